From an optimization exercise on the open Yosys and OpenROAD flow, aimed at small area and a short achievable clock period; shortcuts taken in it are not production practice.
The RTL was checked by simulation tests, not by an equivalence proof against the original design.
Order is by start time. A run may have started before the one above it ended, and the first run may already hold edits.
The series may have gaps, and a smaller design here may also do less where the tests do not look.
No activity file was given, so power comes from the tool's default toggle rates.

==> flow/design.v <==
module clock_divider #(parameter BASE_SPEED = 50000000) (input logic clk, input logic[19:0] speed, input logic reset, output logic outClk);
		localparam counterBits = $clog2(BASE_SPEED);
		logic[(counterBits-1):0] counter;
		logic newClk, rstTrigger, counterRst;
		logic[3:0] shiftReg;
		always @(posedge clk)
		begin
			if (shiftReg == 4'b1111) 
			begin 
				rstTrigger <= 1;
				counter <= 0;
			end
			else if (counterRst)
			begin
				rstTrigger <= 0;
				counter <= 0;
			end
			else 
			begin 
				rstTrigger <= 0;
				counter <= counter + 1; 
			end
			shiftReg <= {shiftReg[2:0], reset};
		end
		always_comb
		begin
			if (rstTrigger) 
			begin 
				newClk = 1'b0; 
				counterRst = 1'b0;
			end
			else if (speed == 0) 
			begin 
				newClk = 1'b0; 
				counterRst = 1'b0;
			end
			else if (counter <= ((BASE_SPEED / speed) / 2))
			begin
				newClk = 1'b0;
				counterRst = 1'b0;
			end
			else if (counter <= (BASE_SPEED / speed)) 
			begin 
				newClk = 1'b1; 
				counterRst = 1'b0;
			end
			else 
			begin 
				newClk = 1'b0;
				counterRst = 1'b1;
			end
		end
		assign outClk = newClk;
endmodule
==> flow/run.sh <==
#!/bin/bash
# synth_recipe.tcl (not shown) runs the flow's synth.tcl, then flattens the netlist and writes it again
# the make line also repeats each setting of config.mk as NAME=value (left out here)
make -C /OpenROAD-flow-scripts/flow DESIGN_CONFIG=/design/flow/config.mk WORK_HOME=/design/flow/orfs CLKGATE_MAP_FILE= SYNTH_SCRIPT=/design/flow/synth_recipe.tcl finish
==> flow/config.mk <==
export PLATFORM = sky130hd
export DESIGN_NAME = clock_divider
export DESIGN_NICKNAME = clock_divider
export VERILOG_FILES = /design/flow/design.v
export SDC_FILE = /design/flow/constraint.sdc
export NUM_CORES = 4
export LEC_CHECK = 0
export CAP_MARGIN = 20
export CORE_MARGIN = 2
export CORE_UTILIZATION = 40
export SLEW_MARGIN = 20
==> flow/constraint.sdc <==
create_clock -name core_clock -period 140.0 [get_ports {clk}]
set_input_delay 28.0000 -clock core_clock [delete_from_list [all_inputs] [get_ports {clk}]]
set_output_delay 28.0000 -clock core_clock [all_outputs]
set_load 0.01 [all_outputs]
==> metrics.md, run 1 <==
| Metric | Value |
|---|---|
| H-tree level count | 2 |
| Seq cells post-synth | 31 |
| Worst setup SP type | input pin |
| Drt via density | 6.092 |
| Slew at the pin closest to its max-slew limit | 0.8775 ns |
| Fin crit period | 135.38 ns |
| Die height | 272.3 µm |
| Core area | 0.07136 mm² |
| Setup CP Type | input pin to output port |
| Placed cells | 5197 |
| CP dominant cell by count | o21a_1 |
| Synth top area share | 20.43% |
| CP required | 112.00 ns |
| Yosys top cell by area | ha_1 |
| Initial antenna violation count | 1 |
| Layout Cells excl Fill | 5267 |
| Largest net degree at the start of global routing | 65 |
| Hold_buf cts | 0 |
| Clock Skew | 0.008534 ns |
| GRT overflow | 0 |
| Async set or reset register ratio after synthesis | 0% |
| Total track usage | 26.01% |
| Initial core utilization | 40.33% |
| Design area | 0.03226 mm² |
| DRT Pass-1 Iters | 7 |
| Post-synth EDFFs | 0 |
| Most common cell in the netlist | ha_1 |
| Via count | 32089 |
| Crit path DAT | 107.38 ns |
| Status | complete, no violations |
| CP max stage cell | or4b_4 |
| Slew Viols, Final | 0 |
| Post-DP Area | 0.03087 mm² |
| Pre-CTS setup slack | -1.042 ns |
| Final Hold Fails | 0 |
| DRT iter0 DRCs | 2492 |
| Synth Instances | 4183 |
| Port-buffer cells | 22 |
| Layout net count | 4808 |
| Post-route setup slack | 4.625 ns |
| Final setup fails | 0 |
| Routed len/inst | 19.48 µm |
| Inserted Clock Buffers | 5 |
| Post-synth top cells | ha_1 (470), nor2_1 (439), nand2_1 (435) |
| Ranking of synthesized cells by area | ha_1 (20%), nor2_1 (5.7%), a21oi_1 (5.7%), nand2_1 (5.7%), xnor2_1 (5.6%) |
| Area grow syn2layout | 12.09% |
| Critical Path Fanout Max | 39 |
| ANT nets after route | 0 |
| Clock buffer depth | 2 |
| GPL Wtd Cong | 0.9824 |
| Synth warnings | 1 |
| Worst hold margin | 0.3448 ns |
| Antenna cells | 0 |
| Crit-path max cell delay | 0.61 ns |
| Mean area per synthesized cell | 6.881 µm² |
| TritonCTS clock tree | built |
| Peak Freq | 7.387 MHz |
| Cell variety after synth | 118 |
| Sequential share of the synthesized area | 2.156% |
| Share of cells above drive strength 1 | 12.30% |
| Die ar. | 0.07412 mm² |
| Final period utilization | 96.70% |
| Residual DRC | 0 |
| WL final | 102600 µm |
| Clk slew on worst S/H paths | 0.06 ns |
| First-pass GRT wire length | 157900 µm |
| Row Count | 98 |
| Vias in the first global route | 29529 |
| Clock Sinks | 31 |
| I/O pin total | 23 |
| CP endpoint kind | output port |
| Root Buffer | clkbuf_16 |
| Die width | 272.3 µm |
| Predominant post-synthesis flop cell | dfxtp_1 |
| Hold/Removal Path Class | register to register |
| Clock Latency Late Sink | 0.29 ns |
| Synthesized cell area | 0.02878 mm² |
| Slew HR | 41.43% |
| Max Cap Viol | 0 |
| Dpl hpwl | 79310 µm |
sequential cells by signal, indices dropped and copies added (netlist names):
name        cells
counter        26
shiftReg        4
rstTrigger      1
placed cells by master, fill, tap and decap left out, drive strengths merged, types with 112 or more instances in the layout:
master,instances
a21o,133
a21oi,332
buf,202
ha,470
inv,148
nand2,435
nand2b,117
nor2,440
nor3,127
o21a,138
o21ai,303
xnor2,185
xor2,112
worst paths after layout:
kind,startpoint,end,slack [ns],cells after the start
max,speed[12],outClk,4.62,399
min,shiftReg[1]$_DFF_P_,shiftReg[2]$_DFF_P_,0.34,0
max reg2reg,counter[1]$_SDFF_PP0_,counter[23]$_SDFF_PP0_,135.66,22
min reg2reg,shiftReg[1]$_DFF_P_,shiftReg[2]$_DFF_P_,0.34,0
per-stage QoR:
step	utilization (%)	TNS, ns
floorplan	-	0
global placement	43.24	0
detailed placement	43.25	-1.042
CTS	43.62	0
global route	45.21	-0.4208
finish	45.21	0
kinds of logic after synthesis:
family	share of synthesized area (%)
flip-flops	2.156
adder cells (fa/ha/maj)	20.43
other	0.01303
AO/OA/AOI/OAI	33.00
XOR/XNOR	9.063
buffers and inverters	3.634
multiplexers	5.181
AND/OR/NAND/NOR	26.52
critical path: cells and delay by family:
family	cells	cell delay, ns
muxes	7	2.38
buffers and inverters	28	5.24
AOI/OAI and AO/OA	233	43.57
adders and majority gates	31	10.14
and+or+nand+nor	100	18.00
timing repair:
action / CTS / global route
buffers inserted: 5 / 52
setup endpoints to repair: 1 / 1
gates cloned: 0 / 5
pin swaps: 1 / 40
resized for setup: 10 / 162
layout make-up:
class	instances	area, µm²
multi-input cells	3897	27830
clock inverters	2	35.03
well taps	950	1189
clock buffers	6	138.9
flip-flops and latches	31	620.6
fillers	7453	39100
repair inverters	3	25.02
inverters	155	621.8
repair buffers	223	1802
layer usage:
layer,wire length [µm],vias to the layer above,global-route usage (%)
met3,4969,228,1.596
met5,0,-,0
met2,47340,931,44.62
li1,-,15952,-
met1,46510,14978,34.46
met4,3778,0,8.690
Power of run 1 is not shown: default switching activity piles up to over one toggle a cycle in this logic, so the estimate is an artifact.
==> run 2: changes to the inputs <==
==> flow/design.v (replaced) <==
module clock_divider #(parameter BASE_SPEED = 50000000) (input logic clk, input logic[19:0] speed, input logic reset, output logic outClk);
	logic [25:0] counter;
	logic rstTrigger;
	logic [3:0] shiftReg;
	logic [19:0] speedOr;    
	always_comb begin
		speedOr[19] = speed[19];
		for (int k = 18; k >= 0; k--) speedOr[k] = speedOr[k+1] | speed[k];
	end
	logic big;
	always_comb begin
		big = 1'b0;
		for (int i = 7; i < 26; i++) big = big | (counter[i] & speedOr[26-i]);
	end
	wire [12:0] d1, d2, d3;
	for (genvar j = 0; j < 13; j++) begin : g_dig
		assign d1[j] = counter[2*j] & ~counter[2*j+1];
		assign d2[j] = ~counter[2*j] & counter[2*j+1];
		assign d3[j] = counter[2*j] & counter[2*j+1];
	end
	wire [21:0] s3 = {2'b0, speed} + {1'b0, speed, 1'b0};
	wire [26:0] prod;
	wire pp_0_0;
	wire pp_0_1;
	wire pp_0_2;
	wire pp_0_3;
	wire pp_0_4;
	wire pp_0_5;
	wire pp_0_6;
	wire pp_0_7;
	wire pp_0_8;
	wire pp_0_9;
	wire pp_0_10;
	wire pp_0_11;
	wire pp_0_12;
	wire pp_0_13;
	wire pp_0_14;
	wire pp_0_15;
	wire pp_0_16;
	wire pp_0_17;
	wire pp_0_18;
	wire pp_0_19;
	wire pp_0_20;
	wire pp_0_21;
	wire pp_1_0;
	wire pp_1_1;
	wire pp_1_2;
	wire pp_1_3;
	wire pp_1_4;
	wire pp_1_5;
	wire pp_1_6;
	wire pp_1_7;
	wire pp_1_8;
	wire pp_1_9;
	wire pp_1_10;
	wire pp_1_11;
	wire pp_1_12;
	wire pp_1_13;
	wire pp_1_14;
	wire pp_1_15;
	wire pp_1_16;
	wire pp_1_17;
	wire pp_1_18;
	wire pp_1_19;
	wire pp_1_20;
	wire pp_1_21;
	wire pp_2_0;
	wire pp_2_1;
	wire pp_2_2;
	wire pp_2_3;
	wire pp_2_4;
	wire pp_2_5;
	wire pp_2_6;
	wire pp_2_7;
	wire pp_2_8;
	wire pp_2_9;
	wire pp_2_10;
	wire pp_2_11;
	wire pp_2_12;
	wire pp_2_13;
	wire pp_2_14;
	wire pp_2_15;
	wire pp_2_16;
	wire pp_2_17;
	wire pp_2_18;
	wire pp_2_19;
	wire pp_2_20;
	wire pp_2_21;
	wire pp_3_0;
	wire pp_3_1;
	wire pp_3_2;
	wire pp_3_3;
	wire pp_3_4;
	wire pp_3_5;
	wire pp_3_6;
	wire pp_3_7;
	wire pp_3_8;
	wire pp_3_9;
	wire pp_3_10;
	wire pp_3_11;
	wire pp_3_12;
	wire pp_3_13;
	wire pp_3_14;
	wire pp_3_15;
	wire pp_3_16;
	wire pp_3_17;
	wire pp_3_18;
	wire pp_3_19;
	wire pp_3_20;
	wire pp_4_0;
	wire pp_4_1;
	wire pp_4_2;
	wire pp_4_3;
	wire pp_4_4;
	wire pp_4_5;
	wire pp_4_6;
	wire pp_4_7;
	wire pp_4_8;
	wire pp_4_9;
	wire pp_4_10;
	wire pp_4_11;
	wire pp_4_12;
	wire pp_4_13;
	wire pp_4_14;
	wire pp_4_15;
	wire pp_4_16;
	wire pp_4_17;
	wire pp_4_18;
	wire pp_5_0;
	wire pp_5_1;
	wire pp_5_2;
	wire pp_5_3;
	wire pp_5_4;
	wire pp_5_5;
	wire pp_5_6;
	wire pp_5_7;
	wire pp_5_8;
	wire pp_5_9;
	wire pp_5_10;
	wire pp_5_11;
	wire pp_5_12;
	wire pp_5_13;
	wire pp_5_14;
	wire pp_5_15;
	wire pp_5_16;
	wire pp_6_0;
	wire pp_6_1;
	wire pp_6_2;
	wire pp_6_3;
	wire pp_6_4;
	wire pp_6_5;
	wire pp_6_6;
	wire pp_6_7;
	wire pp_6_8;
	wire pp_6_9;
	wire pp_6_10;
	wire pp_6_11;
	wire pp_6_12;
	wire pp_6_13;
	wire pp_6_14;
	wire pp_7_0;
	wire pp_7_1;
	wire pp_7_2;
	wire pp_7_3;
	wire pp_7_4;
	wire pp_7_5;
	wire pp_7_6;
	wire pp_7_7;
	wire pp_7_8;
	wire pp_7_9;
	wire pp_7_10;
	wire pp_7_11;
	wire pp_7_12;
	wire pp_8_0;
	wire pp_8_1;
	wire pp_8_2;
	wire pp_8_3;
	wire pp_8_4;
	wire pp_8_5;
	wire pp_8_6;
	wire pp_8_7;
	wire pp_8_8;
	wire pp_8_9;
	wire pp_8_10;
	wire pp_9_0;
	wire pp_9_1;
	wire pp_9_2;
	wire pp_9_3;
	wire pp_9_4;
	wire pp_9_5;
	wire pp_9_6;
	wire pp_9_7;
	wire pp_9_8;
	wire pp_10_0;
	wire pp_10_1;
	wire pp_10_2;
	wire pp_10_3;
	wire pp_10_4;
	wire pp_10_5;
	wire pp_10_6;
	wire pp_11_0;
	wire pp_11_1;
	wire pp_11_2;
	wire pp_11_3;
	wire pp_11_4;
	wire pp_12_0;
	wire pp_12_1;
	wire pp_12_2;
	wire hs1;
	wire hc2;
	wire fs3;
	wire fc4;
	wire fs5;
	wire fc6;
	wire hs7;
	wire hc8;
	wire fs9;
	wire fc10;
	wire fs11;
	wire fc12;
	wire fs13;
	wire fc14;
	wire fs15;
	wire fc16;
	wire fs17;
	wire fc18;
	wire fs19;
	wire fc20;
	wire fs21;
	wire fc22;
	wire fs23;
	wire fc24;
	wire fs25;
	wire fc26;
	wire fs27;
	wire fc28;
	wire fs29;
	wire fc30;
	wire hs31;
	wire hc32;
	wire hs33;
	wire hc34;
	wire fs35;
	wire fc36;
	wire fs37;
	wire fc38;
	wire hs39;
	wire hc40;
	wire fs41;
	wire fc42;
	wire fs43;
	wire fc44;
	wire fs45;
	wire fc46;
	wire fs47;
	wire fc48;
	wire hs49;
	wire hc50;
	wire fs51;
	wire fc52;
	wire fs53;
	wire fc54;
	wire fs55;
	wire fc56;
	wire fs57;
	wire fc58;
	wire fs59;
	wire fc60;
	wire fs61;
	wire fc62;
	wire fs63;
	wire fc64;
	wire fs65;
	wire fc66;
	wire fs67;
	wire fc68;
	wire fs69;
	wire fc70;
	wire fs71;
	wire fc72;
	wire fs73;
	wire fc74;
	wire fs75;
	wire fc76;
	wire fs77;
	wire fc78;
	wire fs79;
	wire fc80;
	wire fs81;
	wire fc82;
	wire fs83;
	wire fc84;
	wire fs85;
	wire fc86;
	wire fs87;
	wire fc88;
	wire fs89;
	wire fc90;
	wire fs91;
	wire fc92;
	wire fs93;
	wire fc94;
	wire fs95;
	wire fc96;
	wire fs97;
	wire fc98;
	wire fs99;
	wire fc100;
	wire fs101;
	wire fc102;
	wire fs103;
	wire fc104;
	wire fs105;
	wire fc106;
	wire fs107;
	wire fc108;
	wire fs109;
	wire fc110;
	wire hs111;
	wire hc112;
	wire fs113;
	wire fc114;
	wire fs115;
	wire fc116;
	wire hs117;
	wire hc118;
	wire fs119;
	wire fc120;
	wire fs121;
	wire fc122;
	wire fs123;
	wire fc124;
	wire fs125;
	wire fc126;
	wire fs127;
	wire fc128;
	wire fs129;
	wire fc130;
	wire fs131;
	wire fc132;
	wire fs133;
	wire fc134;
	wire fs135;
	wire fc136;
	wire fs137;
	wire fc138;
	wire fs139;
	wire fc140;
	wire fs141;
	wire fc142;
	wire fs143;
	wire fc144;
	wire fs145;
	wire fc146;
	wire fs147;
	wire fc148;
	wire fs149;
	wire fc150;
	wire fs151;
	wire fc152;
	wire fs153;
	wire fc154;
	wire fs155;
	wire fc156;
	wire fs157;
	wire fc158;
	wire fs159;
	wire fc160;
	wire fs161;
	wire fc162;
	wire fs163;
	wire fc164;
	wire fs165;
	wire fc166;
	wire fs167;
	wire fc168;
	wire fs169;
	wire fc170;
	wire fs171;
	wire fc172;
	wire fs173;
	wire fc174;
	wire fs175;
	wire fc176;
	wire fs177;
	wire fc178;
	wire fs179;
	wire fc180;
	wire fs181;
	wire fc182;
	wire hs183;
	wire hc184;
	wire fs185;
	wire fc186;
	wire fs187;
	wire fc188;
	wire fs189;
	wire fc190;
	wire fs191;
	wire fc192;
	wire fs193;
	wire fc194;
	wire fs195;
	wire fc196;
	wire fs197;
	wire fc198;
	wire fs199;
	wire fc200;
	wire fs201;
	wire fc202;
	wire fs203;
	wire fc204;
	wire fs205;
	wire fc206;
	wire fs207;
	wire fc208;
	wire fs209;
	wire fc210;
	wire fs211;
	wire fc212;
	wire fs213;
	wire fc214;
	wire fs215;
	wire fc216;
	wire fs217;
	wire fc218;
	wire fs219;
	wire fc220;
	wire fs221;
	wire fc222;
	wire fs223;
	wire fc224;
	wire hs225;
	wire hc226;
	wire fs227;
	wire fc228;
	wire fs229;
	wire fc230;
	wire fs231;
	wire fc232;
	wire fs233;
	wire fc234;
	wire fs235;
	wire fc236;
	wire fs237;
	wire fc238;
	wire fs239;
	wire fc240;
	wire fs241;
	wire fc242;
	wire fs243;
	wire fc244;
	wire fs245;
	wire fc246;
	wire fs247;
	wire fc248;
	wire fs249;
	wire fc250;
	wire fs251;
	wire fc252;
	wire fs253;
	wire fc254;
	wire fs255;
	wire fc256;
	wire fs257;
	wire fc258;
	wire fs259;
	wire fc260;
	wire fs261;
	wire fc262;
	wire fs263;
	wire fc264;
	wire fs265;
	wire fc266;
	wire fs267;
	wire fc268;
	wire fs269;
	wire fc270;
	wire hs271;
	wire hc272;
	wire fs273;
	wire fc274;
	wire fs275;
	wire fc276;
	wire fs277;
	wire fc278;
	wire fs279;
	wire fc280;
	wire fs281;
	wire fc282;
	wire fs283;
	wire fc284;
	wire fs285;
	wire fc286;
	wire fs287;
	wire fc288;
	wire fs289;
	wire fc290;
	wire fs291;
	wire fc292;
	wire fs293;
	wire fc294;
	wire fs295;
	wire fc296;
	wire fs297;
	wire fc298;
	wire fs299;
	wire fc300;
	wire fs301;
	wire fc302;
	wire fs303;
	wire fc304;
	wire fs305;
	wire fc306;
	wire fs307;
	wire fc308;
	wire fs309;
	wire fc310;
	wire fs311;
	wire fc312;
	wire fs313;
	wire fc314;
	wire fs315;
	wire fc316;
	wire fs317;
	wire fc318;
	wire ls319;
	assign pp_0_0 = ((d1[0] & speed[0]) | (d3[0] & s3[0]));
	assign pp_0_1 = ((d1[0] & speed[1]) | (d2[0] & speed[0]) | (d3[0] & s3[1]));
	assign pp_0_2 = ((d1[0] & speed[2]) | (d2[0] & speed[1]) | (d3[0] & s3[2]));
	assign pp_0_3 = ((d1[0] & speed[3]) | (d2[0] & speed[2]) | (d3[0] & s3[3]));
	assign pp_0_4 = ((d1[0] & speed[4]) | (d2[0] & speed[3]) | (d3[0] & s3[4]));
	assign pp_0_5 = ((d1[0] & speed[5]) | (d2[0] & speed[4]) | (d3[0] & s3[5]));
	assign pp_0_6 = ((d1[0] & speed[6]) | (d2[0] & speed[5]) | (d3[0] & s3[6]));
	assign pp_0_7 = ((d1[0] & speed[7]) | (d2[0] & speed[6]) | (d3[0] & s3[7]));
	assign pp_0_8 = ((d1[0] & speed[8]) | (d2[0] & speed[7]) | (d3[0] & s3[8]));
	assign pp_0_9 = ((d1[0] & speed[9]) | (d2[0] & speed[8]) | (d3[0] & s3[9]));
	assign pp_0_10 = ((d1[0] & speed[10]) | (d2[0] & speed[9]) | (d3[0] & s3[10]));
	assign pp_0_11 = ((d1[0] & speed[11]) | (d2[0] & speed[10]) | (d3[0] & s3[11]));
	assign pp_0_12 = ((d1[0] & speed[12]) | (d2[0] & speed[11]) | (d3[0] & s3[12]));
	assign pp_0_13 = ((d1[0] & speed[13]) | (d2[0] & speed[12]) | (d3[0] & s3[13]));
	assign pp_0_14 = ((d1[0] & speed[14]) | (d2[0] & speed[13]) | (d3[0] & s3[14]));
	assign pp_0_15 = ((d1[0] & speed[15]) | (d2[0] & speed[14]) | (d3[0] & s3[15]));
	assign pp_0_16 = ((d1[0] & speed[16]) | (d2[0] & speed[15]) | (d3[0] & s3[16]));
	assign pp_0_17 = ((d1[0] & speed[17]) | (d2[0] & speed[16]) | (d3[0] & s3[17]));
	assign pp_0_18 = ((d1[0] & speed[18]) | (d2[0] & speed[17]) | (d3[0] & s3[18]));
	assign pp_0_19 = ((d1[0] & speed[19]) | (d2[0] & speed[18]) | (d3[0] & s3[19]));
	assign pp_0_20 = ((d2[0] & speed[19]) | (d3[0] & s3[20]));
	assign pp_0_21 = ((d3[0] & s3[21]));
	assign pp_1_0 = ((d1[1] & speed[0]) | (d3[1] & s3[0]));
	assign pp_1_1 = ((d1[1] & speed[1]) | (d2[1] & speed[0]) | (d3[1] & s3[1]));
	assign pp_1_2 = ((d1[1] & speed[2]) | (d2[1] & speed[1]) | (d3[1] & s3[2]));
	assign pp_1_3 = ((d1[1] & speed[3]) | (d2[1] & speed[2]) | (d3[1] & s3[3]));
	assign pp_1_4 = ((d1[1] & speed[4]) | (d2[1] & speed[3]) | (d3[1] & s3[4]));
	assign pp_1_5 = ((d1[1] & speed[5]) | (d2[1] & speed[4]) | (d3[1] & s3[5]));
	assign pp_1_6 = ((d1[1] & speed[6]) | (d2[1] & speed[5]) | (d3[1] & s3[6]));
	assign pp_1_7 = ((d1[1] & speed[7]) | (d2[1] & speed[6]) | (d3[1] & s3[7]));
	assign pp_1_8 = ((d1[1] & speed[8]) | (d2[1] & speed[7]) | (d3[1] & s3[8]));
	assign pp_1_9 = ((d1[1] & speed[9]) | (d2[1] & speed[8]) | (d3[1] & s3[9]));
	assign pp_1_10 = ((d1[1] & speed[10]) | (d2[1] & speed[9]) | (d3[1] & s3[10]));
	assign pp_1_11 = ((d1[1] & speed[11]) | (d2[1] & speed[10]) | (d3[1] & s3[11]));
	assign pp_1_12 = ((d1[1] & speed[12]) | (d2[1] & speed[11]) | (d3[1] & s3[12]));
	assign pp_1_13 = ((d1[1] & speed[13]) | (d2[1] & speed[12]) | (d3[1] & s3[13]));
	assign pp_1_14 = ((d1[1] & speed[14]) | (d2[1] & speed[13]) | (d3[1] & s3[14]));
	assign pp_1_15 = ((d1[1] & speed[15]) | (d2[1] & speed[14]) | (d3[1] & s3[15]));
	assign pp_1_16 = ((d1[1] & speed[16]) | (d2[1] & speed[15]) | (d3[1] & s3[16]));
	assign pp_1_17 = ((d1[1] & speed[17]) | (d2[1] & speed[16]) | (d3[1] & s3[17]));
	assign pp_1_18 = ((d1[1] & speed[18]) | (d2[1] & speed[17]) | (d3[1] & s3[18]));
	assign pp_1_19 = ((d1[1] & speed[19]) | (d2[1] & speed[18]) | (d3[1] & s3[19]));
	assign pp_1_20 = ((d2[1] & speed[19]) | (d3[1] & s3[20]));
	assign pp_1_21 = ((d3[1] & s3[21]));
	assign pp_2_0 = ((d1[2] & speed[0]) | (d3[2] & s3[0]));
	assign pp_2_1 = ((d1[2] & speed[1]) | (d2[2] & speed[0]) | (d3[2] & s3[1]));
	assign pp_2_2 = ((d1[2] & speed[2]) | (d2[2] & speed[1]) | (d3[2] & s3[2]));
	assign pp_2_3 = ((d1[2] & speed[3]) | (d2[2] & speed[2]) | (d3[2] & s3[3]));
	assign pp_2_4 = ((d1[2] & speed[4]) | (d2[2] & speed[3]) | (d3[2] & s3[4]));
	assign pp_2_5 = ((d1[2] & speed[5]) | (d2[2] & speed[4]) | (d3[2] & s3[5]));
	assign pp_2_6 = ((d1[2] & speed[6]) | (d2[2] & speed[5]) | (d3[2] & s3[6]));
	assign pp_2_7 = ((d1[2] & speed[7]) | (d2[2] & speed[6]) | (d3[2] & s3[7]));
	assign pp_2_8 = ((d1[2] & speed[8]) | (d2[2] & speed[7]) | (d3[2] & s3[8]));
	assign pp_2_9 = ((d1[2] & speed[9]) | (d2[2] & speed[8]) | (d3[2] & s3[9]));
	assign pp_2_10 = ((d1[2] & speed[10]) | (d2[2] & speed[9]) | (d3[2] & s3[10]));
	assign pp_2_11 = ((d1[2] & speed[11]) | (d2[2] & speed[10]) | (d3[2] & s3[11]));
	assign pp_2_12 = ((d1[2] & speed[12]) | (d2[2] & speed[11]) | (d3[2] & s3[12]));
	assign pp_2_13 = ((d1[2] & speed[13]) | (d2[2] & speed[12]) | (d3[2] & s3[13]));
	assign pp_2_14 = ((d1[2] & speed[14]) | (d2[2] & speed[13]) | (d3[2] & s3[14]));
	assign pp_2_15 = ((d1[2] & speed[15]) | (d2[2] & speed[14]) | (d3[2] & s3[15]));
	assign pp_2_16 = ((d1[2] & speed[16]) | (d2[2] & speed[15]) | (d3[2] & s3[16]));
	assign pp_2_17 = ((d1[2] & speed[17]) | (d2[2] & speed[16]) | (d3[2] & s3[17]));
	assign pp_2_18 = ((d1[2] & speed[18]) | (d2[2] & speed[17]) | (d3[2] & s3[18]));
	assign pp_2_19 = ((d1[2] & speed[19]) | (d2[2] & speed[18]) | (d3[2] & s3[19]));
	assign pp_2_20 = ((d2[2] & speed[19]) | (d3[2] & s3[20]));
	assign pp_2_21 = ((d3[2] & s3[21]));
	assign pp_3_0 = ((d1[3] & speed[0]) | (d3[3] & s3[0]));
	assign pp_3_1 = ((d1[3] & speed[1]) | (d2[3] & speed[0]) | (d3[3] & s3[1]));
	assign pp_3_2 = ((d1[3] & speed[2]) | (d2[3] & speed[1]) | (d3[3] & s3[2]));
	assign pp_3_3 = ((d1[3] & speed[3]) | (d2[3] & speed[2]) | (d3[3] & s3[3]));
	assign pp_3_4 = ((d1[3] & speed[4]) | (d2[3] & speed[3]) | (d3[3] & s3[4]));
	assign pp_3_5 = ((d1[3] & speed[5]) | (d2[3] & speed[4]) | (d3[3] & s3[5]));
	assign pp_3_6 = ((d1[3] & speed[6]) | (d2[3] & speed[5]) | (d3[3] & s3[6]));
	assign pp_3_7 = ((d1[3] & speed[7]) | (d2[3] & speed[6]) | (d3[3] & s3[7]));
	assign pp_3_8 = ((d1[3] & speed[8]) | (d2[3] & speed[7]) | (d3[3] & s3[8]));
	assign pp_3_9 = ((d1[3] & speed[9]) | (d2[3] & speed[8]) | (d3[3] & s3[9]));
	assign pp_3_10 = ((d1[3] & speed[10]) | (d2[3] & speed[9]) | (d3[3] & s3[10]));
	assign pp_3_11 = ((d1[3] & speed[11]) | (d2[3] & speed[10]) | (d3[3] & s3[11]));
	assign pp_3_12 = ((d1[3] & speed[12]) | (d2[3] & speed[11]) | (d3[3] & s3[12]));
	assign pp_3_13 = ((d1[3] & speed[13]) | (d2[3] & speed[12]) | (d3[3] & s3[13]));
	assign pp_3_14 = ((d1[3] & speed[14]) | (d2[3] & speed[13]) | (d3[3] & s3[14]));
	assign pp_3_15 = ((d1[3] & speed[15]) | (d2[3] & speed[14]) | (d3[3] & s3[15]));
	assign pp_3_16 = ((d1[3] & speed[16]) | (d2[3] & speed[15]) | (d3[3] & s3[16]));
	assign pp_3_17 = ((d1[3] & speed[17]) | (d2[3] & speed[16]) | (d3[3] & s3[17]));
	assign pp_3_18 = ((d1[3] & speed[18]) | (d2[3] & speed[17]) | (d3[3] & s3[18]));
	assign pp_3_19 = ((d1[3] & speed[19]) | (d2[3] & speed[18]) | (d3[3] & s3[19]));
	assign pp_3_20 = ((d2[3] & speed[19]) | (d3[3] & s3[20]));
	assign pp_4_0 = ((d1[4] & speed[0]) | (d3[4] & s3[0]));
	assign pp_4_1 = ((d1[4] & speed[1]) | (d2[4] & speed[0]) | (d3[4] & s3[1]));
	assign pp_4_2 = ((d1[4] & speed[2]) | (d2[4] & speed[1]) | (d3[4] & s3[2]));
	assign pp_4_3 = ((d1[4] & speed[3]) | (d2[4] & speed[2]) | (d3[4] & s3[3]));
	assign pp_4_4 = ((d1[4] & speed[4]) | (d2[4] & speed[3]) | (d3[4] & s3[4]));
	assign pp_4_5 = ((d1[4] & speed[5]) | (d2[4] & speed[4]) | (d3[4] & s3[5]));
	assign pp_4_6 = ((d1[4] & speed[6]) | (d2[4] & speed[5]) | (d3[4] & s3[6]));
	assign pp_4_7 = ((d1[4] & speed[7]) | (d2[4] & speed[6]) | (d3[4] & s3[7]));
	assign pp_4_8 = ((d1[4] & speed[8]) | (d2[4] & speed[7]) | (d3[4] & s3[8]));
	assign pp_4_9 = ((d1[4] & speed[9]) | (d2[4] & speed[8]) | (d3[4] & s3[9]));
	assign pp_4_10 = ((d1[4] & speed[10]) | (d2[4] & speed[9]) | (d3[4] & s3[10]));
	assign pp_4_11 = ((d1[4] & speed[11]) | (d2[4] & speed[10]) | (d3[4] & s3[11]));
	assign pp_4_12 = ((d1[4] & speed[12]) | (d2[4] & speed[11]) | (d3[4] & s3[12]));
	assign pp_4_13 = ((d1[4] & speed[13]) | (d2[4] & speed[12]) | (d3[4] & s3[13]));
	assign pp_4_14 = ((d1[4] & speed[14]) | (d2[4] & speed[13]) | (d3[4] & s3[14]));
	assign pp_4_15 = ((d1[4] & speed[15]) | (d2[4] & speed[14]) | (d3[4] & s3[15]));
	assign pp_4_16 = ((d1[4] & speed[16]) | (d2[4] & speed[15]) | (d3[4] & s3[16]));
	assign pp_4_17 = ((d1[4] & speed[17]) | (d2[4] & speed[16]) | (d3[4] & s3[17]));
	assign pp_4_18 = ((d1[4] & speed[18]) | (d2[4] & speed[17]) | (d3[4] & s3[18]));
	assign pp_5_0 = ((d1[5] & speed[0]) | (d3[5] & s3[0]));
	assign pp_5_1 = ((d1[5] & speed[1]) | (d2[5] & speed[0]) | (d3[5] & s3[1]));
	assign pp_5_2 = ((d1[5] & speed[2]) | (d2[5] & speed[1]) | (d3[5] & s3[2]));
	assign pp_5_3 = ((d1[5] & speed[3]) | (d2[5] & speed[2]) | (d3[5] & s3[3]));
	assign pp_5_4 = ((d1[5] & speed[4]) | (d2[5] & speed[3]) | (d3[5] & s3[4]));
	assign pp_5_5 = ((d1[5] & speed[5]) | (d2[5] & speed[4]) | (d3[5] & s3[5]));
	assign pp_5_6 = ((d1[5] & speed[6]) | (d2[5] & speed[5]) | (d3[5] & s3[6]));
	assign pp_5_7 = ((d1[5] & speed[7]) | (d2[5] & speed[6]) | (d3[5] & s3[7]));
	assign pp_5_8 = ((d1[5] & speed[8]) | (d2[5] & speed[7]) | (d3[5] & s3[8]));
	assign pp_5_9 = ((d1[5] & speed[9]) | (d2[5] & speed[8]) | (d3[5] & s3[9]));
	assign pp_5_10 = ((d1[5] & speed[10]) | (d2[5] & speed[9]) | (d3[5] & s3[10]));
	assign pp_5_11 = ((d1[5] & speed[11]) | (d2[5] & speed[10]) | (d3[5] & s3[11]));
	assign pp_5_12 = ((d1[5] & speed[12]) | (d2[5] & speed[11]) | (d3[5] & s3[12]));
	assign pp_5_13 = ((d1[5] & speed[13]) | (d2[5] & speed[12]) | (d3[5] & s3[13]));
	assign pp_5_14 = ((d1[5] & speed[14]) | (d2[5] & speed[13]) | (d3[5] & s3[14]));
	assign pp_5_15 = ((d1[5] & speed[15]) | (d2[5] & speed[14]) | (d3[5] & s3[15]));
	assign pp_5_16 = ((d1[5] & speed[16]) | (d2[5] & speed[15]) | (d3[5] & s3[16]));
	assign pp_6_0 = ((d1[6] & speed[0]) | (d3[6] & s3[0]));
	assign pp_6_1 = ((d1[6] & speed[1]) | (d2[6] & speed[0]) | (d3[6] & s3[1]));
	assign pp_6_2 = ((d1[6] & speed[2]) | (d2[6] & speed[1]) | (d3[6] & s3[2]));
	assign pp_6_3 = ((d1[6] & speed[3]) | (d2[6] & speed[2]) | (d3[6] & s3[3]));
	assign pp_6_4 = ((d1[6] & speed[4]) | (d2[6] & speed[3]) | (d3[6] & s3[4]));
	assign pp_6_5 = ((d1[6] & speed[5]) | (d2[6] & speed[4]) | (d3[6] & s3[5]));
	assign pp_6_6 = ((d1[6] & speed[6]) | (d2[6] & speed[5]) | (d3[6] & s3[6]));
	assign pp_6_7 = ((d1[6] & speed[7]) | (d2[6] & speed[6]) | (d3[6] & s3[7]));
	assign pp_6_8 = ((d1[6] & speed[8]) | (d2[6] & speed[7]) | (d3[6] & s3[8]));
	assign pp_6_9 = ((d1[6] & speed[9]) | (d2[6] & speed[8]) | (d3[6] & s3[9]));
	assign pp_6_10 = ((d1[6] & speed[10]) | (d2[6] & speed[9]) | (d3[6] & s3[10]));
	assign pp_6_11 = ((d1[6] & speed[11]) | (d2[6] & speed[10]) | (d3[6] & s3[11]));
	assign pp_6_12 = ((d1[6] & speed[12]) | (d2[6] & speed[11]) | (d3[6] & s3[12]));
	assign pp_6_13 = ((d1[6] & speed[13]) | (d2[6] & speed[12]) | (d3[6] & s3[13]));
	assign pp_6_14 = ((d1[6] & speed[14]) | (d2[6] & speed[13]) | (d3[6] & s3[14]));
	assign pp_7_0 = ((d1[7] & speed[0]) | (d3[7] & s3[0]));
	assign pp_7_1 = ((d1[7] & speed[1]) | (d2[7] & speed[0]) | (d3[7] & s3[1]));
	assign pp_7_2 = ((d1[7] & speed[2]) | (d2[7] & speed[1]) | (d3[7] & s3[2]));
	assign pp_7_3 = ((d1[7] & speed[3]) | (d2[7] & speed[2]) | (d3[7] & s3[3]));
	assign pp_7_4 = ((d1[7] & speed[4]) | (d2[7] & speed[3]) | (d3[7] & s3[4]));
	assign pp_7_5 = ((d1[7] & speed[5]) | (d2[7] & speed[4]) | (d3[7] & s3[5]));
	assign pp_7_6 = ((d1[7] & speed[6]) | (d2[7] & speed[5]) | (d3[7] & s3[6]));
	assign pp_7_7 = ((d1[7] & speed[7]) | (d2[7] & speed[6]) | (d3[7] & s3[7]));
	assign pp_7_8 = ((d1[7] & speed[8]) | (d2[7] & speed[7]) | (d3[7] & s3[8]));
	assign pp_7_9 = ((d1[7] & speed[9]) | (d2[7] & speed[8]) | (d3[7] & s3[9]));
	assign pp_7_10 = ((d1[7] & speed[10]) | (d2[7] & speed[9]) | (d3[7] & s3[10]));
	assign pp_7_11 = ((d1[7] & speed[11]) | (d2[7] & speed[10]) | (d3[7] & s3[11]));
	assign pp_7_12 = ((d1[7] & speed[12]) | (d2[7] & speed[11]) | (d3[7] & s3[12]));
	assign pp_8_0 = ((d1[8] & speed[0]) | (d3[8] & s3[0]));
	assign pp_8_1 = ((d1[8] & speed[1]) | (d2[8] & speed[0]) | (d3[8] & s3[1]));
	assign pp_8_2 = ((d1[8] & speed[2]) | (d2[8] & speed[1]) | (d3[8] & s3[2]));
	assign pp_8_3 = ((d1[8] & speed[3]) | (d2[8] & speed[2]) | (d3[8] & s3[3]));
	assign pp_8_4 = ((d1[8] & speed[4]) | (d2[8] & speed[3]) | (d3[8] & s3[4]));
	assign pp_8_5 = ((d1[8] & speed[5]) | (d2[8] & speed[4]) | (d3[8] & s3[5]));
	assign pp_8_6 = ((d1[8] & speed[6]) | (d2[8] & speed[5]) | (d3[8] & s3[6]));
	assign pp_8_7 = ((d1[8] & speed[7]) | (d2[8] & speed[6]) | (d3[8] & s3[7]));
	assign pp_8_8 = ((d1[8] & speed[8]) | (d2[8] & speed[7]) | (d3[8] & s3[8]));
	assign pp_8_9 = ((d1[8] & speed[9]) | (d2[8] & speed[8]) | (d3[8] & s3[9]));
	assign pp_8_10 = ((d1[8] & speed[10]) | (d2[8] & speed[9]) | (d3[8] & s3[10]));
	assign pp_9_0 = ((d1[9] & speed[0]) | (d3[9] & s3[0]));
	assign pp_9_1 = ((d1[9] & speed[1]) | (d2[9] & speed[0]) | (d3[9] & s3[1]));
	assign pp_9_2 = ((d1[9] & speed[2]) | (d2[9] & speed[1]) | (d3[9] & s3[2]));
	assign pp_9_3 = ((d1[9] & speed[3]) | (d2[9] & speed[2]) | (d3[9] & s3[3]));
	assign pp_9_4 = ((d1[9] & speed[4]) | (d2[9] & speed[3]) | (d3[9] & s3[4]));
	assign pp_9_5 = ((d1[9] & speed[5]) | (d2[9] & speed[4]) | (d3[9] & s3[5]));
	assign pp_9_6 = ((d1[9] & speed[6]) | (d2[9] & speed[5]) | (d3[9] & s3[6]));
	assign pp_9_7 = ((d1[9] & speed[7]) | (d2[9] & speed[6]) | (d3[9] & s3[7]));
	assign pp_9_8 = ((d1[9] & speed[8]) | (d2[9] & speed[7]) | (d3[9] & s3[8]));
	assign pp_10_0 = ((d1[10] & speed[0]) | (d3[10] & s3[0]));
	assign pp_10_1 = ((d1[10] & speed[1]) | (d2[10] & speed[0]) | (d3[10] & s3[1]));
	assign pp_10_2 = ((d1[10] & speed[2]) | (d2[10] & speed[1]) | (d3[10] & s3[2]));
	assign pp_10_3 = ((d1[10] & speed[3]) | (d2[10] & speed[2]) | (d3[10] & s3[3]));
	assign pp_10_4 = ((d1[10] & speed[4]) | (d2[10] & speed[3]) | (d3[10] & s3[4]));
	assign pp_10_5 = ((d1[10] & speed[5]) | (d2[10] & speed[4]) | (d3[10] & s3[5]));
	assign pp_10_6 = ((d1[10] & speed[6]) | (d2[10] & speed[5]) | (d3[10] & s3[6]));
	assign pp_11_0 = ((d1[11] & speed[0]) | (d3[11] & s3[0]));
	assign pp_11_1 = ((d1[11] & speed[1]) | (d2[11] & speed[0]) | (d3[11] & s3[1]));
	assign pp_11_2 = ((d1[11] & speed[2]) | (d2[11] & speed[1]) | (d3[11] & s3[2]));
	assign pp_11_3 = ((d1[11] & speed[3]) | (d2[11] & speed[2]) | (d3[11] & s3[3]));
	assign pp_11_4 = ((d1[11] & speed[4]) | (d2[11] & speed[3]) | (d3[11] & s3[4]));
	assign pp_12_0 = ((d1[12] & speed[0]) | (d3[12] & s3[0]));
	assign pp_12_1 = ((d1[12] & speed[1]) | (d2[12] & speed[0]) | (d3[12] & s3[1]));
	assign pp_12_2 = ((d1[12] & speed[2]) | (d2[12] & speed[1]) | (d3[12] & s3[2]));
	assign hs1 = pp_0_18 ^ pp_1_16;
	assign hc2 = pp_0_18 & pp_1_16;
	assign fs3 = pp_0_19 ^ pp_1_17 ^ pp_2_15;
	assign fc4 = (pp_0_19 & pp_1_17) | (pp_0_19 & pp_2_15) | (pp_1_17 & pp_2_15);
	assign fs5 = pp_0_20 ^ pp_1_18 ^ pp_2_16;
	assign fc6 = (pp_0_20 & pp_1_18) | (pp_0_20 & pp_2_16) | (pp_1_18 & pp_2_16);
	assign hs7 = pp_3_14 ^ pp_4_12;
	assign hc8 = pp_3_14 & pp_4_12;
	assign fs9 = pp_0_21 ^ pp_1_19 ^ pp_2_17;
	assign fc10 = (pp_0_21 & pp_1_19) | (pp_0_21 & pp_2_17) | (pp_1_19 & pp_2_17);
	assign fs11 = pp_3_15 ^ pp_4_13 ^ pp_5_11;
	assign fc12 = (pp_3_15 & pp_4_13) | (pp_3_15 & pp_5_11) | (pp_4_13 & pp_5_11);
	assign fs13 = pp_1_20 ^ pp_2_18 ^ pp_3_16;
	assign fc14 = (pp_1_20 & pp_2_18) | (pp_1_20 & pp_3_16) | (pp_2_18 & pp_3_16);
	assign fs15 = pp_4_14 ^ pp_5_12 ^ pp_6_10;
	assign fc16 = (pp_4_14 & pp_5_12) | (pp_4_14 & pp_6_10) | (pp_5_12 & pp_6_10);
	assign fs17 = pp_1_21 ^ pp_2_19 ^ pp_3_17;
	assign fc18 = (pp_1_21 & pp_2_19) | (pp_1_21 & pp_3_17) | (pp_2_19 & pp_3_17);
	assign fs19 = pp_4_15 ^ pp_5_13 ^ pp_6_11;
	assign fc20 = (pp_4_15 & pp_5_13) | (pp_4_15 & pp_6_11) | (pp_5_13 & pp_6_11);
	assign fs21 = pp_2_20 ^ pp_3_18 ^ pp_4_16;
	assign fc22 = (pp_2_20 & pp_3_18) | (pp_2_20 & pp_4_16) | (pp_3_18 & pp_4_16);
	assign fs23 = pp_5_14 ^ pp_6_12 ^ pp_7_10;
	assign fc24 = (pp_5_14 & pp_6_12) | (pp_5_14 & pp_7_10) | (pp_6_12 & pp_7_10);
	assign fs25 = pp_2_21 ^ pp_3_19 ^ pp_4_17;
	assign fc26 = (pp_2_21 & pp_3_19) | (pp_2_21 & pp_4_17) | (pp_3_19 & pp_4_17);
	assign fs27 = pp_5_15 ^ pp_6_13 ^ pp_7_11;
	assign fc28 = (pp_5_15 & pp_6_13) | (pp_5_15 & pp_7_11) | (pp_6_13 & pp_7_11);
	assign fs29 = pp_3_20 ^ pp_4_18 ^ pp_5_16;
	assign fc30 = (pp_3_20 & pp_4_18) | (pp_3_20 & pp_5_16) | (pp_4_18 & pp_5_16);
	assign hs31 = pp_6_14 ^ pp_7_12;
	assign hc32 = pp_6_14 & pp_7_12;
	assign hs33 = pp_0_12 ^ pp_1_10;
	assign hc34 = pp_0_12 & pp_1_10;
	assign fs35 = pp_0_13 ^ pp_1_11 ^ pp_2_9;
	assign fc36 = (pp_0_13 & pp_1_11) | (pp_0_13 & pp_2_9) | (pp_1_11 & pp_2_9);
	assign fs37 = pp_0_14 ^ pp_1_12 ^ pp_2_10;
	assign fc38 = (pp_0_14 & pp_1_12) | (pp_0_14 & pp_2_10) | (pp_1_12 & pp_2_10);
	assign hs39 = pp_3_8 ^ pp_4_6;
	assign hc40 = pp_3_8 & pp_4_6;
	assign fs41 = pp_0_15 ^ pp_1_13 ^ pp_2_11;
	assign fc42 = (pp_0_15 & pp_1_13) | (pp_0_15 & pp_2_11) | (pp_1_13 & pp_2_11);
	assign fs43 = pp_3_9 ^ pp_4_7 ^ pp_5_5;
	assign fc44 = (pp_3_9 & pp_4_7) | (pp_3_9 & pp_5_5) | (pp_4_7 & pp_5_5);
	assign fs45 = pp_0_16 ^ pp_1_14 ^ pp_2_12;
	assign fc46 = (pp_0_16 & pp_1_14) | (pp_0_16 & pp_2_12) | (pp_1_14 & pp_2_12);
	assign fs47 = pp_3_10 ^ pp_4_8 ^ pp_5_6;
	assign fc48 = (pp_3_10 & pp_4_8) | (pp_3_10 & pp_5_6) | (pp_4_8 & pp_5_6);
	assign hs49 = pp_6_4 ^ pp_7_2;
	assign hc50 = pp_6_4 & pp_7_2;
	assign fs51 = pp_0_17 ^ pp_1_15 ^ pp_2_13;
	assign fc52 = (pp_0_17 & pp_1_15) | (pp_0_17 & pp_2_13) | (pp_1_15 & pp_2_13);
	assign fs53 = pp_3_11 ^ pp_4_9 ^ pp_5_7;
	assign fc54 = (pp_3_11 & pp_4_9) | (pp_3_11 & pp_5_7) | (pp_4_9 & pp_5_7);
	assign fs55 = pp_6_5 ^ pp_7_3 ^ pp_8_1;
	assign fc56 = (pp_6_5 & pp_7_3) | (pp_6_5 & pp_8_1) | (pp_7_3 & pp_8_1);
	assign fs57 = pp_2_14 ^ pp_3_12 ^ pp_4_10;
	assign fc58 = (pp_2_14 & pp_3_12) | (pp_2_14 & pp_4_10) | (pp_3_12 & pp_4_10);
	assign fs59 = pp_5_8 ^ pp_6_6 ^ pp_7_4;
	assign fc60 = (pp_5_8 & pp_6_6) | (pp_5_8 & pp_7_4) | (pp_6_6 & pp_7_4);
	assign fs61 = pp_8_2 ^ pp_9_0 ^ hs1;
	assign fc62 = (pp_8_2 & pp_9_0) | (pp_8_2 & hs1) | (pp_9_0 & hs1);
	assign fs63 = pp_3_13 ^ pp_4_11 ^ pp_5_9;
	assign fc64 = (pp_3_13 & pp_4_11) | (pp_3_13 & pp_5_9) | (pp_4_11 & pp_5_9);
	assign fs65 = pp_6_7 ^ pp_7_5 ^ pp_8_3;
	assign fc66 = (pp_6_7 & pp_7_5) | (pp_6_7 & pp_8_3) | (pp_7_5 & pp_8_3);
	assign fs67 = pp_9_1 ^ hc2 ^ fs3;
	assign fc68 = (pp_9_1 & hc2) | (pp_9_1 & fs3) | (hc2 & fs3);
	assign fs69 = pp_5_10 ^ pp_6_8 ^ pp_7_6;
	assign fc70 = (pp_5_10 & pp_6_8) | (pp_5_10 & pp_7_6) | (pp_6_8 & pp_7_6);
	assign fs71 = pp_8_4 ^ pp_9_2 ^ pp_10_0;
	assign fc72 = (pp_8_4 & pp_9_2) | (pp_8_4 & pp_10_0) | (pp_9_2 & pp_10_0);
	assign fs73 = fc4 ^ fs5 ^ hs7;
	assign fc74 = (fc4 & fs5) | (fc4 & hs7) | (fs5 & hs7);
	assign fs75 = pp_6_9 ^ pp_7_7 ^ pp_8_5;
	assign fc76 = (pp_6_9 & pp_7_7) | (pp_6_9 & pp_8_5) | (pp_7_7 & pp_8_5);
	assign fs77 = pp_9_3 ^ pp_10_1 ^ fc6;
	assign fc78 = (pp_9_3 & pp_10_1) | (pp_9_3 & fc6) | (pp_10_1 & fc6);
	assign fs79 = hc8 ^ fs9 ^ fs11;
	assign fc80 = (hc8 & fs9) | (hc8 & fs11) | (fs9 & fs11);
	assign fs81 = pp_7_8 ^ pp_8_6 ^ pp_9_4;
	assign fc82 = (pp_7_8 & pp_8_6) | (pp_7_8 & pp_9_4) | (pp_8_6 & pp_9_4);
	assign fs83 = pp_10_2 ^ pp_11_0 ^ fc10;
	assign fc84 = (pp_10_2 & pp_11_0) | (pp_10_2 & fc10) | (pp_11_0 & fc10);
	assign fs85 = fc12 ^ fs13 ^ fs15;
	assign fc86 = (fc12 & fs13) | (fc12 & fs15) | (fs13 & fs15);
	assign fs87 = pp_7_9 ^ pp_8_7 ^ pp_9_5;
	assign fc88 = (pp_7_9 & pp_8_7) | (pp_7_9 & pp_9_5) | (pp_8_7 & pp_9_5);
	assign fs89 = pp_10_3 ^ pp_11_1 ^ fc14;
	assign fc90 = (pp_10_3 & pp_11_1) | (pp_10_3 & fc14) | (pp_11_1 & fc14);
	assign fs91 = fc16 ^ fs17 ^ fs19;
	assign fc92 = (fc16 & fs17) | (fc16 & fs19) | (fs17 & fs19);
	assign fs93 = pp_8_8 ^ pp_9_6 ^ pp_10_4;
	assign fc94 = (pp_8_8 & pp_9_6) | (pp_8_8 & pp_10_4) | (pp_9_6 & pp_10_4);
	assign fs95 = pp_11_2 ^ pp_12_0 ^ fc18;
	assign fc96 = (pp_11_2 & pp_12_0) | (pp_11_2 & fc18) | (pp_12_0 & fc18);
	assign fs97 = fc20 ^ fs21 ^ fs23;
	assign fc98 = (fc20 & fs21) | (fc20 & fs23) | (fs21 & fs23);
	assign fs99 = pp_8_9 ^ pp_9_7 ^ pp_10_5;
	assign fc100 = (pp_8_9 & pp_9_7) | (pp_8_9 & pp_10_5) | (pp_9_7 & pp_10_5);
	assign fs101 = pp_11_3 ^ pp_12_1 ^ fc22;
	assign fc102 = (pp_11_3 & pp_12_1) | (pp_11_3 & fc22) | (pp_12_1 & fc22);
	assign fs103 = fc24 ^ fs25 ^ fs27;
	assign fc104 = (fc24 & fs25) | (fc24 & fs27) | (fs25 & fs27);
	assign fs105 = pp_8_10 ^ pp_9_8 ^ pp_10_6;
	assign fc106 = (pp_8_10 & pp_9_8) | (pp_8_10 & pp_10_6) | (pp_9_8 & pp_10_6);
	assign fs107 = pp_11_4 ^ pp_12_2 ^ fc26;
	assign fc108 = (pp_11_4 & pp_12_2) | (pp_11_4 & fc26) | (pp_12_2 & fc26);
	assign fs109 = fc28 ^ fs29 ^ hs31;
	assign fc110 = (fc28 & fs29) | (fc28 & hs31) | (fs29 & hs31);
	assign hs111 = pp_0_8 ^ pp_1_6;
	assign hc112 = pp_0_8 & pp_1_6;
	assign fs113 = pp_0_9 ^ pp_1_7 ^ pp_2_5;
	assign fc114 = (pp_0_9 & pp_1_7) | (pp_0_9 & pp_2_5) | (pp_1_7 & pp_2_5);
	assign fs115 = pp_0_10 ^ pp_1_8 ^ pp_2_6;
	assign fc116 = (pp_0_10 & pp_1_8) | (pp_0_10 & pp_2_6) | (pp_1_8 & pp_2_6);
	assign hs117 = pp_3_4 ^ pp_4_2;
	assign hc118 = pp_3_4 & pp_4_2;
	assign fs119 = pp_0_11 ^ pp_1_9 ^ pp_2_7;
	assign fc120 = (pp_0_11 & pp_1_9) | (pp_0_11 & pp_2_7) | (pp_1_9 & pp_2_7);
	assign fs121 = pp_3_5 ^ pp_4_3 ^ pp_5_1;
	assign fc122 = (pp_3_5 & pp_4_3) | (pp_3_5 & pp_5_1) | (pp_4_3 & pp_5_1);
	assign fs123 = pp_2_8 ^ pp_3_6 ^ pp_4_4;
	assign fc124 = (pp_2_8 & pp_3_6) | (pp_2_8 & pp_4_4) | (pp_3_6 & pp_4_4);
	assign fs125 = pp_5_2 ^ pp_6_0 ^ hs33;
	assign fc126 = (pp_5_2 & pp_6_0) | (pp_5_2 & hs33) | (pp_6_0 & hs33);
	assign fs127 = pp_3_7 ^ pp_4_5 ^ pp_5_3;
	assign fc128 = (pp_3_7 & pp_4_5) | (pp_3_7 & pp_5_3) | (pp_4_5 & pp_5_3);
	assign fs129 = pp_6_1 ^ hc34 ^ fs35;
	assign fc130 = (pp_6_1 & hc34) | (pp_6_1 & fs35) | (hc34 & fs35);
	assign fs131 = pp_5_4 ^ pp_6_2 ^ pp_7_0;
	assign fc132 = (pp_5_4 & pp_6_2) | (pp_5_4 & pp_7_0) | (pp_6_2 & pp_7_0);
	assign fs133 = fc36 ^ fs37 ^ hs39;
	assign fc134 = (fc36 & fs37) | (fc36 & hs39) | (fs37 & hs39);
	assign fs135 = pp_6_3 ^ pp_7_1 ^ fc38;
	assign fc136 = (pp_6_3 & pp_7_1) | (pp_6_3 & fc38) | (pp_7_1 & fc38);
	assign fs137 = hc40 ^ fs41 ^ fs43;
	assign fc138 = (hc40 & fs41) | (hc40 & fs43) | (fs41 & fs43);
	assign fs139 = pp_8_0 ^ fc42 ^ fc44;
	assign fc140 = (pp_8_0 & fc42) | (pp_8_0 & fc44) | (fc42 & fc44);
	assign fs141 = fs45 ^ fs47 ^ hs49;
	assign fc142 = (fs45 & fs47) | (fs45 & hs49) | (fs47 & hs49);
	assign fs143 = fc46 ^ fc48 ^ hc50;
	assign fc144 = (fc46 & fc48) | (fc46 & hc50) | (fc48 & hc50);
	assign fs145 = fs51 ^ fs53 ^ fs55;
	assign fc146 = (fs51 & fs53) | (fs51 & fs55) | (fs53 & fs55);
	assign fs147 = fc52 ^ fc54 ^ fc56;
	assign fc148 = (fc52 & fc54) | (fc52 & fc56) | (fc54 & fc56);
	assign fs149 = fs57 ^ fs59 ^ fs61;
	assign fc150 = (fs57 & fs59) | (fs57 & fs61) | (fs59 & fs61);
	assign fs151 = fc58 ^ fc60 ^ fc62;
	assign fc152 = (fc58 & fc60) | (fc58 & fc62) | (fc60 & fc62);
	assign fs153 = fs63 ^ fs65 ^ fs67;
	assign fc154 = (fs63 & fs65) | (fs63 & fs67) | (fs65 & fs67);
	assign fs155 = fc64 ^ fc66 ^ fc68;
	assign fc156 = (fc64 & fc66) | (fc64 & fc68) | (fc66 & fc68);
	assign fs157 = fs69 ^ fs71 ^ fs73;
	assign fc158 = (fs69 & fs71) | (fs69 & fs73) | (fs71 & fs73);
	assign fs159 = fc70 ^ fc72 ^ fc74;
	assign fc160 = (fc70 & fc72) | (fc70 & fc74) | (fc72 & fc74);
	assign fs161 = fs75 ^ fs77 ^ fs79;
	assign fc162 = (fs75 & fs77) | (fs75 & fs79) | (fs77 & fs79);
	assign fs163 = fc76 ^ fc78 ^ fc80;
	assign fc164 = (fc76 & fc78) | (fc76 & fc80) | (fc78 & fc80);
	assign fs165 = fs81 ^ fs83 ^ fs85;
	assign fc166 = (fs81 & fs83) | (fs81 & fs85) | (fs83 & fs85);
	assign fs167 = fc82 ^ fc84 ^ fc86;
	assign fc168 = (fc82 & fc84) | (fc82 & fc86) | (fc84 & fc86);
	assign fs169 = fs87 ^ fs89 ^ fs91;
	assign fc170 = (fs87 & fs89) | (fs87 & fs91) | (fs89 & fs91);
	assign fs171 = fc88 ^ fc90 ^ fc92;
	assign fc172 = (fc88 & fc90) | (fc88 & fc92) | (fc90 & fc92);
	assign fs173 = fs93 ^ fs95 ^ fs97;
	assign fc174 = (fs93 & fs95) | (fs93 & fs97) | (fs95 & fs97);
	assign fs175 = fc94 ^ fc96 ^ fc98;
	assign fc176 = (fc94 & fc96) | (fc94 & fc98) | (fc96 & fc98);
	assign fs177 = fs99 ^ fs101 ^ fs103;
	assign fc178 = (fs99 & fs101) | (fs99 & fs103) | (fs101 & fs103);
	assign fs179 = fc100 ^ fc102 ^ fc104;
	assign fc180 = (fc100 & fc102) | (fc100 & fc104) | (fc102 & fc104);
	assign fs181 = fs105 ^ fs107 ^ fs109;
	assign fc182 = (fs105 & fs107) | (fs105 & fs109) | (fs107 & fs109);
	assign hs183 = pp_0_6 ^ pp_1_4;
	assign hc184 = pp_0_6 & pp_1_4;
	assign fs185 = pp_0_7 ^ pp_1_5 ^ pp_2_3;
	assign fc186 = (pp_0_7 & pp_1_5) | (pp_0_7 & pp_2_3) | (pp_1_5 & pp_2_3);
	assign fs187 = pp_2_4 ^ pp_3_2 ^ pp_4_0;
	assign fc188 = (pp_2_4 & pp_3_2) | (pp_2_4 & pp_4_0) | (pp_3_2 & pp_4_0);
	assign fs189 = pp_3_3 ^ pp_4_1 ^ hc112;
	assign fc190 = (pp_3_3 & pp_4_1) | (pp_3_3 & hc112) | (pp_4_1 & hc112);
	assign fs191 = pp_5_0 ^ fc114 ^ fs115;
	assign fc192 = (pp_5_0 & fc114) | (pp_5_0 & fs115) | (fc114 & fs115);
	assign fs193 = fc116 ^ hc118 ^ fs119;
	assign fc194 = (fc116 & hc118) | (fc116 & fs119) | (hc118 & fs119);
	assign fs195 = fc120 ^ fc122 ^ fs123;
	assign fc196 = (fc120 & fc122) | (fc120 & fs123) | (fc122 & fs123);
	assign fs197 = fc124 ^ fc126 ^ fs127;
	assign fc198 = (fc124 & fc126) | (fc124 & fs127) | (fc126 & fs127);
	assign fs199 = fc128 ^ fc130 ^ fs131;
	assign fc200 = (fc128 & fc130) | (fc128 & fs131) | (fc130 & fs131);
	assign fs201 = fc132 ^ fc134 ^ fs135;
	assign fc202 = (fc132 & fc134) | (fc132 & fs135) | (fc134 & fs135);
	assign fs203 = fc136 ^ fc138 ^ fs139;
	assign fc204 = (fc136 & fc138) | (fc136 & fs139) | (fc138 & fs139);
	assign fs205 = fc140 ^ fc142 ^ fs143;
	assign fc206 = (fc140 & fc142) | (fc140 & fs143) | (fc142 & fs143);
	assign fs207 = fc144 ^ fc146 ^ fs147;
	assign fc208 = (fc144 & fc146) | (fc144 & fs147) | (fc146 & fs147);
	assign fs209 = fc148 ^ fc150 ^ fs151;
	assign fc210 = (fc148 & fc150) | (fc148 & fs151) | (fc150 & fs151);
	assign fs211 = fc152 ^ fc154 ^ fs155;
	assign fc212 = (fc152 & fc154) | (fc152 & fs155) | (fc154 & fs155);
	assign fs213 = fc156 ^ fc158 ^ fs159;
	assign fc214 = (fc156 & fc158) | (fc156 & fs159) | (fc158 & fs159);
	assign fs215 = fc160 ^ fc162 ^ fs163;
	assign fc216 = (fc160 & fc162) | (fc160 & fs163) | (fc162 & fs163);
	assign fs217 = fc164 ^ fc166 ^ fs167;
	assign fc218 = (fc164 & fc166) | (fc164 & fs167) | (fc166 & fs167);
	assign fs219 = fc168 ^ fc170 ^ fs171;
	assign fc220 = (fc168 & fc170) | (fc168 & fs171) | (fc170 & fs171);
	assign fs221 = fc172 ^ fc174 ^ fs175;
	assign fc222 = (fc172 & fc174) | (fc172 & fs175) | (fc174 & fs175);
	assign fs223 = fc176 ^ fc178 ^ fs179;
	assign fc224 = (fc176 & fc178) | (fc176 & fs179) | (fc178 & fs179);
	assign hs225 = pp_0_4 ^ pp_1_2;
	assign hc226 = pp_0_4 & pp_1_2;
	assign fs227 = pp_0_5 ^ pp_1_3 ^ pp_2_1;
	assign fc228 = (pp_0_5 & pp_1_3) | (pp_0_5 & pp_2_1) | (pp_1_3 & pp_2_1);
	assign fs229 = pp_2_2 ^ pp_3_0 ^ hs183;
	assign fc230 = (pp_2_2 & pp_3_0) | (pp_2_2 & hs183) | (pp_3_0 & hs183);
	assign fs231 = pp_3_1 ^ hc184 ^ fs185;
	assign fc232 = (pp_3_1 & hc184) | (pp_3_1 & fs185) | (hc184 & fs185);
	assign fs233 = hs111 ^ fc186 ^ fs187;
	assign fc234 = (hs111 & fc186) | (hs111 & fs187) | (fc186 & fs187);
	assign fs235 = fs113 ^ fc188 ^ fs189;
	assign fc236 = (fs113 & fc188) | (fs113 & fs189) | (fc188 & fs189);
	assign fs237 = hs117 ^ fc190 ^ fs191;
	assign fc238 = (hs117 & fc190) | (hs117 & fs191) | (fc190 & fs191);
	assign fs239 = fs121 ^ fc192 ^ fs193;
	assign fc240 = (fs121 & fc192) | (fs121 & fs193) | (fc192 & fs193);
	assign fs241 = fs125 ^ fc194 ^ fs195;
	assign fc242 = (fs125 & fc194) | (fs125 & fs195) | (fc194 & fs195);
	assign fs243 = fs129 ^ fc196 ^ fs197;
	assign fc244 = (fs129 & fc196) | (fs129 & fs197) | (fc196 & fs197);
	assign fs245 = fs133 ^ fc198 ^ fs199;
	assign fc246 = (fs133 & fc198) | (fs133 & fs199) | (fc198 & fs199);
	assign fs247 = fs137 ^ fc200 ^ fs201;
	assign fc248 = (fs137 & fc200) | (fs137 & fs201) | (fc200 & fs201);
	assign fs249 = fs141 ^ fc202 ^ fs203;
	assign fc250 = (fs141 & fc202) | (fs141 & fs203) | (fc202 & fs203);
	assign fs251 = fs145 ^ fc204 ^ fs205;
	assign fc252 = (fs145 & fc204) | (fs145 & fs205) | (fc204 & fs205);
	assign fs253 = fs149 ^ fc206 ^ fs207;
	assign fc254 = (fs149 & fc206) | (fs149 & fs207) | (fc206 & fs207);
	assign fs255 = fs153 ^ fc208 ^ fs209;
	assign fc256 = (fs153 & fc208) | (fs153 & fs209) | (fc208 & fs209);
	assign fs257 = fs157 ^ fc210 ^ fs211;
	assign fc258 = (fs157 & fc210) | (fs157 & fs211) | (fc210 & fs211);
	assign fs259 = fs161 ^ fc212 ^ fs213;
	assign fc260 = (fs161 & fc212) | (fs161 & fs213) | (fc212 & fs213);
	assign fs261 = fs165 ^ fc214 ^ fs215;
	assign fc262 = (fs165 & fc214) | (fs165 & fs215) | (fc214 & fs215);
	assign fs263 = fs169 ^ fc216 ^ fs217;
	assign fc264 = (fs169 & fc216) | (fs169 & fs217) | (fc216 & fs217);
	assign fs265 = fs173 ^ fc218 ^ fs219;
	assign fc266 = (fs173 & fc218) | (fs173 & fs219) | (fc218 & fs219);
	assign fs267 = fs177 ^ fc220 ^ fs221;
	assign fc268 = (fs177 & fc220) | (fs177 & fs221) | (fc220 & fs221);
	assign fs269 = fs181 ^ fc222 ^ fs223;
	assign fc270 = (fs181 & fc222) | (fs181 & fs223) | (fc222 & fs223);
	assign hs271 = pp_0_2 ^ pp_1_0;
	assign hc272 = pp_0_2 & pp_1_0;
	assign fs273 = pp_0_3 ^ pp_1_1 ^ hc272;
	assign fc274 = (pp_0_3 & pp_1_1) | (pp_0_3 & hc272) | (pp_1_1 & hc272);
	assign fs275 = pp_2_0 ^ hs225 ^ fc274;
	assign fc276 = (pp_2_0 & hs225) | (pp_2_0 & fc274) | (hs225 & fc274);
	assign fs277 = hc226 ^ fs227 ^ fc276;
	assign fc278 = (hc226 & fs227) | (hc226 & fc276) | (fs227 & fc276);
	assign fs279 = fc228 ^ fs229 ^ fc278;
	assign fc280 = (fc228 & fs229) | (fc228 & fc278) | (fs229 & fc278);
	assign fs281 = fc230 ^ fs231 ^ fc280;
	assign fc282 = (fc230 & fs231) | (fc230 & fc280) | (fs231 & fc280);
	assign fs283 = fc232 ^ fs233 ^ fc282;
	assign fc284 = (fc232 & fs233) | (fc232 & fc282) | (fs233 & fc282);
	assign fs285 = fc234 ^ fs235 ^ fc284;
	assign fc286 = (fc234 & fs235) | (fc234 & fc284) | (fs235 & fc284);
	assign fs287 = fc236 ^ fs237 ^ fc286;
	assign fc288 = (fc236 & fs237) | (fc236 & fc286) | (fs237 & fc286);
	assign fs289 = fc238 ^ fs239 ^ fc288;
	assign fc290 = (fc238 & fs239) | (fc238 & fc288) | (fs239 & fc288);
	assign fs291 = fc240 ^ fs241 ^ fc290;
	assign fc292 = (fc240 & fs241) | (fc240 & fc290) | (fs241 & fc290);
	assign fs293 = fc242 ^ fs243 ^ fc292;
	assign fc294 = (fc242 & fs243) | (fc242 & fc292) | (fs243 & fc292);
	assign fs295 = fc244 ^ fs245 ^ fc294;
	assign fc296 = (fc244 & fs245) | (fc244 & fc294) | (fs245 & fc294);
	assign fs297 = fc246 ^ fs247 ^ fc296;
	assign fc298 = (fc246 & fs247) | (fc246 & fc296) | (fs247 & fc296);
	assign fs299 = fc248 ^ fs249 ^ fc298;
	assign fc300 = (fc248 & fs249) | (fc248 & fc298) | (fs249 & fc298);
	assign fs301 = fc250 ^ fs251 ^ fc300;
	assign fc302 = (fc250 & fs251) | (fc250 & fc300) | (fs251 & fc300);
	assign fs303 = fc252 ^ fs253 ^ fc302;
	assign fc304 = (fc252 & fs253) | (fc252 & fc302) | (fs253 & fc302);
	assign fs305 = fc254 ^ fs255 ^ fc304;
	assign fc306 = (fc254 & fs255) | (fc254 & fc304) | (fs255 & fc304);
	assign fs307 = fc256 ^ fs257 ^ fc306;
	assign fc308 = (fc256 & fs257) | (fc256 & fc306) | (fs257 & fc306);
	assign fs309 = fc258 ^ fs259 ^ fc308;
	assign fc310 = (fc258 & fs259) | (fc258 & fc308) | (fs259 & fc308);
	assign fs311 = fc260 ^ fs261 ^ fc310;
	assign fc312 = (fc260 & fs261) | (fc260 & fc310) | (fs261 & fc310);
	assign fs313 = fc262 ^ fs263 ^ fc312;
	assign fc314 = (fc262 & fs263) | (fc262 & fc312) | (fs263 & fc312);
	assign fs315 = fc264 ^ fs265 ^ fc314;
	assign fc316 = (fc264 & fs265) | (fc264 & fc314) | (fs265 & fc314);
	assign fs317 = fc266 ^ fs267 ^ fc316;
	assign fc318 = (fc266 & fs267) | (fc266 & fc316) | (fs267 & fc316);
	assign ls319 = fc268 ^ fs269 ^ fc318;
	assign prod = {ls319, fs317, fs315, fs313, fs311, fs309, fs307, fs305, fs303, fs301, fs299, fs297, fs295, fs293, fs291, fs289, fs287, fs285, fs283, fs281, fs279, fs277, fs275, fs273, hs271, pp_0_1, pp_0_0};
	wire leFull = !big && prod <= 27'(BASE_SPEED);
	wire leHalf = !big && prod <= 27'(BASE_SPEED / 2);
	wire active = !rstTrigger && (speed != 0);
	wire counterRst = active && !leFull;
	assign outClk = active && leFull && !leHalf;
	always @(posedge clk) begin
		if (shiftReg == 4'b1111) begin
			rstTrigger <= 1'b1;
			counter <= '0;
		end else if (counterRst) begin
			rstTrigger <= 1'b0;
			counter <= '0;
		end else begin
			rstTrigger <= 1'b0;
			counter <= counter + 1'b1;
		end
		shiftReg <= {shiftReg[2:0], reset};
	end
endmodule
==> metrics.md, run 2 <==
| Metric | Value |
|---|---|
| Status | complete, no violations (unchanged) |
| Crit-path max cell delay | 1.08 ns (was 0.61 ns) |
| Die width | 161.3 µm (was 272.3 µm) |
| Slew at the pin closest to its max-slew limit | 1.175 ns (was 0.8775 ns) |
| Via count | 9513 (was 32089) |
| Layout net count | 1472 (was 4808) |
| Final setup fails | 0 (unchanged) |
| RSZ-0062 raised after global routing | no |
| ANT nets after route | 0 (unchanged) |
| Post-DP Area | 0.01040 mm² (was 0.03087 mm²) |
| Synth Instances | 1307 (was 4183) |
| Reg with most FFs | counter (unchanged) |
| Seq cells post-synth | 31 (unchanged) |
| Highest-count cells in the layout ignoring fill and taps | inv_1 (192), nand2_1 (165), fa_1 (141) (was ha_1 (462), nor2_1 (432), nand2_1 (430)) |
| Die height | 161.3 µm (was 272.3 µm) |
| Clock buffer depth | 2 (unchanged) |
| Final Hold Fails | 0 (unchanged) |
| Area grow syn2layout | 7.026% (was 12.09%) |
| Yosys top cell by area | fa_1 (was ha_1) |
| GPL Wtd Cong | 1.043 (was 0.9824) |
| Fin crit period | 70.66 ns (was 135.38 ns) |
| Slew HR | 21.51% (was 41.43%) |
| I/O pin total | 23 (unchanged) |
| Initial antenna violation count | 1 (unchanged) |
| Routed len/inst | 22.22 µm (was 19.48 µm) |
| Worst hold path depth | 0 (unchanged) |
| Core area | 0.02432 mm² (was 0.07136 mm²) |
| Synth top area share | 28.51% (was 20.43%) |
| Inserted Clock Buffers | 5 (unchanged) |
| Post-synth top cells | inv_1 (192), nand2_1 (165), fa_1 (141) (was ha_1 (470), nor2_1 (439), nand2_1 (435)) |
| Hold Path Origin | shiftReg[1]$_DFF_P_ (unchanged) |
| Port-buffer cells | 22 (unchanged) |
| Worst r2r src | counter[5]$_SDFF_PP0_ (was counter[1]$_SDFF_PP0_) |
| Synth warnings | 1 (unchanged) |
| Hold/Removal Path Class | register to register (unchanged) |
| Slew Viols, Final | 0 (unchanged) |
| Clock Sinks | 31 (unchanged) |
| Static Leak | 4.278 nW |
| Mean area per synthesized cell | 7.575 µm² (was 6.881 µm²) |
| Initial core utilization | 40.71% (was 40.33%) |
| Worst setup SP type | input pin (unchanged) |
| Crit path DAT | 42.66 ns (was 107.38 ns) |
| CP dominant cell by count | fa_1 (was o21a_1) |
| Pwr/cell area | 14.24 mW/mm² |
| Worst hold margin | 0.3461 ns (was 0.3448 ns) |
| Clock Latency Late Sink | 0.28 ns (was 0.29 ns) |
| Critical Path Fanout Max | 24 (was 39) |
| Clk slew on worst S/H paths | 0.05 ns (was 0.06 ns) |
| Fill count | 2470 (was 7453) |
| Die ar. | 0.02603 mm² (was 0.07412 mm²) |
| CP required | 112.00 ns (about the same) |
| Reg area | 620.6 µm² (unchanged) |
| Multi-input logic area | 0.008098 mm² (was 0.02783 mm²) |
| Synthesized cell area | 0.009901 mm² (was 0.02878 mm²) |
| H-tree level count | 2 (unchanged) |
| Clock Skew | 0.005023 ns (was 0.008534 ns) |
| Dpl hpwl | 27300 µm (was 79310 µm) |
| CP top delay family | adder cells (was compound AO/OA/AOI/OAI gates) |
| Root Buffer | clkbuf_16 (unchanged) |
| Total track usage | 27.63% (was 26.01%) |
| Vias in the first global route | 9334 (was 29529) |
| Setup CP Type | input pin to output port (unchanged) |
| Reg2Reg Setup Slack | 126.95 ns (was 135.66 ns) |
| TritonCTS clock tree | built (unchanged) |
| Predominant post-synthesis flop cell | dfxtp_1 (unchanged) |
| Final period utilization | 50.47% (was 96.70%) |
| Commonest non-fill, non-tap cell in the layout | inv_1 (was ha_1) |
| Hold_buf cts | 0 (unchanged) |
| Async set or reset register ratio after synthesis | 0% (unchanged) |
| Fin Setup TNS | 0 ns (unchanged) |
| CP endpoint kind | output port (unchanged) |
| Worst r2r dst | counter[7]$_SDFF_PP0_ (was counter[23]$_SDFF_PP0_) |
| Largest registers | counter x26, shiftReg x4, rstTrigger x1 (unchanged) |
| Residual DRC | 0 (unchanged) |
| Sequential share of the synthesized area | 6.268% (was 2.156%) |
| First-pass GRT wire length | 55200 µm (was 157900 µm) |
| Max Cap Viol | 0 (unchanged) |
| Design area | 0.01060 mm² (was 0.03226 mm²) |
| WL final | 35400 µm (was 102600 µm) |
| Drt via density | 5.972 (was 6.092) |
| Most common cell in the netlist | inv_1 (was ha_1) |
| Row Count | 57 (was 98) |
| Post_cts resized | 0 (was 10) |
| Peak Freq | 14.15 MHz (was 7.387 MHz) |
| DRT iter0 DRCs | 1162 (was 2492) |
| CP max stage cell | clkdlybuf4s50_1 (was or4b_4) |
| Worst Hold End | shiftReg[2]$_DFF_P_ (unchanged) |
| DRT Pass-1 Iters | 9 (was 7) |
| Final Util | 43.57% (was 45.21%) |
| Ranking of synthesized cells by area | fa_1 (29%), inv_1 (7.3%), dfxtp_1 (6.3%), o21ai_0 (6.3%), nand2_1 (6.3%) (was ha_1 (20%), nor2_1 (5.7%), a21oi_1 (5.7%), nand2_1 (5.7%), xnor2_1 (5.6%)) |
| Worst Reg-to-Reg Cells | 45 (was 22) |
| Post-synth EDFFs | 0 (unchanged) |
| GRT overflow | 0 (unchanged) |
| Setup repair bufs after CTS | 0 (was 5) |
| Largest register FFs | 26 (unchanged) |
| Cell variety after synth | 64 (was 118) |
| Largest net degree at the start of global routing | 42 (was 65) |
| Peak VDD IR | 0.01381 mV |
| Buf+Inv Stages, Crit Path | 10 (was 28) |
| Share of cells above drive strength 1 | 4.657% (was 12.30%) |
-- run 2: cell types whose count changed in the layout (fill, tap and decap cells not counted), sizes merged, moves of 126 or more --
| cell | before | now |
|---|---|---|
| a21oi | 332 | 50 |
| o21ai | 303 | 126 |
| a21o | 133 | 7 |
| ha | 470 | 43 |
| buf | 202 | 44 |
| xnor2 | 185 | 32 |
| nand2 | 435 | 165 |
| fa | 0 | 141 |
| o21a | 138 | 6 |
| nor2 | 440 | 58 |
-- run 2: worst reg2reg max path: cells and delay by family, from the launching register on --
family	cells	cell delay (ns)
adders and majority gates	22	7.35
xor gates and xnor gates	9	2.17
buffers and inverters	10	1.22
and+or+nand+nor	2	1.11
AOI/OAI and AO/OA	2	0.74
DFF	1	0.31
-- run 2: cells by family after synthesis --
logic type	count (synthesis)	share of synthesized area, %
and+or+nand+nor	347	15.82
DFF	31	6.268
adders and majority gates	184	33.94
AOI/OAI and AO/OA	346	23.15
buffers and inverters	308	11.94
muxes	32	3.235
xor gates and xnor gates	59	5.636
-- run 2: per-layer routing --
layer  GRT usage [%]  routed length (µm)  up-vias
met5               0                   0        -
met4           14.69                2105        0
met3           3.441                3310      109
met2           44.08               16000      575
met1           36.76               13990     4549
li1                -                   -     4280
-- run 2: area by class of cell --
cell class / instances / area share, %
Multi-Input combinational cell: 968 / 76.42
Inverter: 194 / 6.872
Sequential cell: 31 / 5.857
Timing Repair Buffer: 66 / 5.195
Tap cell: 324 / 3.826
Clock buffer: 6 / 1.216
Clock inverter: 2 / 0.5668
Antenna cell: 2 / 0.04723
-- run 2: how the worst max path moves through the flow --
stage	start	end	slack, ns	cells past startpoint
floorplan	speed[3]	outClk	72.15	48
global placement	speed[0]	outClk	69.70	50
detailed placement	speed[0]	outClk	69.43	50
CTS	speed[0]	outClk	69.43	50
global route	speed[0]	outClk	68.59	50
finish	speed[0]	outClk	69.34	50
-- run 2: power by group --
group | internal [mW] | switching [mW] | total [mW]
registers | 0.00977 | 0.000741 | 0.0105
logic | 0.0470 | 0.0794 | 0.126
clock network | 0.0102 | 0.00388 | 0.0141
total | 0.0669 | 0.0840 | 0.151
-- run 2: per-stage QoR --
stage | power [mW] | setup WS [ns] | cells
3_3_place_gp | 0.1342 | 69.70 | 1583
5_1_grt | 0.1666 | 68.59 | 1593
2_1_floorplan | 0.09747 | 72.15 | 1307
3_5_place_dp | 0.1362 | 69.43 | 1583
6_report | 0.1509 | 69.34 | 1593
4_1_cts | 0.1508 | 69.43 | 1591
==> run 3: changes to the inputs <==
==> flow/design.v (replaced) <==
module clock_divider #(parameter BASE_SPEED = 50000000) (input logic clk, input logic[19:0] speed, input logic reset, output logic outClk);
	logic [12:0] d1, d2, d3;
	logic rstTrigger;
	logic [3:0] shiftReg;
	wire [25:0] counter;
	for (genvar j = 0; j < 13; j++) begin : g_cnt
		assign counter[2*j]   = d1[j] | d3[j];
		assign counter[2*j+1] = d2[j] | d3[j];
	end
	logic [19:0] speedOr;    
	always_comb begin
		speedOr[19] = speed[19];
		for (int k = 18; k >= 0; k--) speedOr[k] = speedOr[k+1] | speed[k];
	end
	logic big;
	always_comb begin
		big = 1'b0;
		for (int i = 7; i < 26; i++) big = big | (counter[i] & speedOr[26-i]);
	end
	wire [21:0] s3 = {2'b0, speed} + {1'b0, speed, 1'b0};
	wire [26:0] qsum;
		wire pp_0_0;
	wire pp_0_1;
	wire pp_0_2;
	wire pp_0_3;
	wire pp_0_4;
	wire pp_0_5;
	wire pp_0_6;
	wire pp_0_7;
	wire pp_0_8;
	wire pp_0_9;
	wire pp_0_10;
	wire pp_0_11;
	wire pp_0_12;
	wire pp_0_13;
	wire pp_0_14;
	wire pp_0_15;
	wire pp_0_16;
	wire pp_0_17;
	wire pp_0_18;
	wire pp_0_19;
	wire pp_0_20;
	wire pp_0_21;
	wire pp_1_0;
	wire pp_1_1;
	wire pp_1_2;
	wire pp_1_3;
	wire pp_1_4;
	wire pp_1_5;
	wire pp_1_6;
	wire pp_1_7;
	wire pp_1_8;
	wire pp_1_9;
	wire pp_1_10;
	wire pp_1_11;
	wire pp_1_12;
	wire pp_1_13;
	wire pp_1_14;
	wire pp_1_15;
	wire pp_1_16;
	wire pp_1_17;
	wire pp_1_18;
	wire pp_1_19;
	wire pp_1_20;
	wire pp_1_21;
	wire pp_2_0;
	wire pp_2_1;
	wire pp_2_2;
	wire pp_2_3;
	wire pp_2_4;
	wire pp_2_5;
	wire pp_2_6;
	wire pp_2_7;
	wire pp_2_8;
	wire pp_2_9;
	wire pp_2_10;
	wire pp_2_11;
	wire pp_2_12;
	wire pp_2_13;
	wire pp_2_14;
	wire pp_2_15;
	wire pp_2_16;
	wire pp_2_17;
	wire pp_2_18;
	wire pp_2_19;
	wire pp_2_20;
	wire pp_2_21;
	wire pp_3_0;
	wire pp_3_1;
	wire pp_3_2;
	wire pp_3_3;
	wire pp_3_4;
	wire pp_3_5;
	wire pp_3_6;
	wire pp_3_7;
	wire pp_3_8;
	wire pp_3_9;
	wire pp_3_10;
	wire pp_3_11;
	wire pp_3_12;
	wire pp_3_13;
	wire pp_3_14;
	wire pp_3_15;
	wire pp_3_16;
	wire pp_3_17;
	wire pp_3_18;
	wire pp_3_19;
	wire pp_3_20;
	wire pp_4_0;
	wire pp_4_1;
	wire pp_4_2;
	wire pp_4_3;
	wire pp_4_4;
	wire pp_4_5;
	wire pp_4_6;
	wire pp_4_7;
	wire pp_4_8;
	wire pp_4_9;
	wire pp_4_10;
	wire pp_4_11;
	wire pp_4_12;
	wire pp_4_13;
	wire pp_4_14;
	wire pp_4_15;
	wire pp_4_16;
	wire pp_4_17;
	wire pp_4_18;
	wire pp_5_0;
	wire pp_5_1;
	wire pp_5_2;
	wire pp_5_3;
	wire pp_5_4;
	wire pp_5_5;
	wire pp_5_6;
	wire pp_5_7;
	wire pp_5_8;
	wire pp_5_9;
	wire pp_5_10;
	wire pp_5_11;
	wire pp_5_12;
	wire pp_5_13;
	wire pp_5_14;
	wire pp_5_15;
	wire pp_5_16;
	wire pp_6_0;
	wire pp_6_1;
	wire pp_6_2;
	wire pp_6_3;
	wire pp_6_4;
	wire pp_6_5;
	wire pp_6_6;
	wire pp_6_7;
	wire pp_6_8;
	wire pp_6_9;
	wire pp_6_10;
	wire pp_6_11;
	wire pp_6_12;
	wire pp_6_13;
	wire pp_6_14;
	wire pp_7_0;
	wire pp_7_1;
	wire pp_7_2;
	wire pp_7_3;
	wire pp_7_4;
	wire pp_7_5;
	wire pp_7_6;
	wire pp_7_7;
	wire pp_7_8;
	wire pp_7_9;
	wire pp_7_10;
	wire pp_7_11;
	wire pp_7_12;
	wire pp_8_0;
	wire pp_8_1;
	wire pp_8_2;
	wire pp_8_3;
	wire pp_8_4;
	wire pp_8_5;
	wire pp_8_6;
	wire pp_8_7;
	wire pp_8_8;
	wire pp_8_9;
	wire pp_8_10;
	wire pp_9_0;
	wire pp_9_1;
	wire pp_9_2;
	wire pp_9_3;
	wire pp_9_4;
	wire pp_9_5;
	wire pp_9_6;
	wire pp_9_7;
	wire pp_9_8;
	wire pp_10_0;
	wire pp_10_1;
	wire pp_10_2;
	wire pp_10_3;
	wire pp_10_4;
	wire pp_10_5;
	wire pp_10_6;
	wire pp_11_0;
	wire pp_11_1;
	wire pp_11_2;
	wire pp_11_3;
	wire pp_11_4;
	wire pp_12_0;
	wire pp_12_1;
	wire pp_12_2;
	wire hs1;
	wire hc2;
	wire fs3;
	wire fc4;
	wire fs5;
	wire fc6;
	wire hs7;
	wire hc8;
	wire fs9;
	wire fc10;
	wire fs11;
	wire fc12;
	wire fs13;
	wire fc14;
	wire fs15;
	wire fc16;
	wire fs17;
	wire fc18;
	wire fs19;
	wire fc20;
	wire fs21;
	wire fc22;
	wire fs23;
	wire fc24;
	wire fs25;
	wire fc26;
	wire fs27;
	wire fc28;
	wire fs29;
	wire fc30;
	wire hs31;
	wire hc32;
	wire hs33;
	wire hc34;
	wire fs35;
	wire fc36;
	wire fs37;
	wire fc38;
	wire hs39;
	wire hc40;
	wire fs41;
	wire fc42;
	wire fs43;
	wire fc44;
	wire fs45;
	wire fc46;
	wire fs47;
	wire fc48;
	wire hs49;
	wire hc50;
	wire fs51;
	wire fc52;
	wire fs53;
	wire fc54;
	wire fs55;
	wire fc56;
	wire fs57;
	wire fc58;
	wire fs59;
	wire fc60;
	wire fs61;
	wire fc62;
	wire fs63;
	wire fc64;
	wire fs65;
	wire fc66;
	wire fs67;
	wire fc68;
	wire fs69;
	wire fc70;
	wire fs71;
	wire fc72;
	wire fs73;
	wire fc74;
	wire fs75;
	wire fc76;
	wire fs77;
	wire fc78;
	wire fs79;
	wire fc80;
	wire fs81;
	wire fc82;
	wire fs83;
	wire fc84;
	wire fs85;
	wire fc86;
	wire fs87;
	wire fc88;
	wire fs89;
	wire fc90;
	wire fs91;
	wire fc92;
	wire fs93;
	wire fc94;
	wire fs95;
	wire fc96;
	wire fs97;
	wire fc98;
	wire fs99;
	wire fc100;
	wire fs101;
	wire fc102;
	wire fs103;
	wire fc104;
	wire fs105;
	wire fc106;
	wire fs107;
	wire fc108;
	wire fs109;
	wire fc110;
	wire hs111;
	wire hc112;
	wire fs113;
	wire fc114;
	wire fs115;
	wire fc116;
	wire hs117;
	wire hc118;
	wire fs119;
	wire fc120;
	wire fs121;
	wire fc122;
	wire fs123;
	wire fc124;
	wire fs125;
	wire fc126;
	wire fs127;
	wire fc128;
	wire fs129;
	wire fc130;
	wire fs131;
	wire fc132;
	wire fs133;
	wire fc134;
	wire fs135;
	wire fc136;
	wire fs137;
	wire fc138;
	wire fs139;
	wire fc140;
	wire fs141;
	wire fc142;
	wire fs143;
	wire fc144;
	wire fs145;
	wire fc146;
	wire fs147;
	wire fc148;
	wire fs149;
	wire fc150;
	wire fs151;
	wire fc152;
	wire fs153;
	wire fc154;
	wire fs155;
	wire fc156;
	wire fs157;
	wire fc158;
	wire fs159;
	wire fc160;
	wire fs161;
	wire fc162;
	wire fs163;
	wire fc164;
	wire fs165;
	wire fc166;
	wire fs167;
	wire fc168;
	wire fs169;
	wire fc170;
	wire fs171;
	wire fc172;
	wire fs173;
	wire fc174;
	wire fs175;
	wire fc176;
	wire fs177;
	wire fc178;
	wire fs179;
	wire fc180;
	wire fs181;
	wire fc182;
	wire hs183;
	wire hc184;
	wire fs185;
	wire fc186;
	wire fs187;
	wire fc188;
	wire fs189;
	wire fc190;
	wire fs191;
	wire fc192;
	wire fs193;
	wire fc194;
	wire fs195;
	wire fc196;
	wire fs197;
	wire fc198;
	wire fs199;
	wire fc200;
	wire fs201;
	wire fc202;
	wire fs203;
	wire fc204;
	wire fs205;
	wire fc206;
	wire fs207;
	wire fc208;
	wire fs209;
	wire fc210;
	wire fs211;
	wire fc212;
	wire fs213;
	wire fc214;
	wire fs215;
	wire fc216;
	wire fs217;
	wire fc218;
	wire fs219;
	wire fc220;
	wire fs221;
	wire fc222;
	wire fs223;
	wire fc224;
	wire hs225;
	wire hc226;
	wire fs227;
	wire fc228;
	wire fs229;
	wire fc230;
	wire fs231;
	wire fc232;
	wire fs233;
	wire fc234;
	wire fs235;
	wire fc236;
	wire fs237;
	wire fc238;
	wire fs239;
	wire fc240;
	wire fs241;
	wire fc242;
	wire fs243;
	wire fc244;
	wire fs245;
	wire fc246;
	wire fs247;
	wire fc248;
	wire fs249;
	wire fc250;
	wire fs251;
	wire fc252;
	wire fs253;
	wire fc254;
	wire fs255;
	wire fc256;
	wire fs257;
	wire fc258;
	wire fs259;
	wire fc260;
	wire fs261;
	wire fc262;
	wire fs263;
	wire fc264;
	wire fs265;
	wire fc266;
	wire fs267;
	wire fc268;
	wire fs269;
	wire fc270;
	wire hs271;
	wire hc272;
	wire fs273;
	wire fc274;
	wire fs275;
	wire fc276;
	wire fs277;
	wire fc278;
	wire fs279;
	wire fc280;
	wire fs281;
	wire fc282;
	wire fs283;
	wire fc284;
	wire fs285;
	wire fc286;
	wire fs287;
	wire fc288;
	wire fs289;
	wire fc290;
	wire fs291;
	wire fc292;
	wire fs293;
	wire fc294;
	wire fs295;
	wire fc296;
	wire fs297;
	wire fc298;
	wire fs299;
	wire fc300;
	wire fs301;
	wire fc302;
	wire fs303;
	wire fc304;
	wire fs305;
	wire fc306;
	wire fs307;
	wire fc308;
	wire fs309;
	wire fc310;
	wire fs311;
	wire fc312;
	wire fs313;
	wire fc314;
	wire fs315;
	wire fc316;
	wire fs317;
	wire fc318;
	wire ls319;
	cd_pp u_pp_0_0 (.d1(d1[0]), .d2(d2[0]), .d3(d3[0]), .a(speed[0]), .b(1'b0), .c(s3[0]), .y(pp_0_0));
	cd_pp u_pp_0_1 (.d1(d1[0]), .d2(d2[0]), .d3(d3[0]), .a(speed[1]), .b(speed[0]), .c(s3[1]), .y(pp_0_1));
	cd_pp u_pp_0_2 (.d1(d1[0]), .d2(d2[0]), .d3(d3[0]), .a(speed[2]), .b(speed[1]), .c(s3[2]), .y(pp_0_2));
	cd_pp u_pp_0_3 (.d1(d1[0]), .d2(d2[0]), .d3(d3[0]), .a(speed[3]), .b(speed[2]), .c(s3[3]), .y(pp_0_3));
	cd_pp u_pp_0_4 (.d1(d1[0]), .d2(d2[0]), .d3(d3[0]), .a(speed[4]), .b(speed[3]), .c(s3[4]), .y(pp_0_4));
	cd_pp u_pp_0_5 (.d1(d1[0]), .d2(d2[0]), .d3(d3[0]), .a(speed[5]), .b(speed[4]), .c(s3[5]), .y(pp_0_5));
	cd_pp u_pp_0_6 (.d1(d1[0]), .d2(d2[0]), .d3(d3[0]), .a(speed[6]), .b(speed[5]), .c(s3[6]), .y(pp_0_6));
	cd_pp u_pp_0_7 (.d1(d1[0]), .d2(d2[0]), .d3(d3[0]), .a(speed[7]), .b(speed[6]), .c(s3[7]), .y(pp_0_7));
	cd_pp u_pp_0_8 (.d1(d1[0]), .d2(d2[0]), .d3(d3[0]), .a(speed[8]), .b(speed[7]), .c(s3[8]), .y(pp_0_8));
	cd_pp u_pp_0_9 (.d1(d1[0]), .d2(d2[0]), .d3(d3[0]), .a(speed[9]), .b(speed[8]), .c(s3[9]), .y(pp_0_9));
	cd_pp u_pp_0_10 (.d1(d1[0]), .d2(d2[0]), .d3(d3[0]), .a(speed[10]), .b(speed[9]), .c(s3[10]), .y(pp_0_10));
	cd_pp u_pp_0_11 (.d1(d1[0]), .d2(d2[0]), .d3(d3[0]), .a(speed[11]), .b(speed[10]), .c(s3[11]), .y(pp_0_11));
	cd_pp u_pp_0_12 (.d1(d1[0]), .d2(d2[0]), .d3(d3[0]), .a(speed[12]), .b(speed[11]), .c(s3[12]), .y(pp_0_12));
	cd_pp u_pp_0_13 (.d1(d1[0]), .d2(d2[0]), .d3(d3[0]), .a(speed[13]), .b(speed[12]), .c(s3[13]), .y(pp_0_13));
	cd_pp u_pp_0_14 (.d1(d1[0]), .d2(d2[0]), .d3(d3[0]), .a(speed[14]), .b(speed[13]), .c(s3[14]), .y(pp_0_14));
	cd_pp u_pp_0_15 (.d1(d1[0]), .d2(d2[0]), .d3(d3[0]), .a(speed[15]), .b(speed[14]), .c(s3[15]), .y(pp_0_15));
	cd_pp u_pp_0_16 (.d1(d1[0]), .d2(d2[0]), .d3(d3[0]), .a(speed[16]), .b(speed[15]), .c(s3[16]), .y(pp_0_16));
	cd_pp u_pp_0_17 (.d1(d1[0]), .d2(d2[0]), .d3(d3[0]), .a(speed[17]), .b(speed[16]), .c(s3[17]), .y(pp_0_17));
	cd_pp u_pp_0_18 (.d1(d1[0]), .d2(d2[0]), .d3(d3[0]), .a(speed[18]), .b(speed[17]), .c(s3[18]), .y(pp_0_18));
	cd_pp u_pp_0_19 (.d1(d1[0]), .d2(d2[0]), .d3(d3[0]), .a(speed[19]), .b(speed[18]), .c(s3[19]), .y(pp_0_19));
	cd_pp u_pp_0_20 (.d1(d1[0]), .d2(d2[0]), .d3(d3[0]), .a(1'b0), .b(speed[19]), .c(s3[20]), .y(pp_0_20));
	cd_pp u_pp_0_21 (.d1(d1[0]), .d2(d2[0]), .d3(d3[0]), .a(1'b0), .b(1'b0), .c(s3[21]), .y(pp_0_21));
	cd_pp u_pp_1_0 (.d1(d1[1]), .d2(d2[1]), .d3(d3[1]), .a(speed[0]), .b(1'b0), .c(s3[0]), .y(pp_1_0));
	cd_pp u_pp_1_1 (.d1(d1[1]), .d2(d2[1]), .d3(d3[1]), .a(speed[1]), .b(speed[0]), .c(s3[1]), .y(pp_1_1));
	cd_pp u_pp_1_2 (.d1(d1[1]), .d2(d2[1]), .d3(d3[1]), .a(speed[2]), .b(speed[1]), .c(s3[2]), .y(pp_1_2));
	cd_pp u_pp_1_3 (.d1(d1[1]), .d2(d2[1]), .d3(d3[1]), .a(speed[3]), .b(speed[2]), .c(s3[3]), .y(pp_1_3));
	cd_pp u_pp_1_4 (.d1(d1[1]), .d2(d2[1]), .d3(d3[1]), .a(speed[4]), .b(speed[3]), .c(s3[4]), .y(pp_1_4));
	cd_pp u_pp_1_5 (.d1(d1[1]), .d2(d2[1]), .d3(d3[1]), .a(speed[5]), .b(speed[4]), .c(s3[5]), .y(pp_1_5));
	cd_pp u_pp_1_6 (.d1(d1[1]), .d2(d2[1]), .d3(d3[1]), .a(speed[6]), .b(speed[5]), .c(s3[6]), .y(pp_1_6));
	cd_pp u_pp_1_7 (.d1(d1[1]), .d2(d2[1]), .d3(d3[1]), .a(speed[7]), .b(speed[6]), .c(s3[7]), .y(pp_1_7));
	cd_pp u_pp_1_8 (.d1(d1[1]), .d2(d2[1]), .d3(d3[1]), .a(speed[8]), .b(speed[7]), .c(s3[8]), .y(pp_1_8));
	cd_pp u_pp_1_9 (.d1(d1[1]), .d2(d2[1]), .d3(d3[1]), .a(speed[9]), .b(speed[8]), .c(s3[9]), .y(pp_1_9));
	cd_pp u_pp_1_10 (.d1(d1[1]), .d2(d2[1]), .d3(d3[1]), .a(speed[10]), .b(speed[9]), .c(s3[10]), .y(pp_1_10));
	cd_pp u_pp_1_11 (.d1(d1[1]), .d2(d2[1]), .d3(d3[1]), .a(speed[11]), .b(speed[10]), .c(s3[11]), .y(pp_1_11));
	cd_pp u_pp_1_12 (.d1(d1[1]), .d2(d2[1]), .d3(d3[1]), .a(speed[12]), .b(speed[11]), .c(s3[12]), .y(pp_1_12));
	cd_pp u_pp_1_13 (.d1(d1[1]), .d2(d2[1]), .d3(d3[1]), .a(speed[13]), .b(speed[12]), .c(s3[13]), .y(pp_1_13));
	cd_pp u_pp_1_14 (.d1(d1[1]), .d2(d2[1]), .d3(d3[1]), .a(speed[14]), .b(speed[13]), .c(s3[14]), .y(pp_1_14));
	cd_pp u_pp_1_15 (.d1(d1[1]), .d2(d2[1]), .d3(d3[1]), .a(speed[15]), .b(speed[14]), .c(s3[15]), .y(pp_1_15));
	cd_pp u_pp_1_16 (.d1(d1[1]), .d2(d2[1]), .d3(d3[1]), .a(speed[16]), .b(speed[15]), .c(s3[16]), .y(pp_1_16));
	cd_pp u_pp_1_17 (.d1(d1[1]), .d2(d2[1]), .d3(d3[1]), .a(speed[17]), .b(speed[16]), .c(s3[17]), .y(pp_1_17));
	cd_pp u_pp_1_18 (.d1(d1[1]), .d2(d2[1]), .d3(d3[1]), .a(speed[18]), .b(speed[17]), .c(s3[18]), .y(pp_1_18));
	cd_pp u_pp_1_19 (.d1(d1[1]), .d2(d2[1]), .d3(d3[1]), .a(speed[19]), .b(speed[18]), .c(s3[19]), .y(pp_1_19));
	cd_pp u_pp_1_20 (.d1(d1[1]), .d2(d2[1]), .d3(d3[1]), .a(1'b0), .b(speed[19]), .c(s3[20]), .y(pp_1_20));
	cd_pp u_pp_1_21 (.d1(d1[1]), .d2(d2[1]), .d3(d3[1]), .a(1'b0), .b(1'b0), .c(s3[21]), .y(pp_1_21));
	cd_pp u_pp_2_0 (.d1(d1[2]), .d2(d2[2]), .d3(d3[2]), .a(speed[0]), .b(1'b0), .c(s3[0]), .y(pp_2_0));
	cd_pp u_pp_2_1 (.d1(d1[2]), .d2(d2[2]), .d3(d3[2]), .a(speed[1]), .b(speed[0]), .c(s3[1]), .y(pp_2_1));
	cd_pp u_pp_2_2 (.d1(d1[2]), .d2(d2[2]), .d3(d3[2]), .a(speed[2]), .b(speed[1]), .c(s3[2]), .y(pp_2_2));
	cd_pp u_pp_2_3 (.d1(d1[2]), .d2(d2[2]), .d3(d3[2]), .a(speed[3]), .b(speed[2]), .c(s3[3]), .y(pp_2_3));
	cd_pp u_pp_2_4 (.d1(d1[2]), .d2(d2[2]), .d3(d3[2]), .a(speed[4]), .b(speed[3]), .c(s3[4]), .y(pp_2_4));
	cd_pp u_pp_2_5 (.d1(d1[2]), .d2(d2[2]), .d3(d3[2]), .a(speed[5]), .b(speed[4]), .c(s3[5]), .y(pp_2_5));
	cd_pp u_pp_2_6 (.d1(d1[2]), .d2(d2[2]), .d3(d3[2]), .a(speed[6]), .b(speed[5]), .c(s3[6]), .y(pp_2_6));
	cd_pp u_pp_2_7 (.d1(d1[2]), .d2(d2[2]), .d3(d3[2]), .a(speed[7]), .b(speed[6]), .c(s3[7]), .y(pp_2_7));
	cd_pp u_pp_2_8 (.d1(d1[2]), .d2(d2[2]), .d3(d3[2]), .a(speed[8]), .b(speed[7]), .c(s3[8]), .y(pp_2_8));
	cd_pp u_pp_2_9 (.d1(d1[2]), .d2(d2[2]), .d3(d3[2]), .a(speed[9]), .b(speed[8]), .c(s3[9]), .y(pp_2_9));
	cd_pp u_pp_2_10 (.d1(d1[2]), .d2(d2[2]), .d3(d3[2]), .a(speed[10]), .b(speed[9]), .c(s3[10]), .y(pp_2_10));
	cd_pp u_pp_2_11 (.d1(d1[2]), .d2(d2[2]), .d3(d3[2]), .a(speed[11]), .b(speed[10]), .c(s3[11]), .y(pp_2_11));
	cd_pp u_pp_2_12 (.d1(d1[2]), .d2(d2[2]), .d3(d3[2]), .a(speed[12]), .b(speed[11]), .c(s3[12]), .y(pp_2_12));
	cd_pp u_pp_2_13 (.d1(d1[2]), .d2(d2[2]), .d3(d3[2]), .a(speed[13]), .b(speed[12]), .c(s3[13]), .y(pp_2_13));
	cd_pp u_pp_2_14 (.d1(d1[2]), .d2(d2[2]), .d3(d3[2]), .a(speed[14]), .b(speed[13]), .c(s3[14]), .y(pp_2_14));
	cd_pp u_pp_2_15 (.d1(d1[2]), .d2(d2[2]), .d3(d3[2]), .a(speed[15]), .b(speed[14]), .c(s3[15]), .y(pp_2_15));
	cd_pp u_pp_2_16 (.d1(d1[2]), .d2(d2[2]), .d3(d3[2]), .a(speed[16]), .b(speed[15]), .c(s3[16]), .y(pp_2_16));
	cd_pp u_pp_2_17 (.d1(d1[2]), .d2(d2[2]), .d3(d3[2]), .a(speed[17]), .b(speed[16]), .c(s3[17]), .y(pp_2_17));
	cd_pp u_pp_2_18 (.d1(d1[2]), .d2(d2[2]), .d3(d3[2]), .a(speed[18]), .b(speed[17]), .c(s3[18]), .y(pp_2_18));
	cd_pp u_pp_2_19 (.d1(d1[2]), .d2(d2[2]), .d3(d3[2]), .a(speed[19]), .b(speed[18]), .c(s3[19]), .y(pp_2_19));
	cd_pp u_pp_2_20 (.d1(d1[2]), .d2(d2[2]), .d3(d3[2]), .a(1'b0), .b(speed[19]), .c(s3[20]), .y(pp_2_20));
	cd_pp u_pp_2_21 (.d1(d1[2]), .d2(d2[2]), .d3(d3[2]), .a(1'b0), .b(1'b0), .c(s3[21]), .y(pp_2_21));
	cd_pp u_pp_3_0 (.d1(d1[3]), .d2(d2[3]), .d3(d3[3]), .a(speed[0]), .b(1'b0), .c(s3[0]), .y(pp_3_0));
	cd_pp u_pp_3_1 (.d1(d1[3]), .d2(d2[3]), .d3(d3[3]), .a(speed[1]), .b(speed[0]), .c(s3[1]), .y(pp_3_1));
	cd_pp u_pp_3_2 (.d1(d1[3]), .d2(d2[3]), .d3(d3[3]), .a(speed[2]), .b(speed[1]), .c(s3[2]), .y(pp_3_2));
	cd_pp u_pp_3_3 (.d1(d1[3]), .d2(d2[3]), .d3(d3[3]), .a(speed[3]), .b(speed[2]), .c(s3[3]), .y(pp_3_3));
	cd_pp u_pp_3_4 (.d1(d1[3]), .d2(d2[3]), .d3(d3[3]), .a(speed[4]), .b(speed[3]), .c(s3[4]), .y(pp_3_4));
	cd_pp u_pp_3_5 (.d1(d1[3]), .d2(d2[3]), .d3(d3[3]), .a(speed[5]), .b(speed[4]), .c(s3[5]), .y(pp_3_5));
	cd_pp u_pp_3_6 (.d1(d1[3]), .d2(d2[3]), .d3(d3[3]), .a(speed[6]), .b(speed[5]), .c(s3[6]), .y(pp_3_6));
	cd_pp u_pp_3_7 (.d1(d1[3]), .d2(d2[3]), .d3(d3[3]), .a(speed[7]), .b(speed[6]), .c(s3[7]), .y(pp_3_7));
	cd_pp u_pp_3_8 (.d1(d1[3]), .d2(d2[3]), .d3(d3[3]), .a(speed[8]), .b(speed[7]), .c(s3[8]), .y(pp_3_8));
	cd_pp u_pp_3_9 (.d1(d1[3]), .d2(d2[3]), .d3(d3[3]), .a(speed[9]), .b(speed[8]), .c(s3[9]), .y(pp_3_9));
	cd_pp u_pp_3_10 (.d1(d1[3]), .d2(d2[3]), .d3(d3[3]), .a(speed[10]), .b(speed[9]), .c(s3[10]), .y(pp_3_10));
	cd_pp u_pp_3_11 (.d1(d1[3]), .d2(d2[3]), .d3(d3[3]), .a(speed[11]), .b(speed[10]), .c(s3[11]), .y(pp_3_11));
	cd_pp u_pp_3_12 (.d1(d1[3]), .d2(d2[3]), .d3(d3[3]), .a(speed[12]), .b(speed[11]), .c(s3[12]), .y(pp_3_12));
	cd_pp u_pp_3_13 (.d1(d1[3]), .d2(d2[3]), .d3(d3[3]), .a(speed[13]), .b(speed[12]), .c(s3[13]), .y(pp_3_13));
	cd_pp u_pp_3_14 (.d1(d1[3]), .d2(d2[3]), .d3(d3[3]), .a(speed[14]), .b(speed[13]), .c(s3[14]), .y(pp_3_14));
	cd_pp u_pp_3_15 (.d1(d1[3]), .d2(d2[3]), .d3(d3[3]), .a(speed[15]), .b(speed[14]), .c(s3[15]), .y(pp_3_15));
	cd_pp u_pp_3_16 (.d1(d1[3]), .d2(d2[3]), .d3(d3[3]), .a(speed[16]), .b(speed[15]), .c(s3[16]), .y(pp_3_16));
	cd_pp u_pp_3_17 (.d1(d1[3]), .d2(d2[3]), .d3(d3[3]), .a(speed[17]), .b(speed[16]), .c(s3[17]), .y(pp_3_17));
	cd_pp u_pp_3_18 (.d1(d1[3]), .d2(d2[3]), .d3(d3[3]), .a(speed[18]), .b(speed[17]), .c(s3[18]), .y(pp_3_18));
	cd_pp u_pp_3_19 (.d1(d1[3]), .d2(d2[3]), .d3(d3[3]), .a(speed[19]), .b(speed[18]), .c(s3[19]), .y(pp_3_19));
	cd_pp u_pp_3_20 (.d1(d1[3]), .d2(d2[3]), .d3(d3[3]), .a(1'b0), .b(speed[19]), .c(s3[20]), .y(pp_3_20));
	cd_pp u_pp_4_0 (.d1(d1[4]), .d2(d2[4]), .d3(d3[4]), .a(speed[0]), .b(1'b0), .c(s3[0]), .y(pp_4_0));
	cd_pp u_pp_4_1 (.d1(d1[4]), .d2(d2[4]), .d3(d3[4]), .a(speed[1]), .b(speed[0]), .c(s3[1]), .y(pp_4_1));
	cd_pp u_pp_4_2 (.d1(d1[4]), .d2(d2[4]), .d3(d3[4]), .a(speed[2]), .b(speed[1]), .c(s3[2]), .y(pp_4_2));
	cd_pp u_pp_4_3 (.d1(d1[4]), .d2(d2[4]), .d3(d3[4]), .a(speed[3]), .b(speed[2]), .c(s3[3]), .y(pp_4_3));
	cd_pp u_pp_4_4 (.d1(d1[4]), .d2(d2[4]), .d3(d3[4]), .a(speed[4]), .b(speed[3]), .c(s3[4]), .y(pp_4_4));
	cd_pp u_pp_4_5 (.d1(d1[4]), .d2(d2[4]), .d3(d3[4]), .a(speed[5]), .b(speed[4]), .c(s3[5]), .y(pp_4_5));
	cd_pp u_pp_4_6 (.d1(d1[4]), .d2(d2[4]), .d3(d3[4]), .a(speed[6]), .b(speed[5]), .c(s3[6]), .y(pp_4_6));
	cd_pp u_pp_4_7 (.d1(d1[4]), .d2(d2[4]), .d3(d3[4]), .a(speed[7]), .b(speed[6]), .c(s3[7]), .y(pp_4_7));
	cd_pp u_pp_4_8 (.d1(d1[4]), .d2(d2[4]), .d3(d3[4]), .a(speed[8]), .b(speed[7]), .c(s3[8]), .y(pp_4_8));
	cd_pp u_pp_4_9 (.d1(d1[4]), .d2(d2[4]), .d3(d3[4]), .a(speed[9]), .b(speed[8]), .c(s3[9]), .y(pp_4_9));
	cd_pp u_pp_4_10 (.d1(d1[4]), .d2(d2[4]), .d3(d3[4]), .a(speed[10]), .b(speed[9]), .c(s3[10]), .y(pp_4_10));
	cd_pp u_pp_4_11 (.d1(d1[4]), .d2(d2[4]), .d3(d3[4]), .a(speed[11]), .b(speed[10]), .c(s3[11]), .y(pp_4_11));
	cd_pp u_pp_4_12 (.d1(d1[4]), .d2(d2[4]), .d3(d3[4]), .a(speed[12]), .b(speed[11]), .c(s3[12]), .y(pp_4_12));
	cd_pp u_pp_4_13 (.d1(d1[4]), .d2(d2[4]), .d3(d3[4]), .a(speed[13]), .b(speed[12]), .c(s3[13]), .y(pp_4_13));
	cd_pp u_pp_4_14 (.d1(d1[4]), .d2(d2[4]), .d3(d3[4]), .a(speed[14]), .b(speed[13]), .c(s3[14]), .y(pp_4_14));
	cd_pp u_pp_4_15 (.d1(d1[4]), .d2(d2[4]), .d3(d3[4]), .a(speed[15]), .b(speed[14]), .c(s3[15]), .y(pp_4_15));
	cd_pp u_pp_4_16 (.d1(d1[4]), .d2(d2[4]), .d3(d3[4]), .a(speed[16]), .b(speed[15]), .c(s3[16]), .y(pp_4_16));
	cd_pp u_pp_4_17 (.d1(d1[4]), .d2(d2[4]), .d3(d3[4]), .a(speed[17]), .b(speed[16]), .c(s3[17]), .y(pp_4_17));
	cd_pp u_pp_4_18 (.d1(d1[4]), .d2(d2[4]), .d3(d3[4]), .a(speed[18]), .b(speed[17]), .c(s3[18]), .y(pp_4_18));
	cd_pp u_pp_5_0 (.d1(d1[5]), .d2(d2[5]), .d3(d3[5]), .a(speed[0]), .b(1'b0), .c(s3[0]), .y(pp_5_0));
	cd_pp u_pp_5_1 (.d1(d1[5]), .d2(d2[5]), .d3(d3[5]), .a(speed[1]), .b(speed[0]), .c(s3[1]), .y(pp_5_1));
	cd_pp u_pp_5_2 (.d1(d1[5]), .d2(d2[5]), .d3(d3[5]), .a(speed[2]), .b(speed[1]), .c(s3[2]), .y(pp_5_2));
	cd_pp u_pp_5_3 (.d1(d1[5]), .d2(d2[5]), .d3(d3[5]), .a(speed[3]), .b(speed[2]), .c(s3[3]), .y(pp_5_3));
	cd_pp u_pp_5_4 (.d1(d1[5]), .d2(d2[5]), .d3(d3[5]), .a(speed[4]), .b(speed[3]), .c(s3[4]), .y(pp_5_4));
	cd_pp u_pp_5_5 (.d1(d1[5]), .d2(d2[5]), .d3(d3[5]), .a(speed[5]), .b(speed[4]), .c(s3[5]), .y(pp_5_5));
	cd_pp u_pp_5_6 (.d1(d1[5]), .d2(d2[5]), .d3(d3[5]), .a(speed[6]), .b(speed[5]), .c(s3[6]), .y(pp_5_6));
	cd_pp u_pp_5_7 (.d1(d1[5]), .d2(d2[5]), .d3(d3[5]), .a(speed[7]), .b(speed[6]), .c(s3[7]), .y(pp_5_7));
	cd_pp u_pp_5_8 (.d1(d1[5]), .d2(d2[5]), .d3(d3[5]), .a(speed[8]), .b(speed[7]), .c(s3[8]), .y(pp_5_8));
	cd_pp u_pp_5_9 (.d1(d1[5]), .d2(d2[5]), .d3(d3[5]), .a(speed[9]), .b(speed[8]), .c(s3[9]), .y(pp_5_9));
	cd_pp u_pp_5_10 (.d1(d1[5]), .d2(d2[5]), .d3(d3[5]), .a(speed[10]), .b(speed[9]), .c(s3[10]), .y(pp_5_10));
	cd_pp u_pp_5_11 (.d1(d1[5]), .d2(d2[5]), .d3(d3[5]), .a(speed[11]), .b(speed[10]), .c(s3[11]), .y(pp_5_11));
	cd_pp u_pp_5_12 (.d1(d1[5]), .d2(d2[5]), .d3(d3[5]), .a(speed[12]), .b(speed[11]), .c(s3[12]), .y(pp_5_12));
	cd_pp u_pp_5_13 (.d1(d1[5]), .d2(d2[5]), .d3(d3[5]), .a(speed[13]), .b(speed[12]), .c(s3[13]), .y(pp_5_13));
	cd_pp u_pp_5_14 (.d1(d1[5]), .d2(d2[5]), .d3(d3[5]), .a(speed[14]), .b(speed[13]), .c(s3[14]), .y(pp_5_14));
	cd_pp u_pp_5_15 (.d1(d1[5]), .d2(d2[5]), .d3(d3[5]), .a(speed[15]), .b(speed[14]), .c(s3[15]), .y(pp_5_15));
	cd_pp u_pp_5_16 (.d1(d1[5]), .d2(d2[5]), .d3(d3[5]), .a(speed[16]), .b(speed[15]), .c(s3[16]), .y(pp_5_16));
	cd_pp u_pp_6_0 (.d1(d1[6]), .d2(d2[6]), .d3(d3[6]), .a(speed[0]), .b(1'b0), .c(s3[0]), .y(pp_6_0));
	cd_pp u_pp_6_1 (.d1(d1[6]), .d2(d2[6]), .d3(d3[6]), .a(speed[1]), .b(speed[0]), .c(s3[1]), .y(pp_6_1));
	cd_pp u_pp_6_2 (.d1(d1[6]), .d2(d2[6]), .d3(d3[6]), .a(speed[2]), .b(speed[1]), .c(s3[2]), .y(pp_6_2));
	cd_pp u_pp_6_3 (.d1(d1[6]), .d2(d2[6]), .d3(d3[6]), .a(speed[3]), .b(speed[2]), .c(s3[3]), .y(pp_6_3));
	cd_pp u_pp_6_4 (.d1(d1[6]), .d2(d2[6]), .d3(d3[6]), .a(speed[4]), .b(speed[3]), .c(s3[4]), .y(pp_6_4));
	cd_pp u_pp_6_5 (.d1(d1[6]), .d2(d2[6]), .d3(d3[6]), .a(speed[5]), .b(speed[4]), .c(s3[5]), .y(pp_6_5));
	cd_pp u_pp_6_6 (.d1(d1[6]), .d2(d2[6]), .d3(d3[6]), .a(speed[6]), .b(speed[5]), .c(s3[6]), .y(pp_6_6));
	cd_pp u_pp_6_7 (.d1(d1[6]), .d2(d2[6]), .d3(d3[6]), .a(speed[7]), .b(speed[6]), .c(s3[7]), .y(pp_6_7));
	cd_pp u_pp_6_8 (.d1(d1[6]), .d2(d2[6]), .d3(d3[6]), .a(speed[8]), .b(speed[7]), .c(s3[8]), .y(pp_6_8));
	cd_pp u_pp_6_9 (.d1(d1[6]), .d2(d2[6]), .d3(d3[6]), .a(speed[9]), .b(speed[8]), .c(s3[9]), .y(pp_6_9));
	cd_pp u_pp_6_10 (.d1(d1[6]), .d2(d2[6]), .d3(d3[6]), .a(speed[10]), .b(speed[9]), .c(s3[10]), .y(pp_6_10));
	cd_pp u_pp_6_11 (.d1(d1[6]), .d2(d2[6]), .d3(d3[6]), .a(speed[11]), .b(speed[10]), .c(s3[11]), .y(pp_6_11));
	cd_pp u_pp_6_12 (.d1(d1[6]), .d2(d2[6]), .d3(d3[6]), .a(speed[12]), .b(speed[11]), .c(s3[12]), .y(pp_6_12));
	cd_pp u_pp_6_13 (.d1(d1[6]), .d2(d2[6]), .d3(d3[6]), .a(speed[13]), .b(speed[12]), .c(s3[13]), .y(pp_6_13));
	cd_pp u_pp_6_14 (.d1(d1[6]), .d2(d2[6]), .d3(d3[6]), .a(speed[14]), .b(speed[13]), .c(s3[14]), .y(pp_6_14));
	cd_pp u_pp_7_0 (.d1(d1[7]), .d2(d2[7]), .d3(d3[7]), .a(speed[0]), .b(1'b0), .c(s3[0]), .y(pp_7_0));
	cd_pp u_pp_7_1 (.d1(d1[7]), .d2(d2[7]), .d3(d3[7]), .a(speed[1]), .b(speed[0]), .c(s3[1]), .y(pp_7_1));
	cd_pp u_pp_7_2 (.d1(d1[7]), .d2(d2[7]), .d3(d3[7]), .a(speed[2]), .b(speed[1]), .c(s3[2]), .y(pp_7_2));
	cd_pp u_pp_7_3 (.d1(d1[7]), .d2(d2[7]), .d3(d3[7]), .a(speed[3]), .b(speed[2]), .c(s3[3]), .y(pp_7_3));
	cd_pp u_pp_7_4 (.d1(d1[7]), .d2(d2[7]), .d3(d3[7]), .a(speed[4]), .b(speed[3]), .c(s3[4]), .y(pp_7_4));
	cd_pp u_pp_7_5 (.d1(d1[7]), .d2(d2[7]), .d3(d3[7]), .a(speed[5]), .b(speed[4]), .c(s3[5]), .y(pp_7_5));
	cd_pp u_pp_7_6 (.d1(d1[7]), .d2(d2[7]), .d3(d3[7]), .a(speed[6]), .b(speed[5]), .c(s3[6]), .y(pp_7_6));
	cd_pp u_pp_7_7 (.d1(d1[7]), .d2(d2[7]), .d3(d3[7]), .a(speed[7]), .b(speed[6]), .c(s3[7]), .y(pp_7_7));
	cd_pp u_pp_7_8 (.d1(d1[7]), .d2(d2[7]), .d3(d3[7]), .a(speed[8]), .b(speed[7]), .c(s3[8]), .y(pp_7_8));
	cd_pp u_pp_7_9 (.d1(d1[7]), .d2(d2[7]), .d3(d3[7]), .a(speed[9]), .b(speed[8]), .c(s3[9]), .y(pp_7_9));
	cd_pp u_pp_7_10 (.d1(d1[7]), .d2(d2[7]), .d3(d3[7]), .a(speed[10]), .b(speed[9]), .c(s3[10]), .y(pp_7_10));
	cd_pp u_pp_7_11 (.d1(d1[7]), .d2(d2[7]), .d3(d3[7]), .a(speed[11]), .b(speed[10]), .c(s3[11]), .y(pp_7_11));
	cd_pp u_pp_7_12 (.d1(d1[7]), .d2(d2[7]), .d3(d3[7]), .a(speed[12]), .b(speed[11]), .c(s3[12]), .y(pp_7_12));
	cd_pp u_pp_8_0 (.d1(d1[8]), .d2(d2[8]), .d3(d3[8]), .a(speed[0]), .b(1'b0), .c(s3[0]), .y(pp_8_0));
	cd_pp u_pp_8_1 (.d1(d1[8]), .d2(d2[8]), .d3(d3[8]), .a(speed[1]), .b(speed[0]), .c(s3[1]), .y(pp_8_1));
	cd_pp u_pp_8_2 (.d1(d1[8]), .d2(d2[8]), .d3(d3[8]), .a(speed[2]), .b(speed[1]), .c(s3[2]), .y(pp_8_2));
	cd_pp u_pp_8_3 (.d1(d1[8]), .d2(d2[8]), .d3(d3[8]), .a(speed[3]), .b(speed[2]), .c(s3[3]), .y(pp_8_3));
	cd_pp u_pp_8_4 (.d1(d1[8]), .d2(d2[8]), .d3(d3[8]), .a(speed[4]), .b(speed[3]), .c(s3[4]), .y(pp_8_4));
	cd_pp u_pp_8_5 (.d1(d1[8]), .d2(d2[8]), .d3(d3[8]), .a(speed[5]), .b(speed[4]), .c(s3[5]), .y(pp_8_5));
	cd_pp u_pp_8_6 (.d1(d1[8]), .d2(d2[8]), .d3(d3[8]), .a(speed[6]), .b(speed[5]), .c(s3[6]), .y(pp_8_6));
	cd_pp u_pp_8_7 (.d1(d1[8]), .d2(d2[8]), .d3(d3[8]), .a(speed[7]), .b(speed[6]), .c(s3[7]), .y(pp_8_7));
	cd_pp u_pp_8_8 (.d1(d1[8]), .d2(d2[8]), .d3(d3[8]), .a(speed[8]), .b(speed[7]), .c(s3[8]), .y(pp_8_8));
	cd_pp u_pp_8_9 (.d1(d1[8]), .d2(d2[8]), .d3(d3[8]), .a(speed[9]), .b(speed[8]), .c(s3[9]), .y(pp_8_9));
	cd_pp u_pp_8_10 (.d1(d1[8]), .d2(d2[8]), .d3(d3[8]), .a(speed[10]), .b(speed[9]), .c(s3[10]), .y(pp_8_10));
	cd_pp u_pp_9_0 (.d1(d1[9]), .d2(d2[9]), .d3(d3[9]), .a(speed[0]), .b(1'b0), .c(s3[0]), .y(pp_9_0));
	cd_pp u_pp_9_1 (.d1(d1[9]), .d2(d2[9]), .d3(d3[9]), .a(speed[1]), .b(speed[0]), .c(s3[1]), .y(pp_9_1));
	cd_pp u_pp_9_2 (.d1(d1[9]), .d2(d2[9]), .d3(d3[9]), .a(speed[2]), .b(speed[1]), .c(s3[2]), .y(pp_9_2));
	cd_pp u_pp_9_3 (.d1(d1[9]), .d2(d2[9]), .d3(d3[9]), .a(speed[3]), .b(speed[2]), .c(s3[3]), .y(pp_9_3));
	cd_pp u_pp_9_4 (.d1(d1[9]), .d2(d2[9]), .d3(d3[9]), .a(speed[4]), .b(speed[3]), .c(s3[4]), .y(pp_9_4));
	cd_pp u_pp_9_5 (.d1(d1[9]), .d2(d2[9]), .d3(d3[9]), .a(speed[5]), .b(speed[4]), .c(s3[5]), .y(pp_9_5));
	cd_pp u_pp_9_6 (.d1(d1[9]), .d2(d2[9]), .d3(d3[9]), .a(speed[6]), .b(speed[5]), .c(s3[6]), .y(pp_9_6));
	cd_pp u_pp_9_7 (.d1(d1[9]), .d2(d2[9]), .d3(d3[9]), .a(speed[7]), .b(speed[6]), .c(s3[7]), .y(pp_9_7));
	cd_pp u_pp_9_8 (.d1(d1[9]), .d2(d2[9]), .d3(d3[9]), .a(speed[8]), .b(speed[7]), .c(s3[8]), .y(pp_9_8));
	cd_pp u_pp_10_0 (.d1(d1[10]), .d2(d2[10]), .d3(d3[10]), .a(speed[0]), .b(1'b0), .c(s3[0]), .y(pp_10_0));
	cd_pp u_pp_10_1 (.d1(d1[10]), .d2(d2[10]), .d3(d3[10]), .a(speed[1]), .b(speed[0]), .c(s3[1]), .y(pp_10_1));
	cd_pp u_pp_10_2 (.d1(d1[10]), .d2(d2[10]), .d3(d3[10]), .a(speed[2]), .b(speed[1]), .c(s3[2]), .y(pp_10_2));
	cd_pp u_pp_10_3 (.d1(d1[10]), .d2(d2[10]), .d3(d3[10]), .a(speed[3]), .b(speed[2]), .c(s3[3]), .y(pp_10_3));
	cd_pp u_pp_10_4 (.d1(d1[10]), .d2(d2[10]), .d3(d3[10]), .a(speed[4]), .b(speed[3]), .c(s3[4]), .y(pp_10_4));
	cd_pp u_pp_10_5 (.d1(d1[10]), .d2(d2[10]), .d3(d3[10]), .a(speed[5]), .b(speed[4]), .c(s3[5]), .y(pp_10_5));
	cd_pp u_pp_10_6 (.d1(d1[10]), .d2(d2[10]), .d3(d3[10]), .a(speed[6]), .b(speed[5]), .c(s3[6]), .y(pp_10_6));
	cd_pp u_pp_11_0 (.d1(d1[11]), .d2(d2[11]), .d3(d3[11]), .a(speed[0]), .b(1'b0), .c(s3[0]), .y(pp_11_0));
	cd_pp u_pp_11_1 (.d1(d1[11]), .d2(d2[11]), .d3(d3[11]), .a(speed[1]), .b(speed[0]), .c(s3[1]), .y(pp_11_1));
	cd_pp u_pp_11_2 (.d1(d1[11]), .d2(d2[11]), .d3(d3[11]), .a(speed[2]), .b(speed[1]), .c(s3[2]), .y(pp_11_2));
	cd_pp u_pp_11_3 (.d1(d1[11]), .d2(d2[11]), .d3(d3[11]), .a(speed[3]), .b(speed[2]), .c(s3[3]), .y(pp_11_3));
	cd_pp u_pp_11_4 (.d1(d1[11]), .d2(d2[11]), .d3(d3[11]), .a(speed[4]), .b(speed[3]), .c(s3[4]), .y(pp_11_4));
	cd_pp u_pp_12_0 (.d1(d1[12]), .d2(d2[12]), .d3(d3[12]), .a(speed[0]), .b(1'b0), .c(s3[0]), .y(pp_12_0));
	cd_pp u_pp_12_1 (.d1(d1[12]), .d2(d2[12]), .d3(d3[12]), .a(speed[1]), .b(speed[0]), .c(s3[1]), .y(pp_12_1));
	cd_pp u_pp_12_2 (.d1(d1[12]), .d2(d2[12]), .d3(d3[12]), .a(speed[2]), .b(speed[1]), .c(s3[2]), .y(pp_12_2));
	cd_ha u_hs1 (.a(pp_0_18), .b(pp_1_16), .s(hs1), .co(hc2));
	cd_fa u_fs3 (.a(pp_0_19), .b(pp_1_17), .c(pp_2_15), .s(fs3), .co(fc4));
	cd_fa u_fs5 (.a(pp_0_20), .b(pp_1_18), .c(pp_2_16), .s(fs5), .co(fc6));
	cd_ha u_hs7 (.a(pp_3_14), .b(pp_4_12), .s(hs7), .co(hc8));
	cd_fa u_fs9 (.a(pp_0_21), .b(pp_1_19), .c(pp_2_17), .s(fs9), .co(fc10));
	cd_fa u_fs11 (.a(pp_3_15), .b(pp_4_13), .c(pp_5_11), .s(fs11), .co(fc12));
	cd_fa u_fs13 (.a(pp_1_20), .b(pp_2_18), .c(pp_3_16), .s(fs13), .co(fc14));
	cd_fa u_fs15 (.a(pp_4_14), .b(pp_5_12), .c(pp_6_10), .s(fs15), .co(fc16));
	cd_fa u_fs17 (.a(pp_1_21), .b(pp_2_19), .c(pp_3_17), .s(fs17), .co(fc18));
	cd_fa u_fs19 (.a(pp_4_15), .b(pp_5_13), .c(pp_6_11), .s(fs19), .co(fc20));
	cd_fa u_fs21 (.a(pp_2_20), .b(pp_3_18), .c(pp_4_16), .s(fs21), .co(fc22));
	cd_fa u_fs23 (.a(pp_5_14), .b(pp_6_12), .c(pp_7_10), .s(fs23), .co(fc24));
	cd_fa u_fs25 (.a(pp_2_21), .b(pp_3_19), .c(pp_4_17), .s(fs25), .co(fc26));
	cd_fa u_fs27 (.a(pp_5_15), .b(pp_6_13), .c(pp_7_11), .s(fs27), .co(fc28));
	cd_fa u_fs29 (.a(pp_3_20), .b(pp_4_18), .c(pp_5_16), .s(fs29), .co(fc30));
	cd_ha u_hs31 (.a(pp_6_14), .b(pp_7_12), .s(hs31), .co(hc32));
	cd_ha u_hs33 (.a(pp_0_12), .b(pp_1_10), .s(hs33), .co(hc34));
	cd_fa u_fs35 (.a(pp_0_13), .b(pp_1_11), .c(pp_2_9), .s(fs35), .co(fc36));
	cd_fa u_fs37 (.a(pp_0_14), .b(pp_1_12), .c(pp_2_10), .s(fs37), .co(fc38));
	cd_ha u_hs39 (.a(pp_3_8), .b(pp_4_6), .s(hs39), .co(hc40));
	cd_fa u_fs41 (.a(pp_0_15), .b(pp_1_13), .c(pp_2_11), .s(fs41), .co(fc42));
	cd_fa u_fs43 (.a(pp_3_9), .b(pp_4_7), .c(pp_5_5), .s(fs43), .co(fc44));
	cd_fa u_fs45 (.a(pp_0_16), .b(pp_1_14), .c(pp_2_12), .s(fs45), .co(fc46));
	cd_fa u_fs47 (.a(pp_3_10), .b(pp_4_8), .c(pp_5_6), .s(fs47), .co(fc48));
	cd_ha u_hs49 (.a(pp_6_4), .b(pp_7_2), .s(hs49), .co(hc50));
	cd_fa u_fs51 (.a(pp_0_17), .b(pp_1_15), .c(pp_2_13), .s(fs51), .co(fc52));
	cd_fa u_fs53 (.a(pp_3_11), .b(pp_4_9), .c(pp_5_7), .s(fs53), .co(fc54));
	cd_fa u_fs55 (.a(pp_6_5), .b(pp_7_3), .c(pp_8_1), .s(fs55), .co(fc56));
	cd_fa u_fs57 (.a(pp_2_14), .b(pp_3_12), .c(pp_4_10), .s(fs57), .co(fc58));
	cd_fa u_fs59 (.a(pp_5_8), .b(pp_6_6), .c(pp_7_4), .s(fs59), .co(fc60));
	cd_fa u_fs61 (.a(pp_8_2), .b(pp_9_0), .c(hs1), .s(fs61), .co(fc62));
	cd_fa u_fs63 (.a(pp_3_13), .b(pp_4_11), .c(pp_5_9), .s(fs63), .co(fc64));
	cd_fa u_fs65 (.a(pp_6_7), .b(pp_7_5), .c(pp_8_3), .s(fs65), .co(fc66));
	cd_fa u_fs67 (.a(pp_9_1), .b(hc2), .c(fs3), .s(fs67), .co(fc68));
	cd_fa u_fs69 (.a(pp_5_10), .b(pp_6_8), .c(pp_7_6), .s(fs69), .co(fc70));
	cd_fa u_fs71 (.a(pp_8_4), .b(pp_9_2), .c(pp_10_0), .s(fs71), .co(fc72));
	cd_fa u_fs73 (.a(fc4), .b(fs5), .c(hs7), .s(fs73), .co(fc74));
	cd_fa u_fs75 (.a(pp_6_9), .b(pp_7_7), .c(pp_8_5), .s(fs75), .co(fc76));
	cd_fa u_fs77 (.a(pp_9_3), .b(pp_10_1), .c(fc6), .s(fs77), .co(fc78));
	cd_fa u_fs79 (.a(hc8), .b(fs9), .c(fs11), .s(fs79), .co(fc80));
	cd_fa u_fs81 (.a(pp_7_8), .b(pp_8_6), .c(pp_9_4), .s(fs81), .co(fc82));
	cd_fa u_fs83 (.a(pp_10_2), .b(pp_11_0), .c(fc10), .s(fs83), .co(fc84));
	cd_fa u_fs85 (.a(fc12), .b(fs13), .c(fs15), .s(fs85), .co(fc86));
	cd_fa u_fs87 (.a(pp_7_9), .b(pp_8_7), .c(pp_9_5), .s(fs87), .co(fc88));
	cd_fa u_fs89 (.a(pp_10_3), .b(pp_11_1), .c(fc14), .s(fs89), .co(fc90));
	cd_fa u_fs91 (.a(fc16), .b(fs17), .c(fs19), .s(fs91), .co(fc92));
	cd_fa u_fs93 (.a(pp_8_8), .b(pp_9_6), .c(pp_10_4), .s(fs93), .co(fc94));
	cd_fa u_fs95 (.a(pp_11_2), .b(pp_12_0), .c(fc18), .s(fs95), .co(fc96));
	cd_fa u_fs97 (.a(fc20), .b(fs21), .c(fs23), .s(fs97), .co(fc98));
	cd_fa u_fs99 (.a(pp_8_9), .b(pp_9_7), .c(pp_10_5), .s(fs99), .co(fc100));
	cd_fa u_fs101 (.a(pp_11_3), .b(pp_12_1), .c(fc22), .s(fs101), .co(fc102));
	cd_fa u_fs103 (.a(fc24), .b(fs25), .c(fs27), .s(fs103), .co(fc104));
	cd_fa u_fs105 (.a(pp_8_10), .b(pp_9_8), .c(pp_10_6), .s(fs105), .co(fc106));
	cd_fa u_fs107 (.a(pp_11_4), .b(pp_12_2), .c(fc26), .s(fs107), .co(fc108));
	cd_fa u_fs109 (.a(fc28), .b(fs29), .c(hs31), .s(fs109), .co(fc110));
	cd_ha u_hs111 (.a(pp_0_8), .b(pp_1_6), .s(hs111), .co(hc112));
	cd_fa u_fs113 (.a(pp_0_9), .b(pp_1_7), .c(pp_2_5), .s(fs113), .co(fc114));
	cd_fa u_fs115 (.a(pp_0_10), .b(pp_1_8), .c(pp_2_6), .s(fs115), .co(fc116));
	cd_ha u_hs117 (.a(pp_3_4), .b(pp_4_2), .s(hs117), .co(hc118));
	cd_fa u_fs119 (.a(pp_0_11), .b(pp_1_9), .c(pp_2_7), .s(fs119), .co(fc120));
	cd_fa u_fs121 (.a(pp_3_5), .b(pp_4_3), .c(pp_5_1), .s(fs121), .co(fc122));
	cd_fa u_fs123 (.a(pp_2_8), .b(pp_3_6), .c(pp_4_4), .s(fs123), .co(fc124));
	cd_fa u_fs125 (.a(pp_5_2), .b(pp_6_0), .c(hs33), .s(fs125), .co(fc126));
	cd_fa u_fs127 (.a(pp_3_7), .b(pp_4_5), .c(pp_5_3), .s(fs127), .co(fc128));
	cd_fa u_fs129 (.a(pp_6_1), .b(hc34), .c(fs35), .s(fs129), .co(fc130));
	cd_fa u_fs131 (.a(pp_5_4), .b(pp_6_2), .c(pp_7_0), .s(fs131), .co(fc132));
	cd_fa u_fs133 (.a(fc36), .b(fs37), .c(hs39), .s(fs133), .co(fc134));
	cd_fa u_fs135 (.a(pp_6_3), .b(pp_7_1), .c(fc38), .s(fs135), .co(fc136));
	cd_fa u_fs137 (.a(hc40), .b(fs41), .c(fs43), .s(fs137), .co(fc138));
	cd_fa u_fs139 (.a(pp_8_0), .b(fc42), .c(fc44), .s(fs139), .co(fc140));
	cd_fa u_fs141 (.a(fs45), .b(fs47), .c(hs49), .s(fs141), .co(fc142));
	cd_fa u_fs143 (.a(fc46), .b(fc48), .c(hc50), .s(fs143), .co(fc144));
	cd_fa u_fs145 (.a(fs51), .b(fs53), .c(fs55), .s(fs145), .co(fc146));
	cd_fa u_fs147 (.a(fc52), .b(fc54), .c(fc56), .s(fs147), .co(fc148));
	cd_fa u_fs149 (.a(fs57), .b(fs59), .c(fs61), .s(fs149), .co(fc150));
	cd_fa u_fs151 (.a(fc58), .b(fc60), .c(fc62), .s(fs151), .co(fc152));
	cd_fa u_fs153 (.a(fs63), .b(fs65), .c(fs67), .s(fs153), .co(fc154));
	cd_fa u_fs155 (.a(fc64), .b(fc66), .c(fc68), .s(fs155), .co(fc156));
	cd_fa u_fs157 (.a(fs69), .b(fs71), .c(fs73), .s(fs157), .co(fc158));
	cd_fa u_fs159 (.a(fc70), .b(fc72), .c(fc74), .s(fs159), .co(fc160));
	cd_fa u_fs161 (.a(fs75), .b(fs77), .c(fs79), .s(fs161), .co(fc162));
	cd_fa u_fs163 (.a(fc76), .b(fc78), .c(fc80), .s(fs163), .co(fc164));
	cd_fa u_fs165 (.a(fs81), .b(fs83), .c(fs85), .s(fs165), .co(fc166));
	cd_fa u_fs167 (.a(fc82), .b(fc84), .c(fc86), .s(fs167), .co(fc168));
	cd_fa u_fs169 (.a(fs87), .b(fs89), .c(fs91), .s(fs169), .co(fc170));
	cd_fa u_fs171 (.a(fc88), .b(fc90), .c(fc92), .s(fs171), .co(fc172));
	cd_fa u_fs173 (.a(fs93), .b(fs95), .c(fs97), .s(fs173), .co(fc174));
	cd_fa u_fs175 (.a(fc94), .b(fc96), .c(fc98), .s(fs175), .co(fc176));
	cd_fa u_fs177 (.a(fs99), .b(fs101), .c(fs103), .s(fs177), .co(fc178));
	cd_fa u_fs179 (.a(fc100), .b(fc102), .c(fc104), .s(fs179), .co(fc180));
	cd_fa u_fs181 (.a(fs105), .b(fs107), .c(fs109), .s(fs181), .co(fc182));
	cd_ha u_hs183 (.a(pp_0_6), .b(pp_1_4), .s(hs183), .co(hc184));
	cd_fa u_fs185 (.a(pp_0_7), .b(pp_1_5), .c(pp_2_3), .s(fs185), .co(fc186));
	cd_fa u_fs187 (.a(pp_2_4), .b(pp_3_2), .c(pp_4_0), .s(fs187), .co(fc188));
	cd_fa u_fs189 (.a(pp_3_3), .b(pp_4_1), .c(hc112), .s(fs189), .co(fc190));
	cd_fa u_fs191 (.a(pp_5_0), .b(fc114), .c(fs115), .s(fs191), .co(fc192));
	cd_fa u_fs193 (.a(fc116), .b(hc118), .c(fs119), .s(fs193), .co(fc194));
	cd_fa u_fs195 (.a(fc120), .b(fc122), .c(fs123), .s(fs195), .co(fc196));
	cd_fa u_fs197 (.a(fc124), .b(fc126), .c(fs127), .s(fs197), .co(fc198));
	cd_fa u_fs199 (.a(fc128), .b(fc130), .c(fs131), .s(fs199), .co(fc200));
	cd_fa u_fs201 (.a(fc132), .b(fc134), .c(fs135), .s(fs201), .co(fc202));
	cd_fa u_fs203 (.a(fc136), .b(fc138), .c(fs139), .s(fs203), .co(fc204));
	cd_fa u_fs205 (.a(fc140), .b(fc142), .c(fs143), .s(fs205), .co(fc206));
	cd_fa u_fs207 (.a(fc144), .b(fc146), .c(fs147), .s(fs207), .co(fc208));
	cd_fa u_fs209 (.a(fc148), .b(fc150), .c(fs151), .s(fs209), .co(fc210));
	cd_fa u_fs211 (.a(fc152), .b(fc154), .c(fs155), .s(fs211), .co(fc212));
	cd_fa u_fs213 (.a(fc156), .b(fc158), .c(fs159), .s(fs213), .co(fc214));
	cd_fa u_fs215 (.a(fc160), .b(fc162), .c(fs163), .s(fs215), .co(fc216));
	cd_fa u_fs217 (.a(fc164), .b(fc166), .c(fs167), .s(fs217), .co(fc218));
	cd_fa u_fs219 (.a(fc168), .b(fc170), .c(fs171), .s(fs219), .co(fc220));
	cd_fa u_fs221 (.a(fc172), .b(fc174), .c(fs175), .s(fs221), .co(fc222));
	cd_fa u_fs223 (.a(fc176), .b(fc178), .c(fs179), .s(fs223), .co(fc224));
	cd_ha u_hs225 (.a(pp_0_4), .b(pp_1_2), .s(hs225), .co(hc226));
	cd_fa u_fs227 (.a(pp_0_5), .b(pp_1_3), .c(pp_2_1), .s(fs227), .co(fc228));
	cd_fa u_fs229 (.a(pp_2_2), .b(pp_3_0), .c(hs183), .s(fs229), .co(fc230));
	cd_fa u_fs231 (.a(pp_3_1), .b(hc184), .c(fs185), .s(fs231), .co(fc232));
	cd_fa u_fs233 (.a(hs111), .b(fc186), .c(fs187), .s(fs233), .co(fc234));
	cd_fa u_fs235 (.a(fs113), .b(fc188), .c(fs189), .s(fs235), .co(fc236));
	cd_fa u_fs237 (.a(hs117), .b(fc190), .c(fs191), .s(fs237), .co(fc238));
	cd_fa u_fs239 (.a(fs121), .b(fc192), .c(fs193), .s(fs239), .co(fc240));
	cd_fa u_fs241 (.a(fs125), .b(fc194), .c(fs195), .s(fs241), .co(fc242));
	cd_fa u_fs243 (.a(fs129), .b(fc196), .c(fs197), .s(fs243), .co(fc244));
	cd_fa u_fs245 (.a(fs133), .b(fc198), .c(fs199), .s(fs245), .co(fc246));
	cd_fa u_fs247 (.a(fs137), .b(fc200), .c(fs201), .s(fs247), .co(fc248));
	cd_fa u_fs249 (.a(fs141), .b(fc202), .c(fs203), .s(fs249), .co(fc250));
	cd_fa u_fs251 (.a(fs145), .b(fc204), .c(fs205), .s(fs251), .co(fc252));
	cd_fa u_fs253 (.a(fs149), .b(fc206), .c(fs207), .s(fs253), .co(fc254));
	cd_fa u_fs255 (.a(fs153), .b(fc208), .c(fs209), .s(fs255), .co(fc256));
	cd_fa u_fs257 (.a(fs157), .b(fc210), .c(fs211), .s(fs257), .co(fc258));
	cd_fa u_fs259 (.a(fs161), .b(fc212), .c(fs213), .s(fs259), .co(fc260));
	cd_fa u_fs261 (.a(fs165), .b(fc214), .c(fs215), .s(fs261), .co(fc262));
	cd_fa u_fs263 (.a(fs169), .b(fc216), .c(fs217), .s(fs263), .co(fc264));
	cd_fa u_fs265 (.a(fs173), .b(fc218), .c(fs219), .s(fs265), .co(fc266));
	cd_fa u_fs267 (.a(fs177), .b(fc220), .c(fs221), .s(fs267), .co(fc268));
	cd_fa u_fs269 (.a(fs181), .b(fc222), .c(fs223), .s(fs269), .co(fc270));
	cd_ha u_hs271 (.a(pp_0_2), .b(pp_1_0), .s(hs271), .co(hc272));
	cd_fa u_fs273 (.a(pp_0_3), .b(pp_1_1), .c(hc272), .s(fs273), .co(fc274));
	cd_fa u_fs275 (.a(pp_2_0), .b(hs225), .c(fc274), .s(fs275), .co(fc276));
	cd_fa u_fs277 (.a(hc226), .b(fs227), .c(fc276), .s(fs277), .co(fc278));
	cd_fa u_fs279 (.a(fc228), .b(fs229), .c(fc278), .s(fs279), .co(fc280));
	cd_fa u_fs281 (.a(fc230), .b(fs231), .c(fc280), .s(fs281), .co(fc282));
	cd_fa u_fs283 (.a(fc232), .b(fs233), .c(fc282), .s(fs283), .co(fc284));
	cd_fa u_fs285 (.a(fc234), .b(fs235), .c(fc284), .s(fs285), .co(fc286));
	cd_fa u_fs287 (.a(fc236), .b(fs237), .c(fc286), .s(fs287), .co(fc288));
	cd_fa u_fs289 (.a(fc238), .b(fs239), .c(fc288), .s(fs289), .co(fc290));
	cd_fa u_fs291 (.a(fc240), .b(fs241), .c(fc290), .s(fs291), .co(fc292));
	cd_fa u_fs293 (.a(fc242), .b(fs243), .c(fc292), .s(fs293), .co(fc294));
	cd_fa u_fs295 (.a(fc244), .b(fs245), .c(fc294), .s(fs295), .co(fc296));
	cd_fa u_fs297 (.a(fc246), .b(fs247), .c(fc296), .s(fs297), .co(fc298));
	cd_fa u_fs299 (.a(fc248), .b(fs249), .c(fc298), .s(fs299), .co(fc300));
	cd_fa u_fs301 (.a(fc250), .b(fs251), .c(fc300), .s(fs301), .co(fc302));
	cd_fa u_fs303 (.a(fc252), .b(fs253), .c(fc302), .s(fs303), .co(fc304));
	cd_fa u_fs305 (.a(fc254), .b(fs255), .c(fc304), .s(fs305), .co(fc306));
	cd_fa u_fs307 (.a(fc256), .b(fs257), .c(fc306), .s(fs307), .co(fc308));
	cd_fa u_fs309 (.a(fc258), .b(fs259), .c(fc308), .s(fs309), .co(fc310));
	cd_fa u_fs311 (.a(fc260), .b(fs261), .c(fc310), .s(fs311), .co(fc312));
	cd_fa u_fs313 (.a(fc262), .b(fs263), .c(fc312), .s(fs313), .co(fc314));
	cd_fa u_fs315 (.a(fc264), .b(fs265), .c(fc314), .s(fs315), .co(fc316));
	cd_fa u_fs317 (.a(fc266), .b(fs267), .c(fc316), .s(fs317), .co(fc318));
	assign ls319 = fc268 ^ fs269 ^ fc318;
	assign qsum = {ls319, fs317, fs315, fs313, fs311, fs309, fs307, fs305, fs303, fs301, fs299, fs297, fs295, fs293, fs291, fs289, fs287, fs285, fs283, fs281, fs279, fs277, fs275, fs273, hs271, pp_0_1, pp_0_0};
	wire leFull = !big && (qsum >= 27'd15710763 && qsum <= 27'd65710763);
	wire leHalf = !big && (qsum >= 27'd40710763 && qsum <= 27'd65710763);
	wire active = !rstTrigger && (speed != 0);
	wire counterRst = active && !leFull;
	assign outClk = active && leFull && !leHalf;
	logic [13:0] inc;    
	always_comb begin
		inc[0] = 1'b1;
		for (int j = 0; j < 13; j++) inc[j+1] = inc[j] & d3[j];
	end
	always @(posedge clk) begin
		if (shiftReg == 4'b1111) begin
			rstTrigger <= 1'b1;
			d1 <= '0; d2 <= '0; d3 <= '0;
		end else if (counterRst) begin
			rstTrigger <= 1'b0;
			d1 <= '0; d2 <= '0; d3 <= '0;
		end else begin
			rstTrigger <= 1'b0;
			for (int j = 0; j < 13; j++)
				if (inc[j]) begin
					d1[j] <= !(d1[j] | d2[j] | d3[j]);
					d2[j] <= d1[j];
					d3[j] <= d2[j];
				end
		end
		shiftReg <= {shiftReg[2:0], reset};
	end
endmodule
module cd_fa (input logic a, b, c, output logic s, co);
	assign s = a ^ b ^ c;
	assign co = (a & b) | (a & c) | (b & c);
endmodule
module cd_ha (input logic a, b, output logic s, co);
	assign s = a ^ b;
	assign co = a & b;
endmodule
module cd_pp (input logic d1, d2, d3, a, b, c, output logic y);
	assign y = ~((d1 & a) | (d2 & b) | (d3 & c));
endmodule
--- a/flow/config.mk
+++ b/flow/config.mk
@@ -10,2 +10,3 @@
 export CORE_UTILIZATION = 40
 export SLEW_MARGIN = 20
+export SYNTH_HIERARCHICAL = 1
==> metrics.md, run 3 <==
| Metric | Value |
|---|---|
| DRT iter0 DRCs | 2449 (was 1162) |
| Via count | 8388 (was 9513) |
| Pint | 0.09318 mW (was 0.06692 mW) |
| First-pass GRT wire length | 49210 µm (was 55200 µm) |
| Buf+Inv Stages, Crit Path | 4 (was 10) |
| Clock buffer depth | 2 (unchanged) |
| CP max stage cell | xnor2_1 (was clkdlybuf4s50_1) |
| Async set or reset register ratio after synthesis | 0% (unchanged) |
| Design area | 0.009298 mm² (was 0.01060 mm²) |
| Root Buffer | clkbuf_16 (unchanged) |
| Critical Path Fanout Max | 41 (was 24) |
| CP dominant cell by count | fa_1 (unchanged) |
| Area grow syn2layout | 13.11% (was 7.026%) |
| Sw Share | 54.84% (was 55.66%) |
| Share of cells above drive strength 1 | 6.448% (was 4.657%) |
| Clk slew on worst S/H paths | 0.06 ns (was 0.05 ns) |
| Hold_buf cts | 0 (unchanged) |
| Fin Setup TNS | 0 ns (unchanged) |
| Max Cap Viol | 0 (unchanged) |
| Fill count | 1957 (was 2470) |
| Initial antenna violation count | 0 (was 1) |
| Mean area per synthesized cell | 10.76 µm² (was 7.575 µm²) |
| Clk pwr share | 5.6% (was 9.3%) |
| Fin crit period | 69.69 ns (was 70.66 ns) |
| Final Hold Fails | 0 (unchanged) |
| Highest-count cells in the layout ignoring fill and taps | a222oi_1 (186), fa_1 (149), nor2_1 (59) (was inv_1 (192), nand2_1 (165), fa_1 (141)) |
| Die height | 147.4 µm (was 161.3 µm) |
| Synthesized cell area | 0.008220 mm² (was 0.009901 mm²) |
| Synth Instances | 764 (was 1307) |
| Synth top area share | 36.29% (was 28.51%) |
| Routed len/inst | 28.45 µm (was 22.22 µm) |
| Setup CP Type | input pin to output port (unchanged) |
| Clock Sinks | 44 (was 31) |
| ANT nets after route | 0 (unchanged) |
| Clock Latency Late Sink | 0.28 ns (about the same) |
| Vias in the first global route | 7974 (was 9334) |
| Clock Skew | 0.005760 ns (was 0.005023 ns) |
| CP required | 112.00 ns (about the same) |
| Logic pwr share | 85.9% (was 83.7%) |
| Hold/Removal Path Class | register to register (unchanged) |
| Setup repair bufs after CTS | 0 (unchanged) |
| Slew HR | 18.43% (was 21.51%) |
| Pwr/cell area | 22.19 mW/mm² (was 14.24 mW/mm²) |
| Most common cell in the netlist | a222oi_1 (was inv_1) |
| Row Count | 52 (was 57) |
| Largest registers | d1 x13, d2 x13, d3 x13 (was counter x26, shiftReg x4, rstTrigger x1) |
| Cell variety after synth | 53 (was 64) |
| H-tree level count | 2 (unchanged) |
| Predominant post-synthesis flop cell | dfxtp_1 (unchanged) |
| Sequential share of power | 8.4% (was 7.0%) |
| Synth warnings | 7 (was 1) |
| Post-DP Area | 0.009148 mm² (was 0.01040 mm²) |
| Die width | 147.4 µm (was 161.3 µm) |
| Peak Freq | 14.35 MHz (was 14.15 MHz) |
| Slew at the pin closest to its max-slew limit | 1.222 ns (was 1.175 ns) |
| Initial core utilization | 40.76% (was 40.71%) |
| GRT overflow | 0 (unchanged) |
| Largest net degree at the start of global routing | 42 (unchanged) |
| Status | complete, no violations (unchanged) |
| TritonCTS clock tree | built (unchanged) |
| Sequential share of the synthesized area | 10.72% (was 6.268%) |
| Dpl hpwl | 22960 µm (was 27300 µm) |
| Crit path DAT | 41.69 ns (was 42.66 ns) |
| Residual DRC | 0 (unchanged) |
| Final setup fails | 0 (unchanged) |
| Peak VDD IR | 0.01910 mV (was 0.01381 mV) |
| NetSw | 0.1131 mW (was 0.08402 mW) |
| Static Leak | 2.728 nW (was 4.278 nW) |
| Post_cts resized | 0 (unchanged) |
| Seq cells post-synth | 44 (was 31) |
| Post-synth top cells | a222oi_1 (186), fa_1 (149), nor2_1 (59) (was inv_1 (192), nand2_1 (165), fa_1 (141)) |
| I/O pin total | 23 (unchanged) |
| Inserted Clock Buffers | 5 (unchanged) |
| Core area | 0.02017 mm² (was 0.02432 mm²) |
| RSZ-0062 raised after global routing | no (unchanged) |
| Layout net count | 1065 (was 1472) |
| DRT Pass-1 Iters | 22 (was 9) |
| Slew Viols, Final | 0 (unchanged) |
| Total power draw | 0.2063 mW (was 0.1509 mW) |
| Worst setup SP type | input pin (unchanged) |
| Drt via density | 7.469 (was 5.972) |
| Port-buffer cells | 22 (unchanged) |
| Yosys top cell by area | fa_1 (unchanged) |
| WL final | 31940 µm (was 35400 µm) |
| Crit-path max cell delay | 0.83 ns (was 1.08 ns) |
| Total track usage | 29.37% (was 27.63%) |
| Antenna cells | 0 (was 2) |
| Reg2Reg Setup Slack | 127.44 ns (was 126.95 ns) |
| Post-synth EDFFs | 0 (unchanged) |
| Die ar. | 0.02171 mm² (was 0.02603 mm²) |
| GPL Wtd Cong | 1.005 (was 1.043) |
| Ranking of synthesized cells by area | fa_1 (36%), a222oi_1 (23%), dfxtp_1 (11%), ha_1 (6.4%), nor2_1 (2.7%) (was fa_1 (29%), inv_1 (7.3%), dfxtp_1 (6.3%), o21ai_0 (6.3%), nand2_1 (6.3%)) |
| Commonest non-fill, non-tap cell in the layout | a222oi_1 (was inv_1) |
| Final period utilization | 49.78% (was 50.47%) |
| CP endpoint kind | output port (unchanged) |
| Final Util | 46.10% (was 43.57%) |
| CP top delay family | adder cells (unchanged) |
==> run 3: changes by cell type after synthesis, moves of 15 or more <==
cell	change
mux2i_1	-15
nand2_1	-136
xor2_1	-22
nor2b_1	-18
nor4_1	+15
xnor2_1	-17
o21ai_0	-102
a22oi_1	-60
a222oi_1	+171
nor3_1	-33
clkbuf_1	-93
a22o_1	-28
inv_1	-160
==> run 3: worst paths after layout <==
check | from | to | cells past startpoint
worst max-delay path | speed[0] | outClk | 38
worst min register to register | shiftReg[2]$_DFF_P_ | shiftReg[3]$_DFF_P_ | 0
worst min-delay path | shiftReg[2]$_DFF_P_ | shiftReg[3]$_DFF_P_ | 0
worst max register to register | d1[1]$_SDFFE_PP0P_ | d1[0]$_SDFF_PP0_ | 34
==> run 3: metrics by stage <==
stage          setup WS (ns)  hold slack, ns  instances
2_1_floorplan          72.76          0.3236        786
4_1_cts                70.47          0.3447       1123
3_5_place_dp           70.50          0.3302       1115
6_report               70.31          0.3442       1123
5_1_grt                69.74          0.3618       1123
3_3_place_gp           70.73          0.3272       1115
==> run 3: per-module statistics from Yosys, one instance, submodules excluded <==
module | cell area [µm²] | times used | flip-flops and latches
clock_divider | 3258 | 1 | 44
cd_pp | 10.01 | 186 | 0
cd_ha | 12.51 | 11 | 0
cd_fa | 20.02 | 148 | 0
==> run 3: logic make-up after synthesis <==
family | Yosys count | synth area share (%)
AO/OA/AOI/OAI | 295 | 31.08
adder cells (fa/ha/maj) | 191 | 42.68
AND/OR/NAND/NOR | 161 | 9.650
flip-flops | 44 | 10.72
buffers and inverters | 38 | 1.948
XOR/XNOR | 17 | 1.811
multiplexers | 17 | 2.070
other | 1 | 0.04562
==> run 3: final cells by class <==
| class | count | area, µm² | area share [%] |
|---|---|---|---|
| tap | 270 | 337.8 | 3.633 |
| clock inverter | 2 | 10.01 | 0.1077 |
| timing repair buffer | 65 | 543.0 | 5.840 |
| multi-input combinational | 704 | 7266 | 78.15 |
| inverter | 32 | 120.1 | 1.292 |
| clock buffer | 6 | 138.9 | 1.494 |
| sequential | 44 | 882.1 | 9.487 |
==> run 3: power groups by stage <==
stage / clock network (mW) / registers, mW / logic [mW]
2_1_floorplan: 0 / 0.0173 / 0.126
3_3_place_gp: 0 / 0.0174 / 0.175
3_5_place_dp: 0 / 0.0174 / 0.175
4_1_cts: 0.0119 / 0.0171 / 0.175
5_1_grt: 0.0125 / 0.0175 / 0.195
6_report: 0.0116 / 0.0174 / 0.177
==> run 3: metal layers <==
metal	up-vias	GRT usage, %	routed length (µm)
li1	3461	-	-
met1	4112	41.83	12330
met2	701	44.09	13830
met3	114	6.646	4263
met4	0	10.38	1523
met5	-	0	0
==> run 4: changes to the inputs <==
==> flow/design.v (replaced) <==
module clock_divider #(parameter BASE_SPEED = 50000000) (input logic clk, input logic[19:0] speed, input logic reset, output logic outClk);
	logic [25:0] counter;
	logic rstTrigger;
	logic [3:0] shiftReg;
	wire [13:0] rc;
	wire [12:0] p1, p2, n1, n1n;
	assign rc[0] = 1'b0;
	for (genvar j = 0; j < 13; j++) begin : g_dig
		assign rc[j+1] = counter[2*j+1] & (counter[2*j] | rc[j]);
		assign p1[j] = ~counter[2*j+1] & (counter[2*j] ^ rc[j]);
		assign p2[j] = counter[2*j+1] ? (~counter[2*j] & ~rc[j]) : (counter[2*j] & rc[j]);
		assign n1[j] = counter[2*j+1] & (counter[2*j] ^ rc[j]);
		assign n1n[j] = ~n1[j];
	end
	wire topn = ~(rc[13] & speed[0]);
	wire [19:0] nspeed = ~speed;
	logic [19:0] speedOr;    
	always_comb begin
		speedOr[19] = speed[19];
		for (int k = 18; k >= 0; k--) speedOr[k] = speedOr[k+1] | speed[k];
	end
	logic big;
	always_comb begin
		big = 1'b0;
		for (int i = 7; i < 26; i++) big = big | (counter[i] & speedOr[26-i]);
	end
	wire [26:0] qsum;
	wire pp0_0_1;
	wire pp0_1_2;
	wire pp0_2_3;
	wire pp0_3_4;
	wire pp0_4_5;
	wire pp0_5_6;
	wire pp0_6_7;
	wire pp0_7_8;
	wire pp0_8_9;
	wire pp0_9_10;
	wire pp0_10_11;
	wire pp0_11_12;
	wire pp0_12_13;
	wire pp0_13_14;
	wire pp0_14_15;
	wire pp0_15_16;
	wire pp0_16_17;
	wire pp0_17_18;
	wire pp0_18_19;
	wire pp0_19_20;
	wire pp0_20_21;
	wire pp1_0_22;
	wire pp1_1_23;
	wire pp1_2_24;
	wire pp1_3_25;
	wire pp1_4_26;
	wire pp1_5_27;
	wire pp1_6_28;
	wire pp1_7_29;
	wire pp1_8_30;
	wire pp1_9_31;
	wire pp1_10_32;
	wire pp1_11_33;
	wire pp1_12_34;
	wire pp1_13_35;
	wire pp1_14_36;
	wire pp1_15_37;
	wire pp1_16_38;
	wire pp1_17_39;
	wire pp1_18_40;
	wire pp1_19_41;
	wire pp1_20_42;
	wire pp2_0_43;
	wire pp2_1_44;
	wire pp2_2_45;
	wire pp2_3_46;
	wire pp2_4_47;
	wire pp2_5_48;
	wire pp2_6_49;
	wire pp2_7_50;
	wire pp2_8_51;
	wire pp2_9_52;
	wire pp2_10_53;
	wire pp2_11_54;
	wire pp2_12_55;
	wire pp2_13_56;
	wire pp2_14_57;
	wire pp2_15_58;
	wire pp2_16_59;
	wire pp2_17_60;
	wire pp2_18_61;
	wire pp2_19_62;
	wire pp2_20_63;
	wire pp3_0_64;
	wire pp3_1_65;
	wire pp3_2_66;
	wire pp3_3_67;
	wire pp3_4_68;
	wire pp3_5_69;
	wire pp3_6_70;
	wire pp3_7_71;
	wire pp3_8_72;
	wire pp3_9_73;
	wire pp3_10_74;
	wire pp3_11_75;
	wire pp3_12_76;
	wire pp3_13_77;
	wire pp3_14_78;
	wire pp3_15_79;
	wire pp3_16_80;
	wire pp3_17_81;
	wire pp3_18_82;
	wire pp3_19_83;
	wire pp3_20_84;
	wire pp4_0_85;
	wire pp4_1_86;
	wire pp4_2_87;
	wire pp4_3_88;
	wire pp4_4_89;
	wire pp4_5_90;
	wire pp4_6_91;
	wire pp4_7_92;
	wire pp4_8_93;
	wire pp4_9_94;
	wire pp4_10_95;
	wire pp4_11_96;
	wire pp4_12_97;
	wire pp4_13_98;
	wire pp4_14_99;
	wire pp4_15_100;
	wire pp4_16_101;
	wire pp4_17_102;
	wire pp4_18_103;
	wire pp5_0_104;
	wire pp5_1_105;
	wire pp5_2_106;
	wire pp5_3_107;
	wire pp5_4_108;
	wire pp5_5_109;
	wire pp5_6_110;
	wire pp5_7_111;
	wire pp5_8_112;
	wire pp5_9_113;
	wire pp5_10_114;
	wire pp5_11_115;
	wire pp5_12_116;
	wire pp5_13_117;
	wire pp5_14_118;
	wire pp5_15_119;
	wire pp5_16_120;
	wire pp6_0_121;
	wire pp6_1_122;
	wire pp6_2_123;
	wire pp6_3_124;
	wire pp6_4_125;
	wire pp6_5_126;
	wire pp6_6_127;
	wire pp6_7_128;
	wire pp6_8_129;
	wire pp6_9_130;
	wire pp6_10_131;
	wire pp6_11_132;
	wire pp6_12_133;
	wire pp6_13_134;
	wire pp6_14_135;
	wire pp7_0_136;
	wire pp7_1_137;
	wire pp7_2_138;
	wire pp7_3_139;
	wire pp7_4_140;
	wire pp7_5_141;
	wire pp7_6_142;
	wire pp7_7_143;
	wire pp7_8_144;
	wire pp7_9_145;
	wire pp7_10_146;
	wire pp7_11_147;
	wire pp7_12_148;
	wire pp8_0_149;
	wire pp8_1_150;
	wire pp8_2_151;
	wire pp8_3_152;
	wire pp8_4_153;
	wire pp8_5_154;
	wire pp8_6_155;
	wire pp8_7_156;
	wire pp8_8_157;
	wire pp8_9_158;
	wire pp8_10_159;
	wire pp9_0_160;
	wire pp9_1_161;
	wire pp9_2_162;
	wire pp9_3_163;
	wire pp9_4_164;
	wire pp9_5_165;
	wire pp9_6_166;
	wire pp9_7_167;
	wire pp9_8_168;
	wire pp10_0_169;
	wire pp10_1_170;
	wire pp10_2_171;
	wire pp10_3_172;
	wire pp10_4_173;
	wire pp10_5_174;
	wire pp10_6_175;
	wire pp11_0_176;
	wire pp11_1_177;
	wire pp11_2_178;
	wire pp11_3_179;
	wire pp11_4_180;
	wire pp12_0_181;
	wire pp12_1_182;
	wire pp12_2_183;
	wire hs184;
	wire hc185;
	wire hs186;
	wire hc187;
	wire fs188;
	wire fc189;
	wire hs190;
	wire hc191;
	wire fs192;
	wire fc193;
	wire hs194;
	wire hc195;
	wire fs196;
	wire fc197;
	wire fs198;
	wire fc199;
	wire hs200;
	wire hc201;
	wire fs202;
	wire fc203;
	wire fs204;
	wire fc205;
	wire hs206;
	wire hc207;
	wire fs208;
	wire fc209;
	wire fs210;
	wire fc211;
	wire fs212;
	wire fc213;
	wire fs214;
	wire fc215;
	wire fs216;
	wire fc217;
	wire hs218;
	wire hc219;
	wire fs220;
	wire fc221;
	wire fs222;
	wire fc223;
	wire fs224;
	wire fc225;
	wire fs226;
	wire fc227;
	wire fs228;
	wire fc229;
	wire hs230;
	wire hc231;
	wire fs232;
	wire fc233;
	wire fs234;
	wire fc235;
	wire hs236;
	wire hc237;
	wire hs238;
	wire hc239;
	wire hs240;
	wire hc241;
	wire fs242;
	wire fc243;
	wire hs244;
	wire hc245;
	wire fs246;
	wire fc247;
	wire hs248;
	wire hc249;
	wire fs250;
	wire fc251;
	wire fs252;
	wire fc253;
	wire hs254;
	wire hc255;
	wire fs256;
	wire fc257;
	wire fs258;
	wire fc259;
	wire hs260;
	wire hc261;
	wire fs262;
	wire fc263;
	wire fs264;
	wire fc265;
	wire fs266;
	wire fc267;
	wire fs268;
	wire fc269;
	wire fs270;
	wire fc271;
	wire fs272;
	wire fc273;
	wire fs274;
	wire fc275;
	wire fs276;
	wire fc277;
	wire fs278;
	wire fc279;
	wire fs280;
	wire fc281;
	wire fs282;
	wire fc283;
	wire fs284;
	wire fc285;
	wire fs286;
	wire fc287;
	wire fs288;
	wire fc289;
	wire fs290;
	wire fc291;
	wire fs292;
	wire fc293;
	wire fs294;
	wire fc295;
	wire fs296;
	wire fc297;
	wire fs298;
	wire fc299;
	wire fs300;
	wire fc301;
	wire fs302;
	wire fc303;
	wire fs304;
	wire fc305;
	wire fs306;
	wire fc307;
	wire fs308;
	wire fc309;
	wire fs310;
	wire fc311;
	wire fs312;
	wire fc313;
	wire fs314;
	wire fc315;
	wire fs316;
	wire fc317;
	wire fs318;
	wire fc319;
	wire fs320;
	wire fc321;
	wire fs322;
	wire fc323;
	wire fs324;
	wire fc325;
	wire fs326;
	wire fc327;
	wire hs328;
	wire hc329;
	wire hs330;
	wire hc331;
	wire fs332;
	wire fc333;
	wire hs334;
	wire hc335;
	wire fs336;
	wire fc337;
	wire hs338;
	wire hc339;
	wire fs340;
	wire fc341;
	wire fs342;
	wire fc343;
	wire fs344;
	wire fc345;
	wire fs346;
	wire fc347;
	wire fs348;
	wire fc349;
	wire fs350;
	wire fc351;
	wire fs352;
	wire fc353;
	wire fs354;
	wire fc355;
	wire fs356;
	wire fc357;
	wire fs358;
	wire fc359;
	wire fs360;
	wire fc361;
	wire fs362;
	wire fc363;
	wire fs364;
	wire fc365;
	wire fs366;
	wire fc367;
	wire fs368;
	wire fc369;
	wire fs370;
	wire fc371;
	wire fs372;
	wire fc373;
	wire fs374;
	wire fc375;
	wire fs376;
	wire fc377;
	wire fs378;
	wire fc379;
	wire fs380;
	wire fc381;
	wire fs382;
	wire fc383;
	wire fs384;
	wire fc385;
	wire fs386;
	wire fc387;
	wire fs388;
	wire fc389;
	wire fs390;
	wire fc391;
	wire fs392;
	wire fc393;
	wire fs394;
	wire fc395;
	wire fs396;
	wire fc397;
	wire fs398;
	wire fc399;
	wire fs400;
	wire fc401;
	wire fs402;
	wire fc403;
	wire fs404;
	wire fc405;
	wire fs406;
	wire fc407;
	wire hs408;
	wire hc409;
	wire hs410;
	wire hc411;
	wire fs412;
	wire fc413;
	wire fs414;
	wire fc415;
	wire fs416;
	wire fc417;
	wire fs418;
	wire fc419;
	wire fs420;
	wire fc421;
	wire fs422;
	wire fc423;
	wire fs424;
	wire fc425;
	wire fs426;
	wire fc427;
	wire fs428;
	wire fc429;
	wire fs430;
	wire fc431;
	wire fs432;
	wire fc433;
	wire fs434;
	wire fc435;
	wire fs436;
	wire fc437;
	wire fs438;
	wire fc439;
	wire fs440;
	wire fc441;
	wire fs442;
	wire fc443;
	wire fs444;
	wire fc445;
	wire fs446;
	wire fc447;
	wire fs448;
	wire fc449;
	wire fs450;
	wire fc451;
	wire fs452;
	wire fc453;
	wire hs454;
	wire hc455;
	wire hs456;
	wire hc457;
	wire fs458;
	wire fc459;
	wire fs460;
	wire fc461;
	wire fs462;
	wire fc463;
	wire fs464;
	wire fc465;
	wire fs466;
	wire fc467;
	wire fs468;
	wire fc469;
	wire fs470;
	wire fc471;
	wire fs472;
	wire fc473;
	wire fs474;
	wire fc475;
	wire fs476;
	wire fc477;
	wire fs478;
	wire fc479;
	wire fs480;
	wire fc481;
	wire fs482;
	wire fc483;
	wire fs484;
	wire fc485;
	wire fs486;
	wire fc487;
	wire fs488;
	wire fc489;
	wire fs490;
	wire fc491;
	wire fs492;
	wire fc493;
	wire fs494;
	wire fc495;
	wire fs496;
	wire fc497;
	wire fs498;
	wire fc499;
	wire fs500;
	wire fc501;
	wire fs502;
	wire fc503;
	wire hs504;
	wire hc505;
	wire qc506;
	wire qs507;
	wire qc508;
	wire hs509;
	wire hc510;
	wire qs511;
	wire qc512;
	wire hs513;
	wire hc514;
	wire qs515;
	wire qc516;
	wire hs517;
	wire hc518;
	wire qs519;
	wire qc520;
	wire hs521;
	wire hc522;
	wire qs523;
	wire qc524;
	wire hs525;
	wire hc526;
	wire qs527;
	wire qc528;
	wire hs529;
	wire hc530;
	wire qs531;
	wire qc532;
	wire hs533;
	wire hc534;
	wire qs535;
	wire qc536;
	wire hs537;
	wire hc538;
	wire qs539;
	wire qc540;
	wire hs541;
	wire hc542;
	wire qs543;
	wire qc544;
	wire hs545;
	wire hc546;
	wire qs547;
	wire qc548;
	wire hs549;
	wire hc550;
	wire qs551;
	wire qc552;
	wire hs553;
	wire hc554;
	wire qs555;
	wire qc556;
	wire hs557;
	wire hc558;
	wire qs559;
	wire qc560;
	wire hs561;
	wire hc562;
	wire qs563;
	wire qc564;
	wire hs565;
	wire hc566;
	wire qs567;
	wire qc568;
	wire hs569;
	wire hc570;
	wire qs571;
	wire qc572;
	wire hs573;
	wire hc574;
	wire qs575;
	wire qc576;
	wire hs577;
	wire hc578;
	wire qs579;
	wire qc580;
	wire hs581;
	wire hc582;
	wire qs583;
	wire qc584;
	wire hs585;
	wire hc586;
	wire qs587;
	wire qc588;
	wire hs589;
	wire hc590;
	wire qs591;
	wire qc592;
	wire hs593;
	wire hc594;
	wire qs595;
	wire qc596;
	wire hs597;
	wire hc598;
	wire qs599;
	wire qc600;
	wire hs601;
	wire hc602;
	wire qs603;
	wire qc604;
	wire lp605;
	wire qs606;
	cd_pp2 u_pp0_0_1 (.d1(p1[0]), .a(speed[0]), .d3(n1[0]), .c(nspeed[0]), .y(pp0_0_1));
	cd_pp u_pp0_1_2 (.d1(p1[0]), .a(speed[1]), .d2(p2[0]), .b(speed[0]), .d3(n1[0]), .c(nspeed[1]), .y(pp0_1_2));
	cd_pp u_pp0_2_3 (.d1(p1[0]), .a(speed[2]), .d2(p2[0]), .b(speed[1]), .d3(n1[0]), .c(nspeed[2]), .y(pp0_2_3));
	cd_pp u_pp0_3_4 (.d1(p1[0]), .a(speed[3]), .d2(p2[0]), .b(speed[2]), .d3(n1[0]), .c(nspeed[3]), .y(pp0_3_4));
	cd_pp u_pp0_4_5 (.d1(p1[0]), .a(speed[4]), .d2(p2[0]), .b(speed[3]), .d3(n1[0]), .c(nspeed[4]), .y(pp0_4_5));
	cd_pp u_pp0_5_6 (.d1(p1[0]), .a(speed[5]), .d2(p2[0]), .b(speed[4]), .d3(n1[0]), .c(nspeed[5]), .y(pp0_5_6));
	cd_pp u_pp0_6_7 (.d1(p1[0]), .a(speed[6]), .d2(p2[0]), .b(speed[5]), .d3(n1[0]), .c(nspeed[6]), .y(pp0_6_7));
	cd_pp u_pp0_7_8 (.d1(p1[0]), .a(speed[7]), .d2(p2[0]), .b(speed[6]), .d3(n1[0]), .c(nspeed[7]), .y(pp0_7_8));
	cd_pp u_pp0_8_9 (.d1(p1[0]), .a(speed[8]), .d2(p2[0]), .b(speed[7]), .d3(n1[0]), .c(nspeed[8]), .y(pp0_8_9));
	cd_pp u_pp0_9_10 (.d1(p1[0]), .a(speed[9]), .d2(p2[0]), .b(speed[8]), .d3(n1[0]), .c(nspeed[9]), .y(pp0_9_10));
	cd_pp u_pp0_10_11 (.d1(p1[0]), .a(speed[10]), .d2(p2[0]), .b(speed[9]), .d3(n1[0]), .c(nspeed[10]), .y(pp0_10_11));
	cd_pp u_pp0_11_12 (.d1(p1[0]), .a(speed[11]), .d2(p2[0]), .b(speed[10]), .d3(n1[0]), .c(nspeed[11]), .y(pp0_11_12));
	cd_pp u_pp0_12_13 (.d1(p1[0]), .a(speed[12]), .d2(p2[0]), .b(speed[11]), .d3(n1[0]), .c(nspeed[12]), .y(pp0_12_13));
	cd_pp u_pp0_13_14 (.d1(p1[0]), .a(speed[13]), .d2(p2[0]), .b(speed[12]), .d3(n1[0]), .c(nspeed[13]), .y(pp0_13_14));
	cd_pp u_pp0_14_15 (.d1(p1[0]), .a(speed[14]), .d2(p2[0]), .b(speed[13]), .d3(n1[0]), .c(nspeed[14]), .y(pp0_14_15));
	cd_pp u_pp0_15_16 (.d1(p1[0]), .a(speed[15]), .d2(p2[0]), .b(speed[14]), .d3(n1[0]), .c(nspeed[15]), .y(pp0_15_16));
	cd_pp u_pp0_16_17 (.d1(p1[0]), .a(speed[16]), .d2(p2[0]), .b(speed[15]), .d3(n1[0]), .c(nspeed[16]), .y(pp0_16_17));
	cd_pp u_pp0_17_18 (.d1(p1[0]), .a(speed[17]), .d2(p2[0]), .b(speed[16]), .d3(n1[0]), .c(nspeed[17]), .y(pp0_17_18));
	cd_pp u_pp0_18_19 (.d1(p1[0]), .a(speed[18]), .d2(p2[0]), .b(speed[17]), .d3(n1[0]), .c(nspeed[18]), .y(pp0_18_19));
	cd_pp u_pp0_19_20 (.d1(p1[0]), .a(speed[19]), .d2(p2[0]), .b(speed[18]), .d3(n1[0]), .c(nspeed[19]), .y(pp0_19_20));
	cd_pp1 u_pp0_20_21 (.d2(p2[0]), .b(speed[19]), .d3(n1[0]), .y(pp0_20_21));
	cd_pp2 u_pp1_0_22 (.d1(p1[1]), .a(speed[0]), .d3(n1[1]), .c(nspeed[0]), .y(pp1_0_22));
	cd_pp u_pp1_1_23 (.d1(p1[1]), .a(speed[1]), .d2(p2[1]), .b(speed[0]), .d3(n1[1]), .c(nspeed[1]), .y(pp1_1_23));
	cd_pp u_pp1_2_24 (.d1(p1[1]), .a(speed[2]), .d2(p2[1]), .b(speed[1]), .d3(n1[1]), .c(nspeed[2]), .y(pp1_2_24));
	cd_pp u_pp1_3_25 (.d1(p1[1]), .a(speed[3]), .d2(p2[1]), .b(speed[2]), .d3(n1[1]), .c(nspeed[3]), .y(pp1_3_25));
	cd_pp u_pp1_4_26 (.d1(p1[1]), .a(speed[4]), .d2(p2[1]), .b(speed[3]), .d3(n1[1]), .c(nspeed[4]), .y(pp1_4_26));
	cd_pp u_pp1_5_27 (.d1(p1[1]), .a(speed[5]), .d2(p2[1]), .b(speed[4]), .d3(n1[1]), .c(nspeed[5]), .y(pp1_5_27));
	cd_pp u_pp1_6_28 (.d1(p1[1]), .a(speed[6]), .d2(p2[1]), .b(speed[5]), .d3(n1[1]), .c(nspeed[6]), .y(pp1_6_28));
	cd_pp u_pp1_7_29 (.d1(p1[1]), .a(speed[7]), .d2(p2[1]), .b(speed[6]), .d3(n1[1]), .c(nspeed[7]), .y(pp1_7_29));
	cd_pp u_pp1_8_30 (.d1(p1[1]), .a(speed[8]), .d2(p2[1]), .b(speed[7]), .d3(n1[1]), .c(nspeed[8]), .y(pp1_8_30));
	cd_pp u_pp1_9_31 (.d1(p1[1]), .a(speed[9]), .d2(p2[1]), .b(speed[8]), .d3(n1[1]), .c(nspeed[9]), .y(pp1_9_31));
	cd_pp u_pp1_10_32 (.d1(p1[1]), .a(speed[10]), .d2(p2[1]), .b(speed[9]), .d3(n1[1]), .c(nspeed[10]), .y(pp1_10_32));
	cd_pp u_pp1_11_33 (.d1(p1[1]), .a(speed[11]), .d2(p2[1]), .b(speed[10]), .d3(n1[1]), .c(nspeed[11]), .y(pp1_11_33));
	cd_pp u_pp1_12_34 (.d1(p1[1]), .a(speed[12]), .d2(p2[1]), .b(speed[11]), .d3(n1[1]), .c(nspeed[12]), .y(pp1_12_34));
	cd_pp u_pp1_13_35 (.d1(p1[1]), .a(speed[13]), .d2(p2[1]), .b(speed[12]), .d3(n1[1]), .c(nspeed[13]), .y(pp1_13_35));
	cd_pp u_pp1_14_36 (.d1(p1[1]), .a(speed[14]), .d2(p2[1]), .b(speed[13]), .d3(n1[1]), .c(nspeed[14]), .y(pp1_14_36));
	cd_pp u_pp1_15_37 (.d1(p1[1]), .a(speed[15]), .d2(p2[1]), .b(speed[14]), .d3(n1[1]), .c(nspeed[15]), .y(pp1_15_37));
	cd_pp u_pp1_16_38 (.d1(p1[1]), .a(speed[16]), .d2(p2[1]), .b(speed[15]), .d3(n1[1]), .c(nspeed[16]), .y(pp1_16_38));
	cd_pp u_pp1_17_39 (.d1(p1[1]), .a(speed[17]), .d2(p2[1]), .b(speed[16]), .d3(n1[1]), .c(nspeed[17]), .y(pp1_17_39));
	cd_pp u_pp1_18_40 (.d1(p1[1]), .a(speed[18]), .d2(p2[1]), .b(speed[17]), .d3(n1[1]), .c(nspeed[18]), .y(pp1_18_40));
	cd_pp u_pp1_19_41 (.d1(p1[1]), .a(speed[19]), .d2(p2[1]), .b(speed[18]), .d3(n1[1]), .c(nspeed[19]), .y(pp1_19_41));
	cd_pp1 u_pp1_20_42 (.d2(p2[1]), .b(speed[19]), .d3(n1[1]), .y(pp1_20_42));
	cd_pp2 u_pp2_0_43 (.d1(p1[2]), .a(speed[0]), .d3(n1[2]), .c(nspeed[0]), .y(pp2_0_43));
	cd_pp u_pp2_1_44 (.d1(p1[2]), .a(speed[1]), .d2(p2[2]), .b(speed[0]), .d3(n1[2]), .c(nspeed[1]), .y(pp2_1_44));
	cd_pp u_pp2_2_45 (.d1(p1[2]), .a(speed[2]), .d2(p2[2]), .b(speed[1]), .d3(n1[2]), .c(nspeed[2]), .y(pp2_2_45));
	cd_pp u_pp2_3_46 (.d1(p1[2]), .a(speed[3]), .d2(p2[2]), .b(speed[2]), .d3(n1[2]), .c(nspeed[3]), .y(pp2_3_46));
	cd_pp u_pp2_4_47 (.d1(p1[2]), .a(speed[4]), .d2(p2[2]), .b(speed[3]), .d3(n1[2]), .c(nspeed[4]), .y(pp2_4_47));
	cd_pp u_pp2_5_48 (.d1(p1[2]), .a(speed[5]), .d2(p2[2]), .b(speed[4]), .d3(n1[2]), .c(nspeed[5]), .y(pp2_5_48));
	cd_pp u_pp2_6_49 (.d1(p1[2]), .a(speed[6]), .d2(p2[2]), .b(speed[5]), .d3(n1[2]), .c(nspeed[6]), .y(pp2_6_49));
	cd_pp u_pp2_7_50 (.d1(p1[2]), .a(speed[7]), .d2(p2[2]), .b(speed[6]), .d3(n1[2]), .c(nspeed[7]), .y(pp2_7_50));
	cd_pp u_pp2_8_51 (.d1(p1[2]), .a(speed[8]), .d2(p2[2]), .b(speed[7]), .d3(n1[2]), .c(nspeed[8]), .y(pp2_8_51));
	cd_pp u_pp2_9_52 (.d1(p1[2]), .a(speed[9]), .d2(p2[2]), .b(speed[8]), .d3(n1[2]), .c(nspeed[9]), .y(pp2_9_52));
	cd_pp u_pp2_10_53 (.d1(p1[2]), .a(speed[10]), .d2(p2[2]), .b(speed[9]), .d3(n1[2]), .c(nspeed[10]), .y(pp2_10_53));
	cd_pp u_pp2_11_54 (.d1(p1[2]), .a(speed[11]), .d2(p2[2]), .b(speed[10]), .d3(n1[2]), .c(nspeed[11]), .y(pp2_11_54));
	cd_pp u_pp2_12_55 (.d1(p1[2]), .a(speed[12]), .d2(p2[2]), .b(speed[11]), .d3(n1[2]), .c(nspeed[12]), .y(pp2_12_55));
	cd_pp u_pp2_13_56 (.d1(p1[2]), .a(speed[13]), .d2(p2[2]), .b(speed[12]), .d3(n1[2]), .c(nspeed[13]), .y(pp2_13_56));
	cd_pp u_pp2_14_57 (.d1(p1[2]), .a(speed[14]), .d2(p2[2]), .b(speed[13]), .d3(n1[2]), .c(nspeed[14]), .y(pp2_14_57));
	cd_pp u_pp2_15_58 (.d1(p1[2]), .a(speed[15]), .d2(p2[2]), .b(speed[14]), .d3(n1[2]), .c(nspeed[15]), .y(pp2_15_58));
	cd_pp u_pp2_16_59 (.d1(p1[2]), .a(speed[16]), .d2(p2[2]), .b(speed[15]), .d3(n1[2]), .c(nspeed[16]), .y(pp2_16_59));
	cd_pp u_pp2_17_60 (.d1(p1[2]), .a(speed[17]), .d2(p2[2]), .b(speed[16]), .d3(n1[2]), .c(nspeed[17]), .y(pp2_17_60));
	cd_pp u_pp2_18_61 (.d1(p1[2]), .a(speed[18]), .d2(p2[2]), .b(speed[17]), .d3(n1[2]), .c(nspeed[18]), .y(pp2_18_61));
	cd_pp u_pp2_19_62 (.d1(p1[2]), .a(speed[19]), .d2(p2[2]), .b(speed[18]), .d3(n1[2]), .c(nspeed[19]), .y(pp2_19_62));
	cd_pp1 u_pp2_20_63 (.d2(p2[2]), .b(speed[19]), .d3(n1[2]), .y(pp2_20_63));
	cd_pp2 u_pp3_0_64 (.d1(p1[3]), .a(speed[0]), .d3(n1[3]), .c(nspeed[0]), .y(pp3_0_64));
	cd_pp u_pp3_1_65 (.d1(p1[3]), .a(speed[1]), .d2(p2[3]), .b(speed[0]), .d3(n1[3]), .c(nspeed[1]), .y(pp3_1_65));
	cd_pp u_pp3_2_66 (.d1(p1[3]), .a(speed[2]), .d2(p2[3]), .b(speed[1]), .d3(n1[3]), .c(nspeed[2]), .y(pp3_2_66));
	cd_pp u_pp3_3_67 (.d1(p1[3]), .a(speed[3]), .d2(p2[3]), .b(speed[2]), .d3(n1[3]), .c(nspeed[3]), .y(pp3_3_67));
	cd_pp u_pp3_4_68 (.d1(p1[3]), .a(speed[4]), .d2(p2[3]), .b(speed[3]), .d3(n1[3]), .c(nspeed[4]), .y(pp3_4_68));
	cd_pp u_pp3_5_69 (.d1(p1[3]), .a(speed[5]), .d2(p2[3]), .b(speed[4]), .d3(n1[3]), .c(nspeed[5]), .y(pp3_5_69));
	cd_pp u_pp3_6_70 (.d1(p1[3]), .a(speed[6]), .d2(p2[3]), .b(speed[5]), .d3(n1[3]), .c(nspeed[6]), .y(pp3_6_70));
	cd_pp u_pp3_7_71 (.d1(p1[3]), .a(speed[7]), .d2(p2[3]), .b(speed[6]), .d3(n1[3]), .c(nspeed[7]), .y(pp3_7_71));
	cd_pp u_pp3_8_72 (.d1(p1[3]), .a(speed[8]), .d2(p2[3]), .b(speed[7]), .d3(n1[3]), .c(nspeed[8]), .y(pp3_8_72));
	cd_pp u_pp3_9_73 (.d1(p1[3]), .a(speed[9]), .d2(p2[3]), .b(speed[8]), .d3(n1[3]), .c(nspeed[9]), .y(pp3_9_73));
	cd_pp u_pp3_10_74 (.d1(p1[3]), .a(speed[10]), .d2(p2[3]), .b(speed[9]), .d3(n1[3]), .c(nspeed[10]), .y(pp3_10_74));
	cd_pp u_pp3_11_75 (.d1(p1[3]), .a(speed[11]), .d2(p2[3]), .b(speed[10]), .d3(n1[3]), .c(nspeed[11]), .y(pp3_11_75));
	cd_pp u_pp3_12_76 (.d1(p1[3]), .a(speed[12]), .d2(p2[3]), .b(speed[11]), .d3(n1[3]), .c(nspeed[12]), .y(pp3_12_76));
	cd_pp u_pp3_13_77 (.d1(p1[3]), .a(speed[13]), .d2(p2[3]), .b(speed[12]), .d3(n1[3]), .c(nspeed[13]), .y(pp3_13_77));
	cd_pp u_pp3_14_78 (.d1(p1[3]), .a(speed[14]), .d2(p2[3]), .b(speed[13]), .d3(n1[3]), .c(nspeed[14]), .y(pp3_14_78));
	cd_pp u_pp3_15_79 (.d1(p1[3]), .a(speed[15]), .d2(p2[3]), .b(speed[14]), .d3(n1[3]), .c(nspeed[15]), .y(pp3_15_79));
	cd_pp u_pp3_16_80 (.d1(p1[3]), .a(speed[16]), .d2(p2[3]), .b(speed[15]), .d3(n1[3]), .c(nspeed[16]), .y(pp3_16_80));
	cd_pp u_pp3_17_81 (.d1(p1[3]), .a(speed[17]), .d2(p2[3]), .b(speed[16]), .d3(n1[3]), .c(nspeed[17]), .y(pp3_17_81));
	cd_pp u_pp3_18_82 (.d1(p1[3]), .a(speed[18]), .d2(p2[3]), .b(speed[17]), .d3(n1[3]), .c(nspeed[18]), .y(pp3_18_82));
	cd_pp u_pp3_19_83 (.d1(p1[3]), .a(speed[19]), .d2(p2[3]), .b(speed[18]), .d3(n1[3]), .c(nspeed[19]), .y(pp3_19_83));
	cd_pp1 u_pp3_20_84 (.d2(p2[3]), .b(speed[19]), .d3(n1[3]), .y(pp3_20_84));
	cd_pp2 u_pp4_0_85 (.d1(p1[4]), .a(speed[0]), .d3(n1[4]), .c(nspeed[0]), .y(pp4_0_85));
	cd_pp u_pp4_1_86 (.d1(p1[4]), .a(speed[1]), .d2(p2[4]), .b(speed[0]), .d3(n1[4]), .c(nspeed[1]), .y(pp4_1_86));
	cd_pp u_pp4_2_87 (.d1(p1[4]), .a(speed[2]), .d2(p2[4]), .b(speed[1]), .d3(n1[4]), .c(nspeed[2]), .y(pp4_2_87));
	cd_pp u_pp4_3_88 (.d1(p1[4]), .a(speed[3]), .d2(p2[4]), .b(speed[2]), .d3(n1[4]), .c(nspeed[3]), .y(pp4_3_88));
	cd_pp u_pp4_4_89 (.d1(p1[4]), .a(speed[4]), .d2(p2[4]), .b(speed[3]), .d3(n1[4]), .c(nspeed[4]), .y(pp4_4_89));
	cd_pp u_pp4_5_90 (.d1(p1[4]), .a(speed[5]), .d2(p2[4]), .b(speed[4]), .d3(n1[4]), .c(nspeed[5]), .y(pp4_5_90));
	cd_pp u_pp4_6_91 (.d1(p1[4]), .a(speed[6]), .d2(p2[4]), .b(speed[5]), .d3(n1[4]), .c(nspeed[6]), .y(pp4_6_91));
	cd_pp u_pp4_7_92 (.d1(p1[4]), .a(speed[7]), .d2(p2[4]), .b(speed[6]), .d3(n1[4]), .c(nspeed[7]), .y(pp4_7_92));
	cd_pp u_pp4_8_93 (.d1(p1[4]), .a(speed[8]), .d2(p2[4]), .b(speed[7]), .d3(n1[4]), .c(nspeed[8]), .y(pp4_8_93));
	cd_pp u_pp4_9_94 (.d1(p1[4]), .a(speed[9]), .d2(p2[4]), .b(speed[8]), .d3(n1[4]), .c(nspeed[9]), .y(pp4_9_94));
	cd_pp u_pp4_10_95 (.d1(p1[4]), .a(speed[10]), .d2(p2[4]), .b(speed[9]), .d3(n1[4]), .c(nspeed[10]), .y(pp4_10_95));
	cd_pp u_pp4_11_96 (.d1(p1[4]), .a(speed[11]), .d2(p2[4]), .b(speed[10]), .d3(n1[4]), .c(nspeed[11]), .y(pp4_11_96));
	cd_pp u_pp4_12_97 (.d1(p1[4]), .a(speed[12]), .d2(p2[4]), .b(speed[11]), .d3(n1[4]), .c(nspeed[12]), .y(pp4_12_97));
	cd_pp u_pp4_13_98 (.d1(p1[4]), .a(speed[13]), .d2(p2[4]), .b(speed[12]), .d3(n1[4]), .c(nspeed[13]), .y(pp4_13_98));
	cd_pp u_pp4_14_99 (.d1(p1[4]), .a(speed[14]), .d2(p2[4]), .b(speed[13]), .d3(n1[4]), .c(nspeed[14]), .y(pp4_14_99));
	cd_pp u_pp4_15_100 (.d1(p1[4]), .a(speed[15]), .d2(p2[4]), .b(speed[14]), .d3(n1[4]), .c(nspeed[15]), .y(pp4_15_100));
	cd_pp u_pp4_16_101 (.d1(p1[4]), .a(speed[16]), .d2(p2[4]), .b(speed[15]), .d3(n1[4]), .c(nspeed[16]), .y(pp4_16_101));
	cd_pp u_pp4_17_102 (.d1(p1[4]), .a(speed[17]), .d2(p2[4]), .b(speed[16]), .d3(n1[4]), .c(nspeed[17]), .y(pp4_17_102));
	cd_pp u_pp4_18_103 (.d1(p1[4]), .a(speed[18]), .d2(p2[4]), .b(speed[17]), .d3(n1[4]), .c(nspeed[18]), .y(pp4_18_103));
	cd_pp2 u_pp5_0_104 (.d1(p1[5]), .a(speed[0]), .d3(n1[5]), .c(nspeed[0]), .y(pp5_0_104));
	cd_pp u_pp5_1_105 (.d1(p1[5]), .a(speed[1]), .d2(p2[5]), .b(speed[0]), .d3(n1[5]), .c(nspeed[1]), .y(pp5_1_105));
	cd_pp u_pp5_2_106 (.d1(p1[5]), .a(speed[2]), .d2(p2[5]), .b(speed[1]), .d3(n1[5]), .c(nspeed[2]), .y(pp5_2_106));
	cd_pp u_pp5_3_107 (.d1(p1[5]), .a(speed[3]), .d2(p2[5]), .b(speed[2]), .d3(n1[5]), .c(nspeed[3]), .y(pp5_3_107));
	cd_pp u_pp5_4_108 (.d1(p1[5]), .a(speed[4]), .d2(p2[5]), .b(speed[3]), .d3(n1[5]), .c(nspeed[4]), .y(pp5_4_108));
	cd_pp u_pp5_5_109 (.d1(p1[5]), .a(speed[5]), .d2(p2[5]), .b(speed[4]), .d3(n1[5]), .c(nspeed[5]), .y(pp5_5_109));
	cd_pp u_pp5_6_110 (.d1(p1[5]), .a(speed[6]), .d2(p2[5]), .b(speed[5]), .d3(n1[5]), .c(nspeed[6]), .y(pp5_6_110));
	cd_pp u_pp5_7_111 (.d1(p1[5]), .a(speed[7]), .d2(p2[5]), .b(speed[6]), .d3(n1[5]), .c(nspeed[7]), .y(pp5_7_111));
	cd_pp u_pp5_8_112 (.d1(p1[5]), .a(speed[8]), .d2(p2[5]), .b(speed[7]), .d3(n1[5]), .c(nspeed[8]), .y(pp5_8_112));
	cd_pp u_pp5_9_113 (.d1(p1[5]), .a(speed[9]), .d2(p2[5]), .b(speed[8]), .d3(n1[5]), .c(nspeed[9]), .y(pp5_9_113));
	cd_pp u_pp5_10_114 (.d1(p1[5]), .a(speed[10]), .d2(p2[5]), .b(speed[9]), .d3(n1[5]), .c(nspeed[10]), .y(pp5_10_114));
	cd_pp u_pp5_11_115 (.d1(p1[5]), .a(speed[11]), .d2(p2[5]), .b(speed[10]), .d3(n1[5]), .c(nspeed[11]), .y(pp5_11_115));
	cd_pp u_pp5_12_116 (.d1(p1[5]), .a(speed[12]), .d2(p2[5]), .b(speed[11]), .d3(n1[5]), .c(nspeed[12]), .y(pp5_12_116));
	cd_pp u_pp5_13_117 (.d1(p1[5]), .a(speed[13]), .d2(p2[5]), .b(speed[12]), .d3(n1[5]), .c(nspeed[13]), .y(pp5_13_117));
	cd_pp u_pp5_14_118 (.d1(p1[5]), .a(speed[14]), .d2(p2[5]), .b(speed[13]), .d3(n1[5]), .c(nspeed[14]), .y(pp5_14_118));
	cd_pp u_pp5_15_119 (.d1(p1[5]), .a(speed[15]), .d2(p2[5]), .b(speed[14]), .d3(n1[5]), .c(nspeed[15]), .y(pp5_15_119));
	cd_pp u_pp5_16_120 (.d1(p1[5]), .a(speed[16]), .d2(p2[5]), .b(speed[15]), .d3(n1[5]), .c(nspeed[16]), .y(pp5_16_120));
	cd_pp2 u_pp6_0_121 (.d1(p1[6]), .a(speed[0]), .d3(n1[6]), .c(nspeed[0]), .y(pp6_0_121));
	cd_pp u_pp6_1_122 (.d1(p1[6]), .a(speed[1]), .d2(p2[6]), .b(speed[0]), .d3(n1[6]), .c(nspeed[1]), .y(pp6_1_122));
	cd_pp u_pp6_2_123 (.d1(p1[6]), .a(speed[2]), .d2(p2[6]), .b(speed[1]), .d3(n1[6]), .c(nspeed[2]), .y(pp6_2_123));
	cd_pp u_pp6_3_124 (.d1(p1[6]), .a(speed[3]), .d2(p2[6]), .b(speed[2]), .d3(n1[6]), .c(nspeed[3]), .y(pp6_3_124));
	cd_pp u_pp6_4_125 (.d1(p1[6]), .a(speed[4]), .d2(p2[6]), .b(speed[3]), .d3(n1[6]), .c(nspeed[4]), .y(pp6_4_125));
	cd_pp u_pp6_5_126 (.d1(p1[6]), .a(speed[5]), .d2(p2[6]), .b(speed[4]), .d3(n1[6]), .c(nspeed[5]), .y(pp6_5_126));
	cd_pp u_pp6_6_127 (.d1(p1[6]), .a(speed[6]), .d2(p2[6]), .b(speed[5]), .d3(n1[6]), .c(nspeed[6]), .y(pp6_6_127));
	cd_pp u_pp6_7_128 (.d1(p1[6]), .a(speed[7]), .d2(p2[6]), .b(speed[6]), .d3(n1[6]), .c(nspeed[7]), .y(pp6_7_128));
	cd_pp u_pp6_8_129 (.d1(p1[6]), .a(speed[8]), .d2(p2[6]), .b(speed[7]), .d3(n1[6]), .c(nspeed[8]), .y(pp6_8_129));
	cd_pp u_pp6_9_130 (.d1(p1[6]), .a(speed[9]), .d2(p2[6]), .b(speed[8]), .d3(n1[6]), .c(nspeed[9]), .y(pp6_9_130));
	cd_pp u_pp6_10_131 (.d1(p1[6]), .a(speed[10]), .d2(p2[6]), .b(speed[9]), .d3(n1[6]), .c(nspeed[10]), .y(pp6_10_131));
	cd_pp u_pp6_11_132 (.d1(p1[6]), .a(speed[11]), .d2(p2[6]), .b(speed[10]), .d3(n1[6]), .c(nspeed[11]), .y(pp6_11_132));
	cd_pp u_pp6_12_133 (.d1(p1[6]), .a(speed[12]), .d2(p2[6]), .b(speed[11]), .d3(n1[6]), .c(nspeed[12]), .y(pp6_12_133));
	cd_pp u_pp6_13_134 (.d1(p1[6]), .a(speed[13]), .d2(p2[6]), .b(speed[12]), .d3(n1[6]), .c(nspeed[13]), .y(pp6_13_134));
	cd_pp u_pp6_14_135 (.d1(p1[6]), .a(speed[14]), .d2(p2[6]), .b(speed[13]), .d3(n1[6]), .c(nspeed[14]), .y(pp6_14_135));
	cd_pp2 u_pp7_0_136 (.d1(p1[7]), .a(speed[0]), .d3(n1[7]), .c(nspeed[0]), .y(pp7_0_136));
	cd_pp u_pp7_1_137 (.d1(p1[7]), .a(speed[1]), .d2(p2[7]), .b(speed[0]), .d3(n1[7]), .c(nspeed[1]), .y(pp7_1_137));
	cd_pp u_pp7_2_138 (.d1(p1[7]), .a(speed[2]), .d2(p2[7]), .b(speed[1]), .d3(n1[7]), .c(nspeed[2]), .y(pp7_2_138));
	cd_pp u_pp7_3_139 (.d1(p1[7]), .a(speed[3]), .d2(p2[7]), .b(speed[2]), .d3(n1[7]), .c(nspeed[3]), .y(pp7_3_139));
	cd_pp u_pp7_4_140 (.d1(p1[7]), .a(speed[4]), .d2(p2[7]), .b(speed[3]), .d3(n1[7]), .c(nspeed[4]), .y(pp7_4_140));
	cd_pp u_pp7_5_141 (.d1(p1[7]), .a(speed[5]), .d2(p2[7]), .b(speed[4]), .d3(n1[7]), .c(nspeed[5]), .y(pp7_5_141));
	cd_pp u_pp7_6_142 (.d1(p1[7]), .a(speed[6]), .d2(p2[7]), .b(speed[5]), .d3(n1[7]), .c(nspeed[6]), .y(pp7_6_142));
	cd_pp u_pp7_7_143 (.d1(p1[7]), .a(speed[7]), .d2(p2[7]), .b(speed[6]), .d3(n1[7]), .c(nspeed[7]), .y(pp7_7_143));
	cd_pp u_pp7_8_144 (.d1(p1[7]), .a(speed[8]), .d2(p2[7]), .b(speed[7]), .d3(n1[7]), .c(nspeed[8]), .y(pp7_8_144));
	cd_pp u_pp7_9_145 (.d1(p1[7]), .a(speed[9]), .d2(p2[7]), .b(speed[8]), .d3(n1[7]), .c(nspeed[9]), .y(pp7_9_145));
	cd_pp u_pp7_10_146 (.d1(p1[7]), .a(speed[10]), .d2(p2[7]), .b(speed[9]), .d3(n1[7]), .c(nspeed[10]), .y(pp7_10_146));
	cd_pp u_pp7_11_147 (.d1(p1[7]), .a(speed[11]), .d2(p2[7]), .b(speed[10]), .d3(n1[7]), .c(nspeed[11]), .y(pp7_11_147));
	cd_pp u_pp7_12_148 (.d1(p1[7]), .a(speed[12]), .d2(p2[7]), .b(speed[11]), .d3(n1[7]), .c(nspeed[12]), .y(pp7_12_148));
	cd_pp2 u_pp8_0_149 (.d1(p1[8]), .a(speed[0]), .d3(n1[8]), .c(nspeed[0]), .y(pp8_0_149));
	cd_pp u_pp8_1_150 (.d1(p1[8]), .a(speed[1]), .d2(p2[8]), .b(speed[0]), .d3(n1[8]), .c(nspeed[1]), .y(pp8_1_150));
	cd_pp u_pp8_2_151 (.d1(p1[8]), .a(speed[2]), .d2(p2[8]), .b(speed[1]), .d3(n1[8]), .c(nspeed[2]), .y(pp8_2_151));
	cd_pp u_pp8_3_152 (.d1(p1[8]), .a(speed[3]), .d2(p2[8]), .b(speed[2]), .d3(n1[8]), .c(nspeed[3]), .y(pp8_3_152));
	cd_pp u_pp8_4_153 (.d1(p1[8]), .a(speed[4]), .d2(p2[8]), .b(speed[3]), .d3(n1[8]), .c(nspeed[4]), .y(pp8_4_153));
	cd_pp u_pp8_5_154 (.d1(p1[8]), .a(speed[5]), .d2(p2[8]), .b(speed[4]), .d3(n1[8]), .c(nspeed[5]), .y(pp8_5_154));
	cd_pp u_pp8_6_155 (.d1(p1[8]), .a(speed[6]), .d2(p2[8]), .b(speed[5]), .d3(n1[8]), .c(nspeed[6]), .y(pp8_6_155));
	cd_pp u_pp8_7_156 (.d1(p1[8]), .a(speed[7]), .d2(p2[8]), .b(speed[6]), .d3(n1[8]), .c(nspeed[7]), .y(pp8_7_156));
	cd_pp u_pp8_8_157 (.d1(p1[8]), .a(speed[8]), .d2(p2[8]), .b(speed[7]), .d3(n1[8]), .c(nspeed[8]), .y(pp8_8_157));
	cd_pp u_pp8_9_158 (.d1(p1[8]), .a(speed[9]), .d2(p2[8]), .b(speed[8]), .d3(n1[8]), .c(nspeed[9]), .y(pp8_9_158));
	cd_pp u_pp8_10_159 (.d1(p1[8]), .a(speed[10]), .d2(p2[8]), .b(speed[9]), .d3(n1[8]), .c(nspeed[10]), .y(pp8_10_159));
	cd_pp2 u_pp9_0_160 (.d1(p1[9]), .a(speed[0]), .d3(n1[9]), .c(nspeed[0]), .y(pp9_0_160));
	cd_pp u_pp9_1_161 (.d1(p1[9]), .a(speed[1]), .d2(p2[9]), .b(speed[0]), .d3(n1[9]), .c(nspeed[1]), .y(pp9_1_161));
	cd_pp u_pp9_2_162 (.d1(p1[9]), .a(speed[2]), .d2(p2[9]), .b(speed[1]), .d3(n1[9]), .c(nspeed[2]), .y(pp9_2_162));
	cd_pp u_pp9_3_163 (.d1(p1[9]), .a(speed[3]), .d2(p2[9]), .b(speed[2]), .d3(n1[9]), .c(nspeed[3]), .y(pp9_3_163));
	cd_pp u_pp9_4_164 (.d1(p1[9]), .a(speed[4]), .d2(p2[9]), .b(speed[3]), .d3(n1[9]), .c(nspeed[4]), .y(pp9_4_164));
	cd_pp u_pp9_5_165 (.d1(p1[9]), .a(speed[5]), .d2(p2[9]), .b(speed[4]), .d3(n1[9]), .c(nspeed[5]), .y(pp9_5_165));
	cd_pp u_pp9_6_166 (.d1(p1[9]), .a(speed[6]), .d2(p2[9]), .b(speed[5]), .d3(n1[9]), .c(nspeed[6]), .y(pp9_6_166));
	cd_pp u_pp9_7_167 (.d1(p1[9]), .a(speed[7]), .d2(p2[9]), .b(speed[6]), .d3(n1[9]), .c(nspeed[7]), .y(pp9_7_167));
	cd_pp u_pp9_8_168 (.d1(p1[9]), .a(speed[8]), .d2(p2[9]), .b(speed[7]), .d3(n1[9]), .c(nspeed[8]), .y(pp9_8_168));
	cd_pp2 u_pp10_0_169 (.d1(p1[10]), .a(speed[0]), .d3(n1[10]), .c(nspeed[0]), .y(pp10_0_169));
	cd_pp u_pp10_1_170 (.d1(p1[10]), .a(speed[1]), .d2(p2[10]), .b(speed[0]), .d3(n1[10]), .c(nspeed[1]), .y(pp10_1_170));
	cd_pp u_pp10_2_171 (.d1(p1[10]), .a(speed[2]), .d2(p2[10]), .b(speed[1]), .d3(n1[10]), .c(nspeed[2]), .y(pp10_2_171));
	cd_pp u_pp10_3_172 (.d1(p1[10]), .a(speed[3]), .d2(p2[10]), .b(speed[2]), .d3(n1[10]), .c(nspeed[3]), .y(pp10_3_172));
	cd_pp u_pp10_4_173 (.d1(p1[10]), .a(speed[4]), .d2(p2[10]), .b(speed[3]), .d3(n1[10]), .c(nspeed[4]), .y(pp10_4_173));
	cd_pp u_pp10_5_174 (.d1(p1[10]), .a(speed[5]), .d2(p2[10]), .b(speed[4]), .d3(n1[10]), .c(nspeed[5]), .y(pp10_5_174));
	cd_pp u_pp10_6_175 (.d1(p1[10]), .a(speed[6]), .d2(p2[10]), .b(speed[5]), .d3(n1[10]), .c(nspeed[6]), .y(pp10_6_175));
	cd_pp2 u_pp11_0_176 (.d1(p1[11]), .a(speed[0]), .d3(n1[11]), .c(nspeed[0]), .y(pp11_0_176));
	cd_pp u_pp11_1_177 (.d1(p1[11]), .a(speed[1]), .d2(p2[11]), .b(speed[0]), .d3(n1[11]), .c(nspeed[1]), .y(pp11_1_177));
	cd_pp u_pp11_2_178 (.d1(p1[11]), .a(speed[2]), .d2(p2[11]), .b(speed[1]), .d3(n1[11]), .c(nspeed[2]), .y(pp11_2_178));
	cd_pp u_pp11_3_179 (.d1(p1[11]), .a(speed[3]), .d2(p2[11]), .b(speed[2]), .d3(n1[11]), .c(nspeed[3]), .y(pp11_3_179));
	cd_pp u_pp11_4_180 (.d1(p1[11]), .a(speed[4]), .d2(p2[11]), .b(speed[3]), .d3(n1[11]), .c(nspeed[4]), .y(pp11_4_180));
	cd_pp2 u_pp12_0_181 (.d1(p1[12]), .a(speed[0]), .d3(n1[12]), .c(nspeed[0]), .y(pp12_0_181));
	cd_pp u_pp12_1_182 (.d1(p1[12]), .a(speed[1]), .d2(p2[12]), .b(speed[0]), .d3(n1[12]), .c(nspeed[1]), .y(pp12_1_182));
	cd_pp u_pp12_2_183 (.d1(p1[12]), .a(speed[2]), .d2(p2[12]), .b(speed[1]), .d3(n1[12]), .c(nspeed[2]), .y(pp12_2_183));
	cd_ha u_hs184 (.a(pp0_16_17), .b(pp1_14_36), .s(hs184), .co(hc185));
	cd_ha u_hs186 (.a(pp0_17_18), .b(pp1_15_37), .s(hs186), .co(hc187));
	cd_fa u_fs188 (.a(pp0_18_19), .b(pp1_16_38), .c(pp2_14_57), .s(fs188), .co(fc189));
	cd_ha u_hs190 (.a(pp3_12_76), .b(pp4_10_95), .s(hs190), .co(hc191));
	cd_fa u_fs192 (.a(pp0_19_20), .b(pp1_17_39), .c(pp2_15_58), .s(fs192), .co(fc193));
	cd_ha u_hs194 (.a(pp3_13_77), .b(pp4_11_96), .s(hs194), .co(hc195));
	cd_fa u_fs196 (.a(pp0_20_21), .b(pp1_18_40), .c(pp2_16_59), .s(fs196), .co(fc197));
	cd_fa u_fs198 (.a(pp3_14_78), .b(pp4_12_97), .c(pp5_10_114), .s(fs198), .co(fc199));
	cd_ha u_hs200 (.a(pp6_8_129), .b(pp7_6_142), .s(hs200), .co(hc201));
	cd_fa u_fs202 (.a(n1[0]), .b(pp1_19_41), .c(pp2_17_60), .s(fs202), .co(fc203));
	cd_fa u_fs204 (.a(pp3_15_79), .b(pp4_13_98), .c(pp5_11_115), .s(fs204), .co(fc205));
	cd_ha u_hs206 (.a(pp6_9_130), .b(pp7_7_143), .s(hs206), .co(hc207));
	cd_fa u_fs208 (.a(pp1_20_42), .b(pp2_18_61), .c(pp3_16_80), .s(fs208), .co(fc209));
	cd_fa u_fs210 (.a(pp4_14_99), .b(pp5_12_116), .c(pp6_10_131), .s(fs210), .co(fc211));
	cd_fa u_fs212 (.a(pp7_8_144), .b(pp8_6_155), .c(pp9_4_164), .s(fs212), .co(fc213));
	cd_fa u_fs214 (.a(n1[1]), .b(pp2_19_62), .c(pp3_17_81), .s(fs214), .co(fc215));
	cd_fa u_fs216 (.a(pp4_15_100), .b(pp5_13_117), .c(pp6_11_132), .s(fs216), .co(fc217));
	cd_ha u_hs218 (.a(pp7_9_145), .b(pp8_7_156), .s(hs218), .co(hc219));
	cd_fa u_fs220 (.a(pp2_20_63), .b(pp3_18_82), .c(pp4_16_101), .s(fs220), .co(fc221));
	cd_fa u_fs222 (.a(pp5_14_118), .b(pp6_12_133), .c(pp7_10_146), .s(fs222), .co(fc223));
	cd_fa u_fs224 (.a(pp8_8_157), .b(pp9_6_166), .c(pp10_4_173), .s(fs224), .co(fc225));
	cd_fa u_fs226 (.a(n1[2]), .b(pp3_19_83), .c(pp4_17_102), .s(fs226), .co(fc227));
	cd_fa u_fs228 (.a(pp5_15_119), .b(pp6_13_134), .c(pp7_11_147), .s(fs228), .co(fc229));
	cd_ha u_hs230 (.a(pp8_9_158), .b(pp9_7_167), .s(hs230), .co(hc231));
	cd_fa u_fs232 (.a(pp3_20_84), .b(pp4_18_103), .c(pp5_16_120), .s(fs232), .co(fc233));
	cd_fa u_fs234 (.a(pp6_14_135), .b(pp7_12_148), .c(pp8_10_159), .s(fs234), .co(fc235));
	cd_ha u_hs236 (.a(pp9_8_168), .b(pp10_6_175), .s(hs236), .co(hc237));
	cd_ha u_hs238 (.a(pp0_10_11), .b(pp1_8_30), .s(hs238), .co(hc239));
	cd_ha u_hs240 (.a(pp0_11_12), .b(pp1_9_31), .s(hs240), .co(hc241));
	cd_fa u_fs242 (.a(pp0_12_13), .b(pp1_10_32), .c(pp2_8_51), .s(fs242), .co(fc243));
	cd_ha u_hs244 (.a(pp3_6_70), .b(pp4_4_89), .s(hs244), .co(hc245));
	cd_fa u_fs246 (.a(pp0_13_14), .b(pp1_11_33), .c(pp2_9_52), .s(fs246), .co(fc247));
	cd_ha u_hs248 (.a(pp3_7_71), .b(pp4_5_90), .s(hs248), .co(hc249));
	cd_fa u_fs250 (.a(pp0_14_15), .b(pp1_12_34), .c(pp2_10_53), .s(fs250), .co(fc251));
	cd_fa u_fs252 (.a(pp3_8_72), .b(pp4_6_91), .c(pp5_4_108), .s(fs252), .co(fc253));
	cd_ha u_hs254 (.a(pp6_2_123), .b(pp7_0_136), .s(hs254), .co(hc255));
	cd_fa u_fs256 (.a(pp0_15_16), .b(pp1_13_35), .c(pp2_11_54), .s(fs256), .co(fc257));
	cd_fa u_fs258 (.a(pp3_9_73), .b(pp4_7_92), .c(pp5_5_109), .s(fs258), .co(fc259));
	cd_ha u_hs260 (.a(pp6_3_124), .b(pp7_1_137), .s(hs260), .co(hc261));
	cd_fa u_fs262 (.a(pp2_12_55), .b(pp3_10_74), .c(pp4_8_93), .s(fs262), .co(fc263));
	cd_fa u_fs264 (.a(pp5_6_110), .b(pp6_4_125), .c(pp7_2_138), .s(fs264), .co(fc265));
	cd_fa u_fs266 (.a(pp8_0_149), .b(n1n[8]), .c(hs184), .s(fs266), .co(fc267));
	cd_fa u_fs268 (.a(pp2_13_56), .b(pp3_11_75), .c(pp4_9_94), .s(fs268), .co(fc269));
	cd_fa u_fs270 (.a(pp5_7_111), .b(pp6_5_126), .c(pp7_3_139), .s(fs270), .co(fc271));
	cd_fa u_fs272 (.a(pp8_1_150), .b(hc185), .c(hs186), .s(fs272), .co(fc273));
	cd_fa u_fs274 (.a(pp5_8_112), .b(pp6_6_127), .c(pp7_4_140), .s(fs274), .co(fc275));
	cd_fa u_fs276 (.a(pp8_2_151), .b(pp9_0_160), .c(n1n[9]), .s(fs276), .co(fc277));
	cd_fa u_fs278 (.a(hc187), .b(fs188), .c(hs190), .s(fs278), .co(fc279));
	cd_fa u_fs280 (.a(pp5_9_113), .b(pp6_7_128), .c(pp7_5_141), .s(fs280), .co(fc281));
	cd_fa u_fs282 (.a(pp8_3_152), .b(pp9_1_161), .c(fc189), .s(fs282), .co(fc283));
	cd_fa u_fs284 (.a(hc191), .b(fs192), .c(hs194), .s(fs284), .co(fc285));
	cd_fa u_fs286 (.a(pp8_4_153), .b(pp9_2_162), .c(pp10_0_169), .s(fs286), .co(fc287));
	cd_fa u_fs288 (.a(n1n[10]), .b(fc193), .c(hc195), .s(fs288), .co(fc289));
	cd_fa u_fs290 (.a(fs196), .b(fs198), .c(hs200), .s(fs290), .co(fc291));
	cd_fa u_fs292 (.a(pp8_5_154), .b(pp9_3_163), .c(pp10_1_170), .s(fs292), .co(fc293));
	cd_fa u_fs294 (.a(fc197), .b(fc199), .c(hc201), .s(fs294), .co(fc295));
	cd_fa u_fs296 (.a(fs202), .b(fs204), .c(hs206), .s(fs296), .co(fc297));
	cd_fa u_fs298 (.a(pp10_2_171), .b(pp11_0_176), .c(n1n[11]), .s(fs298), .co(fc299));
	cd_fa u_fs300 (.a(fc203), .b(fc205), .c(hc207), .s(fs300), .co(fc301));
	cd_fa u_fs302 (.a(fs208), .b(fs210), .c(fs212), .s(fs302), .co(fc303));
	cd_fa u_fs304 (.a(pp9_5_165), .b(pp10_3_172), .c(pp11_1_177), .s(fs304), .co(fc305));
	cd_fa u_fs306 (.a(fc209), .b(fc211), .c(fc213), .s(fs306), .co(fc307));
	cd_fa u_fs308 (.a(fs214), .b(fs216), .c(hs218), .s(fs308), .co(fc309));
	cd_fa u_fs310 (.a(pp11_2_178), .b(pp12_0_181), .c(n1n[12]), .s(fs310), .co(fc311));
	cd_fa u_fs312 (.a(fc215), .b(fc217), .c(hc219), .s(fs312), .co(fc313));
	cd_fa u_fs314 (.a(fs220), .b(fs222), .c(fs224), .s(fs314), .co(fc315));
	cd_fa u_fs316 (.a(pp10_5_174), .b(pp11_3_179), .c(pp12_1_182), .s(fs316), .co(fc317));
	cd_fa u_fs318 (.a(fc221), .b(fc223), .c(fc225), .s(fs318), .co(fc319));
	cd_fa u_fs320 (.a(fs226), .b(fs228), .c(hs230), .s(fs320), .co(fc321));
	cd_fa u_fs322 (.a(pp11_4_180), .b(pp12_2_183), .c(topn), .s(fs322), .co(fc323));
	cd_fa u_fs324 (.a(fc227), .b(fc229), .c(hc231), .s(fs324), .co(fc325));
	cd_fa u_fs326 (.a(fs232), .b(fs234), .c(hs236), .s(fs326), .co(fc327));
	cd_ha u_hs328 (.a(pp0_6_7), .b(pp1_4_26), .s(hs328), .co(hc329));
	cd_ha u_hs330 (.a(pp0_7_8), .b(pp1_5_27), .s(hs330), .co(hc331));
	cd_fa u_fs332 (.a(pp0_8_9), .b(pp1_6_28), .c(pp2_4_47), .s(fs332), .co(fc333));
	cd_ha u_hs334 (.a(pp3_2_66), .b(pp4_0_85), .s(hs334), .co(hc335));
	cd_fa u_fs336 (.a(pp0_9_10), .b(pp1_7_29), .c(pp2_5_48), .s(fs336), .co(fc337));
	cd_ha u_hs338 (.a(pp3_3_67), .b(pp4_1_86), .s(hs338), .co(hc339));
	cd_fa u_fs340 (.a(pp2_6_49), .b(pp3_4_68), .c(pp4_2_87), .s(fs340), .co(fc341));
	cd_fa u_fs342 (.a(pp5_0_104), .b(n1n[5]), .c(hs238), .s(fs342), .co(fc343));
	cd_fa u_fs344 (.a(pp2_7_50), .b(pp3_5_69), .c(pp4_3_88), .s(fs344), .co(fc345));
	cd_fa u_fs346 (.a(pp5_1_105), .b(hc239), .c(hs240), .s(fs346), .co(fc347));
	cd_fa u_fs348 (.a(pp5_2_106), .b(pp6_0_121), .c(n1n[6]), .s(fs348), .co(fc349));
	cd_fa u_fs350 (.a(hc241), .b(fs242), .c(hs244), .s(fs350), .co(fc351));
	cd_fa u_fs352 (.a(pp5_3_107), .b(pp6_1_122), .c(fc243), .s(fs352), .co(fc353));
	cd_fa u_fs354 (.a(hc245), .b(fs246), .c(hs248), .s(fs354), .co(fc355));
	cd_fa u_fs356 (.a(n1n[7]), .b(fc247), .c(hc249), .s(fs356), .co(fc357));
	cd_fa u_fs358 (.a(fs250), .b(fs252), .c(hs254), .s(fs358), .co(fc359));
	cd_fa u_fs360 (.a(fc251), .b(fc253), .c(hc255), .s(fs360), .co(fc361));
	cd_fa u_fs362 (.a(fs256), .b(fs258), .c(hs260), .s(fs362), .co(fc363));
	cd_fa u_fs364 (.a(fc257), .b(fc259), .c(hc261), .s(fs364), .co(fc365));
	cd_fa u_fs366 (.a(fs262), .b(fs264), .c(fs266), .s(fs366), .co(fc367));
	cd_fa u_fs368 (.a(fc263), .b(fc265), .c(fc267), .s(fs368), .co(fc369));
	cd_fa u_fs370 (.a(fs268), .b(fs270), .c(fs272), .s(fs370), .co(fc371));
	cd_fa u_fs372 (.a(fc269), .b(fc271), .c(fc273), .s(fs372), .co(fc373));
	cd_fa u_fs374 (.a(fs274), .b(fs276), .c(fs278), .s(fs374), .co(fc375));
	cd_fa u_fs376 (.a(fc275), .b(fc277), .c(fc279), .s(fs376), .co(fc377));
	cd_fa u_fs378 (.a(fs280), .b(fs282), .c(fs284), .s(fs378), .co(fc379));
	cd_fa u_fs380 (.a(fc281), .b(fc283), .c(fc285), .s(fs380), .co(fc381));
	cd_fa u_fs382 (.a(fs286), .b(fs288), .c(fs290), .s(fs382), .co(fc383));
	cd_fa u_fs384 (.a(fc287), .b(fc289), .c(fc291), .s(fs384), .co(fc385));
	cd_fa u_fs386 (.a(fs292), .b(fs294), .c(fs296), .s(fs386), .co(fc387));
	cd_fa u_fs388 (.a(fc293), .b(fc295), .c(fc297), .s(fs388), .co(fc389));
	cd_fa u_fs390 (.a(fs298), .b(fs300), .c(fs302), .s(fs390), .co(fc391));
	cd_fa u_fs392 (.a(fc299), .b(fc301), .c(fc303), .s(fs392), .co(fc393));
	cd_fa u_fs394 (.a(fs304), .b(fs306), .c(fs308), .s(fs394), .co(fc395));
	cd_fa u_fs396 (.a(fc305), .b(fc307), .c(fc309), .s(fs396), .co(fc397));
	cd_fa u_fs398 (.a(fs310), .b(fs312), .c(fs314), .s(fs398), .co(fc399));
	cd_fa u_fs400 (.a(fc311), .b(fc313), .c(fc315), .s(fs400), .co(fc401));
	cd_fa u_fs402 (.a(fs316), .b(fs318), .c(fs320), .s(fs402), .co(fc403));
	cd_fa u_fs404 (.a(fc317), .b(fc319), .c(fc321), .s(fs404), .co(fc405));
	cd_fa u_fs406 (.a(fs322), .b(fs324), .c(fs326), .s(fs406), .co(fc407));
	cd_ha u_hs408 (.a(pp0_4_5), .b(pp1_2_24), .s(hs408), .co(hc409));
	cd_ha u_hs410 (.a(pp0_5_6), .b(pp1_3_25), .s(hs410), .co(hc411));
	cd_fa u_fs412 (.a(pp2_2_45), .b(pp3_0_64), .c(n1n[3]), .s(fs412), .co(fc413));
	cd_fa u_fs414 (.a(pp2_3_46), .b(pp3_1_65), .c(hc329), .s(fs414), .co(fc415));
	cd_fa u_fs416 (.a(n1n[4]), .b(hc331), .c(fs332), .s(fs416), .co(fc417));
	cd_fa u_fs418 (.a(fc333), .b(hc335), .c(fs336), .s(fs418), .co(fc419));
	cd_fa u_fs420 (.a(fc337), .b(hc339), .c(fs340), .s(fs420), .co(fc421));
	cd_fa u_fs422 (.a(fc341), .b(fc343), .c(fs344), .s(fs422), .co(fc423));
	cd_fa u_fs424 (.a(fc345), .b(fc347), .c(fs348), .s(fs424), .co(fc425));
	cd_fa u_fs426 (.a(fc349), .b(fc351), .c(fs352), .s(fs426), .co(fc427));
	cd_fa u_fs428 (.a(fc353), .b(fc355), .c(fs356), .s(fs428), .co(fc429));
	cd_fa u_fs430 (.a(fc357), .b(fc359), .c(fs360), .s(fs430), .co(fc431));
	cd_fa u_fs432 (.a(fc361), .b(fc363), .c(fs364), .s(fs432), .co(fc433));
	cd_fa u_fs434 (.a(fc365), .b(fc367), .c(fs368), .s(fs434), .co(fc435));
	cd_fa u_fs436 (.a(fc369), .b(fc371), .c(fs372), .s(fs436), .co(fc437));
	cd_fa u_fs438 (.a(fc373), .b(fc375), .c(fs376), .s(fs438), .co(fc439));
	cd_fa u_fs440 (.a(fc377), .b(fc379), .c(fs380), .s(fs440), .co(fc441));
	cd_fa u_fs442 (.a(fc381), .b(fc383), .c(fs384), .s(fs442), .co(fc443));
	cd_fa u_fs444 (.a(fc385), .b(fc387), .c(fs388), .s(fs444), .co(fc445));
	cd_fa u_fs446 (.a(fc389), .b(fc391), .c(fs392), .s(fs446), .co(fc447));
	cd_fa u_fs448 (.a(fc393), .b(fc395), .c(fs396), .s(fs448), .co(fc449));
	cd_fa u_fs450 (.a(fc397), .b(fc399), .c(fs400), .s(fs450), .co(fc451));
	cd_fa u_fs452 (.a(fc401), .b(fc403), .c(fs404), .s(fs452), .co(fc453));
	cd_ha u_hs454 (.a(pp0_2_3), .b(pp1_0_22), .s(hs454), .co(hc455));
	cd_ha u_hs456 (.a(pp0_3_4), .b(pp1_1_23), .s(hs456), .co(hc457));
	cd_fa u_fs458 (.a(pp2_0_43), .b(n1n[2]), .c(hs408), .s(fs458), .co(fc459));
	cd_fa u_fs460 (.a(pp2_1_44), .b(hc409), .c(hs410), .s(fs460), .co(fc461));
	cd_fa u_fs462 (.a(hs328), .b(hc411), .c(fs412), .s(fs462), .co(fc463));
	cd_fa u_fs464 (.a(hs330), .b(fc413), .c(fs414), .s(fs464), .co(fc465));
	cd_fa u_fs466 (.a(hs334), .b(fc415), .c(fs416), .s(fs466), .co(fc467));
	cd_fa u_fs468 (.a(hs338), .b(fc417), .c(fs418), .s(fs468), .co(fc469));
	cd_fa u_fs470 (.a(fs342), .b(fc419), .c(fs420), .s(fs470), .co(fc471));
	cd_fa u_fs472 (.a(fs346), .b(fc421), .c(fs422), .s(fs472), .co(fc473));
	cd_fa u_fs474 (.a(fs350), .b(fc423), .c(fs424), .s(fs474), .co(fc475));
	cd_fa u_fs476 (.a(fs354), .b(fc425), .c(fs426), .s(fs476), .co(fc477));
	cd_fa u_fs478 (.a(fs358), .b(fc427), .c(fs428), .s(fs478), .co(fc479));
	cd_fa u_fs480 (.a(fs362), .b(fc429), .c(fs430), .s(fs480), .co(fc481));
	cd_fa u_fs482 (.a(fs366), .b(fc431), .c(fs432), .s(fs482), .co(fc483));
	cd_fa u_fs484 (.a(fs370), .b(fc433), .c(fs434), .s(fs484), .co(fc485));
	cd_fa u_fs486 (.a(fs374), .b(fc435), .c(fs436), .s(fs486), .co(fc487));
	cd_fa u_fs488 (.a(fs378), .b(fc437), .c(fs438), .s(fs488), .co(fc489));
	cd_fa u_fs490 (.a(fs382), .b(fc439), .c(fs440), .s(fs490), .co(fc491));
	cd_fa u_fs492 (.a(fs386), .b(fc441), .c(fs442), .s(fs492), .co(fc493));
	cd_fa u_fs494 (.a(fs390), .b(fc443), .c(fs444), .s(fs494), .co(fc495));
	cd_fa u_fs496 (.a(fs394), .b(fc445), .c(fs446), .s(fs496), .co(fc497));
	cd_fa u_fs498 (.a(fs398), .b(fc447), .c(fs448), .s(fs498), .co(fc499));
	cd_fa u_fs500 (.a(fs402), .b(fc449), .c(fs450), .s(fs500), .co(fc501));
	cd_fa u_fs502 (.a(fs406), .b(fc451), .c(fs452), .s(fs502), .co(fc503));
	cd_ha u_hs504 (.a(pp0_0_1), .b(n1n[0]), .s(hs504), .co(hc505));
	assign qc506 = hc505;
	assign qs507 = pp0_1_2 ^ qc506;
	assign qc508 = (pp0_1_2 & qc506);
	cd_ha u_hs509 (.a(n1n[1]), .b(hs454), .s(hs509), .co(hc510));
	assign qs511 = hs509 ^ qc508;
	cd_cy u_qc512 (.g(hc510), .p(hs509), .c(qc508), .y(qc512));
	cd_ha u_hs513 (.a(hc455), .b(hs456), .s(hs513), .co(hc514));
	assign qs515 = hs513 ^ qc512;
	cd_cy u_qc516 (.g(hc514), .p(hs513), .c(qc512), .y(qc516));
	cd_ha u_hs517 (.a(hc457), .b(fs458), .s(hs517), .co(hc518));
	assign qs519 = hs517 ^ qc516;
	cd_cy u_qc520 (.g(hc518), .p(hs517), .c(qc516), .y(qc520));
	cd_ha u_hs521 (.a(fc459), .b(fs460), .s(hs521), .co(hc522));
	assign qs523 = hs521 ^ qc520;
	cd_cy u_qc524 (.g(hc522), .p(hs521), .c(qc520), .y(qc524));
	cd_ha u_hs525 (.a(fc461), .b(fs462), .s(hs525), .co(hc526));
	assign qs527 = hs525 ^ qc524;
	cd_cy u_qc528 (.g(hc526), .p(hs525), .c(qc524), .y(qc528));
	cd_ha u_hs529 (.a(fc463), .b(fs464), .s(hs529), .co(hc530));
	assign qs531 = hs529 ^ qc528;
	cd_cy u_qc532 (.g(hc530), .p(hs529), .c(qc528), .y(qc532));
	cd_ha u_hs533 (.a(fc465), .b(fs466), .s(hs533), .co(hc534));
	assign qs535 = hs533 ^ qc532;
	cd_cy u_qc536 (.g(hc534), .p(hs533), .c(qc532), .y(qc536));
	cd_ha u_hs537 (.a(fc467), .b(fs468), .s(hs537), .co(hc538));
	assign qs539 = hs537 ^ qc536;
	cd_cy u_qc540 (.g(hc538), .p(hs537), .c(qc536), .y(qc540));
	cd_ha u_hs541 (.a(fc469), .b(fs470), .s(hs541), .co(hc542));
	assign qs543 = hs541 ^ qc540;
	cd_cy u_qc544 (.g(hc542), .p(hs541), .c(qc540), .y(qc544));
	cd_ha u_hs545 (.a(fc471), .b(fs472), .s(hs545), .co(hc546));
	assign qs547 = hs545 ^ qc544;
	cd_cy u_qc548 (.g(hc546), .p(hs545), .c(qc544), .y(qc548));
	cd_ha u_hs549 (.a(fc473), .b(fs474), .s(hs549), .co(hc550));
	assign qs551 = hs549 ^ qc548;
	cd_cy u_qc552 (.g(hc550), .p(hs549), .c(qc548), .y(qc552));
	cd_ha u_hs553 (.a(fc475), .b(fs476), .s(hs553), .co(hc554));
	assign qs555 = hs553 ^ qc552;
	cd_cy u_qc556 (.g(hc554), .p(hs553), .c(qc552), .y(qc556));
	cd_ha u_hs557 (.a(fc477), .b(fs478), .s(hs557), .co(hc558));
	assign qs559 = hs557 ^ qc556;
	cd_cy u_qc560 (.g(hc558), .p(hs557), .c(qc556), .y(qc560));
	cd_ha u_hs561 (.a(fc479), .b(fs480), .s(hs561), .co(hc562));
	assign qs563 = hs561 ^ qc560;
	cd_cy u_qc564 (.g(hc562), .p(hs561), .c(qc560), .y(qc564));
	cd_ha u_hs565 (.a(fc481), .b(fs482), .s(hs565), .co(hc566));
	assign qs567 = hs565 ^ qc564;
	cd_cy u_qc568 (.g(hc566), .p(hs565), .c(qc564), .y(qc568));
	cd_ha u_hs569 (.a(fc483), .b(fs484), .s(hs569), .co(hc570));
	assign qs571 = hs569 ^ qc568;
	cd_cy u_qc572 (.g(hc570), .p(hs569), .c(qc568), .y(qc572));
	cd_ha u_hs573 (.a(fc485), .b(fs486), .s(hs573), .co(hc574));
	assign qs575 = hs573 ^ qc572;
	cd_cy u_qc576 (.g(hc574), .p(hs573), .c(qc572), .y(qc576));
	cd_ha u_hs577 (.a(fc487), .b(fs488), .s(hs577), .co(hc578));
	assign qs579 = hs577 ^ qc576;
	cd_cy u_qc580 (.g(hc578), .p(hs577), .c(qc576), .y(qc580));
	cd_ha u_hs581 (.a(fc489), .b(fs490), .s(hs581), .co(hc582));
	assign qs583 = hs581 ^ qc580;
	cd_cy u_qc584 (.g(hc582), .p(hs581), .c(qc580), .y(qc584));
	cd_ha u_hs585 (.a(fc491), .b(fs492), .s(hs585), .co(hc586));
	assign qs587 = hs585 ^ qc584;
	cd_cy u_qc588 (.g(hc586), .p(hs585), .c(qc584), .y(qc588));
	cd_ha u_hs589 (.a(fc493), .b(fs494), .s(hs589), .co(hc590));
	assign qs591 = hs589 ^ qc588;
	cd_cy u_qc592 (.g(hc590), .p(hs589), .c(qc588), .y(qc592));
	cd_ha u_hs593 (.a(fc495), .b(fs496), .s(hs593), .co(hc594));
	assign qs595 = hs593 ^ qc592;
	cd_cy u_qc596 (.g(hc594), .p(hs593), .c(qc592), .y(qc596));
	cd_ha u_hs597 (.a(fc497), .b(fs498), .s(hs597), .co(hc598));
	assign qs599 = hs597 ^ qc596;
	cd_cy u_qc600 (.g(hc598), .p(hs597), .c(qc596), .y(qc600));
	cd_ha u_hs601 (.a(fc499), .b(fs500), .s(hs601), .co(hc602));
	assign qs603 = hs601 ^ qc600;
	cd_cy u_qc604 (.g(hc602), .p(hs601), .c(qc600), .y(qc604));
	assign lp605 = fc501 ^ fs502;
	assign qs606 = lp605 ^ qc604;
	assign qsum = {qs606, qs603, qs599, qs595, qs591, qs587, qs583, qs579, qs575, qs571, qs567, qs563, qs559, qs555, qs551, qs547, qs543, qs539, qs535, qs531, qs527, qs523, qs519, qs515, qs511, qs507, hs504};
	wire leFull = !big && (qsum >= 27'd61149056 && qsum <= 27'd111149056);
	wire leHalf = !big && (qsum >= 27'd86149056 && qsum <= 27'd111149056);
	wire active = !rstTrigger && (speed != 0);
	wire counterRst = active && !leFull;
	assign outClk = active && leFull && !leHalf;
	always @(posedge clk) begin
		if (shiftReg == 4'b1111) begin
			rstTrigger <= 1'b1;
			counter <= '0;
		end else if (counterRst) begin
			rstTrigger <= 1'b0;
			counter <= '0;
		end else begin
			rstTrigger <= 1'b0;
			counter <= counter + 1'b1;
		end
		shiftReg <= {shiftReg[2:0], reset};
	end
endmodule
module cd_fa (input logic a, b, c, output logic s, co);
	assign s = a ^ b ^ c;
	assign co = (a & b) | (a & c) | (b & c);
endmodule
module cd_ha (input logic a, b, output logic s, co);
	assign s = a ^ b;
	assign co = a & b;
endmodule
module cd_pp (input logic d1, a, d2, b, d3, c, output logic y);
	assign y = ~((d1 & a) | (d2 & b) | (d3 & c));
endmodule
module cd_cy (input logic g, p, c, output logic y);
	assign y = g | (p & c);
endmodule
module cd_pp2 (input logic d1, a, d3, c, output logic y);
	assign y = ~((d1 & a) | (d3 & c));
endmodule
module cd_pp1 (input logic d2, b, d3, output logic y);
	assign y = ~((d2 & b) | d3);
endmodule
==> metrics.md, run 4 <==
| Metric | Value |
|---|---|
| Status | complete, no violations (unchanged) |
| Worst r2r dst | counter[2]$_SDFF_PP0_ (was d1[0]$_SDFF_PP0_) |
| Crit-path max cell delay | 1.02 ns (was 0.83 ns) |
| Fin crit period | 65.27 ns (was 69.69 ns) |
| Total track usage | 27.29% (was 29.37%) |
| Xor/xnor cell area share of the yosys netlist | 5.329% (was 1.811%) |
| Residual DRC | 0 (unchanged) |
| I/O pin total | 23 (unchanged) |
| Final setup fails | 0 (unchanged) |
| Critical Path Fanout Max | 21 (was 41) |
| Highest-count cells in the layout ignoring fill and taps | a222oi_1 (167), fa_1 (137), ha_1 (76) (was a222oi_1 (186), fa_1 (149), nor2_1 (59)) |
| GPL Wtd Cong | 0.9401 (was 1.005) |
| Worst Hold End | shiftReg[3]$_DFF_P_ (unchanged) |
| Final Hold Fails | 0 (unchanged) |
| Post-Synth Simple-Gate Area | 7.993% (was 9.650%) |
| Async set or reset register ratio after synthesis | 0% (unchanged) |
| Clock Sinks | 31 (was 44) |
| Post-synth top cells | a222oi_1 (167), fa_1 (137), ha_1 (76) (was a222oi_1 (186), fa_1 (149), nor2_1 (59)) |
| Worst hold path depth | 0 (unchanged) |
| Complex-gate fraction of the synthesized area | 28.96% (was 31.08%) |
| Yosys top cell by area | fa_1 (unchanged) |
| Via count | 7742 (was 8388) |
| RSZ-0062 raised after global routing | no (unchanged) |
| Mean area per synthesized cell | 10.90 µm² (was 10.76 µm²) |
| Initial core utilization | 40.74% (was 40.76%) |
| Crit path DAT | 37.27 ns (was 41.69 ns) |
| Peak Freq | 15.32 MHz (was 14.35 MHz) |
| Reg2Reg Setup Slack | 129.48 ns (was 127.44 ns) |
| Seq cells post-synth | 31 (was 44) |
| Fin Setup TNS | 0 ns (unchanged) |
| CP dominant cell by count | a21o_1 (was fa_1) |
| DRT iter0 DRCs | 2077 (was 2449) |
| ANT nets after route | 0 (unchanged) |
| Ranking of synthesized cells by area | fa_1 (33%), a222oi_1 (20%), ha_1 (12%), dfxtp_1 (7.6%), xnor2_1 (3.9%) (was fa_1 (36%), a222oi_1 (23%), dfxtp_1 (11%), ha_1 (6.4%), nor2_1 (2.7%)) |
| First-pass GRT wire length | 46240 µm (was 49210 µm) |
| Clk slew on worst S/H paths | 0.05 ns (was 0.06 ns) |
| Share of cells above drive strength 1 | 8.470% (was 6.448%) |
| Post_cts resized | 0 (unchanged) |
| Row Count | 52 (unchanged) |
| Setup CP Type | input pin to output port (unchanged) |
| Largest registers | counter x26, shiftReg x4, rstTrigger x1 (was d1 x13, d2 x13, d3 x13) |
| Root Buffer | clkbuf_16 (unchanged) |
| Synth warnings | 7 (unchanged) |
| Synth Instances | 754 (was 764) |
| Worst r2r src | counter[0]$_SDFF_PP0_ (was d1[1]$_SDFFE_PP0P_) |
| Main combinational cell family by area after synthesis | adder cells (unchanged) |
| Most common cell in the netlist | a222oi_1 (unchanged) |
| CP endpoint kind | output port (unchanged) |
| Slew at the pin closest to its max-slew limit | 1.097 ns (was 1.222 ns) |
| Die ar. | 0.02171 mm² (about the same) |
| Inserted Clock Buffers | 5 (unchanged) |
| Clock buffer depth | 2 (unchanged) |
| Slew HR | 26.56% (was 18.43%) |
| Clock Skew | 0.004946 ns (was 0.005760 ns) |
| DRT Pass-1 Iters | 20 (was 22) |
| Reg with most FFs | counter |
| Mux cell area share after synthesis | 1.644% (was 2.070%) |
| Max Cap Viol | 0 (unchanged) |
| Drt via density | 7.290 (was 7.469) |
| Largest net degree at the start of global routing | 30 (was 42) |
| Port-buffer cells | 22 (unchanged) |
| Largest register FFs | 26 |
| Post-synth EDFFs | 0 (unchanged) |
| Synthesized cell area | 0.008218 mm² (was 0.008220 mm²) |
| Layout net count | 1025 (was 1065) |
| Core area | 0.02017 mm² (unchanged) |
| Final period utilization | 46.62% (was 49.78%) |
| CP required | 112.00 ns (about the same) |
| H-tree level count | 2 (unchanged) |
| Adder and majority cell fraction of the synthesized area | 44.95% (was 42.68%) |
| Dpl hpwl | 21040 µm (was 22960 µm) |
| CP max stage cell | clkdlybuf4s50_1 (was xnor2_1) |
| Vias in the first global route | 7988 (was 7974) |
| Area grow syn2layout | 9.653% (was 13.11%) |
| Routed len/inst | 27.76 µm (was 28.45 µm) |
| Die width | 147.3 µm (was 147.4 µm) |
| Setup repair bufs after CTS | 0 (unchanged) |
| Hold/Removal Path Class | register to register (unchanged) |
| Slew Viols, Final | 0 (unchanged) |
| Worst Reg-to-Reg Cells | 42 (was 34) |
| TritonCTS clock tree | built (unchanged) |
| Commonest non-fill, non-tap cell in the layout | a222oi_1 (unchanged) |
| Worst setup SP type | input pin (unchanged) |
| WL final | 29480 µm (was 31940 µm) |
| Hold Path Origin | shiftReg[2]$_DFF_P_ (unchanged) |
| Clock Latency Late Sink | 0.28 ns (about the same) |
| GRT overflow | 0 (unchanged) |
| Cell variety after synth | 51 (was 53) |
| Predominant post-synthesis flop cell | dfxtp_1 (unchanged) |
| Synth top area share | 33.37% (was 36.29%) |
| Sequential share of the synthesized area | 7.552% (was 10.72%) |
| Hold_buf cts | 0 (unchanged) |
| Initial antenna violation count | 1 (was 0) |
| Die height | 147.3 µm (was 147.4 µm) |
## run 4: cell count changes in the layout (fill, tap and decap cells not counted), moves of 20 or more
cell     before  now
ha_1         42   76
a21o_1        4   24
conb_1       23    0
xnor2_1      15   37
buf_4        43   19
nor2_1       59   12
inv_1        32   60
## run 4: metrics by stage
| stage | utilization [%] | hold slack [ns] | std cells | instance area [µm²] | setup WS (ns) |
|---|---|---|---|---|---|
| 5_1_grt | 44.67 | 0.3494 | 1061 | 9009 | 74.25 |
| 3_5_place_dp | 43.89 | 0.3375 | 1053 | 8852 | 74.88 |
| 6_report | 44.68 | 0.3450 | 1062 | 9011 | 74.73 |
| 2_1_floorplan | - | 0.3236 | 754 | 8218 | 77.12 |
| 3_3_place_gp | 43.89 | 0.3351 | 1053 | 8852 | 74.99 |
| 4_1_cts | 44.67 | 0.3479 | 1061 | 9009 | 74.84 |
## run 4: per-module statistics from Yosys, one instance, submodules excluded
module / copies in the design / flip-flops and latches / area, µm²
cd_pp: 166 / 0 / 10.01
cd_cy: 24 / 0 / 7.507
cd_ha: 48 / 0 / 12.51
cd_pp2: 13 / 0 / 12.51
cd_pp1: 4 / 0 / 8.758
cd_fa: 137 / 0 / 20.02
clock_divider: 1 / 31 / 2835
## run 4: final cells by class
type | count | area [µm²]
diodes | 1 | 2.502
fillers | 1965 | 11160
repair buffers | 41 | 362.8
flip-flops and latches | 31 | 620.6
well taps | 270 | 337.8
clock buffers | 8 | 156.4
multi-input cells | 651 | 7306
inverters | 60 | 225.2
## run 4: metal layers
layer	vias to the layer above	track usage (%)	share of wire [%]
met5	-	0	0
met4	0	8.558	3.1
met3	94	10.09	16
met2	686	41.14	43
met1	3753	36.54	38
li1	3209	-	-
## run 4: worst max-delay path by stage
stage | cells past startpoint | startpoint | slack, ns | endpoint
after floorplan | 31 | speed[6] | 77.12 | outClk
after global placement | 33 | speed[8] | 74.99 | outClk
after detailed placement | 33 | speed[8] | 74.88 | outClk
after CTS | 33 | speed[8] | 74.84 | outClk
after global routing | 33 | speed[8] | 74.25 | outClk
final | 33 | speed[8] | 74.73 | outClk
## run 4: logic make-up after synthesis
logic type                 Yosys count
DFF                                 31
xor gates and xnor gates            50
AOI/OAI and AO/OA                  262
buffers and inverters               72
adders and majority gates          213
muxes                               12
and+or+nand+nor                    114
## run 4: worst max-delay path, delay by kind of cell
kind | cells | cell delay (ns)
compound gates | 21 | 4.20
simple gates | 3 | 0.98
xor+xnor | 2 | 0.38
fa+ha+maj | 4 | 1.73
buf+inv | 3 | 1.96
Power of run 4 is not shown: the default activity estimate is doubtful for this run.
==> run 5: changes to the inputs <==
==> flow/flow/run.sh (new file) <==
#!/bin/bash
# The standard layout (standard.sh, the standard flow's own ORFS run, unchanged synthesis),
# with one change: the buffers that placement puts on every input and output
# port are sky130_fd_sc_hd__buf_2 cells instead of the cell buffer_ports picks
# by default (a slow clkdlybuf4s50_1 delay buffer).
set -euo pipefail
printf '\nexport BUFFER_PORTS_ARGS = -buffer_cell sky130_fd_sc_hd__buf_2\n' >> config.mk
bash standard.sh finish > flow_make.log 2>&1
==> flow/standard.sh (new file) <==
#!/bin/bash
# synth_recipe.tcl (not shown) runs the flow's synth.tcl, then flattens the netlist and writes it again
# the make line also repeats each setting of config.mk as NAME=value (left out here)
make -C /OpenROAD-flow-scripts/flow DESIGN_CONFIG=/design/flow/config.mk WORK_HOME=/design/flow/orfs CLKGATE_MAP_FILE= SYNTH_SCRIPT=/design/flow/synth_recipe.tcl "${@:-finish}"
--- a/flow/config.mk
+++ b/flow/config.mk
@@ -8,5 +8,9 @@
 export CAP_MARGIN = 20
 export CORE_MARGIN = 2
-export CORE_UTILIZATION = 40
+export CORE_UTILIZATION = 25
+export CTS_BUF_LIST = sky130_fd_sc_hd__clkbuf_2 sky130_fd_sc_hd__clkbuf_4
+export PLACE_DENSITY = 0.3
 export SLEW_MARGIN = 20
 export SYNTH_HIERARCHICAL = 1
+
+export BUFFER_PORTS_ARGS = -buffer_cell sky130_fd_sc_hd__buf_2
removed: flow/run.sh
==> metrics.md, run 5 <==
| Metric | Value |
|---|---|
| Fin crit period | 64.59 ns (was 65.27 ns) |
| Predominant post-synthesis flop cell | dfxtp_1 (unchanged) |
| Final period utilization | 46.14% (was 46.62%) |
| Worst hold margin | 0.3532 ns (was 0.3450 ns) |
| Largest net degree at the start of global routing | 30 (unchanged) |
| CP required | 112.00 ns (about the same) |
| Adder and majority cell fraction of the synthesized area | 44.95% (unchanged) |
| Share of cells above drive strength 1 | 10.22% (was 8.470%) |
| First-pass GRT wire length | 55610 µm (was 46240 µm) |
| GR peak layer | met2 (unchanged) |
| Clock buffer depth | 2 (unchanged) |
| Residual DRC | 0 (unchanged) |
| GRT overflow | 0 (unchanged) |
| Ranking of synthesized cells by area | fa_1 (33%), a222oi_1 (20%), ha_1 (12%), dfxtp_1 (7.6%), xnor2_1 (3.9%) (unchanged) |
| Complex-gate fraction of the synthesized area | 28.96% (unchanged) |
| CP dominant cell by count | a21o_1 (unchanged) |
| Setup repair bufs after CTS | 0 (unchanged) |
| Fill count | 3422 (was 1965) |
| Slew HR | 22.84% (was 26.56%) |
| Core area | 0.03245 mm² (was 0.02017 mm²) |
| Main combinational cell family by area after synthesis | adder cells (unchanged) |
| DRT iter0 DRCs | 1686 (was 2077) |
| Hold/Removal Path Class | register to register (unchanged) |
| WL final | 37570 µm (was 29480 µm) |
| I/O pin total | 23 (unchanged) |
| Worst setup SP type | input pin (unchanged) |
| Die ar. | 0.03434 mm² (was 0.02171 mm²) |
| Antenna cells | 0 (was 1) |
| Crit-path max cell delay | 0.53 ns (was 1.02 ns) |
| Post-Synth Simple-Gate Area | 7.993% (unchanged) |
| GPL Wtd Cong | 0.8063 (was 0.9401) |
| Design area | 0.008959 mm² (was 0.009011 mm²) |
| Die width | 185.3 µm (was 147.3 µm) |
| Max Cap Viol | 0 (unchanged) |
| Routed len/inst | 30.67 µm (was 27.76 µm) |
| H-tree level count | 2 (unchanged) |
| Post-DP Area | 0.008899 mm² (was 0.008852 mm²) |
| DRT Pass-1 Iters | 10 (was 20) |
| Synth Instances | 754 (unchanged) |
| Post-synth top cells | a222oi_1 (167), fa_1 (137), ha_1 (76) (unchanged) |
| CP endpoint kind | output port (unchanged) |
| Mux cell area share after synthesis | 1.644% (unchanged) |
| Setup CP Type | input pin to output port (unchanged) |
| Largest registers | counter x26, shiftReg x4, rstTrigger x1 (unchanged) |
| Commonest non-fill, non-tap cell in the layout | a222oi_1 (unchanged) |
| Slew Viols, Final | 0 (unchanged) |
| Clk slew on worst S/H paths | 0.10 ns (was 0.05 ns) |
| Multi-input logic area | 0.007315 mm² (was 0.007306 mm²) |
| Most common cell in the netlist | a222oi_1 (unchanged) |
| Largest register FFs | 26 (unchanged) |
| Clock Sinks | 31 (unchanged) |
| Reg with most FFs | counter (unchanged) |
| Status | complete, no violations (unchanged) |
| Post-synth EDFFs | 0 (unchanged) |
| Initial core utilization | 25.32% (was 40.74%) |
| Final Hold Fails | 0 (unchanged) |
| Final setup fails | 0 (unchanged) |
| Synthesized cell area | 0.008218 mm² (unchanged) |
| Mean area per synthesized cell | 10.90 µm² (unchanged) |
| Synth warnings | 7 (unchanged) |
| Xor/xnor cell area share of the yosys netlist | 5.329% (unchanged) |
| Highest-count cells in the layout ignoring fill and taps | a222oi_1 (167), fa_1 (137), ha_1 (76) (unchanged) |
| Synth top area share | 33.37% (unchanged) |
| Clock Latency Late Sink | 0.34 ns (was 0.28 ns) |
| Crit path DAT | 36.59 ns (was 37.27 ns) |
| Post_cts resized | 0 (unchanged) |
| Root Buffer | clkbuf_4 (was clkbuf_16) |
| RSZ-0062 raised after global routing | no (unchanged) |
| Row Count | 66 (was 52) |
| ANT nets after route | 0 (unchanged) |
| Cell variety after synth | 51 (unchanged) |
| Inserted Clock Buffers | 5 (unchanged) |
| Critical Path Fanout Max | 27 (was 21) |
| TritonCTS clock tree | built (unchanged) |
| Sequential share of the synthesized area | 7.552% (unchanged) |
| Dpl hpwl | 27930 µm (was 21040 µm) |
| Vias in the first global route | 8209 (was 7988) |
| Layout net count | 1017 (was 1025) |
| Peak Freq | 15.48 MHz (was 15.32 MHz) |
| Hold_buf cts | 0 (unchanged) |
| GRT met2 Usage | 37.03% (was 41.14%) |
| Die height | 185.3 µm (was 147.3 µm) |
| Area grow syn2layout | 9.013% (was 9.653%) |
| Slew at the pin closest to its max-slew limit | 1.157 ns (was 1.097 ns) |
| Met3 Usage GRT | 3.795% (was 10.09%) |
| Seq cells post-synth | 31 (unchanged) |
| Clock Skew | 0.009529 ns (was 0.004946 ns) |
| Total track usage | 22.12% (was 27.29%) |
| CP max stage cell | buf_2 (was clkdlybuf4s50_1) |
| Initial antenna violation count | 0 (was 1) |
| Met1 Usage GRT | 29.28% (was 36.54%) |
| Reg area | 620.6 µm² (unchanged) |
| Fin Setup TNS | 0 ns (unchanged) |
| Yosys top cell by area | fa_1 (unchanged) |
| Port-buffer cells | 22 (unchanged) |
| Async set or reset register ratio after synthesis | 0% (unchanged) |
| Via count | 7720 (was 7742) |
| Drt via density | 6.302 (was 7.290) |
==> run 5: cell counts after synthesis <==
No cell type changed its count.
==> run 5: logic make-up after synthesis <==
group                      count (synthesis)
AOI/OAI and AO/OA                        262
adders and majority gates                213
and+or+nand+nor                          114
buffers and inverters                     72
xor gates and xnor gates                  50
DFF                                       31
muxes                                     12
==> run 5: final timing paths <==
check	from	to	slack (ns)	cells after the start
setup / recovery	speed[2]	outClk	75.41	36
hold / removal	shiftReg[2]$_DFF_P_	shiftReg[3]$_DFF_P_	0.35	0
setup reg to reg	counter[0]$_SDFF_PP0_	counter[2]$_SDFF_PP0_	129.01	42
hold reg to reg	shiftReg[2]$_DFF_P_	shiftReg[3]$_DFF_P_	0.35	0
==> run 5: area by class of cell <==
type / count / share of cell area [%]
Inverter: 60 / 2.514
Timing Repair Buffer: 33 / 2.151
Sequential cell: 31 / 6.927
Clock inverter: 3 / 0.1676
Multi-Input combinational cell: 651 / 81.65
Tap cell: 442 / 6.173
Clock buffer: 5 / 0.4190
==> run 5: stage by stage <==
stage                     cells  worst slack (ns)  utilization [%]
after global routing       1225             74.92            27.60
after global placement     1217             75.55            27.42
after CTS                  1225             75.40            27.58
after floorplan             754             77.12                -
final                      1225             75.41            27.60
after detailed placement   1217             75.43            27.42
==> run 5: routing by layer <==
metal | vias up | routed length, µm
met5 | - | 0
met2 | 436 | 18070
li1 | 3198 | -
met3 | 57 | 2960
met4 | 0 | 824
met1 | 4029 | 15720
==> run 5: per-module statistics from Yosys, one instance, submodules excluded <==
module,cells,flip-flops and latches,times used
clock_divider,362,31,1
cd_fa,1,0,137
cd_ha,1,0,48
cd_pp2,1,0,13
cd_pp,1,0,166
cd_pp1,1,0,4
cd_cy,1,0,24
==> run 5: worst max-delay path, delay by kind of cell <==
kind | cells | cell delay, ns
and+or+nand+nor | 3 | 0.98
adders and majority gates | 3 | 1.08
xor gates and xnor gates | 2 | 0.39
AOI/OAI and AO/OA | 25 | 4.92
buffers and inverters | 3 | 1.19
Power of run 5 is not shown: the default activity estimate is doubtful for this run.
==> run 6: changes to the inputs <==
--- a/flow/design.v
+++ b/flow/design.v
@@ -7,9 +7,12 @@
 	assign rc[0] = 1'b0;
 	for (genvar j = 0; j < 13; j++) begin : g_dig
-		assign rc[j+1] = counter[2*j+1] & (counter[2*j] | rc[j]);
-		assign p1[j] = ~counter[2*j+1] & (counter[2*j] ^ rc[j]);
-		assign p2[j] = counter[2*j+1] ? (~counter[2*j] & ~rc[j]) : (counter[2*j] & rc[j]);
-		assign n1[j] = counter[2*j+1] & (counter[2*j] ^ rc[j]);
-		assign n1n[j] = ~n1[j];
+		wire x, y;
+		cd_xor2 u_x (.a(counter[2*j]), .b(rc[j]), .y(x));
+		cd_xor2 u_y (.a(counter[2*j]), .b(counter[2*j+1]), .y(y));
+		cd_o21a u_t (.a1(counter[2*j]), .a2(rc[j]), .b1(counter[2*j+1]), .x(rc[j+1]));
+		cd_andn u_p1 (.a(x), .bn(counter[2*j+1]), .y(p1[j]));
+		cd_andn u_p2 (.a(y), .bn(x), .y(p2[j]));
+		cd_nand2 u_n1n (.a(counter[2*j+1]), .b(x), .y(n1n[j]));
+		cd_inv u_n1 (.a(n1n[j]), .y(n1[j]));
 	end
 	wire topn = ~(rc[13] & speed[0]);
@@ -211,14 +214,14 @@
 	wire hs184;
 	wire hc185;
-	wire hs186;
-	wire hc187;
+	wire fs186;
+	wire fc187;
 	wire fs188;
 	wire fc189;
-	wire hs190;
-	wire hc191;
+	wire fs190;
+	wire fc191;
 	wire fs192;
 	wire fc193;
-	wire hs194;
-	wire hc195;
+	wire fs194;
+	wire fc195;
 	wire fs196;
 	wire fc197;
@@ -231,6 +234,6 @@
 	wire fs204;
 	wire fc205;
-	wire hs206;
-	wire hc207;
+	wire fs206;
+	wire fc207;
 	wire fs208;
 	wire fc209;
@@ -243,6 +246,6 @@
 	wire fs216;
 	wire fc217;
-	wire hs218;
-	wire hc219;
+	wire fs218;
+	wire fc219;
 	wire fs220;
 	wire fc221;
@@ -255,30 +258,30 @@
 	wire fs228;
 	wire fc229;
-	wire hs230;
-	wire hc231;
+	wire fs230;
+	wire fc231;
 	wire fs232;
 	wire fc233;
 	wire fs234;
 	wire fc235;
-	wire hs236;
-	wire hc237;
-	wire hs238;
-	wire hc239;
-	wire hs240;
-	wire hc241;
+	wire fs236;
+	wire fc237;
+	wire fs238;
+	wire fc239;
+	wire fs240;
+	wire fc241;
 	wire fs242;
 	wire fc243;
-	wire hs244;
-	wire hc245;
+	wire fs244;
+	wire fc245;
 	wire fs246;
 	wire fc247;
-	wire hs248;
-	wire hc249;
+	wire fs248;
+	wire fc249;
 	wire fs250;
 	wire fc251;
 	wire fs252;
 	wire fc253;
-	wire hs254;
-	wire hc255;
+	wire fs254;
+	wire fc255;
 	wire fs256;
 	wire fc257;
@@ -297,18 +300,18 @@
 	wire fs270;
 	wire fc271;
-	wire fs272;
-	wire fc273;
+	wire hs272;
+	wire hc273;
 	wire fs274;
 	wire fc275;
 	wire fs276;
 	wire fc277;
-	wire fs278;
-	wire fc279;
+	wire hs278;
+	wire hc279;
 	wire fs280;
 	wire fc281;
 	wire fs282;
 	wire fc283;
-	wire fs284;
-	wire fc285;
+	wire hs284;
+	wire hc285;
 	wire fs286;
 	wire fc287;
@@ -321,6 +324,6 @@
 	wire fs294;
 	wire fc295;
-	wire fs296;
-	wire fc297;
+	wire hs296;
+	wire hc297;
 	wire fs298;
 	wire fc299;
@@ -333,6 +336,6 @@
 	wire fs306;
 	wire fc307;
-	wire fs308;
-	wire fc309;
+	wire hs308;
+	wire hc309;
 	wire fs310;
 	wire fc311;
@@ -345,20 +348,20 @@
 	wire fs318;
 	wire fc319;
-	wire fs320;
-	wire fc321;
+	wire hs320;
+	wire hc321;
 	wire fs322;
 	wire fc323;
 	wire fs324;
 	wire fc325;
-	wire fs326;
-	wire fc327;
+	wire hs326;
+	wire hc327;
 	wire hs328;
 	wire hc329;
-	wire hs330;
-	wire hc331;
+	wire fs330;
+	wire fc331;
 	wire fs332;
 	wire fc333;
-	wire hs334;
-	wire hc335;
+	wire fs334;
+	wire fc335;
 	wire fs336;
 	wire fc337;
@@ -367,22 +370,22 @@
 	wire fs340;
 	wire fc341;
-	wire fs342;
-	wire fc343;
+	wire hs342;
+	wire hc343;
 	wire fs344;
 	wire fc345;
-	wire fs346;
-	wire fc347;
+	wire hs346;
+	wire hc347;
 	wire fs348;
 	wire fc349;
-	wire fs350;
-	wire fc351;
+	wire hs350;
+	wire hc351;
 	wire fs352;
 	wire fc353;
-	wire fs354;
-	wire fc355;
+	wire hs354;
+	wire hc355;
 	wire fs356;
 	wire fc357;
-	wire fs358;
-	wire fc359;
+	wire hs358;
+	wire hc359;
 	wire fs360;
 	wire fc361;
@@ -433,6 +436,6 @@
 	wire fs406;
 	wire fc407;
-	wire hs408;
-	wire hc409;
+	wire fs408;
+	wire fc409;
 	wire hs410;
 	wire hc411;
@@ -441,6 +444,6 @@
 	wire fs414;
 	wire fc415;
-	wire fs416;
-	wire fc417;
+	wire hs416;
+	wire hc417;
 	wire fs418;
 	wire fc419;
@@ -479,16 +482,16 @@
 	wire fs452;
 	wire fc453;
-	wire hs454;
-	wire hc455;
+	wire fs454;
+	wire fc455;
 	wire hs456;
 	wire hc457;
-	wire fs458;
-	wire fc459;
+	wire hs458;
+	wire hc459;
 	wire fs460;
 	wire fc461;
 	wire fs462;
 	wire fc463;
-	wire fs464;
-	wire fc465;
+	wire hs464;
+	wire hc465;
 	wire fs466;
 	wire fc467;
@@ -531,105 +534,102 @@
 	wire hs504;
 	wire hc505;
-	wire qc506;
-	wire qs507;
-	wire qc508;
-	wire hs509;
-	wire hc510;
-	wire qs511;
-	wire qc512;
-	wire hs513;
-	wire hc514;
-	wire qs515;
-	wire qc516;
-	wire hs517;
-	wire hc518;
-	wire qs519;
-	wire qc520;
-	wire hs521;
-	wire hc522;
-	wire qs523;
-	wire qc524;
-	wire hs525;
-	wire hc526;
-	wire qs527;
-	wire qc528;
-	wire hs529;
-	wire hc530;
-	wire qs531;
-	wire qc532;
-	wire hs533;
-	wire hc534;
-	wire qs535;
-	wire qc536;
-	wire hs537;
-	wire hc538;
-	wire qs539;
-	wire qc540;
-	wire hs541;
-	wire hc542;
-	wire qs543;
-	wire qc544;
-	wire hs545;
-	wire hc546;
-	wire qs547;
-	wire qc548;
-	wire hs549;
-	wire hc550;
-	wire qs551;
-	wire qc552;
-	wire hs553;
-	wire hc554;
-	wire qs555;
-	wire qc556;
-	wire hs557;
-	wire hc558;
-	wire qs559;
-	wire qc560;
-	wire hs561;
-	wire hc562;
-	wire qs563;
-	wire qc564;
-	wire hs565;
-	wire hc566;
-	wire qs567;
-	wire qc568;
-	wire hs569;
-	wire hc570;
-	wire qs571;
-	wire qc572;
-	wire hs573;
-	wire hc574;
-	wire qs575;
-	wire qc576;
-	wire hs577;
-	wire hc578;
-	wire qs579;
-	wire qc580;
-	wire hs581;
-	wire hc582;
-	wire qs583;
-	wire qc584;
-	wire hs585;
-	wire hc586;
-	wire qs587;
-	wire qc588;
-	wire hs589;
-	wire hc590;
-	wire qs591;
-	wire qc592;
-	wire hs593;
-	wire hc594;
-	wire qs595;
-	wire qc596;
-	wire hs597;
-	wire hc598;
-	wire qs599;
-	wire qc600;
-	wire hs601;
-	wire hc602;
+	wire qs506;
+	wire qc507;
+	wire qs508;
+	wire qc509;
+	wire hs510;
+	wire hc511;
+	wire qs512;
+	wire qc513;
+	wire hpn514;
+	wire hgn515;
+	wire qs516;
+	wire qc517;
+	wire hs518;
+	wire hc519;
+	wire qs520;
+	wire qc521;
+	wire hpn522;
+	wire hgn523;
+	wire qs524;
+	wire qc525;
+	wire hs526;
+	wire hc527;
+	wire qs528;
+	wire qc529;
+	wire hpn530;
+	wire hgn531;
+	wire qs532;
+	wire qc533;
+	wire hs534;
+	wire hc535;
+	wire qs536;
+	wire qc537;
+	wire hpn538;
+	wire hgn539;
+	wire qs540;
+	wire qc541;
+	wire hs542;
+	wire hc543;
+	wire qs544;
+	wire qc545;
+	wire hpn546;
+	wire hgn547;
+	wire qs548;
+	wire qc549;
+	wire hs550;
+	wire hc551;
+	wire qs552;
+	wire qc553;
+	wire hpn554;
+	wire hgn555;
+	wire qs556;
+	wire qc557;
+	wire hs558;
+	wire hc559;
+	wire qs560;
+	wire qc561;
+	wire hpn562;
+	wire hgn563;
+	wire qs564;
+	wire qc565;
+	wire hs566;
+	wire hc567;
+	wire qs568;
+	wire qc569;
+	wire hpn570;
+	wire hgn571;
+	wire qs572;
+	wire qc573;
+	wire hs574;
+	wire hc575;
+	wire qs576;
+	wire qc577;
+	wire hpn578;
+	wire hgn579;
+	wire qs580;
+	wire qc581;
+	wire hs582;
+	wire hc583;
+	wire qs584;
+	wire qc585;
+	wire hpn586;
+	wire hgn587;
+	wire qs588;
+	wire qc589;
+	wire hs590;
+	wire hc591;
+	wire qs592;
+	wire qc593;
+	wire hpn594;
+	wire hgn595;
+	wire qs596;
+	wire qc597;
+	wire hs598;
+	wire hc599;
+	wire qs600;
+	wire qc601;
+	wire lp602;
 	wire qs603;
-	wire qc604;
-	wire lp605;
-	wire qs606;
 	cd_pp2 u_pp0_0_1 (.d1(p1[0]), .a(speed[0]), .d3(n1[0]), .c(nspeed[0]), .y(pp0_0_1));
 	cd_pp u_pp0_1_2 (.d1(p1[0]), .a(speed[1]), .d2(p2[0]), .b(speed[0]), .d3(n1[0]), .c(nspeed[1]), .y(pp0_1_2));
@@ -816,9 +816,9 @@
 	cd_pp u_pp12_2_183 (.d1(p1[12]), .a(speed[2]), .d2(p2[12]), .b(speed[1]), .d3(n1[12]), .c(nspeed[2]), .y(pp12_2_183));
 	cd_ha u_hs184 (.a(pp0_16_17), .b(pp1_14_36), .s(hs184), .co(hc185));
-	cd_ha u_hs186 (.a(pp0_17_18), .b(pp1_15_37), .s(hs186), .co(hc187));
+	cd_fa u_fs186 (.a(pp0_17_18), .b(pp1_15_37), .c(pp2_13_56), .s(fs186), .co(fc187));
 	cd_fa u_fs188 (.a(pp0_18_19), .b(pp1_16_38), .c(pp2_14_57), .s(fs188), .co(fc189));
-	cd_ha u_hs190 (.a(pp3_12_76), .b(pp4_10_95), .s(hs190), .co(hc191));
+	cd_fa u_fs190 (.a(pp3_12_76), .b(pp4_10_95), .c(pp5_8_112), .s(fs190), .co(fc191));
 	cd_fa u_fs192 (.a(pp0_19_20), .b(pp1_17_39), .c(pp2_15_58), .s(fs192), .co(fc193));
-	cd_ha u_hs194 (.a(pp3_13_77), .b(pp4_11_96), .s(hs194), .co(hc195));
+	cd_fa u_fs194 (.a(pp3_13_77), .b(pp4_11_96), .c(pp5_9_113), .s(fs194), .co(fc195));
 	cd_fa u_fs196 (.a(pp0_20_21), .b(pp1_18_40), .c(pp2_16_59), .s(fs196), .co(fc197));
 	cd_fa u_fs198 (.a(pp3_14_78), .b(pp4_12_97), .c(pp5_10_114), .s(fs198), .co(fc199));
@@ -826,5 +826,5 @@
 	cd_fa u_fs202 (.a(n1[0]), .b(pp1_19_41), .c(pp2_17_60), .s(fs202), .co(fc203));
 	cd_fa u_fs204 (.a(pp3_15_79), .b(pp4_13_98), .c(pp5_11_115), .s(fs204), .co(fc205));
-	cd_ha u_hs206 (.a(pp6_9_130), .b(pp7_7_143), .s(hs206), .co(hc207));
+	cd_fa u_fs206 (.a(pp6_9_130), .b(pp7_7_143), .c(pp8_5_154), .s(fs206), .co(fc207));
 	cd_fa u_fs208 (.a(pp1_20_42), .b(pp2_18_61), .c(pp3_16_80), .s(fs208), .co(fc209));
 	cd_fa u_fs210 (.a(pp4_14_99), .b(pp5_12_116), .c(pp6_10_131), .s(fs210), .co(fc211));
@@ -832,5 +832,5 @@
 	cd_fa u_fs214 (.a(n1[1]), .b(pp2_19_62), .c(pp3_17_81), .s(fs214), .co(fc215));
 	cd_fa u_fs216 (.a(pp4_15_100), .b(pp5_13_117), .c(pp6_11_132), .s(fs216), .co(fc217));
-	cd_ha u_hs218 (.a(pp7_9_145), .b(pp8_7_156), .s(hs218), .co(hc219));
+	cd_fa u_fs218 (.a(pp7_9_145), .b(pp8_7_156), .c(pp9_5_165), .s(fs218), .co(fc219));
 	cd_fa u_fs220 (.a(pp2_20_63), .b(pp3_18_82), .c(pp4_16_101), .s(fs220), .co(fc221));
 	cd_fa u_fs222 (.a(pp5_14_118), .b(pp6_12_133), .c(pp7_10_146), .s(fs222), .co(fc223));
@@ -838,17 +838,17 @@
 	cd_fa u_fs226 (.a(n1[2]), .b(pp3_19_83), .c(pp4_17_102), .s(fs226), .co(fc227));
 	cd_fa u_fs228 (.a(pp5_15_119), .b(pp6_13_134), .c(pp7_11_147), .s(fs228), .co(fc229));
-	cd_ha u_hs230 (.a(pp8_9_158), .b(pp9_7_167), .s(hs230), .co(hc231));
+	cd_fa u_fs230 (.a(pp8_9_158), .b(pp9_7_167), .c(pp10_5_174), .s(fs230), .co(fc231));
 	cd_fa u_fs232 (.a(pp3_20_84), .b(pp4_18_103), .c(pp5_16_120), .s(fs232), .co(fc233));
 	cd_fa u_fs234 (.a(pp6_14_135), .b(pp7_12_148), .c(pp8_10_159), .s(fs234), .co(fc235));
-	cd_ha u_hs236 (.a(pp9_8_168), .b(pp10_6_175), .s(hs236), .co(hc237));
-	cd_ha u_hs238 (.a(pp0_10_11), .b(pp1_8_30), .s(hs238), .co(hc239));
-	cd_ha u_hs240 (.a(pp0_11_12), .b(pp1_9_31), .s(hs240), .co(hc241));
+	cd_fa u_fs236 (.a(pp9_8_168), .b(pp10_6_175), .c(pp11_4_180), .s(fs236), .co(fc237));
+	cd_fa u_fs238 (.a(pp0_10_11), .b(pp1_8_30), .c(pp2_6_49), .s(fs238), .co(fc239));
+	cd_fa u_fs240 (.a(pp0_11_12), .b(pp1_9_31), .c(pp2_7_50), .s(fs240), .co(fc241));
 	cd_fa u_fs242 (.a(pp0_12_13), .b(pp1_10_32), .c(pp2_8_51), .s(fs242), .co(fc243));
-	cd_ha u_hs244 (.a(pp3_6_70), .b(pp4_4_89), .s(hs244), .co(hc245));
+	cd_fa u_fs244 (.a(pp3_6_70), .b(pp4_4_89), .c(pp5_2_106), .s(fs244), .co(fc245));
 	cd_fa u_fs246 (.a(pp0_13_14), .b(pp1_11_33), .c(pp2_9_52), .s(fs246), .co(fc247));
-	cd_ha u_hs248 (.a(pp3_7_71), .b(pp4_5_90), .s(hs248), .co(hc249));
+	cd_fa u_fs248 (.a(pp3_7_71), .b(pp4_5_90), .c(pp5_3_107), .s(fs248), .co(fc249));
 	cd_fa u_fs250 (.a(pp0_14_15), .b(pp1_12_34), .c(pp2_10_53), .s(fs250), .co(fc251));
 	cd_fa u_fs252 (.a(pp3_8_72), .b(pp4_6_91), .c(pp5_4_108), .s(fs252), .co(fc253));
-	cd_ha u_hs254 (.a(pp6_2_123), .b(pp7_0_136), .s(hs254), .co(hc255));
+	cd_fa u_fs254 (.a(pp6_2_123), .b(pp7_0_136), .c(n1n[7]), .s(fs254), .co(fc255));
 	cd_fa u_fs256 (.a(pp0_15_16), .b(pp1_13_35), .c(pp2_11_54), .s(fs256), .co(fc257));
 	cd_fa u_fs258 (.a(pp3_9_73), .b(pp4_7_92), .c(pp5_5_109), .s(fs258), .co(fc259));
@@ -857,86 +857,86 @@
 	cd_fa u_fs264 (.a(pp5_6_110), .b(pp6_4_125), .c(pp7_2_138), .s(fs264), .co(fc265));
 	cd_fa u_fs266 (.a(pp8_0_149), .b(n1n[8]), .c(hs184), .s(fs266), .co(fc267));
-	cd_fa u_fs268 (.a(pp2_13_56), .b(pp3_11_75), .c(pp4_9_94), .s(fs268), .co(fc269));
-	cd_fa u_fs270 (.a(pp5_7_111), .b(pp6_5_126), .c(pp7_3_139), .s(fs270), .co(fc271));
-	cd_fa u_fs272 (.a(pp8_1_150), .b(hc185), .c(hs186), .s(fs272), .co(fc273));
-	cd_fa u_fs274 (.a(pp5_8_112), .b(pp6_6_127), .c(pp7_4_140), .s(fs274), .co(fc275));
-	cd_fa u_fs276 (.a(pp8_2_151), .b(pp9_0_160), .c(n1n[9]), .s(fs276), .co(fc277));
-	cd_fa u_fs278 (.a(hc187), .b(fs188), .c(hs190), .s(fs278), .co(fc279));
-	cd_fa u_fs280 (.a(pp5_9_113), .b(pp6_7_128), .c(pp7_5_141), .s(fs280), .co(fc281));
-	cd_fa u_fs282 (.a(pp8_3_152), .b(pp9_1_161), .c(fc189), .s(fs282), .co(fc283));
-	cd_fa u_fs284 (.a(hc191), .b(fs192), .c(hs194), .s(fs284), .co(fc285));
+	cd_fa u_fs268 (.a(pp3_11_75), .b(pp4_9_94), .c(pp5_7_111), .s(fs268), .co(fc269));
+	cd_fa u_fs270 (.a(pp6_5_126), .b(pp7_3_139), .c(pp8_1_150), .s(fs270), .co(fc271));
+	cd_ha u_hs272 (.a(hc185), .b(fs186), .s(hs272), .co(hc273));
+	cd_fa u_fs274 (.a(pp6_6_127), .b(pp7_4_140), .c(pp8_2_151), .s(fs274), .co(fc275));
+	cd_fa u_fs276 (.a(pp9_0_160), .b(n1n[9]), .c(fc187), .s(fs276), .co(fc277));
+	cd_ha u_hs278 (.a(fs188), .b(fs190), .s(hs278), .co(hc279));
+	cd_fa u_fs280 (.a(pp6_7_128), .b(pp7_5_141), .c(pp8_3_152), .s(fs280), .co(fc281));
+	cd_fa u_fs282 (.a(pp9_1_161), .b(fc189), .c(fc191), .s(fs282), .co(fc283));
+	cd_ha u_hs284 (.a(fs192), .b(fs194), .s(hs284), .co(hc285));
 	cd_fa u_fs286 (.a(pp8_4_153), .b(pp9_2_162), .c(pp10_0_169), .s(fs286), .co(fc287));
-	cd_fa u_fs288 (.a(n1n[10]), .b(fc193), .c(hc195), .s(fs288), .co(fc289));
+	cd_fa u_fs288 (.a(n1n[10]), .b(fc193), .c(fc195), .s(fs288), .co(fc289));
 	cd_fa u_fs290 (.a(fs196), .b(fs198), .c(hs200), .s(fs290), .co(fc291));
-	cd_fa u_fs292 (.a(pp8_5_154), .b(pp9_3_163), .c(pp10_1_170), .s(fs292), .co(fc293));
-	cd_fa u_fs294 (.a(fc197), .b(fc199), .c(hc201), .s(fs294), .co(fc295));
-	cd_fa u_fs296 (.a(fs202), .b(fs204), .c(hs206), .s(fs296), .co(fc297));
+	cd_fa u_fs292 (.a(pp9_3_163), .b(pp10_1_170), .c(fc197), .s(fs292), .co(fc293));
+	cd_fa u_fs294 (.a(fc199), .b(hc201), .c(fs202), .s(fs294), .co(fc295));
+	cd_ha u_hs296 (.a(fs204), .b(fs206), .s(hs296), .co(hc297));
 	cd_fa u_fs298 (.a(pp10_2_171), .b(pp11_0_176), .c(n1n[11]), .s(fs298), .co(fc299));
-	cd_fa u_fs300 (.a(fc203), .b(fc205), .c(hc207), .s(fs300), .co(fc301));
+	cd_fa u_fs300 (.a(fc203), .b(fc205), .c(fc207), .s(fs300), .co(fc301));
 	cd_fa u_fs302 (.a(fs208), .b(fs210), .c(fs212), .s(fs302), .co(fc303));
-	cd_fa u_fs304 (.a(pp9_5_165), .b(pp10_3_172), .c(pp11_1_177), .s(fs304), .co(fc305));
-	cd_fa u_fs306 (.a(fc209), .b(fc211), .c(fc213), .s(fs306), .co(fc307));
-	cd_fa u_fs308 (.a(fs214), .b(fs216), .c(hs218), .s(fs308), .co(fc309));
+	cd_fa u_fs304 (.a(pp10_3_172), .b(pp11_1_177), .c(fc209), .s(fs304), .co(fc305));
+	cd_fa u_fs306 (.a(fc211), .b(fc213), .c(fs214), .s(fs306), .co(fc307));
+	cd_ha u_hs308 (.a(fs216), .b(fs218), .s(hs308), .co(hc309));
 	cd_fa u_fs310 (.a(pp11_2_178), .b(pp12_0_181), .c(n1n[12]), .s(fs310), .co(fc311));
-	cd_fa u_fs312 (.a(fc215), .b(fc217), .c(hc219), .s(fs312), .co(fc313));
+	cd_fa u_fs312 (.a(fc215), .b(fc217), .c(fc219), .s(fs312), .co(fc313));
 	cd_fa u_fs314 (.a(fs220), .b(fs222), .c(fs224), .s(fs314), .co(fc315));
-	cd_fa u_fs316 (.a(pp10_5_174), .b(pp11_3_179), .c(pp12_1_182), .s(fs316), .co(fc317));
-	cd_fa u_fs318 (.a(fc221), .b(fc223), .c(fc225), .s(fs318), .co(fc319));
-	cd_fa u_fs320 (.a(fs226), .b(fs228), .c(hs230), .s(fs320), .co(fc321));
-	cd_fa u_fs322 (.a(pp11_4_180), .b(pp12_2_183), .c(topn), .s(fs322), .co(fc323));
-	cd_fa u_fs324 (.a(fc227), .b(fc229), .c(hc231), .s(fs324), .co(fc325));
-	cd_fa u_fs326 (.a(fs232), .b(fs234), .c(hs236), .s(fs326), .co(fc327));
+	cd_fa u_fs316 (.a(pp11_3_179), .b(pp12_1_182), .c(fc221), .s(fs316), .co(fc317));
+	cd_fa u_fs318 (.a(fc223), .b(fc225), .c(fs226), .s(fs318), .co(fc319));
+	cd_ha u_hs320 (.a(fs228), .b(fs230), .s(hs320), .co(hc321));
+	cd_fa u_fs322 (.a(pp12_2_183), .b(topn), .c(fc227), .s(fs322), .co(fc323));
+	cd_fa u_fs324 (.a(fc229), .b(fc231), .c(fs232), .s(fs324), .co(fc325));
+	cd_ha u_hs326 (.a(fs234), .b(fs236), .s(hs326), .co(hc327));
 	cd_ha u_hs328 (.a(pp0_6_7), .b(pp1_4_26), .s(hs328), .co(hc329));
-	cd_ha u_hs330 (.a(pp0_7_8), .b(pp1_5_27), .s(hs330), .co(hc331));
+	cd_fa u_fs330 (.a(pp0_7_8), .b(pp1_5_27), .c(pp2_3_46), .s(fs330), .co(fc331));
 	cd_fa u_fs332 (.a(pp0_8_9), .b(pp1_6_28), .c(pp2_4_47), .s(fs332), .co(fc333));
-	cd_ha u_hs334 (.a(pp3_2_66), .b(pp4_0_85), .s(hs334), .co(hc335));
+	cd_fa u_fs334 (.a(pp3_2_66), .b(pp4_0_85), .c(n1n[4]), .s(fs334), .co(fc335));
 	cd_fa u_fs336 (.a(pp0_9_10), .b(pp1_7_29), .c(pp2_5_48), .s(fs336), .co(fc337));
 	cd_ha u_hs338 (.a(pp3_3_67), .b(pp4_1_86), .s(hs338), .co(hc339));
-	cd_fa u_fs340 (.a(pp2_6_49), .b(pp3_4_68), .c(pp4_2_87), .s(fs340), .co(fc341));
-	cd_fa u_fs342 (.a(pp5_0_104), .b(n1n[5]), .c(hs238), .s(fs342), .co(fc343));
-	cd_fa u_fs344 (.a(pp2_7_50), .b(pp3_5_69), .c(pp4_3_88), .s(fs344), .co(fc345));
-	cd_fa u_fs346 (.a(pp5_1_105), .b(hc239), .c(hs240), .s(fs346), .co(fc347));
-	cd_fa u_fs348 (.a(pp5_2_106), .b(pp6_0_121), .c(n1n[6]), .s(fs348), .co(fc349));
-	cd_fa u_fs350 (.a(hc241), .b(fs242), .c(hs244), .s(fs350), .co(fc351));
-	cd_fa u_fs352 (.a(pp5_3_107), .b(pp6_1_122), .c(fc243), .s(fs352), .co(fc353));
-	cd_fa u_fs354 (.a(hc245), .b(fs246), .c(hs248), .s(fs354), .co(fc355));
-	cd_fa u_fs356 (.a(n1n[7]), .b(fc247), .c(hc249), .s(fs356), .co(fc357));
-	cd_fa u_fs358 (.a(fs250), .b(fs252), .c(hs254), .s(fs358), .co(fc359));
-	cd_fa u_fs360 (.a(fc251), .b(fc253), .c(hc255), .s(fs360), .co(fc361));
+	cd_fa u_fs340 (.a(pp3_4_68), .b(pp4_2_87), .c(pp5_0_104), .s(fs340), .co(fc341));
+	cd_ha u_hs342 (.a(n1n[5]), .b(fs238), .s(hs342), .co(hc343));
+	cd_fa u_fs344 (.a(pp3_5_69), .b(pp4_3_88), .c(pp5_1_105), .s(fs344), .co(fc345));
+	cd_ha u_hs346 (.a(fc239), .b(fs240), .s(hs346), .co(hc347));
+	cd_fa u_fs348 (.a(pp6_0_121), .b(n1n[6]), .c(fc241), .s(fs348), .co(fc349));
+	cd_ha u_hs350 (.a(fs242), .b(fs244), .s(hs350), .co(hc351));
+	cd_fa u_fs352 (.a(pp6_1_122), .b(fc243), .c(fc245), .s(fs352), .co(fc353));
+	cd_ha u_hs354 (.a(fs246), .b(fs248), .s(hs354), .co(hc355));
+	cd_fa u_fs356 (.a(fc247), .b(fc249), .c(fs250), .s(fs356), .co(fc357));
+	cd_ha u_hs358 (.a(fs252), .b(fs254), .s(hs358), .co(hc359));
+	cd_fa u_fs360 (.a(fc251), .b(fc253), .c(fc255), .s(fs360), .co(fc361));
 	cd_fa u_fs362 (.a(fs256), .b(fs258), .c(hs260), .s(fs362), .co(fc363));
 	cd_fa u_fs364 (.a(fc257), .b(fc259), .c(hc261), .s(fs364), .co(fc365));
 	cd_fa u_fs366 (.a(fs262), .b(fs264), .c(fs266), .s(fs366), .co(fc367));
 	cd_fa u_fs368 (.a(fc263), .b(fc265), .c(fc267), .s(fs368), .co(fc369));
-	cd_fa u_fs370 (.a(fs268), .b(fs270), .c(fs272), .s(fs370), .co(fc371));
-	cd_fa u_fs372 (.a(fc269), .b(fc271), .c(fc273), .s(fs372), .co(fc373));
-	cd_fa u_fs374 (.a(fs274), .b(fs276), .c(fs278), .s(fs374), .co(fc375));
-	cd_fa u_fs376 (.a(fc275), .b(fc277), .c(fc279), .s(fs376), .co(fc377));
-	cd_fa u_fs378 (.a(fs280), .b(fs282), .c(fs284), .s(fs378), .co(fc379));
-	cd_fa u_fs380 (.a(fc281), .b(fc283), .c(fc285), .s(fs380), .co(fc381));
+	cd_fa u_fs370 (.a(fs268), .b(fs270), .c(hs272), .s(fs370), .co(fc371));
+	cd_fa u_fs372 (.a(fc269), .b(fc271), .c(hc273), .s(fs372), .co(fc373));
+	cd_fa u_fs374 (.a(fs274), .b(fs276), .c(hs278), .s(fs374), .co(fc375));
+	cd_fa u_fs376 (.a(fc275), .b(fc277), .c(hc279), .s(fs376), .co(fc377));
+	cd_fa u_fs378 (.a(fs280), .b(fs282), .c(hs284), .s(fs378), .co(fc379));
+	cd_fa u_fs380 (.a(fc281), .b(fc283), .c(hc285), .s(fs380), .co(fc381));
 	cd_fa u_fs382 (.a(fs286), .b(fs288), .c(fs290), .s(fs382), .co(fc383));
 	cd_fa u_fs384 (.a(fc287), .b(fc289), .c(fc291), .s(fs384), .co(fc385));
-	cd_fa u_fs386 (.a(fs292), .b(fs294), .c(fs296), .s(fs386), .co(fc387));
-	cd_fa u_fs388 (.a(fc293), .b(fc295), .c(fc297), .s(fs388), .co(fc389));
+	cd_fa u_fs386 (.a(fs292), .b(fs294), .c(hs296), .s(fs386), .co(fc387));
+	cd_fa u_fs388 (.a(fc293), .b(fc295), .c(hc297), .s(fs388), .co(fc389));
 	cd_fa u_fs390 (.a(fs298), .b(fs300), .c(fs302), .s(fs390), .co(fc391));
 	cd_fa u_fs392 (.a(fc299), .b(fc301), .c(fc303), .s(fs392), .co(fc393));
-	cd_fa u_fs394 (.a(fs304), .b(fs306), .c(fs308), .s(fs394), .co(fc395));
-	cd_fa u_fs396 (.a(fc305), .b(fc307), .c(fc309), .s(fs396), .co(fc397));
+	cd_fa u_fs394 (.a(fs304), .b(fs306), .c(hs308), .s(fs394), .co(fc395));
+	cd_fa u_fs396 (.a(fc305), .b(fc307), .c(hc309), .s(fs396), .co(fc397));
 	cd_fa u_fs398 (.a(fs310), .b(fs312), .c(fs314), .s(fs398), .co(fc399));
 	cd_fa u_fs400 (.a(fc311), .b(fc313), .c(fc315), .s(fs400), .co(fc401));
-	cd_fa u_fs402 (.a(fs316), .b(fs318), .c(fs320), .s(fs402), .co(fc403));
-	cd_fa u_fs404 (.a(fc317), .b(fc319), .c(fc321), .s(fs404), .co(fc405));
-	cd_fa u_fs406 (.a(fs322), .b(fs324), .c(fs326), .s(fs406), .co(fc407));
-	cd_ha u_hs408 (.a(pp0_4_5), .b(pp1_2_24), .s(hs408), .co(hc409));
+	cd_fa u_fs402 (.a(fs316), .b(fs318), .c(hs320), .s(fs402), .co(fc403));
+	cd_fa u_fs404 (.a(fc317), .b(fc319), .c(hc321), .s(fs404), .co(fc405));
+	cd_fa u_fs406 (.a(fs322), .b(fs324), .c(hs326), .s(fs406), .co(fc407));
+	cd_fa u_fs408 (.a(pp0_4_5), .b(pp1_2_24), .c(pp2_0_43), .s(fs408), .co(fc409));
 	cd_ha u_hs410 (.a(pp0_5_6), .b(pp1_3_25), .s(hs410), .co(hc411));
 	cd_fa u_fs412 (.a(pp2_2_45), .b(pp3_0_64), .c(n1n[3]), .s(fs412), .co(fc413));
-	cd_fa u_fs414 (.a(pp2_3_46), .b(pp3_1_65), .c(hc329), .s(fs414), .co(fc415));
-	cd_fa u_fs416 (.a(n1n[4]), .b(hc331), .c(fs332), .s(fs416), .co(fc417));
-	cd_fa u_fs418 (.a(fc333), .b(hc335), .c(fs336), .s(fs418), .co(fc419));
+	cd_fa u_fs414 (.a(pp3_1_65), .b(hc329), .c(fs330), .s(fs414), .co(fc415));
+	cd_ha u_hs416 (.a(fc331), .b(fs332), .s(hs416), .co(hc417));
+	cd_fa u_fs418 (.a(fc333), .b(fc335), .c(fs336), .s(fs418), .co(fc419));
 	cd_fa u_fs420 (.a(fc337), .b(hc339), .c(fs340), .s(fs420), .co(fc421));
-	cd_fa u_fs422 (.a(fc341), .b(fc343), .c(fs344), .s(fs422), .co(fc423));
-	cd_fa u_fs424 (.a(fc345), .b(fc347), .c(fs348), .s(fs424), .co(fc425));
-	cd_fa u_fs426 (.a(fc349), .b(fc351), .c(fs352), .s(fs426), .co(fc427));
-	cd_fa u_fs428 (.a(fc353), .b(fc355), .c(fs356), .s(fs428), .co(fc429));
-	cd_fa u_fs430 (.a(fc357), .b(fc359), .c(fs360), .s(fs430), .co(fc431));
+	cd_fa u_fs422 (.a(fc341), .b(hc343), .c(fs344), .s(fs422), .co(fc423));
+	cd_fa u_fs424 (.a(fc345), .b(hc347), .c(fs348), .s(fs424), .co(fc425));
+	cd_fa u_fs426 (.a(fc349), .b(hc351), .c(fs352), .s(fs426), .co(fc427));
+	cd_fa u_fs428 (.a(fc353), .b(hc355), .c(fs356), .s(fs428), .co(fc429));
+	cd_fa u_fs430 (.a(fc357), .b(hc359), .c(fs360), .s(fs430), .co(fc431));
 	cd_fa u_fs432 (.a(fc361), .b(fc363), .c(fs364), .s(fs432), .co(fc433));
 	cd_fa u_fs434 (.a(fc365), .b(fc367), .c(fs368), .s(fs434), .co(fc435));
@@ -950,17 +950,17 @@
 	cd_fa u_fs450 (.a(fc397), .b(fc399), .c(fs400), .s(fs450), .co(fc451));
 	cd_fa u_fs452 (.a(fc401), .b(fc403), .c(fs404), .s(fs452), .co(fc453));
-	cd_ha u_hs454 (.a(pp0_2_3), .b(pp1_0_22), .s(hs454), .co(hc455));
+	cd_fa u_fs454 (.a(pp0_2_3), .b(pp1_0_22), .c(n1n[1]), .s(fs454), .co(fc455));
 	cd_ha u_hs456 (.a(pp0_3_4), .b(pp1_1_23), .s(hs456), .co(hc457));
-	cd_fa u_fs458 (.a(pp2_0_43), .b(n1n[2]), .c(hs408), .s(fs458), .co(fc459));
-	cd_fa u_fs460 (.a(pp2_1_44), .b(hc409), .c(hs410), .s(fs460), .co(fc461));
+	cd_ha u_hs458 (.a(n1n[2]), .b(fs408), .s(hs458), .co(hc459));
+	cd_fa u_fs460 (.a(pp2_1_44), .b(fc409), .c(hs410), .s(fs460), .co(fc461));
 	cd_fa u_fs462 (.a(hs328), .b(hc411), .c(fs412), .s(fs462), .co(fc463));
-	cd_fa u_fs464 (.a(hs330), .b(fc413), .c(fs414), .s(fs464), .co(fc465));
-	cd_fa u_fs466 (.a(hs334), .b(fc415), .c(fs416), .s(fs466), .co(fc467));
-	cd_fa u_fs468 (.a(hs338), .b(fc417), .c(fs418), .s(fs468), .co(fc469));
-	cd_fa u_fs470 (.a(fs342), .b(fc419), .c(fs420), .s(fs470), .co(fc471));
-	cd_fa u_fs472 (.a(fs346), .b(fc421), .c(fs422), .s(fs472), .co(fc473));
-	cd_fa u_fs474 (.a(fs350), .b(fc423), .c(fs424), .s(fs474), .co(fc475));
-	cd_fa u_fs476 (.a(fs354), .b(fc425), .c(fs426), .s(fs476), .co(fc477));
-	cd_fa u_fs478 (.a(fs358), .b(fc427), .c(fs428), .s(fs478), .co(fc479));
+	cd_ha u_hs464 (.a(fc413), .b(fs414), .s(hs464), .co(hc465));
+	cd_fa u_fs466 (.a(fs334), .b(fc415), .c(hs416), .s(fs466), .co(fc467));
+	cd_fa u_fs468 (.a(hs338), .b(hc417), .c(fs418), .s(fs468), .co(fc469));
+	cd_fa u_fs470 (.a(hs342), .b(fc419), .c(fs420), .s(fs470), .co(fc471));
+	cd_fa u_fs472 (.a(hs346), .b(fc421), .c(fs422), .s(fs472), .co(fc473));
+	cd_fa u_fs474 (.a(hs350), .b(fc423), .c(fs424), .s(fs474), .co(fc475));
+	cd_fa u_fs476 (.a(hs354), .b(fc425), .c(fs426), .s(fs476), .co(fc477));
+	cd_fa u_fs478 (.a(hs358), .b(fc427), .c(fs428), .s(fs478), .co(fc479));
 	cd_fa u_fs480 (.a(fs362), .b(fc429), .c(fs430), .s(fs480), .co(fc481));
 	cd_fa u_fs482 (.a(fs366), .b(fc431), .c(fs432), .s(fs482), .co(fc483));
@@ -976,82 +976,91 @@
 	cd_fa u_fs502 (.a(fs406), .b(fc451), .c(fs452), .s(fs502), .co(fc503));
 	cd_ha u_hs504 (.a(pp0_0_1), .b(n1n[0]), .s(hs504), .co(hc505));
-	assign qc506 = hc505;
-	assign qs507 = pp0_1_2 ^ qc506;
-	assign qc508 = (pp0_1_2 & qc506);
-	cd_ha u_hs509 (.a(n1n[1]), .b(hs454), .s(hs509), .co(hc510));
-	assign qs511 = hs509 ^ qc508;
-	cd_cy u_qc512 (.g(hc510), .p(hs509), .c(qc508), .y(qc512));
-	cd_ha u_hs513 (.a(hc455), .b(hs456), .s(hs513), .co(hc514));
-	assign qs515 = hs513 ^ qc512;
-	cd_cy u_qc516 (.g(hc514), .p(hs513), .c(qc512), .y(qc516));
-	cd_ha u_hs517 (.a(hc457), .b(fs458), .s(hs517), .co(hc518));
-	assign qs519 = hs517 ^ qc516;
-	cd_cy u_qc520 (.g(hc518), .p(hs517), .c(qc516), .y(qc520));
-	cd_ha u_hs521 (.a(fc459), .b(fs460), .s(hs521), .co(hc522));
-	assign qs523 = hs521 ^ qc520;
-	cd_cy u_qc524 (.g(hc522), .p(hs521), .c(qc520), .y(qc524));
-	cd_ha u_hs525 (.a(fc461), .b(fs462), .s(hs525), .co(hc526));
-	assign qs527 = hs525 ^ qc524;
-	cd_cy u_qc528 (.g(hc526), .p(hs525), .c(qc524), .y(qc528));
-	cd_ha u_hs529 (.a(fc463), .b(fs464), .s(hs529), .co(hc530));
-	assign qs531 = hs529 ^ qc528;
-	cd_cy u_qc532 (.g(hc530), .p(hs529), .c(qc528), .y(qc532));
-	cd_ha u_hs533 (.a(fc465), .b(fs466), .s(hs533), .co(hc534));
-	assign qs535 = hs533 ^ qc532;
-	cd_cy u_qc536 (.g(hc534), .p(hs533), .c(qc532), .y(qc536));
-	cd_ha u_hs537 (.a(fc467), .b(fs468), .s(hs537), .co(hc538));
-	assign qs539 = hs537 ^ qc536;
-	cd_cy u_qc540 (.g(hc538), .p(hs537), .c(qc536), .y(qc540));
-	cd_ha u_hs541 (.a(fc469), .b(fs470), .s(hs541), .co(hc542));
-	assign qs543 = hs541 ^ qc540;
-	cd_cy u_qc544 (.g(hc542), .p(hs541), .c(qc540), .y(qc544));
-	cd_ha u_hs545 (.a(fc471), .b(fs472), .s(hs545), .co(hc546));
-	assign qs547 = hs545 ^ qc544;
-	cd_cy u_qc548 (.g(hc546), .p(hs545), .c(qc544), .y(qc548));
-	cd_ha u_hs549 (.a(fc473), .b(fs474), .s(hs549), .co(hc550));
-	assign qs551 = hs549 ^ qc548;
-	cd_cy u_qc552 (.g(hc550), .p(hs549), .c(qc548), .y(qc552));
-	cd_ha u_hs553 (.a(fc475), .b(fs476), .s(hs553), .co(hc554));
-	assign qs555 = hs553 ^ qc552;
-	cd_cy u_qc556 (.g(hc554), .p(hs553), .c(qc552), .y(qc556));
-	cd_ha u_hs557 (.a(fc477), .b(fs478), .s(hs557), .co(hc558));
-	assign qs559 = hs557 ^ qc556;
-	cd_cy u_qc560 (.g(hc558), .p(hs557), .c(qc556), .y(qc560));
-	cd_ha u_hs561 (.a(fc479), .b(fs480), .s(hs561), .co(hc562));
-	assign qs563 = hs561 ^ qc560;
-	cd_cy u_qc564 (.g(hc562), .p(hs561), .c(qc560), .y(qc564));
-	cd_ha u_hs565 (.a(fc481), .b(fs482), .s(hs565), .co(hc566));
-	assign qs567 = hs565 ^ qc564;
-	cd_cy u_qc568 (.g(hc566), .p(hs565), .c(qc564), .y(qc568));
-	cd_ha u_hs569 (.a(fc483), .b(fs484), .s(hs569), .co(hc570));
-	assign qs571 = hs569 ^ qc568;
-	cd_cy u_qc572 (.g(hc570), .p(hs569), .c(qc568), .y(qc572));
-	cd_ha u_hs573 (.a(fc485), .b(fs486), .s(hs573), .co(hc574));
-	assign qs575 = hs573 ^ qc572;
-	cd_cy u_qc576 (.g(hc574), .p(hs573), .c(qc572), .y(qc576));
-	cd_ha u_hs577 (.a(fc487), .b(fs488), .s(hs577), .co(hc578));
-	assign qs579 = hs577 ^ qc576;
-	cd_cy u_qc580 (.g(hc578), .p(hs577), .c(qc576), .y(qc580));
-	cd_ha u_hs581 (.a(fc489), .b(fs490), .s(hs581), .co(hc582));
-	assign qs583 = hs581 ^ qc580;
-	cd_cy u_qc584 (.g(hc582), .p(hs581), .c(qc580), .y(qc584));
-	cd_ha u_hs585 (.a(fc491), .b(fs492), .s(hs585), .co(hc586));
-	assign qs587 = hs585 ^ qc584;
-	cd_cy u_qc588 (.g(hc586), .p(hs585), .c(qc584), .y(qc588));
-	cd_ha u_hs589 (.a(fc493), .b(fs494), .s(hs589), .co(hc590));
-	assign qs591 = hs589 ^ qc588;
-	cd_cy u_qc592 (.g(hc590), .p(hs589), .c(qc588), .y(qc592));
-	cd_ha u_hs593 (.a(fc495), .b(fs496), .s(hs593), .co(hc594));
-	assign qs595 = hs593 ^ qc592;
-	cd_cy u_qc596 (.g(hc594), .p(hs593), .c(qc592), .y(qc596));
-	cd_ha u_hs597 (.a(fc497), .b(fs498), .s(hs597), .co(hc598));
-	assign qs599 = hs597 ^ qc596;
-	cd_cy u_qc600 (.g(hc598), .p(hs597), .c(qc596), .y(qc600));
-	cd_ha u_hs601 (.a(fc499), .b(fs500), .s(hs601), .co(hc602));
-	assign qs603 = hs601 ^ qc600;
-	cd_cy u_qc604 (.g(hc602), .p(hs601), .c(qc600), .y(qc604));
-	assign lp605 = fc501 ^ fs502;
-	assign qs606 = lp605 ^ qc604;
-	assign qsum = {qs606, qs603, qs599, qs595, qs591, qs587, qs583, qs579, qs575, qs571, qs567, qs563, qs559, qs555, qs551, qs547, qs543, qs539, qs535, qs531, qs527, qs523, qs519, qs515, qs511, qs507, hs504};
+	assign qs506 = (pp0_1_2 ^ hc505);
+	assign qc507 = pp0_1_2 & hc505;
+	assign qs508 = (fs454 ^ qc507);
+	assign qc509 = fs454 & qc507;
+	cd_ha u_hs510 (.a(fc455), .b(hs456), .s(hs510), .co(hc511));
+	assign qs512 = (hs510 ^ qc509);
+	cd_cya u_qc513 (.g(hc511), .p(hs510), .c(qc509), .yn(qc513));
+	cd_xn u_hpn514 (.a(hc457), .b(hs458), .y(hpn514));
+	cd_nd u_hgn515 (.a(hc457), .b(hs458), .y(hgn515));
+	assign qs516 = (hpn514 ^ qc513);
+	cd_cyo u_qc517 (.gn(hgn515), .pn(hpn514), .cn(qc513), .y(qc517));
+	cd_ha u_hs518 (.a(hc459), .b(fs460), .s(hs518), .co(hc519));
+	assign qs520 = (hs518 ^ qc517);
+	cd_cya u_qc521 (.g(hc519), .p(hs518), .c(qc517), .yn(qc521));
+	cd_xn u_hpn522 (.a(fc461), .b(fs462), .y(hpn522));
+	cd_nd u_hgn523 (.a(fc461), .b(fs462), .y(hgn523));
+	assign qs524 = (hpn522 ^ qc521);
+	cd_cyo u_qc525 (.gn(hgn523), .pn(hpn522), .cn(qc521), .y(qc525));
+	cd_ha u_hs526 (.a(fc463), .b(hs464), .s(hs526), .co(hc527));
+	assign qs528 = (hs526 ^ qc525);
+	cd_cya u_qc529 (.g(hc527), .p(hs526), .c(qc525), .yn(qc529));
+	cd_xn u_hpn530 (.a(hc465), .b(fs466), .y(hpn530));
+	cd_nd u_hgn531 (.a(hc465), .b(fs466), .y(hgn531));
+	assign qs532 = (hpn530 ^ qc529);
+	cd_cyo u_qc533 (.gn(hgn531), .pn(hpn530), .cn(qc529), .y(qc533));
+	cd_ha u_hs534 (.a(fc467), .b(fs468), .s(hs534), .co(hc535));
+	assign qs536 = (hs534 ^ qc533);
+	cd_cya u_qc537 (.g(hc535), .p(hs534), .c(qc533), .yn(qc537));
+	cd_xn u_hpn538 (.a(fc469), .b(fs470), .y(hpn538));
+	cd_nd u_hgn539 (.a(fc469), .b(fs470), .y(hgn539));
+	assign qs540 = (hpn538 ^ qc537);
+	cd_cyo u_qc541 (.gn(hgn539), .pn(hpn538), .cn(qc537), .y(qc541));
+	cd_ha u_hs542 (.a(fc471), .b(fs472), .s(hs542), .co(hc543));
+	assign qs544 = (hs542 ^ qc541);
+	cd_cya u_qc545 (.g(hc543), .p(hs542), .c(qc541), .yn(qc545));
+	cd_xn u_hpn546 (.a(fc473), .b(fs474), .y(hpn546));
+	cd_nd u_hgn547 (.a(fc473), .b(fs474), .y(hgn547));
+	assign qs548 = (hpn546 ^ qc545);
+	cd_cyo u_qc549 (.gn(hgn547), .pn(hpn546), .cn(qc545), .y(qc549));
+	cd_ha u_hs550 (.a(fc475), .b(fs476), .s(hs550), .co(hc551));
+	assign qs552 = (hs550 ^ qc549);
+	cd_cya u_qc553 (.g(hc551), .p(hs550), .c(qc549), .yn(qc553));
+	cd_xn u_hpn554 (.a(fc477), .b(fs478), .y(hpn554));
+	cd_nd u_hgn555 (.a(fc477), .b(fs478), .y(hgn555));
+	assign qs556 = (hpn554 ^ qc553);
+	cd_cyo u_qc557 (.gn(hgn555), .pn(hpn554), .cn(qc553), .y(qc557));
+	cd_ha u_hs558 (.a(fc479), .b(fs480), .s(hs558), .co(hc559));
+	assign qs560 = (hs558 ^ qc557);
+	cd_cya u_qc561 (.g(hc559), .p(hs558), .c(qc557), .yn(qc561));
+	cd_xn u_hpn562 (.a(fc481), .b(fs482), .y(hpn562));
+	cd_nd u_hgn563 (.a(fc481), .b(fs482), .y(hgn563));
+	assign qs564 = (hpn562 ^ qc561);
+	cd_cyo u_qc565 (.gn(hgn563), .pn(hpn562), .cn(qc561), .y(qc565));
+	cd_ha u_hs566 (.a(fc483), .b(fs484), .s(hs566), .co(hc567));
+	assign qs568 = (hs566 ^ qc565);
+	cd_cya u_qc569 (.g(hc567), .p(hs566), .c(qc565), .yn(qc569));
+	cd_xn u_hpn570 (.a(fc485), .b(fs486), .y(hpn570));
+	cd_nd u_hgn571 (.a(fc485), .b(fs486), .y(hgn571));
+	assign qs572 = (hpn570 ^ qc569);
+	cd_cyo u_qc573 (.gn(hgn571), .pn(hpn570), .cn(qc569), .y(qc573));
+	cd_ha u_hs574 (.a(fc487), .b(fs488), .s(hs574), .co(hc575));
+	assign qs576 = (hs574 ^ qc573);
+	cd_cya u_qc577 (.g(hc575), .p(hs574), .c(qc573), .yn(qc577));
+	cd_xn u_hpn578 (.a(fc489), .b(fs490), .y(hpn578));
+	cd_nd u_hgn579 (.a(fc489), .b(fs490), .y(hgn579));
+	assign qs580 = (hpn578 ^ qc577);
+	cd_cyo u_qc581 (.gn(hgn579), .pn(hpn578), .cn(qc577), .y(qc581));
+	cd_ha u_hs582 (.a(fc491), .b(fs492), .s(hs582), .co(hc583));
+	assign qs584 = (hs582 ^ qc581);
+	cd_cya u_qc585 (.g(hc583), .p(hs582), .c(qc581), .yn(qc585));
+	cd_xn u_hpn586 (.a(fc493), .b(fs494), .y(hpn586));
+	cd_nd u_hgn587 (.a(fc493), .b(fs494), .y(hgn587));
+	assign qs588 = (hpn586 ^ qc585);
+	cd_cyo u_qc589 (.gn(hgn587), .pn(hpn586), .cn(qc585), .y(qc589));
+	cd_ha u_hs590 (.a(fc495), .b(fs496), .s(hs590), .co(hc591));
+	assign qs592 = (hs590 ^ qc589);
+	cd_cya u_qc593 (.g(hc591), .p(hs590), .c(qc589), .yn(qc593));
+	cd_xn u_hpn594 (.a(fc497), .b(fs498), .y(hpn594));
+	cd_nd u_hgn595 (.a(fc497), .b(fs498), .y(hgn595));
+	assign qs596 = (hpn594 ^ qc593);
+	cd_cyo u_qc597 (.gn(hgn595), .pn(hpn594), .cn(qc593), .y(qc597));
+	cd_ha u_hs598 (.a(fc499), .b(fs500), .s(hs598), .co(hc599));
+	assign qs600 = (hs598 ^ qc597);
+	cd_cya u_qc601 (.g(hc599), .p(hs598), .c(qc597), .yn(qc601));
+	assign lp602 = fc501 ^ fs502;
+	assign qs603 = ~(lp602 ^ qc601);
+	assign qsum = {qs603, qs600, qs596, qs592, qs588, qs584, qs580, qs576, qs572, qs568, qs564, qs560, qs556, qs552, qs548, qs544, qs540, qs536, qs532, qs528, qs524, qs520, qs516, qs512, qs508, qs506, hs504};
 	wire leFull = !big && (qsum >= 27'd61149056 && qsum <= 27'd111149056);
 	wire leHalf = !big && (qsum >= 27'd86149056 && qsum <= 27'd111149056);
@@ -1059,18 +1068,34 @@
 	wire counterRst = active && !leFull;
 	assign outClk = active && leFull && !leHalf;
+	wire clr = (shiftReg == 4'b1111) || counterRst;
+	wire [26:0] cc;
+	wire [25:0] cnext;
+	assign cc[0] = 1'b1;
+	for (genvar i = 0; i < 26; i++) begin : g_cnt
+		wire sum;
+		cd_ha u_inc (.a(counter[i]), .b(cc[i]), .s(sum), .co(cc[i+1]));
+		cd_andn u_clr (.a(sum), .bn(clr), .y(cnext[i]));
+	end
 	always @(posedge clk) begin
-		if (shiftReg == 4'b1111) begin
-			rstTrigger <= 1'b1;
-			counter <= '0;
-		end else if (counterRst) begin
-			rstTrigger <= 1'b0;
-			counter <= '0;
-		end else begin
-			rstTrigger <= 1'b0;
-			counter <= counter + 1'b1;
-		end
+		counter <= cnext;
+		rstTrigger <= (shiftReg == 4'b1111);
 		shiftReg <= {shiftReg[2:0], reset};
 	end
 endmodule
+module cd_xor2 (input logic a, b, output logic y);
+	assign y = a ^ b;
+endmodule
+module cd_o21a (input logic a1, a2, b1, output logic x);
+	assign x = (a1 | a2) & b1;
+endmodule
+module cd_andn (input logic a, bn, output logic y);
+	assign y = a & ~bn;
+endmodule
+module cd_nand2 (input logic a, b, output logic y);
+	assign y = ~(a & b);
+endmodule
+module cd_inv (input logic a, output logic y);
+	assign y = ~a;
+endmodule
 module cd_fa (input logic a, b, c, output logic s, co);
 	assign s = a ^ b ^ c;
@@ -1084,4 +1109,16 @@
 	assign y = ~((d1 & a) | (d2 & b) | (d3 & c));
 endmodule
+module cd_xn (input logic a, b, output logic y);
+	assign y = ~(a ^ b);
+endmodule
+module cd_nd (input logic a, b, output logic y);
+	assign y = ~(a & b);
+endmodule
+module cd_cya (input logic g, p, c, output logic yn);
+	assign yn = ~(g | (p & c));
+endmodule
+module cd_cyo (input logic gn, pn, cn, output logic y);
+	assign y = ~(gn & (pn | cn));
+endmodule
 module cd_cy (input logic g, p, c, output logic y);
 	assign y = g | (p & c);
==> metrics.md, run 6 <==
| Metric | Value |
|---|---|
| Status | complete, no violations (unchanged) |
| DRT iter0 DRCs | 1403 (was 1686) |
| Row Count | 66 (unchanged) |
| Async set or reset register ratio after synthesis | 0% (unchanged) |
| Synth Instances | 695 (was 754) |
| Peak VDD IR | 0.08163 mV |
| GPL Wtd Cong | 0.8800 (was 0.8063) |
| Buf+Inv Stages, Crit Path | 3 (unchanged) |
| CP top delay family | compound AO/OA/AOI/OAI gates (unchanged) |
| Post-DP Area | 0.008940 mm² (was 0.008899 mm²) |
| GRT overflow | 0 (unchanged) |
| First-pass GRT wire length | 54760 µm (was 55610 µm) |
| Sw Share | 64.18% |
| Sequential share of the synthesized area | 7.535% (was 7.552%) |
| CP endpoint kind | output port (unchanged) |
| Post-synth top cells | a222oi_1 (167), fa_1 (138), ha_1 (63) (was a222oi_1 (167), fa_1 (137), ha_1 (76)) |
| Clock Latency Late Sink | 0.35 ns (was 0.34 ns) |
| Crit path DAT | 35.98 ns (was 36.59 ns) |
| Dpl hpwl | 27890 µm (was 27930 µm) |
| Post-synth EDFFs | 0 (unchanged) |
| Clk pwr share | 3.0% |
| Sequential share of power | 4.9% |
| I/O pin total | 23 (unchanged) |
| Cell variety after synth | 40 (was 51) |
| H-tree level count | 2 (unchanged) |
| Final Hold Fails | 0 (unchanged) |
| Fin Setup TNS | 0 ns (unchanged) |
| CP required | 112.00 ns (about the same) |
| Layout net count | 950 (was 1017) |
| Commonest non-fill, non-tap cell in the layout | a222oi_1 (unchanged) |
| Hold_buf cts | 0 (unchanged) |
| Critical Path Fanout Max | 28 (was 27) |
| Clock Skew | 0.02073 ns (was 0.009529 ns) |
| ANT nets after route | 0 (unchanged) |
| Peak Freq | 15.63 MHz (was 15.48 MHz) |
| Inserted Clock Buffers | 5 (unchanged) |
| Post-route setup slack | 76.02 ns (was 75.41 ns) |
| Total power draw | 0.1945 mW |
| Final setup fails | 0 (unchanged) |
| Die width | 185.5 µm (was 185.3 µm) |
| Initial antenna violation count | 1 (was 0) |
| Crit-path max cell delay | 0.58 ns (was 0.53 ns) |
| Root Buffer | clkbuf_4 (unchanged) |
| Worst r2r src | counter[0]$_DFF_P_ (was counter[0]$_SDFF_PP0_) |
| Core area | 0.03245 mm² (unchanged) |
| Via count | 7145 (was 7720) |
| CP Launch Point | speed[0] (was speed[2]) |
| Total track usage | 21.77% (was 22.12%) |
| Slew Viols, Final | 0 (unchanged) |
| Residual DRC | 0 (unchanged) |
| Post_cts resized | 0 (unchanged) |
| Hold Path Origin | shiftReg[1]$_DFF_P_ (was shiftReg[2]$_DFF_P_) |
| Share of cells above drive strength 1 | 16.48% (was 10.22%) |
| Die height | 185.5 µm (was 185.3 µm) |
| Drt via density | 6.102 (was 6.302) |
| WL final | 35980 µm (was 37570 µm) |
| Worst setup SP type | input pin (unchanged) |
| Yosys top cell by area | fa_1 (unchanged) |
| Clk slew on worst S/H paths | 0.13 ns (was 0.10 ns) |
| Slew at the pin closest to its max-slew limit | 1.038 ns (was 1.157 ns) |
| TritonCTS clock tree | built (unchanged) |
| Synthesized cell area | 0.008237 mm² (was 0.008218 mm²) |
| Logic pwr share | 92.1% |
| Hold/Removal Path Class | register to register (unchanged) |
| CP max stage cell | inv_1 (was buf_2) |
| Largest register FFs | 26 (unchanged) |
| Pwr/cell area | 21.60 mW/mm² |
| Slew HR | 30.70% (was 22.84%) |
| Fin crit period | 63.98 ns (was 64.59 ns) |
| Seq cells post-synth | 31 (unchanged) |
| Synth warnings | 7 (unchanged) |
| NetSw | 0.1248 mW |
| Synth top area share | 33.54% (was 33.37%) |
| Setup repair bufs after CTS | 0 (unchanged) |
| Routed len/inst | 30.73 µm (was 30.67 µm) |
| Pre-CTS setup slack | 75.97 ns (was 75.43 ns) |
| Max Cap Viol | 0 (unchanged) |
| Pint | 0.06967 mW |
| Final period utilization | 45.70% (was 46.14%) |
| Clock buffer depth | 2 (unchanged) |
| Port-buffer cells | 22 (unchanged) |
| Static Leak | 2.619 nW |
| Vias in the first global route | 7707 (was 8209) |
| Most common cell in the netlist | a222oi_1 (unchanged) |
| Design area | 0.009004 mm² (was 0.008959 mm²) |
| Setup CP Type | input pin to output port (unchanged) |
| Fill count | 3412 (was 3422) |
| Largest registers | counter x26, shiftReg x4, rstTrigger x1 (unchanged) |
| Predominant post-synthesis flop cell | dfxtp_1 (unchanged) |
| RSZ-0062 raised after global routing | no (unchanged) |
| Highest-count cells in the layout ignoring fill and taps | a222oi_1 (167), fa_1 (138), ha_1 (63) (was a222oi_1 (167), fa_1 (137), ha_1 (76)) |
| Clock Sinks | 31 (unchanged) |
| Ranking of synthesized cells by area | fa_1 (34%), a222oi_1 (20%), ha_1 (9.6%), nor2b_4 (8.7%), dfxtp_1 (7.5%) (was fa_1 (33%), a222oi_1 (20%), ha_1 (12%), dfxtp_1 (7.6%), xnor2_1 (3.9%)) |
| Largest net degree at the start of global routing | 29 (was 30) |
| Reg with most FFs | counter (unchanged) |
| Area grow syn2layout | 9.312% (was 9.013%) |
| DRT Pass-1 Iters | 15 (was 10) |
| Mean area per synthesized cell | 11.85 µm² (was 10.90 µm²) |
| Initial core utilization | 25.38% (was 25.32%) |
| Die ar. | 0.03441 mm² (was 0.03434 mm²) |
==> run 6: final timing paths <==
kind / endpoint / slack, ns / cells past startpoint
worst max-delay path: outClk / 76.02 / 35
worst max register to register: counter[9]$_DFF_P_ / 130.36 / 35
worst min register to register: shiftReg[2]$_DFF_P_ / 0.36 / 0
worst min-delay path: shiftReg[2]$_DFF_P_ / 0.36 / 0
==> run 6: power groups by stage <==
| stage | combinational, mW | sequential [mW] | clock, mW |
|---|---|---|---|
| 2_1_floorplan | 0.119 | 0.00970 | 0 |
| 3_3_place_gp | 0.180 | 0.00976 | 0 |
| 3_5_place_dp | 0.181 | 0.00977 | 0 |
| 4_1_cts | 0.182 | 0.00957 | 0.00628 |
| 5_1_grt | 0.199 | 0.00961 | 0.00670 |
| 6_report | 0.179 | 0.00955 | 0.00575 |
==> run 6: cell type report <==
class	instances	area [µm²]	area share, %
Multi-Input combinational cell	632	7520	83.52
Sequential cell	31	620.6	6.893
Tap cell	442	553.0	6.142
Inverter	33	123.9	1.376
Timing Repair Buffer	24	122.6	1.362
Clock buffer	5	37.54	0.4169
Clock inverter	3	23.77	0.2640
Antenna cell	1	2.502	0.02779
==> run 6: modules after synthesis (local to each module, per instance), a selection <==
module | cells inside | area, µm² | copies in the design | flops+latches
cd_xn | 1 | 8.758 | 11 | 0
cd_pp2 | 1 | 12.51 | 13 | 0
cd_nd | 1 | 3.754 | 11 | 0
cd_pp1 | 1 | 8.758 | 4 | 0
cd_andn | 1 | 13.76 | 52 | 0
cd_nand2 | 1 | 3.754 | 13 | 0
cd_o21a | 1 | 7.507 | 13 | 0
cd_cyo | 1 | 5.005 | 11 | 0
cd_fa | 1 | 20.02 | 138 | 0
==> run 6: per-stage QoR <==
| stage | hold slack (ns) | std cells | utilization (%) |
|---|---|---|---|
| global route | 0.3604 | 1171 | 27.74 |
| floorplan | 0.3236 | 696 | - |
| global placement | 0.3315 | 1161 | 27.49 |
| finish | 0.3551 | 1171 | 27.74 |
| CTS | 0.3570 | 1170 | 27.74 |
| detailed placement | 0.3305 | 1162 | 27.55 |
==> run 6: routing by layer <==
| metal | part of all wire (%) | vias up | global-route usage [%] |
|---|---|---|---|
| met5 | 0 | - | 0 |
| met2 | 48 | 332 | 37.33 |
| met1 | 43 | 3793 | 29.32 |
| met4 | 1.8 | 0 | 4.381 |
| li1 | - | 2995 | - |
| met3 | 6.9 | 25 | 2.876 |
==> run 6: cells by family (layout without fill, tap and decap cells) <==
kind of cell             after synthesis  in the layout  synth area share (%)
buffers and inverters                 33             65                 1.504
flip-flops                            31             31                 7.535
XOR/XNOR                              66             66                 7.018
AND/OR/NAND/NOR                      113            113                 12.70
other                                  2              4               0.09118
AO/OA/AOI/OAI                        249            249                 28.04
adder cells (fa/ha/maj)              201            201                 43.11
## Run 7: large edit since run 6, in outline
flow/design.v: 1131 -> 1137 lines; modules unchanged: 15
  clock_divider: edited, 1084 -> 1078 lines, shown in part
  cd_orn: new, 3 lines
  cd_and2: new, 3 lines
  cd_nor2: new, 3 lines
  cd_xnor2: new, 3 lines
==> module clock_divider, changes in run 7, first 72 of 2104 lines <==
@@ -4,15 +4,17 @@
 	logic [3:0] shiftReg;
 	wire [13:0] rc;
-	wire [12:0] p1, p2, n1, n1n;
+	wire [12:0] p1, p2, n1, n1n, px;
 	assign rc[0] = 1'b0;
 	for (genvar j = 0; j < 13; j++) begin : g_dig
-		wire x, y;
+		wire x, xn, yn;
 		cd_xor2 u_x (.a(counter[2*j]), .b(rc[j]), .y(x));
-		cd_xor2 u_y (.a(counter[2*j]), .b(counter[2*j+1]), .y(y));
+		assign px[j] = x;
+		cd_inv u_xn (.a(x), .y(xn));
+		cd_xnor2 u_yn (.a(counter[2*j]), .b(counter[2*j+1]), .y(yn));
 		cd_o21a u_t (.a1(counter[2*j]), .a2(rc[j]), .b1(counter[2*j+1]), .x(rc[j+1]));
-		cd_andn u_p1 (.a(x), .bn(counter[2*j+1]), .y(p1[j]));
-		cd_andn u_p2 (.a(y), .bn(x), .y(p2[j]));
-		cd_nand2 u_n1n (.a(counter[2*j+1]), .b(x), .y(n1n[j]));
-		cd_inv u_n1 (.a(n1n[j]), .y(n1[j]));
+		cd_nor2 u_p1 (.a(counter[2*j+1]), .b(xn), .y(p1[j]));
+		cd_nor2 u_p2 (.a(x), .b(yn), .y(p2[j]));
+		cd_and2 u_n1 (.a(counter[2*j+1]), .b(x), .y(n1[j]));
+		assign n1n[j] = 1'b0;
 	end
 	wire topn = ~(rc[13] & speed[0]);
@@ -30,1043 +32,1035 @@
 	wire [26:0] qsum;
 	wire pp0_0_1;
-	wire pp0_1_2;
-	wire pp0_2_3;
-	wire pp0_3_4;
-	wire pp0_4_5;
-	wire pp0_5_6;
-	wire pp0_6_7;
-	wire pp0_7_8;
-	wire pp0_8_9;
-	wire pp0_9_10;
-	wire pp0_10_11;
-	wire pp0_11_12;
-	wire pp0_12_13;
-	wire pp0_13_14;
-	wire pp0_14_15;
-	wire pp0_15_16;
-	wire pp0_16_17;
-	wire pp0_17_18;
-	wire pp0_18_19;
-	wire pp0_19_20;
-	wire pp0_20_21;
-	wire pp1_0_22;
-	wire pp1_1_23;
-	wire pp1_2_24;
-	wire pp1_3_25;
-	wire pp1_4_26;
-	wire pp1_5_27;
-	wire pp1_6_28;
-	wire pp1_7_29;
-	wire pp1_8_30;
-	wire pp1_9_31;
-	wire pp1_10_32;
-	wire pp1_11_33;
-	wire pp1_12_34;
-	wire pp1_13_35;
-	wire pp1_14_36;
-	wire pp1_15_37;
-	wire pp1_16_38;
-	wire pp1_17_39;
-	wire pp1_18_40;
-	wire pp1_19_41;
-	wire pp1_20_42;
-	wire pp2_0_43;
-	wire pp2_1_44;
-	wire pp2_2_45;
==> module cd_orn as of run 7 <==
module cd_orn (input logic a, bn, output logic y);
	assign y = a | ~bn;
endmodule
==> module cd_and2 as of run 7 <==
module cd_and2 (input logic a, b, output logic y);
	assign y = a & b;
endmodule
==> module cd_nor2 as of run 7 <==
module cd_nor2 (input logic a, b, output logic y);
	assign y = ~(a | b);
endmodule
==> module cd_xnor2 as of run 7 <==
module cd_xnor2 (input logic a, b, output logic y);
	assign y = ~(a ^ b);
endmodule
==> metrics.md, run 7 <==
| Metric | Value |
|---|---|
| Status | complete, no violations (unchanged) |
| Logic pwr share | 92.3% (was 92.1%) |
| Clock Latency Late Sink | 0.33 ns (was 0.35 ns) |
| Reg2Reg Setup Slack | 130.21 ns (was 130.36 ns) |
| Worst setup SP type | input pin (unchanged) |
| Final setup fails | 0 (unchanged) |
| Clock buffer depth | 2 (unchanged) |
| Yosys top cell by area | fa_1 (unchanged) |
| TritonCTS clock tree | built (unchanged) |
| Synth warnings | 7 (unchanged) |
| Predominant post-synthesis flop cell | dfxtp_1 (unchanged) |
| Share of cells above drive strength 1 | 9.817% (was 16.48%) |
| Worst r2r src | counter[0]$_DFF_P_ (unchanged) |
| Total power draw | 0.1881 mW (was 0.1945 mW) |
| Worst Hold End | shiftReg[3]$_DFF_P_ (was shiftReg[2]$_DFF_P_) |
| Post-synth EDFFs | 0 (unchanged) |
| Drt via density | 6.442 (was 6.102) |
| Synthesized cell area | 0.007767 mm² (was 0.008237 mm²) |
| Critical Path Fanout Max | 28 (unchanged) |
| Crit path DAT | 36.45 ns (was 35.98 ns) |
| Sequential share of power | 5.1% (was 4.9%) |
| Async set or reset register ratio after synthesis | 0% (unchanged) |
| Largest net degree at the start of global routing | 30 (was 29) |
| Final period utilization | 46.03% (was 45.70%) |
| Dpl hpwl | 27380 µm (was 27890 µm) |
| Post_cts resized | 0 (unchanged) |
| CP required | 112.00 ns (about the same) |
| Initial antenna violation count | 1 (unchanged) |
| Synth Instances | 716 (was 695) |
| Fin crit period | 64.45 ns (was 63.98 ns) |
| WL final | 37550 µm (was 35980 µm) |
| Die ar. | 0.03250 mm² (was 0.03441 mm²) |
| GR peak layer | met2 (unchanged) |
| Seq cells post-synth | 31 (unchanged) |
| Via count | 7479 (was 7145) |
| Worst r2r dst | counter[16]$_DFF_P_ (was counter[9]$_DFF_P_) |
| Clock Skew | 0.008339 ns (was 0.02073 ns) |
| Core area | 0.03059 mm² (was 0.03245 mm²) |
| Routed len/inst | 32.35 µm (was 30.73 µm) |
| Slew at the pin closest to its max-slew limit | 1.191 ns (was 1.038 ns) |
| ANT nets after route | 0 (unchanged) |
| First-pass GRT wire length | 54220 µm (was 54760 µm) |
| Hold/Removal Path Class | register to register (unchanged) |
| Most common cell in the netlist | a222oi_1 (unchanged) |
| Met3 Usage GRT | 3.395% (was 2.876%) |
| DRT Pass-1 Iters | 12 (was 15) |
| Largest register FFs | 26 (unchanged) |
| Sequential share of the synthesized area | 7.990% (was 7.535%) |
| Reg with most FFs | counter (unchanged) |
| Peak Freq | 15.52 MHz (was 15.63 MHz) |
| Cell variety after synth | 46 (was 40) |
| Port-buffer cells | 22 (unchanged) |
| CP max stage cell | or4_4 (was inv_1) |
| Max Cap Viol | 0 (unchanged) |
| Clock Sinks | 31 (unchanged) |
| Setup repair bufs after CTS | 0 (unchanged) |
| DRT iter0 DRCs | 1654 (was 1403) |
| GPL Wtd Cong | 0.8887 (was 0.8800) |
| Pint | 0.07288 mW (was 0.06967 mW) |
| Pre-CTS setup slack | 75.65 ns (was 75.97 ns) |
| Die height | 180.3 µm (was 185.5 µm) |
| RSZ-0062 raised after global routing | no (unchanged) |
| Mean area per synthesized cell | 10.85 µm² (was 11.85 µm²) |
| Post-synth top cells | a222oi_1 (166), fa_1 (138), ha_1 (52) (was a222oi_1 (167), fa_1 (138), ha_1 (63)) |
| Worst Reg-to-Reg Cells | 37 (was 35) |
| Ranking of synthesized cells by area | fa_1 (36%), a222oi_1 (21%), ha_1 (8.4%), dfxtp_1 (8.0%), xnor2_1 (3.9%) (was fa_1 (34%), a222oi_1 (20%), ha_1 (9.6%), nor2b_4 (8.7%), dfxtp_1 (7.5%)) |
| Post-route setup slack | 75.55 ns (was 76.02 ns) |
| Sw Share | 61.25% (was 64.18%) |
| Setup CP Type | input pin to output port (unchanged) |
| Clk pwr share | 2.5% (was 3.0%) |
| Inserted Clock Buffers | 5 (unchanged) |
| Row Count | 64 (was 66) |
| Hold_buf cts | 0 (unchanged) |
| Residual DRC | 0 (unchanged) |
| Fin Setup TNS | 0 ns (unchanged) |
| Layout net count | 977 (was 950) |
| Crit-path max cell delay | 0.57 ns (was 0.58 ns) |
| Slew HR | 20.53% (was 30.70%) |
| NetSw | 0.1152 mW (was 0.1248 mW) |
| Synth top area share | 35.57% (was 33.54%) |
| Largest registers | counter x26, shiftReg x4, rstTrigger x1 (unchanged) |
| Met1 Usage GRT | 31.76% (was 29.32%) |
| Static Leak | 2.458 nW (was 2.619 nW) |
| I/O pin total | 23 (unchanged) |
| Peak VDD IR | 0.01491 mV (was 0.08163 mV) |
| Highest-count cells in the layout ignoring fill and taps | a222oi_1 (166), fa_1 (138), ha_1 (52) (was a222oi_1 (167), fa_1 (138), ha_1 (63)) |
| Pwr/cell area | 21.93 mW/mm² (was 21.60 mW/mm²) |
| Worst hold path depth | 0 (unchanged) |
| H-tree level count | 2 (unchanged) |
| Total track usage | 22.55% (was 21.77%) |
| Clk slew on worst S/H paths | 0.09 ns (was 0.13 ns) |
| GRT overflow | 0 (unchanged) |
| Final Hold Fails | 0 (unchanged) |
| GRT met2 Usage | 34.82% (was 37.33%) |
| Initial core utilization | 25.39% (was 25.38%) |
| Root Buffer | clkbuf_4 (unchanged) |
| Die width | 180.3 µm (was 185.5 µm) |
| Vias in the first global route | 7689 (was 7707) |
| Slew Viols, Final | 0 (unchanged) |
| Area grow syn2layout | 10.42% (was 9.312%) |
| Hold Path Origin | shiftReg[2]$_DFF_P_ (was shiftReg[1]$_DFF_P_) |
| CP endpoint kind | output port (unchanged) |
| Commonest non-fill, non-tap cell in the layout | a222oi_1 (unchanged) |
==> run 7: layout make-up <==
class | instances | area (µm²)
well taps | 396 | 495.5
clock buffers | 6 | 45.04
fillers | 3275 | 22010
multi-input cells | 650 | 7025
flip-flops and latches | 31 | 620.6
inverters | 36 | 135.1
diodes | 1 | 2.502
repair buffers | 41 | 252.7
==> run 7: critical path, delay by kind of cell <==
family	cells	cell delay, ns
AOI/OAI and AO/OA	24	5.09
xor gates and xnor gates	2	0.33
buffers and inverters	3	1.13
adders and majority gates	3	1.29
and+or+nand+nor	1	0.57
==> run 7: worst max-delay path by stage <==
stage	slack, ns	end	start	cells after the start
2_1_floorplan	77.58	outClk	speed[4]	31
3_3_place_gp	75.80	outClk	speed[2]	33
3_5_place_dp	75.65	outClk	speed[2]	33
4_1_cts	75.63	outClk	speed[2]	33
5_1_grt	75.02	outClk	speed[2]	33
6_report	75.55	outClk	speed[2]	33
==> run 7: per-module statistics from Yosys (local to each module, per instance), a selection <==
module | cells | flops+latches | cell area (µm²) | times used
cd_cya | 1 | 0 | 8.758 | 12
cd_ha | 1 | 0 | 12.51 | 51
cd_inv | 1 | 0 | 3.754 | 13
cd_nor2 | 1 | 0 | 3.754 | 26
cd_pp | 1 | 0 | 10.01 | 166
cd_pp1 | 1 | 0 | 8.758 | 4
cd_xn | 1 | 0 | 8.758 | 11
cd_xor2 | 1 | 0 | 8.758 | 13
clock_divider | 169 | 31 | 1559 | 1
==> run 7: metal layers <==
| metal | vias up | part of all wire [%] |
|---|---|---|
| li1 | 3077 | - |
| met1 | 3912 | 43 |
| met2 | 441 | 45 |
| met3 | 49 | 8.8 |
| met4 | 0 | 3.7 |
| met5 | - | 0 |
==> run 7: power groups by stage <==
stage | combinational [mW] | clock (mW) | sequential (mW)
floorplan | 0.118 | 0 | 0.00976
global placement | 0.174 | 0 | 0.00987
detailed placement | 0.174 | 0 | 0.00990
CTS | 0.176 | 0.00513 | 0.00969
global route | 0.190 | 0.00542 | 0.00977
finish | 0.174 | 0.00477 | 0.00967
==> run 7: cell families after synthesis <==
logic type / share of synthesized area [%]
XOR/XNOR: 7.442
AO/OA/AOI/OAI: 28.85
AND/OR/NAND/NOR: 9.939
flip-flops: 7.990
other: 0.09669
buffers and inverters: 1.740
adder cells (fa/ha/maj): 43.94
==> run 7: per-stage QoR <==
| stage | util [%] | hold WS, ns | instance area [µm²] | cells |
|---|---|---|---|---|
| after floorplan | - | 0.3236 | 7771 | 717 |
| after global placement | 27.88 | 0.3303 | 8529 | 1154 |
| after detailed placement | 27.88 | 0.3338 | 8529 | 1154 |
| after CTS | 28.03 | 0.3544 | 8574 | 1160 |
| after global routing | 28.04 | 0.3684 | 8577 | 1161 |
| final | 28.04 | 0.3483 | 8577 | 1161 |
==> run 8: changes to the inputs <==
--- a/flow/design.v
+++ b/flow/design.v
@@ -625,4 +625,35 @@
 	wire lp593;
 	wire qs594;
+	wire calo595;
+	wire cq20_596;
+	wire cag20_597;
+	wire cq21_598;
+	wire cag21_599;
+	wire cq22_600;
+	wire cag22_601;
+	wire cq23_602;
+	wire cag23_603;
+	wire cq24_604;
+	wire cag24_605;
+	wire cq25_606;
+	wire cag25_607;
+	wire cq26_608;
+	wire cag26_609;
+	wire cblo610;
+	wire cbg20_611;
+	wire cbg21_612;
+	wire cbg22_613;
+	wire cbg23_614;
+	wire cbg24_615;
+	wire cbg25_616;
+	wire cbg26_617;
+	wire chlo618;
+	wire chg20_619;
+	wire chg21_620;
+	wire chg22_621;
+	wire chg23_622;
+	wire chg24_623;
+	wire chg25_624;
+	wire chg26_625;
 	cd_nand2 u_pp0_0_1 (.a(speed[0]), .b(px[0]), .y(pp0_0_1));
 	cd_nand2 u_pq0_2 (.a(n1[0]), .b(nspeed[0]), .y(pq0_2));
@@ -1057,9 +1088,46 @@
 	assign qs594 = (lp593 ^ qc592);
 	assign qsum = {qs594, qs591, qs587, qs583, qs579, qs575, qs571, qs567, qs563, qs559, qs555, qs551, qs547, qs543, qs539, qs535, qs531, qs527, qs523, qs519, qs515, qs511, qs507, qs503, qs501, hs497, pp0_0_1};
-	wire leFull = !big && (qsum >= 27'd83518677 && qsum <= 27'd133518677);
-	wire leHalf = !big && (qsum >= 27'd108518677 && qsum <= 27'd133518677);
+	assign calo595 = qsum[19:0] >= 20'd681173;
+	cd_xor2 u_cq20_596 (.a(hs569), .b(qc568), .y(cq20_596));
+	cd_nand2 u_cag20_597 (.a(cq20_596), .b(calo595), .y(cag20_597));
+	cd_xnor2 u_cq21_598 (.a(hpn573), .b(qc572), .y(cq21_598));
+	cd_nor2 u_cag21_599 (.a(cq21_598), .b(cag20_597), .y(cag21_599));
+	cd_xor2 u_cq22_600 (.a(hs577), .b(qc576), .y(cq22_600));
+	cd_nand2 u_cag22_601 (.a(cq22_600), .b(cag21_599), .y(cag22_601));
+	cd_xnor2 u_cq23_602 (.a(hpn581), .b(qc580), .y(cq23_602));
+	cd_nor2 u_cag23_603 (.a(cq23_602), .b(cag22_601), .y(cag23_603));
+	cd_xor2 u_cq24_604 (.a(hs585), .b(qc584), .y(cq24_604));
+	cd_nor2 u_cag24_605 (.a(cq24_604), .b(cag23_603), .y(cag24_605));
+	cd_xnor2 u_cq25_606 (.a(hpn589), .b(qc588), .y(cq25_606));
+	cd_nand2 u_cag25_607 (.a(cq25_606), .b(cag24_605), .y(cag25_607));
+	cd_xor2 u_cq26_608 (.a(lp593), .b(qc592), .y(cq26_608));
+	cd_nand2 u_cag26_609 (.a(cq26_608), .b(cag25_607), .y(cag26_609));
+	assign cblo610 = qsum[19:0] >= 20'd515349;
+	cd_nand2 u_cbg20_611 (.a(cq20_596), .b(cblo610), .y(cbg20_611));
+	cd_nor2 u_cbg21_612 (.a(cq21_598), .b(cbg20_611), .y(cbg21_612));
+	cd_nand2 u_cbg22_613 (.a(cq22_600), .b(cbg21_612), .y(cbg22_613));
+	cd_nand2 u_cbg23_614 (.a(cq23_602), .b(cbg22_613), .y(cbg23_614));
+	cd_nor2 u_cbg24_615 (.a(cq24_604), .b(cbg23_614), .y(cbg24_615));
+	cd_nor2 u_cbg25_616 (.a(cq25_606), .b(cbg24_615), .y(cbg25_616));
+	cd_nand2 u_cbg26_617 (.a(cq26_608), .b(cbg25_616), .y(cbg26_617));
+	assign chlo618 = qsum[19:0] >= 20'd349526;
+	cd_nand2 u_chg20_619 (.a(cq20_596), .b(chlo618), .y(chg20_619));
+	cd_nor2 u_chg21_620 (.a(cq21_598), .b(chg20_619), .y(chg21_620));
+	cd_nand2 u_chg22_621 (.a(cq22_600), .b(chg21_620), .y(chg22_621));
+	cd_nor2 u_chg23_622 (.a(cq23_602), .b(chg22_621), .y(chg23_622));
+	cd_nand2 u_chg24_623 (.a(cq24_604), .b(chg23_622), .y(chg24_623));
+	cd_nor2 u_chg25_624 (.a(cq25_606), .b(chg24_623), .y(chg25_624));
+	cd_nand2 u_chg26_625 (.a(cq26_608), .b(chg25_624), .y(chg26_625));
+	cd_and4b u_out (.an(cag26_609), .b(actnb), .c(cbg26_617), .d(chg26_625), .x(outClk));
+	assign geFull = ~cag26_609;
+	assign geHalf = ~cbg26_617;
+	assign gtTop = ~chg26_625;
+	wire geFull, geHalf, gtTop;
+	wire leFull = !big && geFull && !gtTop;
+	wire leHalf = !big && geHalf && !gtTop;
+	wire actnb;
 	wire active = !rstTrigger && (speed != 0);
 	wire counterRst = active && !leFull;
-	assign outClk = active && leFull && !leHalf;
+	assign actnb = active && !big;
 	wire clrn = !((shiftReg == 4'b1111) || counterRst);
 	wire [26:0] cc;
@@ -1101,4 +1169,7 @@
 	assign y = ~(a ^ b);
 endmodule
+module cd_and4b (input logic an, b, c, d, output logic x);
+	assign x = ~an & b & c & d;
+endmodule
 module cd_inv (input logic a, output logic y);
 	assign y = ~a;
--- a/flow/config.mk
+++ b/flow/config.mk
@@ -9,5 +9,5 @@
 export CORE_MARGIN = 2
 export CORE_UTILIZATION = 25
-export CTS_BUF_LIST = sky130_fd_sc_hd__clkbuf_2 sky130_fd_sc_hd__clkbuf_4
+export CTS_BUF_LIST = sky130_fd_sc_hd__clkbuf_4
 export PLACE_DENSITY = 0.3
 export SLEW_MARGIN = 20
==> metrics.md, run 8 <==
| Metric | Value |
|---|---|
| Status | complete, no violations (unchanged) |
| CP required | 112.00 ns (about the same) |
| Async set or reset register ratio after synthesis | 0% (unchanged) |
| Synth top area share | 35.98% (was 35.57%) |
| Clk slew on worst S/H paths | 0.09 ns (about the same) |
| Area grow syn2layout | 10.07% (was 10.42%) |
| Post-DP Area | 0.008397 mm² (was 0.008529 mm²) |
| Port-buffer cells | 22 (unchanged) |
| Via count | 7319 (was 7479) |
| Layout net count | 975 (was 977) |
| Ranking of synthesized cells by area | fa_1 (36%), a222oi_1 (22%), ha_1 (8.5%), dfxtp_1 (8.1%), xnor2_1 (3.9%) (was fa_1 (36%), a222oi_1 (21%), ha_1 (8.4%), dfxtp_1 (8.0%), xnor2_1 (3.9%)) |
| Design area | 0.008451 mm² (was 0.008577 mm²) |
| H-tree level count | 2 (unchanged) |
| Row Count | 64 (unchanged) |
| First-pass GRT wire length | 51540 µm (was 54220 µm) |
| GRT overflow | 0 (unchanged) |
| Post-synth top cells | a222oi_1 (166), fa_1 (138), nand2_1 (57) (was a222oi_1 (166), fa_1 (138), ha_1 (52)) |
| Hold/Removal Path Class | register to register (unchanged) |
| Fin crit period | 63.07 ns (was 64.45 ns) |
| Slew at the pin closest to its max-slew limit | 1.193 ns (was 1.191 ns) |
| Crit path DAT | 35.07 ns (was 36.45 ns) |
| Mean area per synthesized cell | 10.65 µm² (was 10.85 µm²) |
| Peak Freq | 15.85 MHz (was 15.52 MHz) |
| Final Hold Fails | 0 (unchanged) |
| Synth warnings | 7 (unchanged) |
| DRT Pass-1 Iters | 15 (was 12) |
| Highest-count cells in the layout ignoring fill and taps | a222oi_1 (166), fa_1 (138), nand2_1 (57) (was a222oi_1 (166), fa_1 (138), ha_1 (52)) |
| Buf+Inv Stages, Crit Path | 3 (unchanged) |
| CP top delay family | compound AO/OA/AOI/OAI gates (unchanged) |
| Inserted Clock Buffers | 5 (unchanged) |
| Peak VDD IR | 0.01465 mV (was 0.01491 mV) |
| Critical Path Fanout Max | 27 (was 28) |
| Crit-path max cell delay | 0.51 ns (was 0.57 ns) |
| Die ar. | 0.03213 mm² (was 0.03250 mm²) |
| Setup repair bufs after CTS | 0 (unchanged) |
| Largest register FFs | 26 (unchanged) |
| Predominant post-synthesis flop cell | dfxtp_1 (unchanged) |
| Die width | 179.2 µm (was 180.3 µm) |
| Fin Setup TNS | 0 ns (unchanged) |
| Clock Sinks | 31 (unchanged) |
| Drt via density | 6.309 (was 6.442) |
| Dpl hpwl | 25760 µm (was 27380 µm) |
| Seq cells post-synth | 31 (unchanged) |
| Total track usage | 21.82% (was 22.55%) |
| Static Leak | 2.420 nW (was 2.458 nW) |
| Slew Viols, Final | 0 (unchanged) |
| DRT iter0 DRCs | 1781 (was 1654) |
| Routed len/inst | 29.83 µm (was 32.35 µm) |
| Worst setup SP type | input pin (unchanged) |
| TritonCTS clock tree | built (unchanged) |
| WL final | 34600 µm (was 37550 µm) |
| Initial antenna violation count | 1 (unchanged) |
| Residual DRC | 0 (unchanged) |
| Worst hold margin | 0.3523 ns (was 0.3483 ns) |
| Cell variety after synth | 40 (was 46) |
| Reg with most FFs | counter (unchanged) |
| Max Cap Viol | 0 (unchanged) |
| Synthesized cell area | 0.007677 mm² (was 0.007767 mm²) |
| GPL Wtd Cong | 0.8718 (was 0.8887) |
| RSZ-0062 raised after global routing | no (unchanged) |
| Slew HR | 20.47% (was 20.53%) |
| Setup CP Type | input pin to output port (unchanged) |
| Post-synth EDFFs | 0 (unchanged) |
| Largest registers | counter x26, shiftReg x4, rstTrigger x1 (unchanged) |
| Share of cells above drive strength 1 | 8.770% (was 9.817%) |
| Antenna cells | 0 (was 1) |
| Die height | 179.2 µm (was 180.3 µm) |
| Yosys top cell by area | fa_1 (unchanged) |
| Synth Instances | 721 (was 716) |
| Clock Skew | 0.008274 ns (was 0.008339 ns) |
| Final period utilization | 45.05% (was 46.03%) |
| Sequential share of the synthesized area | 8.083% (was 7.990%) |
| CP endpoint kind | output port (unchanged) |
| Final setup fails | 0 (unchanged) |
| Clock Latency Late Sink | 0.33 ns (about the same) |
| Core area | 0.03043 mm² (was 0.03059 mm²) |
| Post_cts resized | 0 (unchanged) |
| CP max stage cell | fa_1 (was or4_4) |
| ANT nets after route | 0 (unchanged) |
| Commonest non-fill, non-tap cell in the layout | a222oi_1 (unchanged) |
| Clock buffer depth | 2 (unchanged) |
| Hold_buf cts | 0 (unchanged) |
| Pwr/cell area | 24.94 mW/mm² (was 21.93 mW/mm²) |
| Root Buffer | clkbuf_4 (unchanged) |
| Largest net degree at the start of global routing | 29 (was 30) |
| Vias in the first global route | 7546 (was 7689) |
| Most common cell in the netlist | a222oi_1 (unchanged) |
| Initial core utilization | 25.23% (was 25.39%) |
| I/O pin total | 23 (unchanged) |
[run 8: changes by cell type in the layout (fill, tap and decap cells not counted), sizes merged, moves of 4 or more]
cell   before  now
buf        41   34
nor2       35   41
a21oi      19   23
nand2      45   57
[run 8: logic make-up (layout without fill, tap and decap cells)]
| family | count (synthesis) | in the layout | share of synthesized area (%) |
|---|---|---|---|
| compound gates | 235 | 235 | 27.93 |
| xor+xnor | 62 | 62 | 7.073 |
| fa+ha+maj | 190 | 190 | 44.46 |
| other cells | 2 | 3 | 0.09782 |
| simple gates | 166 | 166 | 10.64 |
| flops | 31 | 31 | 8.084 |
| buf+inv | 35 | 77 | 1.711 |
[run 8: per-module statistics from Yosys, one instance, submodules excluded, a selection]
module / copies in the design / cell area, µm²
cd_and4b: 1 / 10.01
cd_cyo: 11 / 5.005
cd_ha: 51 / 12.51
cd_inv: 13 / 3.754
cd_pp: 166 / 10.01
cd_xor2: 17 / 8.758
[run 8: area by class of cell]
class                           count  area (µm²)
Fill cell                        3248       21980
Multi-Input combinational cell    656        6950
Sequential cell                    31       620.6
Tap cell                          396       495.5
Timing Repair Buffer               34       200.2
Inverter                           35       131.4
Clock buffer                        6       45.04
Clock inverter                      2       7.507
[run 8: through the flow]
stage | util [%] | cells | power [mW] | setup slack (ns)
2_1_floorplan | - | 722 | 0.1490 | 78.70
3_3_place_gp | 27.57 | 1152 | 0.2107 | 77.02
3_5_place_dp | 27.59 | 1152 | 0.2102 | 76.86
4_1_cts | 27.77 | 1160 | 0.2161 | 76.88
5_1_grt | 27.77 | 1160 | 0.2372 | 76.34
6_report | 27.77 | 1160 | 0.2107 | 76.93
[run 8: routing by layer]
layer,vias to the layer above,track usage [%],wire length (µm)
met5,-,0,0
met1,3758,32.26,15690
met2,481,33.57,15100
li1,3047,-,-
met3,33,2.566,3036
met4,0,5.511,782
[run 8: path summary, 6_finish.rpt]
kind,to,startpoint,slack (ns),depth (start not counted)
setup / recovery,outClk,speed[2],76.93,30
hold / removal,shiftReg[2]$_DFF_P_,shiftReg[1]$_DFF_P_,0.35,0
setup reg to reg,counter[4]$_DFF_P_,counter[0]$_DFF_P_,131.01,34
hold reg to reg,shiftReg[2]$_DFF_P_,shiftReg[1]$_DFF_P_,0.35,0
[run 8: worst register-to-register path: cells and delay by family, from the launching register on]
kind / cells / cell delay, ns
adders and majority gates: 4 / 1.78
xor gates and xnor gates: 2 / 0.53
DFF: 1 / 0.36
and+or+nand+nor: 4 / 1.55
buffers and inverters: 1 / 0.24
AOI/OAI and AO/OA: 23 / 4.49
[run 8: power by group]
part	switching, mW	total [mW]	internal (mW)
registers	0.000510	0.00984	0.00933
logic	0.121	0.196	0.0747
clock network	0.00291	0.00496	0.00205
==> run 9: changes to the inputs <==
--- a/flow/config.mk
+++ b/flow/config.mk
@@ -8,7 +8,7 @@
 export CAP_MARGIN = 20
 export CORE_MARGIN = 2
-export CORE_UTILIZATION = 25
+export CORE_UTILIZATION = 35
 export CTS_BUF_LIST = sky130_fd_sc_hd__clkbuf_4
-export PLACE_DENSITY = 0.3
+export PLACE_DENSITY = 0.45
 export SLEW_MARGIN = 20
 export SYNTH_HIERARCHICAL = 1
==> metrics.md, run 9 <==
| Metric | Value |
|---|---|
| Peak Freq | 15.91 MHz (was 15.85 MHz) |
| Dpl hpwl | 22940 µm (was 25760 µm) |
| Post-Synth Simple-Gate Area | 10.64% (unchanged) |
| ANT nets after route | 0 (unchanged) |
| Post-synth EDFFs | 0 (unchanged) |
| GRT overflow | 0 (unchanged) |
| Reg with most FFs | counter (unchanged) |
| Root Buffer | clkbuf_4 (unchanged) |
| Vias in the first global route | 7806 (was 7546) |
| Crit path DAT | 34.87 ns (was 35.07 ns) |
| Post-synth top cells | a222oi_1 (166), fa_1 (138), nand2_1 (57) (unchanged) |
| Adder and majority cell fraction of the synthesized area | 44.46% (unchanged) |
| Initial core utilization | 35.40% (was 25.23%) |
| Buf+Inv Stages, Crit Path | 3 (unchanged) |
| Largest net degree at the start of global routing | 29 (unchanged) |
| Final period utilization | 44.91% (was 45.05%) |
| Mean area per synthesized cell | 10.65 µm² (unchanged) |
| Post_cts resized | 0 (unchanged) |
| Synth warnings | 7 (unchanged) |
| Setup CP Type | input pin to output port (unchanged) |
| CP max stage cell | a222oi_1 (was fa_1) |
| Clock Sinks | 31 (unchanged) |
| Synthesized cell area | 0.007677 mm² (unchanged) |
| Synth top area share | 35.98% (unchanged) |
| Largest registers | counter x26, shiftReg x4, rstTrigger x1 (unchanged) |
| Ranking of synthesized cells by area | fa_1 (36%), a222oi_1 (22%), ha_1 (8.5%), dfxtp_1 (8.1%), xnor2_1 (3.9%) (unchanged) |
| DRT iter0 DRCs | 1777 (was 1781) |
| First-pass GRT wire length | 48210 µm (was 51540 µm) |
| Cell variety after synth | 40 (unchanged) |
| Clock Skew | 0.008742 ns (was 0.008274 ns) |
| Via count | 7456 (was 7319) |
| Critical Path Fanout Max | 27 (unchanged) |
| I/O pin total | 23 (unchanged) |
| Core area | 0.02169 mm² (was 0.03043 mm²) |
| Fin crit period | 62.87 ns (was 63.07 ns) |
| Row Count | 54 (was 64) |
| Die height | 152.1 µm (was 179.2 µm) |
| DRT Pass-1 Iters | 15 (unchanged) |
| TritonCTS clock tree | built (unchanged) |
| CP top delay family | compound AO/OA/AOI/OAI gates (unchanged) |
| Hold_buf cts | 0 (unchanged) |
| Final Hold Fails | 0 (unchanged) |
| Highest-count cells in the layout ignoring fill and taps | a222oi_1 (166), fa_1 (138), nand2_1 (57) (unchanged) |
| Crit-path max cell delay | 0.49 ns (was 0.51 ns) |
| Commonest non-fill, non-tap cell in the layout | a222oi_1 (unchanged) |
| Port-buffer cells | 22 (unchanged) |
| Clock Latency Late Sink | 0.33 ns (about the same) |
| Worst setup SP type | input pin (unchanged) |
| Main combinational cell family by area after synthesis | adder cells (unchanged) |
| Synth Instances | 721 (unchanged) |
| Clk slew on worst S/H paths | 0.09 ns (about the same) |
| Status | complete, no violations (unchanged) |
| Die width | 152.1 µm (was 179.2 µm) |
| CP required | 112.00 ns (about the same) |
| CP dominant cell by count | o21ai_1 |
| Layout net count | 979 (was 975) |
| Max Cap Viol | 0 (unchanged) |
| Setup repair bufs after CTS | 0 (unchanged) |
| Largest register FFs | 26 (unchanged) |
| Slew at the pin closest to its max-slew limit | 1.103 ns (was 1.193 ns) |
| Residual DRC | 0 (unchanged) |
| Clock buffer depth | 2 (unchanged) |
| Most common cell in the netlist | a222oi_1 (unchanged) |
| Fin Setup TNS | 0 ns (unchanged) |
| Xor/xnor cell area share of the yosys netlist | 7.073% (unchanged) |
| Predominant post-synthesis flop cell | dfxtp_1 (unchanged) |
| CP endpoint kind | output port (unchanged) |
| Yosys top cell by area | fa_1 (unchanged) |
| Share of cells above drive strength 1 | 8.866% (was 8.770%) |
| Async set or reset register ratio after synthesis | 0% (unchanged) |
| Final setup fails | 0 (unchanged) |
| Slew HR | 26.38% (was 20.47%) |
| Drt via density | 7.115 (was 6.309) |
| Complex-gate fraction of the synthesized area | 27.93% (unchanged) |
| GPL Wtd Cong | 1.039 (was 0.8718) |
| Hold/Removal Path Class | register to register (unchanged) |
| Inserted Clock Buffers | 5 (unchanged) |
| Seq cells post-synth | 31 (unchanged) |
| RSZ-0062 raised after global routing | no (unchanged) |
| Area grow syn2layout | 8.621% (was 10.07%) |
| Die ar. | 0.02314 mm² (was 0.03213 mm²) |
| Initial antenna violation count | 1 (unchanged) |
| H-tree level count | 2 (unchanged) |
| Routed len/inst | 29.62 µm (was 29.83 µm) |
| Mux cell area share after synthesis | 0% (unchanged) |
| Total track usage | 26.58% (was 21.82%) |
| Reg2Reg Setup Slack | 130.89 ns (was 131.01 ns) |
| Slew Viols, Final | 0 (unchanged) |
| WL final | 31040 µm (was 34600 µm) |
| Sequential share of the synthesized area | 8.083% (unchanged) |
run 9: changes by cell type in the layout (fill, tap and decap cells not counted):
cell      previous run  this run
buf_8                0         1
nor2_1              35        38
nor2_2               5         1
o21ai_2              0         1
buf_4               12        15
clkinv_2             0         1
diode_2              0         1
and2_2               1         0
clkinv_1             2         1
o21ai_1             12        11
nor2_4               1         2
and2_1              39        40
clkbuf_4             6         5
run 9: layout make-up:
type,instances,area (µm²)
clock inverter,2,8.758
sequential,31,620.6
clock buffer,5,37.54
timing repair buffer,38,237.7
tap,280,350.3
antenna,1,2.502
fill,2146,13350
multi-input combinational,656,6950
inverter,35,131.4
run 9: path summary, 6_finish.rpt:
kind	end	cells past startpoint	start
worst min register to register	shiftReg[1]$_DFF_P_	0	shiftReg[0]$_DFF_P_
worst max-delay path	outClk	31	speed[3]
worst min-delay path	shiftReg[1]$_DFF_P_	0	shiftReg[0]$_DFF_P_
worst max register to register	counter[22]$_DFF_P_	34	counter[0]$_DFF_P_
run 9: kinds of logic (layout without fill, tap and decap cells):
| logic type | after synthesis | after routing |
|---|---|---|
| compound gates | 235 | 235 |
| fa+ha+maj | 190 | 190 |
| simple gates | 166 | 166 |
| xor+xnor | 62 | 62 |
| buf+inv | 35 | 80 |
| flops | 31 | 31 |
| other cells | 2 | 4 |
run 9: routing by layer:
layer	track usage, %	routed length [µm]	vias up
li1	-	-	3055
met1	36.27	12110	3668
met2	40.93	13530	624
met3	5.647	3802	109
met4	11.26	1595	0
met5	0.6211	0	-
run 9: per-stage QoR:
stage	cells	setup WS, ns	instance area (µm²)	utilization (%)	hold WS, ns
global route	1048	76.47	8339	38.45	0.3624
CTS	1046	77.18	8312	38.32	0.3539
finish	1048	77.13	8339	38.45	0.3496
detailed placement	1039	77.19	8265	38.11	0.3335
global placement	1039	77.30	8262	38.09	0.3301
floorplan	722	78.70	7681	-	0.3236
run 9: Yosys stat by module, one instance, submodules excluded, a selection:
module	times used	cell area [µm²]	flops+latches	cells
cd_fa	138	20.02	0	1
cd_cya	12	8.758	0	1
cd_and4b	1	10.01	0	1
clock_divider	1	1319	31	145
cd_o21a	13	7.507	0	1
cd_and2	39	6.256	0	1
cd_cyo	11	5.005	0	1
cd_pp	166	10.01	0	1
cd_inv	13	3.754	0	1
cd_xnor2	16	8.758	0	1
cd_pp1	4	8.758	0	1
Power of run 9 is not shown: the default activity estimate is doubtful for this run.

-- what the ideal ports hide --
No port has a modelled driver above. Below, the same layouts with a new extraction and two added sets of constraints.
Step 1: set_driving_cell puts a clkbuf_16 on clk and a buf_2 on each other input, an assumption about the parent block.
Step 2 times the ports against the registers' clock, not the clock port: input delays grow and output delays shrink by t, the midpoint of the rising clock arrivals with the driver on.
Slacks: ideal / step 1 / step 2; pairs: ideal / step 1.
run | shift t [ns] | setup slack, ns | hold WS [ns] | worst slew at a driven data input, ns
run 1 | 0.326 | 4.625 / 4.600 / 4.600 | 0.345 / 0.345 / 0.345 | 0.03
run 2 | 0.307 | 69.342 / 69.318 / 69.318 | 0.346 / 0.346 / 0.346 | 0.03
run 3 | 0.313 | 70.309 / 70.282 / 70.282 | 0.344 / 0.344 / 0.344 | 0.03
run 4 | 0.301 | 74.728 / 74.704 / 74.704 | 0.345 / 0.345 / 0.345 | 0.03
run 5 | 0.359 | 75.408 / 75.367 / 75.367 | 0.353 / 0.353 / 0.353 | 0.04
run 6 | 0.382 | 76.019 / 75.961 / 75.961 | 0.355 / 0.355 / 0.355 | 0.06
run 7 | 0.351 | 75.554 / 75.482 / 75.482 | 0.348 / 0.348 / 0.348 | 0.07
run 8 | 0.352 | 76.927 / 76.890 / 76.890 | 0.352 / 0.352 / 0.352 | 0.08
run 9 | 0.348 | 77.130 / 77.054 / 77.054 | 0.350 / 0.350 / 0.350 | 0.07
After both steps setup and hold are still met in every run listed. For run 9, which loses most, drivers alone change the setup slack by -0.076 ns; drivers and shift together by -0.076 ns.
